This design comes from an exercise in tuning for small area and a short achievable clock period on the open sky130 flow, not from production work. RTL that was checked went through simulation tests only; none was proved equivalent to the original. Runs are listed by start time; runs that overlapped did not see each other's results, and the first one shown may already differ from the original design. Some runs may be left out. An edit can pass the tests and still lose a function that they never use. No functional check of the RTL was part of runs 5 to 10, 15 to 18, 25, 28 to 36, 38, 44, 47, 50, 59, 64 and 65. The flow treats the clock pin as an ideal source. Dropping or thinning the clock tree relies on that and would not hold on a real chip. No activity file was given, so power comes from the tool's default toggle rates.

File: flow/design.v
module randomiser #(
	parameter WIDTH = 32
)(
	input clk,
	input reset,
	input enable,
	input  [31:0] i_initial,
	output [31:0] o
);
	reg [31:0] r;
	always @(posedge clk) begin
		if (reset)
			r <= i_initial;
		else if (enable) begin
				r[31] <= r[0];
				r[29] <= r[30] ^ r[0];
				r[25] <= r[26] ^ r[0];
				r[24] <= r[25] ^ r[0];
				r[   30] <= r[   31];
				r[28:26] <= r[29:27];
				r[23: 0] <= r[24: 1];
			end
	end
	assign o = r;
endmodule
module driver #(
	parameter WIDTH = 32
)(
	input reset,
	input clk_dut,
	input  [WIDTH-1:0] i_rand_a,
	input  [WIDTH-1:0] i_rand_b,
	input  [WIDTH-1:0] i_dut_out,
	output      [31:0] o_dut_delay,
	input              i_fselect,
	input  [WIDTH-1:0] i_fmanual_a,
	input  [WIDTH-1:0] i_fmanual_b,
	input  [WIDTH-1:0] i_fbitset_a,
	input  [WIDTH-1:0] i_fbitset_b,
	input  [WIDTH-1:0] i_fbitclr_a,
	input  [WIDTH-1:0] i_fbitclr_b,
	output [WIDTH-1:0] o_drive_dut_a,
	output [WIDTH-1:0] o_drive_dut_b,
	output [WIDTH-1:0] o_drive_mon_a,
	output [WIDTH-1:0] o_drive_mon_b
);
	localparam K = 4;
	reg [K-1:0] delay_count;
	reg [K-1:0] out_count;
	reg [  3:0] test_state;
	localparam STATE_IDLE  = 4'b0001;
	localparam STATE_READY = 4'b0010;
	localparam STATE_COUNT = 4'b0100;
	localparam STATE_DONE  = 4'b1000;
	always @(posedge clk_dut)
		if (reset)
			test_state <= STATE_IDLE;
		else case (test_state)
			STATE_IDLE : if (~|i_dut_out) test_state <= STATE_READY;
			STATE_READY: if ( &out_count) test_state <= STATE_COUNT;
			STATE_COUNT: if (~|i_dut_out) test_state <= STATE_DONE;
			STATE_DONE :                  test_state <= STATE_DONE;
			default    :                  test_state <= STATE_IDLE;
		endcase
	always @(posedge clk_dut)
		if (reset)
			delay_count <= {K{1'b1}};
		else if(test_state == STATE_COUNT)
			delay_count <= delay_count + 1'b1;
	always @(posedge clk_dut)
		if (reset)
			out_count <= {K{1'b0}};
		else if (test_state == STATE_DONE || i_fselect == 1'b1)
			out_count <= {K{1'b0}};
		else
			out_count <= out_count + 1'b1;
	reg [WIDTH-1:0] a_0;
	reg [WIDTH-1:0] b_0;
	always @(posedge clk_dut)
		if (reset) begin
			a_0 <= {WIDTH{1'b0}};
			b_0 <= {WIDTH{1'b0}};
		end
		else if (&out_count) begin
			a_0 <= {WIDTH{1'b0}};
			b_0 <= {WIDTH{1'b0}};
		end
		else begin
			a_0 <= i_rand_a;
			b_0 <= i_rand_b;
		end
	assign o_dut_delay = (test_state == STATE_DONE) ? delay_count : {32{1'b1}};
	reg [WIDTH-1:0] sa_0;
	reg [WIDTH-1:0] sb_0;
	reg [WIDTH-1:0] fa_0;
	reg [WIDTH-1:0] fb_0;
	always @(posedge clk_dut)
		if (i_fselect == 1'b0) begin
			sa_0 <= a_0 | i_fbitset_a;
			sb_0 <= b_0 | i_fbitset_b;
			fa_0 <= sa_0 & (~i_fbitclr_a);
			fb_0 <= sb_0 & (~i_fbitclr_b);
		end
		else begin
			sa_0 <= i_fmanual_a;
			sb_0 <= i_fmanual_b;
			fa_0 <= sa_0;
			fb_0 <= sb_0;
		end
	reg [WIDTH-1:0] fa_1;
	reg [WIDTH-1:0] fa_2;
	reg [WIDTH-1:0] fb_1;
	reg [WIDTH-1:0] fb_2;
	always @(posedge clk_dut) begin
		fa_1 <= fa_0;
		fa_2 <= fa_1;
		fb_1 <= fb_0;
		fb_2 <= fb_1;
	end
	assign o_drive_dut_a = fa_0;
	assign o_drive_dut_b = fb_0;
	assign o_drive_mon_a = fa_2;
	assign o_drive_mon_b = fb_2;
endmodule
module sub_mon #(
	parameter WIDTH = 32
)(
	input clk,
	input en,
	input reset,
	input      [WIDTH-1:0] i_a,
	input      [WIDTH-1:0] i_b,
	input      [WIDTH-1:0] i_dut_o,
	output reg [WIDTH-1:0] o_mon_o,
	output reg [WIDTH-1:0] o_dtm_o
);
	always @(posedge clk)
		if (!en)
			o_mon_o <= o_mon_o;
		else if (i_a[0] && i_b[0])
			o_mon_o <= i_b;
		else
			o_mon_o <= i_a + i_b;
	always @(posedge clk)
		if (en)
			o_dtm_o <= i_dut_o;
endmodule
module monitor #(
	parameter WIDTH       = 32,
	parameter NUM_SUB_MON = 2
)(
	input clk,
	input reset,
	input  [WIDTH-1:0] i_dut_ia,
	input  [WIDTH-1:0] i_dut_ib,
	input  [WIDTH-1:0] i_dut_os,
	output             o_mon_ready,
	output [WIDTH-1:0] o_diff
);
	reg [NUM_SUB_MON-1:0] dist_ctr;
	reg [NUM_SUB_MON-1:0] dist_ctr_delayed;
	always @(posedge clk) begin
		if (reset) begin
			dist_ctr        [NUM_SUB_MON-1]   <= 1'b1;
			dist_ctr        [NUM_SUB_MON-2:0] <= {(NUM_SUB_MON-1){1'b0}};
			dist_ctr_delayed[NUM_SUB_MON-1:0] <= {NUM_SUB_MON{1'b0}};
		end
		else begin
			dist_ctr              [0] <= dist_ctr[NUM_SUB_MON-1];
			dist_ctr[NUM_SUB_MON-1:1] <= dist_ctr[NUM_SUB_MON-2:0];
			dist_ctr_delayed          <= dist_ctr;
		end
	end
	reg        [WIDTH-1:0] a       [NUM_SUB_MON-1:0];
	reg        [WIDTH-1:0] b       [NUM_SUB_MON-1:0];
	reg        [WIDTH-1:0] o_dut   [NUM_SUB_MON-1:0];
	wire       [WIDTH-1:0] o_mon   [NUM_SUB_MON-1:0];
	wire       [WIDTH-1:0] o_dtm   [NUM_SUB_MON-1:0];
	reg        [WIDTH-1:0] sub_diff[NUM_SUB_MON-1:0];
	reg        [WIDTH-1:0] diff;
	wire [NUM_SUB_MON-1:0] en_sub;
	wire [NUM_SUB_MON-1:0] mat_diff[WIDTH-1:0];
	reg [1:0] ready_ctr;
	always @(posedge clk) begin
		if (reset)
			ready_ctr <= 2'b00;
		else if (dist_ctr[0])
			case (ready_ctr)
				2'b00:   ready_ctr <= 2'b01;
				2'b01:   ready_ctr <= 2'b10;
				2'b10:   ready_ctr <= 2'b11;
				2'b11:	ready_ctr <= 2'b11;
				default: ready_ctr <= 2'b00;
			endcase
	end
	assign o_mon_ready = &ready_ctr;
	assign o_diff = (&ready_ctr) ? diff : {WIDTH{1'b0}};
	genvar gi, gj;
	generate
	for (gi=0; gi<NUM_SUB_MON; gi=gi+1) begin: gen_sub_mon
		always @(posedge clk)
			if (reset) begin
				a    [gi] <= {WIDTH{1'b0}};
				b    [gi] <= {WIDTH{1'b0}};
				o_dut[gi] <= {WIDTH{1'b0}};
			end
			else if (dist_ctr[gi]) begin
				a    [gi] <= i_dut_ia;
				b    [gi] <= i_dut_ib;
				o_dut[gi] <= i_dut_os;
			end
		always @(posedge clk)
			if (reset)
				sub_diff [gi] <= {WIDTH{1'b0}};
			else if (dist_ctr[gi])
				sub_diff [gi] <= o_dtm[gi] ^ o_mon[gi];
			else
				sub_diff [gi] <= {WIDTH{1'b0}};
		assign en_sub[gi] = dist_ctr_delayed[gi];
		sub_mon #(
			.WIDTH     ( WIDTH )
		) u_sub_mon (
			.clk       ( clk         ),
			.en        ( en_sub[gi]  ),
			.reset     ( reset    ),
			.i_a       ( a    [gi] ),
			.i_b       ( b    [gi] ),
			.i_dut_o   ( o_dut[gi] ),
			.o_mon_o   ( o_mon[gi] ),
			.o_dtm_o   ( o_dtm[gi] )
		);
	end
	for (gj=0; gj<WIDTH; gj=gj+1) begin: gen_mat_outer
		for (gi=0; gi<NUM_SUB_MON; gi=gi+1) begin: gen_mat_inner
			assign mat_diff[gj][gi] = sub_diff [gi][gj];
		end
	end
	for (gj=0; gj<WIDTH; gj=gj+1) begin: gen_diff
		always @(posedge clk)
			diff[gj] <= |mat_diff[gj];
	end
	endgenerate
endmodule
module scoreboard #(
	parameter WIDTH = 32
)(
	input clk,
	input reset,
	input  i_freeze,
	input  i_mon_ready,
	input  [WIDTH-1:0] i_diff,
	output [31:0] o_data_ctr,
	output [31:0] o_error_ctr,
	output [31:0] o_maxacc,
	output [31:0] o_minacc
);
	wire enable;
	assign enable = !i_freeze && i_mon_ready;
	reg [31:0] data_ctr;
	reg [31:0] error_ctr;
	always @(posedge clk)
		if (reset) begin
			error_ctr <= {32{1'b0}};
			data_ctr  <= {32{1'b0}};
		end
		else if (enable) begin
			data_ctr <= data_ctr + 1'b1;
			if (|i_diff)
				error_ctr <= error_ctr + 1'b1;
		end
	assign o_data_ctr = data_ctr;
	assign o_error_ctr = error_ctr;
	reg [5:0] acc;
	wire [31:0] padded_diff;
	assign padded_diff = {i_diff, {32-WIDTH{1'b0}}};
	always @(posedge clk)
		casex(padded_diff)
			32'b1xxxxxxxxxxxxxxxxxxxxxxxxxxxxxxx: acc <= 6'h00;
			32'b01xxxxxxxxxxxxxxxxxxxxxxxxxxxxxx: acc <= 6'h01;
			32'b001xxxxxxxxxxxxxxxxxxxxxxxxxxxxx: acc <= 6'h02;
			32'b0001xxxxxxxxxxxxxxxxxxxxxxxxxxxx: acc <= 6'h03;
			32'b00001xxxxxxxxxxxxxxxxxxxxxxxxxxx: acc <= 6'h04;
			32'b000001xxxxxxxxxxxxxxxxxxxxxxxxxx: acc <= 6'h05;
			32'b0000001xxxxxxxxxxxxxxxxxxxxxxxxx: acc <= 6'h06;
			32'b00000001xxxxxxxxxxxxxxxxxxxxxxxx: acc <= 6'h07;
			32'b000000001xxxxxxxxxxxxxxxxxxxxxxx: acc <= 6'h08;
			32'b0000000001xxxxxxxxxxxxxxxxxxxxxx: acc <= 6'h09;
			32'b00000000001xxxxxxxxxxxxxxxxxxxxx: acc <= 6'h0a;
			32'b000000000001xxxxxxxxxxxxxxxxxxxx: acc <= 6'h0b;
			32'b0000000000001xxxxxxxxxxxxxxxxxxx: acc <= 6'h0c;
			32'b00000000000001xxxxxxxxxxxxxxxxxx: acc <= 6'h0d;
			32'b000000000000001xxxxxxxxxxxxxxxxx: acc <= 6'h0e;
			32'b0000000000000001xxxxxxxxxxxxxxxx: acc <= 6'h0f;
			32'b00000000000000001xxxxxxxxxxxxxxx: acc <= 6'h10;
			32'b000000000000000001xxxxxxxxxxxxxx: acc <= 6'h11;
			32'b0000000000000000001xxxxxxxxxxxxx: acc <= 6'h12;
			32'b00000000000000000001xxxxxxxxxxxx: acc <= 6'h13;
			32'b000000000000000000001xxxxxxxxxxx: acc <= 6'h14;
			32'b0000000000000000000001xxxxxxxxxx: acc <= 6'h15;
			32'b00000000000000000000001xxxxxxxxx: acc <= 6'h16;
			32'b000000000000000000000001xxxxxxxx: acc <= 6'h17;
			32'b0000000000000000000000001xxxxxxx: acc <= 6'h18;
			32'b00000000000000000000000001xxxxxx: acc <= 6'h19;
			32'b000000000000000000000000001xxxxx: acc <= 6'h1a;
			32'b0000000000000000000000000001xxxx: acc <= 6'h1b;
			32'b00000000000000000000000000001xxx: acc <= 6'h1c;
			32'b000000000000000000000000000001xx: acc <= 6'h1d;
			32'b0000000000000000000000000000001x: acc <= 6'h1e;
			32'b00000000000000000000000000000001: acc <= 6'h1f;
			32'b00000000000000000000000000000000: acc <= 6'h20;
			default:                              acc <= 6'h00;
		endcase
	reg [5:0] maxacc;
	reg [5:0] minacc;
	always @(posedge clk)
		if (reset) begin
			maxacc <= 6'h00;
			minacc <= 6'h20;
		end
		else if (enable) begin
			if (acc > maxacc)
				maxacc <= acc;
			if (acc < minacc)
				minacc <= acc;
		end
	assign o_maxacc = {{32-WIDTH{1'b0}}, maxacc};
	assign o_minacc = {{32-WIDTH{1'b0}}, minacc};
endmodule
module testbench #(
	parameter WIDTH = 16,
	parameter NUM_SUB_MON = 3
)(
	input clk_dut,
	input reset,
	input enable,
	input freeze,
	output [31:0] o_data_ctr,
	output [31:0] o_error_ctr,
	output [31:0] o_dut_delay,
	input              i_fselect,
	input  [WIDTH-1:0] i_fmanual_a,
	input  [WIDTH-1:0] i_fmanual_b,
	input  [WIDTH-1:0] i_fbitset_a,
	input  [WIDTH-1:0] i_fbitset_b,
	input  [WIDTH-1:0] i_fbitclr_a,
	input  [WIDTH-1:0] i_fbitclr_b,
	output [31:0] o_maxacc,
	output [31:0] o_minacc,
	output [WIDTH-1:0] o_dut_a,
	output [WIDTH-1:0] o_dut_b,
	input  [WIDTH-1:0] i_dut_out
);
	wire      [31:0] rand_a;
	wire      [31:0] rand_b;
	wire [WIDTH-1:0] drive_mon_a;
	wire [WIDTH-1:0] drive_mon_b;
	wire [WIDTH-1:0] mnt_diff;
	wire             mon_ready;
	randomiser #(
		.WIDTH      ( WIDTH      )
	) u_randomiser_a (
	  .clk         ( clk_dut    ),
	  .reset       ( reset      ),
	  .enable      ( enable     ),
	  .i_initial   (32'hCAFEF00D),
	  .o           ( rand_a     )
	);
	randomiser #(
		.WIDTH      ( WIDTH      )
	) u_randomiser_b (
	  .clk         ( clk_dut    ),
	  .reset       ( reset      ),
	  .enable      ( enable     ),
	  .i_initial   (32'hFEEDC0DE),
	  .o           ( rand_b     )
	);
	driver #(
		.WIDTH      ( WIDTH      )
	) u_driver (
		.reset      ( reset      ),
		.clk_dut    ( clk_dut    ),
		.i_rand_a   ( rand_a[WIDTH-1:0]),
		.i_rand_b   ( rand_b[WIDTH-1:0]),
		.i_dut_out  ( i_dut_out  ),
		.i_fselect    ( i_fselect  ),
		.i_fmanual_a  ( i_fmanual_a  ),
		.i_fmanual_b  ( i_fmanual_b  ),
		.i_fbitset_a  ( i_fbitset_a  ),
		.i_fbitset_b  ( i_fbitset_b  ),
		.i_fbitclr_a  ( i_fbitclr_a  ),
		.i_fbitclr_b  ( i_fbitclr_b  ),
		.o_dut_delay   ( o_dut_delay ),
		.o_drive_dut_a ( o_dut_a     ),
		.o_drive_dut_b ( o_dut_b     ),
		.o_drive_mon_a ( drive_mon_a ),
		.o_drive_mon_b ( drive_mon_b )
	);
	monitor #(
		.WIDTH      ( WIDTH      ),
		.NUM_SUB_MON( NUM_SUB_MON)
	) u_monitor (
		.clk        ( clk_dut    ),
		.reset      ( reset      ),
		.i_dut_ia   ( drive_mon_a),
		.i_dut_ib   ( drive_mon_b),
		.i_dut_os   ( i_dut_out  ),
		.o_mon_ready( mon_ready  ),
		.o_diff     ( mnt_diff   )
	);
	scoreboard #(
		.WIDTH      ( WIDTH      )
	) u_scoreboard (
		.clk        ( clk_dut    ),
		.reset      ( reset      ),
		.i_freeze   ( freeze     ),
		.i_mon_ready( mon_ready  ),
		.i_diff     ( mnt_diff   ),
		.o_error_ctr( o_error_ctr),
		.o_data_ctr ( o_data_ctr ),
		.o_maxacc   ( o_maxacc   ),
		.o_minacc   ( o_minacc   )
	);
endmodule
module test_wrapper #(
	parameter SYS_VERSION = 41,
	parameter WIDTH = 16,
	parameter NUM_SUB_MON = 3
)(
	input clk,
	input reset,
	input       [5:0] slave_address,
	input             slave_read,
	input             slave_write,
	input      [31:0] slave_writedata,
	output reg [31:0] slave_readdata,
	output [WIDTH-1:0] dut_a,
	output [WIDTH-1:0] dut_b,
	input  [WIDTH-1:0] dut_out
);
	reg  [31:0] d_hpc_ctrl;
	wire [31:0] o_hpc_datctr;
	wire [31:0] o_hpc_errctr;
	wire [31:0] o_hpc_sysver;
	wire [31:0] o_hpc_dutdelay;
	reg  [31:0] i_hpc_fselect;
	reg  [31:0] i_hpc_fmanual_a;
	reg  [31:0] i_hpc_fmanual_b;
	reg  [31:0] i_hpc_fbitset_a;
	reg  [31:0] i_hpc_fbitset_b;
	reg  [31:0] i_hpc_fbitclr_a;
	reg  [31:0] i_hpc_fbitclr_b;
	reg  [31:0] o_hpc_maxacc;
	reg  [31:0] o_hpc_minacc;
	localparam D_CTRL_ADDR     = 6'h00;
	localparam O_SYSVER_ADDR   = 6'h04;
	localparam I_FSELECT_ADDR    = 6'h10;
	localparam I_FMANUAL_A_ADDR  = 6'h14;
	localparam I_FMANUAL_B_ADDR  = 6'h18;
	localparam I_FBITSET_A_ADDR  = 6'h1C;
	localparam I_FBITSET_B_ADDR  = 6'h20;
	localparam I_FBITCLR_A_ADDR  = 6'h24;
	localparam I_FBITCLR_B_ADDR  = 6'h28;
	localparam O_DUTDELAY_ADDR   = 6'h2C;
	localparam O_DATCTR_ADDR   = 6'h30;
	localparam O_ERRCTR_ADDR   = 6'h34;
	localparam O_MAXACC_ADDR   = 6'h38;
	localparam O_MINACC_ADDR   = 6'h3C;
	wire writing = ~slave_read && slave_write;
	wire reading = slave_read && ~slave_write;
	always @(posedge clk) begin
		case (slave_address)
			D_CTRL_ADDR:
				if (writing)
					d_hpc_ctrl <= slave_writedata;
				else if (reading)
					slave_readdata <= d_hpc_ctrl;
			O_DATCTR_ADDR:
				if (reading)
					slave_readdata <= o_hpc_datctr;
			O_ERRCTR_ADDR:
				if (reading)
					slave_readdata <= o_hpc_errctr;
			O_SYSVER_ADDR:
				if (reading)
					slave_readdata <= o_hpc_sysver;
			O_DUTDELAY_ADDR:
				if (reading)
					slave_readdata <= o_hpc_dutdelay;
			O_MAXACC_ADDR:
				if (reading)
					slave_readdata <= o_hpc_maxacc;
			O_MINACC_ADDR:
				if (reading)
					slave_readdata <= o_hpc_minacc;
			I_FSELECT_ADDR:
				if (writing)
					i_hpc_fselect <= slave_writedata;
			I_FMANUAL_A_ADDR:
				if (writing)
					i_hpc_fmanual_a <= slave_writedata;
			I_FMANUAL_B_ADDR:
				if (writing)
					i_hpc_fmanual_b <= slave_writedata;
			I_FBITSET_A_ADDR:
				if (writing)
					i_hpc_fbitset_a <= slave_writedata;
			I_FBITSET_B_ADDR:
				if (writing)
					i_hpc_fbitset_b <= slave_writedata;
			I_FBITCLR_A_ADDR:
				if (writing)
					i_hpc_fbitclr_a <= slave_writedata;
			I_FBITCLR_B_ADDR:
				if (writing)
					i_hpc_fbitclr_b <= slave_writedata;
		endcase
	end
	assign o_hpc_sysver = SYS_VERSION;
	testbench #(
		.WIDTH      ( WIDTH      ),
		.NUM_SUB_MON( NUM_SUB_MON)
	) u_testbench (
		.clk_dut    ( clk        ),
		.reset      ( d_hpc_ctrl[0] ),
		.enable     ( d_hpc_ctrl[1] ),
		.freeze     ( d_hpc_ctrl[2] ),
		.o_data_ctr ( o_hpc_datctr  ),
		.o_error_ctr( o_hpc_errctr  ),
		.o_dut_delay( o_hpc_dutdelay),
		.i_fselect    ( i_hpc_fselect[0] ),
		.i_fmanual_a  ( i_hpc_fmanual_a[WIDTH-1:0] ),
		.i_fmanual_b  ( i_hpc_fmanual_b[WIDTH-1:0] ),
		.i_fbitset_a  ( i_hpc_fbitset_a[WIDTH-1:0] ),
		.i_fbitset_b  ( i_hpc_fbitset_b[WIDTH-1:0] ),
		.i_fbitclr_a  ( i_hpc_fbitclr_a[WIDTH-1:0] ),
		.i_fbitclr_b  ( i_hpc_fbitclr_b[WIDTH-1:0] ),
		.o_maxacc   ( o_hpc_maxacc  ),
		.o_minacc   ( o_hpc_minacc  ),
		.o_dut_a    ( dut_a      ),
		.o_dut_b    ( dut_b      ),
		.i_dut_out  ( dut_out    )
	);
endmodule
File: flow/run.sh
#!/bin/bash
# synth_recipe.tcl (not shown) runs the flow's synth.tcl, then flattens the netlist and writes it again
# the make line also repeats each setting of config.mk as NAME=value (left out here)
make -C /OpenROAD-flow-scripts/flow DESIGN_CONFIG=/design/flow/config.mk WORK_HOME=/design/flow/orfs CLKGATE_MAP_FILE= SYNTH_SCRIPT=/design/flow/synth_recipe.tcl finish
File: flow/config.mk
export PLATFORM = sky130hd
export DESIGN_NAME = test_wrapper
export DESIGN_NICKNAME = test_wrapper
export VERILOG_FILES = /design/flow/design.v
export SDC_FILE = /design/flow/constraint.sdc
export NUM_CORES = 4
export LEC_CHECK = 0
export CAP_MARGIN = 20
export CORE_MARGIN = 2
export CORE_UTILIZATION = 40
export SLEW_MARGIN = 20
File: flow/constraint.sdc
create_clock -name core_clock -period 3.0 [get_ports {clk}]
set_input_delay 0.6000 -clock core_clock [delete_from_list [all_inputs] [get_ports {clk}]]
set_output_delay 0.6000 -clock core_clock [all_outputs]
set_load 0.01 [all_outputs]
==> results.toml, run 1 <==
[outcome]
status = "timing/DRC/antenna clean"

[synth]
async_flop_share = 0
synth_mux_area_frac = 0.0625
synth-xor-area-share = 0.0431
netlist_instances = 2536
synth-seq-area-share = 0.629
syn_area_um2 = 29100
synth_compound_area_frac = 0.0825
yosys.area_share.adder = 0.0237
synth_top_family_by_area = "simple AND/OR/NAND/NOR gates"
ys_ff_latch = 786
synth.distinct_cells = 71
synthSimpleGateAreaFrac = 0.139
synth_flop_cell = "dfxtp_1"
syn_avg_cell_area_um2 = 11.5
ys.warnings.count = 14
synth_edf_count = 257

[routing]
drt_pass1_iterations = 5
via_per_inst = 5.05
ant_nets = 0
vias = 18600
wl_per_cell_um = 18.2
first_iter_violations = 1183
drt-total-wl_mm = 67.1
post-route-drc-count = 0

[clocking]
cts_buffers = 84
path_clk_slew_ps = 60
cts_hold_buf = 0
cts_max_level = 3
cts.sinks = 786
clock_latency_ps = 640
cts_tree = "yes"
cts_setup_buffers = 0
cts.path.max_buffers = 3
post_cts_resized = 0
cts_root_buf = "clkbuf_16"

[power]
total_power_mw = 21.6
cellLeakagePower_nw = 13.1
power_density_nw_per_um2 = 631
peakVddDrop_mv = 0.386

[cells_and_area]
layout_common_cells = "dfxtp_1, nor2_1, edfxtp_1, mux2i_1, nand2_1"
regArea_um2 = 18300
multi_input_area_um2 = 10200
fill_cells = 6349
area_growth_pct = 17.9
drive_gt1_frac = 0.0752
num_antenna_cells = 0
final_common_cell = "dfxtp_1"
layout.nets = 2782

[job]
cap_violations = 0

[placement]
gp_congestion = 0.897
dp_hpwl_mm = 46.0
io_buffers = 120
place_worst_setup_slack_ps = 233

[grt]
grt.overflow.total = 0
grt_pass1_wl_mm = 104
antenna_found_initial = 2
grt_pass1_vias = 18200
grt_max_degree = 154
grtUsageTotal = 0.179

[sta]
setup_slack_ps = 354
worstMarginPinSlew_ps = 1090
max_freq_mhz = 378
maxSlewHeadroom = 0.269
fin_skew_ps = 32.6
maxSlewViolCount = 0
rsz0062_at_grt = "no"
period_share = 0.882
fin_tns_setup_ps = 0
period_needed_ps = 2650
setup_viol = 0
hold_viol_final = 0

[critical_path]
critPathMostFrequentCell = "a21oi_1"
path_class = "register to register"
reg2reg_setup_slack_ps = 350
worstPathCellList = "ha_1, a21oi_1, a21oi_1, o2111ai_1, a21boi_0, o21a_1, o31ai_1"
reg2reg_depth = 7
cp-start-kind = "register"
required_ps = 3440
r2r_start = "u_testbench.u_monitor.a[1][2]$_SDFFE_PP0P_"
cp_top_family = "compound AO/OA/AOI/OAI gates"
endpoint_kind = "register"
cp.buffers_inverters = 0
critPathMaxFanout = 6
slowest_stage = "o2111ai_1"
cpPeakStageDelay_ps = 550
cp.depth = 7
startpoint = "u_testbench.u_monitor.a[1][2]$_SDFFE_PP0P_"
cp.arrival_ps = 3080

[floorplan]
fp.dieW_um = 274
rows = 98
dieArea_um2 = 74900
start_util = 0.405
ios = 122
coreArea_um2 = 71700
die_h_um = 274

[hold_path]
hold_path_class = "register to register"
==> layout make-up <==
cell class	instances	share of cell area
Clock inverter	36	0.0119
Clock buffer	121	0.0702
Inverter	34	0.00372
Multi-Input combinational cell	1602	0.298
Timing Repair Buffer	161	0.0473
Tap cell	950	0.0347
Sequential cell	786	0.534
==> cell usage after synthesis, types with 29 or more instances <==
library cell,instances,area [um2]
clkbuf_1,92,345
nor3_1,38,190
xnor2_1,96,841
mux2i_1,177,1770
inv_1,34,128
ha_1,55,688
nand3_1,62,310
a211o_1,38,333
o21ai_0,79,395
edfxtp_1,257,7720
a22oi_1,29,218
a21oi_1,71,355
xor2_1,47,412
nor2b_1,41,257
dfxtp_1,529,10600
and2_1,38,238
a21boi_0,36,270
nor2_1,387,1450
nand2_1,152,571
or3_1,33,206
==> per-stage QoR <==
stage	cells	hold slack, ps	instance area (um2)	util
floorplan	2536	310	29100	-
global placement	3533	310	31500	0.439
detailed placement	3533	312	31500	0.439
CTS	3690	324	34300	0.478
global route	3690	326	34300	0.478
finish	3690	325	34300	0.478
==> power breakdown <==
part           leakage [nW]  total, mW  internal, mW  switching (mW)
registers              6.71       11.0          11.0          0.0297
logic                  4.96      0.283         0.131           0.152
clock network          1.38       10.3          6.15            4.17
total                  13.1       21.6          17.3            4.35
==> how the worst min path moves through the flow <==
stage / start / endpoint / slack (ps) / depth (start not counted)
after floorplan: u_testbench.u_driver.fa_1[0]$_DFF_P_ / u_testbench.u_driver.fa_2[0]$_DFF_P_ / 310 / 0
after global placement: u_testbench.u_driver.fb_1[8]$_DFF_P_ / u_testbench.u_driver.fb_2[8]$_DFF_P_ / 310 / 0
after detailed placement: u_testbench.u_driver.fa_1[10]$_DFF_P_ / u_testbench.u_driver.fa_2[10]$_DFF_P_ / 310 / 0
after CTS: u_testbench.u_driver.fa_1[8]$_DFF_P_ / u_testbench.u_driver.fa_2[8]$_DFF_P_ / 320 / 0
after global routing: u_testbench.u_driver.fa_1[8]$_DFF_P_ / u_testbench.u_driver.fa_2[8]$_DFF_P_ / 330 / 0
final: u_testbench.u_driver.fa_1[8]$_DFF_P_ / u_testbench.u_driver.fa_2[8]$_DFF_P_ / 320 / 0
==> worst register-to-register path, stage by stage (launching register included) <==
cell and delay (ps):
dfxtp_1 320, ha_1 340, a21oi_1 290, a21oi_1 200, o2111ai_1 550, a21boi_0 280, o21a_1 250, o31ai_1 240
==> cell families after synthesis <==
family | count (synthesis)
DFF | 786
adders and majority gates | 55
muxes | 181
AOI/OAI and AO/OA | 352
and+or+nand+nor | 871
xor gates and xnor gates | 143
buffers and inverters | 148
==> layer usage <==
metal  global-route usage  wire [um]
met4               0.0575       1660
met1                0.241      30600
met2                0.292      31800
met5                    0         10
met3               0.0311       3110
==> flip-flops by register name, summed over array words and instances, names as in the netlist, 32 cells and up <==
name                                                 flops
u_testbench.u_monitor.a                                 48
u_testbench.u_monitor.b                                 48
u_testbench.u_monitor.gen_sub_mon.u_sub_mon.o_dtm_o     48
u_testbench.u_monitor.gen_sub_mon.u_sub_mon.o_mon_o     48
u_testbench.u_monitor.o_dut                             48
u_testbench.u_monitor.sub_diff                          48
d_hpc_ctrl                                              32
slave_readdata                                          32
u_testbench.u_randomiser_a.r                            32
u_testbench.u_randomiser_b.r                            32
u_testbench.u_scoreboard.data_ctr                       32
u_testbench.u_scoreboard.error_ctr                      32
==> run 2, diff against run 1 <==
==> flow/design.v (replaced) <==
module test_wrapper #(
	parameter SYS_VERSION = 41,
	parameter WIDTH = 16,
	parameter NUM_SUB_MON = 3
)(
	input clk,
	input reset,
	input       [5:0] slave_address,
	input             slave_read,
	input             slave_write,
	input      [31:0] slave_writedata,
	output reg [31:0] slave_readdata,
	output [15:0] dut_a,
	output [15:0] dut_b,
	input  [15:0] dut_out
);
	wire writing = ~slave_read && slave_write;
	wire reading = slave_read && ~slave_write;
	reg [31:0] ctrl;
	reg        fsel;
	reg [15:0] man_a, man_b, set_a, set_b, clr_a, clr_b;
	always @(posedge clk)
		if (writing) begin
			if (slave_address == 6'h00) ctrl  <= slave_writedata;
			if (slave_address == 6'h10) fsel  <= slave_writedata[0];
			if (slave_address == 6'h14) man_a <= slave_writedata[15:0];
			if (slave_address == 6'h18) man_b <= slave_writedata[15:0];
			if (slave_address == 6'h1C) set_a <= slave_writedata[15:0];
			if (slave_address == 6'h20) set_b <= slave_writedata[15:0];
			if (slave_address == 6'h24) clr_a <= slave_writedata[15:0];
			if (slave_address == 6'h28) clr_b <= slave_writedata[15:0];
		end
	wire rst    = ctrl[0];
	wire en     = ctrl[1];
	wire freeze = ctrl[2];
	reg [31:0] ra, rb;
	function [31:0] lfsr_step(input [31:0] r);
		lfsr_step = {r[0], r[31], r[30] ^ r[0], r[29:27], r[26] ^ r[0], r[25] ^ r[0], r[24:1]};
	endfunction
	always @(posedge clk)
		if (rst) begin
			ra <= 32'hCAFEF00D;
			rb <= 32'hFEEDC0DE;
		end else if (en) begin
			ra <= lfsr_step(ra);
			rb <= lfsr_step(rb);
		end
	localparam S_IDLE = 2'd0, S_READY = 2'd1, S_COUNT = 2'd2, S_DONE = 2'd3;
	reg [1:0] tstate;
	reg [3:0] delay_count;
	reg [3:0] out_count;
	wire dut_zero = ~|dut_out;
	always @(posedge clk)
		if (rst)
			tstate <= S_IDLE;
		else case (tstate)
			S_IDLE : if (dut_zero)   tstate <= S_READY;
			S_READY: if (&out_count) tstate <= S_COUNT;
			S_COUNT: if (dut_zero)   tstate <= S_DONE;
			default:                 tstate <= S_DONE;
		endcase
	always @(posedge clk)
		if (rst)
			delay_count <= 4'hF;
		else if (tstate == S_COUNT)
			delay_count <= delay_count + 1'b1;
	always @(posedge clk)
		if (rst || tstate == S_DONE || fsel)
			out_count <= 4'h0;
		else
			out_count <= out_count + 1'b1;
	reg [15:0] a_0, b_0, sa_0, sb_0, fa_0, fb_0;
	always @(posedge clk)
		if (rst || &out_count) begin
			a_0 <= 16'h0;
			b_0 <= 16'h0;
		end else begin
			a_0 <= ra[15:0];
			b_0 <= rb[15:0];
		end
	always @(posedge clk)
		if (!fsel) begin
			sa_0 <= a_0 | set_a;
			sb_0 <= b_0 | set_b;
			fa_0 <= sa_0 & ~clr_a;
			fb_0 <= sb_0 & ~clr_b;
		end else begin
			sa_0 <= man_a;
			sb_0 <= man_b;
			fa_0 <= sa_0;
			fb_0 <= sb_0;
		end
	assign dut_a = fa_0;
	assign dut_b = fb_0;
	reg [15:0] ref1, ref2;
	always @(posedge clk) begin
		ref1 <= (fa_0[0] & fb_0[0]) ? fb_0 : fa_0 + fb_0;
		ref2 <= ref1;
	end
	reg [15:0] x;
	always @(posedge clk)
		x <= dut_out ^ ref2;
	integer i;
	reg [4:0] lzc;
	always @(*) begin
		lzc = 5'd16;
		for (i = 0; i < 16; i = i + 1)
			if (x[i]) lzc = 5'd15 - i;
	end
	reg [4:0] lz1, lz2, lz3, lz4;
	always @(posedge clk) begin
		lz1 <= lzc;
		lz2 <= lz1;
		lz3 <= lz2;
		lz4 <= lz3;
	end
	reg [3:0] rdy_ctr;
	always @(posedge clk)
		if (rst)
			rdy_ctr <= 4'd0;
		else if (!rdy_ctr[3])
			rdy_ctr <= rdy_ctr + 1'b1;
	wire ready = rdy_ctr[3];
	wire sb_en = !freeze && ready;
	reg [31:0] data_ctr, error_ctr;
	reg [4:0]  acc, maxacc, minacc;
	always @(posedge clk)
		if (rst) begin
			data_ctr  <= 32'h0;
			error_ctr <= 32'h0;
		end else if (sb_en) begin
			data_ctr <= data_ctr + 1'b1;
			if (lz4 != 5'd16)
				error_ctr <= error_ctr + 1'b1;
		end
	always @(posedge clk)
		acc <= ready ? lz4 : 5'd16;
	always @(posedge clk)
		if (rst) begin
			maxacc <= 5'd0;
			minacc <= 5'd16;
		end else if (sb_en) begin
			if (acc > maxacc) maxacc <= acc;
			if (acc < minacc) minacc <= acc;
		end
	wire [31:0] dut_delay = (tstate == S_DONE) ? {28'h0, delay_count} : 32'hFFFFFFFF;
	always @(posedge clk)
		if (reading)
			case (slave_address)
				6'h00: slave_readdata <= ctrl;
				6'h04: slave_readdata <= SYS_VERSION;
				6'h2C: slave_readdata <= dut_delay;
				6'h30: slave_readdata <= data_ctr;
				6'h34: slave_readdata <= error_ctr;
				6'h38: slave_readdata <= {26'h0, maxacc[4], 1'b0, maxacc[3:0]};
				6'h3C: slave_readdata <= {26'h0, minacc[4], 1'b0, minacc[3:0]};
				default: ;
			endcase
endmodule
==> results.toml, run 2 <==
[outcome]
status = "timing/DRC/antenna clean"

[critical_path]
required_ps = 3460
r2r_start = "rdy_ctr[3]$_SDFF_PP0_"
cp-start-kind = "register"
startpoint = "rdy_ctr[3]$_SDFF_PP0_"
cp.arrival_ps = 2920
endpoint_kind = "register"
path_class = "register to register"
reg2reg_setup_slack_ps = 540
reg2reg_depth = 7
critPathMaxFanout = 11
r2r-end = "data_ctr[31]$_SDFFE_PP0P_"
setup.worst_path.end = "data_ctr[31]$_SDFFE_PP0P_"

[power]
peakVddDrop_mv = 0.374
power_density_nw_per_um2 = 626
total_power_mw = 13.0
cellLeakagePower_nw = 7.65

[grt]
grt_pass1_vias = 10500
grtUsageTotal = 0.171
antenna_found_initial = 3
grtUsageMet1 = 0.237
grt-busiest-layer = "met2"
grt_pass1_wl_mm = 59.2
grt.met2_usage = 0.268
grt_max_degree = 92
use_met3 = 0.0301
grt.overflow.total = 0

[routing]
vias = 10800
first_iter_violations = 822
via_per_inst = 4.88
drt-total-wl_mm = 37.7
wl_per_cell_um = 17.0
ant_nets = 0
post-route-drc-count = 0
drt_pass1_iterations = 5

[sta]
fin_skew_ps = 19.8
maxSlewHeadroom = 0.572
worstMarginPinSlew_ps = 642
maxSlewViolCount = 0
max_freq_mhz = 406
setup_slack_ps = 537
period_share = 0.821
period_needed_ps = 2460
rsz0062_at_grt = "no"
hold_viol_final = 0
setup_viol = 0
fin_tns_setup_ps = 0

[clocking]
cts.path.max_buffers = 3
cts_root_buf = "clkbuf_16"
path_clk_slew_ps = 60
cts_max_level = 2
cts_setup_buffers = 0
cts_tree = "yes"
post_cts_resized = 0
cts.sinks = 482
cts_buffers = 47
clock_latency_ps = 580
cts_hold_buf = 0

[synth]
synth_area_leader_cell = "dfxtp_1"
ys_ff_latch = 482
ys.warnings.count = 1
synth.distinct_cells = 63
synth_edf_count = 161
syn_avg_cell_area_um2 = 11.8
syn_area_um2 = 17300
ys_top_cells_by_area = "dfxtp_1, edfxtp_1, nor2_1"
yosysTopAreaCellShare = 0.372
synth_flop_cell = "dfxtp_1"
synth-seq-area-share = 0.652
synth_most_common_cell = "dfxtp_1"
async_flop_share = 0
netlist_instances = 1466
netlist_top_cells_count = "dfxtp_1, nor2_1, edfxtp_1"

[cells_and_area]
drive_gt1_frac = 0.0699
layout_common_cells = "dfxtp_1, nor2_1, edfxtp_1, clkdlybuf4s50_1, nand2_1"
layout.nets = 1679
multi_input_area_um2 = 5690
fill_cells = 3766
area_growth_pct = 20.5
finalInstanceArea_um2 = 20800
final_common_cell = "dfxtp_1"
fin_cells = 2219
regArea_um2 = 11300

[floorplan]
die_h_um = 212
rows = 76
ios = 122
coreArea_um2 = 42900
start_util = 0.403
dieArea_um2 = 44800
fp.dieW_um = 212

[placement]
io_buffers = 120
postPlaceCellArea_um2 = 19200
place_worst_setup_slack_ps = 204
dp_cells = 2129
dp_hpwl_mm = 25.5
gp_congestion = 0.835

[hold_path]
hold_start = "ref1[9]$_DFF_P_"
hold-path-cell-count = 0
min_to = "ref2[9]$_DFF_P_"
hold_path_class = "register to register"

[job]
cap_violations = 0
-- run 2: final cells by class --
type,instances,area share
diodes,2,0.000240
clock buffers,66,0.0649
clock inverters,22,0.0109
inverters,23,0.00415
multi-input cells,895,0.273
flip-flops and latches,482,0.541
well taps,585,0.0352
repair buffers,144,0.0700
-- run 2: logic make-up after synthesis --
| group | count (synthesis) | synth area share |
|---|---|---|
| xor+xnor | 91 | 0.0462 |
| flops | 482 | 0.652 |
| fa+ha+maj | 28 | 0.0203 |
| mux | 35 | 0.0203 |
| buf+inv | 89 | 0.0214 |
| simple gates | 476 | 0.135 |
| compound gates | 265 | 0.105 |
-- run 2: metrics by stage --
| step | hold WS (ps) | utilization |
|---|---|---|
| floorplan | 310 | - |
| global placement | 311 | 0.448 |
| detailed placement | 312 | 0.448 |
| CTS | 324 | 0.485 |
| global route | 332 | 0.485 |
| finish | 324 | 0.485 |
-- run 2: power breakdown --
group | switching (mW) | leakage [nW] | internal (mW)
clock | 2.45 | 0.764 | 3.50
sequential | 0.0257 | 4.10 | 6.79
combinational | 0.131 | 2.79 | 0.122
total | 2.61 | 7.65 | 10.4
-- run 2: worst max-delay path, cell delays in order, from the launching register on --
cell and delay [ps]:
dfxtp_1 590, nand2b_4 150, nor3_2 540, nand4_2 360, nor2_1 310, nand3_1 180, xor2_1 160, nor2_1 50
-- run 2: layer usage --
| metal | vias to the layer above | routed length (um) |
|---|---|---|
| li1 | 5416 | - |
| met1 | 5116 | 17900 |
| met2 | 228 | 17100 |
| met3 | 60 | 1650 |
| met4 | 4 | 1070 |
| met5 | - | 33 |
==> run 3, diff against run 2 <==
--- a/flow/config.mk
+++ b/flow/config.mk
@@ -8,4 +8,5 @@
 export CAP_MARGIN = 20
 export CORE_MARGIN = 2
 export CORE_UTILIZATION = 40
+export SETUP_SLACK_MARGIN = 1.3
 export SLEW_MARGIN = 20
==> results.toml, run 3 <==
[clocking]
cts_root_buf = "clkbuf_16"
cts_max_level = 2
clock_latency_ps = 600
cts.path.max_buffers = 3
cts_tree = "yes"
cts_buffers = 50
path_clk_slew_ps = 60
cts.sinks = 482

[placement]
dp_hpwl_mm = 25.8
place_worst_setup_slack_ps = 334
io_buffers = 120
dp_cells = 2127
gp_congestion = 0.827

[routing]
drt_pass1_iterations = 5
ant_nets = 0
drt-total-wl_mm = 41.9
via_per_inst = 4.96
first_iter_violations = 820
wl_per_cell_um = 18.1
post-route-drc-count = 0
vias = 11500

[synth]
syn_area_um2 = 17300
yosys.area_share.adder = 0.0203
synth-xor-area-share = 0.0462
yosysTopAreaCellShare = 0.372
synth_top_family_by_area = "simple AND/OR/NAND/NOR gates"
syn_avg_cell_area_um2 = 11.8
synth_edf_count = 161
netlist_instances = 1466
ys_ff_latch = 482
synthSimpleGateAreaFrac = 0.135
synth_most_common_cell = "dfxtp_1"
netlist_top_cells_count = "dfxtp_1, nor2_1, edfxtp_1"
synth.distinct_cells = 63
synth_compound_area_frac = 0.105
ys_top_cells_by_area = "dfxtp_1, edfxtp_1, nor2_1"
synth-seq-area-share = 0.652
ys.warnings.count = 1
synth_mux_area_frac = 0.0203
synth_flop_cell = "dfxtp_1"
synth_area_leader_cell = "dfxtp_1"
async_flop_share = 0

[critical_path]
endpoint_kind = "register"
critPathMaxFanout = 7
required_ps = 3450
path_class = "register to register"
cp.arrival_ps = 2460
r2r-end = "error_ctr[31]$_SDFFE_PP0P_"
r2r_start = "ctrl[2]$_DFFE_PP_"
cp-start-kind = "register"
startpoint = "ctrl[2]$_DFFE_PP_"
setup.worst_path.end = "error_ctr[31]$_SDFFE_PP0P_"
reg2reg_setup_slack_ps = 980
reg2reg_depth = 7

[cells_and_area]
area_growth_pct = 30.5
multi_input_area_um2 = 6360
layout_common_cells = "dfxtp_1, nor2_1, edfxtp_1, nand2_1, buf_6"
final_common_cell = "dfxtp_1"
num_antenna_cells = 0
fin_cells = 2310
regArea_um2 = 11400
drive_gt1_frac = 0.250
layout.nets = 1769
fill_cells = 3676

[grt]
antenna_found_initial = 0
grt_pass1_wl_mm = 62.6
grt.overflow.total = 0
grtUsageTotal = 0.182
grt_max_degree = 151
grt_pass1_vias = 11000

[power]
cellLeakagePower_nw = 8.47
total_power_mw = 13.5
power_density_nw_per_um2 = 597
peakVddDrop_mv = 0.329

[sta]
hold_viol_final = 0
setup_slack_ps = 984
maxSlewViolCount = 0
fin_skew_ps = 21.4
rsz0062_at_grt = "yes"
setup_viol = 0
period_needed_ps = 2020
fin_tns_setup_ps = 0
maxSlewHeadroom = 0.494
worstMarginPinSlew_ps = 759
max_freq_mhz = 496
period_share = 0.672

[floorplan]
fp.dieW_um = 212
start_util = 0.403
coreArea_um2 = 42900
die_h_um = 212
rows = 76
dieArea_um2 = 44800
ios = 122

[hold_path]
hold_path_class = "register to register"
min_to = "ref2[10]$_DFF_P_"
hold-path-cell-count = 0
hold_start = "ref1[10]$_DFF_P_"

[job]
cap_violations = 0

[outcome]
status = "timing/DRC/antenna clean"
## run 3: cell type report
class	count	share of cell area
clock buffers	70	0.0611
inverters	23	0.00383
repair buffers	231	0.100
flip-flops and latches	482	0.505
clock inverters	24	0.0152
multi-input cells	895	0.282
well taps	585	0.0325
## run 3: where the power goes
group          leakage [nW]  internal, mW  switching, mW
sequential             4.12          6.77         0.0280
combinational          3.52         0.141          0.154
clock                 0.828          3.77           2.59
total                  8.47          10.7           2.78
## run 3: kinds of logic after synthesis
| group | count (synthesis) |
|---|---|
| buf+inv | 89 |
| simple gates | 476 |
| compound gates | 265 |
| mux | 35 |
| flops | 482 |
| fa+ha+maj | 28 |
| xor+xnor | 91 |
## run 3: critical path, cell delays in order (launching register included)
cell and delay, ps:
edfxtp_1 440, nand2b_4 220, a21oi_4 200, and4_4 340, and2_4 240, nand4_1 190, xor2_1 180, nor2_1 50
## run 3: layer usage
metal,vias to the layer above,share of wire,global-route usage
met1,5534,0.46,0.251
met2,268,0.46,0.289
met4,0,0.024,0.0636
met5,-,0,0
li1,5583,-,-
met3,67,0.054,0.0331
## run 3: metrics by stage
stage	util	instance area [um2]	hold slack [ps]
final	0.525	22500	321
after global routing	0.525	22500	325
after CTS	0.512	22000	322
after detailed placement	0.453	19400	312
after global placement	0.453	19400	312
after floorplan	-	17500	310
## run 3: repair_timing
| item | 4_1_cts | 5_1_grt |
|---|---|---|
| gates resized for setup | 446 | 78 |
| setup endpoints to repair | 322 | 310 |
| pin swaps | 50 | 41 |
| hold buffers | 0 | 0 |
| cloned | 2 | 4 |
| buffers inserted | 55 | 28 |
==> run 4, diff against run 3 <==
--- a/flow/config.mk
+++ b/flow/config.mk
@@ -5,6 +5,7 @@
 export SDC_FILE = /design/flow/constraint.sdc
 export NUM_CORES = 4
 export LEC_CHECK = 0
+export ABC_CLOCK_PERIOD_IN_PS = 1500
 export CAP_MARGIN = 20
 export CORE_MARGIN = 2
 export CORE_UTILIZATION = 40
==> results.toml, run 4 <==
[outcome]
status = "timing/DRC/antenna clean"

[clocking]
path_clk_slew_ps = 60
cts_buffers = 50
cts.path.max_buffers = 3
cts.sinks = 482
clock_latency_ps = 600
post_cts_resized = 446
cts_root_buf = "clkbuf_16"
cts_max_level = 2
cts_tree = "yes"
cts_hold_buf = 0
cts_setup_buffers = 55

[routing]
drt_pass1_iterations = 5
post-route-drc-count = 0
drt-total-wl_mm = 41.9
wl_per_cell_um = 18.1
ant_nets = 0
vias = 11500
first_iter_violations = 820
via_per_inst = 4.96

[cells_and_area]
layout.nets = 1769
drive_gt1_frac = 0.250
area_growth_pct = 30.5
final_common_cell = "dfxtp_1"
fill_cells = 3676
finalInstanceArea_um2 = 22500
final_core_util = 0.525
fin_cells = 2310
layout_common_cells = "dfxtp_1, nor2_1, edfxtp_1, nand2_1, buf_6"
num_antenna_cells = 0

[grt]
antenna_found_initial = 0
grt_max_degree = 151
grtUsageTotal = 0.182
grt_pass1_vias = 11000
grt.overflow.total = 0
grt_pass1_wl_mm = 62.6

[sta]
worstMarginPinSlew_ps = 759
setup_slack_ps = 984
maxSlewHeadroom = 0.494
max_freq_mhz = 496
rsz0062_at_grt = "yes"
whs_ps = 321
setup_viol = 0
fin_tns_setup_ps = 0
period_share = 0.672
maxSlewViolCount = 0
hold_viol_final = 0
period_needed_ps = 2020
fin_skew_ps = 21.4

[synth]
synth.distinct_cells = 63
async_flop_share = 0
synth_edf_count = 161
synth_flop_cell = "dfxtp_1"
syn_avg_cell_area_um2 = 11.8
synth-seq-area-share = 0.652
yosysTopAreaCellShare = 0.372
synth_area_leader_cell = "dfxtp_1"
netlist_instances = 1466
synth_most_common_cell = "dfxtp_1"
syn_area_um2 = 17300
ys_ff_latch = 482
netlist_top_cells_count = "dfxtp_1, nor2_1, edfxtp_1"
ys_top_cells_by_area = "dfxtp_1, edfxtp_1, nor2_1"
ys.warnings.count = 1

[critical_path]
worstPathCellList = "nand2b_4, a21oi_4, and4_4, and2_4, nand4_1, xor2_1, nor2_1"
cpPeakStageDelay_ps = 440
cp-start-kind = "register"
slowest_stage = "edfxtp_1"
required_ps = 3450
r2r_start = "ctrl[2]$_DFFE_PP_"
reg2reg_setup_slack_ps = 980
cp.buffers_inverters = 0
reg2reg_depth = 7
critPathMaxFanout = 7
cp_top_family = "simple AND/OR/NAND/NOR gates"
cp.arrival_ps = 2460
path_class = "register to register"
endpoint_kind = "register"
r2r-end = "error_ctr[31]$_SDFFE_PP0P_"

[placement]
gp_congestion = 0.827
place_worst_setup_slack_ps = 334
postPlaceCellArea_um2 = 19400
dp_cells = 2127
io_buffers = 120
dp_hpwl_mm = 25.8

[floorplan]
rows = 76
die_h_um = 212
start_util = 0.403
ios = 122
dieArea_um2 = 44800
fp.dieW_um = 212
coreArea_um2 = 42900

[power]
combPwrFrac = 0.022
total_power_mw = 13.5
seq_power_share = 0.505
cellLeakagePower_nw = 8.47
p_int_mw = 10.7
pg_clk_mw = 6.36
maxPowerGroup = "sequential cells"
peakVddDrop_mv = 0.329
p_sw_mw = 2.78
power_density_nw_per_um2 = 597
pg_seq_mw = 6.80
power_frac_clock = 0.473
sw_frac_of_total = 0.206
comb_cell_power_uw = 295

[hold_path]
hold-path-cell-count = 0
hold_start = "ref1[10]$_DFF_P_"
hold_path_class = "register to register"
min_to = "ref2[10]$_DFF_P_"

[job]
cap_violations = 0
## run 4: cell families after synthesis
| kind of cell | after synthesis | synth area share |
|---|---|---|
| compound gates | 265 | 0.105 |
| xor+xnor | 91 | 0.0462 |
| fa+ha+maj | 28 | 0.0203 |
| buf+inv | 89 | 0.0214 |
| flops | 482 | 0.652 |
| mux | 35 | 0.0203 |
| simple gates | 476 | 0.135 |
## run 4: layout make-up
| class | instances | area, um2 | share of cell area |
|---|---|---|---|
| flip-flops and latches | 482 | 11400 | 0.505 |
| repair buffers | 231 | 2250 | 0.100 |
| clock buffers | 70 | 1380 | 0.0611 |
| well taps | 585 | 732 | 0.0325 |
| inverters | 23 | 86.3 | 0.00383 |
| multi-input cells | 895 | 6360 | 0.282 |
| clock inverters | 24 | 342 | 0.0152 |
## run 4: worst max-delay path by stage
stage / startpoint / endpoint / slack [ps] / depth (start not counted)
3_5_place_dp: slave_address[3] / slave_readdata[3]$_DFFE_PP_ / 330 / 7
5_1_grt: error_ctr[7]$_SDFFE_PP0P_ / error_ctr[31]$_SDFFE_PP0P_ / 850 / 7
3_3_place_gp: slave_address[3] / slave_readdata[0]$_DFFE_PP_ / 370 / 7
6_report: ctrl[2]$_DFFE_PP_ / error_ctr[31]$_SDFFE_PP0P_ / 980 / 7
4_1_cts: fb_0[11]$_DFF_P_ / ref1[15]$_DFF_P_ / 1020 / 7
2_1_floorplan: slave_address[1] / ctrl[0]$_DFFE_PP_ / 190 / 3
## run 4: routing by layer
layer | track usage | share of wire | vias up
met5 | 0 | 0 | -
met4 | 0.0636 | 0.024 | 0
met3 | 0.0331 | 0.054 | 67
met2 | 0.289 | 0.46 | 268
met1 | 0.251 | 0.46 | 5534
li1 | - | - | 5583
==> run 5, diff against run 4 <==
--- a/flow/design.v
+++ b/flow/design.v
@@ -17,11 +17,13 @@
 	wire writing = ~slave_read && slave_write;
 	wire reading = slave_read && ~slave_write;
 	reg [31:0] ctrl;
+	wire [31:0] ctrl_next = (writing && slave_address == 6'h00) ? slave_writedata : ctrl;
 	reg        fsel;
 	reg [15:0] man_a, man_b, set_a, set_b, clr_a, clr_b;
 	always @(posedge clk)
+		ctrl <= ctrl_next;
+	always @(posedge clk)
 		if (writing) begin
-			if (slave_address == 6'h00) ctrl  <= slave_writedata;
 			if (slave_address == 6'h10) fsel  <= slave_writedata[0];
 			if (slave_address == 6'h14) man_a <= slave_writedata[15:0];
 			if (slave_address == 6'h18) man_b <= slave_writedata[15:0];
@@ -34,14 +36,19 @@
 	wire en     = ctrl[1];
 	wire freeze = ctrl[2];
 	reg [31:0] ra, rb;
+	reg        rst_d, en_d, zero_d;
 	function [31:0] lfsr_step(input [31:0] r);
 		lfsr_step = {r[0], r[31], r[30] ^ r[0], r[29:27], r[26] ^ r[0], r[25] ^ r[0], r[24:1]};
 	endfunction
+	always @(posedge clk) begin
+		rst_d <= rst;
+		en_d  <= en;
+	end
 	always @(posedge clk)
-		if (rst) begin
+		if (rst_d) begin
 			ra <= 32'hCAFEF00D;
 			rb <= 32'hFEEDC0DE;
-		end else if (en) begin
+		end else if (en_d) begin
 			ra <= lfsr_step(ra);
 			rb <= lfsr_step(rb);
 		end
@@ -69,15 +76,11 @@
 			out_count <= 4'h0;
 		else
 			out_count <= out_count + 1'b1;
-	reg [15:0] a_0, b_0, sa_0, sb_0, fa_0, fb_0;
+	reg [15:0] sa_0, sb_0, fa_0, fb_0;
 	always @(posedge clk)
-		if (rst || &out_count) begin
-			a_0 <= 16'h0;
-			b_0 <= 16'h0;
-		end else begin
-			a_0 <= ra[15:0];
-			b_0 <= rb[15:0];
-		end
+		zero_d <= rst || &out_count;
+	wire [15:0] a_0 = zero_d ? 16'h0 : ra[15:0];
+	wire [15:0] b_0 = zero_d ? 16'h0 : rb[15:0];
 	always @(posedge clk)
 		if (!fsel) begin
 			sa_0 <= a_0 | set_a;
@@ -97,9 +100,7 @@
 		ref1 <= (fa_0[0] & fb_0[0]) ? fb_0 : fa_0 + fb_0;
 		ref2 <= ref1;
 	end
-	reg [15:0] x;
-	always @(posedge clk)
-		x <= dut_out ^ ref2;
+	wire [15:0] x = dut_out ^ ref2;
 	integer i;
 	reg [4:0] lzc;
 	always @(*) begin
@@ -107,12 +108,13 @@
 		for (i = 0; i < 16; i = i + 1)
 			if (x[i]) lzc = 5'd15 - i;
 	end
-	reg [4:0] lz1, lz2, lz3, lz4;
+	reg [4:0] lz1, lz2, lz3, lz4, lz5;
 	always @(posedge clk) begin
 		lz1 <= lzc;
 		lz2 <= lz1;
 		lz3 <= lz2;
 		lz4 <= lz3;
+		lz5 <= lz4;
 	end
 	reg [3:0] rdy_ctr;
 	always @(posedge clk)
@@ -121,7 +123,9 @@
 		else if (!rdy_ctr[3])
 			rdy_ctr <= rdy_ctr + 1'b1;
 	wire ready = rdy_ctr[3];
-	wire sb_en = !freeze && ready;
+	reg sb_en;
+	always @(posedge clk)
+		sb_en <= !ctrl_next[2] && !rst && (rdy_ctr[3] || &rdy_ctr[2:0]);
 	reg [31:0] data_ctr, error_ctr;
 	reg [4:0]  acc, maxacc, minacc;
 	always @(posedge clk)
@@ -130,11 +134,11 @@
 			error_ctr <= 32'h0;
 		end else if (sb_en) begin
 			data_ctr <= data_ctr + 1'b1;
-			if (lz4 != 5'd16)
+			if (!lz5[4])
 				error_ctr <= error_ctr + 1'b1;
 		end
 	always @(posedge clk)
-		acc <= ready ? lz4 : 5'd16;
+		acc <= ready ? lz5 : 5'd16;
 	always @(posedge clk)
 		if (rst) begin
 			maxacc <= 5'd0;
--- a/flow/config.mk
+++ b/flow/config.mk
@@ -5,9 +5,8 @@
 export SDC_FILE = /design/flow/constraint.sdc
 export NUM_CORES = 4
 export LEC_CHECK = 0
-export ABC_CLOCK_PERIOD_IN_PS = 1500
 export CAP_MARGIN = 20
 export CORE_MARGIN = 2
 export CORE_UTILIZATION = 40
-export SETUP_SLACK_MARGIN = 1.3
+export SETUP_SLACK_MARGIN = 1.5
 export SLEW_MARGIN = 20
==> results.toml, run 5 <==
[clocking]
cts.path.max_buffers = 3
cts_setup_buffers = 101
post_cts_resized = 561
cts_root_buf = "clkbuf_16"
cts_buffers = 46
cts_tree = "yes"
clock_latency_ps = 580
path_clk_slew_ps = 60
cts_hold_buf = 0
cts.sinks = 443
cts_max_level = 2

[critical_path]
endpoint_kind = "register"
cp.arrival_ps = 2640
path_class = "register to register"
cpPeakStageDelay_ps = 380
required_ps = 3470
critPathMaxFanout = 2
slowest_stage = "o32a_1"
worstPathCellList = "ha_4, a211o_1, o32a_1, a221o_1, buf_4, xnor2_2, a21oi_1"
cp-start-kind = "register"

[cells_and_area]
fill_cells = 3232
clkbuf_count = 71
nonClkBufAreaFrac = 0.132
nonClockBufferCount = 296
multi_input_gates = 886
clkCellAreaFrac = 0.0674
multi_input_area_um2 = 6790
nFlopsAndLatches = 443
multi_input_area_share = 0.298
num_antenna_cells = 1
layout_common_cells = "dfxtp_1, edfxtp_1, nand2_1, nor2_1, buf_6"
regArea_um2 = 10700
layout.nets = 1783
finalInstanceArea_um2 = 22800
drive_gt1_frac = 0.333
n_all_inverters = 23
seq_share = 0.469
final_common_cell = "dfxtp_1"
area_growth_pct = 39.6
dominant_cells = "flip-flops and latches"

[sta]
max_freq_mhz = 462
maxSlewHeadroom = 0.440
worstMarginPinSlew_ps = 840
setup_slack_ps = 833
period_needed_ps = 2170
setup_viol = 0
fin_tns_setup_ps = 0
fin_skew_ps = 20.4
rsz0062_at_grt = "yes"
hold_viol_final = 0
period_share = 0.722
maxSlewViolCount = 0

[power]
power_frac_clock = 0.464
sw_frac_of_total = 0.208
seq_power_share = 0.509
power_density_nw_per_um2 = 538
comb_cell_power_uw = 321
maxPowerGroup = "sequential cells"
peakVddDrop_mv = 0.468
cellLeakagePower_nw = 8.69
pg_seq_mw = 6.24
pg_clk_mw = 5.69
p_sw_mw = 2.54
p_int_mw = 9.70
combPwrFrac = 0.026

[synth]
netlist_instances = 1410
async_flop_share = 0
synth_compound_area_frac = 0.112
yosys.area_share.adder = 0.0222
synth_mux_area_frac = 0.0230
synthSimpleGateAreaFrac = 0.135
synth_edf_count = 160
ys.warnings.count = 1
ys_top_cells_by_area = "dfxtp_1, edfxtp_1, nand2_1"
synth_area_leader_cell = "dfxtp_1"
yosysTopAreaCellShare = 0.347
synth-seq-area-share = 0.642
syn_avg_cell_area_um2 = 11.6
synth.distinct_cells = 60
netlist_top_cells_count = "dfxtp_1, edfxtp_1, nand2_1"
synth_top_family_by_area = "simple AND/OR/NAND/NOR gates"
syn_area_um2 = 16300
synth-xor-area-share = 0.0456
ys_ff_latch = 443
synth_flop_cell = "dfxtp_1"
synth_most_common_cell = "dfxtp_1"

[routing]
ant_nets = 0
first_iter_violations = 813
drt_pass1_iterations = 5
via_per_inst = 5.26
post-route-drc-count = 0
vias = 11900
drt-total-wl_mm = 44.0
wl_per_cell_um = 19.5

[placement]
postPlaceCellArea_um2 = 18600
dp_hpwl_mm = 25.6
io_buffers = 120
place_worst_setup_slack_ps = 54.0
gp_congestion = 0.875

[floorplan]
ios = 122
rows = 73
start_util = 0.408
fp.dieW_um = 206
num_tap_cells = 525
die_h_um = 206
coreArea_um2 = 40000
dieArea_um2 = 42400

[grt]
grt_pass1_vias = 11800
grt_max_degree = 65
antenna_found_initial = 1
grtUsageTotal = 0.203
grt_pass1_wl_mm = 66.3
grt.overflow.total = 0

[job]
cap_violations = 0

[hold_path]
hold_path_class = "register to register"

[outcome]
status = "timing/DRC/antenna clean"
-- run 5: worst max-delay path, delay by kind of cell, from the launching register on --
| family | cells | cell delay [ps] |
|---|---|---|
| DFF | 1 | 350 |
| adders and majority gates | 1 | 230 |
| xor gates and xnor gates | 1 | 120 |
| AOI/OAI and AO/OA | 4 | 1200 |
| buffers and inverters | 1 | 150 |
-- run 5: layer usage --
layer | global-route usage | share of wire
met1 | 0.268 | 0.44
met2 | 0.336 | 0.49
met3 | 0.0337 | 0.046
met4 | 0.0755 | 0.030
met5 | 0 | 0
-- run 5: kinds of logic (layout without fill, tap and decap cells) --
group | count (synthesis) | in the layout
xor gates and xnor gates | 85 | 85
and+or+nand+nor | 459 | 461
AOI/OAI and AO/OA | 274 | 274
other | 0 | 1
buffers and inverters | 83 | 405
DFF | 443 | 443
adders and majority gates | 29 | 29
muxes | 37 | 37
-- run 5: stage by stage --
stage | hold WS, ps | instances | utilization | power, mW
2_1_floorplan | 310 | 1410 | - | 6.50
3_3_place_gp | 312 | 2024 | 0.465 | 6.67
3_5_place_dp | 312 | 2024 | 0.465 | 6.67
4_1_cts | 326 | 2223 | 0.549 | 12.3
5_1_grt | 328 | 2260 | 0.569 | 12.6
6_report | 321 | 2260 | 0.569 | 12.2
-- run 5: final timing paths --
kind | start | end | slack [ps] | depth (start not counted)
worst min-delay path | lz3[0]$_DFF_P_ | lz4[0]$_DFF_P_ | 320 | 0
worst max register to register | fa_0[8]$_DFF_P_ | ref1[12]$_DFF_P_ | 830 | 7
worst max-delay path | fa_0[8]$_DFF_P_ | ref1[12]$_DFF_P_ | 830 | 7
worst min register to register | lz3[0]$_DFF_P_ | lz4[0]$_DFF_P_ | 320 | 0
==> run 6, diff against run 5 <==
--- a/flow/config.mk
+++ b/flow/config.mk
@@ -8,5 +8,5 @@
 export CAP_MARGIN = 20
 export CORE_MARGIN = 2
 export CORE_UTILIZATION = 40
-export SETUP_SLACK_MARGIN = 1.5
+export SETUP_SLACK_MARGIN = 1.2
 export SLEW_MARGIN = 20
==> results.toml, run 6 <==
[outcome]
status = "timing/DRC/antenna clean"

[cells_and_area]
area_growth_pct = 27.0
multi_input_area_um2 = 5900
num_antenna_cells = 0
regArea_um2 = 10600
layout_common_cells = "dfxtp_1, edfxtp_1, nand2_1, nor2_1, a21oi_1"
final_core_util = 0.518
layout.nets = 1681
drive_gt1_frac = 0.204
final_common_cell = "dfxtp_1"
fill_cells = 3445

[routing]
post-route-drc-count = 0
first_iter_violations = 659
via_per_inst = 5.13
drt-total-wl_mm = 39.8
drt_pass1_iterations = 7
wl_per_cell_um = 18.5
ant_nets = 0
vias = 11100

[critical_path]
cp-start-kind = "register"
critPathMaxFanout = 4
reg2reg_setup_slack_ps = 850
r2r_start = "fb_0[6]$_DFF_P_"
setup.worst_path.end = "ref1[13]$_DFF_P_"
startpoint = "fb_0[6]$_DFF_P_"
r2r-end = "ref1[13]$_DFF_P_"
path_class = "register to register"
cp.arrival_ps = 2580
endpoint_kind = "register"
reg2reg_depth = 8
required_ps = 3420

[synth]
synth_area_leader_cell = "dfxtp_1"
netlist_top_cells_count = "dfxtp_1, edfxtp_1, nand2_1"
synth_flop_cell = "dfxtp_1"
ys_ff_latch = 443
yosysTopAreaCellShare = 0.347
synth_most_common_cell = "dfxtp_1"
ys_top_cells_by_area = "dfxtp_1, edfxtp_1, nand2_1"
synth-seq-area-share = 0.642
async_flop_share = 0
syn_avg_cell_area_um2 = 11.6
synth_edf_count = 160
ys.warnings.count = 1
netlist_instances = 1410
syn_area_um2 = 16300
synth.distinct_cells = 60

[power]
peakVddDrop_mv = 0.375
combPwrFrac = 0.023
comb_cell_power_uw = 275
pg_clk_mw = 5.50
p_int_mw = 9.59
power_frac_clock = 0.457
sw_frac_of_total = 0.203
p_sw_mw = 2.45
seq_power_share = 0.520
pg_seq_mw = 6.26
maxPowerGroup = "sequential cells"
cellLeakagePower_nw = 7.75
power_density_nw_per_um2 = 581

[floorplan]
die_h_um = 206
ios = 122
dieArea_um2 = 42400
rows = 73
coreArea_um2 = 40000
fp.dieW_um = 206
start_util = 0.408

[placement]
dp_hpwl_mm = 25.4
place_worst_setup_slack_ps = 120
gp_congestion = 0.815
io_buffers = 120

[clocking]
path_clk_slew_ps = 60
cts_root_buf = "clkbuf_16"
cts.sinks = 443
clock_latency_ps = 550
cts_buffers = 46
cts_max_level = 2
cts.path.max_buffers = 3
cts_tree = "yes"
cts_hold_buf = 0

[sta]
period_share = 0.718
fin_tns_setup_ps = 0
maxSlewHeadroom = 0.425
maxSlewViolCount = 0
rsz0062_at_grt = "yes"
max_freq_mhz = 464
worstMarginPinSlew_ps = 862
period_needed_ps = 2150
setup_slack_ps = 846
setup_viol = 0
hold_viol_final = 0
fin_skew_ps = 21.6

[hold_path]
min_to = "ref2[1]$_DFF_P_"
hold_path_class = "register to register"
hold-path-cell-count = 0
hold_start = "ref1[1]$_DFF_P_"

[grt]
grt_max_degree = 78
grt_pass1_vias = 10600
antenna_found_initial = 4
grtUsageTotal = 0.185
grt_pass1_wl_mm = 60.1
grt.overflow.total = 0

[job]
cap_violations = 0
==> run 6: cell types whose count changed in the layout (fill, tap and decap cells not counted), sizes merged, moves of 4 or more <==
cell,before,now
buf,242,93
clkbuf,75,82
clkdlybuf4s15,0,41
clkdlybuf4s50,40,50
clkinv,9,13
clkinvlp,6,2
dlygate4sd2,7,2
==> run 6: area by class of cell <==
cell class / instances / area share
flip-flops and latches: 443 / 0.511
multi-input cells: 884 / 0.285
repair buffers: 198 / 0.0958
clock buffers: 70 / 0.0673
well taps: 525 / 0.0317
clock inverters: 15 / 0.00495
inverters: 21 / 0.00399
==> run 6: cells by family (layout without fill, tap and decap cells) <==
kind of cell / after synthesis / in the layout / synth area share
simple gates: 459 / 459 / 0.135
flops: 443 / 443 / 0.642
compound gates: 274 / 274 / 0.112
xor+xnor: 85 / 85 / 0.0456
buf+inv: 83 / 304 / 0.0204
mux: 37 / 37 / 0.0230
fa+ha+maj: 29 / 29 / 0.0222
==> run 6: routing by layer <==
layer  up-vias  track usage  share of wire
li1       5406            -              -
met1      5314        0.254           0.45
met2       289        0.298           0.47
met3        59       0.0317          0.061
met4         0       0.0589          0.025
met5         -            0              0
==> run 6: repair_timing <==
item	in CTS	in global routing
setup buffers	29	19
gates resized for setup	256	98
gates cloned	6	0
pin swaps	20	25
setup endpoints to repair	225	173
==> run 6: stage by stage <==
stage	std cells	power (mW)	area (um2)	hold slack (ps)
after floorplan	1410	6.49	16400	310
after global placement	2017	6.66	18300	312
after detailed placement	2017	6.66	18300	312
after CTS	2137	12.2	20400	318
after global routing	2156	12.4	20700	332
final	2156	12.0	20700	316
==> run 6: critical path, stage by stage, from the launching register on <==
cell	delay [ps]
dfxtp_4	370
ha_2	310
o21a_1	190
o21a_1	170
o32a_1	210
a221o_1	340
a21oi_2	140
xor2_1	210
o21ai_1	80
==> run 7, diff against run 6 <==
--- a/flow/design.v
+++ b/flow/design.v
@@ -95,9 +95,24 @@
 		end
 	assign dut_a = fa_0;
 	assign dut_b = fb_0;
+	function [15:0] add16(input [15:0] a, input [15:0] b);
+		reg [15:0] g, p;
+		integer l, k;
+		begin
+			g = a & b;
+			p = a ^ b;
+			for (l = 0; l < 4; l = l + 1)
+				for (k = 0; k < 16; k = k + 1)
+					if (k[l]) begin
+						g[k] = g[k] | (p[k] & g[((k >> l) << l) - 1]);
+						p[k] = p[k] & p[((k >> l) << l) - 1];
+					end
+			add16 = (a ^ b) ^ {g[14:0], 1'b0};
+		end
+	endfunction
 	reg [15:0] ref1, ref2;
 	always @(posedge clk) begin
-		ref1 <= (fa_0[0] & fb_0[0]) ? fb_0 : fa_0 + fb_0;
+		ref1 <= (fa_0[0] & fb_0[0]) ? fb_0 : add16(fa_0, fb_0);
 		ref2 <= ref1;
 	end
 	wire [15:0] x = dut_out ^ ref2;
==> results.toml, run 7 <==
[synth]
synth.distinct_cells = 58
netlist_instances = 1403
syn_area_um2 = 16300
syn_avg_cell_area_um2 = 11.6
synth_edf_count = 160
ys_top_cells_by_area = "dfxtp_1, edfxtp_1, nand2_1"
synth_flop_cell = "dfxtp_1"
async_flop_share = 0
ys_ff_latch = 443
ys.warnings.count = 1
netlist_top_cells_count = "dfxtp_1, edfxtp_1, nand2_1"
synth-seq-area-share = 0.643
yosysTopAreaCellShare = 0.348
synth_area_leader_cell = "dfxtp_1"
synth_most_common_cell = "dfxtp_1"

[power]
pg_clk_mw = 5.73
comb_cell_power_uw = 270
p_int_mw = 9.75
combPwrFrac = 0.022
p_sw_mw = 2.49
maxPowerGroup = "sequential cells"
sw_frac_of_total = 0.204
power_density_nw_per_um2 = 581
pg_seq_mw = 6.25
total_power_mw = 12.2
power_frac_clock = 0.468
cellLeakagePower_nw = 8.08
seq_power_share = 0.510
peakVddDrop_mv = 0.351

[floorplan]
ios = 122
fp.dieW_um = 206
coreArea_um2 = 40000
dieArea_um2 = 42400
die_h_um = 206
rows = 73
start_util = 0.407

[outcome]
status = "timing/DRC/antenna clean"

[sta]
period_share = 0.729
setup_viol = 0
maxSlewHeadroom = 0.434
whs_ps = 325
setup_slack_ps = 814
period_needed_ps = 2190
max_freq_mhz = 457
hold_viol_final = 0
maxSlewViolCount = 0
worstMarginPinSlew_ps = 848
fin_tns_setup_ps = 0
rsz0062_at_grt = "yes"
fin_skew_ps = 12.7

[critical_path]
r2r_start = "fa_0[4]$_DFF_P_"
critPathMaxFanout = 3
setup.worst_path.end = "ref1[8]$_DFF_P_"
r2r-end = "ref1[8]$_DFF_P_"
reg2reg_setup_slack_ps = 810
startpoint = "fa_0[4]$_DFF_P_"
endpoint_kind = "register"
cp-start-kind = "register"
path_class = "register to register"
required_ps = 3510
cp.arrival_ps = 2690
reg2reg_depth = 9

[placement]
gp_congestion = 0.795
place_worst_setup_slack_ps = 43.8
io_buffers = 120
postPlaceCellArea_um2 = 18300
dp_cells = 2013
dp_hpwl_mm = 25.7

[clocking]
path_clk_slew_ps = 60
cts.path.max_buffers = 3
cts_buffers = 47
cts_max_level = 2
cts_root_buf = "clkbuf_16"
post_cts_resized = 375
cts_hold_buf = 0
cts.sinks = 443
cts_setup_buffers = 48
cts_tree = "yes"
clock_latency_ps = 570

[grt]
grtUsageMet1 = 0.244
grt.overflow.total = 0
grt_pass1_wl_mm = 60.5
grt-busiest-layer = "met2"
grtUsageTotal = 0.187
grt_max_degree = 79
use_met3 = 0.0371
antenna_found_initial = 3
grt.met2_usage = 0.315
grt_pass1_vias = 10900

[cells_and_area]
layout_common_cells = "dfxtp_1, edfxtp_1, nand2_1, nor2_1, buf_4"
multi_input_area_um2 = 6040
finalInstanceArea_um2 = 21100
fill_cells = 3473
num_antenna_cells = 0
layout.nets = 1705
drive_gt1_frac = 0.250
final_core_util = 0.527
final_common_cell = "dfxtp_1"
fin_cells = 2178
area_growth_pct = 29.4
regArea_um2 = 10700

[job]
cap_violations = 0

[routing]
first_iter_violations = 677
drt_pass1_iterations = 5
wl_per_cell_um = 18.5
met1_length_mm = 17.9
post-route-drc-count = 0
top_layer_used = "met4"
vias = 11100
via_per_inst = 5.10
wl_met3_mm = 1.99
wl_met2_mm = 19.4
ant_nets = 0
drt-total-wl_mm = 40.4

[hold_path]
hold_path_class = "register to register"
hold-path-cell-count = 0
-- run 7: cell types whose count changed in the layout (fill, tap and decap cells not counted), moves of 9 or more --
cell,delta
a21oi_1,-9
buf_4,+16
buf_2,+21
clkdlybuf4s15_1,-22
and3_1,-10
dfxtp_4,+19
buf_6,+21
dfxtp_2,-11
-- run 7: cell type report --
| cell class | instances | share of cell area |
|---|---|---|
| Sequential cell | 443 | 0.505 |
| Multi-Input combinational cell | 874 | 0.286 |
| Timing Repair Buffer | 224 | 0.0991 |
| Clock inverter | 22 | 0.00813 |
| Tap cell | 525 | 0.0311 |
| Clock buffer | 65 | 0.0654 |
| Inverter | 25 | 0.00463 |
-- run 7: critical path, cell delays in order, from the launching register on --
cell,delay (ps)
dfxtp_4,350
ha_4,250
a211oi_4,250
nor2_2,70
or3_4,360
a21oi_4,170
inv_2,50
fa_2,510
nand2_1,50
nand2_1,70
-- run 7: worst min path at each step --
stage	start	end	slack, ps
detailed placement	lz2[4]$_DFF_P_	lz3[4]$_DFF_P_	310
global route	ref1[14]$_DFF_P_	ref2[14]$_DFF_P_	330
global placement	ref1[2]$_DFF_P_	ref2[2]$_DFF_P_	310
CTS	lz2[4]$_DFF_P_	lz3[4]$_DFF_P_	330
finish	lz3[0]$_DFF_P_	lz4[0]$_DFF_P_	330
floorplan	lz1[0]$_SDFF_PP0_	lz2[0]$_DFF_P_	310
-- run 7: kinds of logic (layout without fill, tap and decap cells) --
family	count (synthesis)	count (layout)	share of synthesized area
and+or+nand+nor	456	456	0.134
DFF	443	443	0.643
AOI/OAI and AO/OA	257	257	0.105
xor gates and xnor gates	90	90	0.0484
buffers and inverters	86	336	0.0202
muxes	39	39	0.0240
adders and majority gates	32	32	0.0260
==> run 8, diff against run 7 <==
--- a/flow/config.mk
+++ b/flow/config.mk
@@ -5,6 +5,7 @@
 export SDC_FILE = /design/flow/constraint.sdc
 export NUM_CORES = 4
 export LEC_CHECK = 0
+export ABC_AREA = 1
 export CAP_MARGIN = 20
 export CORE_MARGIN = 2
 export CORE_UTILIZATION = 40
==> results.toml, run 8 <==
[synth]
async_flop_share = 0
ys_ff_latch = 443
ys_top_cells_by_area = "dfxtp_1, edfxtp_1, nand2_1"
yosys.area_share.adder = 0.0253
netlist_top_cells_count = "nand2_1, dfxtp_1, edfxtp_1"
synth_compound_area_frac = 0.106
yosysTopAreaCellShare = 0.339
synthSimpleGateAreaFrac = 0.182
synth_most_common_cell = "nand2_1"
synth_top_family_by_area = "simple AND/OR/NAND/NOR gates"
ys.warnings.count = 1
synth_edf_count = 160
synth-xor-area-share = 0.0189
synth-seq-area-share = 0.626
netlist_instances = 1682
synth_mux_area_frac = 0.000673
syn_avg_cell_area_um2 = 9.94
syn_area_um2 = 16700
synth.distinct_cells = 53
synth_area_leader_cell = "dfxtp_1"
synth_flop_cell = "dfxtp_1"

[placement]
gp_congestion = 0.889
dp_hpwl_mm = 29.5
io_buffers = 120
dp_cells = 2298
postPlaceCellArea_um2 = 18800

[sta]
period_share = 0.632
fin_tns_setup_ps = 0
fin_skew_ps = 20.8
setup_viol = 0
maxSlewViolCount = 0
worstMarginPinSlew_ps = 741
maxSlewHeadroom = 0.505
rsz0062_at_grt = "yes"
hold_viol_final = 0
max_freq_mhz = 527
period_needed_ps = 1900

[grt]
grtUsageMet1 = 0.281
grtUsageTotal = 0.201
use_met3 = 0.0356
grt.overflow.total = 0
grt_max_degree = 65
grt_pass1_vias = 12200
antenna_found_initial = 2
grt_pass1_wl_mm = 68.1
grt-busiest-layer = "met2"
grt.met2_usage = 0.316

[cells_and_area]
finalInstanceArea_um2 = 21500
drive_gt1_frac = 0.231
layout_common_cells = "nand2_1, dfxtp_1, edfxtp_1, nor2_1, o21ai_0"
final_common_cell = "nand2_1"
fin_cells = 2472
layout.nets = 1992
area_growth_pct = 28.3

[critical_path]
cp-start-kind = "register"
cp.arrival_ps = 2380
cp.buffers_inverters = 0
cpPeakStageDelay_ps = 390
cp_top_family = "adder cells"
required_ps = 3490
path_class = "register to register"
critPathMaxFanout = 3
slowest_stage = "fa_2"
worstPathCellList = "ha_4, a21oi_2, nand2_2, nand2_2, nand2_4, nand3_4, nand2_4, fa_2, xnor2_1, o21ai_1"
endpoint_kind = "register"

[floorplan]
die_h_um = 208
fp.dieW_um = 208
ios = 122
coreArea_um2 = 41000
rows = 74
start_util = 0.408
dieArea_um2 = 43500

[clocking]
cts_hold_buf = 0
clock_latency_ps = 580
cts_setup_buffers = 60
cts.path.max_buffers = 3
post_cts_resized = 383
cts_max_level = 2
cts_root_buf = "clkbuf_16"
cts.sinks = 443
cts_tree = "yes"
path_clk_slew_ps = 60
cts_buffers = 46

[outcome]
status = "timing/DRC/antenna clean"

[routing]
vias = 12700
drt_pass1_iterations = 5
via_per_inst = 5.14
post-route-drc-count = 0
wl_per_cell_um = 17.9
drt-total-wl_mm = 44.2
first_iter_violations = 879
ant_nets = 0

[hold_path]
hold_path_class = "register to register"

[job]
cap_violations = 0

[power]
cellLeakagePower_nw = 8.61
power_density_nw_per_um2 = 568
peakVddDrop_mv = 0.396
run 8: cell types whose count changed after synthesis, sizes merged, moves of 29 or more:
| cell | change |
|---|---|
| a211o | -36 |
| a21oi | +39 |
| inv | +92 |
| mux2i | -38 |
| nand2 | +178 |
| nand3 | +79 |
| nor2 | +29 |
| nor2b | -46 |
| nor3 | +33 |
| o21ai | +48 |
| xor2 | -38 |
run 8: power by group:
part	switching, mW	internal, mW	leakage [nW]
logic	0.159	0.128	4.06
registers	0.0190	6.24	3.81
clock network	2.33	3.32	0.743
total	2.51	9.68	8.61
run 8: routing by layer:
metal | wire length (um) | share of wire | vias up
li1 | - | - | 6189
met1 | 20200 | 0.46 | 6065
met2 | 20100 | 0.46 | 380
met3 | 2570 | 0.058 | 75
met4 | 1350 | 0.030 | 0
met5 | 0 | 0 | -
run 8: worst paths after layout:
path	startpoint	endpoint	slack [ps]	cells past startpoint
setup reg to reg	fb_0[3]$_DFF_P_	ref1[9]$_DFF_P_	1100	10
hold / removal	lz3[3]$_DFF_P_	lz4[3]$_DFF_P_	320	0
hold reg to reg	lz3[3]$_DFF_P_	lz4[3]$_DFF_P_	320	0
setup / recovery	fb_0[3]$_DFF_P_	ref1[9]$_DFF_P_	1100	10
run 8: metrics by stage:
step                 util  worst slack [ps]  hold slack, ps  total power [mW]
floorplan               -               455             310              6.50
global placement    0.457               205             310              6.67
detailed placement  0.457               143             312              6.67
CTS                 0.512              1100             326              12.3
global route        0.523               999             330              12.6
finish              0.523              1100             322              12.2
run 8: final cells by class:
type	count	area, um2
Antenna cell	1	2.50
Clock buffer	66	1310
Clock inverter	19	203
Fill cell	3561	19600
Inverter	118	467
Multi-Input combinational cell	1060	6220
Sequential cell	443	10600
Tap cell	532	666
Timing Repair Buffer	233	1970
==> run 9, diff against run 8 <==
--- a/flow/design.v
+++ b/flow/design.v
@@ -96,17 +96,22 @@
 	assign dut_a = fa_0;
 	assign dut_b = fb_0;
 	function [15:0] add16(input [15:0] a, input [15:0] b);
-		reg [15:0] g, p;
+		reg [15:0] g, p, gn, pn;
 		integer l, k;
 		begin
 			g = a & b;
 			p = a ^ b;
-			for (l = 0; l < 4; l = l + 1)
+			for (l = 0; l < 4; l = l + 1) begin
+				gn = g;
+				pn = p;
 				for (k = 0; k < 16; k = k + 1)
-					if (k[l]) begin
-						g[k] = g[k] | (p[k] & g[((k >> l) << l) - 1]);
-						p[k] = p[k] & p[((k >> l) << l) - 1];
+					if (k >= (1 << l)) begin
+						gn[k] = g[k] | (p[k] & g[k - (1 << l)]);
+						pn[k] = p[k] & p[k - (1 << l)];
 					end
+				g = gn;
+				p = pn;
+			end
 			add16 = (a ^ b) ^ {g[14:0], 1'b0};
 		end
 	endfunction
--- a/flow/config.mk
+++ b/flow/config.mk
@@ -5,7 +5,6 @@
 export SDC_FILE = /design/flow/constraint.sdc
 export NUM_CORES = 4
 export LEC_CHECK = 0
-export ABC_AREA = 1
 export CAP_MARGIN = 20
 export CORE_MARGIN = 2
 export CORE_UTILIZATION = 40
==> results.toml, run 9 <==
[outcome]
status = "timing/DRC/antenna clean"

[synth]
ys_ff_latch = 443
syn_avg_cell_area_um2 = 11.5
netlist_top_cells_count = "dfxtp_1, edfxtp_1, nand2_1"
synth_most_common_cell = "dfxtp_1"
yosysTopAreaCellShare = 0.343
synth-seq-area-share = 0.634
synth_flop_cell = "dfxtp_1"
async_flop_share = 0
syn_area_um2 = 16500
synth_edf_count = 160
ys.warnings.count = 1
synth_area_leader_cell = "dfxtp_1"
ys_top_cells_by_area = "dfxtp_1, edfxtp_1, nand2_1"
synth.distinct_cells = 62
netlist_instances = 1431

[critical_path]
r2r_start = "fa_0[2]$_DFF_P_"
cp.arrival_ps = 2510
cp-start-kind = "register"
r2r-end = "ref1[12]$_DFF_P_"
critPathMaxFanout = 4
cp_top_family = "simple AND/OR/NAND/NOR gates"
path_class = "register to register"
reg2reg_setup_slack_ps = 980
cpPeakStageDelay_ps = 460
required_ps = 3490
reg2reg_depth = 7
slowest_stage = "or4b_1"
worstPathCellList = "ha_4, nand4_1, a21oi_2, a311oi_2, o21a_2, or4b_1, nand3_1"
cp.buffers_inverters = 0
endpoint_kind = "register"

[clocking]
cts.sinks = 443
cts.path.max_buffers = 3
cts_buffers = 45
cts_max_level = 2
cts_tree = "yes"
clock_latency_ps = 560
cts_hold_buf = 0
path_clk_slew_ps = 60
cts_root_buf = "clkbuf_16"

[floorplan]
start_util = 0.405
die_h_um = 207
rows = 74
ios = 122
fp.dieW_um = 207
coreArea_um2 = 40700
dieArea_um2 = 42900

[power]
power_density_nw_per_um2 = 564
peakVddDrop_mv = 0.418
cellLeakagePower_nw = 8.09
total_power_mw = 12.1

[placement]
postPlaceCellArea_um2 = 18500
place_worst_setup_slack_ps = 14.1
dp_cells = 2050
gp_congestion = 0.857
dp_hpwl_mm = 26.8
io_buffers = 120

[sta]
fin_tns_setup_ps = 0
maxSlewViolCount = 0
maxSlewHeadroom = 0.429
setup_slack_ps = 978
max_freq_mhz = 495
worstMarginPinSlew_ps = 856
fin_skew_ps = 18.2
period_needed_ps = 2020
period_share = 0.674
hold_viol_final = 0
rsz0062_at_grt = "yes"
setup_viol = 0
whs_ps = 325

[routing]
drt_pass1_iterations = 5
via_per_inst = 5.12
wl_per_cell_um = 18.8
ant_nets = 0
post-route-drc-count = 0
first_iter_violations = 819
vias = 11400
drt-total-wl_mm = 41.8

[cells_and_area]
drive_gt1_frac = 0.244
final_core_util = 0.527
final_common_cell = "dfxtp_1"
finalInstanceArea_um2 = 21500
fin_cells = 2227
layout.nets = 1745
layout_common_cells = "dfxtp_1, edfxtp_1, nand2_1, nor2_1, buf_4"
area_growth_pct = 30.0
num_antenna_cells = 0

[grt]
grt_pass1_vias = 11200
grt_max_degree = 75
grtUsageTotal = 0.189
grt.overflow.total = 0
grt_pass1_wl_mm = 63.6
antenna_found_initial = 2

[hold_path]
hold_start = "lz2[3]$_DFF_P_"
hold_path_class = "register to register"
hold-path-cell-count = 0
min_to = "lz3[3]$_DFF_P_"

[job]
cap_violations = 0
run 9: area by class of cell:
type | count | area (um2)
inverter | 27 | 105
clock inverter | 21 | 184
tap | 532 | 666
sequential | 443 | 10600
multi-input combinational | 898 | 6190
clock buffer | 63 | 1320
fill | 3480 | 19300
timing repair buffer | 243 | 2350
run 9: layer usage:
layer  wire length [um]  global-route usage
met5                 10                   0
met4               1530              0.0761
met3               1840              0.0312
met2              20900               0.329
met1              17500               0.232
run 9: timing repair:
item,CTS,global route
pin swaps,37,35
buffers inserted,44,43
gates resized for setup,338,111
endpoints found under the setup margin,284,254
cloned,5,1
run 9: report_power, final:
part | switching, mW | internal (mW) | leakage [nW]
sequential | 0.0218 | 6.22 | 3.81
clock | 2.32 | 3.25 | 0.745
combinational | 0.143 | 0.139 | 3.54
total | 2.48 | 9.62 | 8.09
run 9: worst max path at each step:
stage                                start                           end  slack, ps  depth (start not counted)
final                      fa_0[2]$_DFF_P_              ref1[12]$_DFF_P_        980                          7
after global routing       fa_0[2]$_DFF_P_              ref1[12]$_DFF_P_        930                          7
after CTS                 slave_address[0]  slave_readdata[17]$_DFFE_PP_       1010                          8
after detailed placement  slave_address[2]   slave_readdata[3]$_DFFE_PP_         10                          6
after global placement    slave_address[2]            ctrl[12]$_DFFE_PP_         80                          5
after floorplan           slave_address[1]                 sb_en$_DFF_P_         20                          5
run 9: kinds of logic (layout without fill, tap and decap cells):
group / after synthesis / count (layout) / synth area share
and+or+nand+nor: 476 / 476 / 0.142
adders and majority gates: 29 / 29 / 0.0220
AOI/OAI and AO/OA: 265 / 265 / 0.109
DFF: 443 / 443 / 0.634
muxes: 38 / 38 / 0.0233
xor gates and xnor gates: 90 / 90 / 0.0478
buffers and inverters: 90 / 354 / 0.0213
==> run 10, diff against run 9 <==
--- a/flow/config.mk
+++ b/flow/config.mk
@@ -5,6 +5,7 @@
 export SDC_FILE = /design/flow/constraint.sdc
 export NUM_CORES = 4
 export LEC_CHECK = 0
+export ABC_AREA = 1
 export CAP_MARGIN = 20
 export CORE_MARGIN = 2
 export CORE_UTILIZATION = 40
==> results.toml, run 10 <==
[critical_path]
reg2reg_setup_slack_ps = 1100
worstPathCellList = "inv_8, nor2_8, nand2_4, nor2_4, nand4_1, nor3_4, nand4_1, nor2_2, xnor2_1, nor2_1"
cp.buffers_inverters = 1
r2r-end = "error_ctr[27]$_SDFFE_PP0P_"
cp.depth = 10
required_ps = 3440
critPathMostFrequentCell = "nand4_1"
r2r_start = "sb_en$_DFF_P_"
critPathMaxFanout = 5
cp-start-kind = "register"
cp_top_family = "simple AND/OR/NAND/NOR gates"
setup.worst_path.end = "error_ctr[27]$_SDFFE_PP0P_"
reg2reg_depth = 10
slowest_stage = "dfxtp_4"
cp.arrival_ps = 2340
path_class = "register to register"
endpoint_kind = "register"
startpoint = "sb_en$_DFF_P_"
cpPeakStageDelay_ps = 390

[cells_and_area]
final_common_cell = "nand2_1"
fin_cells = 2464
area_growth_pct = 27.3
final_core_util = 0.518
drive_gt1_frac = 0.215
finalInstanceArea_um2 = 21300
layout_common_cells = "nand2_1, dfxtp_1, edfxtp_1, nor2_1, inv_1"
layout.nets = 1982
fill_cells = 3657
num_antenna_cells = 0

[power]
cellLeakagePower_nw = 8.36
p_int_mw = 9.72
pg_clk_mw = 5.66
comb_cell_power_uw = 285
pg_seq_mw = 6.27
maxPowerGroup = "sequential cells"
power_frac_clock = 0.464
seq_power_share = 0.513
peakVddDrop_mv = 0.394
combPwrFrac = 0.023
sw_frac_of_total = 0.204
power_density_nw_per_um2 = 574
p_sw_mw = 2.49

[sta]
hold_viol_final = 0
period_share = 0.633
setup_viol = 0
worstMarginPinSlew_ps = 919
fin_tns_setup_ps = 0
maxSlewHeadroom = 0.381
max_freq_mhz = 527
fin_skew_ps = 8.89
whs_ps = 322
rsz0062_at_grt = "yes"
period_needed_ps = 1900
maxSlewViolCount = 0

[synth]
synth_flop_cell = "dfxtp_1"
ys_ff_latch = 443
synth_most_common_cell = "nand2_1"
async_flop_share = 0
ys_top_cells_by_area = "dfxtp_1, edfxtp_1, nand2_1"
synth_edf_count = 160
syn_avg_cell_area_um2 = 9.87
ys.warnings.count = 1
synth-seq-area-share = 0.626
synth_area_leader_cell = "dfxtp_1"
netlist_top_cells_count = "nand2_1, dfxtp_1, edfxtp_1"
syn_area_um2 = 16700
netlist_instances = 1696
synth.distinct_cells = 55
yosysTopAreaCellShare = 0.339

[routing]
drt_pass1_iterations = 5
vias = 12500
wl_per_cell_um = 17.5
first_iter_violations = 1021
via_per_inst = 5.07
drt-total-wl_mm = 43.2
ant_nets = 0
post-route-drc-count = 0

[clocking]
cts_hold_buf = 0
post_cts_resized = 302
cts_setup_buffers = 31
cts_root_buf = "clkbuf_16"
clock_latency_ps = 570
cts.path.max_buffers = 3
cts_buffers = 46
cts.sinks = 443
cts_max_level = 2
path_clk_slew_ps = 60
cts_tree = "yes"

[grt]
grt_pass1_vias = 11700
grt.overflow.total = 0
grt_max_degree = 66
antenna_found_initial = 1
grtUsageTotal = 0.192
grt_pass1_wl_mm = 65.1

[floorplan]
ios = 122
rows = 74
die_h_um = 209
start_util = 0.407
dieArea_um2 = 43500
coreArea_um2 = 41100
fp.dieW_um = 209

[outcome]
status = "timing/DRC/antenna clean"

[placement]
io_buffers = 120
gp_congestion = 0.869
postPlaceCellArea_um2 = 18700
dp_cells = 2306
dp_hpwl_mm = 28.6

[job]
cap_violations = 0

[hold_path]
hold_path_class = "register to register"
## run 10: routing by layer
layer / vias up / global-route usage / wire length, um
li1: 6196 / - / -
met1: 5895 / 0.272 / 20500
met2: 348 / 0.296 / 19200
met3: 51 / 0.0441 / 2750
met4: 2 / 0.0493 / 755
met5: - / 0 / 13
## run 10: final cells by class
| class | count | area (um2) | share of cell area |
|---|---|---|---|
| Tap cell | 532 | 666 | 0.0313 |
| Clock buffer | 71 | 1420 | 0.0667 |
| Timing Repair Buffer | 213 | 1900 | 0.0893 |
| Inverter | 126 | 484 | 0.0227 |
| Clock inverter | 14 | 100 | 0.00470 |
| Multi-Input combinational cell | 1065 | 6150 | 0.289 |
| Sequential cell | 443 | 10600 | 0.496 |
## run 10: logic make-up after synthesis
group | after synthesis | synth area share
compound gates | 340 | 0.118
xor+xnor | 28 | 0.0147
fa+ha+maj | 29 | 0.0217
buf+inv | 188 | 0.0431
flops | 443 | 0.626
simple gates | 668 | 0.177
## run 10: stage by stage
stage	worst slack (ps)	power, mW
after floorplan	471	6.50
after global placement	283	6.67
after detailed placement	231	6.67
after CTS	1090	12.3
after global routing	988	12.6
final	1100	12.2
## run 10: how the worst min path moves through the flow
stage	startpoint	end	slack [ps]	depth (start not counted)
detailed placement	ref1[14]$_DFF_P_	ref2[14]$_DFF_P_	310	0
floorplan	lz1[0]$_SDFF_PP0_	lz2[0]$_DFF_P_	310	0
CTS	ref1[9]$_DFF_P_	ref2[9]$_DFF_P_	320	0
finish	ref1[7]$_DFF_P_	ref2[7]$_DFF_P_	320	0
global placement	ref1[0]$_DFF_P_	ref2[0]$_DFF_P_	310	0
global route	ref1[7]$_DFF_P_	ref2[7]$_DFF_P_	330	0
==> run 11, diff against run 10 <==
--- a/flow/design.v
+++ b/flow/design.v
@@ -95,16 +95,29 @@
 		end
 	assign dut_a = fa_0;
 	assign dut_b = fb_0;
-	function [15:0] add16(input [15:0] a, input [15:0] b);
-		reg [15:0] g, p, gn, pn;
+	wire       sel = fa_0[0] & fb_0[0];
+	wire [7:0] lo_p = fa_0[7:0] ^ fb_0[7:0];
+	wire [7:0] lo_g = fa_0[7:0] & fb_0[7:0];
+	wire [8:0] lo_c;
+	wire [8:0] lo_sum = {lo_c[8], lo_p ^ lo_c[7:0]};
+	reg  [7:0] r1_lo, r1_p, r1_g;
+	reg        r1_c;
+	always @(posedge clk) begin
+		r1_lo <= sel ? fb_0[7:0]  : lo_sum[7:0];
+		r1_c  <= sel ? 1'b0       : lo_sum[8];
+		r1_p  <= sel ? fb_0[15:8] : fa_0[15:8] ^ fb_0[15:8];
+		r1_g  <= sel ? 8'h00      : fa_0[15:8] & fb_0[15:8];
+	end
+	function [8:0] carries(input [7:0] g_in, input [7:0] p_in, input c_in);
+		reg [7:0] g, p, gn, pn;
 		integer l, k;
 		begin
-			g = a & b;
-			p = a ^ b;
-			for (l = 0; l < 4; l = l + 1) begin
+			g = g_in;
+			p = p_in;
+			for (l = 0; l < 3; l = l + 1) begin
 				gn = g;
 				pn = p;
-				for (k = 0; k < 16; k = k + 1)
+				for (k = 0; k < 8; k = k + 1)
 					if (k >= (1 << l)) begin
 						gn[k] = g[k] | (p[k] & g[k - (1 << l)]);
 						pn[k] = p[k] & p[k - (1 << l)];
@@ -112,14 +125,14 @@
 				g = gn;
 				p = pn;
 			end
-			add16 = (a ^ b) ^ {g[14:0], 1'b0};
+			carries = {g | (p & {8{c_in}}), c_in};
 		end
 	endfunction
-	reg [15:0] ref1, ref2;
-	always @(posedge clk) begin
-		ref1 <= (fa_0[0] & fb_0[0]) ? fb_0 : add16(fa_0, fb_0);
-		ref2 <= ref1;
-	end
+	assign lo_c = carries(lo_g, lo_p, 1'b0);
+	wire [8:0] hi_c = carries(r1_g, r1_p, r1_c);
+	reg [15:0] ref2;
+	always @(posedge clk)
+		ref2 <= {r1_p ^ hi_c[7:0], r1_lo};
 	wire [15:0] x = dut_out ^ ref2;
 	integer i;
 	reg [4:0] lzc;
@@ -144,18 +157,39 @@
 			rdy_ctr <= rdy_ctr + 1'b1;
 	wire ready = rdy_ctr[3];
 	reg sb_en;
-	always @(posedge clk)
-		sb_en <= !ctrl_next[2] && !rst && (rdy_ctr[3] || &rdy_ctr[2:0]);
+	wire sb_en_next = !ctrl_next[2] && !rst && (rdy_ctr[3] || &rdy_ctr[2:0]);
+	always @(posedge clk)
+		sb_en <= sb_en_next;
 	reg [31:0] data_ctr, error_ctr;
 	reg [4:0]  acc, maxacc, minacc;
+	reg err_en;
+	always @(posedge clk)
+		err_en <= sb_en_next && !lz4[4];
+	reg [2:0] data_f, error_f;
+	always @(posedge clk)
+		if (rst) begin
+			data_f  <= 3'b000;
+			error_f <= 3'b000;
+		end else begin
+			data_f  <= {&data_ctr[23:1],  &data_ctr[15:1],  &data_ctr[7:1]}  & {3{data_ctr[0]  ^ sb_en}};
+			error_f <= {&error_ctr[23:1], &error_ctr[15:1], &error_ctr[7:1]} & {3{error_ctr[0] ^ err_en}};
+		end
+	integer j;
 	always @(posedge clk)
 		if (rst) begin
 			data_ctr  <= 32'h0;
 			error_ctr <= 32'h0;
-		end else if (sb_en) begin
-			data_ctr <= data_ctr + 1'b1;
-			if (!lz5[4])
-				error_ctr <= error_ctr + 1'b1;
+		end else begin
+			if (sb_en)
+				data_ctr[7:0] <= data_ctr[7:0] + 1'b1;
+			if (err_en)
+				error_ctr[7:0] <= error_ctr[7:0] + 1'b1;
+			for (j = 1; j < 4; j = j + 1) begin
+				if (sb_en && data_f[j - 1])
+					data_ctr[8 * j +: 8] <= data_ctr[8 * j +: 8] + 1'b1;
+				if (err_en && error_f[j - 1])
+					error_ctr[8 * j +: 8] <= error_ctr[8 * j +: 8] + 1'b1;
+			end
 		end
 	always @(posedge clk)
 		acc <= ready ? lz5 : 5'd16;
==> flow/flow/run.sh (new file) <==
#!/bin/bash
set -euo pipefail
here=$(cd "$(dirname "$0")" && pwd)
export BUFFER_PORTS_ARGS="-buffer_cell sky130_fd_sc_hd__buf_2"
export PRE_CTS_TCL="$here/cts_root.tcl"
export FLOW_CLOCK_PORT=clk
bash standard.sh > make.log 2>&1
==> flow/flow/cts_root.tcl (new file) <==
rename clock_tree_synthesis my_tritoncts
proc clock_tree_synthesis { args } {
  my_tritoncts {*}$args
  my_drop_root_buffer
}

proc my_drop_root_buffer { } {
  set block [ord::get_db_block]
  set port_net [$block findNet $::env(FLOW_CLOCK_PORT)]
  set roots {}
  foreach it [$port_net getITerms] { lappend roots $it }
  if { [llength $roots] != 1 } { puts "drop_root: port drives [llength $roots] pins, kept"; return }
  set rit [lindex $roots 0]
  set root [$rit getInst]
  if { ![string match "sky130_fd_sc_hd__clkbuf_*" [[$root getMaster] getName]] } { puts "drop_root: no root buffer"; return }
  set root_net "NULL"
  foreach it [$root getITerms] {
    if { [$it isOutputSignal] } { set root_net [$it getNet] }
  }
  set loads {}
  foreach it [$root_net getITerms] {
    if { [$it isOutputSignal] } { continue }
    if { ![string match "sky130_fd_sc_hd__clkbuf_*" [[[$it getInst] getMaster] getName]] } {
      puts "drop_root: root drives a non-buffer, kept"; return
    }
    lappend loads $it
  }
  if { [llength $loads] > 4 } { puts "drop_root: root drives [llength $loads] buffers, kept"; return }
  foreach it $loads {
    $it disconnect
    $it connect $port_net
  }
  foreach it [$root getITerms] { $it disconnect }
  odb::dbInst_destroy $root
  odb::dbNet_destroy $root_net
  puts "drop_root: the clock port drives [llength $loads] buffers directly"
}
==> flow/standard.sh (new file) <==
#!/bin/bash
# synth_recipe.tcl (not shown) runs the flow's synth.tcl, then flattens the netlist and writes it again
# the make line also repeats each setting of config.mk as NAME=value (left out here)
make -C /OpenROAD-flow-scripts/flow DESIGN_CONFIG=/design/flow/config.mk WORK_HOME=/design/flow/orfs CLKGATE_MAP_FILE= SYNTH_SCRIPT=/design/flow/synth_recipe.tcl "${@:-finish}"
removed: flow/run.sh
==> results.toml, run 11 <==
[outcome]
status = "timing/DRC/antenna clean"

[critical_path]
cp.buffers_inverters = 4
cp.arrival_ps = 1970
cpPeakStageDelay_ps = 360
worstPathCellList = "buf_2, inv_1, nor2_4, nand2_4, inv_4, nor3_4, clkbuf_16, a21oi_1"
critPathMaxFanout = 11
reg2reg_depth = 16
slowest_stage = "nor3_4"
required_ps = 3120
cp.depth = 8
cp_top_family = "buffers and inverters"
endpoint_kind = "register"
path_class = "input pin to register"
cp-start-kind = "input pin"

[placement]
dp_hpwl_mm = 26.5
io_buffers = 120
gp_congestion = 0.852
place_worst_setup_slack_ps = 592
dp_cells = 2263
postPlaceCellArea_um2 = 18000

[synth]
ys_top_cells_by_area = "dfxtp_1, edfxtp_1, nand2_1"
syn_area_um2 = 16700
synth_most_common_cell = "nand2_1"
ys.warnings.count = 1
syn_avg_cell_area_um2 = 10.1
synth-seq-area-share = 0.646
netlist_instances = 1646
synth_area_leader_cell = "dfxtp_1"
synth_edf_count = 160
ys_ff_latch = 458
async_flop_share = 0
synth.distinct_cells = 46
netlist_top_cells_count = "nand2_1, dfxtp_1, edfxtp_1"
synth_flop_cell = "dfxtp_1"
yosysTopAreaCellShare = 0.358

[routing]
wl_per_cell_um = 16.9
drt-total-wl_mm = 40.2
first_iter_violations = 871
vias = 12000
via_per_inst = 5.03
drt_pass1_iterations = 7
post-route-drc-count = 0
ant_nets = 0

[clocking]
cts_buffers = 47
cts_tree = "yes"
clock_latency_ps = 400
cts.sinks = 458
cts_hold_buf = 0
path_clk_slew_ps = 60

[sta]
maxSlewViolCount = 0
rsz0062_at_grt = "yes"
period_needed_ps = 1850
whs_ps = 324
setup_slack_ps = 1150
fin_skew_ps = 20.0
maxSlewHeadroom = 0.525
fin_tns_setup_ps = 0
hold_viol_final = 0
worstMarginPinSlew_ps = 712
period_share = 0.617
setup_viol = 0
max_freq_mhz = 541

[floorplan]
rows = 74
start_util = 0.406
die_h_um = 208
ios = 122
coreArea_um2 = 41000
dieArea_um2 = 43300
fp.dieW_um = 208

[grt]
grt_max_degree = 65
grt_pass1_wl_mm = 61.7
grtUsageTotal = 0.179
grt.overflow.total = 0
grt_pass1_vias = 11300
antenna_found_initial = 1

[cells_and_area]
final_core_util = 0.495
multi_input_area_um2 = 5440
final_common_cell = "nand2_1"
layout.nets = 1906
layout_common_cells = "nand2_1, dfxtp_1, edfxtp_1, nor2_1, inv_1"
finalInstanceArea_um2 = 20300
num_antenna_cells = 0
fill_cells = 3703
fin_cells = 2383
regArea_um2 = 10800
drive_gt1_frac = 0.182
area_growth_pct = 21.8

[job]
cap_violations = 0

[power]
power_density_nw_per_um2 = 617
peakVddDrop_mv = 0.420
total_power_mw = 12.5
cellLeakagePower_nw = 8.31

[hold_path]
hold_path_class = "register to register"
hold-path-cell-count = 0
==> run 11: cell type report <==
class                      instances  area share
clock buffer                      70      0.0681
clock inverter                    17      0.0101
inverter                         139      0.0258
multi-input combinational        988       0.268
sequential                       458       0.531
tap                              532      0.0328
timing repair buffer             179      0.0644
==> run 11: what timing repair did <==
| action | 4_1_cts | 5_1_grt |
|---|---|---|
| setup buffers | 19 | 10 |
| cloned | 2 | 2 |
| pin swaps | 11 | 16 |
| resized for setup | 27 | 38 |
| setup endpoints to repair | 100 | 107 |
==> run 11: cells by family after synthesis <==
kind of cell,Yosys count,share of synthesized area
AND/OR/NAND/NOR,608,0.153
AO/OA/AOI/OAI,312,0.111
adder cells (fa/ha/maj),36,0.0270
flip-flops,458,0.646
XOR/XNOR,32,0.0168
buffers and inverters,200,0.0465
==> run 11: worst paths after layout <==
path | from | end | slack [ps]
setup / recovery | slave_address[5] | slave_readdata[0]$_DFFE_PP_ | 1150
hold / removal | lz4[0]$_DFF_P_ | lz5[0]$_DFF_P_ | 320
setup reg to reg | fb_0[1]$_DFF_P_ | r1_lo[7]$_DFF_P_ | 1160
hold reg to reg | lz4[0]$_DFF_P_ | lz5[0]$_DFF_P_ | 320
==> run 11: power by group <==
part / leakage, nW / switching [mW] / internal [mW]
sequential: 3.90 / 0.0188 / 6.46
combinational: 3.62 / 0.165 / 0.107
clock: 0.781 / 2.31 / 3.46
total: 8.31 / 2.49 / 10.0
==> run 11: layer usage <==
metal / wire length, um / vias up / track usage
met5: 0 / - / 0
met4: 1310 / 0 / 0.0615
met3: 2080 / 91 / 0.0258
met2: 18800 / 301 / 0.290
met1: 18000 / 5701 / 0.247
li1: - / 5902 / -
==> run 12, diff against run 11 <==
==> flow/run.sh (new file) <==
#!/bin/bash
# synth_recipe.tcl (not shown) runs the flow's synth.tcl, then flattens the netlist and writes it again
# the make line also repeats each setting of config.mk as NAME=value (left out here)
make -C /OpenROAD-flow-scripts/flow DESIGN_CONFIG=/design/flow/config.mk WORK_HOME=/design/flow/orfs CLKGATE_MAP_FILE= SYNTH_SCRIPT=/design/flow/synth_recipe.tcl finish
removed: flow/flow/run.sh
removed: flow/flow/cts_root.tcl
removed: flow/standard.sh
==> results.toml, run 12 <==
[cells_and_area]
area_growth_pct = 23.4
num_antenna_cells = 0
final_core_util = 0.501
final_common_cell = "nand2_1"
drive_gt1_frac = 0.159
layout_common_cells = "nand2_1, dfxtp_1, edfxtp_1, nor2_1, inv_1"
fill_cells = 3733
layout.nets = 1906

[synth]
synth-seq-area-share = 0.646
synth_area_leader_cell = "dfxtp_1"
synth_flop_cell = "dfxtp_1"
yosysTopAreaCellShare = 0.358
synth_most_common_cell = "nand2_1"
syn_area_um2 = 16700
async_flop_share = 0
synth.distinct_cells = 46
ys_ff_latch = 458
netlist_top_cells_count = "nand2_1, dfxtp_1, edfxtp_1"
synth_edf_count = 160
netlist_instances = 1646
syn_avg_cell_area_um2 = 10.1
ys.warnings.count = 1
ys_top_cells_by_area = "dfxtp_1, edfxtp_1, nand2_1"

[critical_path]
reg2reg_depth = 16
required_ps = 3450
critPathMaxFanout = 2
setup.worst_path.end = "r1_lo[7]$_DFF_P_"
cp.buffers_inverters = 1
path_class = "register to register"
cp_top_family = "simple AND/OR/NAND/NOR gates"
reg2reg_setup_slack_ps = 1200
endpoint_kind = "register"
r2r-end = "r1_lo[7]$_DFF_P_"
cp-start-kind = "register"
cp.depth = 16
critPathMostFrequentCell = "nand2_2"
cpPeakStageDelay_ps = 360
cp.arrival_ps = 2250
worstPathCellList = "ha_4, inv_4, o21bai_4, nand2_2, nand2_2, nand2_2, nand2_2, nand2_4, nand2_4, nand2_2, nand2_2, nand2_2, nand2_2, nand2_2, nand2_2, o21ai_2"
r2r_start = "fb_0[1]$_DFF_P_"
slowest_stage = "dfxtp_4"
startpoint = "fb_0[1]$_DFF_P_"

[hold_path]
min_to = "lz4[3]$_DFF_P_"
hold_path_class = "register to register"
hold-path-cell-count = 0
hold_start = "lz3[3]$_DFF_P_"

[routing]
post-route-drc-count = 0
drt_pass1_iterations = 5
drt-total-wl_mm = 40.1
wl_per_cell_um = 16.8
via_per_inst = 4.98
first_iter_violations = 807
ant_nets = 0
vias = 11900

[sta]
period_share = 0.600
max_freq_mhz = 556
setup_viol = 0
hold_viol_final = 0
rsz0062_at_grt = "yes"
fin_tns_setup_ps = 0
maxSlewHeadroom = 0.507
fin_skew_ps = 17.0
period_needed_ps = 1800
maxSlewViolCount = 0
worstMarginPinSlew_ps = 739

[placement]
gp_congestion = 0.853
io_buffers = 120
dp_hpwl_mm = 26.6

[power]
seq_power_share = 0.527
peakVddDrop_mv = 0.420
power_frac_clock = 0.449
power_density_nw_per_um2 = 597
p_int_mw = 9.80
p_sw_mw = 2.49
cellLeakagePower_nw = 8.20
sw_frac_of_total = 0.203
combPwrFrac = 0.024

[grt]
grt_pass1_wl_mm = 63.0
grtUsageTotal = 0.185
grt_pass1_vias = 11600
grt.overflow.total = 0
grt_max_degree = 65
antenna_found_initial = 0

[clocking]
cts_setup_buffers = 24
clock_latency_ps = 580
cts.path.max_buffers = 3
cts_root_buf = "clkbuf_16"
cts.sinks = 458
post_cts_resized = 306
cts_hold_buf = 0
cts_buffers = 47
cts_max_level = 2
path_clk_slew_ps = 60
cts_tree = "yes"

[floorplan]
die_h_um = 208
ios = 122
coreArea_um2 = 41000
start_util = 0.406
rows = 74
fp.dieW_um = 208
dieArea_um2 = 43300

[job]
cap_violations = 0

[outcome]
status = "timing/DRC/antenna clean"
[run 12: cell counts after synthesis]
Identical to the previous run, type by type.
[run 12: cell families after synthesis]
group,after synthesis,share of synthesized area
simple gates,608,0.153
flops,458,0.646
compound gates,312,0.111
buf+inv,200,0.0465
fa+ha+maj,36,0.0270
xor+xnor,32,0.0168
[run 12: cell type report]
class / count / area, um2 / share of cell area
clock buffers: 76 / 1330 / 0.0644
clock inverters: 12 / 145 / 0.00706
inverters: 139 / 529 / 0.0257
multi-input cells: 988 / 5410 / 0.263
flip-flops and latches: 458 / 10800 / 0.527
well taps: 532 / 666 / 0.0324
repair buffers: 178 / 1650 / 0.0804
[run 12: per-stage QoR]
step | power [mW] | instance area (um2) | cells | hold slack (ps) | setup WS (ps)
floorplan | 6.71 | 16800 | 1646 | 310 | 500
CTS | 12.4 | 20600 | 2377 | 326 | 1100
global route | 12.7 | 20600 | 2383 | 328 | 1090
global placement | 6.88 | 18600 | 2261 | 312 | 361
detailed placement | 6.89 | 18600 | 2261 | 312 | 357
finish | 12.3 | 20600 | 2383 | 325 | 1200
[run 12: power by group through the flow]
stage | Clock, mW | Combinational, mW | Sequential (mW)
4_1_cts | 5.66 | 0.294 | 6.47
2_1_floorplan | 0 | 0.104 | 6.61
5_1_grt | 5.92 | 0.323 | 6.47
3_5_place_dp | 0 | 0.273 | 6.61
6_report | 5.52 | 0.296 | 6.47
3_3_place_gp | 0 | 0.269 | 6.61
[run 12: metal layers]
| layer | vias to the layer above | global-route usage | part of all wire |
|---|---|---|---|
| li1 | 5928 | - | - |
| met4 | 0 | 0.0613 | 0.030 |
| met2 | 277 | 0.306 | 0.47 |
| met3 | 76 | 0.0355 | 0.048 |
| met1 | 5595 | 0.246 | 0.46 |
| met5 | - | 0 | 0 |
==> run 13, diff against run 12 <==
--- a/flow/config.mk
+++ b/flow/config.mk
@@ -5,7 +5,6 @@
 export SDC_FILE = /design/flow/constraint.sdc
 export NUM_CORES = 4
 export LEC_CHECK = 0
-export ABC_AREA = 1
 export CAP_MARGIN = 20
 export CORE_MARGIN = 2
 export CORE_UTILIZATION = 40
==> results.toml, run 13 <==
[floorplan]
rows = 74
ios = 122
start_util = 0.407
dieArea_um2 = 43400
die_h_um = 208
coreArea_um2 = 41000
fp.dieW_um = 208

[critical_path]
r2r-end = "r1_lo[6]$_DFF_P_"
path_class = "register to output port"
cp.buffers_inverters = 1
required_ps = 2400
cpPeakStageDelay_ps = 460
reg2reg_depth = 6
cp.arrival_ps = 1220
critPathMaxFanout = 1
slowest_stage = "edfxtp_1"
endpoint_kind = "output port"
worstPathCellList = "buf_2"
cp-start-kind = "register"
r2r_start = "fa_0[3]$_DFF_P_"
reg2reg_setup_slack_ps = 1290
cp_top_family = "flip-flops"

[cells_and_area]
multi_input_area_um2 = 5730
area_growth_pct = 21.8
fill_cells = 3645
final_common_cell = "dfxtp_1"
final_core_util = 0.496
finalInstanceArea_um2 = 20300
regArea_um2 = 10800
drive_gt1_frac = 0.154
layout.nets = 1680
layout_common_cells = "dfxtp_1, edfxtp_1, nor2_1, nand2_1, a21oi_1"
fin_cells = 2159

[placement]
dp_hpwl_mm = 25.6
io_buffers = 120
dp_cells = 2052
gp_congestion = 0.825
place_worst_setup_slack_ps = 332
postPlaceCellArea_um2 = 18500

[power]
peakVddDrop_mv = 0.462
cellLeakagePower_nw = 7.51
power_density_nw_per_um2 = 622
total_power_mw = 12.6

[grt]
grt.overflow.total = 0
grt_pass1_vias = 10700
grtUsageMet1 = 0.238
antenna_found_initial = 2
grt-busiest-layer = "met2"
grt_max_degree = 78
grt.met2_usage = 0.297
use_met3 = 0.0290
grtUsageTotal = 0.181
grt_pass1_wl_mm = 61.2

[sta]
maxSlewHeadroom = 0.430
whs_ps = 321
fin_tns_setup_ps = 0
fin_skew_ps = 23.7
rsz0062_at_grt = "yes"
period_share = 0.608
hold_viol_final = 0
setup_viol = 0
maxSlewViolCount = 0
worstMarginPinSlew_ps = 854
max_freq_mhz = 548
period_needed_ps = 1820
setup_slack_ps = 1180

[synth]
synth_compound_area_frac = 0.114
synth-xor-area-share = 0.0436
netlist_instances = 1442
synth.distinct_cells = 53
ys.warnings.count = 1
synth-seq-area-share = 0.645
synth_flop_cell = "dfxtp_1"
netlist_top_cells_count = "dfxtp_1, edfxtp_1, nor2_1"
syn_avg_cell_area_um2 = 11.6
syn_area_um2 = 16700
yosysTopAreaCellShare = 0.358
synth_edf_count = 160
async_flop_share = 0
synth_area_leader_cell = "dfxtp_1"
synthSimpleGateAreaFrac = 0.127
ys_top_cells_by_area = "dfxtp_1, edfxtp_1, nor2_1"
synth_top_family_by_area = "simple AND/OR/NAND/NOR gates"
yosys.area_share.adder = 0.0270
synth_most_common_cell = "dfxtp_1"
synth_mux_area_frac = 0.0222
ys_ff_latch = 458

[hold_path]
hold_start = "r1_lo[0]$_DFF_P_"
min_to = "ref2[0]$_DFF_P_"
hold_path_class = "register to register"
hold-path-cell-count = 0

[clocking]
cts.sinks = 458
clock_latency_ps = 590
cts.path.max_buffers = 3
cts_buffers = 48
path_clk_slew_ps = 60
cts_root_buf = "clkbuf_16"
cts_tree = "yes"
cts_max_level = 2

[outcome]
status = "timing/DRC/antenna clean"

[routing]
drt-total-wl_mm = 39.1
wl_per_cell_um = 18.1
via_per_inst = 5.04
drt_pass1_iterations = 6
ant_nets = 0
post-route-drc-count = 0
vias = 10900
first_iter_violations = 742

[job]
cap_violations = 0
## run 13: layout make-up
cell class / instances / share of cell area
Timing Repair Buffer: 157 / 0.0671
Multi-Input combinational cell: 894 / 0.282
Antenna cell: 2 / 0.000246
Tap cell: 532 / 0.0327
Inverter: 27 / 0.00517
Sequential cell: 458 / 0.534
Clock inverter: 22 / 0.0108
Clock buffer: 67 / 0.0681
## run 13: how the worst max path moves through the flow
stage | startpoint | end | slack (ps) | cells after the start
after floorplan | slave_write | man_a[0]$_DFFE_PP_ | 970 | 3
after global placement | slave_address[2] | slave_readdata[5]$_DFFE_PP_ | 400 | 7
after detailed placement | slave_address[1] | slave_readdata[3]$_DFFE_PP_ | 330 | 7
after CTS | fb_0[11]$_DFF_P_ | dut_b[11] | 1110 | 1
after global routing | fa_0[3]$_DFF_P_ | r1_lo[6]$_DFF_P_ | 1150 | 6
final | slave_readdata[6]$_DFFE_PP_ | slave_readdata[6] | 1180 | 1
## run 13: metal layers
| metal | up-vias | part of all wire |
|---|---|---|
| met4 | 0 | 0.034 |
| met2 | 210 | 0.47 |
| met5 | - | 0 |
| met3 | 77 | 0.041 |
| li1 | 5397 | - |
| met1 | 5188 | 0.45 |
## run 13: cells by family (layout without fill, tap and decap cells)
group / count (synthesis) / after routing
flip-flops: 458 / 458
AND/OR/NAND/NOR: 444 / 444
AO/OA/AOI/OAI: 294 / 294
buffers and inverters: 90 / 273
XOR/XNOR: 83 / 83
multiplexers: 37 / 37
adder cells (fa/ha/maj): 36 / 36
other: 0 / 2
## run 13: power by group
group          switching [mW]  internal, mW
Clock                    2.47          3.43
Combinational           0.144         0.128
Sequential             0.0172          6.45
## run 13: what timing repair did
action,CTS,global route
endpoints found under the setup margin,190,111
gates resized for setup,310,31
gates cloned,3,0
hold buffers,0,0
pin swaps,6,6
buffers inserted,12,1
==> run 14, diff against run 13 <==
--- a/flow/config.mk
+++ b/flow/config.mk
@@ -5,8 +5,10 @@
 export SDC_FILE = /design/flow/constraint.sdc
 export NUM_CORES = 4
 export LEC_CHECK = 0
+export ABC_AREA = 1
 export CAP_MARGIN = 20
 export CORE_MARGIN = 2
 export CORE_UTILIZATION = 40
+export CTS_BUF_LIST = sky130_fd_sc_hd__clkbuf_8
 export SETUP_SLACK_MARGIN = 1.2
 export SLEW_MARGIN = 20
==> results.toml, run 14 <==
[floorplan]
dieArea_um2 = 43300
rows = 74
die_h_um = 208
coreArea_um2 = 41000
start_util = 0.406
ios = 122
fp.dieW_um = 208

[placement]
dp_cells = 2261
io_buffers = 120
dp_hpwl_mm = 26.6
gp_congestion = 0.853

[clocking]
clock_latency_ps = 620
cts.path.max_buffers = 3
cts_max_level = 3
cts_tree = "yes"
path_clk_slew_ps = 60
cts.sinks = 458
cts_buffers = 75
cts_root_buf = "clkbuf_8"

[synth]
ys_top_cells_by_area = "dfxtp_1, edfxtp_1, nand2_1"
netlist_instances = 1646
netlist_top_cells_count = "nand2_1, dfxtp_1, edfxtp_1"
ys.warnings.count = 1
syn_avg_cell_area_um2 = 10.1
synth_most_common_cell = "nand2_1"
async_flop_share = 0
synth_flop_cell = "dfxtp_1"
ys_ff_latch = 458
synth_area_leader_cell = "dfxtp_1"
syn_area_um2 = 16700
yosysTopAreaCellShare = 0.358
synth_edf_count = 160
synth-seq-area-share = 0.646
synth.distinct_cells = 46

[sta]
fin_tns_setup_ps = 0
period_needed_ps = 1850
period_share = 0.616
worstMarginPinSlew_ps = 722
maxSlewHeadroom = 0.518
rsz0062_at_grt = "yes"
maxSlewViolCount = 0
whs_ps = 323
hold_viol_final = 0
setup_viol = 0
fin_skew_ps = 28.3
max_freq_mhz = 541

[grt]
antenna_found_initial = 1
grt.overflow.total = 0
grtUsageTotal = 0.189
grt_max_degree = 65
grt_pass1_vias = 11800
grt_pass1_wl_mm = 63.8

[cells_and_area]
multi_input_area_um2 = 5400
area_growth_pct = 22.9
fill_cells = 3729
drive_gt1_frac = 0.173
layout.nets = 1937
layout_common_cells = "nand2_1, dfxtp_1, edfxtp_1, inv_1, nor2_1"
final_common_cell = "nand2_1"
regArea_um2 = 10800
final_core_util = 0.500
fin_cells = 2438

[critical_path]
required_ps = 2400
endpoint_kind = "output port"
critPathMaxFanout = 2
reg2reg_setup_slack_ps = 1190
startpoint = "fb_0[1]$_DFF_P_"
r2r-end = "r1_lo[7]$_DFF_P_"
setup.worst_path.end = "dut_b[1]"
cp.arrival_ps = 1250
cp-start-kind = "register"
path_class = "register to output port"
reg2reg_depth = 16
r2r_start = "fb_0[1]$_DFF_P_"

[hold_path]
hold_path_class = "register to register"
hold_start = "lz2[2]$_DFF_P_"
min_to = "lz3[2]$_DFF_P_"
hold-path-cell-count = 0

[power]
seq_power_share = 0.535
power_frac_clock = 0.440
pg_clk_mw = 5.32
sw_frac_of_total = 0.214
combPwrFrac = 0.024
maxPowerGroup = "sequential cells"
power_density_nw_per_um2 = 590
cellLeakagePower_nw = 8.39
comb_cell_power_uw = 293
p_sw_mw = 2.59
peakVddDrop_mv = 0.351
pg_seq_mw = 6.47
p_int_mw = 9.50

[routing]
drt_pass1_iterations = 5
ant_nets = 0
wl_per_cell_um = 16.8
vias = 12100
drt-total-wl_mm = 40.9
via_per_inst = 4.96
first_iter_violations = 887
post-route-drc-count = 0

[outcome]
status = "timing/DRC/antenna clean"

[job]
cap_violations = 0
run 14: changes by cell type in the layout (fill, tap and decap cells not counted), moves of 20 or more:
cell,change
nand3_1,+30
mux2i_1,-36
nor2b_1,-40
clkbuf_16,-49
buf_4,+20
a221oi_1,+26
inv_1,+130
clkbuf_8,+83
xor2_1,-36
a22oi_1,-29
a211o_1,-38
o21ai_0,+70
nand2_1,+196
nand2b_1,-20
run 14: layer usage:
metal | vias to the layer above | GRT usage | part of all wire
li1 | 5985 | - | -
met1 | 5742 | 0.250 | 0.45
met2 | 304 | 0.305 | 0.47
met3 | 62 | 0.0358 | 0.052
met4 | 0 | 0.0784 | 0.028
met5 | - | 0 | 0
run 14: area by class of cell:
class                      count  area share
antenna                        1    0.000122
clock buffer                  90      0.0604
clock inverter                49      0.0139
inverter                     139      0.0257
multi-input combinational    988       0.264
sequential                   458       0.529
tap                          532      0.0325
timing repair buffer         181      0.0750
run 14: what timing repair did:
item                       4_1_cts  5_1_grt
hold buffers                     0        0
pin swaps                       12       20
setup endpoints to repair      134      112
resized for setup              338       22
gates cloned                     5        1
buffers inserted                24        7
run 14: worst max-delay path, stage by stage (launching register included):
cell and delay (ps):
dfxtp_4 350, buf_4 150, buf_2 130
run 14: kinds of logic after synthesis:
| kind of cell | count (synthesis) | share of synthesized area |
|---|---|---|
| buf+inv | 200 | 0.0465 |
| compound gates | 312 | 0.111 |
| flops | 458 | 0.646 |
| fa+ha+maj | 36 | 0.0270 |
| simple gates | 608 | 0.153 |
| xor+xnor | 32 | 0.0168 |
run 14: metrics by stage:
stage	setup WS, ps	power [mW]	instance area [um2]
after floorplan	500	6.71	16800
after global placement	361	6.88	18600
after detailed placement	357	6.89	18600
after CTS	1110	12.3	20400
after global routing	1090	12.6	20500
final	1150	12.1	20500
==> run 15, diff against run 14 <==
--- a/flow/design.v
+++ b/flow/design.v
@@ -99,6 +99,7 @@
 	wire [7:0] lo_p = fa_0[7:0] ^ fb_0[7:0];
 	wire [7:0] lo_g = fa_0[7:0] & fb_0[7:0];
 	wire [8:0] lo_c;
+	pfx_carries u_lo_carries (.g(lo_g), .p(lo_p), .c_in(1'b0), .c(lo_c));
 	wire [8:0] lo_sum = {lo_c[8], lo_p ^ lo_c[7:0]};
 	reg  [7:0] r1_lo, r1_p, r1_g;
 	reg        r1_c;
@@ -108,28 +109,8 @@
 		r1_p  <= sel ? fb_0[15:8] : fa_0[15:8] ^ fb_0[15:8];
 		r1_g  <= sel ? 8'h00      : fa_0[15:8] & fb_0[15:8];
 	end
-	function [8:0] carries(input [7:0] g_in, input [7:0] p_in, input c_in);
-		reg [7:0] g, p, gn, pn;
-		integer l, k;
-		begin
-			g = g_in;
-			p = p_in;
-			for (l = 0; l < 3; l = l + 1) begin
-				gn = g;
-				pn = p;
-				for (k = 0; k < 8; k = k + 1)
-					if (k >= (1 << l)) begin
-						gn[k] = g[k] | (p[k] & g[k - (1 << l)]);
-						pn[k] = p[k] & p[k - (1 << l)];
-					end
-				g = gn;
-				p = pn;
-			end
-			carries = {g | (p & {8{c_in}}), c_in};
-		end
-	endfunction
-	assign lo_c = carries(lo_g, lo_p, 1'b0);
-	wire [8:0] hi_c = carries(r1_g, r1_p, r1_c);
+	wire [8:0] hi_c;
+	pfx_carries u_hi_carries (.g(r1_g), .p(r1_p), .c_in(r1_c), .c(hi_c));
 	reg [15:0] ref2;
 	always @(posedge clk)
 		ref2 <= {r1_p ^ hi_c[7:0], r1_lo};
@@ -215,3 +196,39 @@
 				default: ;
 			endcase
 endmodule
+module pfx_carries (
+	input  [7:0] g,
+	input  [7:0] p,
+	input        c_in,
+	output [8:0] c
+);
+	wire [8:0] gl [0:4];
+	wire [8:0] pl [0:4];
+	assign gl[0] = {g, c_in};
+	assign pl[0] = {p, 1'b0};
+	genvar l, k;
+	generate
+		for (l = 0; l < 4; l = l + 1) begin: lvl
+			for (k = 0; k < 9; k = k + 1) begin: bt
+				if (k >= (1 << l)) begin: node
+					pfx_pg u_pg (
+						.gh(gl[l][k]), .ph(pl[l][k]),
+						.gl(gl[l][k - (1 << l)]), .pl(pl[l][k - (1 << l)]),
+						.g(gl[l + 1][k]), .p(pl[l + 1][k])
+					);
+				end else begin: pass
+					assign gl[l + 1][k] = gl[l][k];
+					assign pl[l + 1][k] = pl[l][k];
+				end
+			end
+		end
+	endgenerate
+	assign c = gl[4];
+endmodule
+module pfx_pg (
+	input  gh, ph, gl, pl,
+	output g, p
+);
+	assign g = gh | (ph & gl);
+	assign p = ph & pl;
+endmodule
--- a/flow/config.mk
+++ b/flow/config.mk
@@ -9,6 +9,6 @@
 export CAP_MARGIN = 20
 export CORE_MARGIN = 2
 export CORE_UTILIZATION = 40
-export CTS_BUF_LIST = sky130_fd_sc_hd__clkbuf_8
 export SETUP_SLACK_MARGIN = 1.2
 export SLEW_MARGIN = 20
+export SYNTH_HIERARCHICAL = 1
==> results.toml, run 15 <==
[floorplan]
coreArea_um2 = 42800
fp.dieW_um = 211
dieArea_um2 = 44700
die_h_um = 211
rows = 76
ios = 122
start_util = 0.402

[power]
sw_frac_of_total = 0.207
power_density_nw_per_um2 = 604
maxPowerGroup = "sequential cells"
cellLeakagePower_nw = 8.59
power_frac_clock = 0.463
p_sw_mw = 2.61
pg_clk_mw = 5.84
total_power_mw = 12.6
peakVddDrop_mv = 0.404
p_int_mw = 10.0
comb_cell_power_uw = 301
combPwrFrac = 0.024
seq_power_share = 0.514
pg_seq_mw = 6.48

[synth]
ys.warnings.count = 8
netlist_instances = 1752
syn_avg_cell_area_um2 = 9.83
syn_area_um2 = 17200

[routing]
first_iter_violations = 816
post-route-drc-count = 0
vias = 12200
ant_nets = 0
drt_pass1_iterations = 5
drt-total-wl_mm = 40.4
via_per_inst = 4.91
wl_per_cell_um = 16.3

[critical_path]
cp.arrival_ps = 1200
required_ps = 2400
r2r_start = "maxacc[4]$_SDFFE_PP0P_"
r2r-end = "maxacc[3]$_SDFFE_PP0P_"
reg2reg_depth = 7
cp-start-kind = "register"
critPathMaxFanout = 1
worstPathCellList = "buf_2"
slowest_stage = "edfxtp_1"
cpPeakStageDelay_ps = 460
path_class = "register to output port"
cp_top_family = "flip-flops"
reg2reg_setup_slack_ps = 1350
cp.buffers_inverters = 1
endpoint_kind = "output port"

[sta]
period_needed_ps = 1800
rsz0062_at_grt = "yes"
fin_skew_ps = 19.3
hold_viol_final = 0
setup_viol = 0
maxSlewHeadroom = 0.528
maxSlewViolCount = 0
max_freq_mhz = 556
fin_tns_setup_ps = 0
worstMarginPinSlew_ps = 707
setup_slack_ps = 1200
period_share = 0.600

[clocking]
cts_root_buf = "clkbuf_16"
clock_latency_ps = 580
cts_hold_buf = 0
cts_setup_buffers = 18
path_clk_slew_ps = 60
cts.path.max_buffers = 3
cts.sinks = 458
cts_buffers = 46
cts_tree = "yes"
post_cts_resized = 263
cts_max_level = 2

[cells_and_area]
fin_cells = 2477
layout.nets = 1990
drive_gt1_frac = 0.139
layout_common_cells = "nand2_1, dfxtp_1, inv_1, edfxtp_1, nor2_1"
final_core_util = 0.488
final_common_cell = "nand2_1"
area_growth_pct = 21.4
num_antenna_cells = 0

[grt]
grt_pass1_vias = 11700
grt_pass1_wl_mm = 64.0
grt_max_degree = 65
grt.overflow.total = 0
antenna_found_initial = 0
grtUsageTotal = 0.183

[placement]
place_worst_setup_slack_ps = 41.9
io_buffers = 120
gp_congestion = 0.847
dp_cells = 2367
dp_hpwl_mm = 27.1

[hold_path]
min_to = "ref2[6]$_DFF_P_"
hold_start = "r1_lo[6]$_DFF_P_"
hold-path-cell-count = 0
hold_path_class = "register to register"

[job]
cap_violations = 0

[outcome]
status = "timing/DRC/antenna clean"
[run 15: changes by cell type in the layout (fill, tap and decap cells not counted), sizes merged, moves of 8 or more]
| cell | delta |
|---|---|
| nand2 | +50 |
| clkbuf | -19 |
| clkdlybuf4s15 | +16 |
| inv | +9 |
| buf | -36 |
| nor2 | -15 |
| mux2 | +8 |
[run 15: cell type report]
| class | instances | area (um2) |
|---|---|---|
| Multi-Input combinational cell | 1039 | 5600 |
| Tap cell | 546 | 683 |
| Clock inverter | 22 | 243 |
| Fill cell | 3946 | 21900 |
| Inverter | 182 | 702 |
| Clock buffer | 62 | 1340 |
| Sequential cell | 458 | 10800 |
| Timing Repair Buffer | 168 | 1520 |
[run 15: per-stage QoR]
stage               instance area, um2  hold slack, ps
finish                           20900             321
global route                     20900             331
CTS                              20900             322
detailed placement               19100             312
global placement                 19100             311
floorplan                        17300             310
[run 15: layer usage]
metal	routed length [um]	vias to the layer above	GRT usage
met2	18800	277	0.298
met3	1760	66	0.0269
met4	895	0	0.0505
li1	-	6118	-
met1	19000	5709	0.253
met5	0	-	0
[run 15: how the worst max path moves through the flow]
| stage | start | endpoint | slack (ps) | depth (start not counted) |
|---|---|---|---|---|
| 4_1_cts | slave_address[0] | slave_readdata[12]$_DFFE_PP_ | 1120 | 11 |
| 5_1_grt | slave_readdata[7]$_DFFE_PP_ | slave_readdata[7] | 1170 | 1 |
| 3_5_place_dp | slave_address[1] | slave_readdata[0]$_DFFE_PP_ | 40 | 10 |
| 6_report | slave_readdata[7]$_DFFE_PP_ | slave_readdata[7] | 1200 | 1 |
| 2_1_floorplan | slave_address[1] | slave_readdata[0]$_DFFE_PP_ | 470 | 5 |
| 3_3_place_gp | slave_address[1] | slave_readdata[0]$_DFFE_PP_ | 80 | 10 |
==> run 16, diff against run 15 <==
--- a/flow/config.mk
+++ b/flow/config.mk
@@ -5,7 +5,6 @@
 export SDC_FILE = /design/flow/constraint.sdc
 export NUM_CORES = 4
 export LEC_CHECK = 0
-export ABC_AREA = 1
 export CAP_MARGIN = 20
 export CORE_MARGIN = 2
 export CORE_UTILIZATION = 40
==> results.toml, run 16 <==
[grt]
grt_pass1_wl_mm = 61.5
antenna_found_initial = 2
grt_max_degree = 66
grt_pass1_vias = 10900
grt.overflow.total = 0
grtUsageTotal = 0.178

[power]
cellLeakagePower_nw = 8.18
p_sw_mw = 2.58
pg_clk_mw = 5.90
peakVddDrop_mv = 0.407
power_density_nw_per_um2 = 602
sw_frac_of_total = 0.203
seq_power_share = 0.510
maxPowerGroup = "sequential cells"
total_power_mw = 12.7
combPwrFrac = 0.026
pg_seq_mw = 6.47
comb_cell_power_uw = 329
p_int_mw = 10.1
power_frac_clock = 0.464

[floorplan]
start_util = 0.403
dieArea_um2 = 44800
die_h_um = 212
rows = 76
fp.dieW_um = 212
ios = 122
coreArea_um2 = 42800

[clocking]
cts.path.max_buffers = 3
path_clk_slew_ps = 60
cts_setup_buffers = 12
cts_root_buf = "clkbuf_16"
cts.sinks = 458
cts_max_level = 2
cts_tree = "yes"
cts_buffers = 48
cts_hold_buf = 0
clock_latency_ps = 570
post_cts_resized = 265

[critical_path]
r2r_start = "tstate[0]$_SDFFE_PP0P_"
cp-start-kind = "register"
cp.buffers_inverters = 1
reg2reg_setup_slack_ps = 1270
worstPathCellList = "buf_2"
r2r-end = "slave_readdata[23]$_DFFE_PP_"
startpoint = "slave_readdata[30]$_DFFE_PP_"
cp.arrival_ps = 1230
critPathMaxFanout = 1
path_class = "register to output port"
endpoint_kind = "output port"
slowest_stage = "edfxtp_1"
reg2reg_depth = 6
cp_top_family = "flip-flops"
cpPeakStageDelay_ps = 480
required_ps = 2400

[sta]
maxSlewHeadroom = 0.579
fin_skew_ps = 15.3
maxSlewViolCount = 0
period_share = 0.610
worstMarginPinSlew_ps = 632
hold_viol_final = 0
setup_viol = 0
setup_slack_ps = 1170
period_needed_ps = 1830
max_freq_mhz = 547
fin_tns_setup_ps = 0
rsz0062_at_grt = "yes"

[job]
cap_violations = 0

[hold_path]
min_to = "ref2[2]$_DFF_P_"
hold_start = "r1_lo[2]$_DFF_P_"
hold-path-cell-count = 0
hold_path_class = "register to register"

[routing]
first_iter_violations = 700
vias = 11100
ant_nets = 0
post-route-drc-count = 0
drt_pass1_iterations = 5
via_per_inst = 5.03
drt-total-wl_mm = 39.9
wl_per_cell_um = 18.1

[placement]
dp_hpwl_mm = 26.0
io_buffers = 120
gp_congestion = 0.821
place_worst_setup_slack_ps = 280

[cells_and_area]
final_common_cell = "dfxtp_1"
fill_cells = 3778
layout.nets = 1714
layout_common_cells = "dfxtp_1, nor2_1, edfxtp_1, nand2_1, a21oi_1"
drive_gt1_frac = 0.186
final_core_util = 0.493
area_growth_pct = 22.4

[synth]
ys.warnings.count = 8
netlist_instances = 1475
syn_avg_cell_area_um2 = 11.7
syn_area_um2 = 17200

[outcome]
status = "timing/DRC/antenna clean"
==> run 16: cell types whose count changed in the layout (fill, tap and decap cells not counted), moves of 25 or more <==
cell,change
a211o_1,+38
a21o_1,+40
a21oi_1,-29
a221oi_1,-28
and2_1,+31
inv_1,-149
mux2i_1,+38
nand2_1,-291
nand3_1,-32
nor2_1,+37
nor2b_1,+49
o21ai_0,-63
xor2_1,+25
==> run 16: how the worst max path moves through the flow <==
| stage | endpoint | slack [ps] | cells after the start |
|---|---|---|---|
| after floorplan | slave_readdata[0]$_DFFE_PP_ | 360 | 2 |
| after global placement | slave_readdata[23]$_DFFE_PP_ | 280 | 7 |
| after detailed placement | slave_readdata[23]$_DFFE_PP_ | 280 | 7 |
| after CTS | dut_a[3] | 1040 | 1 |
| after global routing | slave_readdata[30] | 1130 | 1 |
| final | slave_readdata[30] | 1170 | 1 |
==> run 16: final cells by class <==
| type | instances | area (um2) | area share |
|---|---|---|---|
| clock inverters | 18 | 144 | 0.00682 |
| diodes | 1 | 2.50 | 0.000119 |
| clock buffers | 70 | 1450 | 0.0685 |
| repair buffers | 173 | 1640 | 0.0776 |
| flip-flops and latches | 458 | 10800 | 0.514 |
| well taps | 546 | 683 | 0.0324 |
| multi-input cells | 913 | 6250 | 0.296 |
| inverters | 25 | 100 | 0.00474 |
==> run 16: stage by stage <==
step | cell area [um2] | instances | hold WS (ps)
3_3_place_gp | 19200 | 2091 | 312
6_report | 21100 | 2204 | 326
3_5_place_dp | 19200 | 2091 | 312
4_1_cts | 21000 | 2195 | 327
5_1_grt | 21100 | 2204 | 333
2_1_floorplan | 17400 | 1479 | 310
==> run 16: metal layers <==
metal,GRT usage,routed length [um]
met5,0,12
met3,0.0350,1800
met2,0.280,18100
met1,0.253,19300
met4,0.0435,669
==> run 17, diff against run 16 <==
--- a/flow/design.v
+++ b/flow/design.v
@@ -14,24 +14,28 @@
 	output [15:0] dut_b,
 	input  [15:0] dut_out
 );
-	wire writing = ~slave_read && slave_write;
-	wire reading = slave_read && ~slave_write;
+	wire [7:0] we;
+	wire [6:0] rs;
+	wire       rd_hold;
+	host_dec u_host_dec (
+		.addr(slave_address), .rd(slave_read), .wr(slave_write),
+		.we(we), .rs(rs), .hold(rd_hold)
+	);
 	reg [31:0] ctrl;
-	wire [31:0] ctrl_next = (writing && slave_address == 6'h00) ? slave_writedata : ctrl;
+	wire [31:0] ctrl_next = we[0] ? slave_writedata : ctrl;
 	reg        fsel;
 	reg [15:0] man_a, man_b, set_a, set_b, clr_a, clr_b;
 	always @(posedge clk)
 		ctrl <= ctrl_next;
-	always @(posedge clk)
-		if (writing) begin
-			if (slave_address == 6'h10) fsel  <= slave_writedata[0];
-			if (slave_address == 6'h14) man_a <= slave_writedata[15:0];
-			if (slave_address == 6'h18) man_b <= slave_writedata[15:0];
-			if (slave_address == 6'h1C) set_a <= slave_writedata[15:0];
-			if (slave_address == 6'h20) set_b <= slave_writedata[15:0];
-			if (slave_address == 6'h24) clr_a <= slave_writedata[15:0];
-			if (slave_address == 6'h28) clr_b <= slave_writedata[15:0];
-		end
+	always @(posedge clk) begin
+		if (we[1]) fsel  <= slave_writedata[0];
+		if (we[2]) man_a <= slave_writedata[15:0];
+		if (we[3]) man_b <= slave_writedata[15:0];
+		if (we[4]) set_a <= slave_writedata[15:0];
+		if (we[5]) set_b <= slave_writedata[15:0];
+		if (we[6]) clr_a <= slave_writedata[15:0];
+		if (we[7]) clr_b <= slave_writedata[15:0];
+	end
 	wire rst    = ctrl[0];
 	wire en     = ctrl[1];
 	wire freeze = ctrl[2];
@@ -182,19 +186,32 @@
 			if (acc > maxacc) maxacc <= acc;
 			if (acc < minacc) minacc <= acc;
 		end
-	wire [31:0] dut_delay = (tstate == S_DONE) ? {28'h0, delay_count} : 32'hFFFFFFFF;
-	always @(posedge clk)
-		if (reading)
-			case (slave_address)
-				6'h00: slave_readdata <= ctrl;
-				6'h04: slave_readdata <= SYS_VERSION;
-				6'h2C: slave_readdata <= dut_delay;
-				6'h30: slave_readdata <= data_ctr;
-				6'h34: slave_readdata <= error_ctr;
-				6'h38: slave_readdata <= {26'h0, maxacc[4], 1'b0, maxacc[3:0]};
-				6'h3C: slave_readdata <= {26'h0, minacc[4], 1'b0, minacc[3:0]};
-				default: ;
-			endcase
+	wire        done = (tstate == S_DONE);
+	wire [31:0] dut_delay = done ? {28'h0, delay_count} : 32'hFFFFFFFF;
+	wire [31:0] sysver = SYS_VERSION;
+	wire [31:0] maxacc_w = {26'h0, maxacc[4], 1'b0, maxacc[3:0]};
+	wire [31:0] minacc_w = {26'h0, minacc[4], 1'b0, minacc[3:0]};
+	wire [31:0] rd_next;
+	genvar gb;
+	generate
+		for (gb = 0; gb < 32; gb = gb + 1) begin: rdbit
+			if (gb == 4 || gb > 5) begin: narrow
+				rd_ao #(.N(5)) u_ao (
+					.s({rd_hold, rs[4], rs[3], rs[2], rs[0]}),
+					.v({slave_readdata[gb], error_ctr[gb], data_ctr[gb], dut_delay[gb], ctrl[gb]}),
+					.y(rd_next[gb])
+				);
+			end else begin: wide
+				rd_ao #(.N(8)) u_ao (
+					.s({rd_hold, rs[6], rs[5], rs[4], rs[3], rs[2], rs[1], rs[0]}),
+					.v({slave_readdata[gb], minacc_w[gb], maxacc_w[gb], error_ctr[gb], data_ctr[gb], dut_delay[gb], sysver[gb], ctrl[gb]}),
+					.y(rd_next[gb])
+				);
+			end
+		end
+	endgenerate
+	always @(posedge clk)
+		slave_readdata <= rd_next;
 endmodule
 module pfx_carries (
 	input  [7:0] g,
@@ -232,3 +249,28 @@
 	assign g = gh | (ph & gl);
 	assign p = ph & pl;
 endmodule
+module host_dec (
+	input  [5:0] addr,
+	input        rd,
+	input        wr,
+	output [7:0] we,
+	output [6:0] rs,
+	output       hold
+);
+	wire writing = wr & ~rd;
+	wire reading = rd & ~wr;
+	assign we = {8{writing}} & {addr == 6'h28, addr == 6'h24, addr == 6'h20, addr == 6'h1C,
+	                          addr == 6'h18, addr == 6'h14, addr == 6'h10, addr == 6'h00};
+	assign rs = {7{reading}} & {addr == 6'h3C, addr == 6'h38, addr == 6'h34, addr == 6'h30,
+	                          addr == 6'h2C, addr == 6'h04, addr == 6'h00};
+	assign hold = ~|rs;
+endmodule
+module rd_ao #(
+	parameter N = 2
+)(
+	input  [N-1:0] s,
+	input  [N-1:0] v,
+	output         y
+);
+	assign y = |(s & v);
+endmodule
--- a/flow/config.mk
+++ b/flow/config.mk
@@ -5,6 +5,7 @@
 export SDC_FILE = /design/flow/constraint.sdc
 export NUM_CORES = 4
 export LEC_CHECK = 0
+export ABC_AREA = 1
 export CAP_MARGIN = 20
 export CORE_MARGIN = 2
 export CORE_UTILIZATION = 40
==> results.toml, run 17 <==
[sta]
period_needed_ps = 1760
max_freq_mhz = 569
maxSlewViolCount = 0
period_share = 0.586
whs_ps = 310
worstMarginPinSlew_ps = 620
fin_skew_ps = 27.9
maxSlewHeadroom = 0.586
setup_slack_ps = 1240
fin_tns_setup_ps = 0
setup_viol = 0
rsz0062_at_grt = "no"
hold_viol_final = 0

[routing]
first_iter_violations = 639
vias = 13100
post-route-drc-count = 0
ant_nets = 0
wl_per_cell_um = 14.5
drt_pass1_iterations = 4
via_per_inst = 4.62
drt-total-wl_mm = 41.1

[clocking]
cts_tree = "yes"
cts_root_buf = "clkbuf_16"
cts_buffers = 47
cts_max_level = 2
cts_hold_buf = 0
cts.path.max_buffers = 3
path_clk_slew_ps = 60
clock_latency_ps = 600
cts.sinks = 458

[power]
p_int_mw = 10.2
peakVddDrop_mv = 0.368
cellLeakagePower_nw = 9.66
total_power_mw = 13.1
power_frac_clock = 0.460
seq_power_share = 0.501
combPwrFrac = 0.039
p_sw_mw = 2.83
sw_frac_of_total = 0.217
power_density_nw_per_um2 = 605

[job]
cap_violations = 0

[grt]
grt_pass1_wl_mm = 65.6
grtUsageTotal = 0.178
grt_max_degree = 65
grt.overflow.total = 0
grt_pass1_vias = 12500
antenna_found_initial = 0

[cells_and_area]
final_core_util = 0.491
area_growth_pct = 21.4
layout.nets = 2290
final_common_cell = "nand2_1"
num_antenna_cells = 0
fin_cells = 2826
drive_gt1_frac = 0.141
fill_cells = 4194
multi_input_area_um2 = 6260
finalInstanceArea_um2 = 21600
regArea_um2 = 10500
layout_common_cells = "nand2_1, dfxtp_1, inv_1, nor2_1, edfxtp_1"

[synth]
ys.warnings.count = 8
syn_area_um2 = 17800
syn_avg_cell_area_um2 = 8.74
netlist_instances = 2036

[critical_path]
startpoint = "slave_address[0]"
worstPathCellList = "clkdlybuf4s50_1, nor2_4, nand3_2, nor3_4, buf_12, mux2_4, nor4_2"
path_class = "input pin to register"
cp.buffers_inverters = 2
critPathMaxFanout = 3
r2r_start = "maxacc[4]$_SDFFE_PP0P_"
cpPeakStageDelay_ps = 470
reg2reg_setup_slack_ps = 1310
cp-start-kind = "input pin"
endpoint_kind = "register"
slowest_stage = "clkdlybuf4s50_1"
required_ps = 3500
cp_top_family = "simple AND/OR/NAND/NOR gates"
cp.arrival_ps = 2260

[placement]
place_worst_setup_slack_ps = 202
dp_hpwl_mm = 28.7
dp_cells = 2717
gp_congestion = 0.825
postPlaceCellArea_um2 = 19800
io_buffers = 120

[floorplan]
start_util = 0.404
dieArea_um2 = 46200
ios = 122
die_h_um = 215
rows = 77
fp.dieW_um = 215
coreArea_um2 = 44000

[hold_path]
hold_start = "lz4[3]$_DFF_P_"
hold_path_class = "register to register"

[outcome]
status = "timing/DRC/antenna clean"
## run 17: power by group through the flow
stage | Sequential (mW) | Combinational [mW] | Clock, mW
2_1_floorplan | 6.69 | 0.202 | 0
3_3_place_gp | 6.68 | 0.554 | 0
3_5_place_dp | 6.69 | 0.564 | 0
4_1_cts | 6.55 | 0.525 | 6.17
5_1_grt | 6.56 | 0.573 | 6.43
6_report | 6.55 | 0.510 | 6.02
## run 17: worst register-to-register path, delay by kind of cell, from the launching register on
| family | cells | cell delay (ps) |
|---|---|---|
| flops | 1 | 330 |
| buf+inv | 2 | 140 |
| fa+ha+maj | 1 | 300 |
| simple gates | 3 | 380 |
| compound gates | 3 | 420 |
## run 17: path summary, 6_finish.rpt
kind                            endpoint  cells past startpoint
hold reg to reg           lz5[3]$_DFF_P_                      0
setup reg to reg  maxacc[3]$_SDFFE_PP0P_                      9
setup / recovery          err_en$_DFF_P_                      7
hold / removal            lz5[3]$_DFF_P_                      0
## run 17: timing repair
action,4_1_cts,5_1_grt
endpoints found under the hold margin,0,0
resized for setup,270,50
cloned,0,1
pin swaps,3,4
setup endpoints to repair,196,120
buffers inserted,16,4
## run 17: area by class of cell
class,count,share of cell area
well taps,592,0.0343
clock buffers,65,0.0641
inverters,244,0.0425
repair buffers,169,0.0697
flip-flops and latches,458,0.488
multi-input cells,1275,0.290
clock inverters,23,0.0121
## run 17: per-layer routing
layer  routed length [um]  part of all wire  vias to the layer above  GRT usage
li1                     -                 -                     6773          -
met1                18100              0.44                     6021      0.217
met2                20300              0.49                      204      0.317
met3                 1650             0.040                       65     0.0347
met4                 1030             0.025                        0     0.0514
met5                    0                 0                        -          0
==> run 18, diff against run 17 <==
==> flow/flow/run.sh (new file) <==
#!/bin/bash
set -euo pipefail
here=$(cd "$(dirname "$0")" && pwd)
export BUFFER_PORTS_ARGS="-buffer_cell sky130_fd_sc_hd__buf_2"
export PRE_CTS_TCL="$here/cts_root.tcl"
export FLOW_CLOCK_PORT=clk
bash standard.sh > make.log 2>&1
==> flow/flow/cts_root.tcl (new file) <==
rename clock_tree_synthesis my_tritoncts
proc clock_tree_synthesis { args } {
  my_tritoncts {*}$args
  my_drop_root_buffer
}

proc my_drop_root_buffer { } {
  set block [ord::get_db_block]
  set port_net [$block findNet $::env(FLOW_CLOCK_PORT)]
  set roots {}
  foreach it [$port_net getITerms] { lappend roots $it }
  if { [llength $roots] != 1 } { puts "drop_root: port drives [llength $roots] pins, kept"; return }
  set rit [lindex $roots 0]
  set root [$rit getInst]
  if { ![string match "sky130_fd_sc_hd__clkbuf_*" [[$root getMaster] getName]] } { puts "drop_root: no root buffer"; return }
  set root_net "NULL"
  foreach it [$root getITerms] {
    if { [$it isOutputSignal] } { set root_net [$it getNet] }
  }
  set loads {}
  foreach it [$root_net getITerms] {
    if { [$it isOutputSignal] } { continue }
    if { ![string match "sky130_fd_sc_hd__clkbuf_*" [[[$it getInst] getMaster] getName]] } {
      puts "drop_root: root drives a non-buffer, kept"; return
    }
    lappend loads $it
  }
  if { [llength $loads] > 4 } { puts "drop_root: root drives [llength $loads] buffers, kept"; return }
  foreach it $loads {
    $it disconnect
    $it connect $port_net
  }
  foreach it [$root getITerms] { $it disconnect }
  odb::dbInst_destroy $root
  odb::dbNet_destroy $root_net
  puts "drop_root: the clock port drives [llength $loads] buffers directly"
}
==> flow/standard.sh (new file) <==
#!/bin/bash
# synth_recipe.tcl (not shown) runs the flow's synth.tcl, then flattens the netlist and writes it again
# the make line also repeats each setting of config.mk as NAME=value (left out here)
make -C /OpenROAD-flow-scripts/flow DESIGN_CONFIG=/design/flow/config.mk WORK_HOME=/design/flow/orfs CLKGATE_MAP_FILE= SYNTH_SCRIPT=/design/flow/synth_recipe.tcl "${@:-finish}"
removed: flow/run.sh
==> results.toml, run 18 <==
[outcome]
status = "timing/DRC/antenna clean"

[cells_and_area]
final_common_cell = "nand2_1"
fill_cells = 4235
num_antenna_cells = 0
layout.nets = 2266
layout_common_cells = "nand2_1, dfxtp_1, inv_1, nor2_1, edfxtp_1"
area_growth_pct = 16.4
finalInstanceArea_um2 = 20700
drive_gt1_frac = 0.131

[critical_path]
reg2reg_depth = 4
r2r_start = "ctrl[0]$_DFFE_PP_"
path_class = "register to register"
cp-start-kind = "register"
r2r-end = "data_f[2]$_SDFF_PP0_"
setup.worst_path.end = "data_f[2]$_SDFF_PP0_"
critPathMaxFanout = 14
required_ps = 3280
reg2reg_setup_slack_ps = 1270
endpoint_kind = "register"
startpoint = "ctrl[0]$_DFFE_PP_"
cp.arrival_ps = 2010

[routing]
wl_per_cell_um = 14.4
via_per_inst = 4.65
post-route-drc-count = 0
drt_pass1_iterations = 5
ant_nets = 0
vias = 13000
first_iter_violations = 703
drt-total-wl_mm = 40.3

[sta]
maxSlewViolCount = 0
period_share = 0.578
fin_tns_setup_ps = 0
rsz0062_at_grt = "yes"
setup_viol = 0
fin_skew_ps = 13.1
worstMarginPinSlew_ps = 608
max_freq_mhz = 577
hold_viol_final = 0
period_needed_ps = 1730
maxSlewHeadroom = 0.595

[floorplan]
start_util = 0.404
fp.dieW_um = 215
ios = 122
die_h_um = 215
coreArea_um2 = 44000
dieArea_um2 = 46200
rows = 77

[synth]
syn_avg_cell_area_um2 = 8.74
syn_area_um2 = 17800
netlist_instances = 2036
ys.warnings.count = 8

[grt]
grt_pass1_vias = 12500
grt.overflow.total = 0
grt_max_degree = 65
grt_pass1_wl_mm = 63.9
antenna_found_initial = 0
grtUsageTotal = 0.173

[clocking]
path_clk_slew_ps = 60
clock_latency_ps = 390
cts_buffers = 47
cts.sinks = 458
cts_hold_buf = 0
cts_tree = "yes"

[placement]
postPlaceCellArea_um2 = 19100
dp_hpwl_mm = 28.5
gp_congestion = 0.817
io_buffers = 120

[hold_path]
min_to = "lz4[1]$_DFF_P_"
hold_path_class = "register to register"
hold_start = "lz3[1]$_DFF_P_"
hold-path-cell-count = 0

[power]
p_sw_mw = 2.67
cellLeakagePower_nw = 9.40
peakVddDrop_mv = 0.430
p_int_mw = 10.0
power_density_nw_per_um2 = 614
combPwrFrac = 0.035
power_frac_clock = 0.451
seq_power_share = 0.515
sw_frac_of_total = 0.210

[job]
cap_violations = 0
[run 18: repair_timing]
action | 4_1_cts | 5_1_grt
hold endpoints to repair | 0 | 0
setup buffers | 1 | 2
pin swaps | 2 | 3
setup endpoints to repair | 33 | 65
gates resized for setup | 2 | 5
[run 18: layout make-up]
class / instances / area [um2] / area share
Inverter: 244 / 916 / 0.0442
Timing Repair Buffer: 146 / 832 / 0.0402
Multi-Input combinational cell: 1275 / 6220 / 0.300
Clock inverter: 22 / 243 / 0.0117
Tap cell: 592 / 741 / 0.0358
Sequential cell: 458 / 10500 / 0.505
Clock buffer: 64 / 1300 / 0.0629
[run 18: power groups by stage]
stage               clock network (mW)  registers, mW  logic [mW]
global route                      6.10           6.55       0.503
floorplan                            0           6.69       0.202
detailed placement                   0           6.68       0.447
global placement                     0           6.68       0.438
finish                            5.73           6.54       0.444
CTS                               5.87           6.55       0.449
[run 18: per-stage QoR]
stage | hold WS (ps) | utilization | setup slack, ps | power, mW | instances
after floorplan | 310 | - | 702 | 6.90 | 2044
after global placement | 313 | 0.434 | 723 | 7.12 | 2712
after detailed placement | 314 | 0.434 | 680 | 7.13 | 2712
after CTS | 325 | 0.469 | 1210 | 12.9 | 2799
after global routing | 333 | 0.470 | 1140 | 13.2 | 2801
final | 323 | 0.470 | 1270 | 12.7 | 2801
[run 18: metal layers]
metal | GRT usage | routed length [um] | share of wire | vias to the layer above
met5 | 0 | 0 | 0 | -
met4 | 0.0590 | 1280 | 0.032 | 0
met3 | 0.0304 | 1720 | 0.043 | 74
met2 | 0.311 | 20000 | 0.50 | 211
met1 | 0.207 | 17300 | 0.43 | 6010
li1 | - | - | - | 6729
[run 18: worst max-delay path: stages, from the launching register on]
cell and delay [ps]:
edfxtp_1 490, buf_4 260, nor4_4 390, nand4_1 240, nor4_2 250
==> run 19, diff against run 18 <==
--- a/flow/design.v
+++ b/flow/design.v
@@ -151,29 +151,25 @@
 	always @(posedge clk)
 		err_en <= sb_en_next && !lz4[4];
 	reg [2:0] data_f, error_f;
-	always @(posedge clk)
-		if (rst) begin
-			data_f  <= 3'b000;
-			error_f <= 3'b000;
-		end else begin
-			data_f  <= {&data_ctr[23:1],  &data_ctr[15:1],  &data_ctr[7:1]}  & {3{data_ctr[0]  ^ sb_en}};
-			error_f <= {&error_ctr[23:1], &error_ctr[15:1], &error_ctr[7:1]} & {3{error_ctr[0] ^ err_en}};
-		end
+	wire [3:0] data_ci  = {sb_en  & (&data_f),  sb_en  & (&data_f[1:0]),  sb_en  & data_f[0],  sb_en};
+	wire [3:0] error_ci = {err_en & (&error_f), err_en & (&error_f[1:0]), err_en & error_f[0], err_en};
 	integer j;
 	always @(posedge clk)
 		if (rst) begin
 			data_ctr  <= 32'h0;
 			error_ctr <= 32'h0;
+			data_f    <= 3'b000;
+			error_f   <= 3'b000;
 		end else begin
-			if (sb_en)
-				data_ctr[7:0] <= data_ctr[7:0] + 1'b1;
-			if (err_en)
-				error_ctr[7:0] <= error_ctr[7:0] + 1'b1;
-			for (j = 1; j < 4; j = j + 1) begin
-				if (sb_en && data_f[j - 1])
+			for (j = 0; j < 4; j = j + 1) begin
+				if (data_ci[j])
 					data_ctr[8 * j +: 8] <= data_ctr[8 * j +: 8] + 1'b1;
-				if (err_en && error_f[j - 1])
+				if (error_ci[j])
 					error_ctr[8 * j +: 8] <= error_ctr[8 * j +: 8] + 1'b1;
+			end
+			for (j = 0; j < 3; j = j + 1) begin
+				data_f[j]  <= &data_ctr[8 * j + 1 +: 7]  & (data_ctr[8 * j]  ^ data_ci[j]);
+				error_f[j] <= &error_ctr[8 * j + 1 +: 7] & (error_ctr[8 * j] ^ error_ci[j]);
 			end
 		end
 	always @(posedge clk)
--- a/flow/config.mk
+++ b/flow/config.mk
@@ -9,6 +9,6 @@
 export CAP_MARGIN = 20
 export CORE_MARGIN = 2
 export CORE_UTILIZATION = 40
-export SETUP_SLACK_MARGIN = 1.2
+export SETUP_SLACK_MARGIN = 1.6
 export SLEW_MARGIN = 20
 export SYNTH_HIERARCHICAL = 1
==> results.toml, run 19 <==
[outcome]
status = "timing/DRC/antenna clean"

[sta]
whs_ps = 320
rsz0062_at_grt = "yes"
hold_viol_final = 0
period_share = 0.544
worstMarginPinSlew_ps = 600
fin_skew_ps = 31.7
period_needed_ps = 1630
setup_viol = 0
maxSlewHeadroom = 0.600
fin_tns_setup_ps = 0
maxSlewViolCount = 0
max_freq_mhz = 612

[hold_path]
hold_path_class = "register to register"
hold_start = "r1_lo[0]$_DFF_P_"
hold-path-cell-count = 0

[critical_path]
cp_top_family = "simple AND/OR/NAND/NOR gates"
cp.arrival_ps = 1950
cpPeakStageDelay_ps = 270
cp.depth = 14
startpoint = "slave_address[3]"
critPathMostFrequentCell = "nand2_2"
slowest_stage = "nor2_4"
reg2reg_depth = 6
required_ps = 3320
cp-start-kind = "input pin"
worstPathCellList = "buf_6, nand2_2, inv_2, nand2_4, nor2_4, nor2_2, nand2_2, nor2_4, buf_6, buf_16, nand2_2, nand2_1, inv_1, nand2_1"
path_class = "input pin to register"
r2r_start = "acc[0]$_SDFF_PN0_"
critPathMaxFanout = 8
cp.buffers_inverters = 5
endpoint_kind = "register"

[clocking]
path_clk_slew_ps = 60
cts.sinks = 458
clock_latency_ps = 410
cts_buffers = 48
cts_tree = "yes"

[floorplan]
die_h_um = 215
ios = 122
start_util = 0.403
coreArea_um2 = 44000
fp.dieW_um = 215
dieArea_um2 = 46100
rows = 77

[placement]
dp_hpwl_mm = 27.9
gp_congestion = 0.836
io_buffers = 120

[power]
power_density_nw_per_um2 = 560
cellLeakagePower_nw = 10.3
peakVddDrop_mv = 0.389

[grt]
grtUsageTotal = 0.189
grt-busiest-layer = "met2"
grt_pass1_wl_mm = 69.1
grt.met2_usage = 0.331
antenna_found_initial = 5
grt_max_degree = 68
grtUsageMet1 = 0.233
use_met3 = 0.0347
grt.overflow.total = 0
grt_pass1_vias = 13000

[routing]
first_iter_violations = 896
drt-total-wl_mm = 45.7
post-route-drc-count = 0
ant_nets = 0
vias = 13700
wl_per_cell_um = 15.8
drt_pass1_iterations = 7
via_per_inst = 4.73

[synth]
syn_area_um2 = 17800
ys.warnings.count = 8
syn_avg_cell_area_um2 = 8.78
netlist_instances = 2022

[cells_and_area]
area_growth_pct = 33.0
layout_common_cells = "nand2_1, dfxtp_1, inv_1, nor2_1, edfxtp_1"
layout.nets = 2358
final_common_cell = "nand2_1"
drive_gt1_frac = 0.291

[job]
cap_violations = 0
-- run 19: cell type report --
class | count | area, um2
inverter | 235 | 963
tap | 592 | 741
timing repair inverter | 1 | 7.51
clock inverter | 22 | 255
fill | 3827 | 20400
multi-input combinational | 1272 | 7240
clock buffer | 67 | 1340
sequential | 458 | 10600
timing repair buffer | 248 | 2440
antenna | 1 | 2.50
-- run 19: repair_timing --
item,CTS,global route
gates cloned,7,4
endpoints found under the setup margin,316,216
pin swaps,45,91
hold buffers,0,0
setup buffers,70,32
resized for setup,281,226
-- run 19: per-layer routing --
metal / up-vias / routed length [um] / share of wire
li1: 6938 / - / -
met1: 6403 / 19600 / 0.43
met2: 261 / 22700 / 0.50
met3: 95 / 1940 / 0.042
met4: 8 / 1460 / 0.032
met5: - / 46 / 0.0010
-- run 19: final timing paths --
path | slack, ps | end
worst min register to register | 320 | ref2[0]$_DFF_P_
worst max-delay path | 1370 | slave_readdata[6]$_DFF_P_
worst min-delay path | 320 | ref2[0]$_DFF_P_
worst max register to register | 1440 | maxacc[3]$_SDFFE_PP0P_
-- run 19: power breakdown --
part / internal [mW] / switching (mW)
Combinational: 0.401 / 0.355
Clock: 3.50 / 2.41
Sequential: 6.48 / 0.0893
-- run 19: metrics by stage --
stage / setup slack [ps] / instance area (um2) / instances / total power, mW / utilization
final: 1370 / 23600 / 2896 / 13.2 / 0.536
after floorplan: 702 / 18100 / 2030 / 6.91 / -
after CTS: 1390 / 22600 / 2859 / 13.2 / 0.512
after global routing: 1290 / 23600 / 2896 / 13.7 / 0.536
after global placement: 696 / 19200 / 2693 / 7.13 / 0.437
after detailed placement: 665 / 19200 / 2693 / 7.14 / 0.437
==> run 20, diff against run 19 <==
--- a/flow/config.mk
+++ b/flow/config.mk
@@ -9,6 +9,6 @@
 export CAP_MARGIN = 20
 export CORE_MARGIN = 2
 export CORE_UTILIZATION = 40
-export SETUP_SLACK_MARGIN = 1.6
+export SETUP_SLACK_MARGIN = 1.4
 export SLEW_MARGIN = 20
 export SYNTH_HIERARCHICAL = 1
==> results.toml, run 20 <==
[sta]
whs_ps = 320
max_freq_mhz = 623
hold_viol_final = 0
fin_skew_ps = 32.8
maxSlewHeadroom = 0.530
setup_slack_ps = 1400
period_share = 0.535
rsz0062_at_grt = "yes"
period_needed_ps = 1600
maxSlewViolCount = 0
setup_viol = 0
worstMarginPinSlew_ps = 705
fin_tns_setup_ps = 0

[critical_path]
endpoint_kind = "register"
slowest_stage = "dfxtp_1"
r2r_start = "minacc[4]$_SDFFE_PP1P_"
cp_top_family = "compound AO/OA/AOI/OAI gates"
required_ps = 3270
cpPeakStageDelay_ps = 340
worstPathCellList = "inv_1, ha_1, nand2_1, inv_1, o2111ai_1, nand3_4, inv_1, a21oi_1, o21ai_0"
cp-start-kind = "register"
path_class = "register to register"
cp.buffers_inverters = 3
startpoint = "minacc[4]$_SDFFE_PP1P_"
cp.arrival_ps = 1880
critPathMaxFanout = 9
critPathMostFrequentCell = "inv_1"

[grt]
antenna_found_initial = 2
grt_pass1_wl_mm = 64.0
grt_pass1_vias = 12400
grt.overflow.total = 0
grt_max_degree = 68
grtUsageTotal = 0.173

[routing]
vias = 13000
wl_met3_mm = 1.69
first_iter_violations = 651
drt_pass1_iterations = 6
wl_per_cell_um = 14.5
post-route-drc-count = 0
top_layer_used = "met4"
met1_length_mm = 17.5
via_per_inst = 4.64
drt-total-wl_mm = 40.6
wl_met2_mm = 20.5
ant_nets = 0

[placement]
postPlaceCellArea_um2 = 19100
io_buffers = 120
place_worst_setup_slack_ps = 655
gp_congestion = 0.821
dp_hpwl_mm = 27.9
dp_cells = 2695

[floorplan]
coreArea_um2 = 44000
start_util = 0.403
die_h_um = 215
fp.dieW_um = 215
rows = 77
ios = 122
dieArea_um2 = 46100

[clocking]
cts_hold_buf = 0
path_clk_slew_ps = 60
cts_buffers = 48
clock_latency_ps = 420
cts.sinks = 458
cts_tree = "yes"

[synth]
ys.warnings.count = 8
netlist_instances = 2022
syn_area_um2 = 17800
syn_avg_cell_area_um2 = 8.78

[cells_and_area]
num_antenna_cells = 0
layout.nets = 2262
layout_common_cells = "nand2_1, dfxtp_1, inv_1, nor2_1, edfxtp_1"
drive_gt1_frac = 0.158
final_common_cell = "nand2_1"
fin_cells = 2799
finalInstanceArea_um2 = 21200
final_core_util = 0.481
area_growth_pct = 19.3

[power]
cellLeakagePower_nw = 9.53
total_power_mw = 12.9
power_density_nw_per_um2 = 609
peakVddDrop_mv = 0.390

[outcome]
status = "timing/DRC/antenna clean"

[hold_path]
hold_path_class = "register to register"
hold_start = "lz2[2]$_DFF_P_"

[job]
cap_violations = 0
==> run 20: cell count changes in the layout (fill, tap and decap cells not counted), sizes merged <==
cell	change
buf	-93
bufinv	-3
clkbuf	+1
clkinv	-1
diode	-1
inv	+1
nand3	-1
==> run 20: final timing paths <==
path	end	slack, ps	depth (start not counted)
worst max register to register	minacc[4]$_SDFFE_PP1P_	1400	9
worst min register to register	lz3[2]$_DFF_P_	320	0
worst min-delay path	lz3[2]$_DFF_P_	320	0
worst max-delay path	minacc[4]$_SDFFE_PP1P_	1400	9
==> run 20: layout make-up <==
type,instances,area [um2]
fill,4153,22800
sequential,458,10500
multi-input combinational,1271,6440
clock buffer,70,1450
timing repair buffer,153,965
inverter,235,900
tap,592,741
clock inverter,19,209
timing repair inverter,1,5.00
==> run 20: what timing repair did <==
| action | CTS | global route |
|---|---|---|
| gates cloned | 0 | 2 |
| pin swaps | 6 | 7 |
| resized for setup | 24 | 59 |
| endpoints found under the setup margin | 141 | 92 |
| buffers inserted | 8 | 5 |
==> run 20: metal layers <==
metal,GRT usage,vias up
li1,-,6718
met5,0,-
met2,0.310,234
met1,0.213,5982
met4,0.0495,0
met3,0.0301,57
==> run 20: power by group <==
group | internal (mW) | total (mW) | switching (mW)
combinational | 0.179 | 0.461 | 0.282
clock | 3.47 | 5.91 | 2.44
sequential | 6.47 | 6.53 | 0.0635
==> run 21, diff against run 20 <==
--- a/flow/config.mk
+++ b/flow/config.mk
@@ -6,6 +6,7 @@
 export NUM_CORES = 4
 export LEC_CHECK = 0
 export ABC_AREA = 1
+export ABC_CLOCK_PERIOD_IN_PS = 1600
 export CAP_MARGIN = 20
 export CORE_MARGIN = 2
 export CORE_UTILIZATION = 40
==> results.toml, run 21 <==
[sta]
hold_viol_final = 0
maxSlewHeadroom = 0.530
period_needed_ps = 1600
whs_ps = 320
setup_viol = 0
max_freq_mhz = 623
setup_slack_ps = 1400
fin_tns_setup_ps = 0
rsz0062_at_grt = "yes"
period_share = 0.535
fin_skew_ps = 32.8
worstMarginPinSlew_ps = 705
maxSlewViolCount = 0

[placement]
io_buffers = 120
place_worst_setup_slack_ps = 655
dp_hpwl_mm = 27.9
dp_cells = 2695
gp_congestion = 0.821
postPlaceCellArea_um2 = 19100

[grt]
grt_pass1_vias = 12400
grtUsageTotal = 0.173
antenna_found_initial = 2
grt_pass1_wl_mm = 64.0
grt_max_degree = 68
grt.overflow.total = 0

[clocking]
path_clk_slew_ps = 60
clock_latency_ps = 420
cts_hold_buf = 0
cts_tree = "yes"
cts.sinks = 458
cts_buffers = 48

[power]
power_frac_clock = 0.458
seq_power_share = 0.506
total_power_mw = 12.9
power_density_nw_per_um2 = 609
peakVddDrop_mv = 0.390
p_int_mw = 10.1
p_sw_mw = 2.78
cellLeakagePower_nw = 9.53
sw_frac_of_total = 0.216
combPwrFrac = 0.036

[routing]
ant_nets = 0
via_per_inst = 4.64
wl_per_cell_um = 14.5
drt-total-wl_mm = 40.6
vias = 13000
first_iter_violations = 651
post-route-drc-count = 0
drt_pass1_iterations = 6

[floorplan]
dieArea_um2 = 46100
rows = 77
start_util = 0.403
coreArea_um2 = 44000
die_h_um = 215
fp.dieW_um = 215
ios = 122

[critical_path]
cp-start-kind = "register"
required_ps = 3270
path_class = "register to register"
worstPathCellList = "inv_1, ha_1, nand2_1, inv_1, o2111ai_1, nand3_4, inv_1, a21oi_1, o21ai_0"
critPathMaxFanout = 9
cp.arrival_ps = 1880
cpPeakStageDelay_ps = 340
critPathMostFrequentCell = "inv_1"
slowest_stage = "dfxtp_1"
endpoint_kind = "register"
reg2reg_depth = 9

[cells_and_area]
drive_gt1_frac = 0.158
fin_cells = 2799
layout.nets = 2262
area_growth_pct = 19.3
layout_common_cells = "nand2_1, dfxtp_1, inv_1, nor2_1, edfxtp_1"
finalInstanceArea_um2 = 21200
final_core_util = 0.481
num_antenna_cells = 0
final_common_cell = "nand2_1"

[outcome]
status = "timing/DRC/antenna clean"

[synth]
syn_area_um2 = 17800
syn_avg_cell_area_um2 = 8.78
ys.warnings.count = 8
netlist_instances = 2022

[hold_path]
hold-path-cell-count = 0
hold_path_class = "register to register"

[job]
cap_violations = 0
## run 21: critical path: cells and delay by family, from the launching register on
family | cells | cell delay (ps)
buffers and inverters | 3 | 200
and+or+nand+nor | 2 | 250
DFF | 1 | 340
adders and majority gates | 1 | 290
AOI/OAI and AO/OA | 3 | 410
## run 21: repair_timing
item | 4_1_cts | 5_1_grt
gates resized for setup | 24 | 59
setup endpoints to repair | 141 | 92
cloned | 0 | 2
pin swaps | 6 | 7
setup buffers | 8 | 5
## run 21: path summary, 6_finish.rpt
path / endpoint / from / slack, ps
max: minacc[4]$_SDFFE_PP1P_ / minacc[4]$_SDFFE_PP1P_ / 1400
min: lz3[2]$_DFF_P_ / lz2[2]$_DFF_P_ / 320
max reg2reg: minacc[4]$_SDFFE_PP1P_ / minacc[4]$_SDFFE_PP1P_ / 1400
min reg2reg: lz3[2]$_DFF_P_ / lz2[2]$_DFF_P_ / 320
## run 21: layer usage
layer | track usage | part of all wire | vias to the layer above
met4 | 0.0495 | 0.022 | 0
met2 | 0.310 | 0.50 | 234
met3 | 0.0301 | 0.042 | 57
met1 | 0.213 | 0.43 | 5982
met5 | 0 | 0 | -
li1 | - | - | 6718
## run 21: final cells by class
| class | count | area [um2] |
|---|---|---|
| inverters | 235 | 900 |
| clock inverters | 19 | 209 |
| flip-flops and latches | 458 | 10500 |
| clock buffers | 70 | 1450 |
| fillers | 4153 | 22800 |
| repair buffers | 153 | 965 |
| multi-input cells | 1271 | 6440 |
| well taps | 592 | 741 |
| repair inverters | 1 | 5.00 |
## run 21: power by group through the flow
stage          sequential [mW]  combinational, mW  clock, mW
2_1_floorplan             6.69              0.204          0
3_3_place_gp              6.67              0.446          0
3_5_place_dp              6.67              0.455          0
4_1_cts                   6.54              0.459       6.05
5_1_grt                   6.55              0.522       6.33
6_report                  6.53              0.461       5.91
==> run 22, diff against run 21 <==
--- a/flow/config.mk
+++ b/flow/config.mk
@@ -6,7 +6,7 @@
 export NUM_CORES = 4
 export LEC_CHECK = 0
 export ABC_AREA = 1
-export ABC_CLOCK_PERIOD_IN_PS = 1600
+export ABC_CLOCK_PERIOD_IN_PS = 1000
 export CAP_MARGIN = 20
 export CORE_MARGIN = 2
 export CORE_UTILIZATION = 40
==> results.toml, run 22 <==
[critical_path]
worstPathCellList = "inv_1, ha_1, nand2_1, inv_1, o2111ai_1, nand3_4, inv_1, a21oi_1, o21ai_0"
slowest_stage = "dfxtp_1"
endpoint_kind = "register"
cpPeakStageDelay_ps = 340
r2r-end = "minacc[4]$_SDFFE_PP1P_"
required_ps = 3270
reg2reg_setup_slack_ps = 1400
path_class = "register to register"
critPathMaxFanout = 9
cp.arrival_ps = 1880
setup.worst_path.end = "minacc[4]$_SDFFE_PP1P_"
critPathMostFrequentCell = "inv_1"
startpoint = "minacc[4]$_SDFFE_PP1P_"
reg2reg_depth = 9
cp-start-kind = "register"
r2r_start = "minacc[4]$_SDFFE_PP1P_"

[floorplan]
dieArea_um2 = 46100
ios = 122
fp.dieW_um = 215
start_util = 0.403
rows = 77
coreArea_um2 = 44000
die_h_um = 215

[synth]
syn_area_um2 = 17800
netlist_instances = 2022
syn_avg_cell_area_um2 = 8.78
ys.warnings.count = 8

[routing]
wl_met2_mm = 20.5
ant_nets = 0
first_iter_violations = 651
top_layer_used = "met4"
drt-total-wl_mm = 40.6
wl_per_cell_um = 14.5
vias = 13000
drt_pass1_iterations = 6
wl_met3_mm = 1.69
via_per_inst = 4.64
post-route-drc-count = 0
met1_length_mm = 17.5

[clocking]
cts_tree = "yes"
cts_buffers = 48
cts.sinks = 458
path_clk_slew_ps = 60
cts_hold_buf = 0
clock_latency_ps = 420

[cells_and_area]
layout_common_cells = "nand2_1, dfxtp_1, inv_1, nor2_1, edfxtp_1"
final_common_cell = "nand2_1"
final_core_util = 0.481
drive_gt1_frac = 0.158
regArea_um2 = 10500
multi_input_area_um2 = 6440
layout.nets = 2262
area_growth_pct = 19.3
fill_cells = 4153
num_antenna_cells = 0

[grt]
grt_max_degree = 68
grt.overflow.total = 0
antenna_found_initial = 2
grtUsageTotal = 0.173
grt_pass1_vias = 12400
grt_pass1_wl_mm = 64.0

[hold_path]
hold_path_class = "register to register"
hold-path-cell-count = 0
min_to = "lz3[2]$_DFF_P_"
hold_start = "lz2[2]$_DFF_P_"

[sta]
period_needed_ps = 1600
rsz0062_at_grt = "yes"
maxSlewHeadroom = 0.530
setup_viol = 0
fin_skew_ps = 32.8
max_freq_mhz = 623
worstMarginPinSlew_ps = 705
fin_tns_setup_ps = 0
hold_viol_final = 0
maxSlewViolCount = 0
period_share = 0.535

[placement]
io_buffers = 120
gp_congestion = 0.821
dp_hpwl_mm = 27.9

[outcome]
status = "timing/DRC/antenna clean"

[power]
cellLeakagePower_nw = 9.53
power_density_nw_per_um2 = 609
peakVddDrop_mv = 0.390

[job]
cap_violations = 0
==> run 22: per-layer routing <==
layer | track usage | vias to the layer above
met5 | 0 | -
met3 | 0.0301 | 57
met2 | 0.310 | 234
li1 | - | 6718
met1 | 0.213 | 5982
met4 | 0.0495 | 0
==> run 22: worst max-delay path, delay by kind of cell (launching register included) <==
kind	cells	cell delay [ps]
adders and majority gates	1	290
and+or+nand+nor	2	250
buffers and inverters	3	200
DFF	1	340
AOI/OAI and AO/OA	3	410
==> run 22: final cells by class <==
class / count / area share
inverters: 235 / 0.0425
flip-flops and latches: 458 / 0.495
multi-input cells: 1271 / 0.304
repair buffers: 153 / 0.0455
clock inverters: 19 / 0.00986
well taps: 592 / 0.0350
repair inverters: 1 / 0.000236
clock buffers: 70 / 0.0682
==> run 22: through the flow <==
stage / area (um2) / hold slack (ps) / worst slack [ps] / instances / power, mW
6_report: 21200 / 320 / 1400 / 2799 / 12.9
5_1_grt: 21200 / 326 / 1270 / 2799 / 13.4
3_5_place_dp: 19100 / 312 / 655 / 2695 / 7.13
2_1_floorplan: 17900 / 310 / 702 / 2030 / 6.90
4_1_cts: 20900 / 320 / 1400 / 2792 / 13.0
3_3_place_gp: 19100 / 312 / 705 / 2695 / 7.12
==> run 22: where the power goes <==
group / switching [mW] / leakage [nW] / internal (mW) / total, mW
clock: 2.44 / 0.809 / 3.47 / 5.91
sequential: 0.0635 / 3.88 / 6.47 / 6.53
combinational: 0.282 / 4.84 / 0.179 / 0.461
==> run 22: timing repair <==
| action | CTS | global route |
|---|---|---|
| gates cloned | 0 | 2 |
| pin swaps | 6 | 7 |
| buffers inserted | 8 | 5 |
| endpoints found under the hold margin | 0 | 0 |
| endpoints found under the setup margin | 141 | 92 |
| resized for setup | 24 | 59 |
==> run 23, diff against run 22 <==
--- a/flow/design.v
+++ b/flow/design.v
@@ -191,18 +191,22 @@
 	genvar gb;
 	generate
 		for (gb = 0; gb < 32; gb = gb + 1) begin: rdbit
+			wire n_cd, n_de, n_mm, n_sv;
+			cell_aoi22 u_cd (.a1(rs[0]), .a2(ctrl[gb]), .b1(rs[2]), .b2(dut_delay[gb]), .y(n_cd));
+			cell_aoi22 u_de (.a1(rs[3]), .a2(data_ctr[gb]), .b1(rs[4]), .b2(error_ctr[gb]), .y(n_de));
 			if (gb == 4 || gb > 5) begin: narrow
-				rd_ao #(.N(5)) u_ao (
-					.s({rd_hold, rs[4], rs[3], rs[2], rs[0]}),
-					.v({slave_readdata[gb], error_ctr[gb], data_ctr[gb], dut_delay[gb], ctrl[gb]}),
-					.y(rd_next[gb])
-				);
+				wire n_h;
+				cell_nand2 u_h (.a(rd_hold), .b(slave_readdata[gb]), .y(n_h));
+				cell_nand3 u_y (.a(n_cd), .b(n_de), .c(n_h), .y(rd_next[gb]));
 			end else begin: wide
-				rd_ao #(.N(8)) u_ao (
-					.s({rd_hold, rs[6], rs[5], rs[4], rs[3], rs[2], rs[1], rs[0]}),
-					.v({slave_readdata[gb], minacc_w[gb], maxacc_w[gb], error_ctr[gb], data_ctr[gb], dut_delay[gb], sysver[gb], ctrl[gb]}),
-					.y(rd_next[gb])
-				);
+				wire n_mh;
+				cell_aoi22 u_mm (.a1(rs[5]), .a2(maxacc_w[gb]), .b1(rs[6]), .b2(minacc_w[gb]), .y(n_mm));
+				if ((SYS_VERSION >> gb) & 1) begin: sv1
+					cell_aoi21 u_sv (.a1(rd_hold), .a2(slave_readdata[gb]), .b(rs[1]), .y(n_mh));
+				end else begin: sv0
+					cell_nand2 u_sv (.a(rd_hold), .b(slave_readdata[gb]), .y(n_mh));
+				end
+				cell_nand4 u_y (.a(n_cd), .b(n_de), .c(n_mm), .d(n_mh), .y(rd_next[gb]));
 			end
 		end
 	endgenerate
@@ -215,20 +219,29 @@
 	input        c_in,
 	output [8:0] c
 );
-	wire [8:0] gl [0:4];
-	wire [8:0] pl [0:4];
-	assign gl[0] = {g, c_in};
-	assign pl[0] = {p, 1'b0};
+	wire [7:0] gl [0:3];
+	wire [7:0] pl [0:3];
+	wire       g0;
+	pfx_g u_cin (.gh(g[0]), .ph(p[0]), .gl(c_in), .g(g0));
+	assign gl[0] = {g[7:1], g0};
+	assign pl[0] = p;
 	genvar l, k;
 	generate
-		for (l = 0; l < 4; l = l + 1) begin: lvl
-			for (k = 0; k < 9; k = k + 1) begin: bt
-				if (k >= (1 << l)) begin: node
-					pfx_pg u_pg (
-						.gh(gl[l][k]), .ph(pl[l][k]),
-						.gl(gl[l][k - (1 << l)]), .pl(pl[l][k - (1 << l)]),
-						.g(gl[l + 1][k]), .p(pl[l + 1][k])
+		for (l = 0; l < 3; l = l + 1) begin: lvl
+			for (k = 0; k < 8; k = k + 1) begin: bt
+				if (k & (1 << l)) begin: node
+					pfx_g u_g (
+						.gh(gl[l][k]), .ph(pl[l][k]), .gl(gl[l][((k >> l) << l) - 1]),
+						.g(gl[l + 1][k])
 					);
+					if (((k >> (l + 1)) << (l + 1)) != 0 && l < 2) begin: prop
+						pfx_p u_p (
+							.ph(pl[l][k]), .pl(pl[l][((k >> l) << l) - 1]),
+							.p(pl[l + 1][k])
+						);
+					end else begin: noprop
+						assign pl[l + 1][k] = 1'b0;
+					end
 				end else begin: pass
 					assign gl[l + 1][k] = gl[l][k];
 					assign pl[l + 1][k] = pl[l][k];
@@ -236,13 +249,18 @@
 			end
 		end
 	endgenerate
-	assign c = gl[4];
-endmodule
-module pfx_pg (
-	input  gh, ph, gl, pl,
-	output g, p
+	assign c = {gl[3], c_in};
+endmodule
+module pfx_g (
+	input  gh, ph, gl,
+	output g
 );
 	assign g = gh | (ph & gl);
+endmodule
+module pfx_p (
+	input  ph, pl,
+	output p
+);
 	assign p = ph & pl;
 endmodule
 module host_dec (
@@ -261,12 +279,18 @@
 	                          addr == 6'h2C, addr == 6'h04, addr == 6'h00};
 	assign hold = ~|rs;
 endmodule
-module rd_ao #(
-	parameter N = 2
-)(
-	input  [N-1:0] s,
-	input  [N-1:0] v,
-	output         y
-);
-	assign y = |(s & v);
-endmodule
+module cell_aoi22 (input a1, a2, b1, b2, output y);
+	assign y = ~((a1 & a2) | (b1 & b2));
+endmodule
+module cell_aoi21 (input a1, a2, b, output y);
+	assign y = ~((a1 & a2) | b);
+endmodule
+module cell_nand2 (input a, b, output y);
+	assign y = ~(a & b);
+endmodule
+module cell_nand3 (input a, b, c, output y);
+	assign y = ~(a & b & c);
+endmodule
+module cell_nand4 (input a, b, c, d, output y);
+	assign y = ~(a & b & c & d);
+endmodule
--- a/flow/config.mk
+++ b/flow/config.mk
@@ -6,7 +6,6 @@
 export NUM_CORES = 4
 export LEC_CHECK = 0
 export ABC_AREA = 1
-export ABC_CLOCK_PERIOD_IN_PS = 1000
 export CAP_MARGIN = 20
 export CORE_MARGIN = 2
 export CORE_UTILIZATION = 40
==> results.toml, run 23 <==
[critical_path]
reg2reg_depth = 6
critPathMaxFanout = 5
reg2reg_setup_slack_ps = 1420
endpoint_kind = "register"
path_class = "register to register"
r2r-end = "maxacc[2]$_SDFFE_PP0P_"
cp-start-kind = "register"
required_ps = 3280
r2r_start = "acc[0]$_SDFF_PN0_"
startpoint = "acc[0]$_SDFF_PN0_"
setup.worst_path.end = "maxacc[2]$_SDFFE_PP0P_"
cp.arrival_ps = 1870

[cells_and_area]
area_growth_pct = 20.7
finalInstanceArea_um2 = 21000
layout.nets = 2184
final_common_cell = "nand2_1"
layout_common_cells = "nand2_1, dfxtp_1, inv_1, edfxtp_1, nor2_1"
final_core_util = 0.489
drive_gt1_frac = 0.165

[synth]
ys.warnings.count = 8
syn_area_um2 = 17400
netlist_instances = 1934
syn_avg_cell_area_um2 = 9.01

[placement]
postPlaceCellArea_um2 = 18700
io_buffers = 120
gp_congestion = 0.835
dp_hpwl_mm = 26.2

[floorplan]
rows = 76
fp.dieW_um = 213
die_h_um = 213
coreArea_um2 = 43000
ios = 122
dieArea_um2 = 45200
start_util = 0.405

[outcome]
status = "timing/DRC/antenna clean"

[clocking]
clock_latency_ps = 410
cts_tree = "yes"
path_clk_slew_ps = 60
cts_buffers = 48
cts_hold_buf = 0
cts.sinks = 458

[grt]
grt_pass1_wl_mm = 61.5
grtUsageTotal = 0.173
grt_max_degree = 65
grt.overflow.total = 0
antenna_found_initial = 4
grt_pass1_vias = 11800

[power]
cellLeakagePower_nw = 9.03
power_density_nw_per_um2 = 604
peakVddDrop_mv = 0.428

[routing]
first_iter_violations = 664
wl_per_cell_um = 15.0
drt-total-wl_mm = 40.8
post-route-drc-count = 0
via_per_inst = 4.74
drt_pass1_iterations = 5
ant_nets = 0
vias = 12900

[job]
cap_violations = 0

[sta]
period_share = 0.528
max_freq_mhz = 631
fin_tns_setup_ps = 0
period_needed_ps = 1580
setup_viol = 0
rsz0062_at_grt = "yes"
maxSlewHeadroom = 0.572
whs_ps = 324
fin_skew_ps = 25.6
worstMarginPinSlew_ps = 639
hold_viol_final = 0
maxSlewViolCount = 0

[hold_path]
hold_path_class = "register to register"
hold-path-cell-count = 0
hold_start = "lz1[0]$_SDFF_PP0_"
min_to = "lz2[0]$_DFF_P_"
[run 23: cell types whose count changed in the layout (fill, tap and decap cells not counted), sizes merged, moves of 2 or more]
cell,change
bufinv,+2
buf,+8
clkinvlp,+2
nand2,-73
o21ai,-2
nand3,+28
inv,-5
nor3,+2
a21oi,+2
nor2,-33
conb,-8
diode,+2
[run 23: cell type report]
class	instances	area, um2
inverters	231	885
diodes	2	5.00
well taps	585	732
repair inverters	1	5.00
fillers	4051	22000
repair buffers	164	1190
flip-flops and latches	458	10500
clock inverters	21	243
multi-input cells	1186	6160
clock buffers	67	1320
[run 23: repair_timing]
item,in CTS,in global routing
buffers inserted,6,17
pin swaps,7,19
hold endpoints to repair,0,0
cloned,1,6
gates resized for setup,27,81
setup endpoints to repair,196,117
[run 23: through the flow]
step / setup slack, ps / power [mW] / instances
after floorplan: 702 / 6.86 / 1935
after global placement: 723 / 7.07 / 2595
after detailed placement: 677 / 7.08 / 2595
after CTS: 1380 / 12.8 / 2690
after global routing: 1330 / 13.1 / 2713
final: 1420 / 12.7 / 2715
[run 23: per-layer routing]
metal,GRT usage,share of wire
met5,0,0.00091
met4,0.0463,0.022
met3,0.0353,0.047
met2,0.287,0.47
met1,0.230,0.46
[run 23: critical path, stage by stage, from the launching register on]
cell	delay, ps
dfxtp_1	410
inv_1	80
ha_1	300
a41oi_1	300
nand2_2	160
o21ai_1	160
a21oi_1	70
[run 23: where the power goes]
part           leakage, nW  total [mW]  switching [mW]  internal (mW)
registers             3.88        6.53          0.0601           6.47
clock network        0.749        5.73            2.37           3.36
logic                 4.40       0.438           0.260          0.179
total                 9.03        12.7            2.69           10.0
==> run 24, diff against run 23 <==
==> flow/flow/run.sh (replaced) <==
#!/bin/bash
set -euo pipefail
here=$(cd "$(dirname "$0")" && pwd)
export BUFFER_PORTS_ARGS="-buffer_cell sky130_fd_sc_hd__buf_2"
export CTS_ARGS="-sink_clustering_enable -repair_clock_nets -dont_use_dummy_load"
export PRE_CTS_TCL="$here/cts_root.tcl"
export FLOW_CLOCK_PORT=clk
bash standard.sh > make.log 2>&1
==> results.toml, run 24 <==
[sta]
max_freq_mhz = 616
maxSlewViolCount = 0
rsz0062_at_grt = "yes"
worstMarginPinSlew_ps = 615
hold_viol_final = 0
maxSlewHeadroom = 0.590
period_needed_ps = 1620
setup_slack_ps = 1380
fin_tns_setup_ps = 0
whs_ps = 316
fin_skew_ps = 69.1
setup_viol = 0
period_share = 0.542

[routing]
first_iter_violations = 670
wl_met2_mm = 18.6
wl_met3_mm = 1.97
vias = 12800
drt_pass1_iterations = 5
via_per_inst = 4.77
ant_nets = 0
post-route-drc-count = 0
drt-total-wl_mm = 39.7
met1_length_mm = 18.2
wl_per_cell_um = 14.8
top_layer_used = "met5"

[synth]
netlist_instances = 1934
syn_area_um2 = 17400
ys.warnings.count = 8
syn_avg_cell_area_um2 = 9.01

[cells_and_area]
layout.nets = 2194
fill_cells = 4063
layout_common_cells = "nand2_1, dfxtp_1, inv_1, edfxtp_1, nor2_1"
area_growth_pct = 18.7
multi_input_area_um2 = 6170
fin_cells = 2684
finalInstanceArea_um2 = 20700
drive_gt1_frac = 0.158
regArea_um2 = 10500
final_common_cell = "nand2_1"
final_core_util = 0.481

[hold_path]
hold-path-cell-count = 0
min_to = "lz3[2]$_DFF_P_"
hold_path_class = "register to register"
hold_start = "lz2[2]$_DFF_P_"

[clocking]
path_clk_slew_ps = 60
cts.sinks = 458
clock_latency_ps = 400
cts_hold_buf = 0

[critical_path]
r2r-end = "maxacc[0]$_SDFFE_PP0P_"
slowest_stage = "nor3_4"
reg2reg_depth = 7
r2r_start = "acc[0]$_SDFF_PN0_"
reg2reg_setup_slack_ps = 1440
cp.arrival_ps = 1660
worstPathCellList = "buf_2, nor2_4, nand3_2, nor3_4, buf_12"
required_ps = 3030
cp-start-kind = "input pin"
cpPeakStageDelay_ps = 330
endpoint_kind = "register"
path_class = "input pin to register"
critPathMaxFanout = 31

[grt]
grt.overflow.total = 0
grt_pass1_vias = 11800
grtUsageTotal = 0.172
grt_pass1_wl_mm = 61.2
antenna_found_initial = 4
grt_max_degree = 65

[placement]
gp_congestion = 0.835
place_worst_setup_slack_ps = 677
dp_hpwl_mm = 26.2
postPlaceCellArea_um2 = 18700
io_buffers = 120
dp_cells = 2595

[power]
cellLeakagePower_nw = 8.87
peakVddDrop_mv = 0.415
total_power_mw = 11.8
power_density_nw_per_um2 = 569

[floorplan]
dieArea_um2 = 45200
die_h_um = 213
ios = 122
fp.dieW_um = 213
rows = 76
start_util = 0.405
coreArea_um2 = 43000

[outcome]
status = "timing/DRC/antenna clean"

[job]
cap_violations = 0
run 24: metal layers:
layer,vias to the layer above,global-route usage
li1,6508,-
met2,236,0.285
met5,-,0
met3,78,0.0354
met1,5970,0.229
met4,6,0.0458
run 24: timing repair:
action                     4_1_cts  5_1_grt
setup endpoints to repair      198      136
resized for setup               30       67
buffers inserted                 9       29
cloned                           1        1
pin swaps                        8       17
run 24: how the worst max path moves through the flow:
| stage | end | slack [ps] | cells past startpoint | startpoint |
|---|---|---|---|---|
| global placement | slave_readdata[30]$_DFF_P_ | 720 | 11 | slave_address[3] |
| floorplan | err_en$_DFF_P_ | 700 | 5 | slave_address[1] |
| global route | slave_readdata[5]$_DFF_P_ | 1310 | 13 | slave_address[1] |
| CTS | slave_readdata[21]$_DFF_P_ | 1400 | 11 | slave_address[3] |
| detailed placement | slave_readdata[26]$_DFF_P_ | 680 | 11 | slave_address[3] |
| finish | ctrl[25]$_DFFE_PP_ | 1380 | 5 | slave_address[4] |
run 24: where the power goes:
part	leakage [nW]	switching, mW	total (mW)	internal, mW
registers	3.88	0.0596	6.53	6.47
logic	4.42	0.254	0.429	0.174
clock network	0.579	2.06	4.80	2.73
total	8.87	2.38	11.8	9.38
run 24: critical path, delay by kind of cell:
family	cells	cell delay (ps)
AND/OR/NAND/NOR	3	610
buffers and inverters	2	410
run 24: cell type report:
cell class,instances,area share
well taps,585,0.0354
flip-flops and latches,458,0.506
clock buffers,47,0.0569
multi-input cells,1185,0.299
repair buffers,176,0.0595
inverters,231,0.0431
diodes,2,0.000242
==> run 25, diff against run 24 <==
--- a/flow/design.v
+++ b/flow/design.v
@@ -188,28 +188,10 @@
 	wire [31:0] maxacc_w = {26'h0, maxacc[4], 1'b0, maxacc[3:0]};
 	wire [31:0] minacc_w = {26'h0, minacc[4], 1'b0, minacc[3:0]};
 	wire [31:0] rd_next;
-	genvar gb;
-	generate
-		for (gb = 0; gb < 32; gb = gb + 1) begin: rdbit
-			wire n_cd, n_de, n_mm, n_sv;
-			cell_aoi22 u_cd (.a1(rs[0]), .a2(ctrl[gb]), .b1(rs[2]), .b2(dut_delay[gb]), .y(n_cd));
-			cell_aoi22 u_de (.a1(rs[3]), .a2(data_ctr[gb]), .b1(rs[4]), .b2(error_ctr[gb]), .y(n_de));
-			if (gb == 4 || gb > 5) begin: narrow
-				wire n_h;
-				cell_nand2 u_h (.a(rd_hold), .b(slave_readdata[gb]), .y(n_h));
-				cell_nand3 u_y (.a(n_cd), .b(n_de), .c(n_h), .y(rd_next[gb]));
-			end else begin: wide
-				wire n_mh;
-				cell_aoi22 u_mm (.a1(rs[5]), .a2(maxacc_w[gb]), .b1(rs[6]), .b2(minacc_w[gb]), .y(n_mm));
-				if ((SYS_VERSION >> gb) & 1) begin: sv1
-					cell_aoi21 u_sv (.a1(rd_hold), .a2(slave_readdata[gb]), .b(rs[1]), .y(n_mh));
-				end else begin: sv0
-					cell_nand2 u_sv (.a(rd_hold), .b(slave_readdata[gb]), .y(n_mh));
-				end
-				cell_nand4 u_y (.a(n_cd), .b(n_de), .c(n_mm), .d(n_mh), .y(rd_next[gb]));
-			end
-		end
-	endgenerate
+	assign rd_next = ({32{rs[0]}} & ctrl) | ({32{rs[1]}} & sysver) | ({32{rs[2]}} & dut_delay) |
+	                 ({32{rs[3]}} & data_ctr) | ({32{rs[4]}} & error_ctr) |
+	                 ({32{rs[5]}} & maxacc_w) | ({32{rs[6]}} & minacc_w) |
+	                 ({32{rd_hold}} & slave_readdata);
 	always @(posedge clk)
 		slave_readdata <= rd_next;
 endmodule
@@ -279,18 +261,3 @@
 	                          addr == 6'h2C, addr == 6'h04, addr == 6'h00};
 	assign hold = ~|rs;
 endmodule
-module cell_aoi22 (input a1, a2, b1, b2, output y);
-	assign y = ~((a1 & a2) | (b1 & b2));
-endmodule
-module cell_aoi21 (input a1, a2, b, output y);
-	assign y = ~((a1 & a2) | b);
-endmodule
-module cell_nand2 (input a, b, output y);
-	assign y = ~(a & b);
-endmodule
-module cell_nand3 (input a, b, c, output y);
-	assign y = ~(a & b & c);
-endmodule
-module cell_nand4 (input a, b, c, d, output y);
-	assign y = ~(a & b & c & d);
-endmodule
==> results.toml, run 25 <==
[outcome]
status = "timing/DRC/antenna clean"

[routing]
post-route-drc-count = 0
vias = 12300
top_layer_used = "met4"
drt_pass1_iterations = 5
first_iter_violations = 690
met1_length_mm = 18.4
wl_met2_mm = 18.8
ant_nets = 0
wl_met3_mm = 2.36
drt-total-wl_mm = 40.8
via_per_inst = 5.02
wl_per_cell_um = 16.7

[hold_path]
hold_path_class = "register to register"
hold-path-cell-count = 0
min_to = "lz2[4]$_DFF_P_"
hold_start = "lz1[4]$_SDFF_PP0_"

[sta]
period_share = 0.589
fin_skew_ps = 66.9
period_needed_ps = 1770
worstMarginPinSlew_ps = 713
maxSlewViolCount = 0
hold_viol_final = 0
fin_tns_setup_ps = 0
rsz0062_at_grt = "yes"
maxSlewHeadroom = 0.525
setup_viol = 0
setup_slack_ps = 1230
max_freq_mhz = 566

[critical_path]
endpoint_kind = "register"
cpPeakStageDelay_ps = 200
cp.buffers_inverters = 3
reg2reg_depth = 8
r2r_start = "minacc[4]$_SDFFE_PP1P_"
r2r-end = "minacc[0]$_SDFFE_PP0P_"
slowest_stage = "a221oi_2"
required_ps = 3250
worstPathCellList = "buf_6, nor2_4, nand2_4, nor2_1, nor2_2, nand2_2, nor2_4, buf_12, buf_4, nand2_4, o21ai_2, a221oi_2, nand2_1"
cp-start-kind = "input pin"
cp_top_family = "simple AND/OR/NAND/NOR gates"
reg2reg_setup_slack_ps = 1310
path_class = "input pin to register"
critPathMaxFanout = 7
cp.arrival_ps = 2020

[power]
peakVddDrop_mv = 0.410
cellLeakagePower_nw = 8.48
total_power_mw = 11.7
power_density_nw_per_um2 = 573

[floorplan]
dieArea_um2 = 43800
coreArea_um2 = 41800
ios = 122
fp.dieW_um = 209
rows = 75
start_util = 0.404
die_h_um = 209

[cells_and_area]
area_growth_pct = 21.4
layout.nets = 2005
finalInstanceArea_um2 = 20400
layout_common_cells = "dfxtp_1, nand2_1, inv_1, edfxtp_1, nor2_1"
final_common_cell = "dfxtp_1"
final_core_util = 0.490
drive_gt1_frac = 0.209

[placement]
gp_congestion = 0.870
io_buffers = 120
postPlaceCellArea_um2 = 18100
place_worst_setup_slack_ps = 640
dp_hpwl_mm = 26.0

[grt]
grtUsageTotal = 0.182
grt.overflow.total = 0
antenna_found_initial = 2
grt_pass1_wl_mm = 62.6
grt_max_degree = 68
grt_pass1_vias = 11700

[synth]
syn_area_um2 = 16800
syn_avg_cell_area_um2 = 9.63
netlist_instances = 1750
ys.warnings.count = 8

[clocking]
clock_latency_ps = 390
cts_hold_buf = 0
path_clk_slew_ps = 50
cts.sinks = 458

[job]
cap_violations = 0
run 25: power breakdown:
| group | total (mW) | internal [mW] | leakage [nW] | switching [mW] |
|---|---|---|---|---|
| clock | 4.59 | 2.57 | 0.542 | 2.03 |
| combinational | 0.570 | 0.259 | 4.06 | 0.311 |
| sequential | 6.56 | 6.48 | 3.88 | 0.0853 |
run 25: how the worst max path moves through the flow:
stage	startpoint	end	depth (start not counted)
floorplan	slave_address[1]	err_en$_DFF_P_	6
global placement	slave_address[1]	slave_readdata[25]$_DFF_P_	11
detailed placement	slave_address[1]	slave_readdata[4]$_DFF_P_	12
CTS	slave_write	slave_readdata[7]$_DFF_P_	13
global route	slave_address[1]	slave_readdata[23]$_DFF_P_	13
finish	slave_address[1]	slave_readdata[4]$_DFF_P_	13
run 25: metal layers:
metal / up-vias / global-route usage
li1: 6105 / -
met1: 5805 / 0.245
met2: 293 / 0.292
met3: 77 / 0.0383
met4: 0 / 0.0643
met5: - / 0
run 25: cell type report:
class | instances | area (um2)
sequential | 458 | 10500
antenna | 1 | 2.50
clock buffer | 44 | 1100
tap | 539 | 674
multi-input combinational | 1054 | 6110
timing repair buffer | 187 | 1430
fill | 3771 | 21300
timing repair inverter | 1 | 7.51
inverter | 164 | 654
run 25: per-stage QoR:
step                      hold slack, ps  instances
after floorplan                      310       1751
after global placement               310       2351
after detailed placement             312       2351
after CTS                            324       2425
after global routing                 324       2447
final                                323       2448
run 25: timing repair:
action / CTS / global route
pin swaps: 23 / 37
gates resized for setup: 113 / 105
setup buffers: 25 / 21
setup endpoints to repair: 150 / 97
gates cloned: 5 / 1
==> run 26, diff against run 25 <==
--- a/flow/design.v
+++ b/flow/design.v
@@ -188,10 +188,28 @@
 	wire [31:0] maxacc_w = {26'h0, maxacc[4], 1'b0, maxacc[3:0]};
 	wire [31:0] minacc_w = {26'h0, minacc[4], 1'b0, minacc[3:0]};
 	wire [31:0] rd_next;
-	assign rd_next = ({32{rs[0]}} & ctrl) | ({32{rs[1]}} & sysver) | ({32{rs[2]}} & dut_delay) |
-	                 ({32{rs[3]}} & data_ctr) | ({32{rs[4]}} & error_ctr) |
-	                 ({32{rs[5]}} & maxacc_w) | ({32{rs[6]}} & minacc_w) |
-	                 ({32{rd_hold}} & slave_readdata);
+	genvar gb;
+	generate
+		for (gb = 0; gb < 32; gb = gb + 1) begin: rdbit
+			wire n_cd, n_de, n_mm, n_sv;
+			cell_aoi22 u_cd (.a1(rs[0]), .a2(ctrl[gb]), .b1(rs[2]), .b2(dut_delay[gb]), .y(n_cd));
+			cell_aoi22 u_de (.a1(rs[3]), .a2(data_ctr[gb]), .b1(rs[4]), .b2(error_ctr[gb]), .y(n_de));
+			if (gb == 4 || gb > 5) begin: narrow
+				wire n_h;
+				cell_nand2 u_h (.a(rd_hold), .b(slave_readdata[gb]), .y(n_h));
+				cell_nand3 u_y (.a(n_cd), .b(n_de), .c(n_h), .y(rd_next[gb]));
+			end else begin: wide
+				wire n_mh;
+				cell_aoi22 u_mm (.a1(rs[5]), .a2(maxacc_w[gb]), .b1(rs[6]), .b2(minacc_w[gb]), .y(n_mm));
+				if ((SYS_VERSION >> gb) & 1) begin: sv1
+					cell_aoi21 u_sv (.a1(rd_hold), .a2(slave_readdata[gb]), .b(rs[1]), .y(n_mh));
+				end else begin: sv0
+					cell_nand2 u_sv (.a(rd_hold), .b(slave_readdata[gb]), .y(n_mh));
+				end
+				cell_nand4 u_y (.a(n_cd), .b(n_de), .c(n_mm), .d(n_mh), .y(rd_next[gb]));
+			end
+		end
+	endgenerate
 	always @(posedge clk)
 		slave_readdata <= rd_next;
 endmodule
@@ -261,3 +279,18 @@
 	                          addr == 6'h2C, addr == 6'h04, addr == 6'h00};
 	assign hold = ~|rs;
 endmodule
+module cell_aoi22 (input a1, a2, b1, b2, output y);
+	assign y = ~((a1 & a2) | (b1 & b2));
+endmodule
+module cell_aoi21 (input a1, a2, b, output y);
+	assign y = ~((a1 & a2) | b);
+endmodule
+module cell_nand2 (input a, b, output y);
+	assign y = ~(a & b);
+endmodule
+module cell_nand3 (input a, b, c, output y);
+	assign y = ~(a & b & c);
+endmodule
+module cell_nand4 (input a, b, c, d, output y);
+	assign y = ~(a & b & c & d);
+endmodule
==> flow/flow/run.sh (replaced) <==
#!/bin/bash
set -euo pipefail
here=$(cd "$(dirname "$0")" && pwd)
export BUFFER_PORTS_ARGS="-buffer_cell sky130_fd_sc_hd__buf_2"
export CTS_ARGS="-sink_clustering_enable -repair_clock_nets -dont_use_dummy_load -sink_clustering_size 30 -sink_clustering_max_diameter 60"
export PRE_CTS_TCL="$here/cts_root.tcl"
export FLOW_CLOCK_PORT=clk
bash standard.sh > make.log 2>&1
==> results.toml, run 26 <==
[job]
cap_violations = 0

[clocking]
path_clk_slew_ps = 100
cts.sinks = 458
clock_latency_ps = 480

[grt]
use_met3 = 0.0249
grt.met2_usage = 0.288
grt-busiest-layer = "met2"
grt_max_degree = 65
grt.overflow.total = 0
grtUsageTotal = 0.169
grtUsageMet1 = 0.229
grt_pass1_wl_mm = 60.9
antenna_found_initial = 4
grt_pass1_vias = 11700

[placement]
gp_congestion = 0.835
place_worst_setup_slack_ps = 677
dp_hpwl_mm = 26.2
dp_cells = 2595
postPlaceCellArea_um2 = 18700
io_buffers = 120

[power]
combPwrFrac = 0.040
total_power_mw = 10.4
p_int_mw = 8.28
power_frac_clock = 0.335
sw_frac_of_total = 0.208
cellLeakagePower_nw = 8.63
p_sw_mw = 2.17
seq_power_share = 0.624
power_density_nw_per_um2 = 516
peakVddDrop_mv = 0.431

[sta]
hold_viol_final = 0
maxSlewViolCount = 0
fin_skew_ps = 89.3
period_needed_ps = 1590
max_freq_mhz = 629
setup_slack_ps = 1410
fin_tns_setup_ps = 0
setup_viol = 0
maxSlewHeadroom = 0.591
worstMarginPinSlew_ps = 614
period_share = 0.530
whs_ps = 311
rsz0062_at_grt = "yes"

[routing]
post-route-drc-count = 0
first_iter_violations = 713
via_per_inst = 4.74
wl_per_cell_um = 14.8
drt-total-wl_mm = 39.4
vias = 12600
ant_nets = 0
drt_pass1_iterations = 5

[hold_path]
hold-path-cell-count = 0
hold_path_class = "register to register"
min_to = "ref2[6]$_DFF_P_"
hold_start = "r1_lo[6]$_DFF_P_"

[cells_and_area]
layout_common_cells = "nand2_1, dfxtp_1, inv_1, edfxtp_1, nor2_1"
area_growth_pct = 16.3
final_common_cell = "nand2_1"
finalInstanceArea_um2 = 20300
layout.nets = 2173
fill_cells = 4084
final_core_util = 0.471
fin_cells = 2663
drive_gt1_frac = 0.159

[floorplan]
rows = 76
start_util = 0.405
ios = 122
die_h_um = 213
dieArea_um2 = 45200
coreArea_um2 = 43000
fp.dieW_um = 213

[outcome]
status = "timing/DRC/antenna clean"

[critical_path]
cp-start-kind = "register"
reg2reg_setup_slack_ps = 1430
cp.buffers_inverters = 1
cp.arrival_ps = 990
slowest_stage = "dfxtp_4"
required_ps = 2400
cpPeakStageDelay_ps = 400
r2r-end = "data_ctr[31]$_SDFFE_PP0P_"
endpoint_kind = "output port"
worstPathCellList = "buf_6"
reg2reg_depth = 10
cp_top_family = "flip-flops"
r2r_start = "sb_en$_DFF_P_"
path_class = "register to output port"
critPathMaxFanout = 2

[synth]
syn_avg_cell_area_um2 = 9.01
ys.warnings.count = 8
syn_area_um2 = 17400
netlist_instances = 1934
## run 26: area by class of cell
type                       instances  area [um2]  share of cell area
antenna                            2        5.00            0.000247
clock buffer                      28         701              0.0346
inverter                         231         887              0.0438
multi-input combinational       1186        6120               0.302
sequential                       458       10500               0.519
tap                              585         732              0.0361
timing repair buffer             173        1310              0.0644
## run 26: worst max-delay path by stage
stage / from / end / slack [ps] / depth (start not counted)
after floorplan: slave_address[1] / err_en$_DFF_P_ / 700 / 5
after global placement: slave_address[3] / slave_readdata[30]$_DFF_P_ / 720 / 11
after detailed placement: slave_address[3] / slave_readdata[26]$_DFF_P_ / 680 / 11
after CTS: fa_0[0]$_DFF_P_ / dut_a[0] / 1380 / 1
after global routing: sb_en$_DFF_P_ / data_ctr[30]$_SDFFE_PP0P_ / 1320 / 10
final: fa_0[0]$_DFF_P_ / dut_a[0] / 1410 / 1
## run 26: layer usage
metal  up-vias  share of wire
met1      5898           0.46
li1       6462              -
met4         6          0.019
met2       203           0.47
met3        54          0.043
met5         -        0.00094
## run 26: power groups by stage
| stage | Clock [mW] | Combinational (mW) | Sequential [mW] |
|---|---|---|---|
| after floorplan | 0 | 0.170 | 6.69 |
| after global placement | 0 | 0.406 | 6.67 |
| after detailed placement | 0 | 0.417 | 6.67 |
| after CTS | 3.63 | 0.423 | 6.52 |
| after global routing | 3.83 | 0.474 | 6.53 |
| final | 3.51 | 0.423 | 6.52 |
## run 26: timing repair
item / 4_1_cts / 5_1_grt
pin swaps: 7 / 16
gates cloned: 1 / 2
gates resized for setup: 69 / 73
setup buffers: 10 / 25
hold buffers: 0 / 0
endpoints found under the setup margin: 209 / 109
==> run 27, diff against run 26 <==
==> flow/flow/run.sh (replaced) <==
#!/bin/bash
set -euo pipefail
here=$(cd "$(dirname "$0")" && pwd)
export BUFFER_PORTS_ARGS="-buffer_cell sky130_fd_sc_hd__buf_2"
export CTS_ARGS="-sink_clustering_enable -repair_clock_nets -dont_use_dummy_load -sink_clustering_size 40 -sink_clustering_max_diameter 60"
export PRE_CTS_TCL="$here/cts_root.tcl"
export FLOW_CLOCK_PORT=clk
bash standard.sh > make.log 2>&1
==> results.toml, run 27 <==
[critical_path]
slowest_stage = "dfxtp_4"
cp.buffers_inverters = 1
cp.arrival_ps = 990
critPathMaxFanout = 2
cp-start-kind = "register"
path_class = "register to output port"
required_ps = 2400
endpoint_kind = "output port"
cpPeakStageDelay_ps = 400
cp_top_family = "flip-flops"
worstPathCellList = "buf_6"

[power]
total_power_mw = 10.4
cellLeakagePower_nw = 8.63
power_density_nw_per_um2 = 515
peakVddDrop_mv = 0.431

[hold_path]
hold_path_class = "register to register"

[placement]
dp_cells = 2595
gp_congestion = 0.835
dp_hpwl_mm = 26.2
io_buffers = 120

[sta]
max_freq_mhz = 628
rsz0062_at_grt = "yes"
hold_viol_final = 0
maxSlewViolCount = 0
period_needed_ps = 1590
worstMarginPinSlew_ps = 628
period_share = 0.530
fin_tns_setup_ps = 0
fin_skew_ps = 90.3
setup_viol = 0
maxSlewHeadroom = 0.582

[synth]
netlist_instances = 1934
ys.warnings.count = 8
syn_avg_cell_area_um2 = 9.01
syn_area_um2 = 17400

[grt]
grt_max_degree = 65
grtUsageMet1 = 0.229
grt_pass1_vias = 11700
antenna_found_initial = 4
grt.met2_usage = 0.288
grt-busiest-layer = "met2"
grt_pass1_wl_mm = 60.9
grt.overflow.total = 0
grtUsageTotal = 0.169
use_met3 = 0.0249

[routing]
via_per_inst = 4.74
wl_met2_mm = 18.6
first_iter_violations = 716
met1_length_mm = 18.2
wl_per_cell_um = 14.8
drt_pass1_iterations = 5
wl_met3_mm = 1.76
ant_nets = 0
drt-total-wl_mm = 39.4
vias = 12600
post-route-drc-count = 0
top_layer_used = "met5"

[floorplan]
start_util = 0.405
die_h_um = 213
fp.dieW_um = 213
rows = 76
coreArea_um2 = 43000
dieArea_um2 = 45200
ios = 122

[clocking]
clock_latency_ps = 480
path_clk_slew_ps = 100
cts.sinks = 458

[job]
cap_violations = 0

[cells_and_area]
layout_common_cells = "nand2_1, dfxtp_1, inv_1, edfxtp_1, nor2_1"
final_core_util = 0.471
fin_cells = 2663
final_common_cell = "nand2_1"
layout.nets = 2173
area_growth_pct = 16.3
drive_gt1_frac = 0.159

[outcome]
status = "timing/DRC/antenna clean"
## run 27: worst register-to-register path: cells and delay by family (launching register included)
kind / cells / cell delay, ps
and+or+nand+nor: 7 / 770
DFF: 1 / 370
buffers and inverters: 3 / 240
## run 27: path summary, 6_finish.rpt
| kind | start | end | slack, ps | cells after the start |
|---|---|---|---|---|
| worst max register to register | sb_en$_DFF_P_ | data_ctr[31]$_SDFFE_PP0P_ | 1430 | 10 |
| worst min-delay path | r1_lo[6]$_DFF_P_ | ref2[6]$_DFF_P_ | 310 | 0 |
| worst min register to register | r1_lo[6]$_DFF_P_ | ref2[6]$_DFF_P_ | 310 | 0 |
| worst max-delay path | fa_0[0]$_DFF_P_ | dut_a[0] | 1410 | 1 |
## run 27: where the power goes
group / leakage (nW) / switching (mW) / internal (mW)
combinational: 4.40 / 0.251 / 0.172
sequential: 3.88 / 0.0599 / 6.46
clock: 0.345 / 1.86 / 1.64
## run 27: area by class of cell
class | count | area (um2)
flip-flops and latches | 458 | 10500
diodes | 2 | 5.00
inverters | 231 | 887
fillers | 4082 | 22700
well taps | 585 | 732
clock buffers | 28 | 701
multi-input cells | 1186 | 6120
repair buffers | 173 | 1310
## run 27: stage by stage
stage	instance area (um2)	hold slack, ps	setup slack, ps
5_1_grt	20300	318	1320
2_1_floorplan	17500	310	702
4_1_cts	19800	312	1380
3_3_place_gp	18700	312	723
3_5_place_dp	18700	312	677
6_report	20300	311	1410
## run 27: repair_timing
item,4_1_cts,5_1_grt
setup buffers,10,25
pin swaps,7,16
hold buffers,0,0
endpoints found under the setup margin,206,109
gates resized for setup,69,74
endpoints found under the hold margin,0,0
gates cloned,1,2
==> run 28, diff against run 27 <==
--- a/flow/design.v
+++ b/flow/design.v
@@ -153,9 +153,12 @@
 	reg [2:0] data_f, error_f;
 	wire [3:0] data_ci  = {sb_en  & (&data_f),  sb_en  & (&data_f[1:0]),  sb_en  & data_f[0],  sb_en};
 	wire [3:0] error_ci = {err_en & (&error_f), err_en & (&error_f[1:0]), err_en & error_f[0], err_en};
+	reg rst_cnt;
+	always @(posedge clk)
+		rst_cnt <= ctrl_next[0];
 	integer j;
 	always @(posedge clk)
-		if (rst) begin
+		if (rst_cnt) begin
 			data_ctr  <= 32'h0;
 			error_ctr <= 32'h0;
 			data_f    <= 3'b000;
==> flow/flow/run.sh (replaced) <==
#!/bin/bash
set -euo pipefail
here=$(cd "$(dirname "$0")" && pwd)
export BUFFER_PORTS_ARGS="-buffer_cell sky130_fd_sc_hd__buf_2"
export CTS_ARGS="-sink_clustering_enable -repair_clock_nets -dont_use_dummy_load -sink_clustering_size 30 -sink_clustering_max_diameter 80"
export PRE_CTS_TCL="$here/cts_root.tcl"
export FLOW_CLOCK_PORT=clk
bash standard.sh > make.log 2>&1
--- a/flow/config.mk
+++ b/flow/config.mk
@@ -8,7 +8,7 @@
 export ABC_AREA = 1
 export CAP_MARGIN = 20
 export CORE_MARGIN = 2
-export CORE_UTILIZATION = 40
+export CORE_UTILIZATION = 55
 export SETUP_SLACK_MARGIN = 1.4
 export SLEW_MARGIN = 20
 export SYNTH_HIERARCHICAL = 1
==> results.toml, run 28 <==
[outcome]
status = "timing/DRC/antenna clean"

[floorplan]
start_util = 0.556
dieArea_um2 = 33100
die_h_um = 182
fp.dieW_um = 182
rows = 65
ios = 122
coreArea_um2 = 31300

[critical_path]
endpoint_kind = "register"
critPathMaxFanout = 12
cp-start-kind = "input pin"
cp.depth = 12
worstPathCellList = "clkbuf_4, nand2_1, inv_2, nand2_2, nor2_4, nor2_1, nand2_1, nor2_4, buf_12, buf_12, nand2_1, nand3_1"
path_class = "input pin to register"
cp_top_family = "simple AND/OR/NAND/NOR gates"
required_ps = 3340
reg2reg_setup_slack_ps = 1450
cpPeakStageDelay_ps = 200
critPathMostFrequentCell = "nand2_1"
r2r_start = "maxacc[4]$_SDFFE_PP0P_"
cp.buffers_inverters = 4
r2r-end = "maxacc[4]$_SDFFE_PP0P_"
cp.arrival_ps = 1920
slowest_stage = "nor2_4"
reg2reg_depth = 9

[placement]
gp_congestion = 0.823
io_buffers = 120
dp_cells = 2406
dp_hpwl_mm = 26.1

[synth]
ys.warnings.count = 8
netlist_instances = 1927
syn_avg_cell_area_um2 = 9.03
syn_area_um2 = 17400

[power]
power_frac_clock = 0.305
pg_clk_mw = 3.05
power_density_nw_per_um2 = 508
cellLeakagePower_nw = 8.46
p_int_mw = 7.89
total_power_mw = 9.98
sw_frac_of_total = 0.209
maxPowerGroup = "sequential cells"
pg_seq_mw = 6.52
seq_power_share = 0.654
combPwrFrac = 0.041
peakVddDrop_mv = 0.437
comb_cell_power_uw = 411
p_sw_mw = 2.09

[hold_path]
hold_path_class = "register to register"
hold-path-cell-count = 0
hold_start = "lz2[2]$_DFF_P_"
min_to = "lz3[2]$_DFF_P_"

[routing]
drt-total-wl_mm = 38.1
drt_pass1_iterations = 5
wl_met3_mm = 1.43
top_layer_used = "met5"
wl_met2_mm = 18.3
met1_length_mm = 17.7
wl_per_cell_um = 15.5
post-route-drc-count = 0
via_per_inst = 5.07
vias = 12500
first_iter_violations = 824
ant_nets = 0

[sta]
setup_viol = 0
period_needed_ps = 1580
worstMarginPinSlew_ps = 595
maxSlewHeadroom = 0.604
maxSlewViolCount = 0
period_share = 0.528
rsz0062_at_grt = "yes"
fin_skew_ps = 60.2
hold_viol_final = 0
max_freq_mhz = 632
fin_tns_setup_ps = 0

[cells_and_area]
fill_cells = 2734
final_common_cell = "nand2_1"
fin_cells = 2458
layout_common_cells = "nand2_1, dfxtp_1, inv_1, edfxtp_1, nor2_1"
layout.nets = 2152
drive_gt1_frac = 0.150
area_growth_pct = 12.8

[clocking]
cts_hold_buf = 0
cts_setup_buffers = 8
cts.sinks = 458
clock_latency_ps = 430
path_clk_slew_ps = 100
post_cts_resized = 22

[grt]
grt.overflow.total = 0
antenna_found_initial = 5
grtUsageTotal = 0.229
grt_pass1_wl_mm = 60.9
grt_pass1_vias = 11700
grt_max_degree = 65

[job]
cap_violations = 0
[run 28: cell count changes in the layout (fill, tap and decap cells not counted), sizes merged, moves of 2 or more]
cell and change:
inv -4, nor4 -2, and3 +3, nand4 -2, nor3 -3, nand2 -3
clkbuf -6, clkinvlp +2, buf -8, a21oi +2
[run 28: cell type report]
class / count / area, um2 / area share
multi-input combinational: 1183 / 6130 / 0.312
timing repair inverter: 1 / 7.51 / 0.000382
sequential: 458 / 10500 / 0.535
antenna: 1 / 2.50 / 0.000127
timing repair buffer: 165 / 1090 / 0.0556
clock buffer: 21 / 526 / 0.0268
tap: 402 / 503 / 0.0256
inverter: 227 / 878 / 0.0448
[run 28: worst max path at each step]
stage	start	endpoint	slack [ps]
5_1_grt	slave_address[4]	err_en$_DFF_P_	1360
3_3_place_gp	slave_address[3]	slave_readdata[31]$_DFF_P_	200
3_5_place_dp	slave_address[3]	slave_readdata[28]$_DFF_P_	190
6_report	slave_address[5]	slave_readdata[16]$_DFF_P_	1420
4_1_cts	fa_0[2]$_DFF_P_	dut_a[2]	1400
2_1_floorplan	slave_address[1]	err_en$_DFF_P_	700
[run 28: metrics by stage]
stage          hold slack [ps]  setup slack [ps]  utilization  area [um2]
2_1_floorplan              310               702            -       17500
3_3_place_gp               310               204        0.591       18500
3_5_place_dp               312               186        0.591       18500
4_1_cts                    337              1400        0.612       19200
5_1_grt                    339              1360        0.627       19600
6_report                   336              1420        0.627       19600
[run 28: routing by layer]
layer | vias to the layer above | GRT usage
li1 | 6420 | -
met4 | 8 | 0.0397
met2 | 154 | 0.395
met1 | 5828 | 0.311
met5 | - | 0
met3 | 47 | 0.0337
==> run 29, diff against run 28 <==
--- a/flow/config.mk
+++ b/flow/config.mk
@@ -8,7 +8,7 @@
 export ABC_AREA = 1
 export CAP_MARGIN = 20
 export CORE_MARGIN = 2
-export CORE_UTILIZATION = 55
+export CORE_UTILIZATION = 40
 export SETUP_SLACK_MARGIN = 1.4
 export SLEW_MARGIN = 20
 export SYNTH_HIERARCHICAL = 1
==> results.toml, run 29 <==
[floorplan]
rows = 76
coreArea_um2 = 43000
dieArea_um2 = 45200
fp.dieW_um = 213
start_util = 0.405
die_h_um = 213
ios = 122

[cells_and_area]
regArea_um2 = 10500
final_core_util = 0.469
drive_gt1_frac = 0.163
final_common_cell = "nand2_1"
multi_input_area_um2 = 6240
area_growth_pct = 15.8
fill_cells = 4052
layout_common_cells = "nand2_1, dfxtp_1, inv_1, edfxtp_1, nor2_1"
fin_cells = 2650
layout.nets = 2160
finalInstanceArea_um2 = 20100

[grt]
antenna_found_initial = 7
grt_max_degree = 68
grt_pass1_wl_mm = 62.1
grt_pass1_vias = 11800
grtUsageTotal = 0.173
grt.overflow.total = 0

[synth]
syn_area_um2 = 17400
syn_avg_cell_area_um2 = 9.03
ys.warnings.count = 8
netlist_instances = 1927

[clocking]
path_clk_slew_ps = 100
clock_latency_ps = 440
cts.sinks = 458
cts_hold_buf = 0

[sta]
hold_viol_final = 0
fin_tns_setup_ps = 0
worstMarginPinSlew_ps = 710
setup_viol = 0
period_needed_ps = 1630
maxSlewHeadroom = 0.526
whs_ps = 294
rsz0062_at_grt = "yes"
fin_skew_ps = 73.6
setup_slack_ps = 1370
period_share = 0.542
maxSlewViolCount = 0
max_freq_mhz = 615

[critical_path]
critPathMaxFanout = 5
critPathMostFrequentCell = "a21oi_1"
cp.buffers_inverters = 1
cp.arrival_ps = 1920
cp_top_family = "compound AO/OA/AOI/OAI gates"
cp-start-kind = "register"
path_class = "register to register"
worstPathCellList = "inv_1, ha_1, a21oi_1, o21a_1, nand3_4, o21ai_0, a21oi_1"
required_ps = 3290
endpoint_kind = "register"
cpPeakStageDelay_ps = 340
slowest_stage = "dfxtp_1"

[placement]
io_buffers = 120
place_worst_setup_slack_ps = 758
gp_congestion = 0.837
dp_hpwl_mm = 26.6
dp_cells = 2588
postPlaceCellArea_um2 = 18700

[power]
power_density_nw_per_um2 = 499
cellLeakagePower_nw = 8.61
peakVddDrop_mv = 0.347
total_power_mw = 10.1

[routing]
wl_per_cell_um = 15.2
first_iter_violations = 733
met1_length_mm = 19.1
drt_pass1_iterations = 5
top_layer_used = "met5"
wl_met3_mm = 1.77
via_per_inst = 4.75
post-route-drc-count = 0
drt-total-wl_mm = 40.2
wl_met2_mm = 18.8
ant_nets = 0
vias = 12600

[job]
cap_violations = 0

[hold_path]
hold_path_class = "register to register"

[outcome]
status = "timing/DRC/antenna clean"
[run 29: worst register-to-register path, delay by kind of cell, from the launching register on]
family,cells,cell delay [ps]
adders and majority gates,1,320
AOI/OAI and AO/OA,4,670
and+or+nand+nor,1,120
DFF,1,340
buffers and inverters,1,70
[run 29: final cells by class]
| type | count | area share |
|---|---|---|
| inverter | 227 | 0.0437 |
| timing repair inverter | 1 | 0.000248 |
| antenna | 2 | 0.000248 |
| timing repair buffer | 171 | 0.0602 |
| multi-input combinational | 1184 | 0.310 |
| clock buffer | 22 | 0.0273 |
| tap | 585 | 0.0363 |
| sequential | 458 | 0.522 |
[run 29: report_power, final]
group	switching, mW	internal [mW]	total (mW)
logic	0.259	0.180	0.440
clock network	1.78	1.31	3.10
registers	0.0625	6.46	6.52
[run 29: final timing paths]
kind | start | endpoint | slack [ps] | depth (start not counted)
min reg2reg | lz4[0]$_DFF_P_ | lz5[0]$_DFF_P_ | 290 | 0
max | minacc[2]$_SDFFE_PP0P_ | minacc[3]$_SDFFE_PP0P_ | 1370 | 7
max reg2reg | minacc[2]$_SDFFE_PP0P_ | minacc[3]$_SDFFE_PP0P_ | 1370 | 7
min | lz4[0]$_DFF_P_ | lz5[0]$_DFF_P_ | 290 | 0
[run 29: layer usage]
metal,vias to the layer above,track usage
met5,-,0
met4,10,0.0258
met3,44,0.0278
met2,182,0.288
met1,5903,0.241
li1,6437,-
[run 29: what timing repair did]
| action | 4_1_cts | 5_1_grt |
|---|---|---|
| pin swaps | 7 | 29 |
| endpoints found under the hold margin | 0 | 0 |
| resized for setup | 45 | 109 |
| setup buffers | 12 | 21 |
| gates cloned | 1 | 4 |
| setup endpoints to repair | 206 | 107 |
==> run 30, diff against run 29 <==
--- a/flow/design.v
+++ b/flow/design.v
@@ -175,15 +175,23 @@
 				error_f[j] <= &error_ctr[8 * j + 1 +: 7] & (error_ctr[8 * j] ^ error_ci[j]);
 			end
 		end
+	wire [4:0] acc_next = ready ? lz5 : 5'd16;
 	always @(posedge clk)
-		acc <= ready ? lz5 : 5'd16;
+		acc <= acc_next;
+	reg        acc_gt, acc_lt;
+	wire       max_upd = sb_en && acc_gt;
+	wire       min_upd = sb_en && acc_lt;
+	always @(posedge clk) begin
+		acc_gt <= rst ? (acc_next > 5'd0)  : max_upd ? (acc_next > acc) : (acc_next > maxacc);
+		acc_lt <= rst ? (acc_next < 5'd16) : min_upd ? (acc_next < acc) : (acc_next < minacc);
+	end
 	always @(posedge clk)
 		if (rst) begin
 			maxacc <= 5'd0;
 			minacc <= 5'd16;
-		end else if (sb_en) begin
-			if (acc > maxacc) maxacc <= acc;
-			if (acc < minacc) minacc <= acc;
+		end else begin
+			if (max_upd) maxacc <= acc;
+			if (min_upd) minacc <= acc;
 		end
 	wire        done = (tstate == S_DONE);
 	wire [31:0] dut_delay = done ? {28'h0, delay_count} : 32'hFFFFFFFF;
@@ -274,13 +282,39 @@
 	output [6:0] rs,
 	output       hold
 );
+	dec_we   u_we   (.addr(addr), .rd(rd), .wr(wr), .we(we));
+	dec_rs   u_rs   (.addr(addr), .rd(rd), .wr(wr), .rs(rs));
+	dec_hold u_hold (.addr(addr), .rd(rd), .wr(wr), .hold(hold));
+endmodule
+module dec_we (
+	input  [5:0] addr,
+	input        rd,
+	input        wr,
+	output [7:0] we
+);
 	wire writing = wr & ~rd;
-	wire reading = rd & ~wr;
 	assign we = {8{writing}} & {addr == 6'h28, addr == 6'h24, addr == 6'h20, addr == 6'h1C,
 	                          addr == 6'h18, addr == 6'h14, addr == 6'h10, addr == 6'h00};
+endmodule
+module dec_rs (
+	input  [5:0] addr,
+	input        rd,
+	input        wr,
+	output [6:0] rs
+);
+	wire reading = rd & ~wr;
 	assign rs = {7{reading}} & {addr == 6'h3C, addr == 6'h38, addr == 6'h34, addr == 6'h30,
 	                          addr == 6'h2C, addr == 6'h04, addr == 6'h00};
-	assign hold = ~|rs;
+endmodule
+module dec_hold (
+	input  [5:0] addr,
+	input        rd,
+	input        wr,
+	output       hold
+);
+	wire readable = (addr[1:0] == 2'b00) &&
+	                (addr[5:3] == 3'b000 || addr[5:4] == 2'b11 || addr[5:2] == 4'b1011);
+	assign hold = ~(rd & ~wr & readable);
 endmodule
 module cell_aoi22 (input a1, a2, b1, b2, output y);
 	assign y = ~((a1 & a2) | (b1 & b2));
==> results.toml, run 30 <==
[floorplan]
rows = 76
coreArea_um2 = 43300
die_h_um = 214
start_util = 0.408
ios = 122
dieArea_um2 = 45800
fp.dieW_um = 214

[cells_and_area]
layout_common_cells = "nand2_1, dfxtp_1, inv_1, nor2_1, edfxtp_1"
layout.nets = 2210
drive_gt1_frac = 0.152
final_core_util = 0.468
finalInstanceArea_um2 = 20300
final_common_cell = "nand2_1"
fin_cells = 2694
area_growth_pct = 14.8

[sta]
setup_viol = 0
whs_ps = 297
fin_tns_setup_ps = 0
period_needed_ps = 1710
maxSlewViolCount = 0
hold_viol_final = 0
max_freq_mhz = 585
maxSlewHeadroom = 0.597
rsz0062_at_grt = "yes"
period_share = 0.570
fin_skew_ps = 73.9
worstMarginPinSlew_ps = 604

[placement]
postPlaceCellArea_um2 = 19000
dp_cells = 2635
gp_congestion = 0.838
dp_hpwl_mm = 27.8
io_buffers = 120

[routing]
via_per_inst = 4.79
first_iter_violations = 879
drt-total-wl_mm = 40.6
wl_per_cell_um = 15.1
post-route-drc-count = 0
ant_nets = 0
drt_pass1_iterations = 5
vias = 12900

[critical_path]
cpPeakStageDelay_ps = 380
worstPathCellList = "inv_4, or2_4, ha_4, nand2_4, nor2_4, nand2_1, o211ai_1, nand2_1, a32oi_2"
r2r-end = "acc_gt$_DFF_P_"
reg2reg_depth = 9
cp.depth = 9
setup.worst_path.end = "acc_gt$_DFF_P_"
required_ps = 3380
slowest_stage = "dfxtp_4"
cp.buffers_inverters = 1
cp_top_family = "simple AND/OR/NAND/NOR gates"
endpoint_kind = "register"
cp.arrival_ps = 2090
r2r_start = "rdy_ctr[3]$_SDFF_PP0_"
path_class = "register to register"
critPathMostFrequentCell = "nand2_1"
critPathMaxFanout = 4
cp-start-kind = "register"
startpoint = "rdy_ctr[3]$_SDFF_PP0_"
reg2reg_setup_slack_ps = 1290

[hold_path]
hold_path_class = "register to register"
min_to = "lz4[2]$_DFF_P_"
hold-path-cell-count = 0
hold_start = "lz3[2]$_DFF_P_"

[clocking]
path_clk_slew_ps = 110
cts.sinks = 460
clock_latency_ps = 450
cts_hold_buf = 0

[power]
cellLeakagePower_nw = 8.64
power_density_nw_per_um2 = 509
peakVddDrop_mv = 0.528

[grt]
grt_pass1_vias = 12000
grt_pass1_wl_mm = 63.9
grt.overflow.total = 0
antenna_found_initial = 1
grtUsageTotal = 0.172
grt_max_degree = 65

[job]
cap_violations = 0

[synth]
syn_avg_cell_area_um2 = 8.97
ys.warnings.count = 8
netlist_instances = 1968
syn_area_um2 = 17600

[outcome]
status = "timing/DRC/antenna clean"
[run 30: worst reg2reg max path, cell delays in order (launching register included)]
cell	delay [ps]
dfxtp_4	380
inv_4	30
or2_4	280
ha_4	290
nand2_4	50
nor2_4	100
nand2_1	50
o211ai_1	120
nand2_1	100
a32oi_2	230
[run 30: layout make-up]
| class | instances | area, um2 |
|---|---|---|
| well taps | 585 | 732 |
| diodes | 1 | 2.50 |
| clock buffers | 26 | 651 |
| fillers | 4115 | 23000 |
| multi-input cells | 1218 | 6340 |
| repair inverters | 1 | 5.00 |
| inverters | 231 | 903 |
| flip-flops and latches | 460 | 10500 |
| repair buffers | 172 | 1080 |
[run 30: power breakdown]
group,internal (mW),total [mW],switching (mW)
registers,6.48,6.53,0.0530
clock network,1.53,3.38,1.84
logic,0.156,0.408,0.252
total,8.17,10.3,2.15
[run 30: stage by stage]
stage                     total power [mW]  setup WS, ps
after global routing                  10.7          1200
after detailed placement              7.08           759
final                                 10.3          1290
after CTS                             10.4          1290
after floorplan                       6.86          1080
after global placement                7.07           806
[run 30: metal layers]
| layer | vias up | wire (um) | track usage |
|---|---|---|---|
| met5 | - | 0 | 0 |
| met4 | 0 | 1280 | 0.0566 |
| met3 | 56 | 1660 | 0.0204 |
| met2 | 227 | 19100 | 0.286 |
| met1 | 6041 | 18500 | 0.234 |
| li1 | 6575 | - | - |
[run 30: timing repair]
action / CTS / global route
pin swaps: 13 / 18
gates resized for setup: 48 / 51
setup buffers: 15 / 13
endpoints found under the setup margin: 128 / 89
gates cloned: 2 / 2
==> run 31, diff against run 30 <==
--- a/flow/config.mk
+++ b/flow/config.mk
@@ -8,7 +8,7 @@
 export ABC_AREA = 1
 export CAP_MARGIN = 20
 export CORE_MARGIN = 2
-export CORE_UTILIZATION = 40
+export CORE_UTILIZATION = 55
 export SETUP_SLACK_MARGIN = 1.4
 export SLEW_MARGIN = 20
 export SYNTH_HIERARCHICAL = 1
==> results.toml, run 31 <==
[routing]
first_iter_violations = 756
ant_nets = 0
drt_pass1_iterations = 5
vias = 12600
drt-total-wl_mm = 38.6
wl_per_cell_um = 15.4
post-route-drc-count = 0
via_per_inst = 5.02

[grt]
antenna_found_initial = 4
grt.overflow.total = 0
grt_pass1_wl_mm = 61.4
grt_max_degree = 65
grt_pass1_vias = 11800
grtUsageTotal = 0.230

[clocking]
path_clk_slew_ps = 90
clock_latency_ps = 420
cts_hold_buf = 0
cts.sinks = 460

[cells_and_area]
layout.nets = 2199
fin_cells = 2502
finalInstanceArea_um2 = 19900
area_growth_pct = 12.9
final_common_cell = "nand2_1"
layout_common_cells = "nand2_1, dfxtp_1, inv_1, nor2_1, edfxtp_1"
final_core_util = 0.631
drive_gt1_frac = 0.147

[sta]
fin_tns_setup_ps = 0
worstMarginPinSlew_ps = 684
period_share = 0.560
rsz0062_at_grt = "yes"
fin_skew_ps = 55.1
hold_viol_final = 0
maxSlewHeadroom = 0.543
max_freq_mhz = 595
period_needed_ps = 1680
setup_viol = 0
whs_ps = 334
setup_slack_ps = 1320
maxSlewViolCount = 0

[synth]
ys.warnings.count = 8
syn_area_um2 = 17600
syn_avg_cell_area_um2 = 8.97
netlist_instances = 1968

[critical_path]
startpoint = "rdy_ctr[3]$_SDFF_PP0_"
setup.worst_path.end = "acc_gt$_DFF_P_"
endpoint_kind = "register"
cp-start-kind = "register"
r2r-end = "acc_gt$_DFF_P_"
path_class = "register to register"
cp.arrival_ps = 1980
reg2reg_depth = 9
reg2reg_setup_slack_ps = 1320
r2r_start = "rdy_ctr[3]$_SDFF_PP0_"
required_ps = 3300
critPathMaxFanout = 5

[floorplan]
coreArea_um2 = 31600
fp.dieW_um = 183
start_util = 0.559
rows = 65
ios = 122
die_h_um = 183
dieArea_um2 = 33500

[outcome]
status = "timing/DRC/antenna clean"

[power]
cellLeakagePower_nw = 8.60
p_sw_mw = 2.06
seq_power_share = 0.659
p_int_mw = 7.84
power_frac_clock = 0.301
total_power_mw = 9.90
sw_frac_of_total = 0.208
peakVddDrop_mv = 0.499
power_density_nw_per_um2 = 497
combPwrFrac = 0.040

[placement]
postPlaceCellArea_um2 = 18800
io_buffers = 120
dp_cells = 2452
dp_hpwl_mm = 26.5
gp_congestion = 0.830
place_worst_setup_slack_ps = 738

[hold_path]
hold-path-cell-count = 0
hold_path_class = "register to register"

[job]
cap_violations = 0
-- run 31: routing by layer --
layer / track usage / part of all wire / vias to the layer above
li1: - / - / 6551
met1: 0.312 / 0.46 / 5807
met2: 0.401 / 0.48 / 160
met3: 0.0264 / 0.036 / 42
met4: 0.0448 / 0.018 / 2
met5: 0 / 0.00018 / -
-- run 31: repair_timing --
action,CTS,global route
pin swaps,15,14
gates cloned,3,0
buffers inserted,15,9
resized for setup,47,52
setup endpoints to repair,93,97
-- run 31: power by group through the flow --
stage	Clock, mW	Sequential, mW	Combinational, mW
2_1_floorplan	0	6.70	0.163
3_3_place_gp	0	6.67	0.376
3_5_place_dp	0	6.67	0.383
4_1_cts	3.08	6.53	0.392
5_1_grt	3.27	6.54	0.439
6_report	2.98	6.53	0.394
-- run 31: how the worst min path moves through the flow --
stage | from | endpoint
after CTS | slave_writedata[31] | ctrl[31]$_DFFE_PP_
after floorplan | lz1[0]$_SDFF_PP0_ | lz2[0]$_DFF_P_
final | lz4[2]$_DFF_P_ | lz5[2]$_DFF_P_
after global routing | slave_writedata[24] | ctrl[24]$_DFFE_PP_
after global placement | lz1[0]$_SDFF_PP0_ | lz2[0]$_DFF_P_
after detailed placement | lz1[0]$_SDFF_PP0_ | lz2[0]$_DFF_P_
-- run 31: critical path: stages (launching register included) --
cell,delay (ps)
dfxtp_4,380
inv_4,30
or2_4,260
ha_4,300
nand2_4,60
inv_2,50
nand3_2,50
o221ai_2,130
nand3_1,90
a32oi_1,240
-- run 31: final cells by class --
cell class / count / area (um2)
fill: 2681 / 11600
multi-input combinational: 1217 / 6400
tap: 402 / 503
timing repair buffer: 169 / 1090
inverter: 231 / 895
antenna: 3 / 7.51
sequential: 460 / 10500
clock buffer: 20 / 500
==> run 32, diff against run 31 <==
--- a/flow/design.v
+++ b/flow/design.v
@@ -126,14 +126,6 @@
 		for (i = 0; i < 16; i = i + 1)
 			if (x[i]) lzc = 5'd15 - i;
 	end
-	reg [4:0] lz1, lz2, lz3, lz4, lz5;
-	always @(posedge clk) begin
-		lz1 <= lzc;
-		lz2 <= lz1;
-		lz3 <= lz2;
-		lz4 <= lz3;
-		lz5 <= lz4;
-	end
 	reg [3:0] rdy_ctr;
 	always @(posedge clk)
 		if (rst)
@@ -141,8 +133,17 @@
 		else if (!rdy_ctr[3])
 			rdy_ctr <= rdy_ctr + 1'b1;
 	wire ready = rdy_ctr[3];
+	wire ready_next = !rst && (rdy_ctr[3] || &rdy_ctr[2:0]);
+	reg [4:0] lz1, lz2, lz3, lz4, lz5;
+	always @(posedge clk) begin
+		lz1 <= lzc;
+		lz2 <= lz1;
+		lz3 <= lz2;
+		lz4 <= lz3;
+		lz5 <= ready_next ? lz4 : 5'd16;
+	end
 	reg sb_en;
-	wire sb_en_next = !ctrl_next[2] && !rst && (rdy_ctr[3] || &rdy_ctr[2:0]);
+	wire sb_en_next = !ctrl_next[2] && ready_next;
 	always @(posedge clk)
 		sb_en <= sb_en_next;
 	reg [31:0] data_ctr, error_ctr;
@@ -175,15 +176,25 @@
 				error_f[j] <= &error_ctr[8 * j + 1 +: 7] & (error_ctr[8 * j] ^ error_ci[j]);
 			end
 		end
-	wire [4:0] acc_next = ready ? lz5 : 5'd16;
+	wire [4:0] acc_next = lz5;
 	always @(posedge clk)
 		acc <= acc_next;
 	reg        acc_gt, acc_lt;
+	function gt5(input [4:0] a, input [4:0] b);
+		reg r;
+		integer i;
+		begin
+			r = 1'b0;
+			for (i = 0; i < 5; i = i + 1)
+				r = (a[i] & ~b[i]) | (~(a[i] ^ b[i]) & r);
+			gt5 = r;
+		end
+	endfunction
 	wire       max_upd = sb_en && acc_gt;
 	wire       min_upd = sb_en && acc_lt;
 	always @(posedge clk) begin
-		acc_gt <= rst ? (acc_next > 5'd0)  : max_upd ? (acc_next > acc) : (acc_next > maxacc);
-		acc_lt <= rst ? (acc_next < 5'd16) : min_upd ? (acc_next < acc) : (acc_next < minacc);
+		acc_gt <= rst ? gt5(acc_next, 5'd0)  : max_upd ? gt5(acc_next, acc) : gt5(acc_next, maxacc);
+		acc_lt <= rst ? gt5(5'd16, acc_next) : min_upd ? gt5(acc, acc_next) : gt5(minacc, acc_next);
 	end
 	always @(posedge clk)
 		if (rst) begin
==> results.toml, run 32 <==
[clocking]
clock_latency_ps = 420
path_clk_slew_ps = 110
cts.sinks = 460

[critical_path]
required_ps = 3080
path_class = "input pin to register"
cp-start-kind = "input pin"
critPathMaxFanout = 16
setup.worst_path.end = "set_b[2]$_DFFE_PP_"
reg2reg_depth = 10
r2r-end = "error_ctr[30]$_SDFFE_PP0P_"
endpoint_kind = "register"
r2r_start = "err_en$_DFF_P_"
startpoint = "slave_write"
cp.arrival_ps = 1680
reg2reg_setup_slack_ps = 1440

[sta]
maxSlewHeadroom = 0.595
max_freq_mhz = 627
maxSlewViolCount = 0
setup_viol = 0
setup_slack_ps = 1400
whs_ps = 320
period_needed_ps = 1600
hold_viol_final = 0
fin_skew_ps = 53.1
period_share = 0.532
worstMarginPinSlew_ps = 608
fin_tns_setup_ps = 0
rsz0062_at_grt = "yes"

[routing]
vias = 12900
wl_per_cell_um = 15.8
via_per_inst = 5.13
drt_pass1_iterations = 5
drt-total-wl_mm = 39.6
ant_nets = 0
first_iter_violations = 890
post-route-drc-count = 0

[grt]
grt.overflow.total = 0
grtUsageTotal = 0.229
grt_pass1_wl_mm = 61.5
grt_pass1_vias = 11900
antenna_found_initial = 4
grt_max_degree = 65

[cells_and_area]
drive_gt1_frac = 0.142
area_growth_pct = 12.3
final_common_cell = "nand2_1"
layout.nets = 2205
layout_common_cells = "nand2_1, dfxtp_1, inv_1, nor2_1, edfxtp_1"

[floorplan]
rows = 65
dieArea_um2 = 33600
fp.dieW_um = 183
start_util = 0.559
coreArea_um2 = 31600
die_h_um = 183
ios = 122

[synth]
ys.warnings.count = 8
syn_avg_cell_area_um2 = 8.97
syn_area_um2 = 17700
netlist_instances = 1971

[placement]
io_buffers = 120
gp_congestion = 0.844
place_worst_setup_slack_ps = 825
dp_hpwl_mm = 26.6

[power]
power_density_nw_per_um2 = 499
cellLeakagePower_nw = 8.61
peakVddDrop_mv = 0.526

[hold_path]
hold_path_class = "register to register"
hold_start = "lz2[0]$_DFF_P_"
hold-path-cell-count = 0
min_to = "lz3[0]$_DFF_P_"

[outcome]
status = "timing/DRC/antenna clean"

[job]
cap_violations = 0
[run 32: cell count changes in the layout (fill, tap and decap cells not counted), sizes merged, moves of 4 or more]
cell / delta
a21oi: -5
nor3: -9
nor2: +12
o21ai: +4
a31o: +5
a21o: +4
and3: -5
inv: +4
[run 32: routing by layer]
metal	vias up	track usage	share of wire
met5	-	0	0.00093
met4	6	0.0438	0.016
met3	47	0.0310	0.048
met2	222	0.392	0.48
met1	6013	0.315	0.46
li1	6566	-	-
[run 32: power breakdown]
group	internal, mW	switching [mW]	leakage (nW)	total (mW)
logic	0.158	0.237	4.47	0.395
clock network	1.20	1.78	0.246	2.99
registers	6.47	0.0547	3.90	6.53
[run 32: stage by stage]
step	total power [mW]	cells	area [um2]	util
3_3_place_gp	7.05	2453	18800	0.595
3_5_place_dp	7.06	2453	18800	0.595
2_1_floorplan	6.86	1972	17800	-
5_1_grt	10.3	2503	19800	0.627
4_1_cts	9.99	2485	19600	0.618
6_report	9.91	2504	19900	0.627
[run 32: area by class of cell]
class	count	area (um2)
inverter	237	923
sequential	460	10500
timing repair buffer	167	1120
multi-input combinational	1216	6270
timing repair inverter	1	5.00
tap	402	503
clock buffer	20	500
antenna	1	2.50
fill	2755	11800
[run 32: timing repair]
item | CTS | global route
pin swaps | 17 | 19
cloned | 0 | 2
buffers inserted | 12 | 16
hold buffers | 0 | 0
setup endpoints to repair | 132 | 68
resized for setup | 28 | 34
[run 32: critical path, cell delays in order]
cell and delay (ps):
buf_2 180, inv_8 40, nor2_4 120, nand2_1 260
nor2_2 160, buf_4 310
==> run 33, diff against run 32 <==
--- a/flow/config.mk
+++ b/flow/config.mk
@@ -8,7 +8,7 @@
 export ABC_AREA = 1
 export CAP_MARGIN = 20
 export CORE_MARGIN = 2
-export CORE_UTILIZATION = 55
+export CORE_UTILIZATION = 40
 export SETUP_SLACK_MARGIN = 1.4
 export SLEW_MARGIN = 20
 export SYNTH_HIERARCHICAL = 1
==> results.toml, run 33 <==
[floorplan]
fp.dieW_um = 214
die_h_um = 214
coreArea_um2 = 43900
dieArea_um2 = 45900
start_util = 0.402
rows = 77
ios = 122

[cells_and_area]
finalInstanceArea_um2 = 20400
area_growth_pct = 15.3
layout.nets = 2213
final_common_cell = "nand2_1"
drive_gt1_frac = 0.154
fill_cells = 4222
final_core_util = 0.464
layout_common_cells = "nand2_1, dfxtp_1, inv_1, nor2_1, edfxtp_1"

[critical_path]
cp.buffers_inverters = 2
cp.depth = 2
cp_top_family = "flip-flops"
r2r-end = "acc_gt$_DFF_P_"
critPathMostFrequentCell = "buf_6"
reg2reg_setup_slack_ps = 1420
r2r_start = "maxacc[1]$_SDFFE_PP0P_"
startpoint = "fb_0[0]$_DFF_P_"
cp.arrival_ps = 1040
cpPeakStageDelay_ps = 370
critPathMaxFanout = 2
worstPathCellList = "buf_6, buf_6"
endpoint_kind = "output port"
slowest_stage = "dfxtp_4"
required_ps = 2400
setup.worst_path.end = "dut_b[0]"
cp-start-kind = "register"
reg2reg_depth = 8
path_class = "register to output port"

[outcome]
status = "timing/DRC/antenna clean"

[sta]
hold_viol_final = 0
period_share = 0.548
fin_tns_setup_ps = 0
maxSlewViolCount = 0
period_needed_ps = 1640
worstMarginPinSlew_ps = 629
max_freq_mhz = 608
fin_skew_ps = 76.6
rsz0062_at_grt = "yes"
setup_viol = 0
whs_ps = 334
maxSlewHeadroom = 0.580

[routing]
via_per_inst = 4.76
vias = 12900
wl_per_cell_um = 15.1
first_iter_violations = 731
drt_pass1_iterations = 6
ant_nets = 0
post-route-drc-count = 0
drt-total-wl_mm = 40.8

[grt]
grt_pass1_vias = 12200
grt.met2_usage = 0.287
grt-busiest-layer = "met2"
antenna_found_initial = 2
grt.overflow.total = 0
grtUsageTotal = 0.175
grtUsageMet1 = 0.234
grt_pass1_wl_mm = 64.7
use_met3 = 0.0267
grt_max_degree = 65

[placement]
postPlaceCellArea_um2 = 19000
dp_hpwl_mm = 27.0
io_buffers = 120
gp_congestion = 0.825

[clocking]
cts.sinks = 460
clock_latency_ps = 430
cts_setup_buffers = 24
cts_hold_buf = 0
path_clk_slew_ps = 110
post_cts_resized = 56

[power]
power_density_nw_per_um2 = 491
power_frac_clock = 0.307
sw_frac_of_total = 0.212
total_power_mw = 10.0
cellLeakagePower_nw = 8.66
p_int_mw = 7.89
peakVddDrop_mv = 0.378
p_sw_mw = 2.12
combPwrFrac = 0.041
seq_power_share = 0.652

[job]
cap_violations = 0

[synth]
ys.warnings.count = 8
netlist_instances = 1971
syn_avg_cell_area_um2 = 8.97
syn_area_um2 = 17700

[hold_path]
hold_path_class = "register to register"
## run 33: layout make-up
| cell class | instances | area [um2] | area share |
|---|---|---|---|
| Multi-Input combinational cell | 1218 | 6370 | 0.313 |
| Timing Repair inverter | 1 | 7.51 | 0.000368 |
| Clock buffer | 21 | 526 | 0.0258 |
| Antenna cell | 1 | 2.50 | 0.000123 |
| Timing Repair Buffer | 172 | 1250 | 0.0612 |
| Sequential cell | 460 | 10600 | 0.518 |
| Tap cell | 592 | 741 | 0.0363 |
| Inverter | 237 | 935 | 0.0458 |
## run 33: stage by stage
step	setup slack (ps)	cells
final	1360	2702
after global routing	1290	2701
after CTS	1380	2689
after detailed placement	777	2639
after global placement	809	2639
after floorplan	1170	1972
## run 33: metal layers
layer | wire length [um] | part of all wire
met1 | 18700 | 0.46
met2 | 18400 | 0.45
met3 | 2050 | 0.050
met4 | 1640 | 0.040
met5 | 28 | 0.00069
## run 33: power groups by stage
stage | registers, mW | clock network (mW) | logic, mW
3_3_place_gp | 6.67 | 0 | 0.394
3_5_place_dp | 6.67 | 0 | 0.400
6_report | 6.52 | 3.07 | 0.412
5_1_grt | 6.53 | 3.39 | 0.452
2_1_floorplan | 6.69 | 0 | 0.165
4_1_cts | 6.52 | 3.17 | 0.411
## run 33: worst min path at each step
stage,start,endpoint,slack [ps],cells past startpoint
CTS,lz1[4]$_SDFF_PP0_,lz2[4]$_DFF_P_,340,0
global placement,lz1[3]$_SDFF_PP0_,lz2[3]$_DFF_P_,310,0
finish,lz1[4]$_SDFF_PP0_,lz2[4]$_DFF_P_,330,0
detailed placement,lz1[4]$_SDFF_PP0_,lz2[4]$_DFF_P_,310,0
global route,lz1[0]$_SDFF_PP0_,lz2[0]$_DFF_P_,340,0
floorplan,lz1[0]$_SDFF_PP0_,lz2[0]$_DFF_P_,310,0
==> run 34, diff against run 33 <==
--- a/flow/config.mk
+++ b/flow/config.mk
@@ -8,7 +8,7 @@
 export ABC_AREA = 1
 export CAP_MARGIN = 20
 export CORE_MARGIN = 2
-export CORE_UTILIZATION = 40
-export SETUP_SLACK_MARGIN = 1.4
+export CORE_UTILIZATION = 55
+export SETUP_SLACK_MARGIN = 1.5
 export SLEW_MARGIN = 20
 export SYNTH_HIERARCHICAL = 1
==> results.toml, run 34 <==
[power]
p_sw_mw = 2.11
combPwrFrac = 0.046
power_density_nw_per_um2 = 480
power_frac_clock = 0.300
cellLeakagePower_nw = 8.96
pg_clk_mw = 3.00
pg_seq_mw = 6.54
maxPowerGroup = "sequential cells"
p_int_mw = 7.89
seq_power_share = 0.654
peakVddDrop_mv = 0.492
sw_frac_of_total = 0.211
comb_cell_power_uw = 457

[routing]
vias = 13000
via_per_inst = 5.13
post-route-drc-count = 0
wl_per_cell_um = 16.5
first_iter_violations = 813
drt-total-wl_mm = 41.8
drt_pass1_iterations = 5
ant_nets = 0

[placement]
dp_hpwl_mm = 27.1
io_buffers = 120
place_worst_setup_slack_ps = 811
gp_congestion = 0.826

[sta]
rsz0062_at_grt = "yes"
maxSlewViolCount = 0
maxSlewHeadroom = 0.547
fin_tns_setup_ps = 0
hold_viol_final = 0
setup_viol = 0
max_freq_mhz = 634
fin_skew_ps = 73.8
whs_ps = 335
period_needed_ps = 1580
worstMarginPinSlew_ps = 680
setup_slack_ps = 1420
period_share = 0.526

[grt]
grt_pass1_vias = 12100
grt_pass1_wl_mm = 63.2
grt_max_degree = 68
antenna_found_initial = 4
grtUsageTotal = 0.237
grt.overflow.total = 0

[critical_path]
cp.arrival_ps = 1830
cp-start-kind = "register"
required_ps = 3260
endpoint_kind = "register"
path_class = "register to register"
critPathMaxFanout = 2

[clocking]
clock_latency_ps = 430
cts.sinks = 460
cts_hold_buf = 0
path_clk_slew_ps = 110

[cells_and_area]
final_common_cell = "nand2_1"
layout_common_cells = "nand2_1, dfxtp_1, inv_1, nor2_1, edfxtp_1"
final_core_util = 0.658
area_growth_pct = 17.8
drive_gt1_frac = 0.198
layout.nets = 2231

[floorplan]
fp.dieW_um = 183
die_h_um = 183
ios = 122
dieArea_um2 = 33600
rows = 65
coreArea_um2 = 31600
start_util = 0.559

[hold_path]
hold_path_class = "register to register"

[job]
cap_violations = 0

[outcome]
status = "timing/DRC/antenna clean"

[synth]
ys.warnings.count = 8
netlist_instances = 1971
syn_area_um2 = 17700
syn_avg_cell_area_um2 = 8.97
run 34: worst paths after layout:
kind / slack (ps) / from / end / cells past startpoint
worst min register to register: 340 / r1_lo[0]$_DFF_P_ / ref2[0]$_DFF_P_ / 0
worst min-delay path: 340 / r1_lo[0]$_DFF_P_ / ref2[0]$_DFF_P_ / 0
worst max register to register: 1420 / acc[1]$_DFF_P_ / acc_gt$_DFF_P_ / 8
worst max-delay path: 1420 / acc[1]$_DFF_P_ / acc_gt$_DFF_P_ / 8
run 34: through the flow:
stage / instance area [um2] / power (mW) / std cells
finish: 20800 / 10.0 / 2530
global route: 20800 / 10.4 / 2529
CTS: 20100 / 10.1 / 2504
detailed placement: 18800 / 7.06 / 2453
global placement: 18800 / 7.05 / 2453
floorplan: 17800 / 6.86 / 1972
run 34: layout make-up:
cell class                 count  area [um2]
clock buffer                  20         500
timing repair buffer         194        1790
antenna                        1        2.50
sequential                   460       10600
tap                          402         503
fill                        2575       10800
multi-input combinational   1216        6490
inverter                     237         928
run 34: per-layer routing:
metal / track usage / vias to the layer above / wire [um]
li1: - / 6605 / -
met1: 0.322 / 6081 / 18900
met2: 0.410 / 229 / 20100
met3: 0.0278 / 50 / 1770
met4: 0.0506 / 4 / 962
met5: 0 / - / 27
run 34: critical path, stage by stage (launching register included):
cell,delay (ps)
dfxtp_2,350
inv_2,50
ha_4,240
a31o_2,240
a21o_1,160
a21oi_2,130
nor2_1,50
o21bai_1,120
a21oi_1,70
run 34: what timing repair did:
action / CTS / global route
gates cloned: 1 / 6
setup endpoints to repair: 253 / 152
pin swaps: 17 / 41
setup buffers: 30 / 19
resized for setup: 145 / 120
==> run 35, diff against run 34 <==
--- a/flow/config.mk
+++ b/flow/config.mk
@@ -8,7 +8,7 @@
 export ABC_AREA = 1
 export CAP_MARGIN = 20
 export CORE_MARGIN = 2
-export CORE_UTILIZATION = 55
-export SETUP_SLACK_MARGIN = 1.5
+export CORE_UTILIZATION = 70
+export SETUP_SLACK_MARGIN = 1.4
 export SLEW_MARGIN = 20
 export SYNTH_HIERARCHICAL = 1
==> results.toml, run 35 <==
[outcome]
status = "timing/DRC/antenna clean"

[synth]
syn_avg_cell_area_um2 = 8.97
netlist_instances = 1971
ys.warnings.count = 8
syn_area_um2 = 17700

[routing]
vias = 13000
first_iter_violations = 1143
drt-total-wl_mm = 39.0
drt_pass1_iterations = 5
ant_nets = 0
post-route-drc-count = 0
via_per_inst = 5.34
wl_per_cell_um = 16.0

[cells_and_area]
final_common_cell = "nand2_1"
final_core_util = 0.793
regArea_um2 = 10500
layout.nets = 2208
area_growth_pct = 11.9
multi_input_area_um2 = 6350
fill_cells = 1680
layout_common_cells = "nand2_1, dfxtp_1, inv_1, nor2_1, edfxtp_1"
finalInstanceArea_um2 = 19800
fin_cells = 2438
drive_gt1_frac = 0.143

[sta]
maxSlewHeadroom = 0.590
rsz0062_at_grt = "yes"
setup_viol = 0
maxSlewViolCount = 0
period_share = 0.550
fin_skew_ps = 44.4
period_needed_ps = 1650
worstMarginPinSlew_ps = 615
max_freq_mhz = 606
whs_ps = 332
fin_tns_setup_ps = 0
setup_slack_ps = 1350
hold_viol_final = 0

[power]
total_power_mw = 9.73
peakVddDrop_mv = 0.568
power_density_nw_per_um2 = 492
cellLeakagePower_nw = 8.56

[clocking]
cts.sinks = 460
path_clk_slew_ps = 110
clock_latency_ps = 410

[critical_path]
r2r-end = "fb_0[8]$_DFF_P_"
cp.buffers_inverters = 1
critPathMaxFanout = 33
reg2reg_setup_slack_ps = 1350
required_ps = 3270
worstPathCellList = "clkinvlp_4, a21boi_0"
startpoint = "fsel$_DFFE_PP_"
slowest_stage = "a21boi_0"
path_class = "register to register"
endpoint_kind = "register"
cpPeakStageDelay_ps = 560
reg2reg_depth = 2
cp-start-kind = "register"
cp_top_family = "compound AO/OA/AOI/OAI gates"
r2r_start = "fsel$_DFFE_PP_"
cp.arrival_ps = 1920
cp.depth = 2

[placement]
gp_congestion = 0.857
place_worst_setup_slack_ps = 815
io_buffers = 120
dp_hpwl_mm = 25.9
postPlaceCellArea_um2 = 18700
dp_cells = 2377

[hold_path]
min_to = "lz3[4]$_DFF_P_"
hold_path_class = "register to register"
hold-path-cell-count = 0
hold_start = "lz2[4]$_DFF_P_"

[grt]
grtUsageTotal = 0.289
grt_max_degree = 65
grt_pass1_wl_mm = 61.0
grt_pass1_vias = 12400
grt.overflow.total = 0
antenna_found_initial = 6

[floorplan]
coreArea_um2 = 25000
fp.dieW_um = 163
ios = 122
die_h_um = 163
dieArea_um2 = 26500
start_util = 0.708
rows = 58

[job]
cap_violations = 0
run 35: final cells by class:
cell class,count,share of cell area
antenna,4,0.000506
clock buffer,18,0.0228
inverter,237,0.0472
multi-input combinational,1218,0.321
sequential,460,0.532
tap,330,0.0209
timing repair buffer,169,0.0556
timing repair inverter,2,0.000506
run 35: routing by layer:
layer,part of all wire,up-vias,global-route usage,wire (um)
met3,0.063,75,0.0428,2470
met2,0.49,377,0.503,19000
li1,-,6564,-,-
met4,0.028,4,0.0897,1080
met1,0.42,6011,0.375,16400
met5,0.00054,-,0,21
run 35: how the worst max path moves through the flow:
stage / end / slack [ps]
2_1_floorplan: sb_en$_DFF_P_ / 1170
3_3_place_gp: slave_readdata[5]$_DFF_P_ / 840
3_5_place_dp: slave_readdata[1]$_DFF_P_ / 810
4_1_cts: slave_readdata[3]$_DFF_P_ / 1380
5_1_grt: out_count[3]$_SDFF_PP0_ / 1220
6_report: fb_0[8]$_DFF_P_ / 1350
run 35: power breakdown:
| group | total (mW) | switching [mW] | internal (mW) |
|---|---|---|---|
| registers | 6.53 | 0.0557 | 6.47 |
| logic | 0.395 | 0.237 | 0.159 |
| clock network | 2.80 | 1.71 | 1.09 |
| total | 9.73 | 2.01 | 7.72 |
run 35: timing repair:
action,CTS,global route
gates cloned,3,3
hold endpoints to repair,0,0
endpoints found under the setup margin,185,76
pin swaps,13,18
setup buffers,16,17
hold buffers,0,0
gates resized for setup,33,43
==> run 36, diff against run 35 <==
--- a/flow/config.mk
+++ b/flow/config.mk
@@ -8,7 +8,7 @@
 export ABC_AREA = 1
 export CAP_MARGIN = 20
 export CORE_MARGIN = 2
-export CORE_UTILIZATION = 70
-export SETUP_SLACK_MARGIN = 1.4
+export CORE_UTILIZATION = 55
+export SETUP_SLACK_MARGIN = 1.3
 export SLEW_MARGIN = 20
 export SYNTH_HIERARCHICAL = 1
==> results.toml, run 36 <==
[sta]
fin_tns_setup_ps = 0
hold_viol_final = 0
maxSlewHeadroom = 0.559
max_freq_mhz = 583
period_needed_ps = 1720
worstMarginPinSlew_ps = 658
setup_slack_ps = 1280
fin_skew_ps = 58.2
period_share = 0.572
setup_viol = 0
maxSlewViolCount = 0
rsz0062_at_grt = "yes"
whs_ps = 320

[critical_path]
endpoint_kind = "register"
cpPeakStageDelay_ps = 630
cp.arrival_ps = 1990
critPathMaxFanout = 12
worstPathCellList = "clkinvlp_2, a21oi_1, o21ai_0"
path_class = "register to register"
required_ps = 3280
reg2reg_depth = 3
cp-start-kind = "register"
reg2reg_setup_slack_ps = 1280
r2r-end = "sb_0[10]$_DFF_P_"
r2r_start = "zero_d$_DFF_P_"
slowest_stage = "clkinvlp_2"

[power]
total_power_mw = 9.88
peakVddDrop_mv = 0.536
cellLeakagePower_nw = 8.46
power_density_nw_per_um2 = 509

[cells_and_area]
layout.nets = 2189
finalInstanceArea_um2 = 19400
fin_cells = 2491
area_growth_pct = 9.81
final_common_cell = "nand2_1"
layout_common_cells = "nand2_1, dfxtp_1, inv_1, nor2_1, edfxtp_1"
final_core_util = 0.614
drive_gt1_frac = 0.118

[floorplan]
dieArea_um2 = 33600
die_h_um = 183
start_util = 0.559
fp.dieW_um = 183
ios = 122
rows = 65
coreArea_um2 = 31600

[placement]
io_buffers = 120
place_worst_setup_slack_ps = 835
gp_congestion = 0.847
dp_hpwl_mm = 26.9
postPlaceCellArea_um2 = 18800
dp_cells = 2458

[grt]
grt_max_degree = 65
antenna_found_initial = 8
grt_pass1_wl_mm = 61.6
grtUsageTotal = 0.230
grt_pass1_vias = 11900
grt.overflow.total = 0

[routing]
drt_pass1_iterations = 5
wl_per_cell_um = 15.5
vias = 12700
first_iter_violations = 824
post-route-drc-count = 0
ant_nets = 0
via_per_inst = 5.10
drt-total-wl_mm = 38.7

[clocking]
clock_latency_ps = 420
path_clk_slew_ps = 110
cts.sinks = 460

[hold_path]
hold_start = "lz1[4]$_SDFF_PP0_"
hold_path_class = "register to register"
hold-path-cell-count = 0
min_to = "lz2[4]$_DFF_P_"

[synth]
syn_area_um2 = 17700
ys.warnings.count = 8
netlist_instances = 1971
syn_avg_cell_area_um2 = 8.97

[outcome]
status = "timing/DRC/antenna clean"

[job]
cap_violations = 0
## run 36: changes by cell type in the layout (fill, tap and decap cells not counted), sizes merged
cell,delta
nor2,-2
nand3,-1
inv,-1
clkbuf,+1
buf,-16
## run 36: timing repair
item	4_1_cts	5_1_grt
gates cloned	0	1
buffers inserted	6	2
pin swaps	3	0
gates resized for setup	8	15
hold buffers	0	0
setup endpoints to repair	55	37
## run 36: how the worst max path moves through the flow
stage	start	slack, ps	end
final	zero_d$_DFF_P_	1280	sb_0[10]$_DFF_P_
after floorplan	slave_write	1080	set_a[0]$_DFFE_PP_
after global routing	zero_d$_DFF_P_	1220	sb_0[1]$_DFF_P_
after global placement	slave_write	870	slave_readdata[8]$_DFF_P_
after detailed placement	slave_write	830	slave_readdata[8]$_DFF_P_
after CTS	fa_0[1]$_DFF_P_	1310	r1_lo[5]$_DFF_P_
## run 36: final cells by class
class	instances	area, um2
Antenna cell	4	10.0
Clock buffer	20	500
Fill cell	2741	12200
Inverter	237	911
Multi-Input combinational cell	1215	6120
Sequential cell	460	10500
Tap cell	402	503
Timing Repair Buffer	152	861
Timing Repair inverter	1	5.00
## run 36: routing by layer
metal  vias to the layer above  track usage  wire length (um)
li1                       6519            -                 -
met1                      5911        0.315             17900
met5                         -            0                40
met3                        45       0.0292              1810
met2                       219        0.394             18300
met4                         6       0.0506               684
## run 36: critical path: cells and delay by family (launching register included)
kind	cells	cell delay [ps]
AOI/OAI and AO/OA	2	440
buffers and inverters	1	630
DFF	1	500
## run 36: report_power, final
part,switching [mW],internal (mW),total (mW)
clock network,1.77,1.20,2.98
registers,0.0583,6.47,6.53
logic,0.218,0.152,0.370
==> run 37, diff against run 36 <==
==> flow/design.v: back to that of run 23 <==
--- a/flow/config.mk
+++ b/flow/config.mk
@@ -8,7 +8,7 @@
 export ABC_AREA = 1
 export CAP_MARGIN = 20
 export CORE_MARGIN = 2
-export CORE_UTILIZATION = 55
-export SETUP_SLACK_MARGIN = 1.3
+export CORE_UTILIZATION = 40
+export SETUP_SLACK_MARGIN = 1.4
 export SLEW_MARGIN = 20
 export SYNTH_HIERARCHICAL = 1
==> results.toml, run 37 <==
[routing]
first_iter_violations = 662
drt_pass1_iterations = 5
drt-total-wl_mm = 39.3
ant_nets = 0
vias = 12500
wl_per_cell_um = 14.8
post-route-drc-count = 0
via_per_inst = 4.72

[placement]
gp_congestion = 0.835
io_buffers = 120
dp_hpwl_mm = 26.2
dp_cells = 2595
place_worst_setup_slack_ps = 677

[critical_path]
slowest_stage = "dfxtp_1"
critPathMaxFanout = 5
r2r-end = "maxacc[2]$_SDFFE_PP0P_"
cp_top_family = "compound AO/OA/AOI/OAI gates"
r2r_start = "acc[0]$_SDFF_PN0_"
cp-start-kind = "register"
endpoint_kind = "register"
reg2reg_depth = 6
cpPeakStageDelay_ps = 430
reg2reg_setup_slack_ps = 1430
worstPathCellList = "inv_1, ha_1, a41oi_2, nand2_4, o21ai_1, a21oi_1"
cp.arrival_ps = 1890
startpoint = "acc[0]$_SDFF_PN0_"
path_class = "register to register"
required_ps = 3320
cp.buffers_inverters = 1

[floorplan]
fp.dieW_um = 213
coreArea_um2 = 43000
rows = 76
start_util = 0.405
die_h_um = 213
dieArea_um2 = 45200
ios = 122

[synth]
netlist_instances = 1934
ys.warnings.count = 8
syn_avg_cell_area_um2 = 9.01
syn_area_um2 = 17400

[cells_and_area]
drive_gt1_frac = 0.148
area_growth_pct = 14.5
multi_input_area_um2 = 6150
regArea_um2 = 10500
layout.nets = 2162
fin_cells = 2652
layout_common_cells = "nand2_1, dfxtp_1, inv_1, edfxtp_1, nor2_1"
final_common_cell = "nand2_1"
fill_cells = 4136

[sta]
whs_ps = 306
fin_skew_ps = 78.0
maxSlewViolCount = 0
max_freq_mhz = 636
setup_slack_ps = 1430
worstMarginPinSlew_ps = 642
period_needed_ps = 1570
setup_viol = 0
period_share = 0.524
rsz0062_at_grt = "yes"
fin_tns_setup_ps = 0
maxSlewHeadroom = 0.570
hold_viol_final = 0

[hold_path]
min_to = "ref2[1]$_DFF_P_"
hold_start = "r1_lo[1]$_DFF_P_"
hold-path-cell-count = 0
hold_path_class = "register to register"

[clocking]
clock_latency_ps = 420
path_clk_slew_ps = 110
cts.sinks = 458

[power]
peakVddDrop_mv = 0.370
power_density_nw_per_um2 = 498
cellLeakagePower_nw = 8.47

[grt]
grt_max_degree = 65
grt_pass1_vias = 11500
grt.overflow.total = 0
antenna_found_initial = 4
grtUsageTotal = 0.168
grt_pass1_wl_mm = 60.4

[job]
cap_violations = 0

[outcome]
status = "timing/DRC/antenna clean"
[run 37: cell type report]
class,count,area share
sequential,458,0.526
multi-input combinational,1186,0.308
timing repair buffer,169,0.0587
inverter,231,0.0446
tap,585,0.0367
clock buffer,20,0.0251
timing repair inverter,1,0.000251
antenna,2,0.000251
[run 37: worst max-delay path by stage]
stage	end	cells after the start
finish	maxacc[2]$_SDFFE_PP0P_	6
global route	error_ctr[30]$_SDFFE_PP0P_	11
CTS	dut_b[3]	1
detailed placement	slave_readdata[26]$_DFF_P_	11
global placement	slave_readdata[30]$_DFF_P_	11
floorplan	err_en$_DFF_P_	5
[run 37: metrics by stage]
stage | util | area, um2 | total power, mW
floorplan | - | 17500 | 6.86
global placement | 0.436 | 18700 | 7.07
detailed placement | 0.436 | 18700 | 7.08
CTS | 0.453 | 19500 | 10.0
global route | 0.464 | 19900 | 10.3
finish | 0.464 | 19900 | 9.92
[run 37: metal layers]
metal / track usage / part of all wire
met2: 0.284 / 0.47
met1: 0.228 / 0.46
met5: 0 / 0.00094
met4: 0.0395 / 0.020
met3: 0.0234 / 0.042
[run 37: where the power goes]
group	total, mW	leakage (nW)	switching, mW	internal [mW]
Combinational	0.422	4.35	0.251	0.171
Sequential	6.52	3.88	0.0594	6.46
Clock	2.98	0.246	1.78	1.20
[run 37: repair_timing]
item | 4_1_cts | 5_1_grt
pin swaps | 6 | 18
hold buffers | 0 | 0
resized for setup | 30 | 74
setup endpoints to repair | 206 | 105
gates cloned | 1 | 3
setup buffers | 6 | 25
==> run 38, diff against run 37 <==
==> flow/design.v: back to that of run 32 <==
==> flow/flow/run.sh (replaced) <==
#!/bin/bash
set -euo pipefail
here=$(cd "$(dirname "$0")" && pwd)
export BUFFER_PORTS_ARGS="-buffer_cell sky130_fd_sc_hd__buf_2"
export CTS_ARGS="-sink_clustering_enable -repair_clock_nets -dont_use_dummy_load -sink_clustering_size 30 -sink_clustering_max_diameter 80"
export PRE_CTS_TCL="$here/cts_root.tcl"
export POST_CTS_TCL="$here/post_cts.tcl"
export FLOW_CLOCK_PORT=clk
bash standard.sh > make.log 2>&1
==> flow/flow/post_cts.tcl (new file) <==
# Area recovery after clock tree synthesis: downsize gates off the critical
# paths while keeping the setup slack margin, then legalize the placement.
log_cmd repair_timing -setup_margin $::env(SETUP_SLACK_MARGIN) -recover_power 100 -verbose
log_cmd detailed_placement
--- a/flow/config.mk
+++ b/flow/config.mk
@@ -8,7 +8,7 @@
 export ABC_AREA = 1
 export CAP_MARGIN = 20
 export CORE_MARGIN = 2
-export CORE_UTILIZATION = 40
+export CORE_UTILIZATION = 55
 export SETUP_SLACK_MARGIN = 1.4
 export SLEW_MARGIN = 20
 export SYNTH_HIERARCHICAL = 1
==> results.toml, run 38 <==
[outcome]
status = "timing/DRC/antenna clean"

[critical_path]
critPathMaxFanout = 6
path_class = "register to register"
cp-start-kind = "register"
required_ps = 3280
cpPeakStageDelay_ps = 400
slowest_stage = "dfxtp_4"
critPathMostFrequentCell = "nand2_4"
worstPathCellList = "nand2_4, clkinvlp_4, nand2_4, clkinvlp_4, nand2_4, nor3_4, nand2_1, nor2_2, nand3_1, nor3b_1"
cp.arrival_ps = 1870
endpoint_kind = "register"

[routing]
vias = 12900
drt-total-wl_mm = 39.8
ant_nets = 0
first_iter_violations = 890
via_per_inst = 5.13
drt_pass1_iterations = 5
wl_per_cell_um = 15.9
post-route-drc-count = 0

[power]
power_frac_clock = 0.302
power_density_nw_per_um2 = 501
p_sw_mw = 2.08
peakVddDrop_mv = 0.521
combPwrFrac = 0.038
p_int_mw = 7.81
cellLeakagePower_nw = 8.37
sw_frac_of_total = 0.210
seq_power_share = 0.660

[grt]
grt_max_degree = 65
grtUsageTotal = 0.230
antenna_found_initial = 2
grt_pass1_vias = 11900
grt_pass1_wl_mm = 61.6
grt.overflow.total = 0

[sta]
rsz0062_at_grt = "yes"
period_needed_ps = 1590
maxSlewViolCount = 0
max_freq_mhz = 628
hold_viol_final = 0
worstMarginPinSlew_ps = 598
fin_tns_setup_ps = 0
period_share = 0.530
maxSlewHeadroom = 0.601
fin_skew_ps = 51.2
setup_viol = 0
setup_slack_ps = 1410

[cells_and_area]
drive_gt1_frac = 0.118
fill_cells = 2782
layout.nets = 2212
regArea_um2 = 10500
multi_input_area_um2 = 6280
final_common_cell = "nand2_1"
area_growth_pct = 11.7
final_core_util = 0.624
finalInstanceArea_um2 = 19800
fin_cells = 2510
layout_common_cells = "nand2_1, dfxtp_1, inv_1, nor2_1, edfxtp_1"
num_antenna_cells = 0

[placement]
dp_cells = 2453
dp_hpwl_mm = 26.6
gp_congestion = 0.844
postPlaceCellArea_um2 = 18800
place_worst_setup_slack_ps = 825
io_buffers = 120

[clocking]
cts.sinks = 460
path_clk_slew_ps = 110
clock_latency_ps = 420

[floorplan]
coreArea_um2 = 31600
rows = 65
start_util = 0.559
fp.dieW_um = 183
ios = 122
dieArea_um2 = 33600
die_h_um = 183

[hold_path]
hold_path_class = "register to register"

[job]
cap_violations = 0

[synth]
netlist_instances = 1971
ys.warnings.count = 8
syn_avg_cell_area_um2 = 8.97
syn_area_um2 = 17700
[run 38: final timing paths]
check	from	end	slack, ps	depth (start not counted)
min reg2reg	lz2[0]$_DFF_P_	lz3[0]$_DFF_P_	320	0
min	lz2[0]$_DFF_P_	lz3[0]$_DFF_P_	320	0
max reg2reg	sb_en$_DFF_P_	data_ctr[30]$_SDFFE_PP0P_	1410	10
max	sb_en$_DFF_P_	data_ctr[30]$_SDFFE_PP0P_	1410	10
[run 38: layer usage]
| layer | routed length, um | track usage | vias to the layer above |
|---|---|---|---|
| met5 | 30 | 0 | - |
| met4 | 698 | 0.0419 | 4 |
| met3 | 1980 | 0.0300 | 45 |
| met2 | 19000 | 0.392 | 243 |
| met1 | 18100 | 0.318 | 6013 |
| li1 | - | - | 6581 |
[run 38: stage by stage]
step                      hold WS, ps  power (mW)
after detailed placement          312        7.06
final                             319        9.89
after global placement            310        7.05
after global routing              330        10.3
after floorplan                   310        6.86
[run 38: area by class of cell]
class	count	area share
clock buffers	20	0.0253
inverters	237	0.0473
multi-input cells	1216	0.318
flip-flops and latches	460	0.533
well taps	402	0.0255
repair buffers	173	0.0500
repair inverters	2	0.000507
[run 38: power groups by stage]
| stage | sequential, mW | clock [mW] | combinational (mW) |
|---|---|---|---|
| after floorplan | 6.69 | 0 | 0.165 |
| after global placement | 6.67 | 0 | 0.378 |
| after detailed placement | 6.67 | 0 | 0.384 |
| after global routing | 6.54 | 3.29 | 0.419 |
| final | 6.53 | 2.98 | 0.373 |
[run 38: critical path, delay by kind of cell (launching register included)]
kind	cells	cell delay, ps
buffers and inverters	2	210
flip-flops	1	400
AND/OR/NAND/NOR	8	850
==> run 39, diff against run 38 <==
==> flow/design.v: back to that of run 23 <==
==> flow/flow/run.sh (replaced) <==
#!/bin/bash
set -euo pipefail
here=$(cd "$(dirname "$0")" && pwd)
export BUFFER_PORTS_ARGS="-buffer_cell sky130_fd_sc_hd__buf_2"
export CTS_ARGS="-sink_clustering_enable -repair_clock_nets -dont_use_dummy_load -sink_clustering_size 30 -sink_clustering_max_diameter 80"
export PRE_CTS_TCL="$here/cts_root.tcl"
export FLOW_CLOCK_PORT=clk
bash standard.sh > make.log 2>&1
--- a/flow/config.mk
+++ b/flow/config.mk
@@ -8,7 +8,7 @@
 export ABC_AREA = 1
 export CAP_MARGIN = 20
 export CORE_MARGIN = 2
-export CORE_UTILIZATION = 55
+export CORE_UTILIZATION = 50
 export SETUP_SLACK_MARGIN = 1.4
 export SLEW_MARGIN = 20
 export SYNTH_HIERARCHICAL = 1
removed: flow/flow/post_cts.tcl
==> results.toml, run 39 <==
[routing]
ant_nets = 0
top_layer_used = "met5"
via_per_inst = 4.98
wl_met2_mm = 18.1
met1_length_mm = 18.2
first_iter_violations = 801
drt-total-wl_mm = 38.8
wl_met3_mm = 1.85
wl_per_cell_um = 15.3
post-route-drc-count = 0
drt_pass1_iterations = 5
vias = 12600

[critical_path]
r2r_start = "acc[3]$_SDFF_PN0_"
cp-start-kind = "input pin"
cp.arrival_ps = 1930
reg2reg_setup_slack_ps = 1420
reg2reg_depth = 8
critPathMaxFanout = 7
path_class = "input pin to register"
required_ps = 3280
r2r-end = "maxacc[1]$_SDFFE_PP0P_"
endpoint_kind = "register"

[placement]
postPlaceCellArea_um2 = 18600
dp_cells = 2471
dp_hpwl_mm = 26.3
io_buffers = 120
gp_congestion = 0.819

[power]
power_density_nw_per_um2 = 502
seq_power_share = 0.653
comb_cell_power_uw = 435
cellLeakagePower_nw = 8.61
sw_frac_of_total = 0.209
pg_clk_mw = 3.03
maxPowerGroup = "sequential cells"
combPwrFrac = 0.044
p_int_mw = 7.90
peakVddDrop_mv = 0.435
p_sw_mw = 2.08
total_power_mw = 9.99
power_frac_clock = 0.303
pg_seq_mw = 6.52

[outcome]
status = "timing/DRC/antenna clean"

[cells_and_area]
layout.nets = 2169
final_common_cell = "nand2_1"
layout_common_cells = "nand2_1, dfxtp_1, inv_1, edfxtp_1, nor2_1"
area_growth_pct = 14.3
fill_cells = 3156
fin_cells = 2531
finalInstanceArea_um2 = 19900
drive_gt1_frac = 0.150

[grt]
antenna_found_initial = 4
use_met3 = 0.0280
grt-busiest-layer = "met2"
grt.met2_usage = 0.347
grtUsageMet1 = 0.297
grt_max_degree = 65
grt_pass1_wl_mm = 60.8
grt.overflow.total = 0
grt_pass1_vias = 11800
grtUsageTotal = 0.209

[clocking]
path_clk_slew_ps = 100
cts_hold_buf = 0
cts.sinks = 458
clock_latency_ps = 410

[sta]
hold_viol_final = 0
period_needed_ps = 1640
maxSlewHeadroom = 0.472
fin_skew_ps = 46.0
fin_tns_setup_ps = 0
rsz0062_at_grt = "yes"
setup_viol = 0
worstMarginPinSlew_ps = 792
maxSlewViolCount = 0
max_freq_mhz = 608
period_share = 0.548

[hold_path]
hold_path_class = "register to register"
hold_start = "lz3[0]$_DFF_P_"
min_to = "lz4[0]$_DFF_P_"
hold-path-cell-count = 0

[floorplan]
rows = 68
fp.dieW_um = 191
dieArea_um2 = 36300
coreArea_um2 = 34500
die_h_um = 191
start_util = 0.505
ios = 122

[job]
cap_violations = 0

[synth]
syn_area_um2 = 17400
netlist_instances = 1934
ys.warnings.count = 8
syn_avg_cell_area_um2 = 9.01
==> run 39: changes by cell type in the layout (fill, tap and decap cells not counted), moves of 7 or more <==
cell      change
buf_2        +63
clkbuf_1     -61
clkbuf_2     -14
dfxtp_1       +7
dfxtp_2       -7
inv_1         -8
nand2_1       -8
nor2_1       -22
==> run 39: per-stage QoR <==
stage	util	hold WS, ps	worst slack, ps
after floorplan	-	310	702
after global placement	0.540	310	744
after detailed placement	0.540	312	693
after CTS	0.560	337	1300
after global routing	0.578	344	1270
final	0.578	335	1360
==> run 39: worst max path at each step <==
stage,cells past startpoint,from,slack [ps],to
6_report,14,slave_address[0],1360,slave_readdata[3]$_DFF_P_
5_1_grt,14,slave_address[0],1270,slave_readdata[3]$_DFF_P_
4_1_cts,11,err_en$_DFF_P_,1300,error_ctr[30]$_SDFFE_PP0P_
3_5_place_dp,11,slave_address[3],690,slave_readdata[12]$_DFF_P_
3_3_place_gp,11,slave_address[3],740,slave_readdata[17]$_DFF_P_
2_1_floorplan,5,slave_address[1],700,err_en$_DFF_P_
==> run 39: final cells by class <==
class	instances	area [um2]	share of cell area
diodes	4	10.0	0.000503
repair buffers	175	1270	0.0637
inverters	231	880	0.0442
multi-input cells	1187	6180	0.310
clock buffers	21	526	0.0264
flip-flops and latches	458	10500	0.526
well taps	455	569	0.0286
==> run 39: repair_timing <==
item | in CTS | in global routing
gates cloned | 0 | 5
setup endpoints to repair | 150 | 120
buffers inserted | 7 | 23
pin swaps | 7 | 23
gates resized for setup | 20 | 84
==> run 39: worst max-delay path, cell delays in order <==
cell	delay, ps
buf_2	120
nor2_4	120
buf_4	140
nand2_4	80
nor2_4	120
nor2_1	60
nand2_1	110
nor2_4	70
buf_12	140
buf_4	130
a21oi_2	100
nand2_1	50
inv_1	50
nand2_1	40
==> run 40, diff against run 39 <==
==> flow/flow/run.sh (replaced) <==
#!/bin/bash
set -euo pipefail
here=$(cd "$(dirname "$0")" && pwd)
export BUFFER_PORTS_ARGS="-buffer_cell sky130_fd_sc_hd__buf_2"
export CTS_ARGS="-sink_clustering_enable -repair_clock_nets -dont_use_dummy_load -sink_clustering_size 25 -sink_clustering_max_diameter 80"
export PRE_CTS_TCL="$here/cts_root.tcl"
export FLOW_CLOCK_PORT=clk
bash standard.sh > make.log 2>&1
--- a/flow/config.mk
+++ b/flow/config.mk
@@ -8,7 +8,7 @@
 export ABC_AREA = 1
 export CAP_MARGIN = 20
 export CORE_MARGIN = 2
-export CORE_UTILIZATION = 50
+export CORE_UTILIZATION = 40
 export SETUP_SLACK_MARGIN = 1.4
 export SLEW_MARGIN = 20
 export SYNTH_HIERARCHICAL = 1
==> results.toml, run 40 <==
[power]
peakVddDrop_mv = 0.574
p_sw_mw = 2.12
power_frac_clock = 0.314
cellLeakagePower_nw = 8.46
total_power_mw = 10.1
combPwrFrac = 0.042
p_int_mw = 8.00
seq_power_share = 0.644
sw_frac_of_total = 0.209
power_density_nw_per_um2 = 508

[job]
cap_violations = 0

[synth]
syn_avg_cell_area_um2 = 9.01
netlist_instances = 1934
syn_area_um2 = 17400
ys.warnings.count = 8

[sta]
setup_viol = 0
setup_slack_ps = 1440
period_share = 0.519
whs_ps = 303
period_needed_ps = 1560
rsz0062_at_grt = "yes"
worstMarginPinSlew_ps = 616
fin_skew_ps = 87.0
fin_tns_setup_ps = 0
max_freq_mhz = 642
maxSlewHeadroom = 0.590
maxSlewViolCount = 0
hold_viol_final = 0

[routing]
drt_pass1_iterations = 5
first_iter_violations = 693
drt-total-wl_mm = 39.2
post-route-drc-count = 0
wl_per_cell_um = 14.8
via_per_inst = 4.77
ant_nets = 0
vias = 12600

[grt]
grt_pass1_vias = 11700
antenna_found_initial = 4
grt_pass1_wl_mm = 60.5
grtUsageTotal = 0.169
grt.overflow.total = 0
grt_max_degree = 65

[cells_and_area]
area_growth_pct = 14.5
regArea_um2 = 10500
final_common_cell = "nand2_1"
drive_gt1_frac = 0.151
layout_common_cells = "nand2_1, dfxtp_1, inv_1, edfxtp_1, nor2_1"
final_core_util = 0.464
layout.nets = 2154
fill_cells = 4132
fin_cells = 2644
finalInstanceArea_um2 = 19900
multi_input_area_um2 = 6150

[critical_path]
critPathMaxFanout = 3
cpPeakStageDelay_ps = 370
r2r-end = "data_ctr[30]$_SDFFE_PP0P_"
required_ps = 2400
cp-start-kind = "register"
worstPathCellList = "buf_4"
cp_top_family = "flip-flops"
path_class = "register to output port"
slowest_stage = "dfxtp_4"
cp.arrival_ps = 960
setup.worst_path.end = "dut_b[0]"
startpoint = "fb_0[0]$_DFF_P_"
reg2reg_depth = 10
reg2reg_setup_slack_ps = 1460
r2r_start = "sb_en$_DFF_P_"
cp.depth = 1
cp.buffers_inverters = 1
endpoint_kind = "output port"

[placement]
gp_congestion = 0.835
place_worst_setup_slack_ps = 677
dp_cells = 2595
io_buffers = 120
dp_hpwl_mm = 26.2
postPlaceCellArea_um2 = 18700

[clocking]
cts_hold_buf = 0
post_cts_resized = 33
clock_latency_ps = 440
cts.sinks = 458
path_clk_slew_ps = 90
cts_setup_buffers = 12

[floorplan]
rows = 76
fp.dieW_um = 213
die_h_um = 213
dieArea_um2 = 45200
coreArea_um2 = 43000
start_util = 0.405
ios = 122

[outcome]
status = "timing/DRC/antenna clean"

[hold_path]
hold_path_class = "register to register"
## run 40: cell count changes in the layout (fill, tap and decap cells not counted), sizes merged
cell,delta
nand3,-1
buf,-16
clkinvlp,+1
bufbuf,+1
diode,-2
## run 40: routing by layer
metal / track usage / wire (um) / up-vias
met1: 0.228 / 18000 / 5899
met5: 0 / 37 / -
met4: 0.0422 / 852 / 6
met3: 0.0244 / 1880 / 56
met2: 0.285 / 18400 / 223
li1: - / - / 6421
## run 40: power groups by stage
stage	Clock, mW	Combinational (mW)	Sequential, mW
global placement	0	0.406	6.67
CTS	3.29	0.423	6.52
global route	3.49	0.473	6.54
detailed placement	0	0.417	6.67
floorplan	0	0.170	6.69
finish	3.18	0.423	6.52
## run 40: worst min path at each step
stage                 startpoint              end  depth (start not counted)  slack (ps)
2_1_floorplan  lz1[0]$_SDFF_PP0_   lz2[0]$_DFF_P_                          0         310
3_3_place_gp   lz1[2]$_SDFF_PP0_   lz2[2]$_DFF_P_                          0         310
3_5_place_dp   lz1[0]$_SDFF_PP0_   lz2[0]$_DFF_P_                          0         310
4_1_cts         r1_lo[0]$_DFF_P_  ref2[0]$_DFF_P_                          0         300
5_1_grt         r1_lo[0]$_DFF_P_  ref2[0]$_DFF_P_                          0         320
6_report        r1_lo[0]$_DFF_P_  ref2[0]$_DFF_P_                          0         300
## run 40: area by class of cell
class / count / area share
Antenna cell: 2 / 0.000251
Tap cell: 585 / 0.0367
Inverter: 231 / 0.0445
Timing Repair Buffer: 158 / 0.0547
Timing Repair inverter: 1 / 0.000251
Multi-Input combinational cell: 1186 / 0.308
Clock buffer: 23 / 0.0289
Sequential cell: 458 / 0.526
==> run 41, diff against run 40 <==
==> flow/flow/run.sh (replaced) <==
#!/bin/bash
set -euo pipefail
here=$(cd "$(dirname "$0")" && pwd)
export BUFFER_PORTS_ARGS="-buffer_cell sky130_fd_sc_hd__buf_2"
export CTS_ARGS="-sink_clustering_enable -repair_clock_nets -dont_use_dummy_load -sink_clustering_size 25 -sink_clustering_max_diameter 100"
export PRE_CTS_TCL="$here/cts_root.tcl"
export FLOW_CLOCK_PORT=clk
bash standard.sh > make.log 2>&1
==> results.toml, run 41 <==
[synth]
netlist_instances = 1934
syn_avg_cell_area_um2 = 9.01
syn_area_um2 = 17400
ys.warnings.count = 8

[critical_path]
cp-start-kind = "input pin"
cp.arrival_ps = 1670
worstPathCellList = "buf_2, nor2_4, nand3_2, nor3_4, buf_12"
cp.buffers_inverters = 2
cpPeakStageDelay_ps = 320
required_ps = 3080
startpoint = "slave_address[0]"
r2r_start = "acc[0]$_SDFF_PN0_"
path_class = "input pin to register"
cp_top_family = "simple AND/OR/NAND/NOR gates"
slowest_stage = "nor3_4"
endpoint_kind = "register"
critPathMaxFanout = 31

[sta]
worstMarginPinSlew_ps = 611
period_share = 0.531
period_needed_ps = 1590
maxSlewViolCount = 0
fin_skew_ps = 67.4
setup_viol = 0
rsz0062_at_grt = "yes"
max_freq_mhz = 627
fin_tns_setup_ps = 0
hold_viol_final = 0
whs_ps = 329
maxSlewHeadroom = 0.590

[placement]
postPlaceCellArea_um2 = 18700
gp_congestion = 0.835
io_buffers = 120
dp_hpwl_mm = 26.2

[floorplan]
coreArea_um2 = 43000
ios = 122
die_h_um = 213
fp.dieW_um = 213
dieArea_um2 = 45200
start_util = 0.405
rows = 76

[grt]
grt.overflow.total = 0
grt_pass1_wl_mm = 60.5
grtUsageTotal = 0.169
grt_pass1_vias = 11600
antenna_found_initial = 4
grt_max_degree = 65

[routing]
post-route-drc-count = 0
wl_per_cell_um = 15.1
drt-total-wl_mm = 40.0
via_per_inst = 4.76
drt_pass1_iterations = 5
first_iter_violations = 762
vias = 12600
ant_nets = 0

[cells_and_area]
drive_gt1_frac = 0.153
layout.nets = 2157
finalInstanceArea_um2 = 20000
area_growth_pct = 14.9
layout_common_cells = "nand2_1, dfxtp_1, inv_1, edfxtp_1, nor2_1"
final_common_cell = "nand2_1"
final_core_util = 0.466
fill_cells = 4099

[power]
p_int_mw = 7.90
p_sw_mw = 2.13
peakVddDrop_mv = 0.398
sw_frac_of_total = 0.212
cellLeakagePower_nw = 8.52
power_frac_clock = 0.306
total_power_mw = 10.0
seq_power_share = 0.650
power_density_nw_per_um2 = 501
combPwrFrac = 0.044

[hold_path]
hold_start = "lz1[0]$_SDFF_PP0_"
hold_path_class = "register to register"

[outcome]
status = "timing/DRC/antenna clean"

[clocking]
cts.sinks = 458
cts_hold_buf = 0
path_clk_slew_ps = 100
clock_latency_ps = 430

[job]
cap_violations = 0
-- run 41: cell type report --
type	count	area [um2]	share of cell area
well taps	585	732	0.0366
inverters	231	887	0.0443
multi-input cells	1186	6170	0.308
repair buffers	163	1200	0.0599
flip-flops and latches	458	10500	0.524
repair inverters	1	5.00	0.000250
clock buffers	21	526	0.0263
diodes	2	5.00	0.000250
-- run 41: final timing paths --
path / to / slack [ps] / cells past startpoint
setup / recovery: ctrl[25]$_DFFE_PP_ / 1410 / 5
hold / removal: lz2[0]$_DFF_P_ / 330 / 0
setup reg to reg: maxacc[2]$_SDFFE_PP0P_ / 1420 / 6
hold reg to reg: lz2[0]$_DFF_P_ / 330 / 0
-- run 41: per-stage QoR --
step,cells,worst slack [ps]
after floorplan,1935,702
after global placement,2595,723
after detailed placement,2595,677
after CTS,2625,1400
after global routing,2645,1300
final,2647,1410
-- run 41: power groups by stage --
stage | Clock [mW] | Sequential [mW] | Combinational [mW]
global placement | 0 | 6.67 | 0.406
finish | 3.07 | 6.52 | 0.440
floorplan | 0 | 6.69 | 0.170
global route | 3.39 | 6.54 | 0.490
CTS | 3.17 | 6.52 | 0.423
detailed placement | 0 | 6.67 | 0.417
-- run 41: repair_timing --
| item | in CTS | in global routing |
|---|---|---|
| buffers inserted | 8 | 15 |
| endpoints found under the hold margin | 0 | 0 |
| cloned | 1 | 5 |
| setup endpoints to repair | 214 | 131 |
| pin swaps | 6 | 27 |
| resized for setup | 39 | 89 |
-- run 41: per-layer routing --
| layer | wire, um | vias up | track usage |
|---|---|---|---|
| li1 | - | 6428 | - |
| met1 | 18500 | 5920 | 0.230 |
| met2 | 18900 | 209 | 0.286 |
| met3 | 1800 | 48 | 0.0241 |
| met4 | 714 | 6 | 0.0357 |
| met5 | 37 | - | 0 |
==> run 42, diff against run 41 <==
==> flow/flow/run.sh (replaced) <==
#!/bin/bash
set -euo pipefail
here=$(cd "$(dirname "$0")" && pwd)
export BUFFER_PORTS_ARGS="-buffer_cell sky130_fd_sc_hd__buf_2"
export CTS_ARGS="-sink_clustering_enable -repair_clock_nets -dont_use_dummy_load -sink_clustering_size 20 -sink_clustering_max_diameter 80"
export PRE_CTS_TCL="$here/cts_root.tcl"
export FLOW_CLOCK_PORT=clk
bash standard.sh > make.log 2>&1
==> results.toml, run 42 <==
[sta]
max_freq_mhz = 602
fin_skew_ps = 88.9
maxSlewHeadroom = 0.587
rsz0062_at_grt = "yes"
period_needed_ps = 1660
fin_tns_setup_ps = 0
period_share = 0.554
hold_viol_final = 0
setup_viol = 0
setup_slack_ps = 1340
whs_ps = 326
worstMarginPinSlew_ps = 619
maxSlewViolCount = 0

[cells_and_area]
fin_cells = 2654
area_growth_pct = 15.6
layout.nets = 2164
finalInstanceArea_um2 = 20100
final_core_util = 0.468
final_common_cell = "nand2_1"
drive_gt1_frac = 0.157
layout_common_cells = "nand2_1, dfxtp_1, inv_1, edfxtp_1, nor2_1"

[critical_path]
cp.depth = 2
slowest_stage = "dfxtp_4"
setup.worst_path.end = "dut_a[0]"
endpoint_kind = "output port"
critPathMostFrequentCell = "buf_6"
cp-start-kind = "register"
cp.buffers_inverters = 2
startpoint = "fa_0[0]$_DFF_P_"
critPathMaxFanout = 2
cp.arrival_ps = 1060
path_class = "register to output port"
r2r-end = "maxacc[2]$_SDFFE_PP0P_"
reg2reg_depth = 6
cpPeakStageDelay_ps = 370
required_ps = 2400
cp_top_family = "flip-flops"
r2r_start = "acc[0]$_SDFF_PN0_"
worstPathCellList = "buf_6, buf_6"
reg2reg_setup_slack_ps = 1420

[routing]
ant_nets = 0
via_per_inst = 4.74
post-route-drc-count = 0
wl_per_cell_um = 14.8
drt_pass1_iterations = 5
first_iter_violations = 725
vias = 12600
drt-total-wl_mm = 39.3

[hold_path]
hold_path_class = "register to register"

[floorplan]
coreArea_um2 = 43000
dieArea_um2 = 45200
die_h_um = 213
fp.dieW_um = 213
ios = 122
start_util = 0.405
rows = 76

[grt]
grt.overflow.total = 0
grt_pass1_vias = 11600
grtUsageTotal = 0.169
antenna_found_initial = 4
grt_pass1_wl_mm = 60.7
grt_max_degree = 65

[placement]
dp_hpwl_mm = 26.2
place_worst_setup_slack_ps = 677
io_buffers = 120
gp_congestion = 0.835
postPlaceCellArea_um2 = 18700
dp_cells = 2595

[clocking]
clock_latency_ps = 450
path_clk_slew_ps = 80
cts.sinks = 458

[power]
cellLeakagePower_nw = 8.55
power_density_nw_per_um2 = 515
total_power_mw = 10.4
peakVddDrop_mv = 0.475

[synth]
syn_area_um2 = 17400
netlist_instances = 1934
syn_avg_cell_area_um2 = 9.01
ys.warnings.count = 8

[job]
cap_violations = 0

[outcome]
status = "timing/DRC/antenna clean"
[run 42: final cells by class]
type / count / area (um2)
timing repair buffer: 164 / 1160
multi-input combinational: 1186 / 6140
antenna: 2 / 5.00
tap: 585 / 732
fill: 4111 / 22900
timing repair inverter: 1 / 5.00
inverter: 231 / 890
sequential: 458 / 10500
clock buffer: 27 / 676
[run 42: report_power, final]
part	switching (mW)	internal, mW
clock	1.84	1.59
sequential	0.0591	6.46
combinational	0.250	0.171
[run 42: worst register-to-register path, cell delays in order (launching register included)]
cell and delay, ps:
dfxtp_1 420, inv_1 90, ha_1 300, a41oi_1 300, nand2_2 150, o21ai_1 150
a21oi_1 70
[run 42: metal layers]
metal / global-route usage / share of wire / vias up
li1: - / - / 6452
met1: 0.230 / 0.46 / 5854
met2: 0.286 / 0.48 / 212
met3: 0.0256 / 0.045 / 52
met4: 0.0383 / 0.018 / 6
met5: 0 / 0.00094 / -
[run 42: worst min-delay path by stage]
stage | depth (start not counted) | slack, ps | start | to
final | 0 | 330 | lz2[2]$_DFF_P_ | lz3[2]$_DFF_P_
after detailed placement | 0 | 310 | lz1[0]$_SDFF_PP0_ | lz2[0]$_DFF_P_
after global routing | 0 | 340 | r1_lo[4]$_DFF_P_ | ref2[4]$_DFF_P_
after floorplan | 0 | 310 | lz1[0]$_SDFF_PP0_ | lz2[0]$_DFF_P_
after CTS | 0 | 330 | lz2[2]$_DFF_P_ | lz3[2]$_DFF_P_
after global placement | 0 | 310 | lz1[2]$_SDFF_PP0_ | lz2[2]$_DFF_P_
[run 42: timing repair]
action                     in CTS  in global routing
gates resized for setup        39                 93
hold buffers                    0                  0
setup buffers                  11                 15
cloned                          1                  3
setup endpoints to repair     203                134
pin swaps                       6                 18
==> run 43, diff against run 42 <==
==> flow/flow/run.sh (replaced) <==
#!/bin/bash
set -euo pipefail
here=$(cd "$(dirname "$0")" && pwd)
export BUFFER_PORTS_ARGS="-buffer_cell sky130_fd_sc_hd__buf_2"
export CTS_ARGS="-sink_clustering_enable -repair_clock_nets -dont_use_dummy_load -sink_clustering_size 25 -sink_clustering_max_diameter 80"
export PRE_CTS_TCL="$here/cts_root.tcl"
export FLOW_CLOCK_PORT=clk
bash standard.sh > make.log 2>&1
--- a/flow/config.mk
+++ b/flow/config.mk
@@ -9,6 +9,6 @@
 export CAP_MARGIN = 20
 export CORE_MARGIN = 2
 export CORE_UTILIZATION = 40
-export SETUP_SLACK_MARGIN = 1.4
+export SETUP_SLACK_MARGIN = 1.45
 export SLEW_MARGIN = 20
 export SYNTH_HIERARCHICAL = 1
==> results.toml, run 43 <==
[outcome]
status = "timing/DRC/antenna clean"

[synth]
syn_area_um2 = 17400
netlist_instances = 1934
syn_avg_cell_area_um2 = 9.01
ys.warnings.count = 8

[critical_path]
cp.arrival_ps = 1890
reg2reg_setup_slack_ps = 1510
cp.buffers_inverters = 4
worstPathCellList = "buf_4, nor2_4, nand2_4, nor2_4, nor2_2, nand2_2, nor2_4, buf_12, buf_8, a21oi_2, nand2_1, inv_1, nand2_1"
path_class = "input pin to register"
cpPeakStageDelay_ps = 200
cp_top_family = "simple AND/OR/NAND/NOR gates"
slowest_stage = "nor2_4"
endpoint_kind = "register"
cp-start-kind = "input pin"
critPathMaxFanout = 5
startpoint = "slave_address[1]"
required_ps = 3340
critPathMostFrequentCell = "nor2_4"
r2r_start = "maxacc[4]$_SDFFE_PP0P_"

[power]
p_sw_mw = 2.16
comb_cell_power_uw = 479
pg_clk_mw = 3.19
maxPowerGroup = "sequential cells"
power_density_nw_per_um2 = 488
p_int_mw = 8.03
sw_frac_of_total = 0.212
pg_seq_mw = 6.52
seq_power_share = 0.640
combPwrFrac = 0.047
total_power_mw = 10.2
cellLeakagePower_nw = 8.84
peakVddDrop_mv = 0.470
power_frac_clock = 0.313

[sta]
fin_skew_ps = 79.4
max_freq_mhz = 647
maxSlewViolCount = 0
rsz0062_at_grt = "yes"
period_needed_ps = 1550
maxSlewHeadroom = 0.600
period_share = 0.515
fin_tns_setup_ps = 0
setup_viol = 0
hold_viol_final = 0
worstMarginPinSlew_ps = 601

[grt]
grt.overflow.total = 0
grt_pass1_wl_mm = 61.7
grt_pass1_vias = 11700
grt_max_degree = 65
grtUsageTotal = 0.171
antenna_found_initial = 5

[floorplan]
dieArea_um2 = 45200
start_util = 0.405
die_h_um = 213
fp.dieW_um = 213
rows = 76
ios = 122
coreArea_um2 = 43000

[clocking]
cts_hold_buf = 0
clock_latency_ps = 440
path_clk_slew_ps = 90
cts.sinks = 458

[routing]
vias = 12800
drt_pass1_iterations = 4
ant_nets = 0
wl_per_cell_um = 15.2
drt-total-wl_mm = 40.7
first_iter_violations = 716
post-route-drc-count = 0
via_per_inst = 4.76

[hold_path]
hold_start = "lz4[2]$_DFF_P_"
hold_path_class = "register to register"

[cells_and_area]
fill_cells = 4070
layout_common_cells = "nand2_1, dfxtp_1, inv_1, edfxtp_1, nor2_1"
final_core_util = 0.485
drive_gt1_frac = 0.190
area_growth_pct = 19.8
layout.nets = 2195
finalInstanceArea_um2 = 20900
final_common_cell = "nand2_1"

[placement]
dp_hpwl_mm = 26.2
io_buffers = 120
postPlaceCellArea_um2 = 18800
gp_congestion = 0.814

[job]
cap_violations = 0
[run 43: through the flow]
step	hold slack (ps)	std cells	setup WS (ps)
final	326	2685	1450
after global routing	330	2683	1350
after CTS	329	2651	1430
after detailed placement	312	2597	684
after global placement	311	2597	703
after floorplan	310	1935	702
[run 43: metal layers]
layer | up-vias | share of wire | GRT usage
met3 | 35 | 0.043 | 0.0287
met4 | 4 | 0.016 | 0.0347
li1 | 6522 | - | -
met5 | - | 0.00069 | 0
met1 | 6024 | 0.47 | 0.231
met2 | 190 | 0.47 | 0.291
[run 43: cell type report]
cell class / instances / area [um2] / share of cell area
clock buffers: 23 / 576 / 0.0276
diodes: 2 / 5.00 / 0.000240
repair inverters: 1 / 7.51 / 0.000360
multi-input cells: 1187 / 6380 / 0.306
repair buffers: 198 / 1710 / 0.0820
inverters: 231 / 908 / 0.0435
well taps: 585 / 732 / 0.0351
flip-flops and latches: 458 / 10500 / 0.505
[run 43: worst paths after layout]
path / end / cells after the start
min reg2reg: lz5[2]$_DFF_P_ / 0
max reg2reg: maxacc[1]$_SDFFE_PP0P_ / 9
max: slave_readdata[5]$_DFF_P_ / 13
min: lz5[2]$_DFF_P_ / 0
[run 43: worst reg2reg max path: cells and delay by family, from the launching register on]
| family | cells | cell delay [ps] |
|---|---|---|
| AO/OA/AOI/OAI | 3 | 390 |
| flip-flops | 1 | 350 |
| adder cells (fa/ha/maj) | 1 | 270 |
| AND/OR/NAND/NOR | 3 | 250 |
| buffers and inverters | 2 | 120 |
[run 43: what timing repair did]
action / 4_1_cts / 5_1_grt
cloned: 3 / 6
gates resized for setup: 119 / 114
setup buffers: 28 / 26
endpoints found under the setup margin: 243 / 123
pin swaps: 17 / 38
==> run 44, diff against run 43 <==
==> flow/design.v: back to that of run 32 <==
--- a/flow/config.mk
+++ b/flow/config.mk
@@ -9,6 +9,6 @@
 export CAP_MARGIN = 20
 export CORE_MARGIN = 2
 export CORE_UTILIZATION = 40
-export SETUP_SLACK_MARGIN = 1.45
+export SETUP_SLACK_MARGIN = 1.4
 export SLEW_MARGIN = 20
 export SYNTH_HIERARCHICAL = 1
==> results.toml, run 44 <==
[sta]
max_freq_mhz = 597
fin_tns_setup_ps = 0
maxSlewHeadroom = 0.590
rsz0062_at_grt = "yes"
setup_viol = 0
setup_slack_ps = 1320
maxSlewViolCount = 0
period_share = 0.559
fin_skew_ps = 102
hold_viol_final = 0
worstMarginPinSlew_ps = 615
period_needed_ps = 1680

[floorplan]
fp.dieW_um = 214
die_h_um = 214
coreArea_um2 = 43900
start_util = 0.402
rows = 77
dieArea_um2 = 45900
ios = 122

[grt]
grtUsageMet1 = 0.239
antenna_found_initial = 2
grt_max_degree = 65
grt_pass1_vias = 12100
grt.met2_usage = 0.295
grtUsageTotal = 0.174
grt_pass1_wl_mm = 64.6
grt.overflow.total = 0
grt-busiest-layer = "met2"
use_met3 = 0.0182

[power]
p_int_mw = 7.99
p_sw_mw = 2.12
power_density_nw_per_um2 = 494
seq_power_share = 0.645
sw_frac_of_total = 0.210
combPwrFrac = 0.040
power_frac_clock = 0.315
cellLeakagePower_nw = 8.72
peakVddDrop_mv = 0.363
total_power_mw = 10.1

[synth]
netlist_instances = 1971
syn_avg_cell_area_um2 = 8.97
ys.warnings.count = 8
syn_area_um2 = 17700

[critical_path]
path_class = "register to output port"
endpoint_kind = "output port"
cp-start-kind = "register"
critPathMaxFanout = 2
cp.arrival_ps = 1080
required_ps = 2400

[routing]
drt_pass1_iterations = 5
ant_nets = 0
drt-total-wl_mm = 40.9
met1_length_mm = 19.2
first_iter_violations = 788
post-route-drc-count = 0
top_layer_used = "met5"
wl_met2_mm = 18.9
vias = 12900
via_per_inst = 4.76
wl_met3_mm = 1.62
wl_per_cell_um = 15.1

[cells_and_area]
area_growth_pct = 15.7
fill_cells = 4233
layout_common_cells = "nand2_1, dfxtp_1, inv_1, nor2_1, edfxtp_1"
final_common_cell = "nand2_1"
drive_gt1_frac = 0.159
fin_cells = 2705
num_antenna_cells = 0
layout.nets = 2217

[clocking]
path_clk_slew_ps = 90
cts.sinks = 460
cts_hold_buf = 0
clock_latency_ps = 450

[placement]
dp_cells = 2639
gp_congestion = 0.825
dp_hpwl_mm = 27.0
io_buffers = 120
place_worst_setup_slack_ps = 777

[outcome]
status = "timing/DRC/antenna clean"

[hold_path]
hold_path_class = "register to register"

[job]
cap_violations = 0
==> run 44: what timing repair did <==
item / CTS / global route
setup buffers: 15 / 23
gates resized for setup: 71 / 51
endpoints found under the setup margin: 163 / 76
pin swaps: 12 / 27
gates cloned: 5 / 0
==> run 44: final timing paths <==
kind,endpoint,slack [ps],start,depth (start not counted)
max,dut_a[0],1320,fa_0[0]$_DFF_P_,2
min,ref2[0]$_DFF_P_,330,r1_lo[0]$_DFF_P_,0
max reg2reg,data_ctr[30]$_SDFFE_PP0P_,1340,sb_en$_DFF_P_,10
min reg2reg,ref2[0]$_DFF_P_,330,r1_lo[0]$_DFF_P_,0
==> run 44: layout make-up <==
cell class	count	area, um2	share of cell area
Sequential cell	460	10600	0.517
Tap cell	592	741	0.0362
Inverter	237	920	0.0450
Clock buffer	23	576	0.0281
Timing Repair Buffer	174	1280	0.0624
Multi-Input combinational cell	1218	6360	0.311
Timing Repair inverter	1	7.51	0.000367
==> run 44: power by group through the flow <==
stage	registers, mW	logic (mW)	clock network (mW)
2_1_floorplan	6.69	0.165	0
3_3_place_gp	6.67	0.394	0
3_5_place_dp	6.67	0.400	0
4_1_cts	6.52	0.410	3.29
5_1_grt	6.53	0.449	3.50
6_report	6.52	0.409	3.19
==> run 44: metrics by stage <==
stage               utilization  hold slack (ps)  area [um2]
CTS                       0.457              333       20100
floorplan                     -              310       17800
detailed placement        0.433              312       19000
global route              0.466              336       20500
finish                    0.466              331       20500
global placement          0.433              311       19000
==> run 44: critical path, stage by stage (launching register included) <==
cell and delay, ps:
dfxtp_4 370, buf_4 130, buf_6 120
==> run 45, diff against run 44 <==
--- a/flow/design.v
+++ b/flow/design.v
@@ -29,30 +29,42 @@
 		ctrl <= ctrl_next;
 	always @(posedge clk) begin
 		if (we[1]) fsel  <= slave_writedata[0];
-		if (we[2]) man_a <= slave_writedata[15:0];
-		if (we[3]) man_b <= slave_writedata[15:0];
-		if (we[4]) set_a <= slave_writedata[15:0];
-		if (we[5]) set_b <= slave_writedata[15:0];
 		if (we[6]) clr_a <= slave_writedata[15:0];
 		if (we[7]) clr_b <= slave_writedata[15:0];
 	end
+	reg [15:0] stg_data;
+	reg [3:0]  stg_we;
+	reg        fsel_d;
+	always @(posedge clk) begin
+		stg_data <= slave_writedata[15:0];
+		stg_we   <= we[5:2];
+		fsel_d   <= fsel;
+	end
+	always @(posedge clk) begin
+		if (stg_we[0]) man_a <= stg_data;
+		if (stg_we[1]) man_b <= stg_data;
+		if (stg_we[2]) set_a <= stg_data;
+		if (stg_we[3]) set_b <= stg_data;
+	end
 	wire rst    = ctrl[0];
 	wire en     = ctrl[1];
 	wire freeze = ctrl[2];
 	reg [31:0] ra, rb;
-	reg        rst_d, en_d, zero_d;
+	reg        rst_d, en_d, rst_dd, en_dd, zero_d, zero_dd;
 	function [31:0] lfsr_step(input [31:0] r);
 		lfsr_step = {r[0], r[31], r[30] ^ r[0], r[29:27], r[26] ^ r[0], r[25] ^ r[0], r[24:1]};
 	endfunction
 	always @(posedge clk) begin
-		rst_d <= rst;
-		en_d  <= en;
+		rst_d  <= rst;
+		en_d   <= en;
+		rst_dd <= rst_d;
+		en_dd  <= en_d;
 	end
 	always @(posedge clk)
-		if (rst_d) begin
+		if (rst_dd) begin
 			ra <= 32'hCAFEF00D;
 			rb <= 32'hFEEDC0DE;
-		end else if (en_d) begin
+		end else if (en_dd) begin
 			ra <= lfsr_step(ra);
 			rb <= lfsr_step(rb);
 		end
@@ -80,20 +92,20 @@
 			out_count <= 4'h0;
 		else
 			out_count <= out_count + 1'b1;
-	reg [15:0] sa_0, sb_0, fa_0, fb_0;
-	always @(posedge clk)
-		zero_d <= rst || &out_count;
-	wire [15:0] a_0 = zero_d ? 16'h0 : ra[15:0];
-	wire [15:0] b_0 = zero_d ? 16'h0 : rb[15:0];
+	reg [15:0] fa_0, fb_0;
+	always @(posedge clk) begin
+		zero_d  <= rst || &out_count;
+		zero_dd <= zero_d;
+	end
+	wire [15:0] a_0  = zero_dd ? 16'h0 : ra[15:0];
+	wire [15:0] b_0  = zero_dd ? 16'h0 : rb[15:0];
+	wire [15:0] sa_0 = fsel_d ? man_a : a_0 | set_a;
+	wire [15:0] sb_0 = fsel_d ? man_b : b_0 | set_b;
 	always @(posedge clk)
 		if (!fsel) begin
-			sa_0 <= a_0 | set_a;
-			sb_0 <= b_0 | set_b;
 			fa_0 <= sa_0 & ~clr_a;
 			fb_0 <= sb_0 & ~clr_b;
 		end else begin
-			sa_0 <= man_a;
-			sb_0 <= man_b;
 			fa_0 <= sa_0;
 			fb_0 <= sb_0;
 		end
@@ -126,24 +138,23 @@
 		for (i = 0; i < 16; i = i + 1)
 			if (x[i]) lzc = 5'd15 - i;
 	end
-	reg [3:0] rdy_ctr;
-	always @(posedge clk)
-		if (rst)
-			rdy_ctr <= 4'd0;
-		else if (!rdy_ctr[3])
-			rdy_ctr <= rdy_ctr + 1'b1;
-	wire ready = rdy_ctr[3];
-	wire ready_next = !rst && (rdy_ctr[3] || &rdy_ctr[2:0]);
 	reg [4:0] lz1, lz2, lz3, lz4, lz5;
 	always @(posedge clk) begin
 		lz1 <= lzc;
 		lz2 <= lz1;
 		lz3 <= lz2;
 		lz4 <= lz3;
-		lz5 <= ready_next ? lz4 : 5'd16;
+		lz5 <= lz4;
 	end
+	reg [3:0] rdy_ctr;
+	always @(posedge clk)
+		if (rst)
+			rdy_ctr <= 4'd0;
+		else if (!rdy_ctr[3])
+			rdy_ctr <= rdy_ctr + 1'b1;
+	wire ready = rdy_ctr[3];
 	reg sb_en;
-	wire sb_en_next = !ctrl_next[2] && ready_next;
+	wire sb_en_next = !ctrl_next[2] && !rst && (rdy_ctr[3] || &rdy_ctr[2:0]);
 	always @(posedge clk)
 		sb_en <= sb_en_next;
 	reg [31:0] data_ctr, error_ctr;
@@ -154,12 +165,9 @@
 	reg [2:0] data_f, error_f;
 	wire [3:0] data_ci  = {sb_en  & (&data_f),  sb_en  & (&data_f[1:0]),  sb_en  & data_f[0],  sb_en};
 	wire [3:0] error_ci = {err_en & (&error_f), err_en & (&error_f[1:0]), err_en & error_f[0], err_en};
-	reg rst_cnt;
-	always @(posedge clk)
-		rst_cnt <= ctrl_next[0];
 	integer j;
 	always @(posedge clk)
-		if (rst_cnt) begin
+		if (rst) begin
 			data_ctr  <= 32'h0;
 			error_ctr <= 32'h0;
 			data_f    <= 3'b000;
@@ -176,33 +184,15 @@
 				error_f[j] <= &error_ctr[8 * j + 1 +: 7] & (error_ctr[8 * j] ^ error_ci[j]);
 			end
 		end
-	wire [4:0] acc_next = lz5;
 	always @(posedge clk)
-		acc <= acc_next;
-	reg        acc_gt, acc_lt;
-	function gt5(input [4:0] a, input [4:0] b);
-		reg r;
-		integer i;
-		begin
-			r = 1'b0;
-			for (i = 0; i < 5; i = i + 1)
-				r = (a[i] & ~b[i]) | (~(a[i] ^ b[i]) & r);
-			gt5 = r;
-		end
-	endfunction
-	wire       max_upd = sb_en && acc_gt;
-	wire       min_upd = sb_en && acc_lt;
-	always @(posedge clk) begin
-		acc_gt <= rst ? gt5(acc_next, 5'd0)  : max_upd ? gt5(acc_next, acc) : gt5(acc_next, maxacc);
-		acc_lt <= rst ? gt5(5'd16, acc_next) : min_upd ? gt5(acc, acc_next) : gt5(minacc, acc_next);
-	end
+		acc <= ready ? lz5 : 5'd16;
 	always @(posedge clk)
 		if (rst) begin
 			maxacc <= 5'd0;
 			minacc <= 5'd16;
-		end else begin
-			if (max_upd) maxacc <= acc;
-			if (min_upd) minacc <= acc;
+		end else if (sb_en) begin
+			if (acc > maxacc) maxacc <= acc;
+			if (acc < minacc) minacc <= acc;
 		end
 	wire        done = (tstate == S_DONE);
 	wire [31:0] dut_delay = done ? {28'h0, delay_count} : 32'hFFFFFFFF;
@@ -293,39 +283,13 @@
 	output [6:0] rs,
 	output       hold
 );
-	dec_we   u_we   (.addr(addr), .rd(rd), .wr(wr), .we(we));
-	dec_rs   u_rs   (.addr(addr), .rd(rd), .wr(wr), .rs(rs));
-	dec_hold u_hold (.addr(addr), .rd(rd), .wr(wr), .hold(hold));
-endmodule
-module dec_we (
-	input  [5:0] addr,
-	input        rd,
-	input        wr,
-	output [7:0] we
-);
 	wire writing = wr & ~rd;
+	wire reading = rd & ~wr;
 	assign we = {8{writing}} & {addr == 6'h28, addr == 6'h24, addr == 6'h20, addr == 6'h1C,
 	                          addr == 6'h18, addr == 6'h14, addr == 6'h10, addr == 6'h00};
-endmodule
-module dec_rs (
-	input  [5:0] addr,
-	input        rd,
-	input        wr,
-	output [6:0] rs
-);
-	wire reading = rd & ~wr;
 	assign rs = {7{reading}} & {addr == 6'h3C, addr == 6'h38, addr == 6'h34, addr == 6'h30,
 	                          addr == 6'h2C, addr == 6'h04, addr == 6'h00};
-endmodule
-module dec_hold (
-	input  [5:0] addr,
-	input        rd,
-	input        wr,
-	output       hold
-);
-	wire readable = (addr[1:0] == 2'b00) &&
-	                (addr[5:3] == 3'b000 || addr[5:4] == 2'b11 || addr[5:2] == 4'b1011);
-	assign hold = ~(rd & ~wr & readable);
+	assign hold = ~|rs;
 endmodule
 module cell_aoi22 (input a1, a2, b1, b2, output y);
 	assign y = ~((a1 & a2) | (b1 & b2));
==> results.toml, run 45 <==
[hold_path]
hold-path-cell-count = 1
min_to = "stg_data[5]$_DFF_P_"
hold_path_class = "input pin to register"
hold_start = "slave_writedata[5]"

[synth]
syn_area_um2 = 17100
ys.warnings.count = 8
netlist_instances = 1892
syn_avg_cell_area_um2 = 9.05

[critical_path]
r2r-end = "fb_0[12]$_DFF_P_"
endpoint_kind = "output port"
reg2reg_depth = 4
cp-start-kind = "register"
cp.buffers_inverters = 1
required_ps = 2400
slowest_stage = "dfxtp_4"
cp_top_family = "flip-flops"
r2r_start = "fsel_d$_DFF_P_"
cp.arrival_ps = 980
path_class = "register to output port"
cpPeakStageDelay_ps = 410
reg2reg_setup_slack_ps = 1440
critPathMaxFanout = 2
worstPathCellList = "buf_2"

[cells_and_area]
fill_cells = 3995
layout_common_cells = "nand2_1, dfxtp_1, inv_1, nor2_1, edfxtp_1"
area_growth_pct = 13.9
finalInstanceArea_um2 = 19500
layout.nets = 2122
num_antenna_cells = 0
drive_gt1_frac = 0.160
regArea_um2 = 10300
multi_input_area_um2 = 5970
final_common_cell = "nand2_1"

[routing]
vias = 12400
drt-total-wl_mm = 39.5
drt_pass1_iterations = 5
post-route-drc-count = 0
via_per_inst = 4.83
ant_nets = 0
first_iter_violations = 877
wl_per_cell_um = 15.4

[power]
p_int_mw = 7.85
sw_frac_of_total = 0.211
combPwrFrac = 0.040
peakVddDrop_mv = 0.336
power_frac_clock = 0.311
cellLeakagePower_nw = 8.35
power_density_nw_per_um2 = 510
p_sw_mw = 2.10
seq_power_share = 0.649

[sta]
fin_tns_setup_ps = 0
fin_skew_ps = 34.8
hold_viol_final = 0
period_share = 0.525
maxSlewHeadroom = 0.306
max_freq_mhz = 635
rsz0062_at_grt = "yes"
period_needed_ps = 1580
setup_viol = 0
worstMarginPinSlew_ps = 1040
maxSlewViolCount = 0

[grt]
grt_pass1_wl_mm = 61.4
grtUsageTotal = 0.174
grt_pass1_vias = 11400
grt_max_degree = 62
antenna_found_initial = 7
grt.overflow.total = 0

[outcome]
status = "timing/DRC/antenna clean"

[job]
cap_violations = 0

[floorplan]
fp.dieW_um = 211
coreArea_um2 = 42100
ios = 122
die_h_um = 211
rows = 75
dieArea_um2 = 44500
start_util = 0.407

[clocking]
path_clk_slew_ps = 100
cts.sinks = 450
post_cts_resized = 28
cts_hold_buf = 0
cts_setup_buffers = 6
clock_latency_ps = 420

[placement]
dp_hpwl_mm = 27.1
io_buffers = 120
gp_congestion = 0.820
postPlaceCellArea_um2 = 18400
[run 45: worst max-delay path by stage]
stage	from	to	slack, ps	cells after the start
2_1_floorplan	slave_address[1]	err_en$_DFF_P_	700	5
3_3_place_gp	slave_address[3]	slave_readdata[31]$_DFF_P_	390	11
3_5_place_dp	slave_address[3]	slave_readdata[17]$_DFF_P_	350	11
4_1_cts	fb_0[5]$_DFF_P_	dut_b[5]	1400	1
5_1_grt	minacc[4]$_SDFFE_PP1P_	minacc[4]$_SDFFE_PP1P_	1330	9
6_report	fa_0[7]$_DFF_P_	dut_a[7]	1420	1
[run 45: area by class of cell]
cell class | count | share of cell area
Timing Repair inverter | 1 | 0.000257
Multi-Input combinational cell | 1153 | 0.306
Sequential cell | 450 | 0.530
Timing Repair Buffer | 168 | 0.0543
Tap cell | 539 | 0.0346
Clock buffer | 22 | 0.0282
Inverter | 231 | 0.0462
[run 45: metal layers]
layer,global-route usage,vias up,wire [um]
met5,0,-,34
met4,0.0410,6,1000
met3,0.0208,63,1750
met2,0.276,226,17300
met1,0.255,5746,19400
li1,-,6339,-
[run 45: power by group through the flow]
stage          Sequential (mW)  Clock [mW]  Combinational [mW]
6_report                  6.45        3.10               0.402
5_1_grt                   6.47        3.41               0.450
4_1_cts                   6.46        3.19               0.402
3_5_place_dp              6.60           0               0.398
3_3_place_gp              6.60           0               0.388
2_1_floorplan             6.60           0               0.169
[run 45: metrics by stage]
step / utilization / setup slack (ps) / total power, mW / hold slack, ps / std cells
finish: 0.463 / 1420 / 9.95 / 327 / 2564
global route: 0.463 / 1330 / 10.3 / 319 / 2564
CTS: 0.453 / 1400 / 10.0 / 312 / 2539
detailed placement: 0.436 / 349 / 7.00 / 312 / 2511
global placement: 0.436 / 387 / 6.99 / 312 / 2511
floorplan: - / 702 / 6.77 / 310 / 1893
==> run 46, diff against run 45 <==
==> flow/flow/run.sh (replaced) <==
#!/bin/bash
set -euo pipefail
here=$(cd "$(dirname "$0")" && pwd)
export BUFFER_PORTS_ARGS="-buffer_cell sky130_fd_sc_hd__buf_2"
export CTS_ARGS="-sink_clustering_enable -repair_clock_nets -dont_use_dummy_load -sink_clustering_size 30 -sink_clustering_max_diameter 80"
export PRE_CTS_TCL="$here/cts_root.tcl"
export FLOW_CLOCK_PORT=clk
bash standard.sh > make.log 2>&1
==> results.toml, run 46 <==
[outcome]
status = "timing/DRC/antenna clean"

[routing]
post-route-drc-count = 0
drt-total-wl_mm = 39.2
first_iter_violations = 907
via_per_inst = 4.82
drt_pass1_iterations = 5
wl_per_cell_um = 15.3
vias = 12400
ant_nets = 0

[grt]
antenna_found_initial = 5
grt_pass1_wl_mm = 61.0
grt_pass1_vias = 11400
grtUsageTotal = 0.173
grt.overflow.total = 0
grt_max_degree = 62

[floorplan]
start_util = 0.407
coreArea_um2 = 42100
ios = 122
dieArea_um2 = 44500
die_h_um = 211
fp.dieW_um = 211
rows = 75

[critical_path]
endpoint_kind = "output port"
worstPathCellList = "buf_2"
cp.buffers_inverters = 1
path_class = "register to output port"
required_ps = 2400
cp_top_family = "flip-flops"
slowest_stage = "dfxtp_2"
cp.arrival_ps = 970
cp-start-kind = "register"
cpPeakStageDelay_ps = 420
critPathMaxFanout = 2

[placement]
gp_congestion = 0.820
place_worst_setup_slack_ps = 349
io_buffers = 120
dp_hpwl_mm = 27.1
postPlaceCellArea_um2 = 18400
dp_cells = 2511

[clocking]
cts.sinks = 450
path_clk_slew_ps = 110
clock_latency_ps = 410

[sta]
period_needed_ps = 1570
maxSlewHeadroom = 0.300
rsz0062_at_grt = "yes"
setup_viol = 0
setup_slack_ps = 1430
worstMarginPinSlew_ps = 1050
fin_skew_ps = 28.8
max_freq_mhz = 637
fin_tns_setup_ps = 0
whs_ps = 326
maxSlewViolCount = 0
period_share = 0.523
hold_viol_final = 0

[job]
cap_violations = 0

[cells_and_area]
drive_gt1_frac = 0.157
layout_common_cells = "nand2_1, dfxtp_1, inv_1, nor2_1, edfxtp_1"
final_common_cell = "nand2_1"
multi_input_area_um2 = 5980
final_core_util = 0.461
finalInstanceArea_um2 = 19400
fill_cells = 4008
num_antenna_cells = 0
layout.nets = 2120
regArea_um2 = 10300
fin_cells = 2562
area_growth_pct = 13.4

[power]
power_density_nw_per_um2 = 501
total_power_mw = 9.74
cellLeakagePower_nw = 8.32
peakVddDrop_mv = 0.321

[synth]
syn_area_um2 = 17100
ys.warnings.count = 8
netlist_instances = 1892
syn_avg_cell_area_um2 = 9.05

[hold_path]
hold_path_class = "register to register"
[run 46: per-layer routing]
layer | part of all wire | GRT usage | up-vias
li1 | - | - | 6342
met1 | 0.50 | 0.254 | 5748
met2 | 0.44 | 0.275 | 211
met3 | 0.042 | 0.0211 | 53
met4 | 0.021 | 0.0379 | 6
met5 | 0.00087 | 0 | -
[run 46: worst paths after layout]
check                    start              end  slack [ps]  depth (start not counted)
max           fa_0[10]$_DFF_P_        dut_a[10]        1430                          1
min reg2reg  lz1[0]$_SDFF_PP0_   lz2[0]$_DFF_P_         330                          0
max reg2reg     fsel$_DFFE_PP_  fb_0[6]$_DFF_P_        1460                          3
min          lz1[0]$_SDFF_PP0_   lz2[0]$_DFF_P_         330                          0
[run 46: what timing repair did]
action / 4_1_cts / 5_1_grt
cloned: 0 / 2
hold buffers: 0 / 0
endpoints found under the setup margin: 159 / 96
resized for setup: 23 / 83
pin swaps: 4 / 13
buffers inserted: 10 / 20
[run 46: layout make-up]
cell class | count | area share
clock buffers | 19 | 0.0245
inverters | 231 | 0.0462
multi-input cells | 1153 | 0.308
flip-flops and latches | 450 | 0.532
well taps | 539 | 0.0347
repair buffers | 169 | 0.0544
repair inverters | 1 | 0.000258
[run 46: power by group]
| group | leakage [nW] | internal, mW | switching, mW |
|---|---|---|---|
| Combinational | 4.27 | 0.171 | 0.231 |
| Clock | 0.234 | 1.15 | 1.74 |
| Sequential | 3.81 | 6.37 | 0.0890 |
==> run 47, diff against run 46 <==
--- a/flow/design.v
+++ b/flow/design.v
@@ -203,22 +203,27 @@
 	genvar gb;
 	generate
 		for (gb = 0; gb < 32; gb = gb + 1) begin: rdbit
-			wire n_cd, n_de, n_mm, n_sv;
-			cell_aoi22 u_cd (.a1(rs[0]), .a2(ctrl[gb]), .b1(rs[2]), .b2(dut_delay[gb]), .y(n_cd));
-			cell_aoi22 u_de (.a1(rs[3]), .a2(data_ctr[gb]), .b1(rs[4]), .b2(error_ctr[gb]), .y(n_de));
+			wire n_c, n_d, n_e, n_f, n_h, a_cdef;
+			cell_nand2 u_c (.a(rs[0]), .b(ctrl[gb]), .y(n_c));
+			cell_nand2 u_d (.a(rs[2]), .b(dut_delay[gb]), .y(n_d));
+			cell_nand2 u_e (.a(rs[3]), .b(data_ctr[gb]), .y(n_e));
+			cell_nand2 u_f (.a(rs[4]), .b(error_ctr[gb]), .y(n_f));
+			cell_nand2 u_h (.a(rd_hold), .b(slave_readdata[gb]), .y(n_h));
+			cell_and4  u_cdef (.a(n_c), .b(n_d), .c(n_e), .d(n_f), .y(a_cdef));
 			if (gb == 4 || gb > 5) begin: narrow
-				wire n_h;
-				cell_nand2 u_h (.a(rd_hold), .b(slave_readdata[gb]), .y(n_h));
-				cell_nand3 u_y (.a(n_cd), .b(n_de), .c(n_h), .y(rd_next[gb]));
+				cell_nand2 u_y (.a(a_cdef), .b(n_h), .y(rd_next[gb]));
 			end else begin: wide
-				wire n_mh;
-				cell_aoi22 u_mm (.a1(rs[5]), .a2(maxacc_w[gb]), .b1(rs[6]), .b2(minacc_w[gb]), .y(n_mm));
+				wire n_mx, n_mn, a_rest;
+				cell_nand2 u_mx (.a(rs[5]), .b(maxacc_w[gb]), .y(n_mx));
+				cell_nand2 u_mn (.a(rs[6]), .b(minacc_w[gb]), .y(n_mn));
 				if ((SYS_VERSION >> gb) & 1) begin: sv1
-					cell_aoi21 u_sv (.a1(rd_hold), .a2(slave_readdata[gb]), .b(rs[1]), .y(n_mh));
+					wire n_sv;
+					cell_inv  u_sv (.a(rs[1]), .y(n_sv));
+					cell_and4 u_rest (.a(n_h), .b(n_mx), .c(n_mn), .d(n_sv), .y(a_rest));
 				end else begin: sv0
-					cell_nand2 u_sv (.a(rd_hold), .b(slave_readdata[gb]), .y(n_mh));
+					cell_and3 u_rest (.a(n_h), .b(n_mx), .c(n_mn), .y(a_rest));
 				end
-				cell_nand4 u_y (.a(n_cd), .b(n_de), .c(n_mm), .d(n_mh), .y(rd_next[gb]));
+				cell_nand2 u_y (.a(a_cdef), .b(a_rest), .y(rd_next[gb]));
 			end
 		end
 	endgenerate
@@ -291,18 +296,15 @@
 	                          addr == 6'h2C, addr == 6'h04, addr == 6'h00};
 	assign hold = ~|rs;
 endmodule
-module cell_aoi22 (input a1, a2, b1, b2, output y);
-	assign y = ~((a1 & a2) | (b1 & b2));
-endmodule
-module cell_aoi21 (input a1, a2, b, output y);
-	assign y = ~((a1 & a2) | b);
-endmodule
 module cell_nand2 (input a, b, output y);
 	assign y = ~(a & b);
 endmodule
-module cell_nand3 (input a, b, c, output y);
-	assign y = ~(a & b & c);
+module cell_and3 (input a, b, c, output y);
+	assign y = a & b & c;
+endmodule
+module cell_and4 (input a, b, c, d, output y);
+	assign y = a & b & c & d;
 endmodule
-module cell_nand4 (input a, b, c, d, output y);
-	assign y = ~(a & b & c & d);
+module cell_inv (input a, output y);
+	assign y = ~a;
 endmodule
==> results.toml, run 47 <==
[outcome]
status = "timing/DRC/antenna clean"

[floorplan]
die_h_um = 210
rows = 75
dieArea_um2 = 44000
fp.dieW_um = 210
coreArea_um2 = 41900
start_util = 0.404
ios = 122

[power]
peakVddDrop_mv = 0.353
total_power_mw = 9.99
power_density_nw_per_um2 = 515
cellLeakagePower_nw = 8.39

[sta]
hold_viol_final = 0
fin_skew_ps = 55.2
worstMarginPinSlew_ps = 1110
rsz0062_at_grt = "yes"
maxSlewViolCount = 0
whs_ps = 286
setup_viol = 0
maxSlewHeadroom = 0.257
max_freq_mhz = 627
period_needed_ps = 1590
period_share = 0.532
fin_tns_setup_ps = 0

[placement]
dp_hpwl_mm = 26.7
postPlaceCellArea_um2 = 18200
gp_congestion = 0.868
io_buffers = 120

[grt]
grt_pass1_vias = 11500
grt_pass1_wl_mm = 61.1
grt_max_degree = 62
antenna_found_initial = 1
grt.overflow.total = 0
grtUsageTotal = 0.174

[hold_path]
hold_path_class = "register to register"
hold_start = "lz1[0]$_SDFF_PP0_"

[synth]
netlist_instances = 1847
ys.warnings.count = 8
syn_avg_cell_area_um2 = 9.16
syn_area_um2 = 16900

[critical_path]
critPathMaxFanout = 15
slowest_stage = "nor3_4"
cp.arrival_ps = 1690
endpoint_kind = "register"
path_class = "input pin to register"
cp-start-kind = "input pin"
startpoint = "slave_address[1]"
r2r_start = "maxacc[4]$_SDFFE_PP0P_"
worstPathCellList = "buf_2, nor2_4, nand3_2, nor3_4, buf_4"
required_ps = 3090
cpPeakStageDelay_ps = 340

[cells_and_area]
area_growth_pct = 14.8
final_common_cell = "nand2_1"
final_core_util = 0.464
layout.nets = 2078
finalInstanceArea_um2 = 19400
layout_common_cells = "nand2_1, dfxtp_1, nor2_1, inv_1, edfxtp_1"
drive_gt1_frac = 0.164

[routing]
wl_per_cell_um = 15.5
ant_nets = 0
drt_pass1_iterations = 5
post-route-drc-count = 0
first_iter_violations = 874
drt-total-wl_mm = 39.1
vias = 12200
via_per_inst = 4.86

[clocking]
cts.sinks = 450
path_clk_slew_ps = 110
clock_latency_ps = 430

[job]
cap_violations = 0
[run 47: cell type report]
| cell class | instances | area (um2) |
|---|---|---|
| inverter | 158 | 626 |
| timing repair buffer | 167 | 1080 |
| multi-input combinational | 1183 | 6090 |
| clock buffer | 23 | 576 |
| sequential | 450 | 10400 |
| tap | 539 | 674 |
| antenna | 1 | 2.50 |
| fill | 3944 | 22400 |
[run 47: worst max-delay path, delay by kind of cell]
kind / cells / cell delay [ps]
buffers and inverters: 2 / 430
and+or+nand+nor: 3 / 650
[run 47: power breakdown]
part	total, mW	internal [mW]	switching (mW)	leakage [nW]
combinational	0.388	0.161	0.228	4.29
clock	3.17	1.37	1.80	0.283
sequential	6.44	6.36	0.0756	3.82
total	9.99	7.89	2.10	8.39
[run 47: through the flow]
step / cells / setup slack (ps)
2_1_floorplan: 1848 / 702
3_3_place_gp: 2470 / 801
3_5_place_dp: 2470 / 793
4_1_cts: 2499 / 1340
5_1_grt: 2520 / 1280
6_report: 2521 / 1410
[run 47: worst paths after layout]
kind / endpoint / slack (ps) / cells past startpoint
max reg2reg: maxacc[4]$_SDFFE_PP0P_ / 1410 / 7
min: lz2[0]$_DFF_P_ / 290 / 0
min reg2reg: lz2[0]$_DFF_P_ / 290 / 0
max: ctrl[9]$_DFFE_PP_ / 1410 / 5
[run 47: repair_timing]
| action | CTS | global route |
|---|---|---|
| buffers inserted | 5 | 19 |
| pin swaps | 3 | 26 |
| gates cloned | 1 | 2 |
| gates resized for setup | 42 | 93 |
| hold buffers | 0 | 0 |
| setup endpoints to repair | 111 | 104 |
[run 47: per-layer routing]
metal  track usage  part of all wire
met4        0.0386             0.019
met2         0.286              0.46
met5             0                 0
met3        0.0226             0.048
met1         0.245              0.48
==> run 48, diff against run 47 <==
==> flow/design.v: back to that of run 45 <==
--- a/flow/config.mk
+++ b/flow/config.mk
@@ -5,7 +5,6 @@
 export SDC_FILE = /design/flow/constraint.sdc
 export NUM_CORES = 4
 export LEC_CHECK = 0
-export ABC_AREA = 1
 export CAP_MARGIN = 20
 export CORE_MARGIN = 2
 export CORE_UTILIZATION = 40
==> results.toml, run 48 <==
[sta]
rsz0062_at_grt = "yes"
setup_viol = 0
max_freq_mhz = 540
period_needed_ps = 1850
setup_slack_ps = 1150
fin_tns_setup_ps = 0
maxSlewViolCount = 0
worstMarginPinSlew_ps = 1030
maxSlewHeadroom = 0.313
hold_viol_final = 0
fin_skew_ps = 79.5
period_share = 0.618
whs_ps = 303

[clocking]
cts_hold_buf = 0
path_clk_slew_ps = 110
cts.sinks = 450
clock_latency_ps = 430

[critical_path]
path_class = "input pin to register"
critPathMaxFanout = 7
cp-start-kind = "input pin"
required_ps = 3320
cp.arrival_ps = 2180
reg2reg_depth = 8
worstPathCellList = "buf_8, or4_4, buf_4, nor4_4, buf_6, buf_12, a22oi_2, nand3_1"
slowest_stage = "or4_4"
cp_top_family = "simple AND/OR/NAND/NOR gates"
endpoint_kind = "register"
r2r_start = "acc[2]$_SDFF_PN0_"
cp.buffers_inverters = 4
r2r-end = "maxacc[3]$_SDFFE_PP0P_"
reg2reg_setup_slack_ps = 1340
cpPeakStageDelay_ps = 580

[hold_path]
hold-path-cell-count = 0
hold_start = "lz2[3]$_DFF_P_"
min_to = "lz3[3]$_DFF_P_"
hold_path_class = "register to register"

[routing]
post-route-drc-count = 0
drt-total-wl_mm = 38.3
ant_nets = 0
wl_per_cell_um = 18.1
vias = 10800
first_iter_violations = 760
drt_pass1_iterations = 5
via_per_inst = 5.13

[cells_and_area]
area_growth_pct = 16.2
layout_common_cells = "dfxtp_1, nor2_1, edfxtp_1, a21oi_1, buf_2"
final_common_cell = "dfxtp_1"
drive_gt1_frac = 0.234
layout.nets = 1671
num_antenna_cells = 0
finalInstanceArea_um2 = 19600

[floorplan]
rows = 75
coreArea_um2 = 41800
dieArea_um2 = 43700
fp.dieW_um = 209
start_util = 0.403
die_h_um = 209
ios = 122

[outcome]
status = "timing/DRC/antenna clean"

[synth]
syn_avg_cell_area_um2 = 11.8
syn_area_um2 = 16800
ys.warnings.count = 8
netlist_instances = 1431

[placement]
postPlaceCellArea_um2 = 18100
gp_congestion = 0.835
io_buffers = 120
place_worst_setup_slack_ps = 568
dp_hpwl_mm = 24.3

[grt]
grt_pass1_wl_mm = 58.7
antenna_found_initial = 1
grtUsageTotal = 0.169
grt_pass1_vias = 10600
grt.overflow.total = 0
grt_max_degree = 72

[job]
cap_violations = 0

[power]
power_density_nw_per_um2 = 502
peakVddDrop_mv = 0.447
total_power_mw = 9.81
cellLeakagePower_nw = 7.43
==> run 48: area by class of cell <==
type	count	area, um2
fillers	3725	22200
flip-flops and latches	450	10400
multi-input cells	904	6370
repair buffers	184	1560
well taps	539	674
clock buffers	21	526
inverters	14	60.1
repair inverters	1	7.51
==> run 48: stage by stage <==
stage,instances,util
after CTS,2102,0.461
after floorplan,1432,-
after global routing,2113,0.468
after global placement,2045,0.432
after detailed placement,2045,0.432
final,2113,0.468
==> run 48: what timing repair did <==
item | CTS | global route
gates cloned | 8 | 6
resized for setup | 65 | 40
buffers inserted | 28 | 5
setup endpoints to repair | 163 | 129
pin swaps | 22 | 30
==> run 48: worst max path at each step <==
| stage | endpoint | start | depth (start not counted) | slack, ps |
|---|---|---|---|---|
| global route | err_en$_DFF_P_ | slave_address[0] | 6 | 1100 |
| CTS | err_en$_DFF_P_ | slave_address[0] | 6 | 1210 |
| detailed placement | err_en$_DFF_P_ | slave_address[2] | 5 | 570 |
| floorplan | err_en$_DFF_P_ | slave_address[2] | 4 | -50 |
| finish | slave_readdata[10]$_DFF_P_ | slave_address[0] | 8 | 1150 |
| global placement | err_en$_DFF_P_ | slave_address[2] | 5 | 610 |
==> run 48: per-layer routing <==
layer | share of wire | routed length, um | track usage
met3 | 0.036 | 1370 | 0.0225
met4 | 0.023 | 874 | 0.0414
met5 | 0.00029 | 11 | 0
met1 | 0.49 | 18700 | 0.237
met2 | 0.45 | 17400 | 0.278
==> run 48: where the power goes <==
group,internal (mW),switching (mW),total (mW),leakage (nW)
clock,1.26,1.77,3.03,0.259
sequential,6.35,0.0752,6.43,3.81
combinational,0.163,0.194,0.358,3.36
==> run 49, diff against run 48 <==
--- a/flow/config.mk
+++ b/flow/config.mk
@@ -5,9 +5,10 @@
 export SDC_FILE = /design/flow/constraint.sdc
 export NUM_CORES = 4
 export LEC_CHECK = 0
+export ABC_AREA = 1
 export CAP_MARGIN = 20
 export CORE_MARGIN = 2
-export CORE_UTILIZATION = 40
+export CORE_UTILIZATION = 45
 export SETUP_SLACK_MARGIN = 1.4
 export SLEW_MARGIN = 20
 export SYNTH_HIERARCHICAL = 1
==> results.toml, run 49 <==
[sta]
worstMarginPinSlew_ps = 1020
max_freq_mhz = 634
maxSlewViolCount = 0
maxSlewHeadroom = 0.321
fin_skew_ps = 51.1
setup_viol = 0
rsz0062_at_grt = "yes"
period_share = 0.525
hold_viol_final = 0
period_needed_ps = 1580
fin_tns_setup_ps = 0

[critical_path]
slowest_stage = "dfxtp_2"
r2r-end = "minacc[1]$_SDFFE_PP0P_"
reg2reg_depth = 6
cp.arrival_ps = 1900
critPathMostFrequentCell = "a21oi_1"
endpoint_kind = "register"
path_class = "register to register"
worstPathCellList = "ha_1, a21oi_1, o21a_1, nand3_4, o21ai_0, a21oi_1"
reg2reg_setup_slack_ps = 1420
cp_top_family = "compound AO/OA/AOI/OAI gates"
required_ps = 3320
cp-start-kind = "register"
cpPeakStageDelay_ps = 370
cp.buffers_inverters = 0
critPathMaxFanout = 5
r2r_start = "acc[2]$_SDFF_PN0_"

[synth]
syn_avg_cell_area_um2 = 9.05
ys.warnings.count = 8
netlist_instances = 1892
syn_area_um2 = 17100

[cells_and_area]
final_common_cell = "nand2_1"
layout_common_cells = "nand2_1, dfxtp_1, inv_1, nor2_1, edfxtp_1"
fin_cells = 2531
drive_gt1_frac = 0.155
num_antenna_cells = 0
final_core_util = 0.520
finalInstanceArea_um2 = 19600
layout.nets = 2117
area_growth_pct = 14.1

[floorplan]
die_h_um = 199
fp.dieW_um = 199
dieArea_um2 = 39600
rows = 71
ios = 122
start_util = 0.456
coreArea_um2 = 37600

[placement]
dp_hpwl_mm = 26.5
io_buffers = 120
postPlaceCellArea_um2 = 18400
gp_congestion = 0.816
dp_cells = 2484

[hold_path]
min_to = "en_dd$_DFF_P_"
hold_start = "en_d$_DFF_P_"
hold-path-cell-count = 0
hold_path_class = "register to register"

[routing]
vias = 12500
drt_pass1_iterations = 5
ant_nets = 0
post-route-drc-count = 0
first_iter_violations = 645
via_per_inst = 4.94
drt-total-wl_mm = 39.5
wl_per_cell_um = 15.6

[grt]
grt_max_degree = 62
grtUsageTotal = 0.194
grt_pass1_vias = 11500
grt.overflow.total = 0
grt_pass1_wl_mm = 60.9
antenna_found_initial = 4

[power]
p_sw_mw = 2.11
peakVddDrop_mv = 0.394
comb_cell_power_uw = 404
seq_power_share = 0.644
p_int_mw = 7.91
cellLeakagePower_nw = 8.35
pg_clk_mw = 3.17
power_frac_clock = 0.316
maxPowerGroup = "sequential cells"
sw_frac_of_total = 0.211
power_density_nw_per_um2 = 512
combPwrFrac = 0.040
pg_seq_mw = 6.45

[outcome]
status = "timing/DRC/antenna clean"

[clocking]
path_clk_slew_ps = 110
cts_hold_buf = 0
clock_latency_ps = 440
cts.sinks = 450

[job]
cap_violations = 0
-- run 49: worst reg2reg max path: stages, from the launching register on --
cell	delay (ps)
dfxtp_2	370
ha_1	350
a21oi_1	160
o21a_1	210
nand3_4	120
o21ai_0	200
a21oi_1	60
-- run 49: layout make-up --
type | count | area, um2
multi-input cells | 1154 | 6040
inverters | 231 | 897
flip-flops and latches | 450 | 10300
fillers | 3457 | 18000
repair inverters | 1 | 7.51
well taps | 511 | 639
repair buffers | 161 | 1050
clock buffers | 23 | 576
-- run 49: routing by layer --
layer | GRT usage | part of all wire
met1 | 0.282 | 0.48
met2 | 0.313 | 0.46
met4 | 0.0437 | 0.018
met3 | 0.0209 | 0.041
met5 | 0 | 0.00028
-- run 49: worst max path at each step --
stage	slack [ps]	to	cells after the start	startpoint
floorplan	700	err_en$_DFF_P_	5	slave_address[1]
global placement	810	slave_readdata[12]$_DFF_P_	11	slave_address[3]
detailed placement	750	slave_readdata[25]$_DFF_P_	11	slave_address[3]
CTS	1290	ra[26]$_SDFFE_PP0P_	4	rst_dd$_DFF_P_
global route	1320	minacc[1]$_SDFFE_PP0P_	6	acc[2]$_SDFF_PN0_
finish	1420	minacc[1]$_SDFFE_PP0P_	6	acc[2]$_SDFF_PN0_
-- run 49: stage by stage --
stage               hold WS [ps]  worst slack, ps  power, mW
finish                       322             1420       10.0
global route                 314             1320       10.4
CTS                          313             1290       10.1
detailed placement           312              752       6.99
global placement             310              808       6.97
floorplan                    310              702       6.77
-- run 49: timing repair --
item,CTS,global route
pin swaps,3,12
cloned,0,4
setup buffers,4,16
gates resized for setup,33,84
setup endpoints to repair,170,128
==> run 50, diff against run 49 <==
--- a/flow/design.v
+++ b/flow/design.v
@@ -17,12 +17,20 @@
 	wire [7:0] we;
 	wire [6:0] rs;
 	wire       rd_hold;
+	wire [7:0] we_hi;
+	wire [6:0] rs_hi;
+	wire       rd_hold_hi;
+	host_dec u_host_dec_hi (
+		.addr(slave_address), .rd(slave_read), .wr(slave_write),
+		.we(we_hi), .rs(rs_hi), .hold(rd_hold_hi)
+	);
 	host_dec u_host_dec (
 		.addr(slave_address), .rd(slave_read), .wr(slave_write),
 		.we(we), .rs(rs), .hold(rd_hold)
 	);
 	reg [31:0] ctrl;
-	wire [31:0] ctrl_next = we[0] ? slave_writedata : ctrl;
+	wire [31:0] ctrl_next = {we_hi[0] ? slave_writedata[31:16] : ctrl[31:16],
+	                         we[0]    ? slave_writedata[15:0]  : ctrl[15:0]};
 	reg        fsel;
 	reg [15:0] man_a, man_b, set_a, set_b, clr_a, clr_b;
 	always @(posedge clk)
@@ -203,20 +211,22 @@
 	genvar gb;
 	generate
 		for (gb = 0; gb < 32; gb = gb + 1) begin: rdbit
+			wire [6:0] rsb   = (gb < 16) ? rs : rs_hi;
+			wire       holdb = (gb < 16) ? rd_hold : rd_hold_hi;
 			wire n_cd, n_de, n_mm, n_sv;
-			cell_aoi22 u_cd (.a1(rs[0]), .a2(ctrl[gb]), .b1(rs[2]), .b2(dut_delay[gb]), .y(n_cd));
-			cell_aoi22 u_de (.a1(rs[3]), .a2(data_ctr[gb]), .b1(rs[4]), .b2(error_ctr[gb]), .y(n_de));
+			cell_aoi22 u_cd (.a1(rsb[0]), .a2(ctrl[gb]), .b1(rsb[2]), .b2(dut_delay[gb]), .y(n_cd));
+			cell_aoi22 u_de (.a1(rsb[3]), .a2(data_ctr[gb]), .b1(rsb[4]), .b2(error_ctr[gb]), .y(n_de));
 			if (gb == 4 || gb > 5) begin: narrow
 				wire n_h;
-				cell_nand2 u_h (.a(rd_hold), .b(slave_readdata[gb]), .y(n_h));
+				cell_nand2 u_h (.a(holdb), .b(slave_readdata[gb]), .y(n_h));
 				cell_nand3 u_y (.a(n_cd), .b(n_de), .c(n_h), .y(rd_next[gb]));
 			end else begin: wide
 				wire n_mh;
-				cell_aoi22 u_mm (.a1(rs[5]), .a2(maxacc_w[gb]), .b1(rs[6]), .b2(minacc_w[gb]), .y(n_mm));
+				cell_aoi22 u_mm (.a1(rsb[5]), .a2(maxacc_w[gb]), .b1(rsb[6]), .b2(minacc_w[gb]), .y(n_mm));
 				if ((SYS_VERSION >> gb) & 1) begin: sv1
-					cell_aoi21 u_sv (.a1(rd_hold), .a2(slave_readdata[gb]), .b(rs[1]), .y(n_mh));
+					cell_aoi21 u_sv (.a1(holdb), .a2(slave_readdata[gb]), .b(rsb[1]), .y(n_mh));
 				end else begin: sv0
-					cell_nand2 u_sv (.a(rd_hold), .b(slave_readdata[gb]), .y(n_mh));
+					cell_nand2 u_sv (.a(holdb), .b(slave_readdata[gb]), .y(n_mh));
 				end
 				cell_nand4 u_y (.a(n_cd), .b(n_de), .c(n_mm), .d(n_mh), .y(rd_next[gb]));
 			end
--- a/flow/config.mk
+++ b/flow/config.mk
@@ -8,7 +8,7 @@
 export ABC_AREA = 1
 export CAP_MARGIN = 20
 export CORE_MARGIN = 2
-export CORE_UTILIZATION = 45
+export CORE_UTILIZATION = 40
 export SETUP_SLACK_MARGIN = 1.4
 export SLEW_MARGIN = 20
 export SYNTH_HIERARCHICAL = 1
==> results.toml, run 50 <==
[power]
p_sw_mw = 2.13
pg_clk_mw = 3.05
sw_frac_of_total = 0.215
power_density_nw_per_um2 = 498
maxPowerGroup = "sequential cells"
peakVddDrop_mv = 0.366
seq_power_share = 0.649
p_int_mw = 7.80
cellLeakagePower_nw = 8.48
comb_cell_power_uw = 437
total_power_mw = 9.94
power_frac_clock = 0.307
pg_seq_mw = 6.44
combPwrFrac = 0.044

[sta]
worstMarginPinSlew_ps = 1070
rsz0062_at_grt = "yes"
fin_tns_setup_ps = 0
period_share = 0.542
setup_viol = 0
fin_skew_ps = 71.8
max_freq_mhz = 615
maxSlewViolCount = 0
period_needed_ps = 1630
maxSlewHeadroom = 0.286
setup_slack_ps = 1370
hold_viol_final = 0

[routing]
drt_pass1_iterations = 7
drt-total-wl_mm = 39.4
vias = 12600
via_per_inst = 4.75
ant_nets = 0
post-route-drc-count = 0
wl_per_cell_um = 14.9
first_iter_violations = 804

[floorplan]
start_util = 0.403
dieArea_um2 = 44900
coreArea_um2 = 42900
ios = 122
fp.dieW_um = 212
die_h_um = 212
rows = 76

[placement]
dp_cells = 2592
place_worst_setup_slack_ps = 790
postPlaceCellArea_um2 = 18600
io_buffers = 120
dp_hpwl_mm = 27.2
gp_congestion = 0.800

[critical_path]
cpPeakStageDelay_ps = 370
reg2reg_depth = 3
slowest_stage = "dfxtp_4"
reg2reg_setup_slack_ps = 1410
cp.buffers_inverters = 2
critPathMostFrequentCell = "buf_6"
endpoint_kind = "output port"
cp_top_family = "flip-flops"
path_class = "register to output port"
r2r_start = "fsel$_DFFE_PP_"
critPathMaxFanout = 2
cp.arrival_ps = 1030
cp-start-kind = "register"
required_ps = 2400
worstPathCellList = "buf_6, buf_6"
r2r-end = "fb_0[5]$_DFF_P_"

[hold_path]
hold_start = "slave_writedata[6]"
hold_path_class = "input pin to register"
hold-path-cell-count = 1
min_to = "stg_data[6]$_DFF_P_"

[cells_and_area]
finalInstanceArea_um2 = 19900
final_common_cell = "nand2_1"
area_growth_pct = 15.3
fin_cells = 2649
layout.nets = 2161
layout_common_cells = "nand2_1, dfxtp_1, inv_1, nor2_1, edfxtp_1"
drive_gt1_frac = 0.164
num_antenna_cells = 0

[clocking]
cts.sinks = 450
clock_latency_ps = 440
cts_hold_buf = 0
cts_setup_buffers = 10
post_cts_resized = 45
path_clk_slew_ps = 110

[synth]
netlist_instances = 1932
syn_avg_cell_area_um2 = 8.95
syn_area_um2 = 17300
ys.warnings.count = 8

[grt]
grt.overflow.total = 0
grt_pass1_wl_mm = 61.7
grt_max_degree = 62
antenna_found_initial = 1
grt_pass1_vias = 11800
grtUsageTotal = 0.172

[outcome]
status = "timing/DRC/antenna clean"

[job]
cap_violations = 0
-- run 50: changes by cell type in the layout (fill, tap and decap cells not counted), sizes merged, moves of 2 or more --
| cell | delta |
|---|---|
| a21oi | +2 |
| inv | +7 |
| nor2 | +14 |
| o21ai | +3 |
| clkinvlp | +3 |
| nand3 | +3 |
| nand2 | +10 |
-- run 50: per-layer routing --
| layer | GRT usage | up-vias | part of all wire |
|---|---|---|---|
| li1 | - | 6464 | - |
| met1 | 0.233 | 5913 | 0.47 |
| met2 | 0.294 | 167 | 0.48 |
| met3 | 0.0187 | 35 | 0.033 |
| met4 | 0.0418 | 2 | 0.020 |
| met5 | 0 | - | 0.00033 |
-- run 50: stage by stage --
stage / util / hold slack (ps)
2_1_floorplan: - / 310
3_3_place_gp: 0.434 / 312
3_5_place_dp: 0.434 / 312
4_1_cts: 0.453 / 313
5_1_grt: 0.465 / 315
6_report: 0.465 / 322
-- run 50: worst max-delay path by stage --
stage                     start                         to  cells past startpoint
2_1_floorplan  slave_address[1]             err_en$_DFF_P_                      5
3_3_place_gp         slave_read  slave_readdata[3]$_DFF_P_                     12
3_5_place_dp   slave_address[1]  slave_readdata[5]$_DFF_P_                     11
4_1_cts          fsel$_DFFE_PP_    out_count[3]$_SDFF_PP0_                      4
5_1_grt        slave_address[1]  slave_readdata[5]$_DFF_P_                     11
6_report        fa_0[0]$_DFF_P_                   dut_a[0]                      2
-- run 50: layout make-up --
cell class,instances,area [um2]
Timing Repair inverter,2,12.5
Timing Repair Buffer,165,1140
Inverter,241,937
Clock buffer,21,526
Multi-Input combinational cell,1185,6240
Tap cell,585,732
Fill cell,4122,22900
Sequential cell,450,10300
==> run 51, diff against run 50 <==
--- a/flow/design.v
+++ b/flow/design.v
@@ -17,20 +17,12 @@
 	wire [7:0] we;
 	wire [6:0] rs;
 	wire       rd_hold;
-	wire [7:0] we_hi;
-	wire [6:0] rs_hi;
-	wire       rd_hold_hi;
-	host_dec u_host_dec_hi (
-		.addr(slave_address), .rd(slave_read), .wr(slave_write),
-		.we(we_hi), .rs(rs_hi), .hold(rd_hold_hi)
-	);
 	host_dec u_host_dec (
 		.addr(slave_address), .rd(slave_read), .wr(slave_write),
 		.we(we), .rs(rs), .hold(rd_hold)
 	);
 	reg [31:0] ctrl;
-	wire [31:0] ctrl_next = {we_hi[0] ? slave_writedata[31:16] : ctrl[31:16],
-	                         we[0]    ? slave_writedata[15:0]  : ctrl[15:0]};
+	wire [31:0] ctrl_next = we[0] ? slave_writedata : ctrl;
 	reg        fsel;
 	reg [15:0] man_a, man_b, set_a, set_b, clr_a, clr_b;
 	always @(posedge clk)
@@ -211,22 +203,20 @@
 	genvar gb;
 	generate
 		for (gb = 0; gb < 32; gb = gb + 1) begin: rdbit
-			wire [6:0] rsb   = (gb < 16) ? rs : rs_hi;
-			wire       holdb = (gb < 16) ? rd_hold : rd_hold_hi;
 			wire n_cd, n_de, n_mm, n_sv;
-			cell_aoi22 u_cd (.a1(rsb[0]), .a2(ctrl[gb]), .b1(rsb[2]), .b2(dut_delay[gb]), .y(n_cd));
-			cell_aoi22 u_de (.a1(rsb[3]), .a2(data_ctr[gb]), .b1(rsb[4]), .b2(error_ctr[gb]), .y(n_de));
+			cell_aoi22 u_cd (.a1(rs[0]), .a2(ctrl[gb]), .b1(rs[2]), .b2(dut_delay[gb]), .y(n_cd));
+			cell_aoi22 u_de (.a1(rs[3]), .a2(data_ctr[gb]), .b1(rs[4]), .b2(error_ctr[gb]), .y(n_de));
 			if (gb == 4 || gb > 5) begin: narrow
 				wire n_h;
-				cell_nand2 u_h (.a(holdb), .b(slave_readdata[gb]), .y(n_h));
+				cell_nand2 u_h (.a(rd_hold), .b(slave_readdata[gb]), .y(n_h));
 				cell_nand3 u_y (.a(n_cd), .b(n_de), .c(n_h), .y(rd_next[gb]));
 			end else begin: wide
 				wire n_mh;
-				cell_aoi22 u_mm (.a1(rsb[5]), .a2(maxacc_w[gb]), .b1(rsb[6]), .b2(minacc_w[gb]), .y(n_mm));
+				cell_aoi22 u_mm (.a1(rs[5]), .a2(maxacc_w[gb]), .b1(rs[6]), .b2(minacc_w[gb]), .y(n_mm));
 				if ((SYS_VERSION >> gb) & 1) begin: sv1
-					cell_aoi21 u_sv (.a1(holdb), .a2(slave_readdata[gb]), .b(rsb[1]), .y(n_mh));
+					cell_aoi21 u_sv (.a1(rd_hold), .a2(slave_readdata[gb]), .b(rs[1]), .y(n_mh));
 				end else begin: sv0
-					cell_nand2 u_sv (.a(holdb), .b(slave_readdata[gb]), .y(n_mh));
+					cell_nand2 u_sv (.a(rd_hold), .b(slave_readdata[gb]), .y(n_mh));
 				end
 				cell_nand4 u_y (.a(n_cd), .b(n_de), .c(n_mm), .d(n_mh), .y(rd_next[gb]));
 			end
--- a/flow/config.mk
+++ b/flow/config.mk
@@ -9,6 +9,7 @@
 export CAP_MARGIN = 20
 export CORE_MARGIN = 2
 export CORE_UTILIZATION = 40
+export PLACE_DENSITY = 0.5
 export SETUP_SLACK_MARGIN = 1.4
 export SLEW_MARGIN = 20
 export SYNTH_HIERARCHICAL = 1
==> results.toml, run 51 <==
[outcome]
status = "timing/DRC/antenna clean"

[sta]
maxSlewViolCount = 0
hold_viol_final = 0
period_share = 0.532
fin_skew_ps = 77.9
worstMarginPinSlew_ps = 1090
maxSlewHeadroom = 0.273
setup_slack_ps = 1400
rsz0062_at_grt = "yes"
setup_viol = 0
fin_tns_setup_ps = 0
whs_ps = 290
period_needed_ps = 1600
max_freq_mhz = 626

[routing]
vias = 12200
wl_per_cell_um = 15.7
drt-total-wl_mm = 40.3
via_per_inst = 4.77
first_iter_violations = 685
ant_nets = 0
post-route-drc-count = 0
drt_pass1_iterations = 5

[power]
combPwrFrac = 0.041
power_frac_clock = 0.322
seq_power_share = 0.638
total_power_mw = 10.1
power_density_nw_per_um2 = 514
cellLeakagePower_nw = 8.36
p_int_mw = 7.97
peakVddDrop_mv = 0.359
p_sw_mw = 2.14
sw_frac_of_total = 0.211

[critical_path]
required_ps = 2400
slowest_stage = "dfxtp_1"
worstPathCellList = "buf_2"
cp_top_family = "flip-flops"
r2r-end = "error_ctr[15]$_SDFFE_PP0P_"
reg2reg_setup_slack_ps = 1480
cp.buffers_inverters = 1
path_class = "register to output port"
cp-start-kind = "register"
r2r_start = "err_en$_DFF_P_"
endpoint_kind = "output port"
cp.arrival_ps = 1000
critPathMaxFanout = 2
cpPeakStageDelay_ps = 420
reg2reg_depth = 10

[clocking]
post_cts_resized = 29
cts.sinks = 450
clock_latency_ps = 450
cts_setup_buffers = 14
path_clk_slew_ps = 110
cts_hold_buf = 0

[cells_and_area]
fin_cells = 2563
layout.nets = 2121
finalInstanceArea_um2 = 19600
multi_input_area_um2 = 6010
fill_cells = 4032
area_growth_pct = 14.7
drive_gt1_frac = 0.155
regArea_um2 = 10300
layout_common_cells = "nand2_1, dfxtp_1, inv_1, nor2_1, edfxtp_1"
final_common_cell = "nand2_1"
final_core_util = 0.466
num_antenna_cells = 0

[synth]
syn_area_um2 = 17100
syn_avg_cell_area_um2 = 9.05
netlist_instances = 1892
ys.warnings.count = 8

[floorplan]
die_h_um = 211
dieArea_um2 = 44500
start_util = 0.407
fp.dieW_um = 211
rows = 75
coreArea_um2 = 42100
ios = 122

[grt]
grt_max_degree = 62
grtUsageTotal = 0.177
grt.overflow.total = 0
antenna_found_initial = 5
grt_pass1_wl_mm = 62.3
grt_pass1_vias = 11500

[placement]
dp_cells = 2513
dp_hpwl_mm = 27.4
postPlaceCellArea_um2 = 18400
gp_congestion = 0.813
io_buffers = 120
place_worst_setup_slack_ps = 243

[hold_path]
hold_start = "slave_writedata[7]"
hold-path-cell-count = 1
min_to = "stg_data[7]$_DFF_P_"
hold_path_class = "input pin to register"

[job]
cap_violations = 0
-- run 51: cell count changes in the layout (fill, tap and decap cells not counted), moves of 4 or more --
cell,previous run,this run
nand2_2,13,8
inv_1,221,213
nor2_1,170,160
clkbuf_16,21,25
dfxtp_2,33,22
dfxtp_1,284,292
buf_6,5,9
nor2_4,21,14
nand2_1,491,486
buf_2,109,116
buf_4,36,29
-- run 51: final cells by class --
type	instances	share of cell area
flip-flops and latches	450	0.527
well taps	539	0.0343
clock buffers	24	0.0306
repair inverters	1	0.000255
multi-input cells	1153	0.306
inverters	231	0.0462
repair buffers	165	0.0564
-- run 51: how the worst max path moves through the flow --
stage / startpoint / endpoint / slack [ps] / depth (start not counted)
6_report: fa_0[3]$_DFF_P_ / dut_a[3] / 1400 / 1
5_1_grt: ctrl[0]$_DFFE_PP_ / data_ctr[29]$_SDFFE_PP0P_ / 1330 / 3
2_1_floorplan: slave_address[1] / err_en$_DFF_P_ / 700 / 5
4_1_cts: slave_readdata[0]$_DFF_P_ / slave_readdata[0] / 1400 / 1
3_3_place_gp: slave_address[3] / slave_readdata[27]$_DFF_P_ / 230 / 11
3_5_place_dp: slave_address[3] / slave_readdata[27]$_DFF_P_ / 240 / 11
-- run 51: power by group through the flow --
| stage | combinational (mW) | clock, mW | sequential, mW |
|---|---|---|---|
| after floorplan | 0.169 | 0 | 6.60 |
| after global placement | 0.389 | 0 | 6.59 |
| after detailed placement | 0.396 | 0 | 6.59 |
| after CTS | 0.401 | 3.38 | 6.44 |
| after global routing | 0.456 | 3.56 | 6.46 |
| final | 0.411 | 3.25 | 6.44 |
-- run 51: layer usage --
layer,vias up,part of all wire,global-route usage
met5,-,0.00020,0
met4,2,0.019,0.0384
met3,42,0.027,0.0196
met2,151,0.45,0.286
met1,5663,0.50,0.258
li1,6358,-,-
==> run 52, diff against run 51 <==
--- a/flow/config.mk
+++ b/flow/config.mk
@@ -9,7 +9,7 @@
 export CAP_MARGIN = 20
 export CORE_MARGIN = 2
 export CORE_UTILIZATION = 40
-export PLACE_DENSITY = 0.5
+export PLACE_DENSITY = 0.75
 export SETUP_SLACK_MARGIN = 1.4
 export SLEW_MARGIN = 20
 export SYNTH_HIERARCHICAL = 1
==> results.toml, run 52 <==
[sta]
setup_viol = 0
setup_slack_ps = 1360
hold_viol_final = 0
period_share = 0.547
max_freq_mhz = 609
rsz0062_at_grt = "yes"
period_needed_ps = 1640
worstMarginPinSlew_ps = 1040
maxSlewHeadroom = 0.307
maxSlewViolCount = 0
fin_tns_setup_ps = 0
fin_skew_ps = 76.0

[placement]
io_buffers = 120
dp_hpwl_mm = 27.0
place_worst_setup_slack_ps = 687
gp_congestion = 0.849

[clocking]
clock_latency_ps = 420
cts_setup_buffers = 5
path_clk_slew_ps = 100
post_cts_resized = 31
cts.sinks = 450
cts_hold_buf = 0

[hold_path]
hold-path-cell-count = 0
hold_path_class = "register to register"
hold_start = "r1_lo[4]$_DFF_P_"
min_to = "ref2[4]$_DFF_P_"

[outcome]
status = "timing/DRC/antenna clean"

[power]
peakVddDrop_mv = 0.378
power_density_nw_per_um2 = 503
p_sw_mw = 2.06
power_frac_clock = 0.299
combPwrFrac = 0.043
cellLeakagePower_nw = 8.37
seq_power_share = 0.658
p_int_mw = 7.74
sw_frac_of_total = 0.210

[floorplan]
fp.dieW_um = 211
start_util = 0.407
rows = 75
dieArea_um2 = 44500
die_h_um = 211
coreArea_um2 = 42100
ios = 122

[grt]
grt_max_degree = 62
grt_pass1_vias = 11800
grtUsageTotal = 0.167
grt_pass1_wl_mm = 59.8
antenna_found_initial = 5
grt.overflow.total = 0

[cells_and_area]
layout_common_cells = "nand2_1, dfxtp_1, inv_1, nor2_1, edfxtp_1"
fill_cells = 3836
layout.nets = 2119
multi_input_area_um2 = 5990
drive_gt1_frac = 0.153
regArea_um2 = 10300
area_growth_pct = 13.9
final_common_cell = "nand2_1"

[routing]
wl_per_cell_um = 15.3
drt-total-wl_mm = 39.2
via_per_inst = 4.95
ant_nets = 0
post-route-drc-count = 0
first_iter_violations = 1018
vias = 12700
drt_pass1_iterations = 5

[critical_path]
r2r_start = "fsel$_DFFE_PP_"
reg2reg_depth = 3
cpPeakStageDelay_ps = 360
cp.arrival_ps = 1770
startpoint = "slave_address[1]"
endpoint_kind = "register"
r2r-end = "fb_0[3]$_DFF_P_"
path_class = "input pin to register"
setup.worst_path.end = "ctrl[25]$_DFFE_PP_"
critPathMaxFanout = 8
required_ps = 3130
worstPathCellList = "buf_8, nor2_4, nand3_4, nor3_4, buf_4, clkbuf_16"
slowest_stage = "nor3_4"
reg2reg_setup_slack_ps = 1380
cp-start-kind = "input pin"

[synth]
ys.warnings.count = 8
syn_avg_cell_area_um2 = 9.05
syn_area_um2 = 17100
netlist_instances = 1892

[job]
cap_violations = 0
run 52: cell type report:
| class | count | area share |
|---|---|---|
| repair buffers | 165 | 0.0569 |
| clock buffers | 20 | 0.0256 |
| diodes | 2 | 0.000256 |
| multi-input cells | 1154 | 0.307 |
| inverters | 231 | 0.0459 |
| flip-flops and latches | 450 | 0.530 |
| repair inverters | 2 | 0.000513 |
| well taps | 539 | 0.0346 |
run 52: power by group through the flow:
stage / Sequential (mW) / Clock (mW) / Combinational (mW)
detailed placement: 6.59 / 0 / 0.407
global placement: 6.58 / 0 / 0.399
floorplan: 6.60 / 0 / 0.169
global route: 6.47 / 3.18 / 0.472
finish: 6.45 / 2.93 / 0.421
CTS: 6.45 / 2.99 / 0.411
run 52: routing by layer:
metal / up-vias / share of wire / GRT usage
li1: 6344 / - / -
met1: 5976 / 0.45 / 0.222
met2: 293 / 0.47 / 0.285
met3: 62 / 0.052 / 0.0235
met4: 2 / 0.024 / 0.0486
met5: - / 0.00041 / 0
run 52: critical path: cells and delay by family:
kind | cells | cell delay [ps]
simple gates | 3 | 710
buf+inv | 3 | 460
run 52: per-stage QoR:
| step | std cells | utilization | instance area [um2] | hold slack (ps) | power, mW |
|---|---|---|---|---|---|
| finish | 2563 | 0.463 | 19500 | 319 | 9.81 |
| floorplan | 1893 | - | 17200 | 310 | 6.77 |
| detailed placement | 2511 | 0.436 | 18400 | 313 | 7.00 |
| global placement | 2511 | 0.436 | 18400 | 312 | 6.98 |
| CTS | 2536 | 0.452 | 19000 | 318 | 9.86 |
| global route | 2563 | 0.463 | 19500 | 323 | 10.1 |
==> run 53, diff against run 52 <==
==> flow/flow/run.sh (replaced) <==
#!/bin/bash
set -euo pipefail
here=$(cd "$(dirname "$0")" && pwd)
export BUFFER_PORTS_ARGS="-buffer_cell sky130_fd_sc_hd__buf_1"
export CTS_ARGS="-sink_clustering_enable -repair_clock_nets -dont_use_dummy_load -sink_clustering_size 30 -sink_clustering_max_diameter 80"
export PRE_CTS_TCL="$here/cts_root.tcl"
export FLOW_CLOCK_PORT=clk
bash standard.sh > make.log 2>&1
--- a/flow/config.mk
+++ b/flow/config.mk
@@ -9,7 +9,6 @@
 export CAP_MARGIN = 20
 export CORE_MARGIN = 2
 export CORE_UTILIZATION = 40
-export PLACE_DENSITY = 0.75
 export SETUP_SLACK_MARGIN = 1.4
 export SLEW_MARGIN = 20
 export SYNTH_HIERARCHICAL = 1
==> results.toml, run 53 <==
[outcome]
status = "timing/DRC/antenna clean"

[grt]
grt_pass1_wl_mm = 61.1
grt.overflow.total = 0
antenna_found_initial = 4
grt_max_degree = 59
grtUsageTotal = 0.174
grt_pass1_vias = 11400

[cells_and_area]
finalInstanceArea_um2 = 19500
drive_gt1_frac = 0.122
multi_input_area_um2 = 6100
area_growth_pct = 14.1
layout.nets = 2126
fill_cells = 3990
final_common_cell = "nand2_1"
layout_common_cells = "nand2_1, dfxtp_1, inv_1, nor2_1, edfxtp_1"
regArea_um2 = 10400

[clocking]
clock_latency_ps = 420
path_clk_slew_ps = 90
cts.sinks = 450
cts_hold_buf = 0

[sta]
setup_viol = 0
period_needed_ps = 1590
hold_viol_final = 0
maxSlewViolCount = 0
maxSlewHeadroom = 0.345
fin_tns_setup_ps = 0
rsz0062_at_grt = "yes"
max_freq_mhz = 629
worstMarginPinSlew_ps = 980
fin_skew_ps = 35.3
period_share = 0.530

[critical_path]
cp.arrival_ps = 990
worstPathCellList = "buf_2"
reg2reg_setup_slack_ps = 1460
cp-start-kind = "register"
endpoint_kind = "output port"
slowest_stage = "dfxtp_1"
cp_top_family = "flip-flops"
critPathMaxFanout = 3
cp.buffers_inverters = 1
path_class = "register to output port"
required_ps = 2400
cpPeakStageDelay_ps = 400

[routing]
via_per_inst = 4.82
drt_pass1_iterations = 5
first_iter_violations = 767
ant_nets = 0
wl_per_cell_um = 15.4
post-route-drc-count = 0
vias = 12400
drt-total-wl_mm = 39.4

[synth]
syn_avg_cell_area_um2 = 9.05
netlist_instances = 1892
ys.warnings.count = 8
syn_area_um2 = 17100

[power]
power_density_nw_per_um2 = 508
peakVddDrop_mv = 0.350
total_power_mw = 9.93
cellLeakagePower_nw = 8.11

[floorplan]
die_h_um = 211
coreArea_um2 = 42100
ios = 122
fp.dieW_um = 211
dieArea_um2 = 44500
start_util = 0.407
rows = 75

[job]
cap_violations = 0

[placement]
postPlaceCellArea_um2 = 18300
dp_hpwl_mm = 27.7
io_buffers = 120
gp_congestion = 0.834

[hold_path]
hold_path_class = "register to register"
## run 53: power breakdown
group,leakage [nW],switching (mW),internal [mW]
Combinational,4.02,0.238,0.151
Sequential,3.82,0.0927,6.37
Clock,0.271,1.77,1.31
Total,8.11,2.10,7.83
## run 53: per-layer routing
| metal | vias up | track usage | wire [um] |
|---|---|---|---|
| met3 | 33 | 0.0236 | 1820 |
| met1 | 5793 | 0.256 | 19300 |
| met5 | - | 0 | 30 |
| li1 | 6356 | - | - |
| met2 | 207 | 0.277 | 17700 |
| met4 | 4 | 0.0306 | 546 |
## run 53: per-stage QoR
step	setup WS, ps	std cells	hold slack [ps]	utilization
CTS	1330	2544	328	0.451
global placement	369	2515	313	0.433
floorplan	702	1893	310	-
detailed placement	285	2515	312	0.433
global route	1300	2568	331	0.464
finish	1410	2569	327	0.464
## run 53: repair_timing
action | in CTS | in global routing
cloned | 1 | 2
setup endpoints to repair | 142 | 110
pin swaps | 4 | 23
buffers inserted | 6 | 22
gates resized for setup | 48 | 115
## run 53: area by class of cell
cell class,instances,share of cell area
sequential,450,0.530
multi-input combinational,1154,0.312
timing repair buffer,171,0.0484
inverter,231,0.0461
tap,539,0.0345
clock buffer,22,0.0282
timing repair inverter,1,0.000384
antenna,1,0.000128
## run 53: final timing paths
| check | start | endpoint | cells after the start |
|---|---|---|---|
| max reg2reg | fsel$_DFFE_PP_ | fa_0[6]$_DFF_P_ | 3 |
| max | fb_0[1]$_DFF_P_ | dut_b[1] | 1 |
| min reg2reg | r1_lo[1]$_DFF_P_ | ref2[1]$_DFF_P_ | 0 |
| min | r1_lo[1]$_DFF_P_ | ref2[1]$_DFF_P_ | 0 |
==> run 54, diff against run 53 <==
==> flow/flow/run.sh (replaced) <==
#!/bin/bash
set -euo pipefail
here=$(cd "$(dirname "$0")" && pwd)
export BUFFER_PORTS_ARGS="-buffer_cell sky130_fd_sc_hd__buf_2"
export CTS_ARGS="-sink_clustering_enable -repair_clock_nets -dont_use_dummy_load -sink_clustering_size 30 -sink_clustering_max_diameter 80"
export PRE_CTS_TCL="$here/cts_root.tcl"
export FLOW_CLOCK_PORT=clk
bash standard.sh > make.log 2>&1
--- a/flow/config.mk
+++ b/flow/config.mk
@@ -9,6 +9,6 @@
 export CAP_MARGIN = 20
 export CORE_MARGIN = 2
 export CORE_UTILIZATION = 40
-export SETUP_SLACK_MARGIN = 1.4
+export SETUP_SLACK_MARGIN = 1.37
 export SLEW_MARGIN = 20
 export SYNTH_HIERARCHICAL = 1
==> results.toml, run 54 <==
[hold_path]
hold_path_class = "input pin to register"

[clocking]
path_clk_slew_ps = 110
clock_latency_ps = 440
cts.sinks = 450

[cells_and_area]
num_antenna_cells = 0
final_common_cell = "nand2_1"
layout_common_cells = "nand2_1, dfxtp_1, inv_1, nor2_1, edfxtp_1"
layout.nets = 2108
drive_gt1_frac = 0.136
area_growth_pct = 12.5

[placement]
place_worst_setup_slack_ps = 350
dp_hpwl_mm = 27.3
io_buffers = 120
gp_congestion = 0.875

[critical_path]
path_class = "register to register"
worstPathCellList = "clkinvlp_4, buf_4, a221oi_1"
endpoint_kind = "register"
cp_top_family = "compound AO/OA/AOI/OAI gates"
cpPeakStageDelay_ps = 600
cp.depth = 3
reg2reg_setup_slack_ps = 1350
r2r_start = "fsel$_DFFE_PP_"
reg2reg_depth = 3
critPathMaxFanout = 9
r2r-end = "fa_0[5]$_DFF_P_"
required_ps = 3260
cp.buffers_inverters = 2
slowest_stage = "a221oi_1"
cp-start-kind = "register"
setup.worst_path.end = "fa_0[5]$_DFF_P_"
cp.arrival_ps = 1910
startpoint = "fsel$_DFFE_PP_"

[power]
peakVddDrop_mv = 0.365
power_density_nw_per_um2 = 513
cellLeakagePower_nw = 8.30

[grt]
grtUsageTotal = 0.174
grtUsageMet1 = 0.252
grt-busiest-layer = "met2"
grt_pass1_vias = 11200
antenna_found_initial = 4
grt_pass1_wl_mm = 60.8
use_met3 = 0.0260
grt_max_degree = 68
grt.met2_usage = 0.276
grt.overflow.total = 0

[floorplan]
start_util = 0.407
dieArea_um2 = 44500
coreArea_um2 = 42100
ios = 122
fp.dieW_um = 211
die_h_um = 211
rows = 75

[routing]
ant_nets = 0
first_iter_violations = 781
wl_met2_mm = 17.2
vias = 12300
met1_length_mm = 19.4
wl_met3_mm = 1.77
drt_pass1_iterations = 5
wl_per_cell_um = 15.3
via_per_inst = 4.83
drt-total-wl_mm = 39.1
top_layer_used = "met5"
post-route-drc-count = 0

[sta]
setup_slack_ps = 1350
period_share = 0.551
fin_skew_ps = 74.2
maxSlewViolCount = 0
fin_tns_setup_ps = 0
period_needed_ps = 1650
maxSlewHeadroom = 0.299
rsz0062_at_grt = "yes"
worstMarginPinSlew_ps = 1050
whs_ps = 301
max_freq_mhz = 604
hold_viol_final = 0
setup_viol = 0

[synth]
ys.warnings.count = 8
syn_area_um2 = 17100
netlist_instances = 1892
syn_avg_cell_area_um2 = 9.05

[job]
cap_violations = 0

[outcome]
status = "timing/DRC/antenna clean"
==> run 54: final cells by class <==
cell class	count	area [um2]
sequential	450	10300
tap	539	674
inverter	231	887
timing repair inverter	1	5.00
timing repair buffer	155	940
multi-input combinational	1153	5910
clock buffer	21	526
fill	4006	22900
==> run 54: timing repair <==
item,4_1_cts,5_1_grt
pin swaps,3,4
hold buffers,0,0
endpoints found under the setup margin,157,53
resized for setup,24,43
setup buffers,11,6
cloned,1,1
==> run 54: how the worst min path moves through the flow <==
stage / start / end / slack, ps / depth (start not counted)
global placement: r1_lo[2]$_DFF_P_ / ref2[2]$_DFF_P_ / 310 / 0
CTS: slave_writedata[5] / stg_data[5]$_DFF_P_ / 280 / 1
global route: slave_writedata[5] / stg_data[5]$_DFF_P_ / 280 / 1
floorplan: en_d$_DFF_P_ / en_dd$_DFF_P_ / 310 / 0
finish: slave_writedata[5] / stg_data[5]$_DFF_P_ / 300 / 1
detailed placement: r1_lo[3]$_DFF_P_ / ref2[3]$_DFF_P_ / 310 / 0
==> run 54: power breakdown <==
group / total (mW) / switching [mW] / internal (mW) / leakage, nW
sequential: 6.45 / 0.0857 / 6.37 / 3.81
clock: 3.03 / 1.77 / 1.26 / 0.259
combinational: 0.398 / 0.230 / 0.168 / 4.23
total: 9.88 / 2.09 / 7.79 / 8.30
==> run 54: metrics by stage <==
stage | instance area [um2] | total power [mW] | utilization | instances
final | 19300 | 9.88 | 0.457 | 2550
after global routing | 19300 | 10.2 | 0.457 | 2550
after CTS | 19100 | 9.98 | 0.453 | 2543
after detailed placement | 18400 | 7.00 | 0.436 | 2510
after global placement | 18400 | 6.99 | 0.436 | 2510
after floorplan | 17200 | 6.77 | - | 1893
==> run 55, diff against run 54 <==
--- a/flow/design.v
+++ b/flow/design.v
@@ -165,9 +165,12 @@
 	reg [2:0] data_f, error_f;
 	wire [3:0] data_ci  = {sb_en  & (&data_f),  sb_en  & (&data_f[1:0]),  sb_en  & data_f[0],  sb_en};
 	wire [3:0] error_ci = {err_en & (&error_f), err_en & (&error_f[1:0]), err_en & error_f[0], err_en};
+	reg rst_cnt;
+	always @(posedge clk)
+		rst_cnt <= ctrl_next[0];
 	integer j;
 	always @(posedge clk)
-		if (rst) begin
+		if (rst_cnt) begin
 			data_ctr  <= 32'h0;
 			error_ctr <= 32'h0;
 			data_f    <= 3'b000;
@@ -203,22 +206,27 @@
 	genvar gb;
 	generate
 		for (gb = 0; gb < 32; gb = gb + 1) begin: rdbit
-			wire n_cd, n_de, n_mm, n_sv;
-			cell_aoi22 u_cd (.a1(rs[0]), .a2(ctrl[gb]), .b1(rs[2]), .b2(dut_delay[gb]), .y(n_cd));
-			cell_aoi22 u_de (.a1(rs[3]), .a2(data_ctr[gb]), .b1(rs[4]), .b2(error_ctr[gb]), .y(n_de));
+			wire n_c, n_d, n_e, n_f, n_h, a_cdef;
+			cell_nand2 u_c (.a(rs[0]), .b(ctrl[gb]), .y(n_c));
+			cell_nand2 u_d (.a(rs[2]), .b(dut_delay[gb]), .y(n_d));
+			cell_nand2 u_e (.a(rs[3]), .b(data_ctr[gb]), .y(n_e));
+			cell_nand2 u_f (.a(rs[4]), .b(error_ctr[gb]), .y(n_f));
+			cell_nand2 u_h (.a(rd_hold), .b(slave_readdata[gb]), .y(n_h));
+			cell_and4  u_cdef (.a(n_c), .b(n_d), .c(n_e), .d(n_f), .y(a_cdef));
 			if (gb == 4 || gb > 5) begin: narrow
-				wire n_h;
-				cell_nand2 u_h (.a(rd_hold), .b(slave_readdata[gb]), .y(n_h));
-				cell_nand3 u_y (.a(n_cd), .b(n_de), .c(n_h), .y(rd_next[gb]));
+				cell_nand2 u_y (.a(a_cdef), .b(n_h), .y(rd_next[gb]));
 			end else begin: wide
-				wire n_mh;
-				cell_aoi22 u_mm (.a1(rs[5]), .a2(maxacc_w[gb]), .b1(rs[6]), .b2(minacc_w[gb]), .y(n_mm));
+				wire n_mx, n_mn, a_rest;
+				cell_nand2 u_mx (.a(rs[5]), .b(maxacc_w[gb]), .y(n_mx));
+				cell_nand2 u_mn (.a(rs[6]), .b(minacc_w[gb]), .y(n_mn));
 				if ((SYS_VERSION >> gb) & 1) begin: sv1
-					cell_aoi21 u_sv (.a1(rd_hold), .a2(slave_readdata[gb]), .b(rs[1]), .y(n_mh));
+					wire n_sv;
+					cell_inv  u_sv (.a(rs[1]), .y(n_sv));
+					cell_and4 u_rest (.a(n_h), .b(n_mx), .c(n_mn), .d(n_sv), .y(a_rest));
 				end else begin: sv0
-					cell_nand2 u_sv (.a(rd_hold), .b(slave_readdata[gb]), .y(n_mh));
+					cell_and3 u_rest (.a(n_h), .b(n_mx), .c(n_mn), .y(a_rest));
 				end
-				cell_nand4 u_y (.a(n_cd), .b(n_de), .c(n_mm), .d(n_mh), .y(rd_next[gb]));
+				cell_nand2 u_y (.a(a_cdef), .b(a_rest), .y(rd_next[gb]));
 			end
 		end
 	endgenerate
@@ -291,18 +299,15 @@
 	                          addr == 6'h2C, addr == 6'h04, addr == 6'h00};
 	assign hold = ~|rs;
 endmodule
-module cell_aoi22 (input a1, a2, b1, b2, output y);
-	assign y = ~((a1 & a2) | (b1 & b2));
-endmodule
-module cell_aoi21 (input a1, a2, b, output y);
-	assign y = ~((a1 & a2) | b);
-endmodule
 module cell_nand2 (input a, b, output y);
 	assign y = ~(a & b);
 endmodule
-module cell_nand3 (input a, b, c, output y);
-	assign y = ~(a & b & c);
+module cell_and3 (input a, b, c, output y);
+	assign y = a & b & c;
+endmodule
+module cell_and4 (input a, b, c, d, output y);
+	assign y = a & b & c & d;
 endmodule
-module cell_nand4 (input a, b, c, d, output y);
-	assign y = ~(a & b & c & d);
+module cell_inv (input a, output y);
+	assign y = ~a;
 endmodule
==> flow/flow/run.sh (replaced) <==
#!/bin/bash
set -euo pipefail
here=$(cd "$(dirname "$0")" && pwd)
export BUFFER_PORTS_ARGS="-buffer_cell sky130_fd_sc_hd__buf_1"
export CTS_ARGS="-sink_clustering_enable -repair_clock_nets -dont_use_dummy_load -sink_clustering_size 30 -sink_clustering_max_diameter 80"
export PRE_CTS_TCL="$here/cts_root.tcl"
export FLOW_CLOCK_PORT=clk
bash standard.sh > make.log 2>&1
--- a/flow/config.mk
+++ b/flow/config.mk
@@ -9,6 +9,6 @@
 export CAP_MARGIN = 20
 export CORE_MARGIN = 2
 export CORE_UTILIZATION = 40
-export SETUP_SLACK_MARGIN = 1.37
+export SETUP_SLACK_MARGIN = 1.4
 export SLEW_MARGIN = 20
 export SYNTH_HIERARCHICAL = 1
==> results.toml, run 55 <==
[outcome]
status = "timing/DRC/antenna clean"

[sta]
fin_skew_ps = 61.8
period_share = 0.538
fin_tns_setup_ps = 0
max_freq_mhz = 620
setup_viol = 0
hold_viol_final = 0
period_needed_ps = 1610
maxSlewViolCount = 0
maxSlewHeadroom = 0.353
worstMarginPinSlew_ps = 969
rsz0062_at_grt = "yes"

[placement]
io_buffers = 120
dp_cells = 2465
gp_congestion = 0.826
dp_hpwl_mm = 26.3

[routing]
post-route-drc-count = 0
wl_per_cell_um = 15.2
drt-total-wl_mm = 38.1
vias = 12100
drt_pass1_iterations = 5
ant_nets = 0
first_iter_violations = 998
via_per_inst = 4.81

[critical_path]
r2r-end = "fb_0[8]$_DFF_P_"
reg2reg_depth = 3
endpoint_kind = "register"
path_class = "input pin to register"
startpoint = "slave_address[1]"
reg2reg_setup_slack_ps = 1440
cp.arrival_ps = 1880
r2r_start = "zero_dd$_DFF_P_"
setup.worst_path.end = "err_en$_DFF_P_"
critPathMaxFanout = 3
required_ps = 3270
cp-start-kind = "input pin"

[hold_path]
hold_path_class = "register to register"
hold-path-cell-count = 0

[power]
power_frac_clock = 0.306
combPwrFrac = 0.038
cellLeakagePower_nw = 8.03
comb_cell_power_uw = 369
p_int_mw = 7.75
pg_seq_mw = 6.44
sw_frac_of_total = 0.211
p_sw_mw = 2.07
pg_clk_mw = 3.01
peakVddDrop_mv = 0.302
maxPowerGroup = "sequential cells"
total_power_mw = 9.82
power_density_nw_per_um2 = 515
seq_power_share = 0.656

[cells_and_area]
clkCellAreaFrac = 0.0275
nonClockBufferCount = 158
clkbuf_count = 21
multi_input_gates = 1182
regArea_um2 = 10300
nonClkBufAreaFrac = 0.0466
multi_input_area_share = 0.316
layout_common_cells = "nand2_1, dfxtp_1, nor2_1, inv_1, edfxtp_1"
dominant_cells = "flip-flops and latches"
nFlopsAndLatches = 450
area_growth_pct = 12.9
final_common_cell = "nand2_1"
fill_cells = 3987
multi_input_area_um2 = 6030
n_all_inverters = 158
drive_gt1_frac = 0.107
layout.nets = 2066
num_antenna_cells = 0
seq_share = 0.542
fin_cells = 2508

[floorplan]
rows = 75
ios = 122
start_util = 0.404
dieArea_um2 = 43900
fp.dieW_um = 210
coreArea_um2 = 41900
num_tap_cells = 539
die_h_um = 210

[synth]
netlist_instances = 1845
syn_area_um2 = 16900
syn_avg_cell_area_um2 = 9.16
ys.warnings.count = 8

[job]
cap_violations = 0

[grt]
grtUsageTotal = 0.169
grt_max_degree = 68
grt.overflow.total = 0
grt_pass1_vias = 11100
antenna_found_initial = 5
grt_pass1_wl_mm = 59.0

[clocking]
path_clk_slew_ps = 110
cts.sinks = 450
clock_latency_ps = 430
cts_hold_buf = 0
-- run 55: metal layers --
metal  track usage  share of wire  up-vias
li1              -              -     6243
met1         0.238           0.49     5562
met2         0.281           0.46      208
met3        0.0206          0.038       41
met4        0.0328          0.015        4
met5             0        0.00066        -
-- run 55: worst min-delay path by stage --
| stage | from | to | slack, ps |
|---|---|---|---|
| final | rst_d$_DFF_P_ | rst_dd$_DFF_P_ | 320 |
| after global routing | slave_writedata[6] | stg_data[6]$_DFF_P_ | 320 |
| after CTS | slave_writedata[6] | stg_data[6]$_DFF_P_ | 310 |
| after detailed placement | lz2[3]$_DFF_P_ | lz3[3]$_DFF_P_ | 310 |
| after global placement | zero_d$_DFF_P_ | zero_dd$_DFF_P_ | 310 |
| after floorplan | en_d$_DFF_P_ | en_dd$_DFF_P_ | 310 |
-- run 55: through the flow --
| step | cell area (um2) | utilization | setup WS, ps | hold slack, ps |
|---|---|---|---|---|
| after floorplan | 17000 | - | 702 | 310 |
| after global placement | 18000 | 0.430 | 755 | 314 |
| after detailed placement | 18000 | 0.430 | 732 | 312 |
| after CTS | 18700 | 0.447 | 1400 | 314 |
| after global routing | 19100 | 0.456 | 1320 | 321 |
| final | 19100 | 0.456 | 1390 | 319 |
-- run 55: repair_timing --
item,4_1_cts,5_1_grt
hold endpoints to repair,0,0
endpoints found under the setup margin,172,124
pin swaps,2,8
gates cloned,0,3
gates resized for setup,58,84
setup buffers,4,15
-- run 55: critical path, stage by stage --
cell and delay (ps):
clkbuf_2 110, nor2_4 210, nand3_4 160, nor3_4 250, mux2_4 340, nor4_2 210
==> run 56, diff against run 55 <==
==> flow/flow/run.sh (replaced) <==
#!/bin/bash
set -euo pipefail
here=$(cd "$(dirname "$0")" && pwd)
export BUFFER_PORTS_ARGS="-buffer_cell sky130_fd_sc_hd__buf_2"
export CTS_ARGS="-sink_clustering_enable -repair_clock_nets -dont_use_dummy_load -sink_clustering_size 30 -sink_clustering_max_diameter 80"
export PRE_CTS_TCL="$here/cts_root.tcl"
export FLOW_CLOCK_PORT=clk
bash standard.sh > make.log 2>&1
==> results.toml, run 56 <==
[hold_path]
min_to = "lz2[1]$_DFF_P_"
hold_path_class = "register to register"
hold-path-cell-count = 0
hold_start = "lz1[1]$_SDFF_PP0_"

[critical_path]
path_class = "register to output port"
required_ps = 2400
worstPathCellList = "buf_2"
critPathMaxFanout = 2
r2r_start = "maxacc[4]$_SDFFE_PP0P_"
cpPeakStageDelay_ps = 390
slowest_stage = "dfxtp_2"
reg2reg_setup_slack_ps = 1460
cp-start-kind = "register"
endpoint_kind = "output port"
r2r-end = "maxacc[3]$_SDFFE_PP0P_"
cp_top_family = "flip-flops"
reg2reg_depth = 7
cp.buffers_inverters = 1
cp.arrival_ps = 980

[sta]
rsz0062_at_grt = "yes"
period_share = 0.528
fin_tns_setup_ps = 0
period_needed_ps = 1580
maxSlewViolCount = 0
maxSlewHeadroom = 0.334
worstMarginPinSlew_ps = 998
fin_skew_ps = 46.6
max_freq_mhz = 631
setup_slack_ps = 1420
hold_viol_final = 0
setup_viol = 0

[placement]
io_buffers = 120
gp_congestion = 0.834
postPlaceCellArea_um2 = 18100
place_worst_setup_slack_ps = 779
dp_hpwl_mm = 26.7

[power]
power_frac_clock = 0.317
total_power_mw = 9.99
p_sw_mw = 2.10
seq_power_share = 0.645
p_int_mw = 7.89
power_density_nw_per_um2 = 519
peakVddDrop_mv = 0.352
combPwrFrac = 0.039
cellLeakagePower_nw = 8.33
sw_frac_of_total = 0.210

[routing]
ant_nets = 0
post-route-drc-count = 0
wl_per_cell_um = 15.3
drt-total-wl_mm = 38.4
vias = 12200
drt_pass1_iterations = 5
first_iter_violations = 919
via_per_inst = 4.87

[cells_and_area]
layout.nets = 2070
drive_gt1_frac = 0.160
final_core_util = 0.460
layout_common_cells = "nand2_1, dfxtp_1, nor2_1, inv_1, edfxtp_1"
num_antenna_cells = 0
area_growth_pct = 14.0
finalInstanceArea_um2 = 19300
final_common_cell = "nand2_1"
fill_cells = 3968

[clocking]
clock_latency_ps = 440
cts.sinks = 450
path_clk_slew_ps = 110

[grt]
grt.overflow.total = 0
grt.met2_usage = 0.274
grtUsageTotal = 0.171
grt-busiest-layer = "met2"
use_met3 = 0.0268
grt_pass1_vias = 11200
grtUsageMet1 = 0.240
grt_pass1_wl_mm = 59.7
antenna_found_initial = 6
grt_max_degree = 62

[floorplan]
die_h_um = 210
start_util = 0.404
dieArea_um2 = 43900
fp.dieW_um = 210
coreArea_um2 = 41900
rows = 75
ios = 122

[synth]
syn_area_um2 = 16900
netlist_instances = 1845
syn_avg_cell_area_um2 = 9.16
ys.warnings.count = 8

[job]
cap_violations = 0

[outcome]
status = "timing/DRC/antenna clean"
## run 56: worst max path at each step
stage                                 endpoint  slack (ps)  cells after the start              startpoint
global route            minacc[2]$_SDFFE_PP0P_        1370                      7  minacc[4]$_SDFFE_PP1P_
floorplan                       err_en$_DFF_P_         700                      5        slave_address[1]
finish                               dut_a[11]        1420                      1        fa_0[11]$_DFF_P_
detailed placement  slave_readdata[27]$_DFF_P_         780                     11        slave_address[3]
CTS                    out_count[3]$_SDFF_PP0_        1300                      4          fsel$_DFFE_PP_
global placement    slave_readdata[26]$_DFF_P_         820                     11        slave_address[3]
## run 56: through the flow
stage	std cells	hold slack (ps)
3_5_place_dp	2465	312
2_1_floorplan	1846	310
6_report	2512	308
3_3_place_gp	2465	313
5_1_grt	2512	305
4_1_cts	2495	299
## run 56: final cells by class
class,instances,area (um2),share of cell area
repair inverters,2,12.5,0.000650
flip-flops and latches,450,10400,0.538
repair buffers,160,991,0.0515
multi-input cells,1181,6030,0.313
well taps,539,674,0.0350
clock buffers,23,576,0.0299
inverters,157,621,0.0322
## run 56: per-layer routing
layer / vias to the layer above / part of all wire
li1: 6241 / -
met4: 6 / 0.029
met2: 247 / 0.45
met1: 5663 / 0.48
met5: - / 0.00086
met3: 66 / 0.049
## run 56: repair_timing
action | 4_1_cts | 5_1_grt
hold buffers | 0 | 0
setup buffers | 6 | 15
gates resized for setup | 39 | 76
endpoints found under the setup margin | 117 | 97
pin swaps | 2 | 18
gates cloned | 1 | 2
## run 56: power by group through the flow
stage	sequential, mW	combinational, mW	clock, mW
after detailed placement	6.59	0.380	0
after CTS	6.45	0.384	3.27
after global placement	6.59	0.371	0
after global routing	6.46	0.433	3.46
final	6.44	0.386	3.16
after floorplan	6.60	0.155	0
==> run 57, diff against run 56 <==
--- a/flow/config.mk
+++ b/flow/config.mk
@@ -8,7 +8,7 @@
 export ABC_AREA = 1
 export CAP_MARGIN = 20
 export CORE_MARGIN = 2
-export CORE_UTILIZATION = 40
+export CORE_UTILIZATION = 45
 export SETUP_SLACK_MARGIN = 1.4
 export SLEW_MARGIN = 20
 export SYNTH_HIERARCHICAL = 1
==> results.toml, run 57 <==
[routing]
drt_pass1_iterations = 7
ant_nets = 0
first_iter_violations = 686
via_per_inst = 4.92
wl_met2_mm = 17.1
wl_per_cell_um = 15.2
drt-total-wl_mm = 37.2
met1_length_mm = 18.1
vias = 12000
post-route-drc-count = 0
wl_met3_mm = 1.42
top_layer_used = "met5"

[floorplan]
dieArea_um2 = 39100
die_h_um = 198
rows = 70
ios = 122
fp.dieW_um = 198
start_util = 0.459
coreArea_um2 = 36800

[critical_path]
cpPeakStageDelay_ps = 410
required_ps = 2400
cp.arrival_ps = 970
endpoint_kind = "output port"
cp_top_family = "flip-flops"
r2r_start = "maxacc[3]$_SDFFE_PP0P_"
path_class = "register to output port"
r2r-end = "maxacc[3]$_SDFFE_PP0P_"
cp.depth = 1
slowest_stage = "dfxtp_2"
reg2reg_depth = 7
reg2reg_setup_slack_ps = 1440
worstPathCellList = "buf_2"
critPathMaxFanout = 2
cp-start-kind = "register"
cp.buffers_inverters = 1

[sta]
period_share = 0.524
fin_skew_ps = 50.1
worstMarginPinSlew_ps = 1060
maxSlewViolCount = 0
rsz0062_at_grt = "yes"
max_freq_mhz = 636
maxSlewHeadroom = 0.294
setup_viol = 0
whs_ps = 319
period_needed_ps = 1570
hold_viol_final = 0
setup_slack_ps = 1430
fin_tns_setup_ps = 0

[grt]
grt_pass1_vias = 11200
grt_pass1_wl_mm = 58.3
grt_max_degree = 62
grtUsageTotal = 0.188
grt.overflow.total = 0
antenna_found_initial = 3

[power]
total_power_mw = 9.90
power_density_nw_per_um2 = 516
cellLeakagePower_nw = 8.29
peakVddDrop_mv = 0.369

[cells_and_area]
fill_cells = 3376
finalInstanceArea_um2 = 19200
drive_gt1_frac = 0.145
regArea_um2 = 10300
layout_common_cells = "nand2_1, dfxtp_1, nor2_1, inv_1, edfxtp_1"
area_growth_pct = 13.5
layout.nets = 2072
multi_input_area_um2 = 5980
final_common_cell = "nand2_1"

[clocking]
cts_hold_buf = 0
path_clk_slew_ps = 110
cts.sinks = 450
clock_latency_ps = 430

[synth]
syn_avg_cell_area_um2 = 9.16
syn_area_um2 = 16900
netlist_instances = 1845
ys.warnings.count = 8

[placement]
postPlaceCellArea_um2 = 18100
io_buffers = 120
gp_congestion = 0.830
dp_hpwl_mm = 25.6
place_worst_setup_slack_ps = 814

[outcome]
status = "timing/DRC/antenna clean"

[hold_path]
hold_path_class = "input pin to register"
hold-path-cell-count = 1
min_to = "stg_data[7]$_DFF_P_"
hold_start = "slave_writedata[7]"

[job]
cap_violations = 0
[run 57: layout make-up]
type | count | area share
Inverter | 157 | 0.0327
Multi-Input combinational cell | 1181 | 0.312
Sequential cell | 450 | 0.539
Clock buffer | 22 | 0.0287
Timing Repair Buffer | 164 | 0.0572
Timing Repair inverter | 1 | 0.000391
Tap cell | 468 | 0.0305
Antenna cell | 1 | 0.000130
[run 57: power by group]
part / internal [mW] / leakage, nW / switching [mW]
registers: 6.36 / 3.81 / 0.0752
logic: 0.156 / 4.21 / 0.221
clock network: 1.31 / 0.271 / 1.77
total: 7.83 / 8.29 / 2.06
[run 57: how the worst max path moves through the flow]
stage                      startpoint                     end  slack (ps)
3_3_place_gp         slave_address[0]     clr_b[13]$_DFFE_PP_         800
2_1_floorplan        slave_address[1]          err_en$_DFF_P_         700
6_report             fa_0[11]$_DFF_P_               dut_a[11]        1430
5_1_grt        maxacc[2]$_SDFFE_PP0P_  maxacc[3]$_SDFFE_PP0P_        1350
3_5_place_dp         slave_address[0]     clr_b[13]$_DFFE_PP_         810
4_1_cts               fb_0[0]$_DFF_P_        r1_lo[6]$_DFF_P_        1280
[run 57: metrics by stage]
stage	std cells	utilization
4_1_cts	2425	0.513
3_5_place_dp	2394	0.491
6_report	2444	0.522
5_1_grt	2443	0.522
2_1_floorplan	1846	-
3_3_place_gp	2394	0.491
[run 57: per-layer routing]
metal / GRT usage / vias up
li1: - / 6248
met1: 0.265 / 5575
met2: 0.315 / 173
met3: 0.0213 / 36
met4: 0.0368 / 2
met5: 0 / -
[run 57: repair_timing]
item / 4_1_cts / 5_1_grt
cloned: 2 / 1
setup endpoints to repair: 146 / 102
resized for setup: 26 / 61
pin swaps: 2 / 12
buffers inserted: 7 / 17
==> run 58, diff against run 57 <==
==> flow/flow/run.sh (replaced) <==
#!/bin/bash
set -euo pipefail
here=$(cd "$(dirname "$0")" && pwd)
export BUFFER_PORTS_ARGS="-buffer_cell sky130_fd_sc_hd__buf_2"
export CTS_ARGS="-sink_clustering_enable -repair_clock_nets -dont_use_dummy_load -sink_clustering_size 25 -sink_clustering_max_diameter 80"
export PRE_CTS_TCL="$here/cts_root.tcl"
export FLOW_CLOCK_PORT=clk
bash standard.sh > make.log 2>&1
--- a/flow/config.mk
+++ b/flow/config.mk
@@ -8,7 +8,7 @@
 export ABC_AREA = 1
 export CAP_MARGIN = 20
 export CORE_MARGIN = 2
-export CORE_UTILIZATION = 45
+export CORE_UTILIZATION = 40
 export SETUP_SLACK_MARGIN = 1.4
 export SLEW_MARGIN = 20
 export SYNTH_HIERARCHICAL = 1
==> results.toml, run 58 <==
[outcome]
status = "timing/DRC/antenna clean"

[placement]
gp_congestion = 0.834
dp_hpwl_mm = 26.7
io_buffers = 120
place_worst_setup_slack_ps = 779
dp_cells = 2465
postPlaceCellArea_um2 = 18100

[sta]
maxSlewViolCount = 0
fin_tns_setup_ps = 0
hold_viol_final = 0
maxSlewHeadroom = 0.307
fin_skew_ps = 57.3
setup_viol = 0
rsz0062_at_grt = "yes"
whs_ps = 300
worstMarginPinSlew_ps = 1040
period_needed_ps = 1570
max_freq_mhz = 637
setup_slack_ps = 1430
period_share = 0.523

[grt]
grt_pass1_wl_mm = 59.9
grtUsageTotal = 0.172
antenna_found_initial = 6
grt.overflow.total = 0
grt_max_degree = 62
grt_pass1_vias = 11200

[job]
cap_violations = 0

[cells_and_area]
fin_cells = 2512
final_common_cell = "nand2_1"
fill_cells = 3973
final_core_util = 0.460
drive_gt1_frac = 0.152
layout.nets = 2069
layout_common_cells = "nand2_1, dfxtp_1, nor2_1, inv_1, edfxtp_1"
area_growth_pct = 13.9
finalInstanceArea_um2 = 19200

[floorplan]
coreArea_um2 = 41900
ios = 122
start_util = 0.404
dieArea_um2 = 43900
fp.dieW_um = 210
die_h_um = 210
rows = 75

[critical_path]
slowest_stage = "dfxtp_2"
path_class = "register to output port"
cp.buffers_inverters = 1
cp.arrival_ps = 970
critPathMaxFanout = 3
cp_top_family = "flip-flops"
cpPeakStageDelay_ps = 410
cp-start-kind = "register"
required_ps = 2400
endpoint_kind = "output port"
worstPathCellList = "buf_2"

[routing]
drt-total-wl_mm = 38.7
vias = 12200
first_iter_violations = 919
ant_nets = 0
post-route-drc-count = 0
via_per_inst = 4.87
drt_pass1_iterations = 7
wl_per_cell_um = 15.4

[power]
peakVddDrop_mv = 0.421
total_power_mw = 10.1
power_density_nw_per_um2 = 526
cellLeakagePower_nw = 8.34

[clocking]
path_clk_slew_ps = 90
cts_hold_buf = 0
cts.sinks = 450
clock_latency_ps = 430

[synth]
syn_area_um2 = 16900
netlist_instances = 1845
ys.warnings.count = 8
syn_avg_cell_area_um2 = 9.16

[hold_path]
hold_path_class = "register to register"
run 58: timing repair:
item / in CTS / in global routing
setup endpoints to repair: 111 / 83
pin swaps: 1 / 12
setup buffers: 7 / 10
resized for setup: 30 / 64
gates cloned: 1 / 3
run 58: worst paths after layout:
kind / slack, ps / cells after the start / start / end
hold / removal: 300 / 0 / lz1[2]$_SDFF_PP0_ / lz2[2]$_DFF_P_
setup / recovery: 1430 / 1 / fa_0[10]$_DFF_P_ / dut_a[10]
hold reg to reg: 300 / 0 / lz1[2]$_SDFF_PP0_ / lz2[2]$_DFF_P_
setup reg to reg: 1450 / 3 / fsel$_DFFE_PP_ / fa_0[8]$_DFF_P_
run 58: layout make-up:
class,count,area [um2],area share
Antenna cell,1,2.50,0.000130
Tap cell,539,674,0.0350
Multi-Input combinational cell,1182,6020,0.313
Sequential cell,450,10300,0.537
Timing Repair Buffer,156,965,0.0501
Timing Repair inverter,2,12.5,0.000650
Inverter,157,619,0.0322
Clock buffer,25,626,0.0325
run 58: report_power, final:
part	internal, mW	leakage, nW	switching, mW
Sequential	6.37	3.81	0.0777
Clock	1.48	0.308	1.80
Combinational	0.159	4.23	0.227
run 58: worst register-to-register path: stages, from the launching register on:
cell and delay (ps):
edfxtp_1 430, clkinvlp_4 120, buf_4 180, a221oi_1 640
run 58: metal layers:
| layer | vias up | GRT usage | part of all wire |
|---|---|---|---|
| li1 | 6246 | - | - |
| met1 | 5654 | 0.241 | 0.47 |
| met2 | 256 | 0.273 | 0.45 |
| met3 | 67 | 0.0253 | 0.049 |
| met4 | 6 | 0.0560 | 0.030 |
| met5 | - | 0 | 0.00088 |
==> run 59, diff against run 58 <==
--- a/flow/design.v
+++ b/flow/design.v
@@ -138,14 +138,6 @@
 		for (i = 0; i < 16; i = i + 1)
 			if (x[i]) lzc = 5'd15 - i;
 	end
-	reg [4:0] lz1, lz2, lz3, lz4, lz5;
-	always @(posedge clk) begin
-		lz1 <= lzc;
-		lz2 <= lz1;
-		lz3 <= lz2;
-		lz4 <= lz3;
-		lz5 <= lz4;
-	end
 	reg [3:0] rdy_ctr;
 	always @(posedge clk)
 		if (rst)
@@ -153,8 +145,17 @@
 		else if (!rdy_ctr[3])
 			rdy_ctr <= rdy_ctr + 1'b1;
 	wire ready = rdy_ctr[3];
+	wire ready_next = !rst && (rdy_ctr[3] || &rdy_ctr[2:0]);
+	reg [4:0] lz1, lz2, lz3, lz4, lz5;
+	always @(posedge clk) begin
+		lz1 <= lzc;
+		lz2 <= lz1;
+		lz3 <= lz2;
+		lz4 <= lz3;
+		lz5 <= ready_next ? lz4 : 5'd16;
+	end
 	reg sb_en;
-	wire sb_en_next = !ctrl_next[2] && !rst && (rdy_ctr[3] || &rdy_ctr[2:0]);
+	wire sb_en_next = !ctrl_next[2] && ready_next;
 	always @(posedge clk)
 		sb_en <= sb_en_next;
 	reg [31:0] data_ctr, error_ctr;
@@ -187,15 +188,33 @@
 				error_f[j] <= &error_ctr[8 * j + 1 +: 7] & (error_ctr[8 * j] ^ error_ci[j]);
 			end
 		end
+	wire [4:0] acc_next = lz5;
 	always @(posedge clk)
-		acc <= ready ? lz5 : 5'd16;
+		acc <= acc_next;
+	reg        acc_gt, acc_lt;
+	wire       max_upd = sb_en && acc_gt;
+	wire       min_upd = sb_en && acc_lt;
+	function gt5(input [4:0] a, input [4:0] b);
+		reg r;
+		integer i;
+		begin
+			r = 1'b0;
+			for (i = 0; i < 5; i = i + 1)
+				r = (a[i] & ~b[i]) | (~(a[i] ^ b[i]) & r);
+			gt5 = r;
+		end
+	endfunction
+	always @(posedge clk) begin
+		acc_gt <= rst ? gt5(acc_next, 5'd0)  : max_upd ? gt5(acc_next, acc) : gt5(acc_next, maxacc);
+		acc_lt <= rst ? gt5(5'd16, acc_next) : min_upd ? gt5(acc, acc_next) : gt5(minacc, acc_next);
+	end
 	always @(posedge clk)
 		if (rst) begin
 			maxacc <= 5'd0;
 			minacc <= 5'd16;
-		end else if (sb_en) begin
-			if (acc > maxacc) maxacc <= acc;
-			if (acc < minacc) minacc <= acc;
+		end else begin
+			if (max_upd) maxacc <= acc;
+			if (min_upd) minacc <= acc;
 		end
 	wire        done = (tstate == S_DONE);
 	wire [31:0] dut_delay = done ? {28'h0, delay_count} : 32'hFFFFFFFF;
==> results.toml, run 59 <==
[synth]
syn_area_um2 = 17200
syn_avg_cell_area_um2 = 9.15
netlist_instances = 1874
ys.warnings.count = 8

[clocking]
clock_latency_ps = 430
cts_hold_buf = 0
cts.sinks = 452
path_clk_slew_ps = 90

[cells_and_area]
final_common_cell = "nand2_1"
fill_cells = 3975
layout_common_cells = "nand2_1, dfxtp_1, nor2_1, inv_1, edfxtp_1"
fin_cells = 2548
multi_input_area_um2 = 6260
area_growth_pct = 14.6
layout.nets = 2113
final_core_util = 0.467
num_antenna_cells = 0
drive_gt1_frac = 0.162
regArea_um2 = 10400

[power]
power_frac_clock = 0.322
power_density_nw_per_um2 = 513
p_int_mw = 7.97
sw_frac_of_total = 0.211
p_sw_mw = 2.13
cellLeakagePower_nw = 8.45
peakVddDrop_mv = 0.379
seq_power_share = 0.640
combPwrFrac = 0.039

[grt]
grt.met2_usage = 0.291
grt-busiest-layer = "met2"
grt_pass1_vias = 11700
use_met3 = 0.0223
antenna_found_initial = 2
grtUsageMet1 = 0.256
grt_max_degree = 68
grt.overflow.total = 0
grt_pass1_wl_mm = 62.9
grtUsageTotal = 0.179

[outcome]
status = "timing/DRC/antenna clean"

[routing]
met1_length_mm = 19.8
drt_pass1_iterations = 5
wl_met3_mm = 1.77
vias = 12400
top_layer_used = "met4"
wl_met2_mm = 18.6
drt-total-wl_mm = 40.7
via_per_inst = 4.88
post-route-drc-count = 0
ant_nets = 0
wl_per_cell_um = 16.0
first_iter_violations = 825

[sta]
maxSlewHeadroom = 0.231
hold_viol_final = 0
setup_viol = 0
setup_slack_ps = 1360
max_freq_mhz = 610
worstMarginPinSlew_ps = 1150
fin_tns_setup_ps = 0
fin_skew_ps = 49.3
period_needed_ps = 1640
maxSlewViolCount = 0
period_share = 0.547
rsz0062_at_grt = "yes"

[job]
cap_violations = 0

[placement]
gp_congestion = 0.802
dp_cells = 2497
io_buffers = 120
dp_hpwl_mm = 27.6
place_worst_setup_slack_ps = 396

[critical_path]
path_class = "register to output port"
cp.arrival_ps = 1040
critPathMaxFanout = 2
cp_top_family = "flip-flops"
cp.buffers_inverters = 2
cp-start-kind = "register"
endpoint_kind = "output port"
slowest_stage = "dfxtp_2"
worstPathCellList = "buf_4, buf_2"
required_ps = 2400
cpPeakStageDelay_ps = 340

[floorplan]
die_h_um = 211
coreArea_um2 = 42100
ios = 122
start_util = 0.407
fp.dieW_um = 211
rows = 75
dieArea_um2 = 44500

[hold_path]
hold_path_class = "register to register"
==> run 59: cell count changes in the layout (fill, tap and decap cells not counted), sizes merged, moves of 4 or more <==
cell   delta
ha        +7
inv       +5
and3      -4
a21o      +4
a31o      +5
buf      +12
a21oi     -4
nor4      -6
nor2     +14
==> run 59: cell type report <==
| cell class | count | area share |
|---|---|---|
| timing repair inverter | 2 | 0.000636 |
| multi-input combinational | 1203 | 0.318 |
| inverter | 160 | 0.0318 |
| tap | 539 | 0.0343 |
| clock buffer | 24 | 0.0306 |
| timing repair buffer | 168 | 0.0554 |
| sequential | 452 | 0.529 |
==> run 59: worst paths after layout <==
kind	start	end	slack (ps)	cells after the start
max	fa_0[0]$_DFF_P_	dut_a[0]	1360	2
min	rst_d$_DFF_P_	rst_dd$_DFF_P_	300	0
max reg2reg	fsel$_DFFE_PP_	fb_0[0]$_DFF_P_	1370	6
min reg2reg	rst_d$_DFF_P_	rst_dd$_DFF_P_	300	0
==> run 59: power by group through the flow <==
stage                     combinational [mW]  sequential (mW)  clock [mW]
after floorplan                        0.156             6.63           0
after detailed placement               0.384             6.61           0
after CTS                              0.388             6.46        3.34
final                                  0.393             6.46        3.25
after global routing                   0.441             6.47        3.55
after global placement                 0.376             6.60           0
==> run 59: per-stage QoR <==
step                      power, mW  area (um2)  hold WS, ps
after floorplan                6.78       17200          310
after CTS                      10.2       19200          309
final                          10.1       19700          303
after global placement         6.98       18400          311
after global routing           10.5       19700          321
after detailed placement       6.99       18400          312
==> run 59: repair_timing <==
| item | 4_1_cts | 5_1_grt |
|---|---|---|
| gates cloned | 1 | 1 |
| buffers inserted | 9 | 16 |
| setup endpoints to repair | 130 | 88 |
| resized for setup | 42 | 79 |
| pin swaps | 4 | 13 |
| endpoints found under the hold margin | 0 | 0 |
==> run 60, diff against run 59 <==
--- a/flow/design.v
+++ b/flow/design.v
@@ -138,24 +138,23 @@
 		for (i = 0; i < 16; i = i + 1)
 			if (x[i]) lzc = 5'd15 - i;
 	end
-	reg [3:0] rdy_ctr;
-	always @(posedge clk)
-		if (rst)
-			rdy_ctr <= 4'd0;
-		else if (!rdy_ctr[3])
-			rdy_ctr <= rdy_ctr + 1'b1;
-	wire ready = rdy_ctr[3];
-	wire ready_next = !rst && (rdy_ctr[3] || &rdy_ctr[2:0]);
 	reg [4:0] lz1, lz2, lz3, lz4, lz5;
 	always @(posedge clk) begin
 		lz1 <= lzc;
 		lz2 <= lz1;
 		lz3 <= lz2;
 		lz4 <= lz3;
-		lz5 <= ready_next ? lz4 : 5'd16;
+		lz5 <= lz4;
 	end
+	reg [3:0] rdy_ctr;
+	always @(posedge clk)
+		if (rst)
+			rdy_ctr <= 4'd0;
+		else if (!rdy_ctr[3])
+			rdy_ctr <= rdy_ctr + 1'b1;
+	wire ready = rdy_ctr[3];
 	reg sb_en;
-	wire sb_en_next = !ctrl_next[2] && ready_next;
+	wire sb_en_next = !ctrl_next[2] && !rst && (rdy_ctr[3] || &rdy_ctr[2:0]);
 	always @(posedge clk)
 		sb_en <= sb_en_next;
 	reg [31:0] data_ctr, error_ctr;
@@ -188,33 +187,15 @@
 				error_f[j] <= &error_ctr[8 * j + 1 +: 7] & (error_ctr[8 * j] ^ error_ci[j]);
 			end
 		end
-	wire [4:0] acc_next = lz5;
 	always @(posedge clk)
-		acc <= acc_next;
-	reg        acc_gt, acc_lt;
-	wire       max_upd = sb_en && acc_gt;
-	wire       min_upd = sb_en && acc_lt;
-	function gt5(input [4:0] a, input [4:0] b);
-		reg r;
-		integer i;
-		begin
-			r = 1'b0;
-			for (i = 0; i < 5; i = i + 1)
-				r = (a[i] & ~b[i]) | (~(a[i] ^ b[i]) & r);
-			gt5 = r;
-		end
-	endfunction
-	always @(posedge clk) begin
-		acc_gt <= rst ? gt5(acc_next, 5'd0)  : max_upd ? gt5(acc_next, acc) : gt5(acc_next, maxacc);
-		acc_lt <= rst ? gt5(5'd16, acc_next) : min_upd ? gt5(acc, acc_next) : gt5(minacc, acc_next);
-	end
+		acc <= ready ? lz5 : 5'd16;
 	always @(posedge clk)
 		if (rst) begin
 			maxacc <= 5'd0;
 			minacc <= 5'd16;
-		end else begin
-			if (max_upd) maxacc <= acc;
-			if (min_upd) minacc <= acc;
+		end else if (sb_en) begin
+			if (acc > maxacc) maxacc <= acc;
+			if (acc < minacc) minacc <= acc;
 		end
 	wire        done = (tstate == S_DONE);
 	wire [31:0] dut_delay = done ? {28'h0, delay_count} : 32'hFFFFFFFF;
==> flow/flow/run.sh (replaced) <==
#!/bin/bash
set -euo pipefail
here=$(cd "$(dirname "$0")" && pwd)
export BUFFER_PORTS_ARGS="-buffer_cell sky130_fd_sc_hd__buf_2"
export CTS_ARGS="-sink_clustering_enable -repair_clock_nets -dont_use_dummy_load -sink_clustering_size 22 -sink_clustering_max_diameter 80"
export PRE_CTS_TCL="$here/cts_root.tcl"
export FLOW_CLOCK_PORT=clk
bash standard.sh > make.log 2>&1
==> results.toml, run 60 <==
[critical_path]
slowest_stage = "dfxtp_2"
cp_top_family = "flip-flops"
worstPathCellList = "buf_2"
startpoint = "fb_0[12]$_DFF_P_"
path_class = "register to output port"
cp.arrival_ps = 980
cpPeakStageDelay_ps = 400
cp.depth = 1
critPathMaxFanout = 3
required_ps = 2400
r2r_start = "fsel$_DFFE_PP_"
reg2reg_depth = 3
cp-start-kind = "register"
reg2reg_setup_slack_ps = 1450
endpoint_kind = "output port"
cp.buffers_inverters = 1

[routing]
first_iter_violations = 872
via_per_inst = 4.86
drt-total-wl_mm = 38.5
drt_pass1_iterations = 5
wl_per_cell_um = 15.3
post-route-drc-count = 0
ant_nets = 0
vias = 12200

[floorplan]
coreArea_um2 = 41900
ios = 122
start_util = 0.404
dieArea_um2 = 43900
rows = 75
die_h_um = 210
fp.dieW_um = 210

[grt]
grt.overflow.total = 0
grt_pass1_vias = 11300
grtUsageTotal = 0.172
grt_max_degree = 62
antenna_found_initial = 6
grt_pass1_wl_mm = 60.0

[cells_and_area]
area_growth_pct = 14.0
num_antenna_cells = 0
layout_common_cells = "nand2_1, dfxtp_1, nor2_1, inv_1, edfxtp_1"
final_common_cell = "nand2_1"
layout.nets = 2070
drive_gt1_frac = 0.150

[power]
maxPowerGroup = "sequential cells"
combPwrFrac = 0.037
comb_cell_power_uw = 379
seq_power_share = 0.632
peakVddDrop_mv = 0.365
pg_clk_mw = 3.37
pg_seq_mw = 6.44
p_sw_mw = 2.14
sw_frac_of_total = 0.210
power_density_nw_per_um2 = 529
power_frac_clock = 0.331
p_int_mw = 8.06
total_power_mw = 10.2
cellLeakagePower_nw = 8.36

[sta]
rsz0062_at_grt = "yes"
fin_tns_setup_ps = 0
max_freq_mhz = 635
maxSlewHeadroom = 0.324
maxSlewViolCount = 0
period_needed_ps = 1580
worstMarginPinSlew_ps = 1010
fin_skew_ps = 40.2
period_share = 0.525
setup_viol = 0
hold_viol_final = 0

[outcome]
status = "timing/DRC/antenna clean"

[job]
cap_violations = 0

[hold_path]
hold_path_class = "register to register"
hold_start = "lz3[1]$_DFF_P_"
hold-path-cell-count = 0

[clocking]
clock_latency_ps = 430
cts.sinks = 450
path_clk_slew_ps = 80

[placement]
gp_congestion = 0.834
dp_hpwl_mm = 26.7
io_buffers = 120

[synth]
syn_area_um2 = 16900
netlist_instances = 1845
ys.warnings.count = 8
syn_avg_cell_area_um2 = 9.16
run 60: metrics by stage:
stage / cells / hold WS [ps] / setup WS [ps] / instance area, um2 / utilization
3_3_place_gp: 2465 / 313 / 817 / 18100 / 0.434
5_1_grt: 2512 / 286 / 1350 / 19300 / 0.460
2_1_floorplan: 1846 / 310 / 702 / 17000 / -
4_1_cts: 2499 / 278 / 1310 / 19000 / 0.453
6_report: 2512 / 295 / 1420 / 19300 / 0.460
3_5_place_dp: 2465 / 312 / 779 / 18100 / 0.434
run 60: worst paths after layout:
| kind | endpoint |
|---|---|
| max reg2reg | fa_0[8]$_DFF_P_ |
| max | dut_b[12] |
| min | lz4[1]$_DFF_P_ |
| min reg2reg | lz4[1]$_DFF_P_ |
run 60: cell type report:
| type | instances | area (um2) |
|---|---|---|
| repair inverters | 1 | 7.51 |
| repair buffers | 158 | 985 |
| well taps | 539 | 674 |
| flip-flops and latches | 450 | 10300 |
| fillers | 3967 | 22600 |
| clock buffers | 26 | 651 |
| multi-input cells | 1181 | 5990 |
| inverters | 157 | 621 |
run 60: layer usage:
| metal | wire [um] | global-route usage | up-vias |
|---|---|---|---|
| li1 | - | - | 6242 |
| met1 | 18500 | 0.241 | 5657 |
| met2 | 17000 | 0.270 | 222 |
| met3 | 1680 | 0.0262 | 75 |
| met4 | 1350 | 0.0629 | 6 |
| met5 | 33 | 0 | - |
run 60: repair_timing:
action / in CTS / in global routing
hold buffers: 0 / 0
setup buffers: 7 / 12
endpoints found under the setup margin: 113 / 81
resized for setup: 31 / 57
gates cloned: 1 / 1
pin swaps: 1 / 11
run 60: worst reg2reg max path, cell delays in order (launching register included):
cell	delay (ps)
edfxtp_1	430
clkinvlp_4	120
buf_4	180
a221oi_1	650
==> run 61, diff against run 60 <==
==> flow/flow/run.sh (replaced) <==
#!/bin/bash
set -euo pipefail
here=$(cd "$(dirname "$0")" && pwd)
export BUFFER_PORTS_ARGS="-buffer_cell sky130_fd_sc_hd__buf_2"
export CTS_ARGS="-sink_clustering_enable -repair_clock_nets -dont_use_dummy_load -sink_clustering_size 25 -sink_clustering_max_diameter 65"
export PRE_CTS_TCL="$here/cts_root.tcl"
export FLOW_CLOCK_PORT=clk
bash standard.sh > make.log 2>&1
==> results.toml, run 61 <==
[placement]
dp_hpwl_mm = 26.7
postPlaceCellArea_um2 = 18100
io_buffers = 120
gp_congestion = 0.834

[grt]
grtUsageTotal = 0.171
grt_pass1_vias = 11200
grt_pass1_wl_mm = 59.9
grt.overflow.total = 0
antenna_found_initial = 6
grt_max_degree = 62

[floorplan]
die_h_um = 210
start_util = 0.404
rows = 75
fp.dieW_um = 210
coreArea_um2 = 41900
ios = 122
dieArea_um2 = 43900

[power]
power_density_nw_per_um2 = 534
total_power_mw = 10.3
cellLeakagePower_nw = 8.34
peakVddDrop_mv = 0.444

[critical_path]
startpoint = "fa_0[7]$_DFF_P_"
cp.buffers_inverters = 1
reg2reg_setup_slack_ps = 1450
setup.worst_path.end = "dut_a[7]"
cp-start-kind = "register"
path_class = "register to output port"
reg2reg_depth = 7
critPathMaxFanout = 2
required_ps = 2400
r2r-end = "maxacc[4]$_SDFFE_PP0P_"
slowest_stage = "dfxtp_1"
r2r_start = "maxacc[4]$_SDFFE_PP0P_"
cp.arrival_ps = 970
cp_top_family = "flip-flops"
cp.depth = 1
worstPathCellList = "buf_2"
endpoint_kind = "output port"
cpPeakStageDelay_ps = 390

[sta]
hold_viol_final = 0
maxSlewViolCount = 0
fin_tns_setup_ps = 0
max_freq_mhz = 635
period_share = 0.525
rsz0062_at_grt = "yes"
fin_skew_ps = 30.3
setup_viol = 0
maxSlewHeadroom = 0.334
worstMarginPinSlew_ps = 998
period_needed_ps = 1570

[cells_and_area]
final_common_cell = "nand2_1"
drive_gt1_frac = 0.151
layout.nets = 2068
num_antenna_cells = 0
area_growth_pct = 14.2
finalInstanceArea_um2 = 19300
layout_common_cells = "nand2_1, dfxtp_1, nor2_1, inv_1, edfxtp_1"
fill_cells = 3966
regArea_um2 = 10300
multi_input_area_um2 = 6020

[routing]
drt_pass1_iterations = 5
drt-total-wl_mm = 38.4
first_iter_violations = 946
ant_nets = 0
vias = 12200
via_per_inst = 4.87
post-route-drc-count = 0
wl_per_cell_um = 15.3

[synth]
netlist_instances = 1845
syn_area_um2 = 16900
syn_avg_cell_area_um2 = 9.16
ys.warnings.count = 8

[outcome]
status = "timing/DRC/antenna clean"

[job]
cap_violations = 0

[clocking]
path_clk_slew_ps = 90
clock_latency_ps = 440
cts_hold_buf = 0
cts.sinks = 450

[hold_path]
hold_path_class = "input pin to register"
==> run 61: per-stage QoR <==
stage	cells	hold slack [ps]	util	worst slack (ps)
after CTS	2499	271	0.454	1330
after detailed placement	2465	312	0.434	779
after global routing	2510	284	0.461	1330
after global placement	2465	313	0.434	817
after floorplan	1846	310	-	702
final	2510	301	0.461	1430
==> run 61: layout make-up <==
type / instances / area share
well taps: 539 / 0.0350
inverters: 157 / 0.0320
clock buffers: 28 / 0.0363
flip-flops and latches: 450 / 0.536
multi-input cells: 1182 / 0.312
repair inverters: 1 / 0.000389
repair buffers: 153 / 0.0481
==> run 61: report_power, final <==
part           switching, mW  internal [mW]
logic                  0.225          0.155
registers             0.0776           6.36
clock network           1.85           1.64
==> run 61: layer usage <==
layer,part of all wire,up-vias,global-route usage
met5,0.00086,-,0
met4,0.030,6,0.0570
met3,0.040,67,0.0257
met2,0.44,215,0.271
met1,0.49,5682,0.242
li1,-,6245,-
==> run 61: timing repair <==
action,in CTS,in global routing
pin swaps,1,8
buffers inserted,5,9
gates cloned,1,2
gates resized for setup,38,60
setup endpoints to repair,112,87
==> run 61: worst min path at each step <==
stage                       startpoint                  end  slack, ps  cells after the start
global placement      r1_lo[4]$_DFF_P_      ref2[4]$_DFF_P_        310                      0
floorplan                 en_d$_DFF_P_        en_dd$_DFF_P_        310                      0
global route        slave_writedata[6]  stg_data[6]$_DFF_P_        280                      1
CTS                 slave_writedata[6]  stg_data[6]$_DFF_P_        270                      1
detailed placement        en_d$_DFF_P_        en_dd$_DFF_P_        310                      0
finish              slave_writedata[7]  stg_data[7]$_DFF_P_        300                      1
==> run 62, diff against run 61 <==
==> flow/flow/run.sh (replaced) <==
#!/bin/bash
set -euo pipefail
here=$(cd "$(dirname "$0")" && pwd)
export BUFFER_PORTS_ARGS="-buffer_cell sky130_fd_sc_hd__buf_2"
export CTS_ARGS="-sink_clustering_enable -repair_clock_nets -dont_use_dummy_load -sink_clustering_size 25 -sink_clustering_max_diameter 80"
export PRE_CTS_TCL="$here/cts_root4.tcl"
export FLOW_CLOCK_PORT=clk
bash standard.sh > make.log 2>&1
==> flow/flow/cts_root4.tcl (new file) <==
rename clock_tree_synthesis my_tritoncts
proc clock_tree_synthesis { args } {
  my_tritoncts {*}$args
  if { [my_drop_root_buffer] } {
    my_split_first_level
  }
}

proc my_is_clkbuf { inst } {
  return [string match "sky130_fd_sc_hd__clkbuf_*" [[$inst getMaster] getName]]
}

proc my_drop_root_buffer { } {
  set block [ord::get_db_block]
  set port_net [$block findNet $::env(FLOW_CLOCK_PORT)]
  set roots {}
  foreach it [$port_net getITerms] { lappend roots $it }
  if { [llength $roots] != 1 } { puts "drop_root: port drives [llength $roots] pins, kept"; return 0 }
  set root [[lindex $roots 0] getInst]
  if { ![my_is_clkbuf $root] } { puts "drop_root: no root buffer"; return 0 }
  set root_net "NULL"
  foreach it [$root getITerms] {
    if { [$it isOutputSignal] } { set root_net [$it getNet] }
  }
  set loads {}
  foreach it [$root_net getITerms] {
    if { [$it isOutputSignal] } { continue }
    if { ![my_is_clkbuf [$it getInst]] } { puts "drop_root: root drives a non-buffer, kept"; return 0 }
    lappend loads $it
  }
  if { [llength $loads] > 4 } { puts "drop_root: root drives [llength $loads] buffers, kept"; return 0 }
  foreach it $loads {
    $it disconnect
    $it connect $port_net
  }
  foreach it [$root getITerms] { $it disconnect }
  odb::dbInst_destroy $root
  odb::dbNet_destroy $root_net
  puts "drop_root: the clock port drives [llength $loads] buffers directly"
  return 1
}

proc my_split_first_level { } {
  set block [ord::get_db_block]
  set port_net [$block findNet $::env(FLOW_CLOCK_PORT)]
  set n 0
  while { [llength [$port_net getITerms]] < 4 } {
    # the first-level buffer with the most loads
    set best "NULL"
    set best_loads {}
    foreach it [$port_net getITerms] {
      set inst [$it getInst]
      set onet "NULL"
      foreach ot [$inst getITerms] { if { [$ot isOutputSignal] } { set onet [$ot getNet] } }
      set loads {}
      foreach lt [$onet getITerms] { if { ![$lt isOutputSignal] } { lappend loads $lt } }
      if { [llength $loads] > [llength $best_loads] } { set best $inst; set best_loads $loads }
    }
    if { [llength $best_loads] < 2 } { break }
    # split the loads along the wider side of their bounding box
    set xs {}; set ys {}
    foreach lt $best_loads {
      set loc [[$lt getInst] getLocation]
      lappend xs [lindex $loc 0]; lappend ys [lindex $loc 1]
    }
    set xs_s [lsort -integer $xs]; set ys_s [lsort -integer $ys]
    set dx [expr {[lindex $xs_s end] - [lindex $xs_s 0]}]
    set dy [expr {[lindex $ys_s end] - [lindex $ys_s 0]}]
    set axis [expr {$dx >= $dy ? 0 : 1}]
    set keyed {}
    foreach lt $best_loads {
      lappend keyed [list [lindex [[$lt getInst] getLocation] $axis] $lt]
    }
    set keyed [lsort -integer -index 0 $keyed]
    set half [expr {[llength $keyed] / 2}]
    set move [lrange $keyed $half end]
    set stay [lrange $keyed 0 [expr {$half - 1}]]
    set name "clkbuf_split_${n}_clk"
    set new_inst [odb::dbInst_create $block [$best getMaster] $name]
    set new_net [odb::dbNet_create $block "clknet_split_${n}_clk"]
    $new_net setSigType CLOCK
    [$new_inst findITerm A] connect $port_net
    [$new_inst findITerm X] connect $new_net
    foreach kv $move {
      set lt [lindex $kv 1]
      $lt disconnect
      $lt connect $new_net
    }
    # each buffer goes to the centre of its loads
    foreach pair [list [list $best $stay] [list $new_inst $move]] {
      set inst [lindex $pair 0]
      set sx 0; set sy 0; set k 0
      foreach kv [lindex $pair 1] {
        set loc [[[lindex $kv 1] getInst] getLocation]
        incr sx [lindex $loc 0]; incr sy [lindex $loc 1]; incr k
      }
      $inst setLocation [expr {$sx / $k}] [expr {$sy / $k}]
      $inst setPlacementStatus PLACED
    }
    incr n
    puts "split: $name takes [llength $move] of the loads of [$best getName]"
  }
}
--- a/flow/config.mk
+++ b/flow/config.mk
@@ -9,6 +9,6 @@
 export CAP_MARGIN = 20
 export CORE_MARGIN = 2
 export CORE_UTILIZATION = 40
-export SETUP_SLACK_MARGIN = 1.4
+export SETUP_SLACK_MARGIN = 1.45
 export SLEW_MARGIN = 20
 export SYNTH_HIERARCHICAL = 1
removed: flow/flow/cts_root.tcl
==> results.toml, run 62 <==
[floorplan]
coreArea_um2 = 41900
fp.dieW_um = 210
start_util = 0.404
dieArea_um2 = 43900
die_h_um = 210
ios = 122
rows = 75

[hold_path]
hold_start = "r1_lo[4]$_DFF_P_"
hold-path-cell-count = 0
min_to = "ref2[4]$_DFF_P_"
hold_path_class = "register to register"

[sta]
setup_viol = 0
rsz0062_at_grt = "yes"
period_share = 0.549
period_needed_ps = 1650
whs_ps = 315
hold_viol_final = 0
max_freq_mhz = 607
maxSlewHeadroom = 0.306
fin_tns_setup_ps = 0
maxSlewViolCount = 0
fin_skew_ps = 44.9
worstMarginPinSlew_ps = 1040

[cells_and_area]
regArea_um2 = 10300
area_growth_pct = 17.7
layout.nets = 2089
final_common_cell = "nand2_1"
fill_cells = 3956
drive_gt1_frac = 0.193
fin_cells = 2535
layout_common_cells = "nand2_1, dfxtp_1, nor2_1, inv_1, edfxtp_1"
multi_input_area_um2 = 6300
finalInstanceArea_um2 = 19900

[critical_path]
worstPathCellList = "buf_8, nor2_4, buf_6, nand2_8, nor2_2, nor2_1, nand2_1, nor2_4, clkbuf_16, clkbuf_16, nand2_1, nand2_1"
r2r-end = "fb_0[5]$_DFF_P_"
reg2reg_depth = 3
critPathMostFrequentCell = "nand2_1"
r2r_start = "fsel$_DFFE_PP_"
cpPeakStageDelay_ps = 200
cp.arrival_ps = 1890
endpoint_kind = "register"
critPathMaxFanout = 7
cp.buffers_inverters = 4
path_class = "input pin to register"
required_ps = 3240
slowest_stage = "nor2_4"
cp-start-kind = "input pin"
cp_top_family = "simple AND/OR/NAND/NOR gates"
reg2reg_setup_slack_ps = 1450

[clocking]
cts_hold_buf = 0
path_clk_slew_ps = 90
cts.sinks = 450
clock_latency_ps = 350

[synth]
syn_area_um2 = 16900
netlist_instances = 1845
syn_avg_cell_area_um2 = 9.16
ys.warnings.count = 8

[grt]
antenna_found_initial = 8
grtUsageTotal = 0.175
grt.overflow.total = 0
grt_pass1_vias = 11600
grt_pass1_wl_mm = 61.0
grt_max_degree = 65

[placement]
dp_cells = 2463
dp_hpwl_mm = 26.6
postPlaceCellArea_um2 = 18100
io_buffers = 120
gp_congestion = 0.840

[power]
power_density_nw_per_um2 = 518
sw_frac_of_total = 0.207
power_frac_clock = 0.331
cellLeakagePower_nw = 8.55
combPwrFrac = 0.042
p_sw_mw = 2.13
peakVddDrop_mv = 0.285
p_int_mw = 8.17
seq_power_share = 0.627

[outcome]
status = "timing/DRC/antenna clean"

[routing]
drt_pass1_iterations = 5
vias = 12400
first_iter_violations = 820
post-route-drc-count = 0
wl_per_cell_um = 15.7
drt-total-wl_mm = 39.9
via_per_inst = 4.88
ant_nets = 0

[job]
cap_violations = 0
run 62: final cells by class, without the clock buffers:
cell class	count	area share
tap	539	0.0339
inverter	157	0.0312
buffer	2	0.00252
sequential	450	0.520
multi-input combinational	1181	0.317
timing repair buffer	174	0.0631
antenna	4	0.000503
timing repair inverter	3	0.000755
run 62: per-layer routing:
layer	vias up	share of wire	track usage	wire [um]
li1	6304	-	-	-
met1	5772	0.48	0.244	19100
met2	236	0.45	0.283	17900
met3	56	0.045	0.0256	1810
met4	2	0.026	0.0531	1050
met5	-	0.00028	0	11
run 62: through the flow:
step                setup WS [ps]   util  power, mW
finish                       1350  0.475       10.3
global route                 1300  0.475       10.7
CTS                          1380  0.454       10.4
detailed placement            809  0.433       6.97
global placement              865  0.433       6.96
floorplan                     702      -       6.76
run 62: timing repair:
action                                  CTS  global route
pin swaps                                 5            52
buffers inserted                          3            30
gates cloned                              1             7
gates resized for setup                  37           164
endpoints found under the setup margin  178           156
run 62: worst max path at each step:
stage                                start                         end  slack, ps  depth (start not counted)
after floorplan           slave_address[1]              err_en$_DFF_P_        700                          5
after global placement    slave_address[3]  slave_readdata[30]$_DFF_P_        870                         11
after detailed placement  slave_address[3]  slave_readdata[17]$_DFF_P_        810                         11
after CTS                 slave_address[0]  slave_readdata[17]$_DFF_P_       1380                         11
after global routing      slave_address[1]   slave_readdata[2]$_DFF_P_       1300                         13
final                     slave_address[1]  slave_readdata[13]$_DFF_P_       1350                         12
run 62: power by group through the flow:
stage	registers (mW)	clock network [mW]	logic, mW
floorplan	6.60	0	0.157
global placement	6.58	0	0.372
detailed placement	6.59	0	0.380
CTS	6.45	3.52	0.387
global route	6.47	3.72	0.480
finish	6.46	3.41	0.432
==> run 63, diff against run 62 <==
--- a/flow/config.mk
+++ b/flow/config.mk
@@ -9,6 +9,6 @@
 export CAP_MARGIN = 20
 export CORE_MARGIN = 2
 export CORE_UTILIZATION = 40
-export SETUP_SLACK_MARGIN = 1.45
+export SETUP_SLACK_MARGIN = 1.4
 export SLEW_MARGIN = 20
 export SYNTH_HIERARCHICAL = 1
==> results.toml, run 63 <==
[outcome]
status = "timing/DRC/antenna clean"

[critical_path]
setup.worst_path.end = "slave_readdata[14]$_DFF_P_"
reg2reg_depth = 7
reg2reg_setup_slack_ps = 1460
r2r_start = "maxacc[4]$_SDFFE_PP0P_"
endpoint_kind = "register"
critPathMaxFanout = 13
path_class = "input pin to register"
r2r-end = "maxacc[3]$_SDFFE_PP0P_"
cp-start-kind = "input pin"
required_ps = 3220
startpoint = "slave_address[1]"
cp.arrival_ps = 1830

[floorplan]
die_h_um = 210
ios = 122
dieArea_um2 = 43900
coreArea_um2 = 41900
start_util = 0.404
fp.dieW_um = 210
rows = 75

[grt]
grt-busiest-layer = "met2"
grt.overflow.total = 0
grt_max_degree = 62
grt_pass1_vias = 11300
grt.met2_usage = 0.274
grtUsageMet1 = 0.243
antenna_found_initial = 4
use_met3 = 0.0283
grtUsageTotal = 0.173
grt_pass1_wl_mm = 60.1

[sta]
maxSlewHeadroom = 0.324
maxSlewViolCount = 0
period_needed_ps = 1620
fin_tns_setup_ps = 0
worstMarginPinSlew_ps = 1010
fin_skew_ps = 59.6
setup_viol = 0
period_share = 0.539
whs_ps = 326
hold_viol_final = 0
rsz0062_at_grt = "yes"
max_freq_mhz = 619

[cells_and_area]
final_common_cell = "nand2_1"
num_antenna_cells = 0
area_growth_pct = 15.4
fill_cells = 3941
layout.nets = 2078
layout_common_cells = "nand2_1, dfxtp_1, nor2_1, inv_1, edfxtp_1"
fin_cells = 2520
drive_gt1_frac = 0.155

[routing]
post-route-drc-count = 0
top_layer_used = "met5"
drt-total-wl_mm = 39.5
ant_nets = 0
first_iter_violations = 1013
drt_pass1_iterations = 5
wl_met3_mm = 1.84
via_per_inst = 4.90
wl_per_cell_um = 15.7
wl_met2_mm = 17.6
met1_length_mm = 18.8
vias = 12400

[hold_path]
min_to = "lz2[2]$_DFF_P_"
hold_path_class = "register to register"
hold-path-cell-count = 0
hold_start = "lz1[2]$_SDFF_PP0_"

[clocking]
clock_latency_ps = 350
cts.sinks = 450
path_clk_slew_ps = 90

[power]
total_power_mw = 10.3
power_density_nw_per_um2 = 527
peakVddDrop_mv = 0.303
cellLeakagePower_nw = 8.48

[placement]
dp_cells = 2465
gp_congestion = 0.834
dp_hpwl_mm = 26.7
io_buffers = 120

[synth]
syn_area_um2 = 16900
ys.warnings.count = 8
netlist_instances = 1845
syn_avg_cell_area_um2 = 9.16

[job]
cap_violations = 0
[run 63: worst max-delay path: stages]
cell and delay (ps):
buf_2 120, nor2_4 160, buf_4 150, nand2_4 60
nor2_1 120, nor2_1 70, nand2_2 70, nor2_4 50
buf_12 130, clkbuf_16 180, nand2_1 70, nand2_1 50
[run 63: per-stage QoR]
| stage | util | area [um2] | setup slack (ps) |
|---|---|---|---|
| floorplan | - | 17000 | 702 |
| global placement | 0.434 | 18100 | 817 |
| detailed placement | 0.434 | 18100 | 779 |
| CTS | 0.455 | 19000 | 1330 |
| global route | 0.466 | 19500 | 1360 |
| finish | 0.466 | 19500 | 1380 |
[run 63: final cells by class, without the clock buffers]
cell class / instances / area (um2) / area share
Multi-Input combinational cell: 1182 / 6080 / 0.312
Timing Repair inverter: 2 / 12.5 / 0.000641
Buffer: 2 / 50.0 / 0.00257
Tap cell: 539 / 674 / 0.0346
Timing Repair Buffer: 163 / 1140 / 0.0582
Inverter: 157 / 619 / 0.0318
Sequential cell: 450 / 10300 / 0.529
[run 63: repair_timing]
| action | 4_1_cts | 5_1_grt |
|---|---|---|
| hold buffers | 0 | 0 |
| buffers inserted | 8 | 13 |
| pin swaps | 2 | 26 |
| gates cloned | 1 | 6 |
| endpoints found under the setup margin | 101 | 99 |
| resized for setup | 26 | 83 |
[run 63: report_power, final]
part	internal [mW]	switching (mW)
sequential	6.37	0.0781
clock	1.61	1.81
combinational	0.171	0.234
total	8.15	2.12
==> run 64, diff against run 63 <==
--- a/flow/design.v
+++ b/flow/design.v
@@ -17,12 +17,20 @@
 	wire [7:0] we;
 	wire [6:0] rs;
 	wire       rd_hold;
+	wire [7:0] we_hi;
+	wire [6:0] rs_hi;
+	wire       rd_hold_hi;
+	host_dec u_host_dec_hi (
+		.addr(slave_address), .rd(slave_read), .wr(slave_write),
+		.we(we_hi), .rs(rs_hi), .hold(rd_hold_hi)
+	);
 	host_dec u_host_dec (
 		.addr(slave_address), .rd(slave_read), .wr(slave_write),
 		.we(we), .rs(rs), .hold(rd_hold)
 	);
 	reg [31:0] ctrl;
-	wire [31:0] ctrl_next = we[0] ? slave_writedata : ctrl;
+	wire [31:0] ctrl_next = {we_hi[0] ? slave_writedata[31:16] : ctrl[31:16],
+	                         we[0]    ? slave_writedata[15:0]  : ctrl[15:0]};
 	reg        fsel;
 	reg [15:0] man_a, man_b, set_a, set_b, clr_a, clr_b;
 	always @(posedge clk)
@@ -206,22 +214,24 @@
 	genvar gb;
 	generate
 		for (gb = 0; gb < 32; gb = gb + 1) begin: rdbit
+			wire [6:0] rsb   = (gb < 16) ? rs : rs_hi;
+			wire       holdb = (gb < 16) ? rd_hold : rd_hold_hi;
 			wire n_c, n_d, n_e, n_f, n_h, a_cdef;
-			cell_nand2 u_c (.a(rs[0]), .b(ctrl[gb]), .y(n_c));
-			cell_nand2 u_d (.a(rs[2]), .b(dut_delay[gb]), .y(n_d));
-			cell_nand2 u_e (.a(rs[3]), .b(data_ctr[gb]), .y(n_e));
-			cell_nand2 u_f (.a(rs[4]), .b(error_ctr[gb]), .y(n_f));
-			cell_nand2 u_h (.a(rd_hold), .b(slave_readdata[gb]), .y(n_h));
+			cell_nand2 u_c (.a(rsb[0]), .b(ctrl[gb]), .y(n_c));
+			cell_nand2 u_d (.a(rsb[2]), .b(dut_delay[gb]), .y(n_d));
+			cell_nand2 u_e (.a(rsb[3]), .b(data_ctr[gb]), .y(n_e));
+			cell_nand2 u_f (.a(rsb[4]), .b(error_ctr[gb]), .y(n_f));
+			cell_nand2 u_h (.a(holdb), .b(slave_readdata[gb]), .y(n_h));
 			cell_and4  u_cdef (.a(n_c), .b(n_d), .c(n_e), .d(n_f), .y(a_cdef));
 			if (gb == 4 || gb > 5) begin: narrow
 				cell_nand2 u_y (.a(a_cdef), .b(n_h), .y(rd_next[gb]));
 			end else begin: wide
 				wire n_mx, n_mn, a_rest;
-				cell_nand2 u_mx (.a(rs[5]), .b(maxacc_w[gb]), .y(n_mx));
-				cell_nand2 u_mn (.a(rs[6]), .b(minacc_w[gb]), .y(n_mn));
+				cell_nand2 u_mx (.a(rsb[5]), .b(maxacc_w[gb]), .y(n_mx));
+				cell_nand2 u_mn (.a(rsb[6]), .b(minacc_w[gb]), .y(n_mn));
 				if ((SYS_VERSION >> gb) & 1) begin: sv1
 					wire n_sv;
-					cell_inv  u_sv (.a(rs[1]), .y(n_sv));
+					cell_inv  u_sv (.a(rsb[1]), .y(n_sv));
 					cell_and4 u_rest (.a(n_h), .b(n_mx), .c(n_mn), .d(n_sv), .y(a_rest));
 				end else begin: sv0
 					cell_and3 u_rest (.a(n_h), .b(n_mx), .c(n_mn), .y(a_rest));
==> flow/flow/run.sh (replaced) <==
#!/bin/bash
set -euo pipefail
here=$(cd "$(dirname "$0")" && pwd)
export BUFFER_PORTS_ARGS="-buffer_cell sky130_fd_sc_hd__buf_2"
export CTS_ARGS="-sink_clustering_enable -repair_clock_nets -dont_use_dummy_load -sink_clustering_size 25 -sink_clustering_max_diameter 80"
export PRE_CTS_TCL="$here/cts_root.tcl"
export FLOW_CLOCK_PORT=clk
bash standard.sh > make.log 2>&1
==> flow/flow/cts_root.tcl (new file) <==
rename clock_tree_synthesis my_tritoncts
proc clock_tree_synthesis { args } {
  my_tritoncts {*}$args
  my_drop_root_buffer
}

proc my_drop_root_buffer { } {
  set block [ord::get_db_block]
  set port_net [$block findNet $::env(FLOW_CLOCK_PORT)]
  set roots {}
  foreach it [$port_net getITerms] { lappend roots $it }
  if { [llength $roots] != 1 } { puts "drop_root: port drives [llength $roots] pins, kept"; return }
  set rit [lindex $roots 0]
  set root [$rit getInst]
  if { ![string match "sky130_fd_sc_hd__clkbuf_*" [[$root getMaster] getName]] } { puts "drop_root: no root buffer"; return }
  set root_net "NULL"
  foreach it [$root getITerms] {
    if { [$it isOutputSignal] } { set root_net [$it getNet] }
  }
  set loads {}
  foreach it [$root_net getITerms] {
    if { [$it isOutputSignal] } { continue }
    if { ![string match "sky130_fd_sc_hd__clkbuf_*" [[[$it getInst] getMaster] getName]] } {
      puts "drop_root: root drives a non-buffer, kept"; return
    }
    lappend loads $it
  }
  if { [llength $loads] > 4 } { puts "drop_root: root drives [llength $loads] buffers, kept"; return }
  foreach it $loads {
    $it disconnect
    $it connect $port_net
  }
  foreach it [$root getITerms] { $it disconnect }
  odb::dbInst_destroy $root
  odb::dbNet_destroy $root_net
  puts "drop_root: the clock port drives [llength $loads] buffers directly"
}
removed: flow/flow/cts_root4.tcl
==> results.toml, run 64 <==
[cells_and_area]
layout_common_cells = "nand2_1, dfxtp_1, nor2_1, inv_1, edfxtp_1"
drive_gt1_frac = 0.170
final_core_util = 0.470
final_common_cell = "nand2_1"
layout.nets = 2127
fin_cells = 2569
area_growth_pct = 15.7
num_antenna_cells = 0
fill_cells = 3978
finalInstanceArea_um2 = 19800

[synth]
syn_area_um2 = 17100
netlist_instances = 1889
syn_avg_cell_area_um2 = 9.05
ys.warnings.count = 8

[critical_path]
reg2reg_setup_slack_ps = 1400
cp_top_family = "compound AO/OA/AOI/OAI gates"
endpoint_kind = "register"
cpPeakStageDelay_ps = 350
slowest_stage = "dfxtp_2"
critPathMaxFanout = 5
cp-start-kind = "register"
path_class = "register to register"
required_ps = 3310
worstPathCellList = "ha_1, nand4_1, o221ai_2, nand2_2, buf_4, a21oi_1"
cp.arrival_ps = 1910
cp.buffers_inverters = 1

[placement]
gp_congestion = 0.819
dp_cells = 2504
dp_hpwl_mm = 26.9
postPlaceCellArea_um2 = 18300
io_buffers = 120

[job]
cap_violations = 0

[sta]
setup_viol = 0
period_needed_ps = 1600
maxSlewHeadroom = 0.294
period_share = 0.532
rsz0062_at_grt = "yes"
worstMarginPinSlew_ps = 1060
fin_skew_ps = 64.1
fin_tns_setup_ps = 0
maxSlewViolCount = 0
hold_viol_final = 0
max_freq_mhz = 626

[grt]
antenna_found_initial = 1
grtUsageTotal = 0.174
grt.overflow.total = 0
grt_max_degree = 68
grt_pass1_vias = 11900
grt_pass1_wl_mm = 62.1

[floorplan]
die_h_um = 211
coreArea_um2 = 42000
dieArea_um2 = 44400
start_util = 0.407
fp.dieW_um = 211
ios = 122
rows = 75

[clocking]
path_clk_slew_ps = 90
cts.sinks = 450
clock_latency_ps = 430

[power]
power_density_nw_per_um2 = 510
cellLeakagePower_nw = 8.51
total_power_mw = 10.1
peakVddDrop_mv = 0.404

[routing]
via_per_inst = 4.81
post-route-drc-count = 0
ant_nets = 0
drt_pass1_iterations = 5
first_iter_violations = 816
vias = 12400
drt-total-wl_mm = 39.2
wl_per_cell_um = 15.2

[outcome]
status = "timing/DRC/antenna clean"

[hold_path]
hold_path_class = "input pin to register"
==> run 64: repair_timing <==
item                                    CTS  global route
endpoints found under the setup margin  151            97
pin swaps                                 7            23
resized for setup                        41            96
gates cloned                              2             2
setup buffers                            10            27
hold buffers                              0             0
==> run 64: cell type report <==
cell class	count	area (um2)	share of cell area
inverter	167	667	0.0337
clock buffer	24	601	0.0304
timing repair buffer	172	1180	0.0596
multi-input combinational	1215	6290	0.318
sequential	450	10400	0.524
tap	539	674	0.0341
timing repair inverter	2	10.0	0.000506
==> run 64: through the flow <==
| stage | hold WS [ps] | setup slack [ps] |
|---|---|---|
| after floorplan | 310 | 1070 |
| after global placement | 312 | 837 |
| after detailed placement | 312 | 809 |
| after CTS | 290 | 1400 |
| after global routing | 288 | 1310 |
| final | 305 | 1400 |
==> run 64: metal layers <==
layer	GRT usage	up-vias	wire, um
met4	0.0362	2	629
met5	0	-	13
met1	0.235	5756	18100
li1	-	6390	-
met2	0.301	162	18900
met3	0.0230	45	1520
==> run 64: path summary, 6_finish.rpt <==
path,cells after the start,end,start
min,1,stg_data[6]$_DFF_P_,slave_writedata[6]
min reg2reg,0,lz4[3]$_DFF_P_,lz3[3]$_DFF_P_
max,6,maxacc[0]$_SDFFE_PP0P_,acc[1]$_SDFF_PN0_
max reg2reg,6,maxacc[0]$_SDFFE_PP0P_,acc[1]$_SDFF_PN0_
==> run 64: power breakdown <==
part           internal [mW]  switching [mW]  total (mW)  leakage (nW)
logic                  0.169           0.254       0.423          4.40
clock network           1.42            1.81        3.23         0.296
registers               6.36          0.0710        6.43          3.82
total                   7.96            2.13        10.1          8.51
==> run 65, diff against run 64 <==
==> flow/flow/run.sh (replaced) <==
#!/bin/bash
set -euo pipefail
here=$(cd "$(dirname "$0")" && pwd)
export BUFFER_PORTS_ARGS="-buffer_cell sky130_fd_sc_hd__buf_2"
export CTS_ARGS="-sink_clustering_enable -repair_clock_nets -dont_use_dummy_load -sink_clustering_size 25 -sink_clustering_max_diameter 80"
export PRE_CTS_TCL="$here/cts_root4.tcl"
export FLOW_CLOCK_PORT=clk
bash standard.sh > make.log 2>&1
==> flow/flow/cts_root4.tcl: back to that of run 62 <==
removed: flow/flow/cts_root.tcl
==> results.toml, run 65 <==
[cells_and_area]
fill_cells = 3942
drive_gt1_frac = 0.168
final_core_util = 0.474
layout.nets = 2138
regArea_um2 = 10300
fin_cells = 2580
num_antenna_cells = 0
final_common_cell = "nand2_1"
area_growth_pct = 16.7
layout_common_cells = "nand2_1, dfxtp_1, nor2_1, inv_1, edfxtp_1"
multi_input_area_um2 = 6330
finalInstanceArea_um2 = 19900

[sta]
worstMarginPinSlew_ps = 1070
period_share = 0.554
setup_viol = 0
maxSlewViolCount = 0
rsz0062_at_grt = "yes"
maxSlewHeadroom = 0.288
max_freq_mhz = 602
setup_slack_ps = 1340
fin_tns_setup_ps = 0
whs_ps = 322
fin_skew_ps = 49.8
period_needed_ps = 1660
hold_viol_final = 0

[routing]
wl_per_cell_um = 15.3
via_per_inst = 4.83
vias = 12500
first_iter_violations = 880
drt-total-wl_mm = 39.5
ant_nets = 0
drt_pass1_iterations = 5
post-route-drc-count = 0

[floorplan]
die_h_um = 211
ios = 122
coreArea_um2 = 42000
rows = 75
fp.dieW_um = 211
dieArea_um2 = 44400
start_util = 0.407

[power]
combPwrFrac = 0.042
p_sw_mw = 2.13
peakVddDrop_mv = 0.309
p_int_mw = 8.10
power_density_nw_per_um2 = 513
sw_frac_of_total = 0.208
total_power_mw = 10.2
cellLeakagePower_nw = 8.60
seq_power_share = 0.629
power_frac_clock = 0.329

[synth]
syn_avg_cell_area_um2 = 9.05
ys.warnings.count = 8
netlist_instances = 1889
syn_area_um2 = 17100

[critical_path]
startpoint = "slave_address[1]"
required_ps = 3230
endpoint_kind = "register"
r2r_start = "acc[1]$_SDFF_PN0_"
cp-start-kind = "input pin"
cp.arrival_ps = 1890
path_class = "input pin to register"
critPathMaxFanout = 4

[placement]
postPlaceCellArea_um2 = 18300
gp_congestion = 0.819
place_worst_setup_slack_ps = 809
io_buffers = 120
dp_cells = 2504
dp_hpwl_mm = 26.9

[grt]
grt.overflow.total = 0
grtUsageTotal = 0.176
antenna_found_initial = 1
grt_pass1_wl_mm = 62.3
grt_pass1_vias = 12000
grt_max_degree = 68

[clocking]
cts.sinks = 450
clock_latency_ps = 350
cts_hold_buf = 0
path_clk_slew_ps = 90

[job]
cap_violations = 0

[hold_path]
hold_start = "lz2[4]$_DFF_P_"
hold_path_class = "register to register"

[outcome]
status = "timing/DRC/antenna clean"
## run 65: area by class of cell, without the clock buffers
class | instances | share of cell area
flip-flops and latches | 450 | 0.518
multi-input cells | 1215 | 0.317
repair buffers | 181 | 0.0646
well taps | 539 | 0.0338
inverters | 167 | 0.0334
plain buffers | 2 | 0.00251
repair inverters | 2 | 0.000502
## run 65: power by group through the flow
stage          Clock [mW]  Sequential [mW]  Combinational (mW)
2_1_floorplan           0             6.60               0.170
3_3_place_gp            0             6.58               0.403
3_5_place_dp            0             6.58               0.411
4_1_cts              3.47             6.44               0.423
5_1_grt              3.68             6.45               0.480
6_report             3.36             6.44               0.431
## run 65: what timing repair did
item,in CTS,in global routing
buffers inserted,18,28
pin swaps,14,28
gates resized for setup,36,97
setup endpoints to repair,145,100
gates cloned,2,2
## run 65: layer usage
layer | share of wire | routed length [um] | track usage
met4 | 0.021 | 835 | 0.0430
met5 | 0.00033 | 13 | 0
met3 | 0.035 | 1400 | 0.0265
met1 | 0.46 | 18300 | 0.237
met2 | 0.48 | 18900 | 0.299
## run 65: worst paths after layout
path	slack, ps	cells after the start	end
hold reg to reg	320	0	lz3[4]$_DFF_P_
setup reg to reg	1400	6	maxacc[0]$_SDFFE_PP0P_
hold / removal	320	0	lz3[4]$_DFF_P_
setup / recovery	1340	6	err_en$_DFF_P_
## run 65: critical path, cell delays in order
cell     delay (ps)
buf_12          110
nor2_4          150
nand3_4         100
nor3_4          320
mux2_4          370
nor4_4          240

==> afterwards: timing with drivers on the ports <==
Ports are ideal in the flow. The routed layouts listed here were re-timed in OpenROAD. Step 1 assumes that a clkbuf_16 drives the clock port and a buf_2 every other input. Step 2 moves the port delays by t, midway between the first and last clock arrival at a register: inputs arrive t later, outputs are due t later. That takes back most of the time a late clock gives input paths. Slacks: ideal ports / drivers / drivers and shift; pairs: ideal ports / drivers.
run | t (ns) | setup WS [ns] | slew at the worst register clock pin (ns) | worst slew at a driven data input, ns | cell pins on the clock port's net
run 1 | 0.688 | 0.354 / 0.354 / 0.205 | 0.06 / 0.06 | 0.07 | 1
run 2 | 0.630 | 0.537 / 0.537 / 0.197 | 0.07 / 0.07 | 0.10 | 1
run 3 | 0.645 | 0.984 / 0.984 / 0.695 | 0.07 / 0.07 | 0.04 | 1
run 4 | 0.645 | 0.984 / 0.984 / 0.695 | 0.07 / 0.07 | 0.04 | 1
run 5 | 0.627 | 0.833 / 0.833 / 0.338 | 0.06 / 0.06 | 0.08 | 1
run 6 | 0.595 | 0.846 / 0.846 / 0.349 | 0.06 / 0.06 | 0.07 | 1
run 7 | 0.617 | 0.814 / 0.814 / 0.425 | 0.06 / 0.06 | 0.05 | 1
run 8 | 0.620 | 1.104 / 1.104 / 0.651 | 0.06 / 0.06 | 0.11 | 1
run 9 | 0.613 | 0.978 / 0.978 / 0.434 | 0.06 / 0.06 | 0.07 | 1
run 10 | 0.622 | 1.101 / 1.101 / 0.641 | 0.06 / 0.06 | 0.06 | 1
run 11 | 0.485 | 1.150 / 1.160 / 0.737 | 0.06 / 0.06 | 0.06 | 4
run 12 | 0.625 | 1.201 / 1.150 / 0.656 | 0.06 / 0.06 | 0.06 | 1
run 13 | 0.633 | 1.176 / 1.125 / 0.611 | 0.06 / 0.06 | 0.08 | 1
run 14 | 0.658 | 1.153 / 1.101 / 0.599 | 0.07 / 0.07 | 0.08 | 1
run 15 | 0.621 | 1.201 / 1.145 / 0.613 | 0.07 / 0.07 | 0.04 | 1
run 16 | 0.619 | 1.171 / 1.114 / 0.603 | 0.07 / 0.07 | 0.09 | 1
run 17 | 0.644 | 1.242 / 1.186 / 0.634 | 0.06 / 0.06 | 0.05 | 1
run 18 | 0.492 | 1.267 / 1.267 / 0.899 | 0.06 / 0.06 | 0.06 | 4
run 19 | 0.512 | 1.367 / 1.347 / 0.925 | 0.07 / 0.07 | 0.08 | 4
run 20 | 0.524 | 1.395 / 1.282 / 1.049 | 0.07 / 0.07 | 0.04 | 4
run 21 | 0.524 | 1.395 / 1.282 / 1.049 | 0.07 / 0.07 | 0.04 | 4
run 22 | 0.524 | 1.395 / 1.282 / 1.049 | 0.07 / 0.07 | 0.04 | 4
run 23 | 0.512 | 1.416 / 1.331 / 1.006 | 0.06 / 0.06 | 0.12 | 4
run 24 | 0.490 | 1.375 / 1.328 / 0.985 | 0.06 / 0.06 | 0.11 | 4
run 25 | 0.475 | 1.232 / 1.285 / 0.838 | 0.06 / 0.06 | 0.10 | 4
run 26 | 0.496 | 1.411 / 1.339 / 1.011 | 0.10 / 0.10 | 0.11 | 2
run 27 | 0.496 | 1.409 / 1.338 / 1.011 | 0.11 / 0.11 | 0.11 | 2
run 28 | 0.461 | 1.417 / 1.377 / 0.972 | 0.11 / 0.11 | 0.09 | 2
run 29 | 0.477 | 1.374 / 1.367 / 0.969 | 0.11 / 0.11 | 0.10 | 2
run 30 | 0.492 | 1.290 / 1.290 / 0.956 | 0.11 / 0.11 | 0.09 | 2
run 31 | 0.459 | 1.320 / 1.300 / 1.059 | 0.11 / 0.11 | 0.08 | 2
run 32 | 0.461 | 1.404 / 1.363 / 0.985 | 0.11 / 0.11 | 0.07 | 2
run 33 | 0.472 | 1.355 / 1.283 / 0.988 | 0.11 / 0.11 | 0.12 | 2
run 34 | 0.460 | 1.423 / 1.397 / 1.080 | 0.12 / 0.12 | 0.09 | 2
run 35 | 0.449 | 1.351 / 1.311 / 0.978 | 0.11 / 0.11 | 0.08 | 2
run 36 | 0.460 | 1.285 / 1.285 / 0.996 | 0.11 / 0.11 | 0.07 | 2
run 37 | 0.454 | 1.427 / 1.368 / 1.080 | 0.12 / 0.12 | 0.11 | 2
run 38 | 0.462 | 1.409 / 1.344 / 0.994 | 0.11 / 0.11 | 0.07 | 2
run 39 | 0.456 | 1.356 / 1.323 / 0.931 | 0.11 / 0.11 | 0.11 | 2
run 40 | 0.469 | 1.443 / 1.371 / 1.041 | 0.10 / 0.10 | 0.11 | 2
run 41 | 0.468 | 1.406 / 1.367 / 0.984 | 0.10 / 0.10 | 0.12 | 2
run 42 | 0.482 | 1.338 / 1.266 / 1.041 | 0.08 / 0.08 | 0.09 | 2
run 43 | 0.477 | 1.455 / 1.383 / 1.020 | 0.10 / 0.10 | 0.11 | 2
run 44 | 0.466 | 1.324 / 1.256 / 1.008 | 0.10 / 0.10 | 0.11 | 2
run 45 | 0.472 | 1.425 / 1.356 / 1.024 | 0.10 / 0.10 | 0.10 | 2
run 46 | 0.456 | 1.430 / 1.367 / 1.016 | 0.12 / 0.12 | 0.09 | 2
run 47 | 0.470 | 1.405 / 1.367 / 0.982 | 0.11 / 0.11 | 0.05 | 2
run 48 | 0.464 | 1.146 / 1.181 / 0.718 | 0.12 / 0.12 | 0.06 | 2
run 49 | 0.478 | 1.424 / 1.363 / 1.014 | 0.11 / 0.11 | 0.07 | 2
run 50 | 0.480 | 1.374 / 1.303 / 1.045 | 0.12 / 0.12 | 0.07 | 2
run 51 | 0.482 | 1.403 / 1.327 / 1.021 | 0.11 / 0.11 | 0.09 | 2
run 52 | 0.449 | 1.359 / 1.371 / 0.935 | 0.11 / 0.11 | 0.10 | 2
run 53 | 0.473 | 1.410 / 1.340 / 1.042 | 0.11 / 0.11 | 0.11 | 2
run 54 | 0.469 | 1.346 / 1.327 / 1.028 | 0.11 / 0.11 | 0.09 | 2
run 55 | 0.474 | 1.387 / 1.357 / 0.959 | 0.12 / 0.12 | 0.09 | 2
run 56 | 0.482 | 1.416 / 1.347 / 0.982 | 0.11 / 0.11 | 0.10 | 2
run 57 | 0.475 | 1.427 / 1.357 / 1.059 | 0.11 / 0.11 | 0.07 | 2
run 58 | 0.481 | 1.430 / 1.357 / 1.003 | 0.09 / 0.09 | 0.10 | 2
run 59 | 0.481 | 1.360 / 1.288 / 0.957 | 0.10 / 0.10 | 0.08 | 2
run 60 | 0.487 | 1.424 / 1.352 / 0.987 | 0.09 / 0.09 | 0.11 | 2
run 61 | 0.492 | 1.426 / 1.359 / 0.997 | 0.09 / 0.09 | 0.09 | 2
run 62 | 0.435 | 1.352 / 1.325 / 0.982 | 0.09 / 0.09 | 0.08 | 4
run 63 | 0.433 | 1.384 / 1.340 / 1.028 | 0.09 / 0.09 | 0.10 | 4
run 64 | 0.478 | 1.403 / 1.358 / 1.045 | 0.10 / 0.10 | 0.08 | 2
run 65 | 0.439 | 1.338 / 1.308 / 0.963 | 0.10 / 0.10 | 0.08 | 4
After both steps setup and hold are still met in every run listed. For run 17, which loses most, drivers alone change the setup slack by -0.056 ns; drivers and shift together by -0.608 ns.
